Context: an optimization exercise on an open-source flow, tuned for small area. The choices shown serve that exercise and are no tape-out recipe.
RTL that was checked went through simulation tests only; none was proved equivalent to the original.
Order is by start time. A run may have started before the one above it ended, and the first run may already hold edits.
The series may have gaps, and a smaller design here may also do less where the tests do not look.
The RTL of runs 2, 3, 8, 9, 11 to 13, 19, 21, 23, 25, 26 and 28 was laid out without a check of its function.
Power is estimated from default activity; no workload was simulated.

--- flow/design.v ---
`timescale 1ns/10ps
module rgb2ycrcb(clk, rst, r, g, b, y, cr, cb);
	input        clk;
	input        rst;
	input  [9:0] r, g, b;
	output reg [9:0] y, cr, cb;
	reg [21:0] y1, cr1, cb1;
	reg [19:0] yr, yg, yb;
	always@(posedge clk)
		if (rst) begin
			yr <= 0;
			yb <= 0;
			yg <= 0;
			y1 <= 0;
		end else begin
			yr <= 10'h132 * r;
			yg <= 10'h259 * g;		
			yb <= 10'h074 * b;
			y1 <= yr + yg + yb;
		end
	reg [19:0] crr, crg, crb;
	always@(posedge clk)
		if (rst) begin
			crr <= 0;
			crg <= 0;
			crb <= 0;
			cr1 <= 0;
		end else begin
			crr <= r << 9;
			crg <= 10'h1ad * g;		
			crb <= 10'h053 * b;
			cr1 <= crr - crg - crb;
		end
	reg [19:0] cbr, cbg, cbb;
	always@(posedge clk)
		if (rst) begin
			cbr <= 0;
			cbg <= 0;
			cbb <= 0;
			cb1 <= 0;
		end else begin
			cbr <= 10'h0ad * r;
			cbg <= 10'h153 * g;		
			cbb <= b << 9;
			cb1 <= cbb - cbr - cbg;
		end
	always@(posedge clk)
		if (rst) begin
			y <= 0;
			cr <= 0;
			cb <= 0;
		end else begin
			y <= (y1[19:10] & {10{!y1[21]}}) | {10{(!y1[21] && y1[20])}};
			cr <= (cr1[19:10] & {10{!cr1[21]}}) | {10{(!cr1[21] && cr1[20])}};
			cb <= (cb1[19:10] & {10{!cb1[21]}}) | {10{(!cb1[21] && cb1[20])}};
		end
	endmodule
--- flow/run.sh ---
#!/bin/bash
# synth_recipe.tcl (not shown) runs the flow's synth.tcl, then flattens the netlist and writes it again
# the make line also repeats each setting of config.mk as NAME=value (left out here)
make -C /OpenROAD-flow-scripts/flow DESIGN_CONFIG=/design/flow/config.mk WORK_HOME=/design/flow/orfs CLKGATE_MAP_FILE= SYNTH_SCRIPT=/design/flow/synth_recipe.tcl finish
--- flow/config.mk ---
export PLATFORM = sky130hd
export DESIGN_NAME = rgb2ycrcb
export DESIGN_NICKNAME = rgb2ycrcb
export VERILOG_FILES = /design/flow/design.v
export SDC_FILE = /design/flow/constraint.sdc
export NUM_CORES = 4
export LEC_CHECK = 0
export CAP_MARGIN = 20
export CORE_MARGIN = 2
export CORE_UTILIZATION = 40
export SLEW_MARGIN = 20
--- flow/constraint.sdc ---
create_clock -name core_clock -period 6.0 [get_ports {clk}]
set_input_delay 1.2000 -clock core_clock [delete_from_list [all_inputs] [get_ports {clk}]]
set_output_delay 1.2000 -clock core_clock [all_outputs]
set_load 0.01 [all_outputs]
==> results.cfg, run 1 <==
[yosys]
synth_area_leaders = ha_1 (27%), dfxtp_1 (22%), fa_1 (15%), inv_1 (7.5%), nor2_1 (3.5%)
synth_edf_count = 0
synth-warning-count = 1
synth_async_sr_flop_share = 0
synthFlopType = dfxtp_1
ys_types = 64
synth-seq-area-share = 0.221
avgSynthCellArea_um2 = 9.28
synth_seq_cells = 200
synth_top_area_share = 0.269
netlist_instances = 1953
netlist_area_um2 = 18100
yosysTopAreaCell = ha_1

[timing]
fmax_ghz = 0.183
hold_viol_final = 0
clock-skew-final_ps = 21.2
fin_tns_setup_ps = 0
setup_viol = 0
relSlewSlack = 0.346
worst_slew_pin_slew_ps = 980
fin_ws_ps = 543
fin_crit_sh = 0.909
min_period_ps = 5460
rsz0062_at_grt = false
maxSlewViolCount = 0

[drt]
dr.pass1.iters = 5
drt_iter0_markers = 557
drc = 0
num_vias = 13100
post_drt_wl_per_cell_um = 15.4
routed_wl_mm = 40.8
vias_per_cell = 4.95
ant_nets = 0

[critical_path]
path_common_cell = fa_1
crit_fanout = 6
cp-start-kind = primary input
crit_type = in2reg
cp_data_required_time_ps = 6330
path_buf_inv = 4
cp_cell_sequence = clkdlybuf4s50_1, ha_1, inv_1, fa_1, inv_1, fa_1, fa_1, ha_1, or3_1, o211a_1, a41o_1, o41ai_1, buf_4, o21ai_1, mux2_2
crit_arrival_ps = 5790
crit_slowest_cell = clkdlybuf4s50_1
cp-end-kind = register
cpLargestDelayFamily = adder cells
crit_path_max_incr_delay_ps = 660

[final_layout]
nets = 2595
syn_to_final_growth_pct = 11.7
nFillCells = 4354
drive_gt1_frac = 0.0395
diodes = 0
final_cell_area_um2 = 20200

[cts]
clk_latency_ps = 450
cts_sinks = 200
clk_path_buf_depth = 2
cts_resized = 0
cts_max_level = 4
cts_buffers = 17
clk_pin_slew_ps = 90
postCtsSetupRepairBufs = 0
cts_hold_buf = 0
cts-root-buf = clkbuf_16
cts_tree = yes

[run]
cap_violations = 0

[die]
dieHeight_um = 217
initial_core_util = 0.408
dieArea_um2 = 47000
coreArea_um2 = 44400
num_io_pins = 62
std_cell_rows = 77
chipWidth_um = 217

[placement]
gp_congestion = 0.858
pre_cts_slack_ps = 170
place_area_um2 = 19600
dpl.hpwl_mm = 34.9
port_buffers = 61

[outcome]
status = no timing/DRC/antenna violations

[global_routing]
antenna_found_initial = 1
grt_use_total = 0.178
grt_pass1_vias = 13300
grt_pass1_wl_mm = 66.5
gr-total-overflow = 0
grt_max_degree = 78

[power]
ir_worst_vdd_mv = 0.211
p_leak_nw = 10.1
power_density_nw_per_um2 = 419

[min_path]
min_path_type = reg2reg
[synthesized netlist by cell type, drive strengths merged (9+ instances only)]
master / n
nor2b: 54
a211oi: 11
o21ai: 52
nand2: 52
nor3: 60
a21oi: 69
dfxtp: 200
inv: 361
fa: 134
a21o: 35
a31oi: 10
clkbuf: 19
o211ai: 9
xor2: 50
nand3: 18
xnor2: 58
or3: 14
and3: 19
o21a: 46
nor2: 167
nand2b: 16
ha: 389
[area by class of cell]
type	instances	area (um2)	area share
Multi-Input combinational cell	1367	12700	0.626
Tap cell	592	741	0.0366
Inverter	361	1360	0.0670
Clock inverter	15	194	0.00958
Timing Repair Buffer	93	852	0.0421
Clock buffer	17	425	0.0210
Sequential cell	200	4000	0.198
[where the power goes]
| group | switching [W] | internal (W) |
|---|---|---|
| clock | 0.000599 | 0.000570 |
| combinational | 0.00293 | 0.00239 |
| sequential | 0.000218 | 0.00175 |
[cells in the final DEF (no fill, tap or decap), drive strengths merged, types with 9 or more instances in the layout]
master / instances
a211oi: 11
a21o: 35
a21oi: 69
a31oi: 10
and3: 19
buf: 33
clkbuf: 17
clkdlybuf4s50: 60
clkinv: 9
dfxtp: 200
fa: 134
ha: 389
inv: 367
nand2: 52
nand2b: 16
nand3: 18
nor2: 167
nor2b: 54
nor3: 60
o211ai: 9
o21a: 46
o21ai: 52
or3: 14
xnor2: 58
xor2: 50
[path summary, 6_finish.rpt]
check | from | end | slack [ps] | depth (start not counted)
worst max-delay path | r[0] | cbr[17] | 540 | 15
worst min-delay path | cb1[10] | cb[0] | 420 | 1
worst max register to register | crr[10] | cr1[19] | 2060 | 13
worst min register to register | cb1[10] | cb[0] | 420 | 1
[logic make-up (layout without fill, tap and decap cells)]
kind of cell | after synthesis | in the layout | synth area share
flip-flops | 200 | 200 | 0.221
AO/OA/AOI/OAI | 286 | 286 | 0.106
AND/OR/NAND/NOR | 443 | 443 | 0.120
buffers and inverters | 386 | 486 | 0.0800
XOR/XNOR | 108 | 108 | 0.0522
multiplexers | 7 | 7 | 0.00414
adder cells (fa/ha/maj) | 523 | 523 | 0.417
[per-layer routing]
| layer | track usage | share of wire | wire length, um | up-vias |
|---|---|---|---|---|
| met5 | 0 | 0.00029 | 12 | - |
| met4 | 0.0514 | 0.025 | 1020 | 2 |
| met3 | 0.0229 | 0.024 | 986 | 43 |
| met2 | 0.307 | 0.48 | 19500 | 159 |
| met1 | 0.234 | 0.47 | 19300 | 6232 |
| li1 | - | - | - | 6644 |
[stage by stage]
stage / utilization / cells / total power (W) / hold WS [ps]
floorplan: - / 1953 / 0.00598 / 405
global route: 0.456 / 2645 / 0.00931 / 453
global placement: 0.442 / 2613 / 0.00721 / 413
finish: 0.456 / 2645 / 0.00847 / 424
detailed placement: 0.442 / 2613 / 0.00733 / 411
CTS: 0.456 / 2645 / 0.00855 / 430
[state kept, by name (all words and copies together), names as in the netlist]
name	cells
cb	10
y1	11
y	10
cr	10
cr1	12
crr	10
cbb	10
yb	13
crb	16
crg	17
yr	15
cbg	18
yg	20
cbr	16
cb1	12
==> run 2, diff against run 1 <==
==> flow/design.v (replaced) <==
`timescale 1ns/10ps
module rgb2ycrcb(clk, rst, r, g, b, y, cr, cb);
	input        clk;
	input        rst;
	input  [9:0] r, g, b;
	output reg [9:0] y, cr, cb;
	reg [9:0] ga;
	reg [10:0] d1a;
	reg [10:0] d2a;
	reg [9:0] yb;
	reg [10:0] d1b;
	reg [10:0] d2b;
	reg rst1, rst2;
	wire kill = rst | rst1 | rst2;
	wire i1;
	assign i1 = ~g[0];
	wire i2;
	assign i2 = ~g[1];
	wire i3;
	assign i3 = ~g[2];
	wire i4;
	assign i4 = ~g[3];
	wire i5;
	assign i5 = ~g[4];
	wire i6;
	assign i6 = ~g[5];
	wire i7;
	assign i7 = ~g[6];
	wire i8;
	assign i8 = ~g[7];
	wire i9;
	assign i9 = ~g[8];
	wire i10;
	assign i10 = ~g[9];
	wire s11;
	wire c12;
	ha us11 (.a(r[0]), .b(i1), .s(s11), .co(c12));
	wire s13;
	wire c14;
	fa us13 (.a(r[1]), .b(i2), .c(c12), .s(s13), .co(c14));
	wire s15;
	wire c16;
	fa us15 (.a(r[2]), .b(i3), .c(c14), .s(s15), .co(c16));
	wire s17;
	wire c18;
	fa us17 (.a(r[3]), .b(i4), .c(c16), .s(s17), .co(c18));
	wire s19;
	wire c20;
	fa us19 (.a(r[4]), .b(i5), .c(c18), .s(s19), .co(c20));
	wire s21;
	wire c22;
	fa us21 (.a(r[5]), .b(i6), .c(c20), .s(s21), .co(c22));
	wire s23;
	wire c24;
	fa us23 (.a(r[6]), .b(i7), .c(c22), .s(s23), .co(c24));
	wire s25;
	wire c26;
	fa us25 (.a(r[7]), .b(i8), .c(c24), .s(s25), .co(c26));
	wire s27;
	wire c28;
	fa us27 (.a(r[8]), .b(i9), .c(c26), .s(s27), .co(c28));
	wire s29;
	wire c30;
	fa us29 (.a(r[9]), .b(i10), .c(c28), .s(s29), .co(c30));
	wire s31;
	wire c32;
	ha us31 (.a(b[0]), .b(i1), .s(s31), .co(c32));
	wire s33;
	wire c34;
	fa us33 (.a(b[1]), .b(i2), .c(c32), .s(s33), .co(c34));
	wire s35;
	wire c36;
	fa us35 (.a(b[2]), .b(i3), .c(c34), .s(s35), .co(c36));
	wire s37;
	wire c38;
	fa us37 (.a(b[3]), .b(i4), .c(c36), .s(s37), .co(c38));
	wire s39;
	wire c40;
	fa us39 (.a(b[4]), .b(i5), .c(c38), .s(s39), .co(c40));
	wire s41;
	wire c42;
	fa us41 (.a(b[5]), .b(i6), .c(c40), .s(s41), .co(c42));
	wire s43;
	wire c44;
	fa us43 (.a(b[6]), .b(i7), .c(c42), .s(s43), .co(c44));
	wire s45;
	wire c46;
	fa us45 (.a(b[7]), .b(i8), .c(c44), .s(s45), .co(c46));
	wire s47;
	wire c48;
	fa us47 (.a(b[8]), .b(i9), .c(c46), .s(s47), .co(c48));
	wire s49;
	wire c50;
	fa us49 (.a(b[9]), .b(i10), .c(c48), .s(s49), .co(c50));
	wire i51;
	assign i51 = ~ga[0];
	wire i52;
	assign i52 = ~ga[1];
	wire i53;
	assign i53 = ~ga[2];
	wire i54;
	assign i54 = ~ga[3];
	wire i55;
	assign i55 = ~ga[4];
	wire i56;
	assign i56 = ~ga[5];
	wire i57;
	assign i57 = ~ga[6];
	wire i58;
	assign i58 = ~ga[7];
	wire i59;
	assign i59 = ~ga[8];
	wire i60;
	assign i60 = ~ga[9];
	wire i61;
	assign i61 = ~d1a[0];
	wire i62;
	assign i62 = ~d1a[1];
	wire i63;
	assign i63 = ~d1a[2];
	wire i64;
	assign i64 = ~d1a[3];
	wire i65;
	assign i65 = ~d1a[4];
	wire i66;
	assign i66 = ~d1a[5];
	wire i67;
	assign i67 = ~d1a[6];
	wire i68;
	assign i68 = ~d1a[7];
	wire i69;
	assign i69 = ~d1a[8];
	wire i70;
	assign i70 = ~d1a[9];
	wire i71;
	assign i71 = ~d1a[10];
	wire i72;
	assign i72 = ~d2a[0];
	wire i73;
	assign i73 = ~d2a[1];
	wire i74;
	assign i74 = ~d2a[2];
	wire i75;
	assign i75 = ~d2a[3];
	wire i76;
	assign i76 = ~d2a[4];
	wire i77;
	assign i77 = ~d2a[5];
	wire i78;
	assign i78 = ~d2a[6];
	wire i79;
	assign i79 = ~d2a[7];
	wire i80;
	assign i80 = ~d2a[8];
	wire i81;
	assign i81 = ~d2a[9];
	wire i82;
	assign i82 = ~d2a[10];
	wire s83;
	wire c84;
	assign s83 = ~i51;
	assign c84 = i51;
	wire s85;
	wire c86;
	assign s85 = ~(d1a[0] ^ i52);
	assign c86 = d1a[0] | i52;
	wire s87;
	wire c88;
	ha us87 (.a(c84), .b(s85), .s(s87), .co(c88));
	wire s89;
	wire c90;
	assign s89 = ~(d1a[1] ^ d2a[0]);
	assign c90 = d1a[1] | d2a[0];
	wire s91;
	wire c92;
	fa us91 (.a(i53), .b(s89), .c(c86), .s(s91), .co(c92));
	wire s93;
	wire c94;
	ha us93 (.a(c88), .b(s91), .s(s93), .co(c94));
	wire s95;
	wire c96;
	fa us95 (.a(d1a[2]), .b(d2a[1]), .c(i54), .s(s95), .co(c96));
	wire s97;
	wire c98;
	fa us97 (.a(c90), .b(s95), .c(c92), .s(s97), .co(c98));
	wire s99;
	wire c100;
	ha us99 (.a(c94), .b(s97), .s(s99), .co(c100));
	wire s101;
	wire c102;
	fa us101 (.a(d1a[3]), .b(d2a[2]), .c(i55), .s(s101), .co(c102));
	wire s103;
	wire c104;
	fa us103 (.a(i61), .b(i72), .c(c96), .s(s103), .co(c104));
	wire s105;
	wire c106;
	fa us105 (.a(s101), .b(s103), .c(c98), .s(s105), .co(c106));
	wire s107;
	wire c108;
	ha us107 (.a(c100), .b(s105), .s(s107), .co(c108));
	wire s109;
	wire c110;
	fa us109 (.a(d1a[4]), .b(d2a[3]), .c(i56), .s(s109), .co(c110));
	wire s111;
	wire c112;
	fa us111 (.a(i62), .b(i73), .c(c102), .s(s111), .co(c112));
	wire s113;
	wire c114;
	fa us113 (.a(s109), .b(c104), .c(s111), .s(s113), .co(c114));
	wire s115;
	wire c116;
	fa us115 (.a(s113), .b(c106), .c(c108), .s(s115), .co(c116));
	wire s117;
	wire c118;
	assign s117 = ~(d1a[0] ^ d1a[5]);
	assign c118 = d1a[0] | d1a[5];
	wire s119;
	wire c120;
	fa us119 (.a(d2a[4]), .b(i57), .c(i63), .s(s119), .co(c120));
	wire s121;
	wire c122;
	fa us121 (.a(i74), .b(s117), .c(c110), .s(s121), .co(c122));
	wire s123;
	wire c124;
	fa us123 (.a(s119), .b(c112), .c(s121), .s(s123), .co(c124));
	wire s125;
	wire c126;
	fa us125 (.a(c114), .b(s123), .c(c116), .s(s125), .co(c126));
	wire s127;
	wire c128;
	assign s127 = ~(d1a[1] ^ d1a[6]);
	assign c128 = d1a[1] | d1a[6];
	wire s129;
	wire c130;
	fa us129 (.a(d2a[0]), .b(d2a[5]), .c(i58), .s(s129), .co(c130));
	wire s131;
	wire c132;
	fa us131 (.a(i64), .b(i75), .c(c118), .s(s131), .co(c132));
	wire s133;
	wire c134;
	fa us133 (.a(s127), .b(c120), .c(s129), .s(s133), .co(c134));
	wire s135;
	wire c136;
	fa us135 (.a(s131), .b(c122), .c(s133), .s(s135), .co(c136));
	wire s137;
	wire c138;
	fa us137 (.a(c124), .b(s135), .c(c126), .s(s137), .co(c138));
	wire s139;
	wire c140;
	assign s139 = ~(d1a[0] ^ d1a[2]);
	assign c140 = d1a[0] | d1a[2];
	wire s141;
	wire c142;
	fa us141 (.a(d1a[7]), .b(d2a[1]), .c(d2a[6]), .s(s141), .co(c142));
	wire s143;
	wire c144;
	fa us143 (.a(i59), .b(i65), .c(i76), .s(s143), .co(c144));
	wire s145;
	wire c146;
	fa us145 (.a(c128), .b(s139), .c(s141), .s(s145), .co(c146));
	wire s147;
	wire c148;
	fa us147 (.a(c130), .b(s143), .c(c132), .s(s147), .co(c148));
	wire s149;
	wire c150;
	fa us149 (.a(s145), .b(c134), .c(s147), .s(s149), .co(c150));
	wire s151;
	wire c152;
	fa us151 (.a(c136), .b(s149), .c(c138), .s(s151), .co(c152));
	wire s153;
	wire c154;
	fa us153 (.a(d1a[1]), .b(d1a[3]), .c(d1a[8]), .s(s153), .co(c154));
	wire s155;
	wire c156;
	fa us155 (.a(d2a[2]), .b(d2a[7]), .c(i60), .s(s155), .co(c156));
	wire s157;
	wire c158;
	fa us157 (.a(i66), .b(i77), .c(c140), .s(s157), .co(c158));
	wire s159;
	wire c160;
	fa us159 (.a(c142), .b(s153), .c(c144), .s(s159), .co(c160));
	wire s161;
	wire c162;
	fa us161 (.a(s155), .b(s157), .c(c146), .s(s161), .co(c162));
	wire s163;
	wire c164;
	fa us163 (.a(s159), .b(c148), .c(s161), .s(s163), .co(c164));
	wire s165;
	wire c166;
	fa us165 (.a(c150), .b(s163), .c(c152), .s(s165), .co(c166));
	wire s167;
	wire c168;
	assign s167 = ~(ga[0] ^ d1a[2]);
	assign c168 = ga[0] | d1a[2];
	wire s169;
	wire c170;
	fa us169 (.a(d1a[4]), .b(d1a[9]), .c(d2a[3]), .s(s169), .co(c170));
	wire s171;
	wire c172;
	fa us171 (.a(d2a[8]), .b(i67), .c(i78), .s(s171), .co(c172));
	wire s173;
	wire c174;
	fa us173 (.a(s167), .b(c154), .c(s169), .s(s173), .co(c174));
	wire s175;
	wire c176;
	fa us175 (.a(c156), .b(s171), .c(c158), .s(s175), .co(c176));
	wire s177;
	wire c178;
	fa us177 (.a(c160), .b(s173), .c(s175), .s(s177), .co(c178));
	wire s179;
	wire c180;
	fa us179 (.a(c162), .b(s177), .c(c164), .s(s179), .co(c180));
	wire s181;
	wire c182;
	ha us181 (.a(c166), .b(s179), .s(s181), .co(c182));
	wire s183;
	wire c184;
	fa us183 (.a(ga[1]), .b(d1a[3]), .c(d1a[5]), .s(s183), .co(c184));
	wire s185;
	wire c186;
	fa us185 (.a(d1a[10]), .b(d2a[4]), .c(d2a[9]), .s(s185), .co(c186));
	wire s187;
	wire c188;
	fa us187 (.a(i68), .b(i79), .c(c168), .s(s187), .co(c188));
	wire s189;
	wire c190;
	fa us189 (.a(c170), .b(s183), .c(s185), .s(s189), .co(c190));
	wire s191;
	wire c192;
	fa us191 (.a(c172), .b(s187), .c(c174), .s(s191), .co(c192));
	wire s193;
	wire c194;
	fa us193 (.a(s189), .b(c176), .c(s191), .s(s193), .co(c194));
	wire s195;
	wire c196;
	fa us195 (.a(c178), .b(s193), .c(c180), .s(s195), .co(c196));
	wire s197;
	wire c198;
	ha us197 (.a(c182), .b(s195), .s(s197), .co(c198));
	wire s199;
	wire c200;
	fa us199 (.a(ga[2]), .b(d1a[4]), .c(d1a[6]), .s(s199), .co(c200));
	wire s201;
	wire c202;
	fa us201 (.a(d2a[5]), .b(d2a[10]), .c(i69), .s(s201), .co(c202));
	wire s203;
	wire c204;
	fa us203 (.a(i80), .b(c184), .c(c186), .s(s203), .co(c204));
	wire s205;
	wire c206;
	fa us205 (.a(s199), .b(s201), .c(c188), .s(s205), .co(c206));
	wire s207;
	wire c208;
	fa us207 (.a(c190), .b(s203), .c(s205), .s(s207), .co(c208));
	wire s209;
	wire c210;
	fa us209 (.a(c192), .b(s207), .c(c194), .s(s209), .co(c210));
	wire s211;
	wire c212;
	fa us211 (.a(s209), .b(c196), .c(c198), .s(s211), .co(c212));
	wire s213;
	wire c214;
	assign s213 = ~(ga[3] ^ d1a[5]);
	assign c214 = ga[3] | d1a[5];
	wire s215;
	wire c216;
	fa us215 (.a(d1a[7]), .b(d2a[6]), .c(i70), .s(s215), .co(c216));
	wire s217;
	wire c218;
	fa us217 (.a(i81), .b(s213), .c(c200), .s(s217), .co(c218));
	wire s219;
	wire c220;
	fa us219 (.a(c202), .b(s215), .c(c204), .s(s219), .co(c220));
	wire s221;
	wire c222;
	fa us221 (.a(s217), .b(c206), .c(s219), .s(s221), .co(c222));
	wire s223;
	wire c224;
	fa us223 (.a(c208), .b(s221), .c(c210), .s(s223), .co(c224));
	wire s225;
	wire c226;
	ha us225 (.a(c212), .b(s223), .s(s225), .co(c226));
	wire s227;
	wire c228;
	assign s227 = ~(ga[4] ^ d1a[6]);
	assign c228 = ga[4] | d1a[6];
	wire s229;
	wire c230;
	fa us229 (.a(d1a[8]), .b(d2a[7]), .c(i71), .s(s229), .co(c230));
	wire s231;
	wire c232;
	fa us231 (.a(i82), .b(c214), .c(s227), .s(s231), .co(c232));
	wire s233;
	wire c234;
	fa us233 (.a(c216), .b(s229), .c(s231), .s(s233), .co(c234));
	wire s235;
	wire c236;
	fa us235 (.a(c218), .b(s233), .c(c220), .s(s235), .co(c236));
	wire s237;
	wire c238;
	fa us237 (.a(c222), .b(s235), .c(c224), .s(s237), .co(c238));
	wire s239;
	wire c240;
	ha us239 (.a(c226), .b(s237), .s(s239), .co(c240));
	wire s241;
	wire c242;
	fa us241 (.a(ga[5]), .b(d1a[7]), .c(d1a[9]), .s(s241), .co(c242));
	wire s243;
	wire c244;
	fa us243 (.a(d2a[8]), .b(c228), .c(s241), .s(s243), .co(c244));
	wire s245;
	wire c246;
	fa us245 (.a(c230), .b(c232), .c(s243), .s(s245), .co(c246));
	wire s247;
	wire c248;
	fa us247 (.a(c234), .b(s245), .c(c236), .s(s247), .co(c248));
	wire s249;
	wire c250;
	fa us249 (.a(s247), .b(c238), .c(c240), .s(s249), .co(c250));
	wire s251;
	wire c252;
	fa us251 (.a(ga[6]), .b(d1a[8]), .c(d1a[10]), .s(s251), .co(c252));
	wire s253;
	wire c254;
	fa us253 (.a(d2a[9]), .b(c242), .c(s251), .s(s253), .co(c254));
	wire s255;
	wire c256;
	fa us255 (.a(c244), .b(s253), .c(c246), .s(s255), .co(c256));
	wire s257;
	wire c258;
	fa us257 (.a(s255), .b(c248), .c(c250), .s(s257), .co(c258));
	wire s259;
	wire c260;
	fa us259 (.a(ga[7]), .b(d1a[9]), .c(d2a[10]), .s(s259), .co(c260));
	wire s261;
	wire c262;
	fa us261 (.a(c252), .b(s259), .c(c254), .s(s261), .co(c262));
	wire s263;
	wire c264;
	fa us263 (.a(s261), .b(c256), .c(c258), .s(s263), .co(c264));
	wire s265;
	wire c266;
	fa us265 (.a(ga[8]), .b(d1a[10]), .c(c260), .s(s265), .co(c266));
	wire s267;
	wire c268;
	fa us267 (.a(s265), .b(c262), .c(c264), .s(s267), .co(c268));
	wire s269;
	wire c270;
	assign s269 = ~(ga[9] ^ c266);
	assign c270 = ga[9] | c266;
	wire s271;
	wire c272;
	ha us271 (.a(c268), .b(s269), .s(s271), .co(c272));
	wire i273;
	assign i273 = ~d2b[0];
	wire i274;
	assign i274 = ~d2b[1];
	wire i275;
	assign i275 = ~d2b[2];
	wire i276;
	assign i276 = ~d2b[3];
	wire i277;
	assign i277 = ~d2b[4];
	wire i278;
	assign i278 = ~d2b[5];
	wire i279;
	assign i279 = ~d2b[6];
	wire i280;
	assign i280 = ~d2b[7];
	wire i281;
	assign i281 = ~d2b[8];
	wire i282;
	assign i282 = ~d2b[9];
	wire i283;
	assign i283 = ~d2b[10];
	wire s284;
	wire c285;
	ha us284 (.a(i273), .b(i274), .s(s284), .co(c285));
	wire s286;
	wire c287;
	fa us286 (.a(i274), .b(i275), .c(c285), .s(s286), .co(c287));
	wire s288;
	wire c289;
	fa us288 (.a(i275), .b(i276), .c(c287), .s(s288), .co(c289));
	wire s290;
	wire c291;
	fa us290 (.a(i273), .b(i276), .c(i277), .s(s290), .co(c291));
	wire s292;
	wire c293;
	ha us292 (.a(c289), .b(s290), .s(s292), .co(c293));
	wire s294;
	wire c295;
	fa us294 (.a(i274), .b(i277), .c(i278), .s(s294), .co(c295));
	wire s296;
	wire c297;
	fa us296 (.a(c291), .b(s294), .c(c293), .s(s296), .co(c297));
	wire s298;
	wire c299;
	fa us298 (.a(i273), .b(i275), .c(i278), .s(s298), .co(c299));
	wire s300;
	wire c301;
	fa us300 (.a(i279), .b(c295), .c(s298), .s(s300), .co(c301));
	wire s302;
	wire c303;
	ha us302 (.a(c297), .b(s300), .s(s302), .co(c303));
	wire s304;
	wire c305;
	fa us304 (.a(i274), .b(i276), .c(i279), .s(s304), .co(c305));
	wire s306;
	wire c307;
	fa us306 (.a(i280), .b(c299), .c(s304), .s(s306), .co(c307));
	wire s308;
	wire c309;
	fa us308 (.a(c301), .b(s306), .c(c303), .s(s308), .co(c309));
	wire s310;
	wire c311;
	fa us310 (.a(i275), .b(i277), .c(i280), .s(s310), .co(c311));
	wire s312;
	wire c313;
	fa us312 (.a(i281), .b(c305), .c(s310), .s(s312), .co(c313));
	wire s314;
	wire c315;
	fa us314 (.a(c307), .b(s312), .c(c309), .s(s314), .co(c315));
	wire s316;
	wire c317;
	assign s316 = ~(d1b[0] ^ i276);
	assign c317 = d1b[0] | i276;
	wire s318;
	wire c319;
	fa us318 (.a(i278), .b(i281), .c(i282), .s(s318), .co(c319));
	wire s320;
	wire c321;
	fa us320 (.a(s316), .b(c311), .c(s318), .s(s320), .co(c321));
	wire s322;
	wire c323;
	fa us322 (.a(c313), .b(s320), .c(c315), .s(s322), .co(c323));
	wire s324;
	wire c325;
	assign s324 = ~(d1b[1] ^ i277);
	assign c325 = d1b[1] | i277;
	wire s326;
	wire c327;
	fa us326 (.a(i279), .b(i282), .c(i283), .s(s326), .co(c327));
	wire s328;
	wire c329;
	fa us328 (.a(c317), .b(s324), .c(c319), .s(s328), .co(c329));
	wire s330;
	wire c331;
	fa us330 (.a(s326), .b(c321), .c(s328), .s(s330), .co(c331));
	wire s332;
	wire c333;
	ha us332 (.a(c323), .b(s330), .s(s332), .co(c333));
	wire s334;
	wire c335;
	fa us334 (.a(d1b[2]), .b(i278), .c(i280), .s(s334), .co(c335));
	wire s336;
	wire c337;
	fa us336 (.a(i283), .b(c325), .c(c327), .s(s336), .co(c337));
	wire s338;
	wire c339;
	fa us338 (.a(s334), .b(c329), .c(s336), .s(s338), .co(c339));
	wire s340;
	wire c341;
	fa us340 (.a(c331), .b(s338), .c(c333), .s(s340), .co(c341));
	wire s342;
	wire c343;
	assign s342 = ~(d1b[3] ^ i279);
	assign c343 = d1b[3] | i279;
	wire s344;
	wire c345;
	fa us344 (.a(i281), .b(s342), .c(c335), .s(s344), .co(c345));
	wire s346;
	wire c347;
	fa us346 (.a(c337), .b(s344), .c(c339), .s(s346), .co(c347));
	wire s348;
	wire c349;
	ha us348 (.a(c341), .b(s346), .s(s348), .co(c349));
	wire s350;
	wire c351;
	assign s350 = ~(d1b[4] ^ i280);
	assign c351 = d1b[4] | i280;
	wire s352;
	wire c353;
	fa us352 (.a(i282), .b(c343), .c(s350), .s(s352), .co(c353));
	wire s354;
	wire c355;
	fa us354 (.a(s352), .b(c345), .c(c347), .s(s354), .co(c355));
	wire s356;
	wire c357;
	ha us356 (.a(c349), .b(s354), .s(s356), .co(c357));
	wire s358;
	wire c359;
	fa us358 (.a(d1b[5]), .b(i281), .c(i283), .s(s358), .co(c359));
	wire s360;
	wire c361;
	fa us360 (.a(c351), .b(s358), .c(c353), .s(s360), .co(c361));
	wire s362;
	wire c363;
	fa us362 (.a(s360), .b(c355), .c(c357), .s(s362), .co(c363));
	wire s364;
	wire c365;
	assign s364 = ~(d1b[6] ^ i282);
	assign c365 = d1b[6] | i282;
	wire s366;
	wire c367;
	fa us366 (.a(s364), .b(c359), .c(c361), .s(s366), .co(c367));
	wire s368;
	wire c369;
	ha us368 (.a(c363), .b(s366), .s(s368), .co(c369));
	wire s370;
	wire c371;
	fa us370 (.a(d1b[7]), .b(i283), .c(c365), .s(s370), .co(c371));
	wire s372;
	wire c373;
	fa us372 (.a(s370), .b(c367), .c(c369), .s(s372), .co(c373));
	wire s374;
	wire c375;
	assign s374 = ~(d1b[8] ^ c371);
	assign c375 = d1b[8] | c371;
	wire s376;
	wire c377;
	ha us376 (.a(c373), .b(s374), .s(s376), .co(c377));
	wire s378;
	wire c379;
	assign s378 = ~(d1b[9] ^ c375);
	assign c379 = d1b[9] | c375;
	wire s380;
	wire c381;
	ha us380 (.a(c377), .b(s378), .s(s380), .co(c381));
	wire s382;
	wire c383;
	fa us382 (.a(d1b[10]), .b(c379), .c(c381), .s(s382), .co(c383));
	wire s384;
	wire c385;
	assign s384 = ~c383;
	assign c385 = c383;
	wire i386;
	assign i386 = ~d1b[0];
	wire i387;
	assign i387 = ~d1b[1];
	wire i388;
	assign i388 = ~d1b[2];
	wire i389;
	assign i389 = ~d1b[3];
	wire i390;
	assign i390 = ~d1b[4];
	wire i391;
	assign i391 = ~d1b[5];
	wire i392;
	assign i392 = ~d1b[6];
	wire i393;
	assign i393 = ~d1b[7];
	wire i394;
	assign i394 = ~d1b[8];
	wire i395;
	assign i395 = ~d1b[9];
	wire i396;
	assign i396 = ~d1b[10];
	wire s397;
	wire c398;
	assign s397 = ~d1b[0];
	assign c398 = d1b[0];
	wire s399;
	wire c400;
	assign s399 = ~(d1b[0] ^ d1b[1]);
	assign c400 = d1b[0] | d1b[1];
	wire s401;
	wire c402;
	ha us401 (.a(c398), .b(s399), .s(s401), .co(c402));
	wire s403;
	wire c404;
	fa us403 (.a(d1b[1]), .b(d1b[2]), .c(c400), .s(s403), .co(c404));
	wire s405;
	wire c406;
	ha us405 (.a(c402), .b(s403), .s(s405), .co(c406));
	wire s407;
	wire c408;
	fa us407 (.a(d1b[2]), .b(d1b[3]), .c(c404), .s(s407), .co(c408));
	wire s409;
	wire c410;
	ha us409 (.a(c406), .b(s407), .s(s409), .co(c410));
	wire s411;
	wire c412;
	assign s411 = ~(d1b[0] ^ d1b[3]);
	assign c412 = d1b[0] | d1b[3];
	wire s413;
	wire c414;
	fa us413 (.a(d1b[4]), .b(s411), .c(c408), .s(s413), .co(c414));
	wire s415;
	wire c416;
	ha us415 (.a(c410), .b(s413), .s(s415), .co(c416));
	wire s417;
	wire c418;
	fa us417 (.a(d1b[1]), .b(d1b[4]), .c(d1b[5]), .s(s417), .co(c418));
	wire s419;
	wire c420;
	fa us419 (.a(c412), .b(s417), .c(c414), .s(s419), .co(c420));
	wire s421;
	wire c422;
	ha us421 (.a(c416), .b(s419), .s(s421), .co(c422));
	wire s423;
	wire c424;
	assign s423 = ~(d1b[0] ^ d1b[2]);
	assign c424 = d1b[0] | d1b[2];
	wire s425;
	wire c426;
	fa us425 (.a(d1b[5]), .b(d1b[6]), .c(s423), .s(s425), .co(c426));
	wire s427;
	wire c428;
	fa us427 (.a(c418), .b(s425), .c(c420), .s(s427), .co(c428));
	wire s429;
	wire c430;
	ha us429 (.a(c422), .b(s427), .s(s429), .co(c430));
	wire s431;
	wire c432;
	fa us431 (.a(d1b[1]), .b(d1b[3]), .c(d1b[6]), .s(s431), .co(c432));
	wire s433;
	wire c434;
	fa us433 (.a(d1b[7]), .b(c424), .c(s431), .s(s433), .co(c434));
	wire s435;
	wire c436;
	fa us435 (.a(c426), .b(s433), .c(c428), .s(s435), .co(c436));
	wire s437;
	wire c438;
	ha us437 (.a(c430), .b(s435), .s(s437), .co(c438));
	wire s439;
	wire c440;
	fa us439 (.a(d1b[2]), .b(d1b[4]), .c(d1b[7]), .s(s439), .co(c440));
	wire s441;
	wire c442;
	fa us441 (.a(d1b[8]), .b(i386), .c(c432), .s(s441), .co(c442));
	wire s443;
	wire c444;
	fa us443 (.a(s439), .b(c434), .c(s441), .s(s443), .co(c444));
	wire s445;
	wire c446;
	fa us445 (.a(s443), .b(c436), .c(c438), .s(s445), .co(c446));
	wire s447;
	wire c448;
	assign s447 = ~(d2b[0] ^ d1b[3]);
	assign c448 = d2b[0] | d1b[3];
	wire s449;
	wire c450;
	fa us449 (.a(d1b[5]), .b(d1b[8]), .c(d1b[9]), .s(s449), .co(c450));
	wire s451;
	wire c452;
	fa us451 (.a(i387), .b(s447), .c(c440), .s(s451), .co(c452));
	wire s453;
	wire c454;
	fa us453 (.a(s449), .b(c442), .c(s451), .s(s453), .co(c454));
	wire s455;
	wire c456;
	fa us455 (.a(c444), .b(s453), .c(c446), .s(s455), .co(c456));
	wire s457;
	wire c458;
	assign s457 = ~(d2b[1] ^ d1b[4]);
	assign c458 = d2b[1] | d1b[4];
	wire s459;
	wire c460;
	fa us459 (.a(d1b[6]), .b(d1b[9]), .c(d1b[10]), .s(s459), .co(c460));
	wire s461;
	wire c462;
	fa us461 (.a(i388), .b(c448), .c(s457), .s(s461), .co(c462));
	wire s463;
	wire c464;
	fa us463 (.a(c450), .b(s459), .c(s461), .s(s463), .co(c464));
	wire s465;
	wire c466;
	fa us465 (.a(c452), .b(s463), .c(c454), .s(s465), .co(c466));
	wire s467;
	wire c468;
	ha us467 (.a(c456), .b(s465), .s(s467), .co(c468));
	wire s469;
	wire c470;
	fa us469 (.a(d2b[2]), .b(d1b[5]), .c(d1b[7]), .s(s469), .co(c470));
	wire s471;
	wire c472;
	fa us471 (.a(d1b[10]), .b(i389), .c(c458), .s(s471), .co(c472));
	wire s473;
	wire c474;
	fa us473 (.a(c460), .b(s469), .c(c462), .s(s473), .co(c474));
	wire s475;
	wire c476;
	fa us475 (.a(s471), .b(c464), .c(s473), .s(s475), .co(c476));
	wire s477;
	wire c478;
	fa us477 (.a(s475), .b(c466), .c(c468), .s(s477), .co(c478));
	wire s479;
	wire c480;
	assign s479 = ~(d2b[3] ^ d1b[6]);
	assign c480 = d2b[3] | d1b[6];
	wire s481;
	wire c482;
	fa us481 (.a(d1b[8]), .b(i390), .c(s479), .s(s481), .co(c482));
	wire s483;
	wire c484;
	fa us483 (.a(c470), .b(c472), .c(s481), .s(s483), .co(c484));
	wire s485;
	wire c486;
	fa us485 (.a(c474), .b(s483), .c(c476), .s(s485), .co(c486));
	wire s487;
	wire c488;
	ha us487 (.a(c478), .b(s485), .s(s487), .co(c488));
	wire s489;
	wire c490;
	assign s489 = ~(d2b[4] ^ d1b[7]);
	assign c490 = d2b[4] | d1b[7];
	wire s491;
	wire c492;
	fa us491 (.a(d1b[9]), .b(i391), .c(c480), .s(s491), .co(c492));
	wire s493;
	wire c494;
	fa us493 (.a(s489), .b(c482), .c(s491), .s(s493), .co(c494));
	wire s495;
	wire c496;
	fa us495 (.a(c484), .b(s493), .c(c486), .s(s495), .co(c496));
	wire s497;
	wire c498;
	ha us497 (.a(c488), .b(s495), .s(s497), .co(c498));
	wire s499;
	wire c500;
	fa us499 (.a(d2b[5]), .b(d1b[8]), .c(d1b[10]), .s(s499), .co(c500));
	wire s501;
	wire c502;
	fa us501 (.a(i392), .b(c490), .c(s499), .s(s501), .co(c502));
	wire s503;
	wire c504;
	fa us503 (.a(c492), .b(s501), .c(c494), .s(s503), .co(c504));
	wire s505;
	wire c506;
	fa us505 (.a(s503), .b(c496), .c(c498), .s(s505), .co(c506));
	wire s507;
	wire c508;
	assign s507 = ~(d2b[6] ^ d1b[9]);
	assign c508 = d2b[6] | d1b[9];
	wire s509;
	wire c510;
	fa us509 (.a(i393), .b(s507), .c(c500), .s(s509), .co(c510));
	wire s511;
	wire c512;
	fa us511 (.a(c502), .b(s509), .c(c504), .s(s511), .co(c512));
	wire s513;
	wire c514;
	ha us513 (.a(c506), .b(s511), .s(s513), .co(c514));
	wire s515;
	wire c516;
	fa us515 (.a(d2b[7]), .b(d1b[10]), .c(i394), .s(s515), .co(c516));
	wire s517;
	wire c518;
	fa us517 (.a(c508), .b(s515), .c(c510), .s(s517), .co(c518));
	wire s519;
	wire c520;
	fa us519 (.a(s517), .b(c512), .c(c514), .s(s519), .co(c520));
	wire s521;
	wire c522;
	assign s521 = ~(d2b[8] ^ i395);
	assign c522 = d2b[8] | i395;
	wire s523;
	wire c524;
	fa us523 (.a(s521), .b(c516), .c(c518), .s(s523), .co(c524));
	wire s525;
	wire c526;
	ha us525 (.a(c520), .b(s523), .s(s525), .co(c526));
	wire s527;
	wire c528;
	fa us527 (.a(d2b[9]), .b(i396), .c(c522), .s(s527), .co(c528));
	wire s529;
	wire c530;
	fa us529 (.a(s527), .b(c524), .c(c526), .s(s529), .co(c530));
	wire s531;
	wire c532;
	fa us531 (.a(d2b[10]), .b(c528), .c(c530), .s(s531), .co(c532));
	wire s533;
	wire c534;
	assign s533 = ~c532;
	assign c534 = c532;
	wire [9:0] yn = yb;
	wire [10:0] crn = {s384, s382, s380, s376, s372, s368, s362, s356, s348, s340, s332};
	wire [10:0] cbn = {s533, s531, s529, s525, s519, s513, s505, s497, s487, s477, s467};
	always @(posedge clk) begin
		rst1 <= rst;
		rst2 <= rst1;
		ga <= {g[9], g[8], g[7], g[6], g[5], g[4], g[3], g[2], g[1], g[0]};
		d1a <= {c30, s29, s27, s25, s23, s21, s19, s17, s15, s13, s11};
		d2a <= {c50, s49, s47, s45, s43, s41, s39, s37, s35, s33, s31};
		yb <= {s271, s267, s263, s257, s249, s239, s225, s211, s197, s181};
		d1b <= {d1a[10], d1a[9], d1a[8], d1a[7], d1a[6], d1a[5], d1a[4], d1a[3], d1a[2], d1a[1], d1a[0]};
		d2b <= {d2a[10], d2a[9], d2a[8], d2a[7], d2a[6], d2a[5], d2a[4], d2a[3], d2a[2], d2a[1], d2a[0]};
		y  <= yn & {10{~kill}};
		cr <= crn[9:0] & {10{~(kill | crn[10])}};
		cb <= cbn[9:0] & {10{~(kill | cbn[10])}};
	end
endmodule
module fa(a, b, c, s, co);
	input a, b, c;
	output s, co;
	assign s = a ^ b ^ c;
	assign co = (a & b) | (a & c) | (b & c);
endmodule
module ha(a, b, s, co);
	input a, b;
	output s, co;
	assign s = a ^ b;
	assign co = a & b;
endmodule
--- a/flow/config.mk
+++ b/flow/config.mk
@@ -9,3 +9,5 @@
 export CORE_MARGIN = 2
 export CORE_UTILIZATION = 40
 export SLEW_MARGIN = 20
+export SYNTH_HIERARCHICAL = 1
+export SYNTH_MINIMUM_KEEP_SIZE = 0
==> run 2 against run 1 <==
The layout now fails its checks (setup timing). Non-clock buffer count is 14 higher. Final cell count is 69% lower. Synthesized cell count is 76% lower. Worst setup slack worse by 1200 ps. Register-to-register slack worse by 2700 ps. Via count is 73% lower. Maximum frequency is 18% lower. Critical path depth is 9 higher. Global-route usage is 2.5 points lower. Flip-flop and latch count is 104 lower. Clock skew is 14 ps lower. Critical endpoint is now cb[2].
==> results.cfg, run 2 <==
[outcome]
status = failed layout checks
violations = setup timing

[drt]
drc = 0
num_vias = 3572
drt_iter0_markers = 153
post_drt_wl_per_cell_um = 15.3
routed_wl_mm = 12.4
dr.pass1.iters = 4
ant_nets = 0
vias_per_cell = 4.40

[die]
chipWidth_um = 134
dieHeight_um = 134
coreArea_um2 = 16600
num_io_pins = 62
std_cell_rows = 47
dieArea_um2 = 18000
initial_core_util = 0.408

[yosys]
yosysTopAreaCell = fa_1
synth_area_leaders = fa_1 (51%), dfxtp_1 (28%), ha_1 (10%), inv_1 (6.2%), and3_1 (1.8%)
synthFlopType = dfxtp_1
synth_common_cells = fa_1 (174), inv_1 (111), dfxtp_1 (96)
ys_types = 10
netlist_area_um2 = 6770
avgSynthCellArea_um2 = 14.3
synth_seq_cells = 96
synth_top_area_share = 0.515
synth_edf_count = 0
synth-seq-area-share = 0.284
synth-warning-count = 7
netlist_instances = 472
synth_most_common_cell = fa_1
synth_async_sr_flop_share = 0

[cts]
cts_sinks = 96
cts-root-buf = clkbuf_16
clk_latency_ps = 340
cts_tree = yes
clk_path_buf_depth = 2
clk_pin_slew_ps = 60
cts_max_level = 3
cts_buffers = 9

[final_layout]
nFillCells = 1444
nets = 849
diodes = 0
mostFrequentLayoutCells = fa_1 (140), inv_1 (103), dfxtp_1 (91)
syn_to_final_growth_pct = 27.0
final_common_cell = fa_1
drive_gt1_frac = 0.231

[critical_path]
crit_arrival_ps = 6890
cp_data_required_time_ps = 6240
crit_fanout = 5
cp-end-kind = register
crit_type = reg2reg
cp_cell_sequence = inv_4, ha_4, inv_2, fa_2, fa_2, fa_2, fa_2, fa_2, fa_1, ha_2, fa_2, fa_2, ha_4, fa_2, ha_4, ha_4, fa_2, ha_4, fa_2, ha_4, fa_2, fa_2, buf_6, and3_1
path_common_cell = fa_2
crit_path_max_incr_delay_ps = 450
cp-start-kind = register
crit_slowest_cell = fa_1

[timing]
maxSlewViolCount = 0
rsz0062_at_grt = true
fin_crit_sh = 1.11
fmax_ghz = 0.150
relSlewSlack = 0.439
fin_ws_ps = -648
hold_viol_final = 0
min_period_ps = 6650
setup_viol = 13
clock-skew-final_ps = 7.41
worst_slew_pin_slew_ps = 838

[global_routing]
gr-total-overflow = 0
grt_use_total = 0.153
grt_pass1_wl_mm = 20.8
antenna_found_initial = 0
grt_pass1_vias = 4236
grt_max_degree = 31

[placement]
gp_congestion = 0.840
pre_cts_slack_ps = -757
dpl.hpwl_mm = 10.8
port_buffers = 61

[run]
cap_violations = 0

[min_path]
min_path_type = reg2reg
[run 2: cell count changes in the layout (fill, tap and decap cells not counted), sizes merged, moves of 57 or more]
cell   delta
a21oi    -69
ha      -333
inv     -255
nor3     -59
xnor2    -57
dfxtp   -104
nor2    -167
[run 2: Yosys stat by module (local to each module, per instance)]
module | cells | cell area (um2) | copies in the design
rgb2ycrcb | 266 | 2880 | 1
ha | 1 | 12.5 | 32
fa | 1 | 20.0 | 174
[run 2: critical path, delay by kind of cell (launching register included)]
family | cells | cell delay, ps
AND/OR/NAND/NOR | 1 | 140
adder cells (fa/ha/maj) | 20 | 5840
buffers and inverters | 3 | 230
flip-flops | 1 | 350
[run 2: through the flow]
step                      TNS (ps)  cell area (um2)  cells  hold WS (ps)  utilization
after floorplan              -6570             6890    472           331            -
after global placement       -9050             8070    792           376        0.486
after detailed placement     -9690             8070    792           380        0.486
after CTS                    -6740             8430    809           390        0.508
after global routing         -9300             8590    812           400        0.518
final                        -7310             8590    812           387        0.518
[run 2: path summary, 6_finish.rpt]
kind,slack (ps),depth (start not counted),endpoint,start
worst max-delay path,-650,24,cb[2],d1b[1]
worst min-delay path,390,0,rst2,rst1
worst max register to register,-650,24,cb[2],d1b[1]
worst min register to register,390,0,rst2,rst1
[run 2: repair_timing]
| action | in CTS | in global routing |
|---|---|---|
| resized for setup | 16 | 22 |
| hold buffers | 0 | 0 |
| endpoints found under the setup margin | 23 | 23 |
| buffers inserted | 1 | 3 |
| pin swaps | 15 | 6 |
[run 2: cells by family after synthesis]
group	synth area share
XOR/XNOR	0.00129
flip-flops	0.284
AND/OR/NAND/NOR	0.0301
adder cells (fa/ha/maj)	0.618
buffers and inverters	0.0660
[run 2: final cells by class]
class	instances	area, um2	share of cell area
tap	220	275	0.0320
clock buffer	10	229	0.0266
clock inverter	6	68.8	0.00801
inverter	111	419	0.0488
sequential	96	1930	0.225
timing repair buffer	107	963	0.112
multi-input combinational	262	4710	0.548
[run 2: metal layers]
metal	part of all wire	vias to the layer above	GRT usage
met3	0.037	14	0.0363
met1	0.41	1901	0.191
li1	-	1591	-
met2	0.54	66	0.267
met4	0.015	0	0.0415
met5	0	-	0
Power of run 2 is not shown: the default activity estimate is doubtful for this run.
## Run 3: large edit since run 2, in outline
flow/design.v: 905 -> 844 lines; modules unchanged: 1
  rgb2ycrcb: edited, 892 -> 837 lines, shown in part
  removed: ha
==> module rgb2ycrcb, changes in run 3, first 81 of 1521 lines <==
@@ -3,888 +3,833 @@
 	input        rst;
 	input  [9:0] r, g, b;
 	output reg [9:0] y, cr, cb;
-	reg [9:0] ga;
-	reg [10:0] d1a;
-	reg [10:0] d2a;
-	reg [9:0] yb;
-	reg [10:0] d1b;
-	reg [10:0] d2b;
+	reg [31:0] pa;
+	reg [39:0] pb;
 	reg rst1, rst2;
 	wire kill = rst | rst1 | rst2;
-	wire i1;
-	assign i1 = ~g[0];
-	wire i2;
-	assign i2 = ~g[1];
+	wire x1;
+	assign x1 = r[0] ^ g[0];
+	wire c2;
+	assign c2 = r[0] & ~g[0];
 	wire i3;
-	assign i3 = ~g[2];
-	wire i4;
-	assign i4 = ~g[3];
-	wire i5;
-	assign i5 = ~g[4];
+	assign i3 = ~g[1];
+	wire s4;
+	wire c5;
+	fa us4 (.a(r[1]), .b(i3), .c(c2), .s(s4), .co(c5));
 	wire i6;
-	assign i6 = ~g[5];
-	wire i7;
-	assign i7 = ~g[6];
-	wire i8;
-	assign i8 = ~g[7];
+	assign i6 = ~g[2];
+	wire s7;
+	wire c8;
+	fa us7 (.a(r[2]), .b(i6), .c(c5), .s(s7), .co(c8));
 	wire i9;
-	assign i9 = ~g[8];
-	wire i10;
-	assign i10 = ~g[9];
-	wire s11;
-	wire c12;
-	ha us11 (.a(r[0]), .b(i1), .s(s11), .co(c12));
+	assign i9 = ~g[3];
+	wire s10;
+	wire c11;
+	fa us10 (.a(r[3]), .b(i9), .c(c8), .s(s10), .co(c11));
+	wire i12;
+	assign i12 = ~g[4];
 	wire s13;
 	wire c14;
-	fa us13 (.a(r[1]), .b(i2), .c(c12), .s(s13), .co(c14));
-	wire s15;
-	wire c16;
-	fa us15 (.a(r[2]), .b(i3), .c(c14), .s(s15), .co(c16));
-	wire s17;
-	wire c18;
-	fa us17 (.a(r[3]), .b(i4), .c(c16), .s(s17), .co(c18));
+	fa us13 (.a(r[4]), .b(i12), .c(c11), .s(s13), .co(c14));
+	wire i15;
+	assign i15 = ~g[5];
+	wire s16;
+	wire c17;
+	fa us16 (.a(r[5]), .b(i15), .c(c14), .s(s16), .co(c17));
+	wire i18;
+	assign i18 = ~g[6];
 	wire s19;
 	wire c20;
-	fa us19 (.a(r[4]), .b(i5), .c(c18), .s(s19), .co(c20));
-	wire s21;
-	wire c22;
-	fa us21 (.a(r[5]), .b(i6), .c(c20), .s(s21), .co(c22));
-	wire s23;
-	wire c24;
-	fa us23 (.a(r[6]), .b(i7), .c(c22), .s(s23), .co(c24));
==> run 3 against run 2 <==
The run now finishes clean. Clock skew down 1.3 ps. Flip-flop and latch count up 8. Die area down 1.5%. Routed wire length down 2.3%. Global-route usage up 0.57 points. Synthesized area down 1.6%. Core utilization down 3.5 points. Final cell count down 3.6%. Worst setup slack better by 1300 ps. Via count down 4.6%. Critical path type is now in2reg. Largest cell class unchanged. Highest routed layer unchanged.
==> results.cfg, run 3 <==
[drt]
dr.pass1.iters = 4
drc = 0
routed_wl_mm = 12.1
post_drt_wl_per_cell_um = 15.5
ant_nets = 0
drt_iter0_markers = 92
vias_per_cell = 4.35
num_vias = 3407

[timing]
fmax_ghz = 0.188
clock-skew-final_ps = 6.16
worst_slew_pin_slew_ps = 806
holdWs_ps = 382
hold_viol_final = 0
min_period_ps = 5330
fin_tns_setup_ps = 0
rsz0062_at_grt = false
relSlewSlack = 0.462
fin_crit_sh = 0.888
setup_viol = 0
maxSlewViolCount = 0

[critical_path]
cp_data_required_time_ps = 6230
cp-start-kind = primary input
crit_type = in2reg
cp-end-kind = register
r2r_start = pa[10]
startpoint = g[0]
crit_arrival_ps = 5560
crit_fanout = 2

[global_routing]
grt_pass1_vias = 4125
grt_max_degree = 26
grt_pass1_wl_mm = 21.2
gr-total-overflow = 0
grt_use_total = 0.159
antenna_found_initial = 0

[yosys]
synth_top_family_by_area = adder cells
netlist_area_um2 = 6660
synth_most_common_cell = fa_1
synthFlopType = dfxtp_1
ys_types = 29
synth_async_sr_flop_share = 0
synthMuxAreaShare = 0
synth_edf_count = 0
netlist_instances = 483
synth_xor_area_frac = 0.00263
synth-warning-count = 7
synth_fa_ha_area_frac = 0.564
synth_area_leaders = fa_1 (48%), dfxtp_1 (31%), ha_1 (7.5%), inv_1 (6.2%), and3_2 (1.2%)
synth-seq-area-share = 0.313
synth_compound_area_frac = 0.0137
synth_top_area_share = 0.484
synth_seq_cells = 104
synthSimpleGateAreaFrac = 0.0440
avgSynthCellArea_um2 = 13.8
yosysTopAreaCell = fa_1
synth_common_cells = fa_1 (161), inv_1 (110), dfxtp_1 (104)

[min_path]
min_path_type = reg2reg
min_from = pb[26]

[final_layout]
fin_cells = 783
ff_latch_area_um2 = 2080
largest_register_ffs = 40
syn_to_final_growth_pct = 18.9
nets = 791
top_regs = pb x40, pa x32
nFillCells = 1411
final_cell_area_um2 = 7920
mostFrequentLayoutCells = fa_1 (161), inv_1 (110), dfxtp_1 (104)
top_register = pb
drive_gt1_frac = 0.0657
diodes = 0
multi_input_comb_area_um2 = 4160
final_common_cell = fa_1

[die]
dieHeight_um = 133
initial_core_util = 0.406
std_cell_rows = 47
chipWidth_um = 133
coreArea_um2 = 16400
dieArea_um2 = 17700
num_io_pins = 62

[placement]
port_buffers = 61
dpl.hpwl_mm = 10.5
place_area_um2 = 7570
gp_congestion = 0.833
dp.cells = 767

[run]
cap_violations = 0

[cts]
clk_path_buf_depth = 2
clk_latency_ps = 350
cts-root-buf = clkbuf_16
cts_hold_buf = 0
postCtsSetupRepairBufs = 0
cts_tree = yes
cts_buffers = 9
cts_resized = 0
clk_pin_slew_ps = 70
cts_sinks = 104
cts_max_level = 3

[outcome]
status = no timing/DRC/antenna violations
-- run 3: final timing paths --
check                               to  slack [ps]  cells past startpoint
worst max register to register  pb[15]         770                     13
worst min-delay path              y[1]         380                      1
worst max-delay path            pa[19]         670                     12
worst min register to register    y[1]         380                      1
-- run 3: per-module statistics from Yosys, one instance, submodules excluded --
module | area, um2 | times used | cells
fa | 20.0 | 161 | 1
rgb2ycrcb | 3440 | 1 | 322
-- run 3: per-layer routing --
metal / up-vias / track usage / wire length (um) / share of wire
met3: 13 / 0.0284 / 406 / 0.034
met2: 67 / 0.276 / 6150 / 0.51
met4: 0 / 0.0538 / 199 / 0.016
met1: 1742 / 0.200 / 5350 / 0.44
li1: 1585 / - / - / -
met5: - / 0 / 0 / 0
-- run 3: cells by family (layout without fill, tap and decap cells) --
group	count (synthesis)	after routing
buffers and inverters	112	192
and+or+nand+nor	48	48
DFF	104	104
AOI/OAI and AO/OA	13	13
xor gates and xnor gates	2	2
adders and majority gates	204	204
-- run 3: metrics by stage --
step / util / setup slack, ps
2_1_floorplan: - / 990
3_3_place_gp: 0.462 / 387
3_5_place_dp: 0.462 / 283
4_1_cts: 0.482 / 659
5_1_grt: 0.483 / 531
6_report: 0.483 / 672
-- run 3: final cells by class --
cell class	instances	share of cell area
Multi-Input combinational cell	267	0.526
Sequential cell	104	0.263
Timing Repair Buffer	66	0.0818
Inverter	110	0.0521
Tap cell	220	0.0348
Clock buffer	11	0.0319
Clock inverter	5	0.0109
-- run 3: critical path: stages --
cell and delay (ps):
clkdlybuf4s50_1 480, inv_1 70, ha_1 200, fa_1 390, fa_1 390, fa_1 390
fa_1 390, fa_1 400, fa_1 390, fa_1 420, fa_1 400, fa_1 430
Power of run 3 is not shown: the default activity estimate is doubtful for this run.
==> run 4: too many edits to list; what changed since run 3 <==
flow/design.v: 844 -> 852 lines; modules unchanged: 1
  rgb2ycrcb: edited, 837 -> 834 lines, shown in part
  ha: new, 6 lines
  gx2: new, 5 lines
==> module rgb2ycrcb, changes in run 4, first 74 of 1139 lines <==
@@ -7,15 +7,15 @@
 	reg [39:0] pb;
 	reg rst1, rst2;
 	wire kill = rst | rst1 | rst2;
-	wire x1;
-	assign x1 = r[0] ^ g[0];
-	wire c2;
-	assign c2 = r[0] & ~g[0];
+	wire g1;
+	assign g1 = r[0] & ~g[0];
+	wire g2;
+	gx2 ug2 (.a(r[0]), .b(g[0]), .y(g2));
 	wire i3;
 	assign i3 = ~g[1];
 	wire s4;
 	wire c5;
-	fa us4 (.a(r[1]), .b(i3), .c(c2), .s(s4), .co(c5));
+	fa us4 (.a(r[1]), .b(i3), .c(g1), .s(s4), .co(c5));
 	wire i6;
 	assign i6 = ~g[2];
 	wire s7;
@@ -56,13 +56,13 @@
 	wire s28;
 	wire c29;
 	fa us28 (.a(r[9]), .b(i27), .c(c26), .s(s28), .co(c29));
-	wire x30;
-	assign x30 = b[0] ^ g[0];
-	wire c31;
-	assign c31 = b[0] & ~g[0];
+	wire g30;
+	assign g30 = b[0] & ~g[0];
+	wire g31;
+	gx2 ug31 (.a(b[0]), .b(g[0]), .y(g31));
 	wire s32;
 	wire c33;
-	fa us32 (.a(b[1]), .b(i3), .c(c31), .s(s32), .co(c33));
+	fa us32 (.a(b[1]), .b(i3), .c(g30), .s(s32), .co(c33));
 	wire s34;
 	wire c35;
 	fa us34 (.a(b[2]), .b(i6), .c(c33), .s(s34), .co(c35));
@@ -87,29 +87,29 @@
 	wire s48;
 	wire c49;
 	fa us48 (.a(b[9]), .b(i27), .c(c47), .s(s48), .co(c49));
-	wire x50;
-	assign x50 = pa[1] ^ pa[10];
-	wire c51;
-	assign c51 = ~(pa[1] & pa[10]);
-	wire c52;
-	assign c52 = ~(pa[0] | x50);
-	wire x53;
-	assign x53 = pa[2] ^ pa[21];
-	wire c54;
-	assign c54 = ~(pa[2] & pa[21]);
+	wire g50;
+	assign g50 = ~(pa[1] & pa[10]);
+	wire g51;
+	gx2 ug51 (.a(pa[1]), .b(pa[10]), .y(g51));
+	wire g52;
+	assign g52 = ~(pa[0] | g51);
+	wire g53;
+	assign g53 = ~(pa[2] & pa[21]);
+	wire g54;
+	gx2 ug54 (.a(pa[2]), .b(pa[21]), .y(g54));
 	wire s55;
 	wire c56;
-	fa us55 (.a(pa[11]), .b(c51), .c(c52), .s(s55), .co(c56));
-	wire c57;
-	assign c57 = ~x53 & s55;
+	fa us55 (.a(pa[11]), .b(g50), .c(g52), .s(s55), .co(c56));
+	wire g57;
+	assign g57 = s55 & ~g54;
 	wire s58;
 	wire c59;
==> module ha as of run 4 <==
module ha(a, b, s, co);
	input a, b;
	output s, co;
	assign s = a ^ b;
	assign co = a & b;
endmodule
==> module gx2 as of run 4 <==
module gx2(a, b, y);
	input a, b;
	output y;
	assign y = a ^ b;
endmodule
==> run 4 against run 3 <==
Still clean on timing, DRC and antenna. Via count is 1.3% lower. Synthesized cell count is 3.7% lower. Count of clock-buffer cells in the layout is 1 higher. Largest cell class unchanged. Highest routed layer unchanged.
==> results.cfg, run 4 <==
[outcome]
status = no timing/DRC/antenna violations

[drt]
num_vias = 3362
drt_iter0_markers = 139
ant_nets = 0
post_drt_wl_per_cell_um = 15.6
routed_wl_mm = 12.0
drc = 0
dr.pass1.iters = 5
vias_per_cell = 4.39

[cts]
cts-root-buf = clkbuf_16
clk_path_buf_depth = 2
clk_latency_ps = 350
cts_sinks = 104
cts_resized = 0
cts_buffers = 9
cts_hold_buf = 0
cts_max_level = 3
cts_tree = yes
postCtsSetupRepairBufs = 0
clk_pin_slew_ps = 70

[yosys]
synth_async_sr_flop_share = 0
synth-warning-count = 7
synth_top_area_share = 0.497
netlist_area_um2 = 6480
synth_seq_cells = 104
ys_types = 33
avgSynthCellArea_um2 = 13.9
netlist_instances = 465
synth_common_cells = fa_1 (161), dfxtp_1 (104), inv_1 (50)
synth_edf_count = 0
yosysTopAreaCell = fa_1
synth-seq-area-share = 0.321
synth_area_leaders = fa_1 (50%), dfxtp_1 (32%), xor2_1 (5.7%), inv_1 (2.9%), nor2_1 (1.8%)
synth_most_common_cell = fa_1
synthFlopType = dfxtp_1

[critical_path]
crit_arrival_ps = 5440
cp-end-kind = register
r2r_slack_ps = 910
crit_fanout = 5
crit_type = in2reg
cp-start-kind = primary input
cp_data_required_time_ps = 6220

[timing]
holdWs_ps = 372
fin_tns_setup_ps = 0
relSlewSlack = 0.383
worst_slew_pin_slew_ps = 925
min_period_ps = 5210
fin_crit_sh = 0.869
maxSlewViolCount = 0
fmax_ghz = 0.192
setup_viol = 0
clock-skew-final_ps = 6.03
rsz0062_at_grt = false
hold_viol_final = 0

[global_routing]
grt_pass1_vias = 3917
grt_use_total = 0.155
grt_max_degree = 18
gr-total-overflow = 0
antenna_found_initial = 0
grt_pass1_wl_mm = 20.4

[die]
dieArea_um2 = 17200
dieHeight_um = 131
coreArea_um2 = 15900
initial_core_util = 0.408
chipWidth_um = 131
num_io_pins = 62
std_cell_rows = 46

[final_layout]
nets = 739
drive_gt1_frac = 0.0618
top_regs = pb x40, pa x32
final_common_cell = fa_1
largest_register_ffs = 40
syn_to_final_growth_pct = 19.3
mostFrequentLayoutCells = fa_1 (161), dfxtp_1 (104), clkdlybuf4s50_1 (61)
diodes = 0
final_cell_area_um2 = 7730
top_register = pb
final_core_util = 0.487
nFillCells = 1450

[placement]
port_buffers = 61
gp_congestion = 0.858
place_area_um2 = 7430
dpl.hpwl_mm = 10.0

[min_path]
min_path_type = reg2reg

[run]
cap_violations = 0
## run 4: per-layer routing
metal  GRT usage  up-vias  share of wire
met5           0        -              0
met4      0.0459        0          0.014
met3      0.0336       13          0.047
met2       0.267       72           0.50
met1       0.196     1714           0.44
li1            -     1563              -
## run 4: critical path, cell delays in order
cell and delay (ps):
clkdlybuf4s50_1 570, nor2b_1 90, fa_1 390, fa_1 390, fa_1 390, fa_1 390
fa_1 390, fa_1 390, fa_1 400, fa_1 390, fa_1 440
## run 4: final cells by class
cell class	count	area, um2	area share
Inverter	51	193	0.0249
Tap cell	216	270	0.0349
Clock inverter	4	51.3	0.00663
Sequential cell	104	2080	0.269
Timing Repair Buffer	70	678	0.0877
Clock buffer	12	256	0.0332
Multi-Input combinational cell	309	4200	0.544
## run 4: cell families (layout without fill, tap and decap cells)
group / Yosys count / in the layout / synth area share
fa+ha+maj: 165 / 165 / 0.504
xor+xnor: 42 / 42 / 0.0567
simple gates: 88 / 88 / 0.0708
flops: 104 / 104 / 0.321
compound gates: 14 / 14 / 0.0168
buf+inv: 52 / 137 / 0.0303
## run 4: modules after synthesis (local to each module, per instance)
module	cells inside	flops+latches	cell area [um2]
rgb2ycrcb	261	104	2880
ha	1	0	12.5
gx2	1	0	8.76
fa	1	0	20.0
## run 4: stage by stage
stage	setup slack (ps)	instances
after global routing	600	766
final	788	766
after global placement	470	750
after detailed placement	412	750
after CTS	785	766
after floorplan	902	465
## run 4: worst paths after layout
kind         cells after the start  startpoint     end
max                             11        g[0]  pa[30]
min                              0       pa[3]   pb[9]
max reg2reg                     13      pa[21]  pb[15]
min reg2reg                      0       pa[3]   pb[9]
Power of run 4 is not shown: the default activity estimate is doubtful for this run.
==> run 5, diff against run 4 <==
==> flow/flow/run.sh (new file) <==
#!/bin/bash
# Standard ORFS layout; the only change is the cell used for the port buffers.
set -euo pipefail
bash standard.sh "BUFFER_PORTS_ARGS=-buffer_cell sky130_fd_sc_hd__buf_1" finish > make_finish.log 2>&1
==> flow/standard.sh (new file) <==
#!/bin/bash
# synth_recipe.tcl (not shown) runs the flow's synth.tcl, then flattens the netlist and writes it again
# the make line also repeats each setting of config.mk as NAME=value (left out here)
make -C /OpenROAD-flow-scripts/flow DESIGN_CONFIG=/design/flow/config.mk WORK_HOME=/design/flow/orfs CLKGATE_MAP_FILE= SYNTH_SCRIPT=/design/flow/synth_recipe.tcl "${@:-finish}"
removed: flow/run.sh
==> run 5 against run 4 <==
Die area unchanged. Maximum frequency up 1.1%. Final cell count down 0.26%. Register-to-register slack worse by 70 ps. Worst setup slack better by 56 ps. Critical endpoint is now pb[15].
==> results.cfg, run 5 <==
[yosys]
synth_area_leaders = fa_1 (50%), dfxtp_1 (32%), xor2_1 (5.7%), inv_1 (2.9%), nor2_1 (1.8%)
avgSynthCellArea_um2 = 13.9
yosysTopAreaCell = fa_1
netlist_area_um2 = 6480
synth_top_area_share = 0.497
synth_seq_cells = 104
netlist_instances = 465
synth_top_family_by_area = adder cells
synthMuxAreaShare = 0
synth_fa_ha_area_frac = 0.504
synthSimpleGateAreaFrac = 0.0708
synth_compound_area_frac = 0.0168
synth_common_cells = fa_1 (161), dfxtp_1 (104), inv_1 (50)
synth_edf_count = 0
ys_types = 33
synth_async_sr_flop_share = 0
synthFlopType = dfxtp_1
synth-seq-area-share = 0.321
synth-warning-count = 7
synth_xor_area_frac = 0.0567
synth_most_common_cell = fa_1

[global_routing]
grt_max_degree = 18
grt_pass1_vias = 3975
grt_use_total = 0.154
gr-total-overflow = 0
antenna_found_initial = 0
grt_pass1_wl_mm = 20.4

[drt]
num_vias = 3418
dr.pass1.iters = 4
ant_nets = 0
routed_wl_mm = 12.2
drc = 0
drt_iter0_markers = 111
vias_per_cell = 4.47
post_drt_wl_per_cell_um = 15.9

[cts]
cts_resized = 0
cts_max_level = 3
clk_pin_slew_ps = 70
clk_path_buf_depth = 2
postCtsSetupRepairBufs = 0
cts_tree = yes
cts_sinks = 104
clk_latency_ps = 350
cts-root-buf = clkbuf_16
cts_hold_buf = 0
cts_buffers = 9

[die]
coreArea_um2 = 15900
dieHeight_um = 131
num_io_pins = 62
chipWidth_um = 131
std_cell_rows = 46
dieArea_um2 = 17200
initial_core_util = 0.408

[critical_path]
cp-start-kind = register
cp_cell_sequence = fa_1, fa_1, fa_1, inv_1, fa_1, fa_1, fa_1, fa_1, fa_1, fa_1, fa_1, inv_1, fa_1
crit_arrival_ps = 5380
path_buf_inv = 2
cpLargestDelayFamily = adder cells
path_common_cell = fa_1
crit_slowest_cell = fa_1
cp_data_required_time_ps = 6220
cp-end-kind = register
crit_fanout = 7
crit_type = reg2reg
crit_path_max_incr_delay_ps = 490

[final_layout]
drive_gt1_frac = 0.0602
mostFrequentLayoutCells = fa_1 (161), dfxtp_1 (104), buf_1 (61)
top_regs = pb x40, pa x32
largest_register_ffs = 40
final_core_util = 0.461
top_register = pb
syn_to_final_growth_pct = 13.0
diodes = 0
final_common_cell = fa_1
final_cell_area_um2 = 7330
nFillCells = 1510
nets = 737

[min_path]
min_path_type = reg2reg

[timing]
hold_viol_final = 0
maxSlewViolCount = 0
setup_viol = 0
min_period_ps = 5160
clock-skew-final_ps = 10.1
fin_tns_setup_ps = 0
relSlewSlack = 0.412
fmax_ghz = 0.194
fin_crit_sh = 0.859
rsz0062_at_grt = false
worst_slew_pin_slew_ps = 881

[outcome]
status = no timing/DRC/antenna violations

[placement]
place_area_um2 = 7030
gp_congestion = 0.869
dpl.hpwl_mm = 10.2
port_buffers = 61

[run]
cap_violations = 0
## run 5: cell count changes in the layout (fill, tap and decap cells not counted), sizes merged
cell	delta
clkinv	+4
buf	+59
clkinvlp	-1
clkdlybuf4s50	-61
clkbuf	-3
## run 5: path summary, 6_finish.rpt
kind / slack, ps / from / endpoint / cells past startpoint
setup / recovery: 840 / pa[21] / pb[15] / 13
hold / removal: 380 / rst1 / rst2 / 0
setup reg to reg: 840 / pa[21] / pb[15] / 13
hold reg to reg: 380 / rst1 / rst2 / 0
## run 5: area by class of cell
cell class	count	area, um2	area share
clock buffer	9	225	0.0307
multi-input combinational	309	4200	0.574
tap	216	270	0.0369
timing repair buffer	68	282	0.0384
sequential	104	2080	0.284
clock inverter	7	71.3	0.00973
inverter	51	193	0.0263
## run 5: per-module statistics from Yosys (local to each module, per instance)
module | copies in the design | flip-flops and latches
rgb2ycrcb | 1 | 104
fa | 161 | 0
ha | 1 | 0
gx2 | 42 | 0
## run 5: cells by family after synthesis
group           count (synthesis)
simple gates                   88
flops                         104
buf+inv                        52
xor+xnor                       42
fa+ha+maj                     165
compound gates                 14
## run 5: through the flow
stage / hold slack (ps) / setup slack [ps] / std cells
3_3_place_gp: 364 / 857 / 748
3_5_place_dp: 371 / 720 / 748
6_report: 375 / 844 / 764
2_1_floorplan: 331 / 902 / 465
5_1_grt: 392 / 693 / 764
4_1_cts: 375 / 886 / 764
## run 5: worst register-to-register path, delay by kind of cell, from the launching register on
family / cells / cell delay (ps)
fa+ha+maj: 11 / 4510
flops: 1 / 410
buf+inv: 2 / 130
## run 5: per-layer routing
metal / vias up / track usage / part of all wire
li1: 1563 / - / -
met1: 1773 / 0.198 / 0.44
met2: 70 / 0.266 / 0.50
met3: 12 / 0.0270 / 0.037
met4: 0 / 0.0525 / 0.016
met5: - / 0 / 0
Power of run 5 is not shown: the default activity estimate is doubtful for this run.
==> run 6, diff against run 5 <==
--- a/flow/config.mk
+++ b/flow/config.mk
@@ -7,7 +7,8 @@
 export LEC_CHECK = 0
 export CAP_MARGIN = 20
 export CORE_MARGIN = 2
-export CORE_UTILIZATION = 40
+export CORE_UTILIZATION = 65
+export CTS_BUF_LIST = sky130_fd_sc_hd__clkbuf_8
 export SLEW_MARGIN = 20
 export SYNTH_HIERARCHICAL = 1
 export SYNTH_MINIMUM_KEEP_SIZE = 0
==> run 6 against run 5 <==
Hold slack improved by 7.3 ps. Routed wire length is 5.1% lower. Design area decreased by 2.6%. First-iteration DRC count decreased by 14%. Final cell count decreased by 11%. Sequential share of layout area grew 0.77 points. Synthesized area is the same. Global-route usage grew 8.7 points. Via count up 1.3%. Critical endpoint unchanged.
==> results.cfg, run 6 <==
[yosys]
ys_types = 33
synth_area_leaders = fa_1 (50%), dfxtp_1 (32%), xor2_1 (5.7%), inv_1 (2.9%), nor2_1 (1.8%)
synth_seq_cells = 104
synth-seq-area-share = 0.321
synth_most_common_cell = fa_1
synth_top_area_share = 0.497
synth_edf_count = 0
netlist_area_um2 = 6480
synthFlopType = dfxtp_1
netlist_instances = 465
avgSynthCellArea_um2 = 13.9
synth_common_cells = fa_1 (161), dfxtp_1 (104), inv_1 (50)
synth-warning-count = 7
yosysTopAreaCell = fa_1
synth_async_sr_flop_share = 0

[global_routing]
grt_pass1_wl_mm = 19.4
grt_pass1_vias = 3926
antenna_found_initial = 0
grt_max_degree = 18
gr-total-overflow = 0
grt_use_total = 0.241

[critical_path]
crit_type = reg2reg
path_common_cell = fa_1
crit_arrival_ps = 5350
cp_data_required_time_ps = 6250
cp_cell_sequence = fa_1, fa_1, fa_1, inv_1, fa_1, fa_1, fa_1, fa_1, fa_1, fa_1, fa_1, inv_1, fa_1
crit_slowest_cell = fa_1
cp-start-kind = register
cp-end-kind = register
crit_fanout = 7
crit_path_max_incr_delay_ps = 490

[die]
initial_core_util = 0.666
chipWidth_um = 104
dieArea_um2 = 10800
std_cell_rows = 36
coreArea_um2 = 9730
num_io_pins = 62
dieHeight_um = 104

[placement]
gp_congestion = 0.872
port_buffers = 61
dpl.hpwl_mm = 9.80
dp.cells = 665

[timing]
fmax_ghz = 0.196
rsz0062_at_grt = false
worst_slew_pin_slew_ps = 836
fin_tns_setup_ps = 0
hold_viol_final = 0
clock-skew-final_ps = 9.18
maxSlewViolCount = 0
min_period_ps = 5100
relSlewSlack = 0.442
fin_crit_sh = 0.850
setup_viol = 0

[cts]
clk_path_buf_depth = 2
cts-root-buf = clkbuf_8
cts_resized = 0
clk_latency_ps = 360
clk_pin_slew_ps = 90
cts_sinks = 104
cts_tree = yes
postCtsSetupRepairBufs = 0
cts_max_level = 3
cts_hold_buf = 0
cts_buffers = 9

[outcome]
status = no timing/DRC/antenna violations

[drt]
num_vias = 3464
routed_wl_mm = 11.5
drc = 0
ant_nets = 0
drt_iter0_markers = 95
vias_per_cell = 5.09
dr.pass1.iters = 4
post_drt_wl_per_cell_um = 17.0

[final_layout]
final_core_util = 0.733
fin_cells = 680
final_common_cell = fa_1
syn_to_final_growth_pct = 10.0
drive_gt1_frac = 0.0567
mostFrequentLayoutCells = fa_1 (161), dfxtp_1 (104), buf_1 (61)
top_register = pb
nets = 737
top_regs = pb x40, pa x32
largest_register_ffs = 40
diodes = 0

[run]
cap_violations = 0

[min_path]
min_path_type = reg2reg
[run 6: cell counts after synthesis]
No cell type changed its count.
[run 6: Yosys stat by module, one instance, submodules excluded]
module	flip-flops and latches	cell area [um2]	cells
fa	0	20.0	1
gx2	0	8.76	1
ha	0	12.5	1
rgb2ycrcb	104	2880	261
[run 6: final cells by class]
class	instances	area [um2]
multi-input combinational	309	4200
fill	677	2600
sequential	104	2080
timing repair buffer	68	282
inverter	51	193
tap	133	166
clock buffer	12	165
clock inverter	3	41.3
[run 6: path summary, 6_finish.rpt]
path	from	endpoint	slack (ps)	cells past startpoint
setup / recovery	pa[21]	pb[15]	900	13
hold / removal	rst1	rst2	380	0
setup reg to reg	pa[21]	pb[15]	900	13
hold reg to reg	rst1	rst2	380	0
[run 6: metrics by stage]
step	area, um2	hold slack, ps	setup WS (ps)
global placement	6930	363	833
finish	7130	383	898
floorplan	6480	331	902
CTS	7130	385	911
global route	7130	392	709
detailed placement	6930	371	794
[run 6: logic make-up (layout without fill, tap and decap cells)]
logic type | after synthesis | in the layout | synth area share
compound gates | 14 | 14 | 0.0168
xor+xnor | 42 | 42 | 0.0567
fa+ha+maj | 165 | 165 | 0.504
buf+inv | 52 | 134 | 0.0303
flops | 104 | 104 | 0.321
simple gates | 88 | 88 | 0.0708
[run 6: critical path: cells and delay by family, from the launching register on]
family / cells / cell delay, ps
buf+inv: 2 / 130
fa+ha+maj: 11 / 4440
flops: 1 / 420
[run 6: metal layers]
layer | wire (um) | track usage | vias to the layer above
li1 | - | - | 1559
met1 | 4690 | 0.310 | 1775
met2 | 5880 | 0.413 | 113
met3 | 686 | 0.0520 | 17
met4 | 286 | 0.0811 | 0
met5 | 0 | 0 | -
Power of run 6 is not shown: the default activity estimate is doubtful for this run.
==> run 7, diff against run 6 <==
==> flow/flow/run.sh (replaced) <==
#!/bin/bash
# Standard ORFS layout with two changes: small port buffers, and a clock tree of small
# buffers without dummy loads.
set -euo pipefail
bash standard.sh \
  "BUFFER_PORTS_ARGS=-buffer_cell sky130_fd_sc_hd__buf_1" \
  "CTS_ARGS=-sink_clustering_enable -repair_clock_nets -root_buf sky130_fd_sc_hd__clkbuf_8 -buf_list sky130_fd_sc_hd__clkbuf_4 -sink_clustering_size 7 -sink_clustering_max_diameter 40 -dont_use_dummy_load" \
  finish > make_finish.log 2>&1
--- a/flow/config.mk
+++ b/flow/config.mk
@@ -7,8 +7,7 @@
 export LEC_CHECK = 0
 export CAP_MARGIN = 20
 export CORE_MARGIN = 2
-export CORE_UTILIZATION = 65
-export CTS_BUF_LIST = sky130_fd_sc_hd__clkbuf_8
+export CORE_UTILIZATION = 70
 export SLEW_MARGIN = 20
 export SYNTH_HIERARCHICAL = 1
 export SYNTH_MINIMUM_KEEP_SIZE = 0
==> run 7 against run 6 <==
Routed wire length shrank 0.18%. Maximum frequency is 0.85% lower. Register-to-register slack worse by 40 ps. Still clean on timing, DRC and antenna. Clock skew rose by 24 ps. Core utilization up 3.7 points. Die area is 6.9% lower. Count of clock-buffer cells in the layout is 3 lower. First-iteration DRC count is 13% higher. Sequential share of layout area rose by 0.49 points. Critical endpoint unchanged. Critical path depth unchanged. Via count rose by 1.0%.
==> results.cfg, run 7 <==
[timing]
clock-skew-final_ps = 33.1
fin_crit_sh = 0.858
rsz0062_at_grt = false
fin_tns_setup_ps = 0
worst_slew_pin_slew_ps = 903
fmax_ghz = 0.194
maxSlewViolCount = 0
hold_viol_final = 0
setup_viol = 0
min_period_ps = 5150
relSlewSlack = 0.397

[final_layout]
nets = 736
drive_gt1_frac = 0.0463
top_regs = pb x40, pa x32
largest_register_ffs = 40
diodes = 0
syn_to_final_growth_pct = 8.22
nFillCells = 592
final_common_cell = fa_1
top_register = pb
mostFrequentLayoutCells = fa_1 (161), dfxtp_1 (104), buf_1 (61)

[yosys]
synthMuxAreaShare = 0
synth_most_common_cell = fa_1
synth_async_sr_flop_share = 0
synthFlopType = dfxtp_1
synth-seq-area-share = 0.321
synth-warning-count = 7
netlist_area_um2 = 6480
synth_top_area_share = 0.497
synth_area_leaders = fa_1 (50%), dfxtp_1 (32%), xor2_1 (5.7%), inv_1 (2.9%), nor2_1 (1.8%)
synth_seq_cells = 104
synth_top_family_by_area = adder cells
yosysTopAreaCell = fa_1
avgSynthCellArea_um2 = 13.9
synth_xor_area_frac = 0.0567
netlist_instances = 465
ys_types = 33
synth_compound_area_frac = 0.0168
synthSimpleGateAreaFrac = 0.0708
synth_edf_count = 0
synth_fa_ha_area_frac = 0.504
synth_common_cells = fa_1 (161), dfxtp_1 (104), inv_1 (50)

[min_path]
holdPathStages = 0
min_path_type = reg2reg

[critical_path]
crit_fanout = 7
crit_path_max_incr_delay_ps = 490
path_common_cell = fa_1
crit_arrival_ps = 5360
cpLargestDelayFamily = adder cells
cp_cell_sequence = fa_1, fa_1, fa_1, inv_1, fa_1, fa_1, fa_1, fa_1, fa_1, fa_1, fa_1, inv_1, fa_1
path_buf_inv = 2
cp-end-kind = register
crit_slowest_cell = fa_1
crit_type = reg2reg
cp_data_required_time_ps = 6220
worstRegToRegCells = 13
cp-start-kind = register
cp_num_cells = 13

[global_routing]
use_met2 = 0.459
grt_use_total = 0.268
use_met1 = 0.360
grt_max_degree = 19
grt_pass1_wl_mm = 19.8
busiest_layer = met2
antenna_found_initial = 0
gr-total-overflow = 0
grt_pass1_vias = 4049
globalRouteMet3Util = 0.0383

[die]
dieHeight_um = 100
std_cell_rows = 35
chipWidth_um = 100
coreArea_um2 = 9110
num_io_pins = 62
dieArea_um2 = 10000
initial_core_util = 0.712

[placement]
port_buffers = 61
dpl.hpwl_mm = 9.81
gp_congestion = 0.897

[drt]
num_vias = 3500
dr.pass1.iters = 4
routed_wl_mm = 11.5
vias_per_cell = 5.38
post_drt_wl_per_cell_um = 17.7
drc = 0
drt_iter0_markers = 107
ant_nets = 0

[cts]
clk_pin_slew_ps = 110
cts_buffers = 9
cts_resized = 0
postCtsSetupRepairBufs = 0
clk_path_buf_depth = 2
cts_hold_buf = 0
clk_latency_ps = 370
cts_sinks = 104
cts_tree = yes
cts-root-buf = clkbuf_8
cts_max_level = 3

[run]
cap_violations = 0

[outcome]
status = no timing/DRC/antenna violations
## run 7: cell families (layout without fill, tap and decap cells)
kind of cell               count (synthesis)  count (layout)
adders and majority gates                165             165
DFF                                      104             104
and+or+nand+nor                           88              88
buffers and inverters                     52             127
xor gates and xnor gates                  42              42
AOI/OAI and AO/OA                         14              14
## run 7: layout make-up
type / instances / area [um2] / area share
well taps: 111 / 139 / 0.0198
flip-flops and latches: 104 / 2080 / 0.297
clock buffers: 9 / 124 / 0.0177
repair buffers: 67 / 274 / 0.0391
inverters: 51 / 193 / 0.0275
multi-input cells: 309 / 4200 / 0.599
## run 7: modules after synthesis, one instance, submodules excluded
module	copies in the design	cells inside	cell area, um2	flops+latches
fa	161	1	20.0	0
gx2	42	1	8.76	0
ha	1	1	12.5	0
rgb2ycrcb	1	261	2880	104
## run 7: worst register-to-register path, stage by stage (launching register included)
cell and delay [ps]:
dfxtp_1 440, fa_1 440, fa_1 390, fa_1 490, inv_1 50, fa_1 370
fa_1 390, fa_1 390, fa_1 390, fa_1 390, fa_1 390, fa_1 380
inv_1 80, fa_1 410
## run 7: path summary, 6_finish.rpt
path	from	endpoint	slack, ps
max	pa[21]	pb[15]	850
min reg2reg	pa[4]	pb[16]	390
min	pa[4]	pb[16]	390
max reg2reg	pa[21]	pb[15]	850
## run 7: metrics by stage
step / setup slack [ps] / util / area, um2 / std cells / hold slack [ps]
4_1_cts: 885 / 0.770 / 7020 / 651 / 372
6_report: 854 / 0.770 / 7020 / 651 / 387
3_3_place_gp: 836 / 0.757 / 6890 / 642 / 363
2_1_floorplan: 902 / - / 6480 / 465 / 331
3_5_place_dp: 743 / 0.757 / 6890 / 642 / 373
5_1_grt: 687 / 0.770 / 7020 / 651 / 381
## run 7: metal layers
layer / vias to the layer above / routed length, um / part of all wire
met5: - / 0 / 0
met4: 0 / 184 / 0.016
met3: 16 / 480 / 0.042
met2: 116 / 6010 / 0.52
met1: 1820 / 4840 / 0.42
li1: 1548 / - / -
Power of run 7 is not shown: the default activity estimate is doubtful for this run.
--- run 8: outline of the changes from run 7 ---
flow/design.v: 852 -> 865 lines; modules unchanged: 3
  rgb2ycrcb: edited, 834 -> 847 lines, not shown
==> flow/flow/run.sh (replaced) <==
#!/bin/bash
# Standard ORFS layout with two changes: small port buffers, and a clock tree of small
# buffers without dummy loads.
set -euo pipefail
bash standard.sh \
  "BUFFER_PORTS_ARGS=-buffer_cell sky130_fd_sc_hd__buf_1" \
  "CTS_ARGS=-sink_clustering_enable -repair_clock_nets -buf_list sky130_fd_sc_hd__clkbuf_8 -dont_use_dummy_load" \
  finish > make_finish.log 2>&1
--- a/flow/config.mk
+++ b/flow/config.mk
@@ -7,7 +7,7 @@
 export LEC_CHECK = 0
 export CAP_MARGIN = 20
 export CORE_MARGIN = 2
-export CORE_UTILIZATION = 70
+export CORE_UTILIZATION = 80
 export SLEW_MARGIN = 20
 export SYNTH_HIERARCHICAL = 1
 export SYNTH_MINIMUM_KEEP_SIZE = 0
==> run 8 against run 7 <==
Sequential share of layout area down 1.2 points. Synthesized area decreased by 0.48%. First-iteration DRC count rose to 3.4 times the previous value. Worst setup slack worse by 710 ps. Register-to-register slack got worse by 710 ps. Count of clock-buffer cells in the layout is the same. Hold slack better by 0.52 ps. Non-clock buffer count rose by 15. Final cell count rose by 0.15%. Clock skew about the same. Critical path type unchanged.
==> results.cfg, run 8 <==
[timing]
hold_viol_final = 0
clock-skew-final_ps = 32.9
holdWs_ps = 387
min_period_ps = 5850
relSlewSlack = 0.452
fin_tns_setup_ps = 0
rsz0062_at_grt = false
worst_slew_pin_slew_ps = 820
maxSlewViolCount = 0
setup_viol = 0
fmax_ghz = 0.171
fin_crit_sh = 0.976

[drt]
dr.pass1.iters = 6
drt_iter0_markers = 364
vias_per_cell = 6.27
drc = 0
post_drt_wl_per_cell_um = 24.5
routed_wl_mm = 16.0
num_vias = 4091
ant_nets = 0

[cts]
clk_latency_ps = 370
cts_max_level = 3
cts_tree = yes
cts_hold_buf = 0
clk_path_buf_depth = 2
cts-root-buf = clkbuf_8
cts_buffers = 9
cts_sinks = 101
clk_pin_slew_ps = 100

[outcome]
status = no timing/DRC/antenna violations

[final_layout]
fin_cells = 652
largest_register_ffs = 37
mostFrequentLayoutCells = fa_1 (157), dfxtp_1 (100), buf_1 (61)
final_cell_area_um2 = 7100
top_regs = pa x37, pb x32
drive_gt1_frac = 0.0800
nFillCells = 277
syn_to_final_growth_pct = 10.1
top_register = pa
diodes = 0
nets = 753
final_common_cell = fa_1

[yosys]
ys_types = 31
synth_area_leaders = fa_1 (50%), dfxtp_1 (31%), xor2_1 (4.8%), inv_1 (3.4%), ha_1 (1.6%)
netlist_instances = 461
yosysTopAreaCell = fa_1
synth_edf_count = 0
synth-seq-area-share = 0.313
synth_seq_cells = 101
synth_common_cells = fa_1 (161), dfxtp_1 (101), inv_1 (58)
synth-warning-count = 7
synth_most_common_cell = fa_1
synth_top_area_share = 0.500
synthFlopType = dfxtp_1
netlist_area_um2 = 6450
synth_async_sr_flop_share = 0
avgSynthCellArea_um2 = 14.0

[critical_path]
cp-end-kind = register
cp-start-kind = register
cp_data_required_time_ps = 6220
crit_fanout = 2
crit_arrival_ps = 6070
crit_type = reg2reg

[global_routing]
grt_max_degree = 25
gr-total-overflow = 0
grt_pass1_vias = 4656
grt_pass1_wl_mm = 25.0
grt_use_total = 0.404
antenna_found_initial = 0

[die]
std_cell_rows = 32
num_io_pins = 62
initial_core_util = 0.831
dieHeight_um = 93.8
dieArea_um2 = 8800
coreArea_um2 = 7770
chipWidth_um = 93.8

[placement]
gp_congestion = 0.954
port_buffers = 61
dpl.hpwl_mm = 12.6
dp.cells = 643
place_area_um2 = 6960

[run]
cap_violations = 0

[min_path]
min_path_type = reg2reg
==> run 8: changes by cell type in the layout (fill, tap and decap cells not counted), moves of 4 or more <==
cell,previous run,this run
nor2_1,31,15
buf_4,6,20
inv_1,50,58
ha_1,1,8
xor2_1,42,35
and2_1,5,9
and3_1,10,14
dfxtp_1,104,100
fa_1,161,157
fa_2,0,4
nor2b_1,13,9
==> run 8: cell type report <==
type	instances	area [um2]	share of cell area
Clock buffer	9	124	0.0174
Inverter	58	218	0.0307
Multi-Input combinational cell	300	4220	0.594
Sequential cell	101	2020	0.285
Tap cell	102	128	0.0180
Timing Repair Buffer	82	390	0.0550
==> run 8: cell families after synthesis <==
kind of cell / count (synthesis) / share of synthesized area
AOI/OAI and AO/OA: 15 / 0.0169
xor gates and xnor gates: 35 / 0.0475
adders and majority gates: 174 / 0.524
buffers and inverters: 60 / 0.0349
DFF: 101 / 0.313
and+or+nand+nor: 76 / 0.0636
==> run 8: repair_timing <==
item                       CTS  global route
gates resized for setup      0             6
buffers inserted             0             0
setup endpoints to repair    0             1
hold endpoints to repair     0             0
==> run 8: path summary, 6_finish.rpt <==
| kind | startpoint | to | slack (ps) | cells past startpoint |
|---|---|---|---|---|
| worst max-delay path | pa[11] | pb[9] | 150 | 15 |
| worst min-delay path | pb[14] | cr[3] | 390 | 1 |
| worst max register to register | pa[11] | pb[9] | 150 | 15 |
| worst min register to register | pb[14] | cr[3] | 390 | 1 |
==> run 8: critical path, stage by stage, from the launching register on <==
cell and delay, ps:
dfxtp_1 340, fa_1 440, fa_1 480, fa_2 400
fa_1 430, fa_1 410, fa_1 450, ha_1 230
fa_1 380, ha_1 190, ha_1 210, fa_2 350
fa_1 390, fa_1 400, fa_1 410, xor2_1 180
==> run 8: routing by layer <==
metal / share of wire / global-route usage / up-vias
met5: 0 / 0 / -
met4: 0.056 / 0.191 / 0
met3: 0.092 / 0.0835 / 103
met2: 0.51 / 0.674 / 342
met1: 0.34 / 0.515 / 2081
li1: - / - / 1565
==> run 8: modules after synthesis, one instance, submodules excluded <==
module / cells inside / cell area [um2] / copies in the design / flops+latches
rgb2ycrcb: 257 / 2820 / 1 / 101
fa: 1 / 20.0 / 161 / 0
ha: 1 / 12.5 / 8 / 0
gx2: 1 / 8.76 / 35 / 0
==> run 8: stage by stage <==
stage          worst slack (ps)  utilization
2_1_floorplan              97.7            -
3_3_place_gp                303        0.896
3_5_place_dp               92.0        0.896
4_1_cts                    17.3        0.912
5_1_grt                    22.8        0.914
6_report                    146        0.914
Power of run 8 is not shown: the default activity estimate is doubtful for this run.
==> run 9, diff against run 8 <==
--- a/flow/config.mk
+++ b/flow/config.mk
@@ -7,7 +7,7 @@
 export LEC_CHECK = 0
 export CAP_MARGIN = 20
 export CORE_MARGIN = 2
-export CORE_UTILIZATION = 80
+export CORE_UTILIZATION = 88
 export SLEW_MARGIN = 20
 export SYNTH_HIERARCHICAL = 1
 export SYNTH_MINIMUM_KEEP_SIZE = 0
==> run 9 against run 8 <==
The run now fails in detailed placement (3_5_place_dp). Synthesized cell count unchanged. Synthesized area unchanged.
==> results.cfg, run 9 <==
[outcome]
status = aborted with a tool error
stop_stage = detailed placement (3_5_place_dp)
tool.error = [ERROR DPL-0033] detailed placement checks failed during check placement.

[die]
dieHeight_um = 89.6
chipWidth_um = 89.6
std_cell_rows = 31
num_io_pins = 62
initial_core_util = 0.899

[yosys]
synthMuxAreaShare = 0
synth_top_area_share = 0.500
netlist_area_um2 = 6450
synth-seq-area-share = 0.313
synthSimpleGateAreaFrac = 0.0636
synth_seq_cells = 101
synth_common_cells = fa_1 (161), dfxtp_1 (101), inv_1 (58)
synth-warning-count = 7
synth_xor_area_frac = 0.0475
synth_most_common_cell = fa_1
netlist_instances = 461
synth_top_family_by_area = adder cells
synth_fa_ha_area_frac = 0.524
synthFlopType = dfxtp_1
yosysTopAreaCell = fa_1
avgSynthCellArea_um2 = 14.0
synth_edf_count = 0
synth_compound_area_frac = 0.0169
ys_types = 31
synth_async_sr_flop_share = 0
synth_area_leaders = fa_1 (50%), dfxtp_1 (31%), xor2_1 (4.8%), inv_1 (3.4%), ha_1 (1.6%)

[placement]
dpl.hpwl_mm = 14.6
port_buffers = 61
gp_congestion = 1.06
==> run 9: cell counts after synthesis <==
No cell type changed its count.
==> run 9: how the worst min path moves through the flow <==
stage / startpoint / depth (start not counted) / end
after floorplan: pb[26] / 1 / cb[5]
after global placement: pb[27] / 1 / cb[6]
==> run 9: metrics by stage <==
stage,worst slack (ps),instance area (um2),std cells,hold slack [ps]
floorplan,97.7,6450,461,368
global placement,315,6940,638,375
==> run 9: kinds of logic after synthesis <==
kind of cell | Yosys count
buffers and inverters | 60
AOI/OAI and AO/OA | 15
xor gates and xnor gates | 35
DFF | 101
and+or+nand+nor | 76
adders and majority gates | 174
==> run 9: modules after synthesis, one instance, submodules excluded <==
module | cell area [um2] | cells | flops+latches | copies in the design
fa | 20.0 | 1 | 0 | 161
gx2 | 8.76 | 1 | 0 | 35
ha | 12.5 | 1 | 0 | 8
rgb2ycrcb | 2820 | 257 | 101 | 1
==> run 10, diff against run 9 <==
==> flow/design.v: back to that of run 4 <==
--- a/flow/config.mk
+++ b/flow/config.mk
@@ -7,7 +7,7 @@
 export LEC_CHECK = 0
 export CAP_MARGIN = 20
 export CORE_MARGIN = 2
-export CORE_UTILIZATION = 88
+export CORE_UTILIZATION = 70
 export SLEW_MARGIN = 20
 export SYNTH_HIERARCHICAL = 1
 export SYNTH_MINIMUM_KEEP_SIZE = 0
==> run 10 against run 9 <==
Now clean on timing, DRC and antenna. Synthesized area is 0.48% higher. Synthesized cell count up 0.87%.
==> results.cfg, run 10 <==
[final_layout]
final_core_util = 0.770
drive_gt1_frac = 0.0463
nets = 736
top_regs = pb x40, pa x32
syn_to_final_growth_pct = 8.22
largest_register_ffs = 40
diodes = 0
mostFrequentLayoutCells = fa_1 (161), dfxtp_1 (104), buf_1 (61)
ff_latch_area_um2 = 2080
nFillCells = 592
multi_input_comb_area_um2 = 4200
top_register = pb
final_common_cell = fa_1

[drt]
dr.pass1.iters = 4
post_drt_wl_per_cell_um = 17.7
drt_iter0_markers = 107
num_vias = 3500
vias_per_cell = 5.38
ant_nets = 0
routed_wl_mm = 11.5
drc = 0

[yosys]
synth_top_area_share = 0.497
netlist_area_um2 = 6480
synth_seq_cells = 104
synth_edf_count = 0
synth-seq-area-share = 0.321
synth_area_leaders = fa_1 (50%), dfxtp_1 (32%), xor2_1 (5.7%), inv_1 (2.9%), nor2_1 (1.8%)
synth-warning-count = 7
netlist_instances = 465
synth_common_cells = fa_1 (161), dfxtp_1 (104), inv_1 (50)
synth_async_sr_flop_share = 0
ys_types = 33
avgSynthCellArea_um2 = 13.9
synth_most_common_cell = fa_1
yosysTopAreaCell = fa_1
synthFlopType = dfxtp_1

[cts]
clk_path_buf_depth = 2
cts_sinks = 104
cts_hold_buf = 0
cts_tree = yes
cts-root-buf = clkbuf_8
cts_buffers = 9
postCtsSetupRepairBufs = 0
cts_max_level = 3
clk_latency_ps = 370
cts_resized = 0
clk_pin_slew_ps = 110

[critical_path]
crit_slowest_cell = fa_1
critical_path.endpoint = pb[15]
cp_cell_sequence = fa_1, fa_1, fa_1, inv_1, fa_1, fa_1, fa_1, fa_1, fa_1, fa_1, fa_1, inv_1, fa_1
crit_fanout = 7
timing.rr.end = pb[15]
path_common_cell = fa_1
cp_data_required_time_ps = 6220
r2r_slack_ps = 850
r2r_start = pa[21]
crit_arrival_ps = 5360
cp-start-kind = register
worstRegToRegCells = 13
crit_path_max_incr_delay_ps = 490
startpoint = pa[21]
crit_type = reg2reg
cp-end-kind = register

[die]
chipWidth_um = 100
dieHeight_um = 100
dieArea_um2 = 10000
std_cell_rows = 35
num_io_pins = 62
initial_core_util = 0.712
coreArea_um2 = 9110

[run]
cap_violations = 0

[global_routing]
gr-total-overflow = 0
grt_pass1_wl_mm = 19.8
grt_pass1_vias = 4049
grt_use_total = 0.268
grt_max_degree = 19
antenna_found_initial = 0

[timing]
fin_tns_setup_ps = 0
maxSlewViolCount = 0
worst_slew_pin_slew_ps = 903
fin_crit_sh = 0.858
clock-skew-final_ps = 33.1
rsz0062_at_grt = false
fin_ws_ps = 854
hold_viol_final = 0
min_period_ps = 5150
setup_viol = 0
relSlewSlack = 0.397
fmax_ghz = 0.194

[outcome]
status = no timing/DRC/antenna violations

[min_path]
min_path_type = reg2reg

[placement]
gp_congestion = 0.897
pre_cts_slack_ps = 743
dpl.hpwl_mm = 9.81
port_buffers = 61
[run 10: logic make-up after synthesis]
kind of cell / count (synthesis) / share of synthesized area
flip-flops: 104 / 0.321
AO/OA/AOI/OAI: 14 / 0.0168
buffers and inverters: 52 / 0.0303
AND/OR/NAND/NOR: 88 / 0.0708
XOR/XNOR: 42 / 0.0567
adder cells (fa/ha/maj): 165 / 0.504
[run 10: routing by layer]
metal	GRT usage	part of all wire
met2	0.459	0.52
met4	0.0875	0.016
met1	0.360	0.42
met5	0	0
met3	0.0383	0.042
[run 10: how the worst min path moves through the flow]
stage	cells after the start	slack (ps)	start	to
6_report	0	390	pa[4]	pb[16]
3_3_place_gp	0	360	rst1	rst2
3_5_place_dp	0	370	rst1	rst2
5_1_grt	0	380	pa[4]	pb[16]
4_1_cts	0	370	pa[4]	pb[16]
2_1_floorplan	0	330	pa[3]	pb[9]
[run 10: metrics by stage]
step / hold WS (ps) / cell area (um2) / cells
floorplan: 331 / 6480 / 465
finish: 387 / 7020 / 651
global route: 381 / 7020 / 651
detailed placement: 373 / 6890 / 642
global placement: 363 / 6890 / 642
CTS: 372 / 7020 / 651
[run 10: modules after synthesis (local to each module, per instance)]
module     copies in the design  cell area, um2  flops+latches
rgb2ycrcb                     1            2880            104
ha                            1            12.5              0
gx2                          42            8.76              0
fa                          161            20.0              0
[run 10: final cells by class]
cell class              instances  area share
multi-input cells             309       0.599
repair buffers                 67      0.0391
well taps                     111      0.0198
flip-flops and latches        104       0.297
inverters                      51      0.0275
clock buffers                   9      0.0177
[run 10: worst max-delay path: cells and delay by family, from the launching register on]
kind       cells  cell delay, ps
flops          1             440
buf+inv        2             130
fa+ha+maj     11            4430
Power of run 10 is not shown: the default activity estimate is doubtful for this run.
==> run 11: too many edits to list; what changed since run 10 <==
flow/design.v: 852 -> 832 lines; modules unchanged: 3
  rgb2ycrcb: edited, 834 -> 809 lines, shown in part
  gxn: new, 5 lines
==> module rgb2ycrcb, changes in run 11, first 72 of 1326 lines <==
@@ -4,18 +4,18 @@
 	input  [9:0] r, g, b;
 	output reg [9:0] y, cr, cb;
 	reg [31:0] pa;
-	reg [39:0] pb;
+	reg [40:0] pb;
 	reg rst1, rst2;
 	wire kill = rst | rst1 | rst2;
-	wire g1;
-	assign g1 = r[0] & ~g[0];
-	wire g2;
-	gx2 ug2 (.a(r[0]), .b(g[0]), .y(g2));
+	wire x1;
+	gxn ux1 (.a(r[0]), .b(g[0]), .y(x1));
+	wire c2;
+	assign c2 = (r[0] & ~g[0]);
 	wire i3;
 	assign i3 = ~g[1];
 	wire s4;
 	wire c5;
-	fa us4 (.a(r[1]), .b(i3), .c(g1), .s(s4), .co(c5));
+	fa us4 (.a(r[1]), .b(i3), .c(c2), .s(s4), .co(c5));
 	wire i6;
 	assign i6 = ~g[2];
 	wire s7;
@@ -56,13 +56,13 @@
 	wire s28;
 	wire c29;
 	fa us28 (.a(r[9]), .b(i27), .c(c26), .s(s28), .co(c29));
-	wire g30;
-	assign g30 = b[0] & ~g[0];
-	wire g31;
-	gx2 ug31 (.a(b[0]), .b(g[0]), .y(g31));
+	wire x30;
+	gxn ux30 (.a(b[0]), .b(g[0]), .y(x30));
+	wire c31;
+	assign c31 = (b[0] & ~g[0]);
 	wire s32;
 	wire c33;
-	fa us32 (.a(b[1]), .b(i3), .c(g30), .s(s32), .co(c33));
+	fa us32 (.a(b[1]), .b(i3), .c(c31), .s(s32), .co(c33));
 	wire s34;
 	wire c35;
 	fa us34 (.a(b[2]), .b(i6), .c(c33), .s(s34), .co(c35));
@@ -87,212 +87,212 @@
 	wire s48;
 	wire c49;
 	fa us48 (.a(b[9]), .b(i27), .c(c47), .s(s48), .co(c49));
-	wire g50;
-	assign g50 = ~(pa[1] & pa[10]);
-	wire g51;
-	gx2 ug51 (.a(pa[1]), .b(pa[10]), .y(g51));
-	wire g52;
-	assign g52 = ~(pa[0] | g51);
-	wire g53;
-	assign g53 = ~(pa[2] & pa[21]);
-	wire g54;
-	gx2 ug54 (.a(pa[2]), .b(pa[21]), .y(g54));
+	wire x50;
+	gxn ux50 (.a(pa[1]), .b(pa[0]), .y(x50));
+	wire c51;
+	assign c51 = ~(~pa[1] | ~pa[0]);
+	wire c52;
+	assign c52 = ~(pa[10] & x50);
+	wire x53;
+	gx2 ux53 (.a(pa[11]), .b(pa[21]), .y(x53));
+	wire c54;
+	assign c54 = ~(pa[11] | pa[21]);
 	wire s55;
 	wire c56;
-	fa us55 (.a(pa[11]), .b(g50), .c(g52), .s(s55), .co(c56));
-	wire g57;
==> module gxn as of run 11 <==
module gxn(a, b, y);
	input a, b;
	output y;
	assign y = ~(a ^ b);
endmodule
==> run 11 against run 10 <==
Still clean on timing, DRC and antenna. Flip-flop and latch count fell by 1. Clock skew fell by 1.2 ps. Register-to-register slack got worse by 420 ps. Count of clock-buffer cells in the layout did not move. Die area fell by 1.2%. Highest routed layer unchanged.
==> results.cfg, run 11 <==
[die]
num_io_pins = 62
chipWidth_um = 99.6
dieHeight_um = 99.6
initial_core_util = 0.727
std_cell_rows = 34
coreArea_um2 = 8810
dieArea_um2 = 9920

[critical_path]
crit_fanout = 10
r2r_start = pa[10]
path_buf_inv = 0
crit_slowest_cell = dfxtp_1
timing.rr.end = pb[40]
crit_arrival_ps = 5840
cp-end-kind = register
crit_path_max_incr_delay_ps = 630
worstRegToRegCells = 18
r2r_slack_ps = 430
cpLargestDelayFamily = adder cells
path_common_cell = fa_1
cp_cell_sequence = xor2_1, nor2_1, fa_1, fa_1, fa_1, nand3_1, a21oi_1, fa_1, o21a_1, fa_1, nor2b_1, fa_1, o21a_1, maj3_2, maj3_2, ha_1, fa_1, xnor2_1
cp_data_required_time_ps = 6270
cp-start-kind = register
crit_type = reg2reg

[timing]
fmax_ghz = 0.180
holdWs_ps = 389
worst_slew_pin_slew_ps = 748
fin_ws_ps = 434
relSlewSlack = 0.501
fin_crit_sh = 0.928
min_period_ps = 5570
rsz0062_at_grt = false
fin_tns_setup_ps = 0
clock-skew-final_ps = 31.8
maxSlewViolCount = 0
hold_viol_final = 0
setup_viol = 0

[cts]
cts_sinks = 103
postCtsSetupRepairBufs = 0
cts_resized = 0
cts-root-buf = clkbuf_8
cts_max_level = 3
cts_tree = yes
cts_buffers = 9
clk_pin_slew_ps = 100
clk_path_buf_depth = 2
cts_hold_buf = 0
clk_latency_ps = 370

[yosys]
synth-warning-count = 7
synth_most_common_cell = fa_1
synth_async_sr_flop_share = 0
synth_common_cells = fa_1 (159), dfxtp_1 (103), inv_1 (40)
synth_top_area_share = 0.497
synth-seq-area-share = 0.322
synth_edf_count = 0
synthFlopType = dfxtp_1
netlist_instances = 460
yosysTopAreaCell = fa_1
netlist_area_um2 = 6400
ys_types = 34
synth_area_leaders = fa_1 (50%), dfxtp_1 (32%), xor2_1 (4.1%), inv_1 (2.3%), nor2_1 (2.2%)
synth_seq_cells = 103
avgSynthCellArea_um2 = 13.9

[final_layout]
largest_register_ffs = 41
drive_gt1_frac = 0.0358
diodes = 0
nFillCells = 553
final_core_util = 0.784
syn_to_final_growth_pct = 7.90
top_register = pb
mostFrequentLayoutCells = fa_1 (159), dfxtp_1 (103), buf_1 (59)
top_regs = pb x41, pa x32, y x10
nets = 726
final_common_cell = fa_1

[global_routing]
grt_pass1_vias = 3934
grt_pass1_wl_mm = 19.2
grt_max_degree = 20
antenna_found_initial = 0
grt_use_total = 0.264
gr-total-overflow = 0

[placement]
dpl.hpwl_mm = 9.60
pre_cts_slack_ps = 406
gp_congestion = 0.909
port_buffers = 59

[drt]
drc = 0
ant_nets = 0
post_drt_wl_per_cell_um = 17.8
dr.pass1.iters = 4
num_vias = 3458
drt_iter0_markers = 99
vias_per_cell = 5.41
routed_wl_mm = 11.4

[run]
cap_violations = 0

[min_path]
hold-path-endpoint = y[0]
holdPathStages = 1
min_path_type = reg2reg
min_from = pb[25]

[outcome]
status = no timing/DRC/antenna violations
## run 11: kinds of logic (layout without fill, tap and decap cells)
group,after synthesis,in the layout,synth area share
simple gates,83,83,0.0596
other cells,1,2,0.000586
compound gates,20,20,0.0223
xor+xnor,45,45,0.0616
fa+ha+maj,164,164,0.507
flops,103,103,0.322
buf+inv,44,114,0.0272
## run 11: worst max-delay path by stage
| stage | slack [ps] | end | cells past startpoint | from |
|---|---|---|---|---|
| detailed placement | 410 | pb[40] | 18 | pa[10] |
| finish | 430 | pb[40] | 18 | pa[10] |
| floorplan | 560 | pb[40] | 18 | pa[11] |
| global placement | 550 | pb[40] | 18 | pa[10] |
| CTS | 430 | pb[40] | 18 | pa[10] |
| global route | 150 | pb[40] | 18 | pa[10] |
## run 11: metal layers
| metal | track usage | vias to the layer above | wire length [um] |
|---|---|---|---|
| met2 | 0.460 | 125 | 5930 |
| met1 | 0.339 | 1778 | 4620 |
| li1 | - | 1530 | - |
| met3 | 0.0394 | 25 | 533 |
| met4 | 0.101 | 0 | 301 |
| met5 | 0 | - | 0 |
## run 11: final cells by class
| class | count | area, um2 | share of cell area |
|---|---|---|---|
| repair buffers | 65 | 267 | 0.0386 |
| clock buffers | 9 | 124 | 0.0179 |
| inverters | 40 | 150 | 0.0217 |
| multi-input cells | 314 | 4170 | 0.604 |
| flip-flops and latches | 103 | 2060 | 0.299 |
| well taps | 108 | 135 | 0.0196 |
## run 11: per-module statistics from Yosys (local to each module, per instance)
module | cells inside | times used
rgb2ycrcb | 254 | 1
fa | 1 | 159
ha | 1 | 2
gx2 | 1 | 30
gxn | 1 | 15
## run 11: stage by stage
step	instances	cell area, um2
after floorplan	461	6400
after global placement	630	6780
after detailed placement	630	6780
after CTS	639	6910
after global routing	639	6910
final	639	6910
Power of run 11 is not shown: the default activity estimate is doubtful for this run.
## Run 12: large edit since run 11, in outline
flow/design.v: 832 -> 827 lines; modules unchanged: 4
  rgb2ycrcb: edited, 809 -> 804 lines, shown in part
==> module rgb2ycrcb, changes in run 12, first 61 of 1013 lines <==
@@ -4,7 +4,7 @@
 	input  [9:0] r, g, b;
 	output reg [9:0] y, cr, cb;
 	reg [31:0] pa;
-	reg [40:0] pb;
+	reg [35:0] pb;
 	reg rst1, rst2;
 	wire kill = rst | rst1 | rst2;
 	wire x1;
@@ -277,531 +277,526 @@
 	gx2 ux163 (.a(s161), .b(c147), .y(x163));
 	wire c164;
 	assign c164 = (s161 & ~c147);
-	wire i165;
-	assign i165 = ~c153;
-	wire s166;
-	wire c167;
-	fa us166 (.a(c149), .b(c151), .c(i165), .s(s166), .co(c167));
-	wire s168;
-	wire c169;
-	fa us168 (.a(c155), .b(s166), .c(c157), .s(s168), .co(c169));
-	wire i170;
-	assign i170 = ~c159;
+	wire s165;
+	wire c166;
+	fa us165 (.a(pa[2]), .b(pa[14]), .c(pa[16]), .s(s165), .co(c166));
+	wire s167;
+	wire c168;
+	fa us167 (.a(pa[26]), .b(pa[31]), .c(c149), .s(s167), .co(c168));
+	wire s169;
+	wire c170;
+	fa us169 (.a(pa[18]), .b(pa[29]), .c(c153), .s(s169), .co(c170));
 	wire s171;
 	wire c172;
-	fa us171 (.a(s168), .b(i170), .c(c162), .s(s171), .co(c172));
+	fa us171 (.a(c151), .b(s165), .c(s167), .s(s171), .co(c172));
 	wire s173;
 	wire c174;
-	fa us173 (.a(c167), .b(c169), .c(c172), .s(s173), .co(c174));
-	wire s175;
-	wire c176;
-	fa us175 (.a(pb[0]), .b(pb[1]), .c(pb[2]), .s(s175), .co(c176));
+	fa us173 (.a(c155), .b(s171), .c(c157), .s(s173), .co(c174));
+	wire i175;
+	assign i175 = ~s169;
+	wire i176;
+	assign i176 = ~c159;
 	wire s177;
 	wire c178;
-	fa us177 (.a(pb[4]), .b(pb[6]), .c(pb[7]), .s(s177), .co(c178));
+	fa us177 (.a(i175), .b(s173), .c(i176), .s(s177), .co(c178));
 	wire s179;
 	wire c180;
-	fa us179 (.a(pb[8]), .b(s175), .c(s177), .s(s179), .co(c180));
-	wire i181;
-	assign i181 = ~s179;
-	wire s182;
-	wire c183;
-	fa us182 (.a(pb[3]), .b(pb[5]), .c(i181), .s(s182), .co(c183));
-	wire x184;
-	gx2 ux184 (.a(pb[9]), .b(pb[10]), .y(x184));
==> run 12 against run 11 <==
Flip-flop and latch count down 5. Critical path depth decreased by 3. First-iteration DRC count grew 48%. Global-route usage up 1.7 points. Highest routed layer unchanged. Register-to-register slack got worse by 130 ps.
==> results.cfg, run 12 <==
[timing]
maxSlewViolCount = 0
fmax_ghz = 0.176
min_period_ps = 5700
hold_viol_final = 0
clock-skew-final_ps = 39.5
fin_crit_sh = 0.950
rsz0062_at_grt = false
setup_viol = 0
fin_tns_setup_ps = 0
relSlewSlack = 0.429
worst_slew_pin_slew_ps = 855

[yosys]
synth_most_common_cell = fa_1
synth_common_cells = fa_1 (159), dfxtp_1 (98), inv_1 (37)
synthSimpleGateAreaFrac = 0.0625
synthMuxAreaShare = 0
synth_top_family_by_area = adder cells
ys_types = 35
yosysTopAreaCell = fa_1
synth_fa_ha_area_frac = 0.520
netlist_area_um2 = 6310
synth_edf_count = 0
synth_compound_area_frac = 0.0226
synth_async_sr_flop_share = 0
synth_top_area_share = 0.505
synth_seq_cells = 98
synth-seq-area-share = 0.311
synth_area_leaders = fa_1 (50%), dfxtp_1 (31%), xor2_1 (3.7%), inv_1 (2.2%), xnor2_1 (2.1%)
netlist_instances = 448
avgSynthCellArea_um2 = 14.1
synth_xor_area_frac = 0.0583
synthFlopType = dfxtp_1
synth-warning-count = 7

[global_routing]
grt_use_total = 0.281
antenna_found_initial = 0
grt_pass1_wl_mm = 20.5
grt_max_degree = 18
gr-total-overflow = 0
grt_pass1_vias = 4094

[cts]
cts-root-buf = clkbuf_8
clk_latency_ps = 370
clk_path_buf_depth = 2
postCtsSetupRepairBufs = 0
cts_max_level = 3
cts_resized = 0
cts_tree = yes
cts_hold_buf = 0
clk_pin_slew_ps = 100
cts_sinks = 98
cts_buffers = 9

[die]
initial_core_util = 0.723
std_cell_rows = 34
chipWidth_um = 98.9
coreArea_um2 = 8720
dieHeight_um = 98.9
num_io_pins = 62
dieArea_um2 = 9790

[final_layout]
top_register = pb
diodes = 0
mostFrequentLayoutCells = fa_1 (159), dfxtp_1 (98), buf_1 (59)
final_common_cell = fa_1
largest_register_ffs = 36
nFillCells = 540
drive_gt1_frac = 0.0404
syn_to_final_growth_pct = 8.07
multi_input_comb_area_um2 = 4190
fin_cells = 628
nets = 718
top_regs = pb x36, pa x32, y x10
ff_latch_area_um2 = 1960

[critical_path]
cp_data_required_time_ps = 6240
crit_type = reg2reg
cpLargestDelayFamily = adder cells
startpoint = pb[8]
crit_path_max_incr_delay_ps = 620
cp_cell_sequence = fa_1, fa_1, fa_1, fa_1, ha_1, fa_1, inv_1, fa_1, fa_1, fa_1, inv_1, fa_1, xnor2_1, nor2_4, and2_1
crit_fanout = 7
r2r_start = pb[8]
cp-start-kind = register
crit_arrival_ps = 5930
path_common_cell = fa_1
cp-end-kind = register
path_buf_inv = 2
crit_slowest_cell = dfxtp_1

[drt]
routed_wl_mm = 11.7
ant_nets = 0
num_vias = 3474
post_drt_wl_per_cell_um = 18.7
dr.pass1.iters = 4
drt_iter0_markers = 147
vias_per_cell = 5.53
drc = 0

[run]
cap_violations = 0

[placement]
gp_congestion = 0.860
dp.cells = 619
dpl.hpwl_mm = 9.93
port_buffers = 59

[outcome]
status = no timing/DRC/antenna violations

[min_path]
min_path_type = reg2reg
min_from = rst1
## run 12: cell type report
type,count,area share
Tap cell,108,0.0198
Sequential cell,98,0.288
Timing Repair Buffer,65,0.0391
Clock buffer,9,0.0182
Inverter,37,0.0204
Multi-Input combinational cell,311,0.615
## run 12: layer usage
metal,up-vias,GRT usage,share of wire
li1,1499,-,-
met1,1831,0.380,0.42
met2,121,0.474,0.52
met3,23,0.0589,0.050
met4,0,0.0759,0.019
met5,-,0,0
## run 12: logic make-up (layout without fill, tap and decap cells)
logic type / after synthesis / count (layout)
simple gates: 80 / 80
compound gates: 20 / 20
fa+ha+maj: 167 / 167
other cells: 1 / 2
flops: 98 / 98
xor+xnor: 42 / 42
buf+inv: 40 / 111
## run 12: Yosys stat by module (local to each module, per instance)
module | copies in the design | cells inside | area [um2] | flip-flops and latches
gx2 | 27 | 1 | 8.76 | 0
rgb2ycrcb | 1 | 242 | 2700 | 98
gxn | 15 | 1 | 8.76 | 0
ha | 5 | 1 | 12.5 | 0
fa | 159 | 1 | 20.0 | 0
## run 12: stage by stage
stage	hold slack, ps	util	setup slack, ps	instance area (um2)
after global placement	351	0.768	504	6690
after floorplan	346	-	557	6310
after global routing	390	0.782	36.0	6820
final	369	0.782	303	6820
after detailed placement	358	0.768	343	6690
after CTS	369	0.782	264	6820
## run 12: final timing paths
check | end | slack, ps | cells past startpoint
worst max-delay path | cb[0] | 300 | 15
worst min register to register | rst2 | 370 | 0
worst max register to register | cb[0] | 300 | 15
worst min-delay path | rst2 | 370 | 0
Power of run 12 is not shown: the default activity estimate is doubtful for this run.
## Run 13: large edit since run 12, in outline
flow/design.v: 827 -> 800 lines; modules unchanged: 4
  rgb2ycrcb: edited, 804 -> 777 lines, shown in part
==> module rgb2ycrcb, changes in run 13, first 64 of 1273 lines <==
@@ -10,7 +10,7 @@
 	wire x1;
 	gxn ux1 (.a(r[0]), .b(g[0]), .y(x1));
 	wire c2;
-	assign c2 = (r[0] & ~g[0]);
+	assign c2 = (r[0] | ~g[0]);
 	wire i3;
 	assign i3 = ~g[1];
 	wire s4;
@@ -87,716 +87,689 @@
 	wire s48;
 	wire c49;
 	fa us48 (.a(b[9]), .b(i27), .c(c47), .s(s48), .co(c49));
-	wire x50;
-	gxn ux50 (.a(pa[1]), .b(pa[0]), .y(x50));
-	wire c51;
-	assign c51 = ~(~pa[1] | ~pa[0]);
+	wire c50;
+	assign c50 = (pa[1] & pa[10]) | (pa[1] & pa[0]) | (pa[10] & pa[0]);
+	wire x51;
+	gx2 ux51 (.a(pa[11]), .b(pa[21]), .y(x51));
 	wire c52;
-	assign c52 = ~(pa[10] & x50);
-	wire x53;
-	gx2 ux53 (.a(pa[11]), .b(pa[21]), .y(x53));
-	wire c54;
-	assign c54 = ~(pa[11] | pa[21]);
-	wire s55;
-	wire c56;
-	fa us55 (.a(pa[2]), .b(c51), .c(x53), .s(s55), .co(c56));
+	assign c52 = ~(pa[11] | pa[21]);
+	wire c53;
+	assign c53 = (pa[2] & x51) | (pa[2] & c50) | (x51 & c50);
+	wire s54;
+	wire c55;
+	fa us54 (.a(pa[3]), .b(c52), .c(c53), .s(s54), .co(c55));
+	wire i56;
+	assign i56 = ~s54;
 	wire c57;
-	assign c57 = (~c52 & ~s55);
-	wire s58;
+	assign c57 = (pa[12] & pa[22]) | (pa[12] & i56) | (pa[22] & i56);
+	wire x58;
+	gx2 ux58 (.a(pa[4]), .b(pa[21]), .y(x58));
 	wire c59;
-	fa us58 (.a(pa[3]), .b(c54), .c(c56), .s(s58), .co(c59));
+	assign c59 = (~pa[4] | ~pa[21]);
 	wire s60;
 	wire c61;
-	fa us60 (.a(pa[12]), .b(pa[22]), .c(c57), .s(s60), .co(c61));
-	wire c62;
-	assign c62 = ~(~s58 & s60);
+	fa us60 (.a(pa[10]), .b(pa[13]), .c(pa[23]), .s(s60), .co(c61));
+	wire i62;
+	assign i62 = ~s60;
 	wire s63;
 	wire c64;
-	fa us63 (.a(pa[4]), .b(pa[10]), .c(pa[21]), .s(s63), .co(c64));
-	wire s65;
-	wire c66;
-	fa us65 (.a(pa[13]), .b(pa[23]), .c(c61), .s(s65), .co(c66));
-	wire s67;
-	wire c68;
-	fa us67 (.a(s63), .b(c59), .c(c62), .s(s67), .co(c68));
==> run 13 against run 12 <==
Global-route usage is 1.1 points lower. Count of clock-buffer cells in the layout stayed put. Final cell count is 0.32% higher. Synthesized cell count stayed put. Synthesized area is 1.9% lower. Register-to-register slack better by 710 ps. Worst setup slack better by 710 ps. Clock skew is 19 ps lower. Hold slack better by 10 ps.
==> results.cfg, run 13 <==
[timing]
maxSlewViolCount = 0
min_period_ps = 4990
hold_viol_final = 0
clock-skew-final_ps = 20.7
worst_slew_pin_slew_ps = 734
fmax_ghz = 0.201
fin_tns_setup_ps = 0
rsz0062_at_grt = false
fin_crit_sh = 0.831
relSlewSlack = 0.510
setup_viol = 0

[drt]
drc = 0
dr.pass1.iters = 4
ant_nets = 0
post_drt_wl_per_cell_um = 17.9
routed_wl_mm = 11.3
num_vias = 3342
drt_iter0_markers = 126
vias_per_cell = 5.30

[yosys]
ys_types = 36
synth_top_area_share = 0.498
synth_most_common_cell = fa_1
synth_area_leaders = fa_1 (50%), dfxtp_1 (32%), xor2_1 (4.1%), inv_1 (2.9%), nor2_1 (2.5%)
synthFlopType = dfxtp_1
synth-warning-count = 7
netlist_instances = 448
yosysTopAreaCell = fa_1
synth_seq_cells = 98
synth-seq-area-share = 0.317
synth_edf_count = 0
synth_common_cells = fa_1 (154), dfxtp_1 (98), inv_1 (47)
netlist_area_um2 = 6190
synth_async_sr_flop_share = 0
avgSynthCellArea_um2 = 13.8

[cts]
cts_resized = 0
cts_max_level = 3
cts_sinks = 98
cts_hold_buf = 0
cts-root-buf = clkbuf_8
clk_path_buf_depth = 2
postCtsSetupRepairBufs = 0
clk_latency_ps = 360
clk_pin_slew_ps = 80
cts_buffers = 9
cts_tree = yes

[critical_path]
path_buf_inv = 3
cp_data_required_time_ps = 6230
crit_type = reg2reg
crit_slowest_cell = dfxtp_1
cp-end-kind = register
crit_path_max_incr_delay_ps = 490
cpLargestDelayFamily = adder cells
cp-start-kind = register
path_common_cell = fa_1
cp_cell_sequence = inv_1, fa_1, ha_1, fa_1, inv_1, fa_1, fa_1, fa_1, fa_1, fa_1, inv_1, fa_1, xnor2_1, nand2b_1, nor2_1
crit_arrival_ps = 5220
crit_fanout = 9

[placement]
port_buffers = 59
gp_congestion = 0.840
dpl.hpwl_mm = 9.59

[final_layout]
syn_to_final_growth_pct = 8.55
top_regs = pb x36, pa x32, y x10
mostFrequentLayoutCells = fa_1 (154), dfxtp_1 (98), buf_1 (59)
nFillCells = 564
final_common_cell = fa_1
largest_register_ffs = 36
drive_gt1_frac = 0.0498
top_register = pb
diodes = 0
nets = 711

[die]
num_io_pins = 62
coreArea_um2 = 8640
initial_core_util = 0.716
dieArea_um2 = 9610
dieHeight_um = 98.0
std_cell_rows = 34
chipWidth_um = 98.0

[run]
cap_violations = 0

[global_routing]
antenna_found_initial = 0
gr-total-overflow = 0
grt_use_total = 0.271
grt_max_degree = 16
grt_pass1_wl_mm = 19.3
grt_pass1_vias = 3829

[min_path]
min_path_type = reg2reg

[outcome]
status = no timing/DRC/antenna violations
run 13: changes by cell type after synthesis, sizes merged, moves of 3 or more:
cell	change
nor2b	-3
fa	-5
xnor2	-3
and2	-8
nor2	+13
o22ai	+4
inv	+10
a21oi	+5
nand2	-9
ha	-4
run 13: per-module statistics from Yosys (local to each module, per instance):
module	cells inside	times used
fa	1	154
gx2	1	29
gxn	1	12
ha	1	1
rgb2ycrcb	252	1
run 13: area by class of cell:
cell class / count / area, um2 / share of cell area
well taps: 108 / 135 / 0.0201
multi-input cells: 300 / 4030 / 0.600
clock buffers: 9 / 124 / 0.0184
inverters: 47 / 176 / 0.0263
repair buffers: 68 / 289 / 0.0430
flip-flops and latches: 98 / 1960 / 0.292
run 13: final timing paths:
check             startpoint     to  slack [ps]  depth (start not counted)
setup / recovery       pb[0]  cb[6]        1010                         15
hold / removal          rst1   rst2         380                          0
setup reg to reg       pb[0]  cb[6]        1010                         15
hold reg to reg         rst1   rst2         380                          0
run 13: worst register-to-register path: cells and delay by family, from the launching register on:
family	cells	cell delay (ps)
flops	1	490
fa+ha+maj	9	3620
xor+xnor	1	140
simple gates	2	410
buf+inv	3	220
run 13: metrics by stage:
| stage | cell area, um2 | utilization | setup slack, ps | hold slack (ps) | instances |
|---|---|---|---|---|---|
| floorplan | 6190 | - | 945 | 358 | 449 |
| detailed placement | 6590 | 0.763 | 707 | 370 | 621 |
| finish | 6720 | 0.778 | 1010 | 380 | 630 |
| CTS | 6720 | 0.778 | 1040 | 381 | 630 |
| global route | 6720 | 0.778 | 753 | 394 | 630 |
| global placement | 6590 | 0.763 | 832 | 364 | 621 |
run 13: logic make-up (layout without fill, tap and decap cells):
family / count (synthesis) / in the layout / synth area share
DFF: 98 / 98 / 0.317
AOI/OAI and AO/OA: 26 / 26 / 0.0301
and+or+nand+nor: 71 / 71 / 0.0530
xor gates and xnor gates: 41 / 41 / 0.0580
other: 1 / 2 / 0.000606
adders and majority gates: 160 / 160 / 0.509
buffers and inverters: 51 / 124 / 0.0322
run 13: layer usage:
layer  vias to the layer above  GRT usage  wire length [um]
met5                         -          0                 0
met4                         0     0.0609               165
met3                        13     0.0415               458
met2                        96      0.471              5880
met1                      1736      0.369              4760
li1                       1497          -                 -
Power of run 13 is not shown: the default activity estimate is doubtful for this run.
==> run 14: too many edits to list; what changed since run 13 <==
flow/design.v: 800 -> 802 lines; modules unchanged: 4
  rgb2ycrcb: edited, 777 -> 779 lines, shown in part
==> module rgb2ycrcb, changes in run 14, first 71 of 1233 lines <==
@@ -4,7 +4,7 @@
 	input  [9:0] r, g, b;
 	output reg [9:0] y, cr, cb;
 	reg [31:0] pa;
-	reg [35:0] pb;
+	reg [33:0] pb;
 	reg rst1, rst2;
 	wire kill = rst | rst1 | rst2;
 	wire x1;
@@ -99,677 +99,679 @@
 	wire c55;
 	fa us54 (.a(pa[3]), .b(c52), .c(c53), .s(s54), .co(c55));
 	wire i56;
-	assign i56 = ~s54;
-	wire c57;
-	assign c57 = (pa[12] & pa[22]) | (pa[12] & i56) | (pa[22] & i56);
-	wire x58;
-	gx2 ux58 (.a(pa[4]), .b(pa[21]), .y(x58));
-	wire c59;
-	assign c59 = (~pa[4] | ~pa[21]);
-	wire s60;
-	wire c61;
-	fa us60 (.a(pa[10]), .b(pa[13]), .c(pa[23]), .s(s60), .co(c61));
-	wire i62;
-	assign i62 = ~s60;
-	wire s63;
-	wire c64;
-	fa us63 (.a(x58), .b(i62), .c(c55), .s(s63), .co(c64));
+	assign i56 = ~pa[12];
+	wire i57;
+	assign i57 = ~pa[22];
+	wire c58;
+	assign c58 = (i56 & i57) | (i56 & s54) | (i57 & s54);
+	wire x59;
+	gx2 ux59 (.a(pa[4]), .b(pa[21]), .y(x59));
+	wire c60;
+	assign c60 = (~pa[4] | ~pa[21]);
+	wire s61;
+	wire c62;
+	fa us61 (.a(pa[10]), .b(pa[13]), .c(pa[23]), .s(s61), .co(c62));
+	wire i63;
+	assign i63 = ~s61;
+	wire s64;
 	wire c65;
-	assign c65 = (c57 & ~s63);
-	wire s66;
-	wire c67;
-	fa us66 (.a(pa[5]), .b(pa[11]), .c(pa[22]), .s(s66), .co(c67));
-	wire s68;
-	wire c69;
-	fa us68 (.a(pa[14]), .b(pa[24]), .c(c59), .s(s68), .co(c69));
-	wire s70;
-	wire c71;
-	fa us70 (.a(c61), .b(s68), .c(c65), .s(s70), .co(c71));
-	wire i72;
-	assign i72 = ~s70;
-	wire c73;
-	assign c73 = (s66 & c64) | (s66 & i72) | (c64 & i72);
-	wire s74;
-	wire c75;
-	fa us74 (.a(pa[6]), .b(pa[10]), .c(pa[12]), .s(s74), .co(c75));
-	wire s76;
-	wire c77;
-	fa us76 (.a(pa[23]), .b(c67), .c(s74), .s(s76), .co(c77));
-	wire s78;
-	wire c79;
-	fa us78 (.a(pa[15]), .b(pa[25]), .c(c69), .s(s78), .co(c79));
-	wire i80;
-	assign i80 = ~s76;
-	wire s81;
-	wire c82;
==> run 14 against run 13 <==
Largest cell class unchanged. Count of clock-buffer cells in the layout stayed put. Via count is 1.9% higher. Critical path depth is 2 higher. First-iteration DRC count is 32% higher. Hold slack worse by 8.3 ps. Routed wire length is 2.1% lower. Die area is 1.1% lower. Core utilization is 0.28 points lower. Sequential share of layout area is 0.35 points lower. Non-clock buffer count is 2 higher. Critical endpoint unchanged. Still clean. Design area is 0.86% lower.
==> results.cfg, run 14 <==
[outcome]
status = no timing/DRC/antenna violations

[yosys]
netlist_instances = 446
synth_top_area_share = 0.501
netlist_area_um2 = 6120
synth_fa_ha_area_frac = 0.509
synth_edf_count = 0
yosysTopAreaCell = fa_1
synthMuxAreaShare = 0
avgSynthCellArea_um2 = 13.7
synth_most_common_cell = fa_1
synth_seq_cells = 96
synth_top_family_by_area = adder cells
synth-warning-count = 7
ys_types = 32
synth_compound_area_frac = 0.0235
synth_async_sr_flop_share = 0
synth_common_cells = fa_1 (153), dfxtp_1 (96), nor2_1 (45)
synth-seq-area-share = 0.314
synthSimpleGateAreaFrac = 0.0607
synth_area_leaders = fa_1 (50%), dfxtp_1 (31%), xor2_1 (4.3%), nor2_1 (2.8%), inv_1 (2.5%)
synthFlopType = dfxtp_1
synth_xor_area_frac = 0.0630

[critical_path]
crit_path_max_incr_delay_ps = 560
crit_fanout = 9
path_common_cell = fa_1
cp-start-kind = register
crit_type = reg2reg
cp_cell_sequence = fa_1, fa_1, fa_1, nor2b_1, fa_1, inv_1, fa_1, fa_1, fa_1, nor2_1, fa_1, inv_1, fa_1, nor2_1, xnor2_1, nand2b_1, nor2_1
crit_arrival_ps = 5860
cp_data_required_time_ps = 6230
crit_slowest_cell = dfxtp_1
cp-end-kind = register

[global_routing]
grt_pass1_wl_mm = 18.0
grt_max_degree = 19
antenna_found_initial = 0
grt_pass1_vias = 3795
grt_use_total = 0.257
gr-total-overflow = 0

[die]
std_cell_rows = 34
num_io_pins = 62
chipWidth_um = 97.5
coreArea_um2 = 8590
initial_core_util = 0.712
dieArea_um2 = 9500
dieHeight_um = 97.5

[cts]
cts_tree = yes
cts_sinks = 96
postCtsSetupRepairBufs = 0
cts_buffers = 9
cts_hold_buf = 0
cts-root-buf = clkbuf_8
cts_max_level = 3
cts_resized = 0
clk_pin_slew_ps = 90
clk_latency_ps = 370
clk_path_buf_depth = 2

[final_layout]
final_core_util = 0.775
diodes = 0
fin_cells = 629
top_regs = pb x34, pa x32, y x10
mostFrequentLayoutCells = fa_1 (153), dfxtp_1 (96), buf_1 (59)
top_register = pb
nets = 708
syn_to_final_growth_pct = 8.83
drive_gt1_frac = 0.0499
final_common_cell = fa_1
largest_register_ffs = 34

[timing]
maxSlewViolCount = 0
fin_tns_setup_ps = 0
worst_slew_pin_slew_ps = 771
fin_ws_ps = 363
clock-skew-final_ps = 37.6
min_period_ps = 5640
fin_crit_sh = 0.940
setup_viol = 0
hold_viol_final = 0
relSlewSlack = 0.482
rsz0062_at_grt = false
fmax_ghz = 0.177

[run]
cap_violations = 0

[drt]
drt_iter0_markers = 166
ant_nets = 0
vias_per_cell = 5.42
drc = 0
dr.pass1.iters = 4
num_vias = 3407
routed_wl_mm = 11.0
post_drt_wl_per_cell_um = 17.5

[placement]
port_buffers = 59
gp_congestion = 0.923
dp.cells = 620
pre_cts_slack_ps = 334
dpl.hpwl_mm = 9.44

[min_path]
min_path_type = reg2reg
[run 14: Yosys stat by module (local to each module, per instance)]
module / times used / area (um2) / flip-flops and latches
gx2: 30 / 8.76 / 0
fa: 153 / 20.0 / 0
gxn: 14 / 8.76 / 0
rgb2ycrcb: 1 / 2670 / 96
[run 14: cells by family after synthesis]
family	Yosys count
AND/OR/NAND/NOR	83
flip-flops	96
adder cells (fa/ha/maj)	158
AO/OA/AOI/OAI	19
buffers and inverters	45
other	1
XOR/XNOR	44
[run 14: layout make-up]
| class | count | area, um2 |
|---|---|---|
| repair buffers | 70 | 304 |
| clock buffers | 9 | 124 |
| flip-flops and latches | 96 | 1920 |
| multi-input cells | 306 | 4020 |
| fillers | 579 | 1930 |
| inverters | 40 | 150 |
| well taps | 108 | 135 |
[run 14: critical path, delay by kind of cell, from the launching register on]
family | cells | cell delay [ps]
XOR/XNOR | 1 | 130
adder cells (fa/ha/maj) | 9 | 4070
buffers and inverters | 2 | 110
flip-flops | 1 | 560
AND/OR/NAND/NOR | 5 | 660
[run 14: per-stage QoR]
step	cell area, um2	hold slack [ps]
2_1_floorplan	6120	310
3_3_place_gp	6540	351
3_5_place_dp	6540	365
4_1_cts	6660	374
5_1_grt	6660	385
6_report	6660	371
[run 14: path summary, 6_finish.rpt]
kind | from | end | slack (ps) | cells past startpoint
setup / recovery | pb[8] | cb[6] | 360 | 17
hold / removal | rst1 | rst2 | 370 | 0
setup reg to reg | pb[8] | cb[6] | 360 | 17
hold reg to reg | rst1 | rst2 | 370 | 0
[run 14: routing by layer]
| layer | vias up | routed length (um) | track usage |
|---|---|---|---|
| met3 | 38 | 470 | 0.0345 |
| met4 | 0 | 544 | 0.151 |
| met1 | 1761 | 4300 | 0.316 |
| met5 | - | 0 | 0 |
| met2 | 111 | 5720 | 0.437 |
| li1 | 1497 | - | - |
Power of run 14 is not shown: the default activity estimate is doubtful for this run.
==> run 15, diff against run 14 <==
--- a/flow/config.mk
+++ b/flow/config.mk
@@ -8,6 +8,7 @@
 export CAP_MARGIN = 20
 export CORE_MARGIN = 2
 export CORE_UTILIZATION = 70
+export GPL_TIMING_DRIVEN = 0
 export SLEW_MARGIN = 20
 export SYNTH_HIERARCHICAL = 1
 export SYNTH_MINIMUM_KEEP_SIZE = 0
==> run 15 against run 14 <==
Still clean on timing, DRC and antenna. Critical path depth rose by 1. Non-clock buffer count fell by 7. First-iteration DRC count down 28%. Core utilization is 0.63 points lower. Synthesized cell count did not move. Register-to-register slack got worse by 80 ps. Final cell count shrank 1.1%. Maximum frequency down 1.4%. Design area decreased by 0.81%. Flip-flop and latch count unchanged. Largest cell class unchanged.
==> results.cfg, run 15 <==
[outcome]
status = no timing/DRC/antenna violations

[global_routing]
grt_pass1_wl_mm = 17.6
busiest_layer = met2
grt_max_degree = 19
grt_pass1_vias = 3696
antenna_found_initial = 0
gr-total-overflow = 0
grt_use_total = 0.245
globalRouteMet3Util = 0.0439
use_met2 = 0.420
use_met1 = 0.320

[critical_path]
crit_slowest_cell = fa_1
cp-end-kind = register
crit_arrival_ps = 5920
worstRegToRegCells = 18
cp-start-kind = register
crit_fanout = 10
crit_path_max_incr_delay_ps = 540
crit_type = reg2reg
cp_data_required_time_ps = 6200
path_common_cell = fa_1
cp_cell_sequence = fa_1, fa_1, fa_1, nor2b_1, fa_1, inv_1, fa_1, fa_1, fa_1, nor2_1, fa_1, inv_1, fa_1, nor2_1, xnor2_1, nand2b_1, clkbuf_1, nor2_1

[timing]
relSlewSlack = 0.472
clock-skew-final_ps = 36.4
rsz0062_at_grt = false
min_period_ps = 5720
fin_ws_ps = 281
hold_viol_final = 0
maxSlewViolCount = 0
setup_viol = 0
worst_slew_pin_slew_ps = 790
fin_crit_sh = 0.953
fin_tns_setup_ps = 0
fmax_ghz = 0.175

[yosys]
synthMuxAreaShare = 0
synthSimpleGateAreaFrac = 0.0607
synth_top_family_by_area = adder cells
synth_area_leaders = fa_1 (50%), dfxtp_1 (31%), xor2_1 (4.3%), nor2_1 (2.8%), inv_1 (2.5%)
synth-seq-area-share = 0.314
netlist_area_um2 = 6120
synth_most_common_cell = fa_1
synth_fa_ha_area_frac = 0.509
yosysTopAreaCell = fa_1
netlist_instances = 446
synth_seq_cells = 96
synth_top_area_share = 0.501
synth_async_sr_flop_share = 0
synth_common_cells = fa_1 (153), dfxtp_1 (96), nor2_1 (45)
synth_xor_area_frac = 0.0630
ys_types = 32
avgSynthCellArea_um2 = 13.7
synth_compound_area_frac = 0.0235
synth_edf_count = 0
synth-warning-count = 7
synthFlopType = dfxtp_1

[final_layout]
diodes = 0
syn_to_final_growth_pct = 7.95
mostFrequentLayoutCells = fa_1 (153), dfxtp_1 (93), buf_1 (59)
largest_register_ffs = 34
final_common_cell = fa_1
top_regs = pb x34, pa x32, y x10
top_register = pb
multi_input_comb_area_um2 = 4020
final_core_util = 0.769
fin_cells = 622
drive_gt1_frac = 0.0389
ff_latch_area_um2 = 1930
nets = 701
nFillCells = 564

[drt]
ant_nets = 0
dr.pass1.iters = 4
vias_per_cell = 5.28
routed_wl_mm = 10.3
num_vias = 3284
drc = 0
post_drt_wl_per_cell_um = 16.6
drt_iter0_markers = 119

[die]
dieHeight_um = 97.5
num_io_pins = 62
chipWidth_um = 97.5
std_cell_rows = 34
dieArea_um2 = 9500
coreArea_um2 = 8590
initial_core_util = 0.712

[run]
cap_violations = 0

[cts]
cts_hold_buf = 0
cts_sinks = 96
clk_path_buf_depth = 2
clk_latency_ps = 360
clk_pin_slew_ps = 100
cts_buffers = 9
cts_max_level = 3
cts-root-buf = clkbuf_8
cts_tree = yes

[placement]
dpl.hpwl_mm = 8.87
port_buffers = 59
gp_congestion = 0.892
dp.cells = 614
pre_cts_slack_ps = 4.87

[min_path]
holdPathStages = 0
min_path_type = reg2reg
[run 15: cell counts after synthesis]
No cell type changed its count.
[run 15: path summary, 6_finish.rpt]
check,startpoint,end,slack (ps)
setup reg to reg,pb[2],cb[6],280
setup / recovery,pb[2],cb[6],280
hold / removal,pa[31],pb[5],330
hold reg to reg,pa[31],pb[5],330
[run 15: modules after synthesis (local to each module, per instance)]
module	flip-flops and latches	cells	times used
fa	0	1	153
gx2	0	1	30
gxn	0	1	14
rgb2ycrcb	96	249	1
[run 15: layer usage]
layer  routed length [um]  part of all wire
met4                  284             0.027
met2                 5380              0.52
met1                 4250              0.41
met3                  426             0.041
met5                    0                 0
[run 15: logic make-up after synthesis]
logic type               after synthesis
adder cells (fa/ha/maj)              158
flip-flops                            96
AND/OR/NAND/NOR                       83
buffers and inverters                 45
XOR/XNOR                              44
AO/OA/AOI/OAI                         19
other                                  1
[run 15: cell type report]
cell class,instances,share of cell area
plain buffers,4,0.00341
flip-flops and latches,96,0.292
well taps,108,0.0205
repair buffers,59,0.0335
inverters,40,0.0227
multi-input cells,306,0.609
clock buffers,9,0.0188
[run 15: worst max-delay path, delay by kind of cell, from the launching register on]
family | cells | cell delay, ps
and+or+nand+nor | 5 | 470
buffers and inverters | 3 | 400
DFF | 1 | 530
adders and majority gates | 9 | 4060
xor gates and xnor gates | 1 | 120
[run 15: stage by stage]
step / hold WS [ps] / cell area (um2)
2_1_floorplan: 310 / 6120
3_3_place_gp: 313 / 6480
3_5_place_dp: 315 / 6480
4_1_cts: 336 / 6610
5_1_grt: 339 / 6610
6_report: 331 / 6610
[run 15: timing repair]
item	4_1_cts	5_1_grt
setup buffers	0	0
gates resized for setup	2	2
setup endpoints to repair	10	18
Power of run 15 is not shown: the default activity estimate is doubtful for this run.
==> run 16, diff against run 15 <==
==> flow/flow/run.sh (replaced) <==
#!/bin/bash
# Standard ORFS layout with two changes: small port buffers, and a clock tree of small
# buffers without dummy loads.
set -euo pipefail
bash standard.sh \
  "BUFFER_PORTS_ARGS=-buffer_cell sky130_fd_sc_hd__buf_1" \
  "CTS_ARGS=-sink_clustering_enable -repair_clock_nets -root_buf sky130_fd_sc_hd__clkbuf_8 -buf_list sky130_fd_sc_hd__clkbuf_4 -sink_clustering_size 6 -sink_clustering_max_diameter 25 -sink_clustering_levels 1 -dont_use_dummy_load" \
  finish > make_finish.log 2>&1
--- a/flow/config.mk
+++ b/flow/config.mk
@@ -7,7 +7,7 @@
 export LEC_CHECK = 0
 export CAP_MARGIN = 20
 export CORE_MARGIN = 2
-export CORE_UTILIZATION = 70
+export CORE_UTILIZATION = 75
 export GPL_TIMING_DRIVEN = 0
 export SLEW_MARGIN = 20
 export SYNTH_HIERARCHICAL = 1
==> run 16 against run 15 <==
Still clean on timing, DRC and antenna. Count of clock-buffer cells in the layout is the same. Critical path depth is 1 lower. Hold slack improved by 2.3 ps. Critical endpoint is now cb[7]. Largest cell class unchanged.
==> results.cfg, run 16 <==
[drt]
ant_nets = 0
drt_iter0_markers = 218
drc = 0
post_drt_wl_per_cell_um = 18.8
dr.pass1.iters = 4
routed_wl_mm = 11.6
num_vias = 3420
vias_per_cell = 5.56

[final_layout]
top_regs = pb x34, pa x32, y x10
drive_gt1_frac = 0.0409
final_cell_area_um2 = 6600
final_common_cell = fa_1
nFillCells = 378
fin_cells = 615
mostFrequentLayoutCells = fa_1 (153), dfxtp_1 (93), buf_1 (59)
nets = 700
largest_register_ffs = 34
syn_to_final_growth_pct = 7.81
diodes = 0
top_register = pb

[placement]
dpl.hpwl_mm = 9.47
dp.cells = 608
place_area_um2 = 6470
port_buffers = 59
gp_congestion = 0.894

[timing]
holdWs_ps = 333
worst_slew_pin_slew_ps = 840
hold_viol_final = 0
fin_crit_sh = 0.952
fin_tns_setup_ps = 0
min_period_ps = 5710
maxSlewViolCount = 0
fmax_ghz = 0.175
clock-skew-final_ps = 36.6
setup_viol = 0
relSlewSlack = 0.436
rsz0062_at_grt = false

[yosys]
synth_compound_area_frac = 0.0235
synth-warning-count = 7
netlist_area_um2 = 6120
synth_async_sr_flop_share = 0
synth_top_area_share = 0.501
synthFlopType = dfxtp_1
synth_fa_ha_area_frac = 0.509
synthMuxAreaShare = 0
synthSimpleGateAreaFrac = 0.0607
netlist_instances = 446
ys_types = 32
avgSynthCellArea_um2 = 13.7
synth_top_family_by_area = adder cells
synth_edf_count = 0
synth_xor_area_frac = 0.0630
synth_area_leaders = fa_1 (50%), dfxtp_1 (31%), xor2_1 (4.3%), nor2_1 (2.8%), inv_1 (2.5%)
yosysTopAreaCell = fa_1
synth_most_common_cell = fa_1
synth_common_cells = fa_1 (153), dfxtp_1 (96), nor2_1 (45)
synth_seq_cells = 96
synth-seq-area-share = 0.314

[critical_path]
crit_arrival_ps = 5940
cp-end-kind = register
worstRegToRegCells = 17
r2r_slack_ps = 290
cp-start-kind = register
critical_path.endpoint = cb[7]
cp_data_required_time_ps = 6230
r2r_start = pb[8]
startpoint = pb[8]
crit_type = reg2reg
crit_fanout = 9
timing.rr.end = cb[7]

[die]
initial_core_util = 0.784
dieArea_um2 = 8900
num_io_pins = 62
chipWidth_um = 94.3
std_cell_rows = 32
dieHeight_um = 94.3
coreArea_um2 = 7810

[cts]
postCtsSetupRepairBufs = 0
clk_pin_slew_ps = 100
cts_buffers = 9
cts_max_level = 3
clk_path_buf_depth = 2
cts_tree = yes
cts_hold_buf = 0
cts-root-buf = clkbuf_8
cts_sinks = 96
clk_latency_ps = 370
cts_resized = 3

[global_routing]
grt_use_total = 0.303
grt_max_degree = 19
gr-total-overflow = 0
antenna_found_initial = 0
grt_pass1_vias = 3981
grt_pass1_wl_mm = 19.3

[min_path]
min_from = pa[31]
min_path_type = reg2reg

[run]
cap_violations = 0

[outcome]
status = no timing/DRC/antenna violations
## run 16: Yosys stat by module (local to each module, per instance)
module,cell area [um2],cells,flip-flops and latches
rgb2ycrcb,2670,249,96
gx2,8.76,1,0
gxn,8.76,1,0
fa,20.0,1,0
## run 16: through the flow
stage	setup WS [ps]	utilization
final	288	0.845
after global routing	11.8	0.845
after CTS	82.0	0.845
after detailed placement	-90.2	0.829
after global placement	77.4	0.829
after floorplan	389	-
## run 16: worst min-delay path by stage
stage          depth (start not counted)  slack (ps)    end
5_1_grt                                0         340  pb[5]
4_1_cts                                0         340  pb[5]
3_5_place_dp                           0         320  pb[5]
3_3_place_gp                           0         310  pb[5]
6_report                               0         330  pb[5]
2_1_floorplan                          0         310  pb[5]
## run 16: worst max-delay path: stages (launching register included)
cell,delay (ps)
dfxtp_2,510
fa_1,490
fa_1,400
fa_1,530
nor2b_1,70
fa_1,490
inv_1,50
fa_1,370
fa_1,390
fa_1,530
nor2_1,70
fa_1,480
inv_1,50
fa_1,390
nor2_1,180
xnor2_1,150
nand2b_1,320
nor2_1,90
## run 16: cells by family (layout without fill, tap and decap cells)
| logic type | Yosys count | count (layout) |
|---|---|---|
| buf+inv | 45 | 111 |
| flops | 96 | 96 |
| xor+xnor | 44 | 44 |
| fa+ha+maj | 158 | 158 |
| simple gates | 83 | 83 |
| compound gates | 19 | 19 |
| other cells | 1 | 2 |
## run 16: layout make-up
cell class | instances | area (um2) | area share
sequential | 96 | 1930 | 0.292
inverter | 40 | 150 | 0.0228
clock buffer | 9 | 124 | 0.0188
timing repair buffer | 59 | 221 | 0.0336
buffer | 3 | 18.8 | 0.00285
multi-input combinational | 306 | 4030 | 0.610
tap | 102 | 128 | 0.0193
## run 16: metal layers
metal,vias to the layer above,GRT usage,share of wire,wire (um)
met5,-,0,0,0
met4,0,0.122,0.031,360
met3,34,0.0690,0.064,744
met2,136,0.518,0.53,6170
met1,1763,0.380,0.37,4270
li1,1487,-,-,-
Power of run 16 is not shown: the default activity estimate is doubtful for this run.
==> run 17, diff against run 16 <==
==> flow/flow/run.sh (replaced) <==
#!/bin/bash
# Standard ORFS layout with two changes: small port buffers, and a clock tree of small
# buffers without dummy loads.
set -euo pipefail
bash standard.sh \
  "BUFFER_PORTS_ARGS=-buffer_cell sky130_fd_sc_hd__buf_1" \
  "CTS_ARGS=-sink_clustering_enable -repair_clock_nets -buf_list sky130_fd_sc_hd__clkbuf_8 -dont_use_dummy_load" \
  finish > make_finish.log 2>&1
==> run 17 against run 16 <==
Still clean. Synthesized cell count unchanged. Via count unchanged. Hold slack unchanged. Core utilization unchanged. Routed wire length unchanged. Global-route usage unchanged. Sequential share of layout area unchanged. Flip-flop and latch count unchanged. Register-to-register slack about the same. Highest routed layer unchanged.
==> results.cfg, run 17 <==
[cts]
cts_buffers = 9
postCtsSetupRepairBufs = 0
cts_max_level = 3
cts-root-buf = clkbuf_8
cts_tree = yes
clk_path_buf_depth = 2
cts_sinks = 96
clk_latency_ps = 370
clk_pin_slew_ps = 100

[final_layout]
top_register = pb
fin_cells = 615
nFillCells = 378
top_regs = pb x34, pa x32, y x10
drive_gt1_frac = 0.0409
diodes = 0
final_common_cell = fa_1
mostFrequentLayoutCells = fa_1 (153), dfxtp_1 (93), buf_1 (59)
largest_register_ffs = 34
nets = 700
final_core_util = 0.845
syn_to_final_growth_pct = 7.81

[timing]
fmax_ghz = 0.175
setup_viol = 0
rsz0062_at_grt = false
fin_ws_ps = 288
worst_slew_pin_slew_ps = 840
holdWs_ps = 333
maxSlewViolCount = 0
clock-skew-final_ps = 36.6
fin_crit_sh = 0.952
hold_viol_final = 0
min_period_ps = 5710
relSlewSlack = 0.436

[global_routing]
grt_pass1_vias = 3981
grt_use_total = 0.303
antenna_found_initial = 0
gr-total-overflow = 0
grt_pass1_wl_mm = 19.3
grt_max_degree = 19

[yosys]
synth_top_area_share = 0.501
synth_common_cells = fa_1 (153), dfxtp_1 (96), nor2_1 (45)
yosysTopAreaCell = fa_1
synth_area_leaders = fa_1 (50%), dfxtp_1 (31%), xor2_1 (4.3%), nor2_1 (2.8%), inv_1 (2.5%)
avgSynthCellArea_um2 = 13.7
synth_seq_cells = 96
synthFlopType = dfxtp_1
synth_most_common_cell = fa_1
netlist_instances = 446
ys_types = 32
synth-warning-count = 7
synth_edf_count = 0
netlist_area_um2 = 6120
synth_async_sr_flop_share = 0
synth-seq-area-share = 0.314

[drt]
ant_nets = 0
vias_per_cell = 5.56
routed_wl_mm = 11.6
dr.pass1.iters = 4
post_drt_wl_per_cell_um = 18.8
drt_iter0_markers = 218
drc = 0
num_vias = 3420

[critical_path]
crit_arrival_ps = 5940
cp-start-kind = register
r2r_slack_ps = 290
crit_type = reg2reg
timing.rr.end = cb[7]
crit_fanout = 9
cp-end-kind = register
r2r_start = pb[8]
cp_data_required_time_ps = 6230
worstRegToRegCells = 17

[placement]
pre_cts_slack_ps = -90.2
dp.cells = 608
dpl.hpwl_mm = 9.47
port_buffers = 59
gp_congestion = 0.894

[min_path]
holdPathStages = 0
min_path_type = reg2reg
min_from = pa[31]
hold-path-endpoint = pb[5]

[die]
dieHeight_um = 94.3
dieArea_um2 = 8900
std_cell_rows = 32
num_io_pins = 62
chipWidth_um = 94.3
coreArea_um2 = 7810
initial_core_util = 0.784

[run]
cap_violations = 0

[outcome]
status = no timing/DRC/antenna violations
==> run 17: area by class of cell <==
type                       instances  area [um2]  share of cell area
timing repair buffer              59         221              0.0336
tap                              102         128              0.0193
inverter                          40         150              0.0228
clock buffer                       9         124              0.0188
buffer                             3        18.8             0.00285
sequential                        96        1930               0.292
multi-input combinational        306        4030               0.610
==> run 17: logic make-up (layout without fill, tap and decap cells) <==
family / Yosys count / in the layout / synth area share
and+or+nand+nor: 83 / 83 / 0.0607
buffers and inverters: 45 / 111 / 0.0288
adders and majority gates: 158 / 158 / 0.509
xor gates and xnor gates: 44 / 44 / 0.0630
AOI/OAI and AO/OA: 19 / 19 / 0.0235
other: 1 / 2 / 0.000613
DFF: 96 / 96 / 0.314
==> run 17: repair_timing <==
item | 4_1_cts | 5_1_grt
setup endpoints to repair | 18 | 18
hold buffers | 0 | 0
resized for setup | 3 | 2
==> run 17: critical path, stage by stage, from the launching register on <==
cell and delay (ps):
dfxtp_2 510, fa_1 490, fa_1 400, fa_1 530, nor2b_1 70, fa_1 490
inv_1 50, fa_1 370, fa_1 390, fa_1 530, nor2_1 70, fa_1 480
inv_1 50, fa_1 390, nor2_1 180, xnor2_1 150, nand2b_1 320, nor2_1 90
==> run 17: Yosys stat by module (local to each module, per instance) <==
module,times used,cells,flip-flops and latches
rgb2ycrcb,1,249,96
fa,153,1,0
gx2,30,1,0
gxn,14,1,0
==> run 17: stage by stage <==
step	setup TNS, ps	area, um2
after floorplan	0	6120
after global placement	0	6470
after detailed placement	-623	6470
after CTS	0	6600
after global routing	0	6600
final	0	6600
==> run 17: worst max-delay path by stage <==
| stage | start | end | cells after the start |
|---|---|---|---|
| after floorplan | pb[5] | cr[0] | 18 |
| after global placement | pb[5] | cr[7] | 18 |
| after detailed placement | pb[2] | cb[7] | 18 |
| after CTS | pb[2] | cb[7] | 18 |
| final | pb[8] | cb[7] | 17 |
| after global routing | pb[5] | cr[8] | 17 |
==> run 17: per-layer routing <==
layer / part of all wire / global-route usage / routed length [um]
met5: 0 / 0 / 0
met4: 0.031 / 0.122 / 360
met3: 0.064 / 0.0690 / 744
met2: 0.53 / 0.518 / 6170
met1: 0.37 / 0.380 / 4270
Power of run 17 is not shown: the default activity estimate is doubtful for this run.
==> run 18, diff against run 17 <==
--- a/flow/config.mk
+++ b/flow/config.mk
@@ -7,7 +7,7 @@
 export LEC_CHECK = 0
 export CAP_MARGIN = 20
 export CORE_MARGIN = 2
-export CORE_UTILIZATION = 75
+export CORE_UTILIZATION = 82
 export GPL_TIMING_DRIVEN = 0
 export SLEW_MARGIN = 20
 export SYNTH_HIERARCHICAL = 1
==> run 18 against run 17 <==
Synthesized area did not move. Clock skew fell by 5.8 ps. Flip-flop and latch count did not move. Critical endpoint is now cr[2]. Largest cell class unchanged.
==> results.cfg, run 18 <==
[yosys]
avgSynthCellArea_um2 = 13.7
synth_top_area_share = 0.501
yosysTopAreaCell = fa_1
synthFlopType = dfxtp_1
synth_common_cells = fa_1 (153), dfxtp_1 (96), nor2_1 (45)
synth_edf_count = 0
netlist_area_um2 = 6120
synth-warning-count = 7
synth-seq-area-share = 0.314
synth_async_sr_flop_share = 0
synth_most_common_cell = fa_1
synth_area_leaders = fa_1 (50%), dfxtp_1 (31%), xor2_1 (4.3%), nor2_1 (2.8%), inv_1 (2.5%)
ys_types = 32
netlist_instances = 446
synth_seq_cells = 96

[cts]
postCtsSetupRepairBufs = 0
clk_path_buf_depth = 2
clk_pin_slew_ps = 100
cts_sinks = 96
cts_max_level = 3
cts-root-buf = clkbuf_8
clk_latency_ps = 370
cts_tree = yes
cts_buffers = 9

[final_layout]
nets = 700
top_regs = pb x34, pa x32, y x10
largest_register_ffs = 34
diodes = 0
drive_gt1_frac = 0.0468
syn_to_final_growth_pct = 7.85
multi_input_comb_area_um2 = 4030
ff_latch_area_um2 = 1930
top_register = pb
fin_cells = 612
nFillCells = 252
mostFrequentLayoutCells = fa_1 (153), dfxtp_1 (90), buf_1 (59)
final_common_cell = fa_1

[min_path]
min_path_type = reg2reg
min_from = pa[31]
holdPathStages = 0
hold-path-endpoint = pb[5]

[critical_path]
crit_type = reg2reg
timing.rr.end = cr[2]
cp_data_required_time_ps = 6280
cp-start-kind = register
worstRegToRegCells = 17
crit_arrival_ps = 6040
crit_fanout = 9
r2r_start = pb[11]
cp-end-kind = register
r2r_slack_ps = 240

[run]
cap_violations = 0

[placement]
gp_congestion = 0.910
pre_cts_slack_ps = -249
dpl.hpwl_mm = 11.6
port_buffers = 59
dp.cells = 605

[die]
num_io_pins = 62
initial_core_util = 0.844
dieArea_um2 = 8170
coreArea_um2 = 7250
dieHeight_um = 90.4
chipWidth_um = 90.4
std_cell_rows = 31

[timing]
rsz0062_at_grt = false
clock-skew-final_ps = 30.9
maxSlewViolCount = 0
fin_ws_ps = 240
worst_slew_pin_slew_ps = 943
fin_crit_sh = 0.960
hold_viol_final = 0
relSlewSlack = 0.366
holdWs_ps = 335
min_period_ps = 5760
setup_viol = 0
fmax_ghz = 0.174

[drt]
met3_length_mm = 1.21
routed_wl_mm = 14.6
ant_nets = 0
drc = 0
num_vias = 3764
wl_met2_mm = 7.69
met1Wirelength_mm = 4.49
vias_per_cell = 6.15
drt_iter0_markers = 288
top_layer = met4
post_drt_wl_per_cell_um = 23.8
dr.pass1.iters = 5

[outcome]
status = no timing/DRC/antenna violations

[global_routing]
grt_pass1_vias = 4552
gr-total-overflow = 0
grt_pass1_wl_mm = 23.0
grt_use_total = 0.393
antenna_found_initial = 0
grt_max_degree = 20
## run 18: cell counts after synthesis
Identical to the previous run, type by type.
## run 18: kinds of logic after synthesis
logic type | share of synthesized area
adders and majority gates | 0.509
other | 0.000613
DFF | 0.314
buffers and inverters | 0.0288
and+or+nand+nor | 0.0607
xor gates and xnor gates | 0.0630
AOI/OAI and AO/OA | 0.0235
## run 18: final cells by class
cell class | instances | share of cell area
clock buffer | 9 | 0.0188
timing repair buffer | 59 | 0.0336
buffer | 3 | 0.00284
multi-input combinational | 306 | 0.610
sequential | 96 | 0.293
tap | 99 | 0.0188
inverter | 40 | 0.0228
## run 18: worst max path at each step
stage,start,to,slack [ps],cells after the start
CTS,pb[8],cb[2],40,18
detailed placement,pb[5],cr[4],-250,18
global placement,pb[5],cr[0],100,18
global route,pb[5],cr[4],20,17
floorplan,pb[5],cr[0],390,18
finish,pb[11],cr[2],240,17
## run 18: worst max-delay path, cell delays in order (launching register included)
cell and delay, ps:
dfxtp_2 420, fa_1 510, fa_1 430, fa_1 530, nor2_1 70, fa_1 380
fa_1 480, fa_1 400, fa_1 400, fa_1 500, inv_1 50, fa_1 400
nor2_1 200, xor2_1 240, nor2_1 100, xnor2_1 130, nand2b_2 260, nor2_1 160
## run 18: routing by layer
| layer | vias to the layer above | GRT usage |
|---|---|---|
| met5 | - | 0 |
| met4 | 0 | 0.268 |
| met3 | 109 | 0.0918 |
| met2 | 303 | 0.680 |
| met1 | 1875 | 0.432 |
| li1 | 1477 | - |
## run 18: per-stage QoR
step / instance area (um2) / TNS, ps / util
2_1_floorplan: 6120 / 0 / -
3_3_place_gp: 6470 / 0 / 0.892
3_5_place_dp: 6470 / -2330 / 0.892
4_1_cts: 6590 / 0 / 0.909
5_1_grt: 6600 / 0 / 0.910
6_report: 6600 / 0 / 0.910
## run 18: modules after synthesis, one instance, submodules excluded
module	flip-flops and latches	cells inside
gx2	0	1
gxn	0	1
rgb2ycrcb	96	249
fa	0	1
## run 18: repair_timing
action | 4_1_cts | 5_1_grt
gates resized for setup | 2 | 7
hold buffers | 0 | 0
endpoints found under the setup margin | 18 | 18
pin swaps | 0 | 0
Power of run 18 is left out: the tool's default activity adds up to more than one toggle a clock period on the data nets, which glitch-free logic cannot reach.
==> run 19, diff against run 18 <==
==> flow/design.v (replaced) <==
`timescale 1ns/10ps
module rgb2ycrcb(clk, rst, r, g, b, y, cr, cb);
	input        clk;
	input        rst;
	input  [9:0] r, g, b;
	output reg [9:0] y, cr, cb;
	reg [31:0] pa;
	reg [41:0] pb;
	reg rst1, rst2;
	wire kill = rst | rst1 | rst2;
	wire x1;
	gxn ux1 (.a(r[0]), .b(g[0]), .y(x1));
	wire c2;
	assign c2 = (r[0] | ~g[0]);
	wire i3;
	assign i3 = ~g[1];
	wire s4;
	wire c5;
	fa us4 (.a(r[1]), .b(i3), .c(c2), .s(s4), .co(c5));
	wire i6;
	assign i6 = ~g[2];
	wire s7;
	wire c8;
	fa us7 (.a(r[2]), .b(i6), .c(c5), .s(s7), .co(c8));
	wire i9;
	assign i9 = ~g[3];
	wire s10;
	wire c11;
	fa us10 (.a(r[3]), .b(i9), .c(c8), .s(s10), .co(c11));
	wire i12;
	assign i12 = ~g[4];
	wire s13;
	wire c14;
	fa us13 (.a(r[4]), .b(i12), .c(c11), .s(s13), .co(c14));
	wire i15;
	assign i15 = ~g[5];
	wire s16;
	wire c17;
	fa us16 (.a(r[5]), .b(i15), .c(c14), .s(s16), .co(c17));
	wire i18;
	assign i18 = ~g[6];
	wire s19;
	wire c20;
	fa us19 (.a(r[6]), .b(i18), .c(c17), .s(s19), .co(c20));
	wire i21;
	assign i21 = ~g[7];
	wire s22;
	wire c23;
	fa us22 (.a(r[7]), .b(i21), .c(c20), .s(s22), .co(c23));
	wire i24;
	assign i24 = ~g[8];
	wire s25;
	wire c26;
	fa us25 (.a(r[8]), .b(i24), .c(c23), .s(s25), .co(c26));
	wire i27;
	assign i27 = ~g[9];
	wire s28;
	wire c29;
	fa us28 (.a(r[9]), .b(i27), .c(c26), .s(s28), .co(c29));
	wire x30;
	gxn ux30 (.a(b[0]), .b(g[0]), .y(x30));
	wire c31;
	assign c31 = (b[0] & ~g[0]);
	wire s32;
	wire c33;
	fa us32 (.a(b[1]), .b(i3), .c(c31), .s(s32), .co(c33));
	wire s34;
	wire c35;
	fa us34 (.a(b[2]), .b(i6), .c(c33), .s(s34), .co(c35));
	wire s36;
	wire c37;
	fa us36 (.a(b[3]), .b(i9), .c(c35), .s(s36), .co(c37));
	wire s38;
	wire c39;
	fa us38 (.a(b[4]), .b(i12), .c(c37), .s(s38), .co(c39));
	wire s40;
	wire c41;
	fa us40 (.a(b[5]), .b(i15), .c(c39), .s(s40), .co(c41));
	wire s42;
	wire c43;
	fa us42 (.a(b[6]), .b(i18), .c(c41), .s(s42), .co(c43));
	wire s44;
	wire c45;
	fa us44 (.a(b[7]), .b(i21), .c(c43), .s(s44), .co(c45));
	wire s46;
	wire c47;
	fa us46 (.a(b[8]), .b(i24), .c(c45), .s(s46), .co(c47));
	wire s48;
	wire c49;
	fa us48 (.a(b[9]), .b(i27), .c(c47), .s(s48), .co(c49));
	wire x50;
	gxn ux50 (.a(pa[11]), .b(pa[10]), .y(x50));
	wire c51;
	assign c51 = (pa[11] & ~pa[10]);
	wire s52;
	wire c53;
	fa us52 (.a(pa[12]), .b(pa[11]), .c(c51), .s(s52), .co(c53));
	wire s54;
	wire c55;
	fa us54 (.a(pa[13]), .b(pa[12]), .c(c53), .s(s54), .co(c55));
	wire s56;
	wire c57;
	fa us56 (.a(pa[14]), .b(pa[13]), .c(c55), .s(s56), .co(c57));
	wire s58;
	wire c59;
	fa us58 (.a(pa[15]), .b(pa[14]), .c(c57), .s(s58), .co(c59));
	wire s60;
	wire c61;
	fa us60 (.a(pa[16]), .b(pa[15]), .c(c59), .s(s60), .co(c61));
	wire s62;
	wire c63;
	fa us62 (.a(pa[17]), .b(pa[16]), .c(c61), .s(s62), .co(c63));
	wire s64;
	wire c65;
	fa us64 (.a(pa[18]), .b(pa[17]), .c(c63), .s(s64), .co(c65));
	wire s66;
	wire c67;
	fa us66 (.a(pa[19]), .b(pa[18]), .c(c65), .s(s66), .co(c67));
	wire s68;
	wire c69;
	fa us68 (.a(pa[20]), .b(pa[19]), .c(c67), .s(s68), .co(c69));
	wire x70;
	gx2 ux70 (.a(pa[20]), .b(c69), .y(x70));
	wire c71;
	assign c71 = ~(pa[20] & c69);
	wire c72;
	assign c72 = (pa[1] & pa[10]) | (pa[1] & pa[0]) | (pa[10] & pa[0]);
	wire s73;
	wire c74;
	fa us73 (.a(pa[2]), .b(pa[21]), .c(c72), .s(s73), .co(c74));
	wire c75;
	assign c75 = ~(pa[11] & ~s73);
	wire s76;
	wire c77;
	fa us76 (.a(pa[3]), .b(pa[21]), .c(pa[22]), .s(s76), .co(c77));
	wire i78;
	assign i78 = ~pa[12];
	wire s79;
	wire c80;
	fa us79 (.a(i78), .b(s76), .c(c74), .s(s79), .co(c80));
	wire c81;
	assign c81 = (~c75 & ~s79);
	wire s82;
	wire c83;
	fa us82 (.a(pa[4]), .b(pa[10]), .c(pa[22]), .s(s82), .co(c83));
	wire s84;
	wire c85;
	fa us84 (.a(pa[23]), .b(c77), .c(s82), .s(s84), .co(c85));
	wire i86;
	assign i86 = ~pa[13];
	wire s87;
	wire c88;
	fa us87 (.a(i86), .b(s84), .c(c80), .s(s87), .co(c88));
	wire c89;
	assign c89 = (c81 & ~s87);
	wire s90;
	wire c91;
	fa us90 (.a(pa[5]), .b(pa[23]), .c(pa[24]), .s(s90), .co(c91));
	wire s92;
	wire c93;
	fa us92 (.a(c83), .b(s90), .c(c85), .s(s92), .co(c93));
	wire s94;
	wire c95;
	fa us94 (.a(pa[14]), .b(x50), .c(c89), .s(s94), .co(c95));
	wire i96;
	assign i96 = ~s94;
	wire c97;
	assign c97 = (s92 & c88) | (s92 & i96) | (c88 & i96);
	wire s98;
	wire c99;
	fa us98 (.a(pa[6]), .b(pa[24]), .c(pa[25]), .s(s98), .co(c99));
	wire s100;
	wire c101;
	fa us100 (.a(c91), .b(s98), .c(c93), .s(s100), .co(c101));
	wire s102;
	wire c103;
	fa us102 (.a(pa[15]), .b(s52), .c(c95), .s(s102), .co(c103));
	wire i104;
	assign i104 = ~s102;
	wire c105;
	assign c105 = (s100 & c97) | (s100 & i104) | (c97 & i104);
	wire x106;
	gx2 ux106 (.a(pa[7]), .b(pa[25]), .y(x106));
	wire c107;
	assign c107 = (~pa[7] | ~pa[25]);
	wire s108;
	wire c109;
	fa us108 (.a(pa[26]), .b(x106), .c(c99), .s(s108), .co(c109));
	wire s110;
	wire c111;
	fa us110 (.a(pa[16]), .b(pa[21]), .c(s54), .s(s110), .co(c111));
	wire i112;
	assign i112 = ~s110;
	wire s113;
	wire c114;
	fa us113 (.a(s108), .b(i112), .c(c101), .s(s113), .co(c114));
	wire i115;
	assign i115 = ~c103;
	wire c116;
	assign c116 = (s113 & i115) | (s113 & c105) | (i115 & c105);
	wire s117;
	wire c118;
	fa us117 (.a(pa[8]), .b(pa[10]), .c(pa[26]), .s(s117), .co(c118));
	wire s119;
	wire c120;
	fa us119 (.a(pa[17]), .b(pa[22]), .c(c107), .s(s119), .co(c120));
	wire s121;
	wire c122;
	fa us121 (.a(pa[27]), .b(s117), .c(c109), .s(s121), .co(c122));
	wire s123;
	wire c124;
	fa us123 (.a(s119), .b(s56), .c(c111), .s(s123), .co(c124));
	wire i125;
	assign i125 = ~s123;
	wire s126;
	wire c127;
	fa us126 (.a(s121), .b(i125), .c(c114), .s(s126), .co(c127));
	wire c128;
	assign c128 = (~s126 & ~c116);
	wire s129;
	wire c130;
	fa us129 (.a(pa[11]), .b(pa[18]), .c(pa[23]), .s(s129), .co(c130));
	wire s131;
	wire c132;
	fa us131 (.a(pa[9]), .b(pa[27]), .c(pa[28]), .s(s131), .co(c132));
	wire s133;
	wire c134;
	fa us133 (.a(c118), .b(s131), .c(c122), .s(s133), .co(c134));
	wire s135;
	wire c136;
	fa us135 (.a(s129), .b(c120), .c(s58), .s(s135), .co(c136));
	wire s137;
	wire c138;
	fa us137 (.a(c124), .b(s135), .c(c128), .s(s137), .co(c138));
	wire i139;
	assign i139 = ~s137;
	wire c140;
	assign c140 = (s133 & c127) | (s133 & i139) | (c127 & i139);
	wire x141;
	gx2 ux141 (.a(pa[0]), .b(pa[12]), .y(x141));
	wire c142;
	assign c142 = ~(pa[0] | pa[12]);
	wire s143;
	wire c144;
	fa us143 (.a(pa[28]), .b(pa[29]), .c(x141), .s(s143), .co(c144));
	wire s145;
	wire c146;
	fa us145 (.a(pa[19]), .b(pa[24]), .c(c130), .s(s145), .co(c146));
	wire s147;
	wire c148;
	fa us147 (.a(c132), .b(s143), .c(c134), .s(s147), .co(c148));
	wire s149;
	wire c150;
	fa us149 (.a(s145), .b(s60), .c(c136), .s(s149), .co(c150));
	wire i151;
	assign i151 = ~s147;
	wire s152;
	wire c153;
	fa us152 (.a(i151), .b(s149), .c(c138), .s(s152), .co(c153));
	wire x154;
	gx2 ux154 (.a(c140), .b(s152), .y(x154));
	wire c155;
	assign c155 = (~c140 & s152);
	wire s156;
	wire c157;
	fa us156 (.a(pa[1]), .b(pa[13]), .c(pa[20]), .s(s156), .co(c157));
	wire s158;
	wire c159;
	fa us158 (.a(pa[29]), .b(pa[30]), .c(c142), .s(s158), .co(c159));
	wire s160;
	wire c161;
	fa us160 (.a(pa[25]), .b(s156), .c(c146), .s(s160), .co(c161));
	wire s162;
	wire c163;
	fa us162 (.a(s158), .b(c144), .c(c148), .s(s162), .co(c163));
	wire s164;
	wire c165;
	fa us164 (.a(s160), .b(s62), .c(c150), .s(s164), .co(c165));
	wire s166;
	wire c167;
	fa us166 (.a(s164), .b(c153), .c(c155), .s(s166), .co(c167));
	wire x168;
	gx2 ux168 (.a(s162), .b(s166), .y(x168));
	wire c169;
	assign c169 = (~s162 & s166);
	wire i170;
	assign i170 = ~c159;
	wire s171;
	wire c172;
	fa us171 (.a(pa[2]), .b(c157), .c(i170), .s(s171), .co(c172));
	wire i173;
	assign i173 = ~c163;
	wire s174;
	wire c175;
	fa us174 (.a(s171), .b(c161), .c(i173), .s(s174), .co(c175));
	wire s176;
	wire c177;
	fa us176 (.a(s174), .b(c165), .c(c167), .s(s176), .co(c177));
	wire s178;
	wire c179;
	fa us178 (.a(pa[3]), .b(c172), .c(c175), .s(s178), .co(c179));
	wire s180;
	wire c181;
	fa us180 (.a(pb[0]), .b(pb[1]), .c(pb[2]), .s(s180), .co(c181));
	wire s182;
	wire c183;
	fa us182 (.a(pb[5]), .b(pb[6]), .c(s180), .s(s182), .co(c183));
	wire i184;
	assign i184 = ~pb[3];
	wire i185;
	assign i185 = ~pb[4];
	wire s186;
	wire c187;
	fa us186 (.a(i184), .b(i185), .c(s182), .s(s186), .co(c187));
	wire s188;
	wire c189;
	fa us188 (.a(pb[7]), .b(pb[8]), .c(pb[9]), .s(s188), .co(c189));
	wire s190;
	wire c191;
	fa us190 (.a(pb[10]), .b(pb[11]), .c(c181), .s(s190), .co(c191));
	wire s192;
	wire c193;
	fa us192 (.a(s188), .b(s190), .c(c183), .s(s192), .co(c193));
	wire s194;
	wire c195;
	fa us194 (.a(i185), .b(s192), .c(c187), .s(s194), .co(c195));
	wire s196;
	wire c197;
	fa us196 (.a(pb[12]), .b(pb[13]), .c(pb[14]), .s(s196), .co(c197));
	wire s198;
	wire c199;
	fa us198 (.a(pb[15]), .b(pb[16]), .c(c189), .s(s198), .co(c199));
	wire s200;
	wire c201;
	fa us200 (.a(s196), .b(c191), .c(s198), .s(s200), .co(c201));
	wire s202;
	wire c203;
	fa us202 (.a(c193), .b(s200), .c(c195), .s(s202), .co(c203));
	wire s204;
	wire c205;
	fa us204 (.a(pb[17]), .b(pb[18]), .c(pb[19]), .s(s204), .co(c205));
	wire s206;
	wire c207;
	fa us206 (.a(pb[20]), .b(c197), .c(s204), .s(s206), .co(c207));
	wire s208;
	wire c209;
	fa us208 (.a(c199), .b(s206), .c(c201), .s(s208), .co(c209));
	wire x210;
	gxn ux210 (.a(s208), .b(c203), .y(x210));
	wire c211;
	assign c211 = ~(s208 & c203);
	wire x212;
	gx2 ux212 (.a(pb[21]), .b(pb[22]), .y(x212));
	wire c213;
	assign c213 = ~(pb[21] | pb[22]);
	wire s214;
	wire c215;
	fa us214 (.a(pb[3]), .b(c205), .c(c207), .s(s214), .co(c215));
	wire s216;
	wire c217;
	fa us216 (.a(pb[23]), .b(x212), .c(c211), .s(s216), .co(c217));
	wire i218;
	assign i218 = ~s216;
	wire s219;
	wire c220;
	fa us219 (.a(s214), .b(c209), .c(i218), .s(s219), .co(c220));
	wire s221;
	wire c222;
	fa us221 (.a(pb[24]), .b(pb[25]), .c(pb[4]), .s(s221), .co(c222));
	wire s223;
	wire c224;
	fa us223 (.a(s221), .b(c215), .c(c220), .s(s223), .co(c224));
	wire i225;
	assign i225 = ~s223;
	wire s226;
	wire c227;
	fa us226 (.a(c213), .b(c217), .c(i225), .s(s226), .co(c227));
	wire s228;
	wire c229;
	fa us228 (.a(pb[26]), .b(pb[27]), .c(c222), .s(s228), .co(c229));
	wire i230;
	assign i230 = ~c227;
	wire s231;
	wire c232;
	fa us231 (.a(s228), .b(c224), .c(i230), .s(s231), .co(c232));
	wire x233;
	gx2 ux233 (.a(pb[28]), .b(c229), .y(x233));
	wire x234;
	gx2 ux234 (.a(x233), .b(c232), .y(x234));
	wire c235;
	assign c235 = ~(~pa[21] & ~pa[22]);
	wire c236;
	assign c236 = (pa[22] & pa[23]) | (pa[22] & c235) | (pa[23] & c235);
	wire c237;
	assign c237 = (pa[23] & pa[24]) | (pa[23] & c236) | (pa[24] & c236);
	wire s238;
	wire c239;
	fa us238 (.a(pa[21]), .b(pa[24]), .c(pa[25]), .s(s238), .co(c239));
	wire c240;
	assign c240 = ~(~s238 & ~c237);
	wire s241;
	wire c242;
	fa us241 (.a(pa[22]), .b(pa[25]), .c(pa[26]), .s(s241), .co(c242));
	wire c243;
	assign c243 = (c239 & s241) | (c239 & c240) | (s241 & c240);
	wire s244;
	wire c245;
	fa us244 (.a(pa[21]), .b(pa[23]), .c(pa[26]), .s(s244), .co(c245));
	wire s246;
	wire c247;
	fa us246 (.a(pa[27]), .b(c242), .c(s244), .s(s246), .co(c247));
	wire c248;
	assign c248 = ~(~s246 & ~c243);
	wire s249;
	wire c250;
	fa us249 (.a(pa[22]), .b(pa[24]), .c(pa[27]), .s(s249), .co(c250));
	wire s251;
	wire c252;
	fa us251 (.a(pa[28]), .b(c245), .c(s249), .s(s251), .co(c252));
	wire c253;
	assign c253 = (c247 & s251) | (c247 & c248) | (s251 & c248);
	wire s254;
	wire c255;
	fa us254 (.a(pa[23]), .b(pa[25]), .c(pa[28]), .s(s254), .co(c255));
	wire s256;
	wire c257;
	fa us256 (.a(pa[29]), .b(c250), .c(s254), .s(s256), .co(c257));
	wire c258;
	assign c258 = (c252 & s256) | (c252 & c253) | (s256 & c253);
	wire s259;
	wire c260;
	fa us259 (.a(pa[10]), .b(pa[24]), .c(pa[26]), .s(s259), .co(c260));
	wire s261;
	wire c262;
	fa us261 (.a(pa[29]), .b(pa[30]), .c(c255), .s(s261), .co(c262));
	wire s263;
	wire c264;
	fa us263 (.a(s259), .b(s261), .c(c257), .s(s263), .co(c264));
	wire c265;
	assign c265 = (~s263 & ~c258);
	wire x266;
	gx2 ux266 (.a(pa[25]), .b(pa[27]), .y(x266));
	wire c267;
	assign c267 = (~pa[25] | ~pa[27]);
	wire s268;
	wire c269;
	fa us268 (.a(pa[30]), .b(pa[31]), .c(x266), .s(s268), .co(c269));
	wire s270;
	wire c271;
	fa us270 (.a(c260), .b(s268), .c(c262), .s(s270), .co(c271));
	wire i272;
	assign i272 = ~pa[11];
	wire s273;
	wire c274;
	fa us273 (.a(i272), .b(s270), .c(c264), .s(s273), .co(c274));
	wire x275;
	gx2 ux275 (.a(s273), .b(c265), .y(x275));
	wire c276;
	assign c276 = (~s273 & c265);
	wire s277;
	wire c278;
	fa us277 (.a(pa[26]), .b(pa[28]), .c(pa[31]), .s(s277), .co(c278));
	wire s279;
	wire c280;
	fa us279 (.a(s277), .b(c269), .c(c271), .s(s279), .co(c280));
	wire s281;
	wire c282;
	fa us281 (.a(pa[12]), .b(c267), .c(c276), .s(s281), .co(c282));
	wire i283;
	assign i283 = ~s281;
	wire s284;
	wire c285;
	fa us284 (.a(s279), .b(c274), .c(i283), .s(s284), .co(c285));
	wire s286;
	wire c287;
	fa us286 (.a(i86), .b(c278), .c(c280), .s(s286), .co(c287));
	wire i288;
	assign i288 = ~c282;
	wire s289;
	wire c290;
	fa us289 (.a(s286), .b(i288), .c(c285), .s(s289), .co(c290));
	wire x291;
	gx2 ux291 (.a(pb[9]), .b(pb[20]), .y(x291));
	wire c292;
	assign c292 = (~pb[9] | ~pb[20]);
	wire x293;
	gxn ux293 (.a(pb[31]), .b(x291), .y(x293));
	wire c294;
	assign c294 = (~pb[31] & ~x291);
	wire x295;
	gx2 ux295 (.a(pb[15]), .b(pb[3]), .y(x295));
	wire c296;
	assign c296 = (~pb[15] | ~pb[3]);
	wire s297;
	wire c298;
	fa us297 (.a(pb[32]), .b(pb[33]), .c(x295), .s(s297), .co(c298));
	wire s299;
	wire c300;
	fa us299 (.a(pb[0]), .b(c292), .c(c294), .s(s299), .co(c300));
	wire x301;
	gx2 ux301 (.a(s297), .b(s299), .y(x301));
	wire c302;
	assign c302 = (~s297 & s299);
	wire s303;
	wire c304;
	fa us303 (.a(pb[20]), .b(pb[4]), .c(c298), .s(s303), .co(c304));
	wire s305;
	wire c306;
	fa us305 (.a(pb[7]), .b(c296), .c(c300), .s(s305), .co(c306));
	wire i307;
	assign i307 = ~s303;
	wire s308;
	wire c309;
	fa us308 (.a(c302), .b(i307), .c(s305), .s(s308), .co(c309));
	wire x310;
	gxn ux310 (.a(pb[3]), .b(c304), .y(x310));
	wire c311;
	assign c311 = (~pb[3] | ~c304);
	wire s312;
	wire c313;
	fa us312 (.a(pb[13]), .b(c306), .c(c309), .s(s312), .co(c313));
	wire s314;
	wire c315;
	ha us314 (.a(x310), .b(s312), .s(s314), .co(c315));
	wire s316;
	wire c317;
	fa us316 (.a(pb[18]), .b(c311), .c(c313), .s(s316), .co(c317));
	wire s318;
	wire c319;
	fa us318 (.a(i185), .b(c315), .c(s316), .s(s318), .co(c319));
	wire x320;
	gxn ux320 (.a(pb[22]), .b(c317), .y(x320));
	wire c321;
	assign c321 = ~(pb[22] | c317);
	wire s322;
	wire c323;
	ha us322 (.a(x320), .b(c319), .s(s322), .co(c323));
	wire x324;
	gx2 ux324 (.a(pb[25]), .b(c323), .y(x324));
	wire c325;
	assign c325 = ~(pb[25] | c323);
	wire x326;
	gxn ux326 (.a(c321), .b(x324), .y(x326));
	wire c327;
	assign c327 = (~c321 & ~x324);
	wire x328;
	gx2 ux328 (.a(pb[27]), .b(c325), .y(x328));
	wire x329;
	gxn ux329 (.a(x328), .b(c327), .y(x329));
	wire c330;
	assign c330 = ~(pa[10] | s56);
	wire i331;
	assign i331 = ~s58;
	wire c332;
	assign c332 = (x50 & c330) | (x50 & i331) | (c330 & i331);
	wire i333;
	assign i333 = ~s60;
	wire c334;
	assign c334 = (s52 & c332) | (s52 & i333) | (c332 & i333);
	wire x335;
	gxn ux335 (.a(pa[10]), .b(s54), .y(x335));
	wire c336;
	assign c336 = ~(pa[10] | ~s54);
	wire i337;
	assign i337 = ~s62;
	wire c338;
	assign c338 = (x335 & c334) | (x335 & i337) | (c334 & i337);
	wire s339;
	wire c340;
	fa us339 (.a(pa[11]), .b(c336), .c(s56), .s(s339), .co(c340));
	wire i341;
	assign i341 = ~s64;
	wire c342;
	assign c342 = (s339 & c338) | (s339 & i341) | (c338 & i341);
	wire x343;
	gxn ux343 (.a(pa[21]), .b(pa[12]), .y(x343));
	wire c344;
	assign c344 = (pa[21] | ~pa[12]);
	wire s345;
	wire c346;
	fa us345 (.a(x343), .b(c340), .c(s58), .s(s345), .co(c346));
	wire i347;
	assign i347 = ~s66;
	wire c348;
	assign c348 = (s345 & c342) | (s345 & i347) | (c342 & i347);
	wire x349;
	gx2 ux349 (.a(pa[22]), .b(c344), .y(x349));
	wire c350;
	assign c350 = ~(pa[22] | c344);
	wire s351;
	wire c352;
	fa us351 (.a(pa[13]), .b(x349), .c(s60), .s(s351), .co(c352));
	wire s353;
	wire c354;
	fa us353 (.a(c346), .b(s351), .c(c348), .s(s353), .co(c354));
	wire x355;
	gx2 ux355 (.a(s68), .b(s353), .y(x355));
	wire c356;
	assign c356 = (s68 & ~s353);
	wire i357;
	assign i357 = ~pa[23];
	wire s358;
	wire c359;
	fa us358 (.a(i357), .b(c350), .c(s62), .s(s358), .co(c359));
	wire s360;
	wire c361;
	fa us360 (.a(c352), .b(s358), .c(c354), .s(s360), .co(c361));
	wire i362;
	assign i362 = ~pa[24];
	wire s363;
	wire c364;
	fa us363 (.a(i362), .b(c359), .c(c361), .s(s363), .co(c364));
	wire i365;
	assign i365 = ~pb[0];
	wire s366;
	wire c367;
	fa us366 (.a(i365), .b(pb[19]), .c(pb[36]), .s(s366), .co(c367));
	wire x368;
	gx2 ux368 (.a(pb[37]), .b(s366), .y(x368));
	wire c369;
	assign c369 = (~pb[37] & s366);
	wire x370;
	gx2 ux370 (.a(pb[7]), .b(pb[1]), .y(x370));
	wire c371;
	assign c371 = (~pb[7] | ~pb[1]);
	wire s372;
	wire c373;
	fa us372 (.a(pb[23]), .b(pb[38]), .c(x370), .s(s372), .co(c373));
	wire i374;
	assign i374 = ~s372;
	wire s375;
	wire c376;
	fa us375 (.a(c367), .b(c369), .c(i374), .s(s375), .co(c376));
	wire x377;
	gx2 ux377 (.a(pb[13]), .b(pb[8]), .y(x377));
	wire c378;
	assign c378 = (~pb[13] | ~pb[8]);
	wire s379;
	wire c380;
	fa us379 (.a(pb[40]), .b(x377), .c(c373), .s(s379), .co(c380));
	wire s381;
	wire c382;
	fa us381 (.a(pb[39]), .b(c371), .c(c376), .s(s381), .co(c382));
	wire x383;
	gx2 ux383 (.a(s379), .b(s381), .y(x383));
	wire c384;
	assign c384 = (~s379 & s381);
	wire s385;
	wire c386;
	fa us385 (.a(pb[18]), .b(pb[14]), .c(c380), .s(s385), .co(c386));
	wire s387;
	wire c388;
	fa us387 (.a(pb[2]), .b(c378), .c(c382), .s(s387), .co(c388));
	wire i389;
	assign i389 = ~s385;
	wire s390;
	wire c391;
	fa us390 (.a(i389), .b(c384), .c(s387), .s(s390), .co(c391));
	wire x392;
	gx2 ux392 (.a(pb[22]), .b(pb[19]), .y(x392));
	wire c393;
	assign c393 = (~pb[22] | ~pb[19]);
	wire s394;
	wire c395;
	fa us394 (.a(pb[9]), .b(c388), .c(c391), .s(s394), .co(c395));
	wire i396;
	assign i396 = ~s394;
	wire s397;
	wire c398;
	fa us397 (.a(x392), .b(c386), .c(i396), .s(s397), .co(c398));
	wire s399;
	wire c400;
	fa us399 (.a(pb[15]), .b(pb[23]), .c(c393), .s(s399), .co(c400));
	wire i401;
	assign i401 = ~pb[25];
	wire s402;
	wire c403;
	fa us402 (.a(i401), .b(s399), .c(c395), .s(s402), .co(c403));
	wire x404;
	gx2 ux404 (.a(s402), .b(c398), .y(x404));
	wire c405;
	assign c405 = ~(s402 & ~c398);
	wire s406;
	wire c407;
	fa us406 (.a(pb[20]), .b(c400), .c(c403), .s(s406), .co(c407));
	wire i408;
	assign i408 = ~s406;
	wire s409;
	wire c410;
	fa us409 (.a(pb[27]), .b(c405), .c(i408), .s(s409), .co(c410));
	wire x411;
	gx2 ux411 (.a(pb[3]), .b(c407), .y(x411));
	wire c412;
	assign c412 = ~(pb[3] | c407);
	wire x413;
	gxn ux413 (.a(x411), .b(c410), .y(x413));
	wire c414;
	assign c414 = (~x411 & ~c410);
	wire x415;
	gx2 ux415 (.a(pb[4]), .b(c412), .y(x415));
	wire x416;
	gxn ux416 (.a(x415), .b(c414), .y(x416));
	wire [9:0] yn = {~x234, s231, ~s226, s219, ~x210, s202, s194, s186, ~pb[30], ~pb[29]};
	wire [9:0] crn = {x329, ~x326, s322, s318, s314, s308, ~x301, ~x293, ~pb[35], ~pb[34]};
	wire [9:0] cbn = {x416, ~x413, ~s409, ~x404, ~s397, s390, ~x383, s375, ~x368, ~pb[41]};
	always @(posedge clk) begin
		rst1 <= rst;
		rst2 <= rst1;
		pa <= {c49, s48, s46, s44, s42, s40, s38, s36, s34, s32, x30, c29, s28, s25, s22, s19, s16, s13, s10, s7, s4, x1, g[9], g[8], g[7], g[6], g[5], g[4], g[3], g[2], g[1], g[0]};
		pb <= {x355, c364, pa[25], s363, s360, c356, s284, x275, c290, c287, s289, x168, x154, pa[9], pa[20], pa[8], pa[19], pa[7], c71, pa[18], pa[6], pa[29], x70, pa[17], pa[5], c179, pa[28], s68, pa[16], pa[4], s178, c177, pa[27], s66, pa[15], s176, c169, pa[31], pa[30], pa[26], s64, pa[14]};
		y  <= yn & {10{~kill}};
		cr <= {1'b0, crn[8:0] & {9{~(kill | crn[9])}}};
		cb <= {1'b0, cbn[8:0] & {9{~(kill | cbn[9])}}};
	end
endmodule
module fa(a, b, c, s, co);
	input a, b, c;
	output s, co;
	assign s = a ^ b ^ c;
	assign co = (a & b) | (a & c) | (b & c);
endmodule
module ha(a, b, s, co);
	input a, b;
	output s, co;
	assign s = a ^ b;
	assign co = a & b;
endmodule
module gx2(a, b, y);
	input a, b;
	output y;
	assign y = a ^ b;
endmodule
module gxn(a, b, y);
	input a, b;
	output y;
	assign y = ~(a ^ b);
endmodule
--- a/flow/config.mk
+++ b/flow/config.mk
@@ -7,7 +7,7 @@
 export LEC_CHECK = 0
 export CAP_MARGIN = 20
 export CORE_MARGIN = 2
-export CORE_UTILIZATION = 82
+export CORE_UTILIZATION = 75
 export GPL_TIMING_DRIVEN = 0
 export SLEW_MARGIN = 20
 export SYNTH_HIERARCHICAL = 1
==> run 19 against run 18 <==
Global-route usage down 11 points. Count of clock-buffer cells in the layout did not move. Sequential share of layout area is 3.3 points higher. Routed wire length down 27%. Maximum frequency down 0.89%. Die area increased by 5.3%. First-iteration DRC count fell by 54%. Final cell count is 3.1% lower. Synthesized cell count is 5.4% lower. Flip-flop and latch count up 8.
==> results.cfg, run 19 <==
[run]
cap_violations = 0

[yosys]
synth_area_leaders = fa_1 (47%), dfxtp_1 (35%), xor2_1 (3.7%), inv_1 (2.5%), nor2_1 (2.0%)
avgSynthCellArea_um2 = 14.0
synth_top_area_share = 0.467
netlist_area_um2 = 5910
yosysTopAreaCell = fa_1
synth_edf_count = 0
synthFlopType = dfxtp_1
synth-warning-count = 7
synth-seq-area-share = 0.352
netlist_instances = 422
synth_seq_cells = 104
ys_types = 33
synth_most_common_cell = fa_1
synth_async_sr_flop_share = 0
synth_common_cells = fa_1 (138), dfxtp_1 (104), inv_1 (40)

[timing]
relSlewSlack = 0.590
maxSlewViolCount = 0
fin_tns_setup_ps = 0
fin_crit_sh = 0.969
fmax_ghz = 0.172
setup_viol = 0
worst_slew_pin_slew_ps = 614
hold_viol_final = 0
clock-skew-final_ps = 38.4
rsz0062_at_grt = false
min_period_ps = 5810

[global_routing]
grt_pass1_vias = 3669
gr-total-overflow = 0
antenna_found_initial = 0
grt_max_degree = 22
grt_pass1_wl_mm = 18.1
grt_use_total = 0.288

[drt]
post_drt_wl_per_cell_um = 18.0
drt_iter0_markers = 132
routed_wl_mm = 10.7
vias_per_cell = 5.37
dr.pass1.iters = 4
num_vias = 3186
drc = 0
ant_nets = 0

[final_layout]
fin_cells = 593
mostFrequentLayoutCells = fa_1 (138), dfxtp_1 (104), buf_1 (59)
diodes = 0
top_register = pb
final_core_util = 0.831
final_common_cell = fa_1
nets = 665
syn_to_final_growth_pct = 8.07
nFillCells = 418
largest_register_ffs = 42
drive_gt1_frac = 0.0305
top_regs = pb x42, pa x32, y x10

[outcome]
status = no timing/DRC/antenna violations

[placement]
dp.cells = 584
port_buffers = 59
dpl.hpwl_mm = 9.05
gp_congestion = 0.915

[cts]
clk_path_buf_depth = 2
clk_latency_ps = 370
cts-root-buf = clkbuf_8
clk_pin_slew_ps = 110
cts_resized = 0
cts_tree = yes
cts_sinks = 104
cts_max_level = 3
cts_hold_buf = 0
postCtsSetupRepairBufs = 0
cts_buffers = 9

[critical_path]
timing.rr.end = pb[38]
startpoint = pa[10]
cp_data_required_time_ps = 6220
crit_fanout = 9
worstRegToRegCells = 14
cp-start-kind = register
cp-end-kind = register
crit_arrival_ps = 6030
crit_type = reg2reg
critical_path.endpoint = pb[38]
r2r_start = pa[10]
r2r_slack_ps = 190

[die]
coreArea_um2 = 7690
initial_core_util = 0.769
dieHeight_um = 92.8
chipWidth_um = 92.8
num_io_pins = 62
dieArea_um2 = 8610
std_cell_rows = 32

[min_path]
min_path_type = reg2reg
min_from = pb[29]
## run 19: cell types whose count changed in the layout (fill, tap and decap cells not counted), sizes merged, moves of 4 or more
cell / delta
nor2: -13
nand2b: +4
dfxtp: +8
nor2b: +7
nor3: -5
xor2: -5
fa: -15
## run 19: worst min-delay path by stage
stage	end	slack, ps	cells past startpoint
after detailed placement	rst2	370	0
after global routing	y[0]	400	1
after global placement	rst2	360	0
after floorplan	rst2	360	0
final	y[0]	380	1
after CTS	y[0]	390	1
## run 19: cells by family after synthesis
kind of cell | count (synthesis) | synth area share
flip-flops | 104 | 0.352
buffers and inverters | 44 | 0.0292
adder cells (fa/ha/maj) | 145 | 0.480
AND/OR/NAND/NOR | 78 | 0.0656
AO/OA/AOI/OAI | 12 | 0.0155
XOR/XNOR | 38 | 0.0563
other | 1 | 0.000635
## run 19: final cells by class
type,instances,area (um2),area share
Sequential cell,104,2080,0.326
Tap cell,102,128,0.0200
Clock buffer,9,124,0.0194
Inverter,40,150,0.0235
Multi-Input combinational cell,275,3660,0.573
Buffer,4,22.5,0.00353
Timing Repair Buffer,59,221,0.0347
## run 19: modules after synthesis (local to each module, per instance)
module | cells | times used | flops+latches
gxn | 1 | 13 | 0
ha | 1 | 2 | 0
fa | 1 | 138 | 0
rgb2ycrcb | 244 | 1 | 104
gx2 | 1 | 25 | 0
## run 19: layer usage
layer  routed length [um]  up-vias  track usage
met1                 4010     1640        0.368
met3                  587       25       0.0561
met2                 5760      123        0.507
met4                  313        0       0.0809
met5                    0        -            0
li1                     -     1398            -
## run 19: metrics by stage
| stage | area [um2] | worst slack, ps | hold slack [ps] |
|---|---|---|---|
| after floorplan | 5910 | 560 | 358 |
| after global placement | 6260 | 276 | 363 |
| after detailed placement | 6260 | 219 | 372 |
| after CTS | 6390 | 223 | 386 |
| after global routing | 6390 | 1.56 | 399 |
| final | 6390 | 189 | 379 |
## run 19: critical path: stages, from the launching register on
cell	delay, ps
dfxtp_1	650
nor2_1	110
fa_1	410
fa_1	400
fa_1	420
fa_1	400
fa_1	390
fa_1	390
fa_1	390
fa_1	510
inv_1	50
maj3_1	370
fa_1	400
fa_1	380
fa_1	430
Power of run 19 is not shown: the default activity estimate is doubtful for this run.
==> run 20, diff against run 19 <==
==> flow/design.v (replaced) <==
`timescale 1ns/10ps
module rgb2ycrcb(clk, rst, r, g, b, y, cr, cb);
	input        clk;
	input        rst;
	input  [9:0] r, g, b;
	output reg [9:0] y, cr, cb;
	reg [31:0] pa;
	reg [38:0] pb;
	reg rst1, rst2;
	wire kill = rst | rst1 | rst2;
	wire x1;
	gxn ux1 (.a(r[0]), .b(g[0]), .y(x1));
	wire c2;
	assign c2 = (r[0] | ~g[0]);
	wire i3;
	assign i3 = ~g[1];
	wire s4;
	wire c5;
	fa us4 (.a(r[1]), .b(i3), .c(c2), .s(s4), .co(c5));
	wire i6;
	assign i6 = ~g[2];
	wire s7;
	wire c8;
	fa us7 (.a(r[2]), .b(i6), .c(c5), .s(s7), .co(c8));
	wire i9;
	assign i9 = ~g[3];
	wire s10;
	wire c11;
	fa us10 (.a(r[3]), .b(i9), .c(c8), .s(s10), .co(c11));
	wire i12;
	assign i12 = ~g[4];
	wire s13;
	wire c14;
	fa us13 (.a(r[4]), .b(i12), .c(c11), .s(s13), .co(c14));
	wire i15;
	assign i15 = ~g[5];
	wire s16;
	wire c17;
	fa us16 (.a(r[5]), .b(i15), .c(c14), .s(s16), .co(c17));
	wire i18;
	assign i18 = ~g[6];
	wire s19;
	wire c20;
	fa us19 (.a(r[6]), .b(i18), .c(c17), .s(s19), .co(c20));
	wire i21;
	assign i21 = ~g[7];
	wire s22;
	wire c23;
	fa us22 (.a(r[7]), .b(i21), .c(c20), .s(s22), .co(c23));
	wire i24;
	assign i24 = ~g[8];
	wire s25;
	wire c26;
	fa us25 (.a(r[8]), .b(i24), .c(c23), .s(s25), .co(c26));
	wire i27;
	assign i27 = ~g[9];
	wire s28;
	wire c29;
	fa us28 (.a(r[9]), .b(i27), .c(c26), .s(s28), .co(c29));
	wire x30;
	gxn ux30 (.a(b[0]), .b(g[0]), .y(x30));
	wire c31;
	assign c31 = (b[0] & ~g[0]);
	wire s32;
	wire c33;
	fa us32 (.a(b[1]), .b(i3), .c(c31), .s(s32), .co(c33));
	wire s34;
	wire c35;
	fa us34 (.a(b[2]), .b(i6), .c(c33), .s(s34), .co(c35));
	wire s36;
	wire c37;
	fa us36 (.a(b[3]), .b(i9), .c(c35), .s(s36), .co(c37));
	wire s38;
	wire c39;
	fa us38 (.a(b[4]), .b(i12), .c(c37), .s(s38), .co(c39));
	wire s40;
	wire c41;
	fa us40 (.a(b[5]), .b(i15), .c(c39), .s(s40), .co(c41));
	wire s42;
	wire c43;
	fa us42 (.a(b[6]), .b(i18), .c(c41), .s(s42), .co(c43));
	wire s44;
	wire c45;
	fa us44 (.a(b[7]), .b(i21), .c(c43), .s(s44), .co(c45));
	wire s46;
	wire c47;
	fa us46 (.a(b[8]), .b(i24), .c(c45), .s(s46), .co(c47));
	wire s48;
	wire c49;
	fa us48 (.a(b[9]), .b(i27), .c(c47), .s(s48), .co(c49));
	wire x50;
	gxn ux50 (.a(pa[11]), .b(pa[10]), .y(x50));
	wire c51;
	assign c51 = (pa[11] & ~pa[10]);
	wire s52;
	wire c53;
	fa us52 (.a(pa[12]), .b(pa[11]), .c(c51), .s(s52), .co(c53));
	wire s54;
	wire c55;
	fa us54 (.a(pa[13]), .b(pa[12]), .c(c53), .s(s54), .co(c55));
	wire s56;
	wire c57;
	fa us56 (.a(pa[14]), .b(pa[13]), .c(c55), .s(s56), .co(c57));
	wire s58;
	wire c59;
	fa us58 (.a(pa[15]), .b(pa[14]), .c(c57), .s(s58), .co(c59));
	wire s60;
	wire c61;
	fa us60 (.a(pa[16]), .b(pa[15]), .c(c59), .s(s60), .co(c61));
	wire s62;
	wire c63;
	fa us62 (.a(pa[17]), .b(pa[16]), .c(c61), .s(s62), .co(c63));
	wire s64;
	wire c65;
	fa us64 (.a(pa[18]), .b(pa[17]), .c(c63), .s(s64), .co(c65));
	wire s66;
	wire c67;
	fa us66 (.a(pa[19]), .b(pa[18]), .c(c65), .s(s66), .co(c67));
	wire s68;
	wire c69;
	fa us68 (.a(pa[20]), .b(pa[19]), .c(c67), .s(s68), .co(c69));
	wire x70;
	gx2 ux70 (.a(pa[20]), .b(c69), .y(x70));
	wire c71;
	assign c71 = ~(pa[20] & c69);
	wire c72;
	assign c72 = (pa[1] & pa[10]) | (pa[1] & pa[0]) | (pa[10] & pa[0]);
	wire s73;
	wire c74;
	fa us73 (.a(pa[2]), .b(pa[21]), .c(c72), .s(s73), .co(c74));
	wire c75;
	assign c75 = ~(pa[11] & ~s73);
	wire s76;
	wire c77;
	fa us76 (.a(pa[3]), .b(pa[21]), .c(pa[22]), .s(s76), .co(c77));
	wire i78;
	assign i78 = ~pa[12];
	wire s79;
	wire c80;
	fa us79 (.a(i78), .b(s76), .c(c74), .s(s79), .co(c80));
	wire c81;
	assign c81 = (~c75 & ~s79);
	wire s82;
	wire c83;
	fa us82 (.a(pa[4]), .b(pa[10]), .c(pa[22]), .s(s82), .co(c83));
	wire s84;
	wire c85;
	fa us84 (.a(pa[23]), .b(c77), .c(s82), .s(s84), .co(c85));
	wire i86;
	assign i86 = ~pa[13];
	wire s87;
	wire c88;
	fa us87 (.a(i86), .b(s84), .c(c80), .s(s87), .co(c88));
	wire c89;
	assign c89 = ~(c81 & ~s87);
	wire s90;
	wire c91;
	fa us90 (.a(pa[5]), .b(pa[23]), .c(pa[24]), .s(s90), .co(c91));
	wire i92;
	assign i92 = ~c83;
	wire s93;
	wire c94;
	fa us93 (.a(pa[14]), .b(x50), .c(i92), .s(s93), .co(c94));
	wire i95;
	assign i95 = ~s93;
	wire s96;
	wire c97;
	fa us96 (.a(s90), .b(c85), .c(i95), .s(s96), .co(c97));
	wire c98;
	assign c98 = (s96 & c88) | (s96 & c89) | (c88 & c89);
	wire s99;
	wire c100;
	fa us99 (.a(pa[6]), .b(pa[24]), .c(pa[25]), .s(s99), .co(c100));
	wire s101;
	wire c102;
	fa us101 (.a(pa[15]), .b(s52), .c(c94), .s(s101), .co(c102));
	wire s103;
	wire c104;
	fa us103 (.a(c91), .b(s99), .c(c97), .s(s103), .co(c104));
	wire i105;
	assign i105 = ~s101;
	wire c106;
	assign c106 = (i105 & s103) | (i105 & c98) | (s103 & c98);
	wire x107;
	gx2 ux107 (.a(pa[7]), .b(pa[25]), .y(x107));
	wire c108;
	assign c108 = (~pa[7] | ~pa[25]);
	wire s109;
	wire c110;
	fa us109 (.a(pa[26]), .b(x107), .c(c100), .s(s109), .co(c110));
	wire s111;
	wire c112;
	fa us111 (.a(pa[16]), .b(pa[21]), .c(s54), .s(s111), .co(c112));
	wire i113;
	assign i113 = ~s109;
	wire s114;
	wire c115;
	fa us114 (.a(i113), .b(c102), .c(s111), .s(s114), .co(c115));
	wire i116;
	assign i116 = ~s114;
	wire c117;
	assign c117 = (c104 & i116) | (c104 & c106) | (i116 & c106);
	wire s118;
	wire c119;
	fa us118 (.a(pa[8]), .b(pa[10]), .c(pa[26]), .s(s118), .co(c119));
	wire s120;
	wire c121;
	fa us120 (.a(pa[17]), .b(pa[22]), .c(c108), .s(s120), .co(c121));
	wire s122;
	wire c123;
	fa us122 (.a(pa[27]), .b(s118), .c(c110), .s(s122), .co(c123));
	wire s124;
	wire c125;
	fa us124 (.a(s120), .b(s56), .c(c112), .s(s124), .co(c125));
	wire i126;
	assign i126 = ~s122;
	wire s127;
	wire c128;
	fa us127 (.a(i126), .b(c115), .c(s124), .s(s127), .co(c128));
	wire c129;
	assign c129 = (s127 & ~c117);
	wire s130;
	wire c131;
	fa us130 (.a(pa[11]), .b(pa[18]), .c(pa[23]), .s(s130), .co(c131));
	wire s132;
	wire c133;
	fa us132 (.a(pa[9]), .b(pa[27]), .c(pa[28]), .s(s132), .co(c133));
	wire i134;
	assign i134 = ~s130;
	wire s135;
	wire c136;
	fa us135 (.a(c119), .b(i134), .c(s132), .s(s135), .co(c136));
	wire i137;
	assign i137 = ~s135;
	wire i138;
	assign i138 = ~c123;
	wire s139;
	wire c140;
	fa us139 (.a(c121), .b(i137), .c(i138), .s(s139), .co(c140));
	wire s141;
	wire c142;
	fa us141 (.a(s139), .b(s58), .c(c125), .s(s141), .co(c142));
	wire c143;
	assign c143 = (c128 & s141) | (c128 & c129) | (s141 & c129);
	wire x144;
	gx2 ux144 (.a(pa[0]), .b(pa[12]), .y(x144));
	wire c145;
	assign c145 = ~(pa[0] | pa[12]);
	wire s146;
	wire c147;
	fa us146 (.a(pa[28]), .b(pa[29]), .c(x144), .s(s146), .co(c147));
	wire s148;
	wire c149;
	fa us148 (.a(pa[19]), .b(pa[24]), .c(c131), .s(s148), .co(c149));
	wire s150;
	wire c151;
	fa us150 (.a(c133), .b(s146), .c(c136), .s(s150), .co(c151));
	wire i152;
	assign i152 = ~s150;
	wire s153;
	wire c154;
	fa us153 (.a(s148), .b(i152), .c(c140), .s(s153), .co(c154));
	wire s155;
	wire c156;
	fa us155 (.a(s153), .b(s60), .c(c142), .s(s155), .co(c156));
	wire x157;
	gxn ux157 (.a(s155), .b(c143), .y(x157));
	wire c158;
	assign c158 = ~(s155 & c143);
	wire s159;
	wire c160;
	fa us159 (.a(pa[1]), .b(pa[13]), .c(pa[20]), .s(s159), .co(c160));
	wire s161;
	wire c162;
	fa us161 (.a(pa[29]), .b(pa[30]), .c(c145), .s(s161), .co(c162));
	wire s163;
	wire c164;
	fa us163 (.a(pa[25]), .b(s159), .c(c149), .s(s163), .co(c164));
	wire s165;
	wire c166;
	fa us165 (.a(s161), .b(c147), .c(c151), .s(s165), .co(c166));
	wire i167;
	assign i167 = ~s165;
	wire s168;
	wire c169;
	fa us168 (.a(s163), .b(i167), .c(c154), .s(s168), .co(c169));
	wire s170;
	wire c171;
	fa us170 (.a(s168), .b(s62), .c(c156), .s(s170), .co(c171));
	wire x172;
	gx2 ux172 (.a(s170), .b(c158), .y(x172));
	wire c173;
	assign c173 = (s170 & ~c158);
	wire i174;
	assign i174 = ~c162;
	wire s175;
	wire c176;
	fa us175 (.a(pa[2]), .b(c160), .c(i174), .s(s175), .co(c176));
	wire i177;
	assign i177 = ~c166;
	wire s178;
	wire c179;
	fa us178 (.a(s175), .b(c164), .c(i177), .s(s178), .co(c179));
	wire s180;
	wire c181;
	fa us180 (.a(s178), .b(c169), .c(s64), .s(s180), .co(c181));
	wire s182;
	wire c183;
	fa us182 (.a(c171), .b(s180), .c(c173), .s(s182), .co(c183));
	wire s184;
	wire c185;
	fa us184 (.a(pa[3]), .b(c176), .c(c179), .s(s184), .co(c185));
	wire s186;
	wire c187;
	fa us186 (.a(s184), .b(c181), .c(c183), .s(s186), .co(c187));
	wire s188;
	wire c189;
	fa us188 (.a(pa[4]), .b(c185), .c(c187), .s(s188), .co(c189));
	wire s190;
	wire c191;
	fa us190 (.a(pb[0]), .b(pb[1]), .c(pb[4]), .s(s190), .co(c191));
	wire i192;
	assign i192 = ~pb[2];
	wire i193;
	assign i193 = ~pb[3];
	wire s194;
	wire c195;
	fa us194 (.a(i192), .b(i193), .c(s190), .s(s194), .co(c195));
	wire s196;
	wire c197;
	fa us196 (.a(pb[5]), .b(pb[6]), .c(pb[7]), .s(s196), .co(c197));
	wire s198;
	wire c199;
	fa us198 (.a(pb[8]), .b(c191), .c(s196), .s(s198), .co(c199));
	wire s200;
	wire c201;
	fa us200 (.a(i193), .b(c195), .c(s198), .s(s200), .co(c201));
	wire s202;
	wire c203;
	fa us202 (.a(pb[9]), .b(pb[10]), .c(pb[11]), .s(s202), .co(c203));
	wire s204;
	wire c205;
	fa us204 (.a(pb[12]), .b(c197), .c(s202), .s(s204), .co(c205));
	wire s206;
	wire c207;
	fa us206 (.a(c199), .b(s204), .c(c201), .s(s206), .co(c207));
	wire s208;
	wire c209;
	fa us208 (.a(pb[13]), .b(pb[14]), .c(pb[15]), .s(s208), .co(c209));
	wire s210;
	wire c211;
	fa us210 (.a(pb[16]), .b(pb[17]), .c(c203), .s(s210), .co(c211));
	wire s212;
	wire c213;
	fa us212 (.a(s208), .b(s210), .c(c205), .s(s212), .co(c213));
	wire x214;
	gxn ux214 (.a(s212), .b(c207), .y(x214));
	wire c215;
	assign c215 = ~(s212 & c207);
	wire x216;
	gx2 ux216 (.a(pb[18]), .b(pb[19]), .y(x216));
	wire c217;
	assign c217 = ~(pb[18] | pb[19]);
	wire s218;
	wire c219;
	fa us218 (.a(pb[2]), .b(c209), .c(c211), .s(s218), .co(c219));
	wire s220;
	wire c221;
	fa us220 (.a(pb[20]), .b(x216), .c(c215), .s(s220), .co(c221));
	wire i222;
	assign i222 = ~s220;
	wire s223;
	wire c224;
	fa us223 (.a(s218), .b(c213), .c(i222), .s(s223), .co(c224));
	wire s225;
	wire c226;
	fa us225 (.a(pb[21]), .b(pb[22]), .c(pb[3]), .s(s225), .co(c226));
	wire s227;
	wire c228;
	fa us227 (.a(s225), .b(c219), .c(c224), .s(s227), .co(c228));
	wire i229;
	assign i229 = ~s227;
	wire s230;
	wire c231;
	fa us230 (.a(c217), .b(c221), .c(i229), .s(s230), .co(c231));
	wire s232;
	wire c233;
	fa us232 (.a(pb[23]), .b(pb[24]), .c(c226), .s(s232), .co(c233));
	wire i234;
	assign i234 = ~c231;
	wire s235;
	wire c236;
	fa us235 (.a(s232), .b(c228), .c(i234), .s(s235), .co(c236));
	wire x237;
	gx2 ux237 (.a(pb[25]), .b(c233), .y(x237));
	wire x238;
	gx2 ux238 (.a(x237), .b(c236), .y(x238));
	wire c239;
	assign c239 = ~(~pa[21] & ~pa[22]);
	wire c240;
	assign c240 = (pa[22] & pa[23]) | (pa[22] & c239) | (pa[23] & c239);
	wire c241;
	assign c241 = (pa[23] & pa[24]) | (pa[23] & c240) | (pa[24] & c240);
	wire s242;
	wire c243;
	fa us242 (.a(pa[21]), .b(pa[24]), .c(pa[25]), .s(s242), .co(c243));
	wire c244;
	assign c244 = ~(~s242 & ~c241);
	wire s245;
	wire c246;
	fa us245 (.a(pa[22]), .b(pa[25]), .c(pa[26]), .s(s245), .co(c246));
	wire c247;
	assign c247 = (c243 & s245) | (c243 & c244) | (s245 & c244);
	wire s248;
	wire c249;
	fa us248 (.a(pa[21]), .b(pa[23]), .c(pa[26]), .s(s248), .co(c249));
	wire s250;
	wire c251;
	fa us250 (.a(pa[27]), .b(c246), .c(s248), .s(s250), .co(c251));
	wire c252;
	assign c252 = ~(~s250 & ~c247);
	wire s253;
	wire c254;
	fa us253 (.a(pa[22]), .b(pa[24]), .c(pa[27]), .s(s253), .co(c254));
	wire s255;
	wire c256;
	fa us255 (.a(pa[28]), .b(c249), .c(s253), .s(s255), .co(c256));
	wire c257;
	assign c257 = (c251 & s255) | (c251 & c252) | (s255 & c252);
	wire s258;
	wire c259;
	fa us258 (.a(pa[23]), .b(pa[25]), .c(pa[28]), .s(s258), .co(c259));
	wire s260;
	wire c261;
	fa us260 (.a(pa[29]), .b(c254), .c(s258), .s(s260), .co(c261));
	wire c262;
	assign c262 = (c256 & s260) | (c256 & c257) | (s260 & c257);
	wire s263;
	wire c264;
	fa us263 (.a(pa[10]), .b(pa[24]), .c(pa[26]), .s(s263), .co(c264));
	wire s265;
	wire c266;
	fa us265 (.a(pa[29]), .b(pa[30]), .c(c259), .s(s265), .co(c266));
	wire s267;
	wire c268;
	fa us267 (.a(s263), .b(s265), .c(c261), .s(s267), .co(c268));
	wire c269;
	assign c269 = ~(~s267 & ~c262);
	wire i270;
	assign i270 = ~pa[11];
	wire s271;
	wire c272;
	fa us271 (.a(i270), .b(c264), .c(c266), .s(s271), .co(c272));
	wire s273;
	wire c274;
	fa us273 (.a(s271), .b(c268), .c(c269), .s(s273), .co(c274));
	wire s275;
	wire c276;
	fa us275 (.a(i78), .b(c272), .c(c274), .s(s275), .co(c276));
	wire x277;
	gx2 ux277 (.a(pb[28]), .b(pb[7]), .y(x277));
	wire c278;
	assign c278 = ~(~pb[28] | ~pb[7]);
	wire s279;
	wire c280;
	fa us279 (.a(pb[2]), .b(pb[3]), .c(pb[29]), .s(s279), .co(c280));
	wire x281;
	gxn ux281 (.a(x277), .b(s279), .y(x281));
	wire c282;
	assign c282 = ~(~x277 & ~s279);
	wire s283;
	wire c284;
	fa us283 (.a(pb[1]), .b(pb[11]), .c(pb[3]), .s(s283), .co(c284));
	wire s285;
	wire c286;
	fa us285 (.a(pb[30]), .b(c280), .c(s283), .s(s285), .co(c286));
	wire s287;
	wire c288;
	fa us287 (.a(c278), .b(c282), .c(s285), .s(s287), .co(c288));
	wire x289;
	gx2 ux289 (.a(pb[7]), .b(pb[16]), .y(x289));
	wire c290;
	assign c290 = (~pb[7] | ~pb[16]);
	wire s291;
	wire c292;
	fa us291 (.a(pb[32]), .b(x289), .c(c284), .s(s291), .co(c292));
	wire i293;
	assign i293 = ~pb[31];
	wire s294;
	wire c295;
	fa us294 (.a(i293), .b(s291), .c(c286), .s(s294), .co(c295));
	wire x296;
	gxn ux296 (.a(s294), .b(c288), .y(x296));
	wire c297;
	assign c297 = (~s294 & ~c288);
	wire x298;
	gx2 ux298 (.a(pb[11]), .b(pb[2]), .y(x298));
	wire c299;
	assign c299 = (~pb[11] | ~pb[2]);
	wire s300;
	wire c301;
	fa us300 (.a(x298), .b(c292), .c(c295), .s(s300), .co(c301));
	wire s302;
	wire c303;
	fa us302 (.a(pb[0]), .b(c290), .c(c297), .s(s302), .co(c303));
	wire x304;
	gx2 ux304 (.a(s300), .b(s302), .y(x304));
	wire c305;
	assign c305 = (~s300 & s302);
	wire s306;
	wire c307;
	fa us306 (.a(pb[16]), .b(pb[3]), .c(c301), .s(s306), .co(c307));
	wire s308;
	wire c309;
	fa us308 (.a(pb[5]), .b(c299), .c(c303), .s(s308), .co(c309));
	wire i310;
	assign i310 = ~s306;
	wire s311;
	wire c312;
	fa us311 (.a(i310), .b(c305), .c(s308), .s(s311), .co(c312));
	wire x313;
	gxn ux313 (.a(pb[2]), .b(c307), .y(x313));
	wire c314;
	assign c314 = (~pb[2] | ~c307);
	wire s315;
	wire c316;
	fa us315 (.a(pb[9]), .b(c309), .c(c312), .s(s315), .co(c316));
	wire s317;
	wire c318;
	ha us317 (.a(x313), .b(s315), .s(s317), .co(c318));
	wire s319;
	wire c320;
	fa us319 (.a(pb[14]), .b(c314), .c(c316), .s(s319), .co(c320));
	wire s321;
	wire c322;
	fa us321 (.a(i193), .b(c318), .c(s319), .s(s321), .co(c322));
	wire x323;
	gxn ux323 (.a(pb[19]), .b(c320), .y(x323));
	wire c324;
	assign c324 = ~(pb[19] | c320);
	wire s325;
	wire c326;
	ha us325 (.a(x323), .b(c322), .s(s325), .co(c326));
	wire x327;
	gx2 ux327 (.a(pb[22]), .b(c326), .y(x327));
	wire c328;
	assign c328 = ~(pb[22] | c326);
	wire x329;
	gxn ux329 (.a(c324), .b(x327), .y(x329));
	wire c330;
	assign c330 = (~c324 & ~x327);
	wire x331;
	gx2 ux331 (.a(pb[24]), .b(c328), .y(x331));
	wire x332;
	gxn ux332 (.a(x331), .b(c330), .y(x332));
	wire c333;
	assign c333 = ~(pa[10] | s56);
	wire i334;
	assign i334 = ~s58;
	wire c335;
	assign c335 = (x50 & c333) | (x50 & i334) | (c333 & i334);
	wire i336;
	assign i336 = ~s60;
	wire c337;
	assign c337 = (s52 & c335) | (s52 & i336) | (c335 & i336);
	wire x338;
	gxn ux338 (.a(pa[10]), .b(s54), .y(x338));
	wire c339;
	assign c339 = ~(pa[10] | ~s54);
	wire i340;
	assign i340 = ~s62;
	wire c341;
	assign c341 = (x338 & c337) | (x338 & i340) | (c337 & i340);
	wire s342;
	wire c343;
	fa us342 (.a(pa[11]), .b(c339), .c(s56), .s(s342), .co(c343));
	wire i344;
	assign i344 = ~s64;
	wire c345;
	assign c345 = (s342 & c341) | (s342 & i344) | (c341 & i344);
	wire x346;
	gxn ux346 (.a(pa[21]), .b(pa[12]), .y(x346));
	wire c347;
	assign c347 = (pa[21] | ~pa[12]);
	wire s348;
	wire c349;
	fa us348 (.a(x346), .b(c343), .c(s58), .s(s348), .co(c349));
	wire i350;
	assign i350 = ~s66;
	wire c351;
	assign c351 = (s348 & c345) | (s348 & i350) | (c345 & i350);
	wire x352;
	gx2 ux352 (.a(pa[22]), .b(c347), .y(x352));
	wire c353;
	assign c353 = ~(pa[22] | c347);
	wire s354;
	wire c355;
	fa us354 (.a(pa[13]), .b(x352), .c(s60), .s(s354), .co(c355));
	wire s356;
	wire c357;
	fa us356 (.a(c349), .b(s354), .c(c351), .s(s356), .co(c357));
	wire x358;
	gx2 ux358 (.a(s68), .b(s356), .y(x358));
	wire c359;
	assign c359 = ~(s68 & ~s356);
	wire i360;
	assign i360 = ~pa[23];
	wire s361;
	wire c362;
	fa us361 (.a(i360), .b(pa[14]), .c(c353), .s(s361), .co(c362));
	wire s363;
	wire c364;
	fa us363 (.a(s361), .b(s62), .c(c355), .s(s363), .co(c364));
	wire i365;
	assign i365 = ~x70;
	wire s366;
	wire c367;
	fa us366 (.a(s363), .b(i365), .c(c357), .s(s366), .co(c367));
	wire x368;
	gxn ux368 (.a(c359), .b(s366), .y(x368));
	wire c369;
	assign c369 = ~(~c359 & ~s366);
	wire x370;
	gxn ux370 (.a(pa[24]), .b(pa[15]), .y(x370));
	wire c371;
	assign c371 = ~(pa[24] | ~pa[15]);
	wire s372;
	wire c373;
	fa us372 (.a(x370), .b(c362), .c(s64), .s(s372), .co(c373));
	wire s374;
	wire c375;
	fa us374 (.a(c364), .b(s372), .c(c71), .s(s374), .co(c375));
	wire s376;
	wire c377;
	fa us376 (.a(s374), .b(c367), .c(c369), .s(s376), .co(c377));
	wire s378;
	wire c379;
	fa us378 (.a(c371), .b(c373), .c(c375), .s(s378), .co(c379));
	wire x380;
	gx2 ux380 (.a(pb[9]), .b(pb[6]), .y(x380));
	wire c381;
	assign c381 = (~pb[9] | ~pb[6]);
	wire s382;
	wire c383;
	fa us382 (.a(pb[33]), .b(pb[34]), .c(x380), .s(s382), .co(c383));
	wire x384;
	gx2 ux384 (.a(pb[28]), .b(s382), .y(x384));
	wire c385;
	assign c385 = (pb[28] & ~s382);
	wire s386;
	wire c387;
	fa us386 (.a(pb[14]), .b(pb[10]), .c(pb[35]), .s(s386), .co(c387));
	wire s388;
	wire c389;
	fa us388 (.a(pb[1]), .b(c381), .c(c385), .s(s388), .co(c389));
	wire i390;
	assign i390 = ~s388;
	wire s391;
	wire c392;
	fa us391 (.a(s386), .b(c383), .c(i390), .s(s391), .co(c392));
	wire x393;
	gx2 ux393 (.a(pb[19]), .b(pb[15]), .y(x393));
	wire c394;
	assign c394 = (~pb[19] | ~pb[15]);
	wire s395;
	wire c396;
	fa us395 (.a(x393), .b(c387), .c(c392), .s(s395), .co(c396));
	wire i397;
	assign i397 = ~pb[7];
	wire i398;
	assign i398 = ~c389;
	wire s399;
	wire c400;
	fa us399 (.a(i397), .b(i398), .c(s395), .s(s399), .co(c400));
	wire s401;
	wire c402;
	fa us401 (.a(pb[11]), .b(pb[20]), .c(c394), .s(s401), .co(c402));
	wire i403;
	assign i403 = ~s401;
	wire s404;
	wire c405;
	fa us404 (.a(pb[22]), .b(i403), .c(c396), .s(s404), .co(c405));
	wire x406;
	gxn ux406 (.a(s404), .b(c400), .y(x406));
	wire c407;
	assign c407 = (~s404 & ~c400);
	wire s408;
	wire c409;
	fa us408 (.a(pb[16]), .b(c402), .c(c407), .s(s408), .co(c409));
	wire i410;
	assign i410 = ~s408;
	wire s411;
	wire c412;
	fa us411 (.a(pb[24]), .b(c405), .c(i410), .s(s411), .co(c412));
	wire x413;
	gx2 ux413 (.a(pb[2]), .b(c409), .y(x413));
	wire c414;
	assign c414 = ~(pb[2] | c409);
	wire x415;
	gxn ux415 (.a(x413), .b(c412), .y(x415));
	wire c416;
	assign c416 = (~x413 & ~c412);
	wire x417;
	gx2 ux417 (.a(pb[3]), .b(c414), .y(x417));
	wire x418;
	gxn ux418 (.a(x417), .b(c416), .y(x418));
	wire [9:0] yn = {~x238, s235, ~s230, s223, ~x214, s206, s200, s194, ~pb[27], ~pb[26]};
	wire [9:0] crn = {x332, ~x329, s325, s321, s317, s311, ~x304, ~x296, ~s287, ~x281};
	wire [9:0] cbn = {x418, ~x415, ~s411, ~x406, ~s399, ~s391, ~x384, ~pb[38], ~pb[37], ~pb[36]};
	always @(posedge clk) begin
		rst1 <= rst;
		rst2 <= rst1;
		pa <= {c49, s48, s46, s44, s42, s40, s38, s36, s34, s32, x30, c29, s28, s25, s22, s19, s16, s13, s10, s7, s4, x1, g[9], g[8], g[7], g[6], g[5], g[4], g[3], g[2], g[1], g[0]};
		pb <= {s376, x368, x358, c379, s378, c377, c276, pa[13], s275, s273, pa[25], x172, x157, pa[9], pa[20], pa[8], pa[19], pa[7], c71, pa[18], pa[6], c189, pa[29], x70, pa[17], pa[5], s188, pa[28], s68, pa[16], s186, pa[27], s66, pa[15], s182, pa[31], pa[30], pa[26], pa[14]};
		y  <= yn & {10{~kill}};
		cr <= {1'b0, crn[8:0] & {9{~(kill | crn[9])}}};
		cb <= {1'b0, cbn[8:0] & {9{~(kill | cbn[9])}}};
	end
endmodule
module fa(a, b, c, s, co);
	input a, b, c;
	output s, co;
	assign s = a ^ b ^ c;
	assign co = (a & b) | (a & c) | (b & c);
endmodule
module ha(a, b, s, co);
	input a, b;
	output s, co;
	assign s = a ^ b;
	assign co = a & b;
endmodule
module gx2(a, b, y);
	input a, b;
	output y;
	assign y = a ^ b;
endmodule
module gxn(a, b, y);
	input a, b;
	output y;
	assign y = ~(a ^ b);
endmodule
==> run 20 against run 19 <==
First-iteration DRC count fell by 8.3%. Maximum frequency fell by 1.4%. Final cell count fell by 0.51%. Worst setup slack got worse by 85 ps. Sequential share of layout area fell by 0.52 points. Die area fell by 1.2%. Register-to-register slack got worse by 90 ps. Global-route usage rose by 1.3 points. Flip-flop and latch count fell by 3. Non-clock buffer count did not move. Critical path depth rose by 3.
==> results.cfg, run 20 <==
[outcome]
status = no timing/DRC/antenna violations

[yosys]
synth-warning-count = 7
yosysTopAreaCell = fa_1
ys_types = 31
netlist_area_um2 = 5840
synth_area_leaders = fa_1 (47%), dfxtp_1 (35%), xor2_1 (3.0%), inv_1 (2.7%), xnor2_1 (2.7%)
netlist_instances = 419
synth_edf_count = 0
synth_seq_cells = 101
synth_common_cells = fa_1 (138), dfxtp_1 (101), inv_1 (42)
synth_most_common_cell = fa_1
synthFlopType = dfxtp_1
avgSynthCellArea_um2 = 13.9
synth-seq-area-share = 0.346
synth_top_area_share = 0.473
synth_async_sr_flop_share = 0

[critical_path]
crit_path_max_incr_delay_ps = 560
cp-end-kind = register
path_common_cell = fa_1
crit_type = reg2reg
crit_arrival_ps = 6130
worstRegToRegCells = 17
cp_data_required_time_ps = 6240
cp_cell_sequence = inv_2, nor2_1, fa_1, fa_1, fa_1, fa_1, fa_1, fa_1, fa_1, fa_1, nor2b_1, a21oi_1, a21oi_1, fa_1, fa_1, or2_2, fa_1
crit_slowest_cell = fa_1
crit_fanout = 6
cp-start-kind = register

[drt]
num_vias = 3205
dr.pass1.iters = 4
routed_wl_mm = 11.1
ant_nets = 0
vias_per_cell = 5.43
post_drt_wl_per_cell_um = 18.9
drc = 0
drt_iter0_markers = 121

[die]
num_io_pins = 62
initial_core_util = 0.763
std_cell_rows = 32
dieArea_um2 = 8510
dieHeight_um = 92.2
chipWidth_um = 92.2
coreArea_um2 = 7650

[global_routing]
grt_pass1_vias = 3691
grt_max_degree = 19
gr-total-overflow = 0
grt_pass1_wl_mm = 18.3
antenna_found_initial = 0
grt_use_total = 0.300

[final_layout]
mostFrequentLayoutCells = fa_1 (138), dfxtp_1 (98), buf_1 (59)
nets = 662
final_core_util = 0.827
ff_latch_area_um2 = 2030
largest_register_ffs = 39
top_register = pb
diodes = 0
nFillCells = 443
multi_input_comb_area_um2 = 3640
syn_to_final_growth_pct = 8.27
final_common_cell = fa_1
drive_gt1_frac = 0.0451
top_regs = pb x39, pa x32, y x10

[min_path]
holdPathStages = 0
min_path_type = reg2reg

[placement]
port_buffers = 59
dpl.hpwl_mm = 9.36
gp_congestion = 0.977

[timing]
min_period_ps = 5900
setup_viol = 0
fin_crit_sh = 0.983
hold_viol_final = 0
worst_slew_pin_slew_ps = 775
rsz0062_at_grt = true
relSlewSlack = 0.479
fmax_ghz = 0.170
clock-skew-final_ps = 33.1
maxSlewViolCount = 0

[run]
cap_violations = 0

[cts]
cts-root-buf = clkbuf_8
cts_sinks = 101
postCtsSetupRepairBufs = 0
cts_max_level = 3
clk_pin_slew_ps = 100
clk_latency_ps = 370
clk_path_buf_depth = 2
cts_tree = yes
cts_buffers = 9
run 20: modules after synthesis, one instance, submodules excluded:
module,copies in the design,cells
gx2,20,1
ha,2,1
rgb2ycrcb,1,241
gxn,18,1
fa,138,1
run 20: cell type report:
cell class / instances / area share
sequential: 101 / 0.321
tap: 102 / 0.0202
clock buffer: 9 / 0.0196
buffer: 4 / 0.00356
multi-input combinational: 273 / 0.576
timing repair buffer: 59 / 0.0350
inverter: 42 / 0.0249
run 20: metrics by stage:
stage / setup TNS [ps] / std cells / setup WS (ps) / hold slack (ps) / instance area (um2)
after CTS: 0 / 590 / 8.35 / 319 / 6320
after global routing: -67.5 / 590 / -67.5 / 322 / 6320
after global placement: 0 / 581 / 14.6 / 333 / 6190
after floorplan: 0 / 420 / 310 / 310 / 5840
after detailed placement: -146 / 581 / -113 / 323 / 6190
final: 0 / 590 / 103 / 319 / 6320
run 20: final timing paths:
path             to    from  slack (ps)
min reg2reg   pb[3]  pa[31]         320
max reg2reg  pb[38]  pa[11]         100
max          pb[38]  pa[11]         100
min           pb[3]  pa[31]         320
run 20: critical path, delay by kind of cell (launching register included):
| kind | cells | cell delay (ps) |
|---|---|---|
| buffers and inverters | 1 | 100 |
| DFF | 1 | 390 |
| AOI/OAI and AO/OA | 2 | 200 |
| adders and majority gates | 11 | 4660 |
| and+or+nand+nor | 3 | 450 |
run 20: layer usage:
layer / wire length (um) / track usage / vias up
met5: 0 / 0 / -
met4: 429 / 0.114 / 0
met3: 615 / 0.0616 / 28
met2: 6060 / 0.543 / 138
met1: 4020 / 0.356 / 1643
li1: - / - / 1396
run 20: cell families after synthesis:
family	Yosys count	synth area share
flops	101	0.346
fa+ha+maj	144	0.485
other cells	1	0.000642
buf+inv	46	0.0309
xor+xnor	38	0.0570
simple gates	76	0.0628
compound gates	13	0.0174
run 20: what timing repair did:
item                       in CTS  in global routing
setup endpoints to repair       2                 10
resized for setup               1                  4
cloned                          0                  0
hold buffers                    0                  0
Power of run 20 is not shown: default switching activity piles up to over one toggle a cycle in this logic, so the estimate is an artifact.
==> run 21, diff against run 20 <==
==> flow/design.v (replaced) <==
`timescale 1ns/10ps
module rgb2ycrcb(clk, rst, r, g, b, y, cr, cb);
	input        clk;
	input        rst;
	input  [9:0] r, g, b;
	output reg [9:0] y, cr, cb;
	reg [31:0] pa;
	reg [40:0] pb;
	reg rst1, rst2;
	wire kill = rst | rst1 | rst2;
	wire x1;
	gxn ux1 (.a(r[0]), .b(g[0]), .y(x1));
	wire c2;
	assign c2 = (r[0] | ~g[0]);
	wire i3;
	assign i3 = ~g[1];
	wire s4;
	wire c5;
	fa us4 (.a(r[1]), .b(i3), .c(c2), .s(s4), .co(c5));
	wire i6;
	assign i6 = ~g[2];
	wire s7;
	wire c8;
	fa us7 (.a(r[2]), .b(i6), .c(c5), .s(s7), .co(c8));
	wire i9;
	assign i9 = ~g[3];
	wire s10;
	wire c11;
	fa us10 (.a(r[3]), .b(i9), .c(c8), .s(s10), .co(c11));
	wire i12;
	assign i12 = ~g[4];
	wire s13;
	wire c14;
	fa us13 (.a(r[4]), .b(i12), .c(c11), .s(s13), .co(c14));
	wire i15;
	assign i15 = ~g[5];
	wire s16;
	wire c17;
	fa us16 (.a(r[5]), .b(i15), .c(c14), .s(s16), .co(c17));
	wire i18;
	assign i18 = ~g[6];
	wire s19;
	wire c20;
	fa us19 (.a(r[6]), .b(i18), .c(c17), .s(s19), .co(c20));
	wire i21;
	assign i21 = ~g[7];
	wire s22;
	wire c23;
	fa us22 (.a(r[7]), .b(i21), .c(c20), .s(s22), .co(c23));
	wire i24;
	assign i24 = ~g[8];
	wire s25;
	wire c26;
	fa us25 (.a(r[8]), .b(i24), .c(c23), .s(s25), .co(c26));
	wire i27;
	assign i27 = ~g[9];
	wire s28;
	wire c29;
	fa us28 (.a(r[9]), .b(i27), .c(c26), .s(s28), .co(c29));
	wire x30;
	gxn ux30 (.a(b[0]), .b(g[0]), .y(x30));
	wire c31;
	assign c31 = (b[0] | ~g[0]);
	wire s32;
	wire c33;
	fa us32 (.a(b[1]), .b(i3), .c(c31), .s(s32), .co(c33));
	wire s34;
	wire c35;
	fa us34 (.a(b[2]), .b(i6), .c(c33), .s(s34), .co(c35));
	wire s36;
	wire c37;
	fa us36 (.a(b[3]), .b(i9), .c(c35), .s(s36), .co(c37));
	wire s38;
	wire c39;
	fa us38 (.a(b[4]), .b(i12), .c(c37), .s(s38), .co(c39));
	wire s40;
	wire c41;
	fa us40 (.a(b[5]), .b(i15), .c(c39), .s(s40), .co(c41));
	wire s42;
	wire c43;
	fa us42 (.a(b[6]), .b(i18), .c(c41), .s(s42), .co(c43));
	wire s44;
	wire c45;
	fa us44 (.a(b[7]), .b(i21), .c(c43), .s(s44), .co(c45));
	wire s46;
	wire c47;
	fa us46 (.a(b[8]), .b(i24), .c(c45), .s(s46), .co(c47));
	wire s48;
	wire c49;
	fa us48 (.a(b[9]), .b(i27), .c(c47), .s(s48), .co(c49));
	wire x50;
	gxn ux50 (.a(pa[11]), .b(pa[10]), .y(x50));
	wire c51;
	assign c51 = (pa[11] & ~pa[10]);
	wire s52;
	wire c53;
	fa us52 (.a(pa[12]), .b(pa[11]), .c(c51), .s(s52), .co(c53));
	wire s54;
	wire c55;
	fa us54 (.a(pa[13]), .b(pa[12]), .c(c53), .s(s54), .co(c55));
	wire s56;
	wire c57;
	fa us56 (.a(pa[14]), .b(pa[13]), .c(c55), .s(s56), .co(c57));
	wire s58;
	wire c59;
	fa us58 (.a(pa[15]), .b(pa[14]), .c(c57), .s(s58), .co(c59));
	wire s60;
	wire c61;
	fa us60 (.a(pa[16]), .b(pa[15]), .c(c59), .s(s60), .co(c61));
	wire s62;
	wire c63;
	fa us62 (.a(pa[17]), .b(pa[16]), .c(c61), .s(s62), .co(c63));
	wire s64;
	wire c65;
	fa us64 (.a(pa[18]), .b(pa[17]), .c(c63), .s(s64), .co(c65));
	wire s66;
	wire c67;
	fa us66 (.a(pa[19]), .b(pa[18]), .c(c65), .s(s66), .co(c67));
	wire s68;
	wire c69;
	fa us68 (.a(pa[20]), .b(pa[19]), .c(c67), .s(s68), .co(c69));
	wire x70;
	gx2 ux70 (.a(pa[20]), .b(c69), .y(x70));
	wire c71;
	assign c71 = ~(pa[20] & c69);
	wire x72;
	gxn ux72 (.a(pa[22]), .b(pa[21]), .y(x72));
	wire c73;
	assign c73 = (pa[22] & ~pa[21]);
	wire s74;
	wire c75;
	fa us74 (.a(pa[23]), .b(pa[22]), .c(c73), .s(s74), .co(c75));
	wire s76;
	wire c77;
	fa us76 (.a(pa[24]), .b(pa[23]), .c(c75), .s(s76), .co(c77));
	wire s78;
	wire c79;
	fa us78 (.a(pa[25]), .b(pa[24]), .c(c77), .s(s78), .co(c79));
	wire s80;
	wire c81;
	fa us80 (.a(pa[26]), .b(pa[25]), .c(c79), .s(s80), .co(c81));
	wire s82;
	wire c83;
	fa us82 (.a(pa[27]), .b(pa[26]), .c(c81), .s(s82), .co(c83));
	wire s84;
	wire c85;
	fa us84 (.a(pa[28]), .b(pa[27]), .c(c83), .s(s84), .co(c85));
	wire s86;
	wire c87;
	fa us86 (.a(pa[29]), .b(pa[28]), .c(c85), .s(s86), .co(c87));
	wire s88;
	wire c89;
	fa us88 (.a(pa[30]), .b(pa[29]), .c(c87), .s(s88), .co(c89));
	wire s90;
	wire c91;
	fa us90 (.a(pa[31]), .b(pa[30]), .c(c89), .s(s90), .co(c91));
	wire x92;
	gx2 ux92 (.a(pa[31]), .b(c91), .y(x92));
	wire c93;
	assign c93 = ~(pa[31] & c91);
	wire c94;
	assign c94 = (pa[1] & pa[10]) | (pa[1] & pa[0]) | (pa[10] & pa[0]);
	wire x95;
	gx2 ux95 (.a(pa[11]), .b(pa[21]), .y(x95));
	wire c96;
	assign c96 = ~(pa[11] | pa[21]);
	wire c97;
	assign c97 = (pa[2] & x95) | (pa[2] & c94) | (x95 & c94);
	wire s98;
	wire c99;
	fa us98 (.a(pa[3]), .b(c96), .c(x72), .s(s98), .co(c99));
	wire i100;
	assign i100 = ~pa[12];
	wire c101;
	assign c101 = (i100 & c97) | (i100 & s98) | (c97 & s98);
	wire i102;
	assign i102 = ~pa[13];
	wire s103;
	wire c104;
	fa us103 (.a(pa[4]), .b(pa[10]), .c(i102), .s(s103), .co(c104));
	wire s105;
	wire c106;
	fa us105 (.a(s103), .b(s74), .c(c99), .s(s105), .co(c106));
	wire c107;
	assign c107 = (~c101 & ~s105);
	wire i108;
	assign i108 = ~pa[5];
	wire s109;
	wire c110;
	fa us109 (.a(i108), .b(pa[14]), .c(x50), .s(s109), .co(c110));
	wire s111;
	wire c112;
	fa us111 (.a(c104), .b(s76), .c(c106), .s(s111), .co(c112));
	wire i113;
	assign i113 = ~s111;
	wire c114;
	assign c114 = (s109 & c107) | (s109 & i113) | (c107 & i113);
	wire s115;
	wire c116;
	fa us115 (.a(pa[15]), .b(s52), .c(c110), .s(s115), .co(c116));
	wire s117;
	wire c118;
	fa us117 (.a(pa[6]), .b(s78), .c(c112), .s(s117), .co(c118));
	wire i119;
	assign i119 = ~s117;
	wire c120;
	assign c120 = (s115 & c114) | (s115 & i119) | (c114 & i119);
	wire i121;
	assign i121 = ~pa[16];
	wire s122;
	wire c123;
	fa us122 (.a(pa[7]), .b(i121), .c(pa[21]), .s(s122), .co(c123));
	wire i124;
	assign i124 = ~s122;
	wire s125;
	wire c126;
	fa us125 (.a(i124), .b(s54), .c(c116), .s(s125), .co(c126));
	wire i127;
	assign i127 = ~s125;
	wire s128;
	wire c129;
	fa us128 (.a(i127), .b(s80), .c(c118), .s(s128), .co(c129));
	wire c130;
	assign c130 = ~(c120 & ~s128);
	wire s131;
	wire c132;
	fa us131 (.a(pa[8]), .b(pa[10]), .c(c123), .s(s131), .co(c132));
	wire i133;
	assign i133 = ~s131;
	wire s134;
	wire c135;
	fa us134 (.a(pa[17]), .b(pa[22]), .c(i133), .s(s134), .co(c135));
	wire s136;
	wire c137;
	fa us136 (.a(s56), .b(c126), .c(s134), .s(s136), .co(c137));
	wire i138;
	assign i138 = ~s136;
	wire s139;
	wire c140;
	fa us139 (.a(i138), .b(s82), .c(c129), .s(s139), .co(c140));
	wire c141;
	assign c141 = (~c130 & ~s139);
	wire s142;
	wire c143;
	fa us142 (.a(pa[11]), .b(pa[18]), .c(pa[23]), .s(s142), .co(c143));
	wire i144;
	assign i144 = ~s142;
	wire s145;
	wire c146;
	fa us145 (.a(pa[9]), .b(i144), .c(c132), .s(s145), .co(c146));
	wire s147;
	wire c148;
	fa us147 (.a(c135), .b(s58), .c(c137), .s(s147), .co(c148));
	wire s149;
	wire c150;
	fa us149 (.a(s145), .b(s84), .c(c140), .s(s149), .co(c150));
	wire i151;
	assign i151 = ~s149;
	wire c152;
	assign c152 = (s147 & c141) | (s147 & i151) | (c141 & i151);
	wire x153;
	gx2 ux153 (.a(pa[0]), .b(pa[12]), .y(x153));
	wire c154;
	assign c154 = ~(pa[0] | pa[12]);
	wire s155;
	wire c156;
	fa us155 (.a(pa[19]), .b(pa[24]), .c(c143), .s(s155), .co(c156));
	wire i157;
	assign i157 = ~s155;
	wire s158;
	wire c159;
	fa us158 (.a(x153), .b(i157), .c(c146), .s(s158), .co(c159));
	wire i160;
	assign i160 = ~s158;
	wire s161;
	wire c162;
	fa us161 (.a(i160), .b(s60), .c(c148), .s(s161), .co(c162));
	wire i163;
	assign i163 = ~s161;
	wire s164;
	wire c165;
	fa us164 (.a(i163), .b(s86), .c(c150), .s(s164), .co(c165));
	wire x166;
	gx2 ux166 (.a(c152), .b(s164), .y(x166));
	wire c167;
	assign c167 = ~(c152 & ~s164);
	wire s168;
	wire c169;
	fa us168 (.a(pa[1]), .b(pa[13]), .c(pa[20]), .s(s168), .co(c169));
	wire s170;
	wire c171;
	fa us170 (.a(pa[25]), .b(s168), .c(c156), .s(s170), .co(c171));
	wire i172;
	assign i172 = ~s170;
	wire s173;
	wire c174;
	fa us173 (.a(c154), .b(i172), .c(c159), .s(s173), .co(c174));
	wire i175;
	assign i175 = ~s173;
	wire s176;
	wire c177;
	fa us176 (.a(i175), .b(s62), .c(c162), .s(s176), .co(c177));
	wire i178;
	assign i178 = ~s176;
	wire s179;
	wire c180;
	fa us179 (.a(i178), .b(s88), .c(c165), .s(s179), .co(c180));
	wire x181;
	gxn ux181 (.a(c167), .b(s179), .y(x181));
	wire c182;
	assign c182 = (~c167 & ~s179);
	wire s183;
	wire c184;
	fa us183 (.a(pa[2]), .b(pa[14]), .c(pa[26]), .s(s183), .co(c184));
	wire s185;
	wire c186;
	fa us185 (.a(c169), .b(s183), .c(c171), .s(s185), .co(c186));
	wire s187;
	wire c188;
	fa us187 (.a(s185), .b(s64), .c(c177), .s(s187), .co(c188));
	wire s189;
	wire c190;
	fa us189 (.a(c174), .b(s90), .c(c180), .s(s189), .co(c190));
	wire i191;
	assign i191 = ~s189;
	wire s192;
	wire c193;
	fa us192 (.a(s187), .b(c182), .c(i191), .s(s192), .co(c193));
	wire s194;
	wire c195;
	fa us194 (.a(pa[3]), .b(c184), .c(c186), .s(s194), .co(c195));
	wire i196;
	assign i196 = ~c190;
	wire s197;
	wire c198;
	fa us197 (.a(s194), .b(c188), .c(i196), .s(s197), .co(c198));
	wire s199;
	wire c200;
	fa us199 (.a(pa[4]), .b(c195), .c(c198), .s(s199), .co(c200));
	wire x201;
	gx2 ux201 (.a(pb[0]), .b(pb[1]), .y(x201));
	wire c202;
	assign c202 = ~(pb[0] | pb[1]);
	wire s203;
	wire c204;
	fa us203 (.a(pb[2]), .b(pb[4]), .c(pb[5]), .s(s203), .co(c204));
	wire i205;
	assign i205 = ~s203;
	wire s206;
	wire c207;
	fa us206 (.a(pb[3]), .b(x201), .c(i205), .s(s206), .co(c207));
	wire x208;
	gx2 ux208 (.a(pb[6]), .b(pb[7]), .y(x208));
	wire c209;
	assign c209 = ~(pb[6] | pb[7]);
	wire s210;
	wire c211;
	fa us210 (.a(pb[8]), .b(pb[9]), .c(pb[10]), .s(s210), .co(c211));
	wire s212;
	wire c213;
	fa us212 (.a(c202), .b(x208), .c(c207), .s(s212), .co(c213));
	wire i214;
	assign i214 = ~s212;
	wire s215;
	wire c216;
	fa us215 (.a(c204), .b(s210), .c(i214), .s(s215), .co(c216));
	wire x217;
	gx2 ux217 (.a(pb[11]), .b(pb[12]), .y(x217));
	wire c218;
	assign c218 = ~(pb[11] | pb[12]);
	wire s219;
	wire c220;
	fa us219 (.a(pb[13]), .b(pb[14]), .c(pb[15]), .s(s219), .co(c220));
	wire s221;
	wire c222;
	fa us221 (.a(c209), .b(x217), .c(c213), .s(s221), .co(c222));
	wire s223;
	wire c224;
	fa us223 (.a(c211), .b(s219), .c(c216), .s(s223), .co(c224));
	wire x225;
	gx2 ux225 (.a(s221), .b(s223), .y(x225));
	wire c226;
	assign c226 = (~s221 & s223);
	wire s227;
	wire c228;
	fa us227 (.a(pb[16]), .b(pb[17]), .c(pb[19]), .s(s227), .co(c228));
	wire i229;
	assign i229 = ~c220;
	wire s230;
	wire c231;
	fa us230 (.a(pb[18]), .b(c218), .c(i229), .s(s230), .co(c231));
	wire s232;
	wire c233;
	fa us232 (.a(s227), .b(c224), .c(c226), .s(s232), .co(c233));
	wire i234;
	assign i234 = ~s232;
	wire s235;
	wire c236;
	fa us235 (.a(s230), .b(c222), .c(i234), .s(s235), .co(c236));
	wire s237;
	wire c238;
	fa us237 (.a(pb[20]), .b(pb[21]), .c(pb[22]), .s(s237), .co(c238));
	wire i239;
	assign i239 = ~c231;
	wire s240;
	wire c241;
	fa us240 (.a(c228), .b(s237), .c(i239), .s(s240), .co(c241));
	wire i242;
	assign i242 = ~c236;
	wire s243;
	wire c244;
	fa us243 (.a(s240), .b(c233), .c(i242), .s(s243), .co(c244));
	wire s245;
	wire c246;
	fa us245 (.a(pb[23]), .b(pb[24]), .c(c238), .s(s245), .co(c246));
	wire s247;
	wire c248;
	fa us247 (.a(s245), .b(c241), .c(c244), .s(s247), .co(c248));
	wire x249;
	gx2 ux249 (.a(pb[25]), .b(c246), .y(x249));
	wire x250;
	gx2 ux250 (.a(x249), .b(c248), .y(x250));
	wire c251;
	assign c251 = ~(pa[21] & ~x72);
	wire c252;
	assign c252 = (~c251 & ~s74);
	wire c253;
	assign c253 = (c252 & ~s76);
	wire x254;
	gx2 ux254 (.a(pa[21]), .b(c253), .y(x254));
	wire c255;
	assign c255 = ~(pa[21] | c253);
	wire c256;
	assign c256 = (~s78 & ~x254);
	wire s257;
	wire c258;
	fa us257 (.a(pa[22]), .b(c255), .c(s80), .s(s257), .co(c258));
	wire c259;
	assign c259 = ~(c256 & ~s257);
	wire x260;
	gxn ux260 (.a(pa[21]), .b(pa[23]), .y(x260));
	wire c261;
	assign c261 = ~(pa[21] | ~pa[23]);
	wire s262;
	wire c263;
	fa us262 (.a(x260), .b(s82), .c(c258), .s(s262), .co(c263));
	wire c264;
	assign c264 = (~c259 & ~s262);
	wire s265;
	wire c266;
	fa us265 (.a(pa[22]), .b(pa[24]), .c(c261), .s(s265), .co(c266));
	wire s267;
	wire c268;
	fa us267 (.a(s265), .b(s84), .c(c263), .s(s267), .co(c268));
	wire c269;
	assign c269 = ~(c264 & ~s267);
	wire s270;
	wire c271;
	fa us270 (.a(pa[23]), .b(pa[25]), .c(c266), .s(s270), .co(c271));
	wire s272;
	wire c273;
	fa us272 (.a(s270), .b(s86), .c(c268), .s(s272), .co(c273));
	wire c274;
	assign c274 = ~(~c269 & ~s272);
	wire s275;
	wire c276;
	fa us275 (.a(pa[10]), .b(pa[24]), .c(pa[26]), .s(s275), .co(c276));
	wire s277;
	wire c278;
	fa us277 (.a(s275), .b(c271), .c(s88), .s(s277), .co(c278));
	wire c279;
	assign c279 = (c273 & c274) | (c273 & s277) | (c274 & s277);
	wire i280;
	assign i280 = ~pa[11];
	wire s281;
	wire c282;
	fa us281 (.a(i280), .b(c276), .c(s90), .s(s281), .co(c282));
	wire s283;
	wire c284;
	fa us283 (.a(c278), .b(c279), .c(s281), .s(s283), .co(c284));
	wire s285;
	wire c286;
	fa us285 (.a(i100), .b(c282), .c(c284), .s(s285), .co(c286));
	wire x287;
	gx2 ux287 (.a(pb[29]), .b(pb[2]), .y(x287));
	wire c288;
	assign c288 = ~(~pb[29] | ~pb[2]);
	wire x289;
	gxn ux289 (.a(pb[30]), .b(x287), .y(x289));
	wire c290;
	assign c290 = ~(~pb[30] & ~x287);
	wire x291;
	gx2 ux291 (.a(pb[31]), .b(pb[8]), .y(x291));
	wire c292;
	assign c292 = (~pb[31] | ~pb[8]);
	wire s293;
	wire c294;
	fa us293 (.a(pb[3]), .b(pb[32]), .c(x291), .s(s293), .co(c294));
	wire s295;
	wire c296;
	fa us295 (.a(c288), .b(c290), .c(s293), .s(s295), .co(c296));
	wire s297;
	wire c298;
	fa us297 (.a(pb[2]), .b(pb[14]), .c(pb[34]), .s(s297), .co(c298));
	wire s299;
	wire c300;
	fa us299 (.a(pb[33]), .b(pb[9]), .c(c292), .s(s299), .co(c300));
	wire i301;
	assign i301 = ~s299;
	wire s302;
	wire c303;
	fa us302 (.a(s297), .b(i301), .c(c294), .s(s302), .co(c303));
	wire x304;
	gxn ux304 (.a(s302), .b(c296), .y(x304));
	wire c305;
	assign c305 = (~s302 & ~c296);
	wire x306;
	gx2 ux306 (.a(pb[8]), .b(pb[19]), .y(x306));
	wire c307;
	assign c307 = (~pb[8] | ~pb[19]);
	wire s308;
	wire c309;
	fa us308 (.a(x306), .b(c298), .c(c303), .s(s308), .co(c309));
	wire s310;
	wire c311;
	fa us310 (.a(pb[35]), .b(c300), .c(c305), .s(s310), .co(c311));
	wire x312;
	gx2 ux312 (.a(s308), .b(s310), .y(x312));
	wire c313;
	assign c313 = (~s308 & s310);
	wire i314;
	assign i314 = ~pb[0];
	wire s315;
	wire c316;
	fa us315 (.a(i314), .b(pb[14]), .c(pb[22]), .s(s315), .co(c316));
	wire s317;
	wire c318;
	fa us317 (.a(c307), .b(c311), .c(c313), .s(s317), .co(c318));
	wire i319;
	assign i319 = ~s317;
	wire s320;
	wire c321;
	fa us320 (.a(s315), .b(c309), .c(i319), .s(s320), .co(c321));
	wire x322;
	gxn ux322 (.a(pb[19]), .b(c316), .y(x322));
	wire c323;
	assign c323 = (~pb[19] | ~c316);
	wire s324;
	wire c325;
	fa us324 (.a(pb[6]), .b(x322), .c(c318), .s(s324), .co(c325));
	wire x326;
	gx2 ux326 (.a(s324), .b(c321), .y(x326));
	wire c327;
	assign c327 = (s324 & ~c321);
	wire i328;
	assign i328 = ~pb[22];
	wire s329;
	wire c330;
	fa us329 (.a(pb[12]), .b(i328), .c(c323), .s(s329), .co(c330));
	wire s331;
	wire c332;
	fa us331 (.a(s329), .b(c325), .c(c327), .s(s331), .co(c332));
	wire x333;
	gxn ux333 (.a(pb[17]), .b(c330), .y(x333));
	wire c334;
	assign c334 = ~(pb[17] | c330);
	wire x335;
	gxn ux335 (.a(x333), .b(c332), .y(x335));
	wire c336;
	assign c336 = ~(x333 & c332);
	wire x337;
	gxn ux337 (.a(pb[21]), .b(c334), .y(x337));
	wire c338;
	assign c338 = (pb[21] | ~c334);
	wire x339;
	gxn ux339 (.a(x337), .b(c336), .y(x339));
	wire c340;
	assign c340 = (~x337 & ~c336);
	wire x341;
	gx2 ux341 (.a(pb[24]), .b(c338), .y(x341));
	wire x342;
	gx2 ux342 (.a(x341), .b(c340), .y(x342));
	wire c343;
	assign c343 = ~(pa[10] | s56);
	wire i344;
	assign i344 = ~s58;
	wire c345;
	assign c345 = (x50 & c343) | (x50 & i344) | (c343 & i344);
	wire i346;
	assign i346 = ~s60;
	wire c347;
	assign c347 = (s52 & c345) | (s52 & i346) | (c345 & i346);
	wire x348;
	gxn ux348 (.a(pa[10]), .b(s54), .y(x348));
	wire c349;
	assign c349 = ~(pa[10] | ~s54);
	wire i350;
	assign i350 = ~s62;
	wire c351;
	assign c351 = (x348 & c347) | (x348 & i350) | (c347 & i350);
	wire s352;
	wire c353;
	fa us352 (.a(pa[11]), .b(c349), .c(s56), .s(s352), .co(c353));
	wire i354;
	assign i354 = ~s64;
	wire c355;
	assign c355 = (s352 & c351) | (s352 & i354) | (c351 & i354);
	wire s356;
	wire c357;
	fa us356 (.a(pa[21]), .b(pa[12]), .c(c353), .s(s356), .co(c357));
	wire s358;
	wire c359;
	fa us358 (.a(s58), .b(s356), .c(c355), .s(s358), .co(c359));
	wire c360;
	assign c360 = ~(s66 & ~s358);
	wire i361;
	assign i361 = ~pa[22];
	wire s362;
	wire c363;
	fa us362 (.a(i361), .b(c357), .c(s60), .s(s362), .co(c363));
	wire s364;
	wire c365;
	fa us364 (.a(s362), .b(c359), .c(c360), .s(s364), .co(c365));
	wire i366;
	assign i366 = ~pa[23];
	wire s367;
	wire c368;
	fa us367 (.a(i366), .b(s62), .c(c363), .s(s367), .co(c368));
	wire i369;
	assign i369 = ~pa[24];
	wire s370;
	wire c371;
	fa us370 (.a(i369), .b(s64), .c(c368), .s(s370), .co(c371));
	wire x372;
	gxn ux372 (.a(pb[33]), .b(pb[36]), .y(x372));
	wire c373;
	assign c373 = (~pb[33] | ~pb[36]);
	wire s374;
	wire c375;
	ha us374 (.a(pb[7]), .b(x372), .s(s374), .co(c375));
	wire s376;
	wire c377;
	fa us376 (.a(pb[35]), .b(pb[37]), .c(pb[38]), .s(s376), .co(c377));
	wire s378;
	wire c379;
	fa us378 (.a(pb[13]), .b(c373), .c(c375), .s(s378), .co(c379));
	wire x380;
	gx2 ux380 (.a(s376), .b(s378), .y(x380));
	wire c381;
	assign c381 = (~s376 & s378);
	wire x382;
	gx2 ux382 (.a(pb[0]), .b(pb[18]), .y(x382));
	wire c383;
	assign c383 = (~pb[0] | ~pb[18]);
	wire s384;
	wire c385;
	fa us384 (.a(pb[39]), .b(x382), .c(c377), .s(s384), .co(c385));
	wire i386;
	assign i386 = ~s384;
	wire s387;
	wire c388;
	fa us387 (.a(c379), .b(i386), .c(c381), .s(s387), .co(c388));
	wire x389;
	gx2 ux389 (.a(pb[6]), .b(pb[1]), .y(x389));
	wire c390;
	assign c390 = (~pb[6] | ~pb[1]);
	wire s391;
	wire c392;
	fa us391 (.a(pb[40]), .b(x389), .c(c385), .s(s391), .co(c392));
	wire s393;
	wire c394;
	fa us393 (.a(pb[29]), .b(c383), .c(c388), .s(s393), .co(c394));
	wire x395;
	gx2 ux395 (.a(s391), .b(s393), .y(x395));
	wire c396;
	assign c396 = (~s391 & s393);
	wire s397;
	wire c398;
	fa us397 (.a(pb[12]), .b(pb[7]), .c(c392), .s(s397), .co(c398));
	wire s399;
	wire c400;
	fa us399 (.a(pb[31]), .b(c390), .c(c394), .s(s399), .co(c400));
	wire i401;
	assign i401 = ~s397;
	wire s402;
	wire c403;
	fa us402 (.a(i401), .b(c396), .c(s399), .s(s402), .co(c403));
	wire x404;
	gx2 ux404 (.a(pb[17]), .b(pb[13]), .y(x404));
	wire c405;
	assign c405 = (~pb[17] | ~pb[13]);
	wire s406;
	wire c407;
	fa us406 (.a(pb[2]), .b(c400), .c(c403), .s(s406), .co(c407));
	wire i408;
	assign i408 = ~s406;
	wire s409;
	wire c410;
	fa us409 (.a(x404), .b(c398), .c(i408), .s(s409), .co(c410));
	wire s411;
	wire c412;
	fa us411 (.a(pb[8]), .b(pb[18]), .c(c405), .s(s411), .co(c412));
	wire i413;
	assign i413 = ~pb[21];
	wire s414;
	wire c415;
	fa us414 (.a(i413), .b(s411), .c(c407), .s(s414), .co(c415));
	wire x416;
	gx2 ux416 (.a(s414), .b(c410), .y(x416));
	wire c417;
	assign c417 = (s414 & ~c410);
	wire i418;
	assign i418 = ~pb[24];
	wire s419;
	wire c420;
	fa us419 (.a(pb[14]), .b(i418), .c(c412), .s(s419), .co(c420));
	wire s421;
	wire c422;
	fa us421 (.a(s419), .b(c415), .c(c417), .s(s421), .co(c422));
	wire x423;
	gxn ux423 (.a(pb[19]), .b(c420), .y(x423));
	wire c424;
	assign c424 = ~(pb[19] | c420);
	wire s425;
	wire c426;
	ha us425 (.a(x423), .b(c422), .s(s425), .co(c426));
	wire x427;
	gx2 ux427 (.a(pb[22]), .b(c424), .y(x427));
	wire x428;
	gxn ux428 (.a(x427), .b(c426), .y(x428));
	wire [9:0] yn = {~x250, s247, s243, ~s235, ~x225, s215, ~s206, pb[28], ~pb[27], ~pb[26]};
	wire [9:0] crn = {x342, ~x339, ~x335, s331, ~x326, ~s320, ~x312, ~x304, ~s295, ~x289};
	wire [9:0] cbn = {x428, s425, s421, ~x416, ~s409, s402, ~x395, s387, ~x380, s374};
	always @(posedge clk) begin
		rst1 <= rst;
		rst2 <= rst1;
		pa <= {c49, s48, s46, s44, s42, s40, s38, s36, s34, s32, x30, c29, s28, s25, s22, s19, s16, s13, s10, s7, s4, x1, g[9], g[8], g[7], g[6], g[5], g[4], g[3], g[2], g[1], g[0]};
		pb <= {c371, s370, s367, c365, s364, pa[14], c286, pa[13], s285, pa[26], s283, pa[25], s192, x181, x166, pa[9], pa[20], pa[8], pa[31], pa[19], pa[7], pa[30], c71, pa[18], pa[6], c200, pa[29], x70, pa[17], pa[5], s199, c93, pa[28], s68, pa[16], s197, c193, x92, pa[27], s66, pa[15]};
		y  <= yn & {10{~kill}};
		cr <= {1'b0, crn[8:0] & {9{~(kill | crn[9])}}};
		cb <= {1'b0, cbn[8:0] & {9{~(kill | cbn[9])}}};
	end
endmodule
module fa(a, b, c, s, co);
	input a, b, c;
	output s, co;
	assign s = a ^ b ^ c;
	assign co = (a & b) | (a & c) | (b & c);
endmodule
module ha(a, b, s, co);
	input a, b;
	output s, co;
	assign s = a ^ b;
	assign co = a & b;
endmodule
module gx2(a, b, y);
	input a, b;
	output y;
	assign y = a ^ b;
endmodule
module gxn(a, b, y);
	input a, b;
	output y;
	assign y = ~(a ^ b);
endmodule
==> run 21 against run 20 <==
Synthesized area increased by 1.5%. Still clean on timing, DRC and antenna. Clock skew increased by 17 ps. Hold slack improved by 39 ps. Largest cell class unchanged.
==> results.cfg, run 21 <==
[critical_path]
cp_data_required_time_ps = 6240
crit_arrival_ps = 6010
startpoint = pa[21]
cp-start-kind = register
r2r_start = pa[21]
crit_fanout = 10
cp-end-kind = register
crit_type = reg2reg

[timing]
relSlewSlack = 0.637
setup_viol = 0
fmax_ghz = 0.173
rsz0062_at_grt = false
min_period_ps = 5770
hold_viol_final = 0
maxSlewViolCount = 0
fin_crit_sh = 0.962
worst_slew_pin_slew_ps = 544
fin_tns_setup_ps = 0
clock-skew-final_ps = 49.7

[yosys]
synth_async_sr_flop_share = 0
synth_most_common_cell = fa_1
ys_types = 31
netlist_instances = 439
synth-warning-count = 7
synth_seq_cells = 103
synth_edf_count = 0
synth-seq-area-share = 0.348
synth_area_leaders = fa_1 (45%), dfxtp_1 (35%), xor2_1 (3.8%), inv_1 (3.2%), xnor2_1 (2.5%)
avgSynthCellArea_um2 = 13.5
synth_top_area_share = 0.453
synth_common_cells = fa_1 (134), dfxtp_1 (103), inv_1 (51)
synthFlopType = dfxtp_1
netlist_area_um2 = 5930
yosysTopAreaCell = fa_1

[drt]
routed_wl_mm = 11.5
vias_per_cell = 5.38
num_vias = 3284
drt_iter0_markers = 112
ant_nets = 0
post_drt_wl_per_cell_um = 18.8
dr.pass1.iters = 4
drc = 0

[final_layout]
nets = 678
largest_register_ffs = 41
syn_to_final_growth_pct = 8.09
top_regs = pb x41, pa x32, y x10
final_common_cell = fa_1
mostFrequentLayoutCells = fa_1 (134), dfxtp_1 (101), buf_1 (59)
diodes = 0
top_register = pb
drive_gt1_frac = 0.0413

[min_path]
min_from = pa[5]
min_path_type = reg2reg

[global_routing]
antenna_found_initial = 0
grt_max_degree = 24
grt_pass1_wl_mm = 19.0
grt_pass1_vias = 3844
grt_use_total = 0.309
gr-total-overflow = 0

[placement]
gp_congestion = 0.942
port_buffers = 59
dpl.hpwl_mm = 10.0

[cts]
clk_latency_ps = 390
cts_sinks = 103
postCtsSetupRepairBufs = 0
cts_max_level = 3
cts_tree = yes
clk_path_buf_depth = 2
cts-root-buf = clkbuf_8
clk_pin_slew_ps = 120
cts_buffers = 9
cts_hold_buf = 0

[die]
chipWidth_um = 92.9
coreArea_um2 = 7690
initial_core_util = 0.771
num_io_pins = 62
std_cell_rows = 32
dieHeight_um = 92.9
dieArea_um2 = 8630

[run]
cap_violations = 0

[outcome]
status = no timing/DRC/antenna violations
## run 21: area by class of cell
class / instances / area, um2
tap: 102 / 128
buffer: 4 / 30.0
inverter: 51 / 191
multi-input combinational: 282 / 3650
fill: 406 / 1280
sequential: 103 / 2060
clock buffer: 9 / 124
timing repair buffer: 59 / 221
## run 21: logic make-up (layout without fill, tap and decap cells)
logic type / Yosys count / after routing / synth area share
AOI/OAI and AO/OA: 11 / 11 / 0.0150
adders and majority gates: 138 / 138 / 0.461
xor gates and xnor gates: 43 / 43 / 0.0636
and+or+nand+nor: 88 / 88 / 0.0750
other: 1 / 2 / 0.000633
DFF: 103 / 103 / 0.348
buffers and inverters: 55 / 123 / 0.0374
## run 21: timing repair
item	CTS	global route
endpoints found under the hold margin	0	0
gates resized for setup	0	2
setup endpoints to repair	0	3
## run 21: critical path, cell delays in order, from the launching register on
cell	delay, ps
dfxtp_2	500
nor2_1	100
fa_1	380
fa_1	400
fa_1	430
fa_1	400
fa_1	390
fa_1	390
fa_1	390
fa_1	390
fa_1	590
fa_1	460
fa_1	390
fa_1	430
## run 21: through the flow
stage / instance area, um2 / setup slack [ps] / cells / hold slack (ps) / util
2_1_floorplan: 5930 / 438 / 440 / 331 / -
3_3_place_gp: 6280 / 130 / 601 / 363 / 0.817
3_5_place_dp: 6280 / 65.2 / 601 / 369 / 0.817
4_1_cts: 6400 / 44.2 / 610 / 350 / 0.833
5_1_grt: 6400 / 37.7 / 610 / 344 / 0.833
6_report: 6400 / 225 / 610 / 357 / 0.833
## run 21: path summary, 6_finish.rpt
kind	cells after the start	slack [ps]	end
setup / recovery	13	230	pb[32]
hold / removal	0	360	pb[11]
setup reg to reg	13	230	pb[32]
hold reg to reg	0	360	pb[11]
## run 21: per-module statistics from Yosys, one instance, submodules excluded
module	cells inside	times used	area, um2	flops+latches
rgb2ycrcb	260	1	2840	103
ha	1	2	12.5	0
gxn	1	17	8.76	0
gx2	1	26	8.76	0
fa	1	134	20.0	0
## run 21: layer usage
layer / wire, um / GRT usage / part of all wire / up-vias
li1: - / - / - / 1451
met1: 4440 / 0.385 / 0.39 / 1698
met2: 6140 / 0.533 / 0.54 / 104
met3: 532 / 0.0675 / 0.046 / 31
met4: 356 / 0.120 / 0.031 / 0
met5: 0 / 0 / 0 / -
Power of run 21 is left out for the same reason.
==> run 22, diff against run 21 <==
==> flow/design.v: back to that of run 20 <==
--- a/flow/config.mk
+++ b/flow/config.mk
@@ -8,7 +8,7 @@
 export CAP_MARGIN = 20
 export CORE_MARGIN = 2
 export CORE_UTILIZATION = 75
-export GPL_TIMING_DRIVEN = 0
+export GPL_TIMING_DRIVEN = 1
 export SLEW_MARGIN = 20
 export SYNTH_HIERARCHICAL = 1
 export SYNTH_MINIMUM_KEEP_SIZE = 0
==> run 22 against run 21 <==
Die area fell by 1.4%. Highest routed layer unchanged. Design area fell by 0.96%. Non-clock buffer count rose by 2. Synthesized area fell by 1.5%. Critical path type unchanged. Hold slack got worse by 15 ps. Still clean on timing, DRC and antenna. Routed wire length fell by 3.1%.
==> results.cfg, run 22 <==
[critical_path]
crit_arrival_ps = 6030
r2r_slack_ps = 200
worstRegToRegCells = 17
cp-end-kind = register
cp_cell_sequence = inv_2, nor2_1, fa_1, fa_1, fa_1, fa_2, fa_1, fa_1, fa_2, fa_1, nor2b_1, a21oi_1, a21oi_1, fa_1, fa_1, or2_2, fa_1
crit_path_max_incr_delay_ps = 580
path_common_cell = fa_1
crit_type = reg2reg
path_buf_inv = 1
cpLargestDelayFamily = adder cells
crit_slowest_cell = fa_1
crit_fanout = 6
r2r_start = pa[11]
cp_data_required_time_ps = 6240
cp-start-kind = register
timing.rr.end = pb[38]

[min_path]
min_from = pa[31]
holdPathStages = 0
hold-path-endpoint = pb[3]
min_path_type = reg2reg

[die]
dieArea_um2 = 8510
initial_core_util = 0.763
dieHeight_um = 92.2
chipWidth_um = 92.2
num_io_pins = 62
std_cell_rows = 32
coreArea_um2 = 7650

[drt]
routed_wl_mm = 11.1
ant_nets = 0
vias_per_cell = 5.39
drc = 0
num_vias = 3193
drt_iter0_markers = 154
post_drt_wl_per_cell_um = 18.8
dr.pass1.iters = 5

[timing]
clock-skew-final_ps = 33.3
relSlewSlack = 0.509
min_period_ps = 5800
fin_crit_sh = 0.966
worst_slew_pin_slew_ps = 731
maxSlewViolCount = 0
rsz0062_at_grt = false
setup_viol = 0
hold_viol_final = 0
fmax_ghz = 0.173
fin_tns_setup_ps = 0

[cts]
clk_pin_slew_ps = 90
cts_tree = yes
cts-root-buf = clkbuf_8
cts_max_level = 3
cts_buffers = 9
cts_sinks = 101
clk_latency_ps = 370
cts_hold_buf = 0
clk_path_buf_depth = 2

[global_routing]
gr-total-overflow = 0
grt_max_degree = 19
antenna_found_initial = 0
grt_pass1_vias = 3780
grt_use_total = 0.302
grt_pass1_wl_mm = 18.5

[yosys]
synth-seq-area-share = 0.346
ys_types = 31
synth-warning-count = 7
synth_most_common_cell = fa_1
synth_area_leaders = fa_1 (47%), dfxtp_1 (35%), xor2_1 (3.0%), inv_1 (2.7%), xnor2_1 (2.7%)
synth_edf_count = 0
avgSynthCellArea_um2 = 13.9
yosysTopAreaCell = fa_1
synth_top_area_share = 0.473
synth_seq_cells = 101
synthFlopType = dfxtp_1
synth_async_sr_flop_share = 0
synth_common_cells = fa_1 (138), dfxtp_1 (101), inv_1 (42)
netlist_area_um2 = 5840
netlist_instances = 419

[final_layout]
final_common_cell = fa_1
top_register = pb
diodes = 0
mostFrequentLayoutCells = fa_1 (136), dfxtp_1 (100), buf_1 (59)
syn_to_final_growth_pct = 8.66
largest_register_ffs = 39
drive_gt1_frac = 0.0531
top_regs = pb x39, pa x32, y x10
nets = 664
nFillCells = 442

[placement]
gp_congestion = 0.937
dpl.hpwl_mm = 9.37
port_buffers = 59

[run]
cap_violations = 0

[outcome]
status = no timing/DRC/antenna violations
run 22: how the worst max path moves through the flow:
stage	startpoint	endpoint	slack, ps	depth (start not counted)
2_1_floorplan	pa[10]	pb[38]	310	16
3_3_place_gp	pa[11]	pb[38]	230	17
3_5_place_dp	pa[11]	pb[38]	110	17
4_1_cts	pa[11]	pb[38]	70	17
5_1_grt	pa[11]	pb[38]	20	17
6_report	pa[11]	pb[38]	200	17
run 22: layer usage:
layer	vias up	wire length (um)	global-route usage
met1	1635	4100	0.368
met3	35	663	0.0624
met5	-	0	0.0256
met2	124	5930	0.520
met4	0	429	0.138
li1	1399	-	-
run 22: cells by family after synthesis:
logic type	synth area share
fa+ha+maj	0.485
flops	0.346
simple gates	0.0628
buf+inv	0.0309
xor+xnor	0.0570
compound gates	0.0174
other cells	0.000642
run 22: final cells by class:
cell class | instances | area (um2) | share of cell area
clock buffers | 9 | 124 | 0.0195
multi-input cells | 273 | 3640 | 0.575
flip-flops and latches | 101 | 2020 | 0.319
inverters | 42 | 158 | 0.0249
repair buffers | 65 | 267 | 0.0420
well taps | 102 | 128 | 0.0201
run 22: stage by stage:
stage	area, um2	std cells	setup slack, ps	util	hold WS (ps)
floorplan	5840	420	310	-	310
global placement	6210	582	233	0.812	337
detailed placement	6210	582	113	0.812	325
CTS	6330	591	68.9	0.828	347
global route	6340	592	18.7	0.830	350
finish	6340	592	205	0.830	342
run 22: per-module statistics from Yosys, one instance, submodules excluded:
| module | area, um2 | cells | flip-flops and latches | copies in the design |
|---|---|---|---|---|
| fa | 20.0 | 1 | 0 | 138 |
| gx2 | 8.76 | 1 | 0 | 20 |
| gxn | 8.76 | 1 | 0 | 18 |
| ha | 12.5 | 1 | 0 | 2 |
| rgb2ycrcb | 2720 | 241 | 101 | 1 |
run 22: worst register-to-register path: stages (launching register included):
cell	delay (ps)
dfxtp_2	380
inv_2	90
nor2_1	50
fa_1	370
fa_1	410
fa_1	410
fa_2	370
fa_1	390
fa_1	400
fa_2	360
fa_1	580
nor2b_1	60
a21oi_1	120
a21oi_1	100
fa_1	390
fa_1	470
or2_2	320
fa_1	420
run 22: repair_timing:
item	in CTS	in global routing
buffers inserted	0	1
hold endpoints to repair	0	0
setup endpoints to repair	0	2
resized for setup	0	4
Power of run 22 is left out for the same reason.
==> run 23, diff against run 22 <==
==> flow/design.v (replaced) <==
`timescale 1ns/10ps
module rgb2ycrcb(clk, rst, r, g, b, y, cr, cb);
	input        clk;
	input        rst;
	input  [9:0] r, g, b;
	output reg [9:0] y, cr, cb;
	reg [31:0] pa;
	reg [37:0] pb;
	reg rst1, rst2;
	wire kill = rst | rst1 | rst2;
	wire x1;
	gxn ux1 (.a(r[0]), .b(g[0]), .y(x1));
	wire c2;
	assign c2 = (r[0] | ~g[0]);
	wire i3;
	assign i3 = ~g[1];
	wire s4;
	wire c5;
	fa us4 (.a(r[1]), .b(i3), .c(c2), .s(s4), .co(c5));
	wire i6;
	assign i6 = ~g[2];
	wire s7;
	wire c8;
	fa us7 (.a(r[2]), .b(i6), .c(c5), .s(s7), .co(c8));
	wire i9;
	assign i9 = ~g[3];
	wire s10;
	wire c11;
	fa us10 (.a(r[3]), .b(i9), .c(c8), .s(s10), .co(c11));
	wire i12;
	assign i12 = ~g[4];
	wire s13;
	wire c14;
	fa us13 (.a(r[4]), .b(i12), .c(c11), .s(s13), .co(c14));
	wire i15;
	assign i15 = ~g[5];
	wire s16;
	wire c17;
	fa us16 (.a(r[5]), .b(i15), .c(c14), .s(s16), .co(c17));
	wire i18;
	assign i18 = ~g[6];
	wire s19;
	wire c20;
	fa us19 (.a(r[6]), .b(i18), .c(c17), .s(s19), .co(c20));
	wire i21;
	assign i21 = ~g[7];
	wire s22;
	wire c23;
	fa us22 (.a(r[7]), .b(i21), .c(c20), .s(s22), .co(c23));
	wire i24;
	assign i24 = ~g[8];
	wire s25;
	wire c26;
	fa us25 (.a(r[8]), .b(i24), .c(c23), .s(s25), .co(c26));
	wire i27;
	assign i27 = ~g[9];
	wire s28;
	wire c29;
	fa us28 (.a(r[9]), .b(i27), .c(c26), .s(s28), .co(c29));
	wire x30;
	gxn ux30 (.a(b[0]), .b(g[0]), .y(x30));
	wire c31;
	assign c31 = (b[0] & ~g[0]);
	wire s32;
	wire c33;
	fa us32 (.a(b[1]), .b(i3), .c(c31), .s(s32), .co(c33));
	wire s34;
	wire c35;
	fa us34 (.a(b[2]), .b(i6), .c(c33), .s(s34), .co(c35));
	wire s36;
	wire c37;
	fa us36 (.a(b[3]), .b(i9), .c(c35), .s(s36), .co(c37));
	wire s38;
	wire c39;
	fa us38 (.a(b[4]), .b(i12), .c(c37), .s(s38), .co(c39));
	wire s40;
	wire c41;
	fa us40 (.a(b[5]), .b(i15), .c(c39), .s(s40), .co(c41));
	wire s42;
	wire c43;
	fa us42 (.a(b[6]), .b(i18), .c(c41), .s(s42), .co(c43));
	wire s44;
	wire c45;
	fa us44 (.a(b[7]), .b(i21), .c(c43), .s(s44), .co(c45));
	wire s46;
	wire c47;
	fa us46 (.a(b[8]), .b(i24), .c(c45), .s(s46), .co(c47));
	wire s48;
	wire c49;
	fa us48 (.a(b[9]), .b(i27), .c(c47), .s(s48), .co(c49));
	wire x50;
	gxn ux50 (.a(pa[11]), .b(pa[10]), .y(x50));
	wire c51;
	assign c51 = (pa[11] & ~pa[10]);
	wire s52;
	wire c53;
	fa us52 (.a(pa[12]), .b(pa[11]), .c(c51), .s(s52), .co(c53));
	wire s54;
	wire c55;
	fa us54 (.a(pa[13]), .b(pa[12]), .c(c53), .s(s54), .co(c55));
	wire s56;
	wire c57;
	fa us56 (.a(pa[14]), .b(pa[13]), .c(c55), .s(s56), .co(c57));
	wire s58;
	wire c59;
	fa us58 (.a(pa[15]), .b(pa[14]), .c(c57), .s(s58), .co(c59));
	wire s60;
	wire c61;
	fa us60 (.a(pa[16]), .b(pa[15]), .c(c59), .s(s60), .co(c61));
	wire s62;
	wire c63;
	fa us62 (.a(pa[17]), .b(pa[16]), .c(c61), .s(s62), .co(c63));
	wire s64;
	wire c65;
	fa us64 (.a(pa[18]), .b(pa[17]), .c(c63), .s(s64), .co(c65));
	wire s66;
	wire c67;
	fa us66 (.a(pa[19]), .b(pa[18]), .c(c65), .s(s66), .co(c67));
	wire s68;
	wire c69;
	fa us68 (.a(pa[20]), .b(pa[19]), .c(c67), .s(s68), .co(c69));
	wire x70;
	gx2 ux70 (.a(pa[20]), .b(c69), .y(x70));
	wire c71;
	assign c71 = ~(pa[20] & c69);
	wire c72;
	assign c72 = (pa[1] & pa[10]) | (pa[1] & pa[0]) | (pa[10] & pa[0]);
	wire s73;
	wire c74;
	fa us73 (.a(pa[2]), .b(pa[21]), .c(c72), .s(s73), .co(c74));
	wire c75;
	assign c75 = ~(pa[11] & ~s73);
	wire s76;
	wire c77;
	fa us76 (.a(pa[3]), .b(pa[21]), .c(pa[22]), .s(s76), .co(c77));
	wire i78;
	assign i78 = ~pa[12];
	wire s79;
	wire c80;
	fa us79 (.a(i78), .b(s76), .c(c74), .s(s79), .co(c80));
	wire c81;
	assign c81 = (~c75 & ~s79);
	wire s82;
	wire c83;
	fa us82 (.a(pa[4]), .b(pa[10]), .c(pa[22]), .s(s82), .co(c83));
	wire s84;
	wire c85;
	fa us84 (.a(pa[23]), .b(c77), .c(s82), .s(s84), .co(c85));
	wire i86;
	assign i86 = ~pa[13];
	wire s87;
	wire c88;
	fa us87 (.a(i86), .b(s84), .c(c80), .s(s87), .co(c88));
	wire c89;
	assign c89 = ~(c81 & ~s87);
	wire s90;
	wire c91;
	fa us90 (.a(pa[5]), .b(pa[23]), .c(pa[24]), .s(s90), .co(c91));
	wire i92;
	assign i92 = ~c83;
	wire s93;
	wire c94;
	fa us93 (.a(pa[14]), .b(x50), .c(i92), .s(s93), .co(c94));
	wire i95;
	assign i95 = ~s93;
	wire s96;
	wire c97;
	fa us96 (.a(s90), .b(c85), .c(i95), .s(s96), .co(c97));
	wire c98;
	assign c98 = (s96 & c88) | (s96 & c89) | (c88 & c89);
	wire s99;
	wire c100;
	fa us99 (.a(pa[6]), .b(pa[24]), .c(pa[25]), .s(s99), .co(c100));
	wire s101;
	wire c102;
	fa us101 (.a(pa[15]), .b(s52), .c(c94), .s(s101), .co(c102));
	wire s103;
	wire c104;
	fa us103 (.a(c91), .b(s99), .c(c97), .s(s103), .co(c104));
	wire i105;
	assign i105 = ~s101;
	wire c106;
	assign c106 = (i105 & s103) | (i105 & c98) | (s103 & c98);
	wire x107;
	gx2 ux107 (.a(pa[7]), .b(pa[25]), .y(x107));
	wire c108;
	assign c108 = (~pa[7] | ~pa[25]);
	wire s109;
	wire c110;
	fa us109 (.a(pa[26]), .b(x107), .c(c100), .s(s109), .co(c110));
	wire s111;
	wire c112;
	fa us111 (.a(pa[16]), .b(pa[21]), .c(s54), .s(s111), .co(c112));
	wire i113;
	assign i113 = ~s109;
	wire s114;
	wire c115;
	fa us114 (.a(i113), .b(c102), .c(s111), .s(s114), .co(c115));
	wire i116;
	assign i116 = ~s114;
	wire c117;
	assign c117 = (c104 & i116) | (c104 & c106) | (i116 & c106);
	wire s118;
	wire c119;
	fa us118 (.a(pa[8]), .b(pa[10]), .c(pa[26]), .s(s118), .co(c119));
	wire s120;
	wire c121;
	fa us120 (.a(pa[17]), .b(pa[22]), .c(c108), .s(s120), .co(c121));
	wire s122;
	wire c123;
	fa us122 (.a(pa[27]), .b(s118), .c(c110), .s(s122), .co(c123));
	wire s124;
	wire c125;
	fa us124 (.a(s120), .b(s56), .c(c112), .s(s124), .co(c125));
	wire i126;
	assign i126 = ~s122;
	wire s127;
	wire c128;
	fa us127 (.a(i126), .b(c115), .c(s124), .s(s127), .co(c128));
	wire c129;
	assign c129 = (s127 & ~c117);
	wire s130;
	wire c131;
	fa us130 (.a(pa[9]), .b(pa[27]), .c(pa[28]), .s(s130), .co(c131));
	wire s132;
	wire c133;
	fa us132 (.a(pa[11]), .b(pa[18]), .c(pa[23]), .s(s132), .co(c133));
	wire i134;
	assign i134 = ~s132;
	wire s135;
	wire c136;
	fa us135 (.a(c119), .b(s130), .c(i134), .s(s135), .co(c136));
	wire i137;
	assign i137 = ~s135;
	wire i138;
	assign i138 = ~c123;
	wire s139;
	wire c140;
	fa us139 (.a(c121), .b(i137), .c(i138), .s(s139), .co(c140));
	wire s141;
	wire c142;
	fa us141 (.a(s139), .b(s58), .c(c125), .s(s141), .co(c142));
	wire c143;
	assign c143 = (c128 & s141) | (c128 & c129) | (s141 & c129);
	wire x144;
	gx2 ux144 (.a(pa[0]), .b(pa[12]), .y(x144));
	wire c145;
	assign c145 = ~(pa[0] | pa[12]);
	wire s146;
	wire c147;
	fa us146 (.a(pa[28]), .b(pa[29]), .c(x144), .s(s146), .co(c147));
	wire s148;
	wire c149;
	fa us148 (.a(pa[19]), .b(pa[24]), .c(c133), .s(s148), .co(c149));
	wire s150;
	wire c151;
	fa us150 (.a(c131), .b(s146), .c(c136), .s(s150), .co(c151));
	wire i152;
	assign i152 = ~s150;
	wire s153;
	wire c154;
	fa us153 (.a(s148), .b(i152), .c(c140), .s(s153), .co(c154));
	wire s155;
	wire c156;
	fa us155 (.a(s153), .b(s60), .c(c142), .s(s155), .co(c156));
	wire x157;
	gxn ux157 (.a(s155), .b(c143), .y(x157));
	wire c158;
	assign c158 = ~(s155 & c143);
	wire s159;
	wire c160;
	fa us159 (.a(pa[1]), .b(pa[13]), .c(pa[20]), .s(s159), .co(c160));
	wire s161;
	wire c162;
	fa us161 (.a(pa[29]), .b(pa[30]), .c(c145), .s(s161), .co(c162));
	wire s163;
	wire c164;
	fa us163 (.a(pa[25]), .b(s159), .c(c149), .s(s163), .co(c164));
	wire s165;
	wire c166;
	fa us165 (.a(s161), .b(c147), .c(c151), .s(s165), .co(c166));
	wire i167;
	assign i167 = ~s165;
	wire s168;
	wire c169;
	fa us168 (.a(s163), .b(i167), .c(c154), .s(s168), .co(c169));
	wire s170;
	wire c171;
	fa us170 (.a(s168), .b(s62), .c(c156), .s(s170), .co(c171));
	wire x172;
	gx2 ux172 (.a(s170), .b(c158), .y(x172));
	wire c173;
	assign c173 = (s170 & ~c158);
	wire s174;
	wire c175;
	fa us174 (.a(pa[2]), .b(pa[14]), .c(pa[26]), .s(s174), .co(c175));
	wire s176;
	wire c177;
	fa us176 (.a(pa[30]), .b(pa[31]), .c(c162), .s(s176), .co(c177));
	wire s178;
	wire c179;
	fa us178 (.a(c160), .b(s174), .c(c164), .s(s178), .co(c179));
	wire i180;
	assign i180 = ~s176;
	wire i181;
	assign i181 = ~c166;
	wire s182;
	wire c183;
	fa us182 (.a(i180), .b(s178), .c(i181), .s(s182), .co(c183));
	wire s184;
	wire c185;
	fa us184 (.a(s182), .b(s64), .c(c171), .s(s184), .co(c185));
	wire s186;
	wire c187;
	fa us186 (.a(c169), .b(s184), .c(c173), .s(s186), .co(c187));
	wire s188;
	wire c189;
	fa us188 (.a(pa[3]), .b(pa[15]), .c(pa[27]), .s(s188), .co(c189));
	wire i190;
	assign i190 = ~pa[31];
	wire s191;
	wire c192;
	fa us191 (.a(i190), .b(c175), .c(s188), .s(s191), .co(c192));
	wire i193;
	assign i193 = ~c177;
	wire s194;
	wire c195;
	fa us194 (.a(i193), .b(s191), .c(c179), .s(s194), .co(c195));
	wire s196;
	wire c197;
	fa us196 (.a(s194), .b(s66), .c(c185), .s(s196), .co(c197));
	wire s198;
	wire c199;
	fa us198 (.a(c183), .b(s196), .c(c187), .s(s198), .co(c199));
	wire s200;
	wire c201;
	fa us200 (.a(pa[4]), .b(pa[16]), .c(pa[28]), .s(s200), .co(c201));
	wire s202;
	wire c203;
	fa us202 (.a(c189), .b(s200), .c(c192), .s(s202), .co(c203));
	wire s204;
	wire c205;
	fa us204 (.a(s202), .b(c195), .c(s68), .s(s204), .co(c205));
	wire s206;
	wire c207;
	fa us206 (.a(c197), .b(s204), .c(c199), .s(s206), .co(c207));
	wire s208;
	wire c209;
	fa us208 (.a(pa[5]), .b(c201), .c(c203), .s(s208), .co(c209));
	wire s210;
	wire c211;
	fa us210 (.a(s208), .b(c205), .c(c207), .s(s210), .co(c211));
	wire s212;
	wire c213;
	fa us212 (.a(pb[0]), .b(pb[1]), .c(pb[2]), .s(s212), .co(c213));
	wire x214;
	gxn ux214 (.a(pb[3]), .b(s212), .y(x214));
	wire c215;
	assign c215 = ~(pb[3] & s212);
	wire x216;
	gx2 ux216 (.a(pb[4]), .b(pb[5]), .y(x216));
	wire c217;
	assign c217 = ~(pb[4] | pb[5]);
	wire s218;
	wire c219;
	fa us218 (.a(pb[7]), .b(pb[8]), .c(pb[9]), .s(s218), .co(c219));
	wire s220;
	wire c221;
	fa us220 (.a(pb[6]), .b(x216), .c(c215), .s(s220), .co(c221));
	wire i222;
	assign i222 = ~s220;
	wire s223;
	wire c224;
	fa us223 (.a(c213), .b(s218), .c(i222), .s(s223), .co(c224));
	wire s225;
	wire c226;
	fa us225 (.a(pb[10]), .b(pb[11]), .c(pb[12]), .s(s225), .co(c226));
	wire s227;
	wire c228;
	fa us227 (.a(c219), .b(s225), .c(c224), .s(s227), .co(c228));
	wire i229;
	assign i229 = ~s227;
	wire s230;
	wire c231;
	fa us230 (.a(c217), .b(c221), .c(i229), .s(s230), .co(c231));
	wire s232;
	wire c233;
	fa us232 (.a(pb[13]), .b(pb[14]), .c(c226), .s(s232), .co(c233));
	wire i234;
	assign i234 = ~c231;
	wire s235;
	wire c236;
	fa us235 (.a(s232), .b(c228), .c(i234), .s(s235), .co(c236));
	wire x237;
	gx2 ux237 (.a(pb[15]), .b(c233), .y(x237));
	wire x238;
	gx2 ux238 (.a(x237), .b(c236), .y(x238));
	wire c239;
	assign c239 = ~(~pa[21] & ~pa[22]);
	wire c240;
	assign c240 = (pa[22] & pa[23]) | (pa[22] & c239) | (pa[23] & c239);
	wire c241;
	assign c241 = (pa[23] & pa[24]) | (pa[23] & c240) | (pa[24] & c240);
	wire s242;
	wire c243;
	fa us242 (.a(pa[21]), .b(pa[24]), .c(pa[25]), .s(s242), .co(c243));
	wire c244;
	assign c244 = ~(~s242 & ~c241);
	wire s245;
	wire c246;
	fa us245 (.a(pa[22]), .b(pa[25]), .c(pa[26]), .s(s245), .co(c246));
	wire c247;
	assign c247 = (c243 & s245) | (c243 & c244) | (s245 & c244);
	wire s248;
	wire c249;
	fa us248 (.a(pa[21]), .b(pa[23]), .c(pa[26]), .s(s248), .co(c249));
	wire s250;
	wire c251;
	fa us250 (.a(pa[27]), .b(c246), .c(s248), .s(s250), .co(c251));
	wire c252;
	assign c252 = ~(~s250 & ~c247);
	wire s253;
	wire c254;
	fa us253 (.a(pa[22]), .b(pa[24]), .c(pa[27]), .s(s253), .co(c254));
	wire s255;
	wire c256;
	fa us255 (.a(pa[28]), .b(c249), .c(s253), .s(s255), .co(c256));
	wire c257;
	assign c257 = (c251 & s255) | (c251 & c252) | (s255 & c252);
	wire s258;
	wire c259;
	fa us258 (.a(pa[23]), .b(pa[25]), .c(pa[28]), .s(s258), .co(c259));
	wire s260;
	wire c261;
	fa us260 (.a(pa[29]), .b(c254), .c(s258), .s(s260), .co(c261));
	wire c262;
	assign c262 = (c256 & s260) | (c256 & c257) | (s260 & c257);
	wire s263;
	wire c264;
	fa us263 (.a(pa[10]), .b(pa[24]), .c(pa[26]), .s(s263), .co(c264));
	wire s265;
	wire c266;
	fa us265 (.a(pa[29]), .b(pa[30]), .c(c259), .s(s265), .co(c266));
	wire s267;
	wire c268;
	fa us267 (.a(s263), .b(s265), .c(c261), .s(s267), .co(c268));
	wire c269;
	assign c269 = (~s267 & ~c262);
	wire x270;
	gx2 ux270 (.a(pa[25]), .b(pa[27]), .y(x270));
	wire c271;
	assign c271 = (~pa[25] | ~pa[27]);
	wire s272;
	wire c273;
	fa us272 (.a(pa[30]), .b(pa[31]), .c(x270), .s(s272), .co(c273));
	wire s274;
	wire c275;
	fa us274 (.a(c264), .b(s272), .c(c266), .s(s274), .co(c275));
	wire i276;
	assign i276 = ~pa[11];
	wire s277;
	wire c278;
	fa us277 (.a(i276), .b(s274), .c(c268), .s(s277), .co(c278));
	wire x279;
	gx2 ux279 (.a(s277), .b(c269), .y(x279));
	wire c280;
	assign c280 = ~(~s277 & c269);
	wire i281;
	assign i281 = ~pa[26];
	wire i282;
	assign i282 = ~pa[28];
	wire s283;
	wire c284;
	fa us283 (.a(i281), .b(i282), .c(i190), .s(s283), .co(c284));
	wire s285;
	wire c286;
	fa us285 (.a(pa[12]), .b(c271), .c(s283), .s(s285), .co(c286));
	wire i287;
	assign i287 = ~s285;
	wire s288;
	wire c289;
	fa us288 (.a(c273), .b(i287), .c(c275), .s(s288), .co(c289));
	wire s290;
	wire c291;
	fa us290 (.a(s288), .b(c278), .c(c280), .s(s290), .co(c291));
	wire s292;
	wire c293;
	fa us292 (.a(pa[13]), .b(c284), .c(c286), .s(s292), .co(c293));
	wire i294;
	assign i294 = ~s292;
	wire s295;
	wire c296;
	fa us295 (.a(i294), .b(c289), .c(c291), .s(s295), .co(c296));
	wire i297;
	assign i297 = ~c296;
	wire s298;
	wire c299;
	fa us298 (.a(pa[14]), .b(c293), .c(i297), .s(s298), .co(c299));
	wire x300;
	gx2 ux300 (.a(pb[21]), .b(pb[2]), .y(x300));
	wire c301;
	assign c301 = (~pb[21] | ~pb[2]);
	wire x302;
	gxn ux302 (.a(pb[22]), .b(x300), .y(x302));
	wire c303;
	assign c303 = (~pb[22] & ~x300);
	wire x304;
	gxn ux304 (.a(pb[23]), .b(pb[7]), .y(x304));
	wire c305;
	assign c305 = (~pb[23] | ~pb[7]);
	wire s306;
	wire c307;
	fa us306 (.a(pb[24]), .b(c301), .c(c303), .s(s306), .co(c307));
	wire s308;
	wire c309;
	ha us308 (.a(x304), .b(s306), .s(s308), .co(c309));
	wire s310;
	wire c311;
	fa us310 (.a(pb[25]), .b(pb[26]), .c(c305), .s(s310), .co(c311));
	wire s312;
	wire c313;
	fa us312 (.a(s310), .b(c307), .c(c309), .s(s312), .co(c313));
	wire i314;
	assign i314 = ~s312;
	wire s315;
	wire c316;
	fa us315 (.a(pb[2]), .b(pb[12]), .c(i314), .s(s315), .co(c316));
	wire x317;
	gx2 ux317 (.a(pb[27]), .b(c311), .y(x317));
	wire c318;
	assign c318 = ~(pb[27] | c311);
	wire s319;
	wire c320;
	fa us319 (.a(pb[7]), .b(x317), .c(c316), .s(s319), .co(c320));
	wire x321;
	gx2 ux321 (.a(c313), .b(s319), .y(x321));
	wire c322;
	assign c322 = (c313 & ~s319);
	wire s323;
	wire c324;
	fa us323 (.a(pb[12]), .b(c318), .c(c320), .s(s323), .co(c324));
	wire i325;
	assign i325 = ~s323;
	wire s326;
	wire c327;
	fa us326 (.a(pb[0]), .b(c322), .c(i325), .s(s326), .co(c327));
	wire x328;
	gx2 ux328 (.a(pb[5]), .b(c327), .y(x328));
	wire c329;
	assign c329 = ~(pb[5] | c327);
	wire x330;
	gxn ux330 (.a(c324), .b(x328), .y(x330));
	wire c331;
	assign c331 = (~c324 & ~x328);
	wire x332;
	gx2 ux332 (.a(pb[11]), .b(c331), .y(x332));
	wire c333;
	assign c333 = ~(pb[11] | c331);
	wire x334;
	gxn ux334 (.a(c329), .b(x332), .y(x334));
	wire c335;
	assign c335 = (~c329 & ~x332);
	wire x336;
	gx2 ux336 (.a(pb[14]), .b(c333), .y(x336));
	wire x337;
	gxn ux337 (.a(x336), .b(c335), .y(x337));
	wire c338;
	assign c338 = ~(pa[10] | s56);
	wire i339;
	assign i339 = ~s58;
	wire c340;
	assign c340 = (x50 & c338) | (x50 & i339) | (c338 & i339);
	wire i341;
	assign i341 = ~s60;
	wire c342;
	assign c342 = (s52 & c340) | (s52 & i341) | (c340 & i341);
	wire x343;
	gxn ux343 (.a(pa[10]), .b(s54), .y(x343));
	wire c344;
	assign c344 = ~(pa[10] | ~s54);
	wire i345;
	assign i345 = ~s62;
	wire c346;
	assign c346 = (x343 & c342) | (x343 & i345) | (c342 & i345);
	wire s347;
	wire c348;
	fa us347 (.a(pa[11]), .b(c344), .c(s56), .s(s347), .co(c348));
	wire i349;
	assign i349 = ~s64;
	wire c350;
	assign c350 = (s347 & c346) | (s347 & i349) | (c346 & i349);
	wire x351;
	gxn ux351 (.a(pa[21]), .b(pa[12]), .y(x351));
	wire c352;
	assign c352 = (pa[21] | ~pa[12]);
	wire s353;
	wire c354;
	fa us353 (.a(x351), .b(c348), .c(s58), .s(s353), .co(c354));
	wire i355;
	assign i355 = ~s66;
	wire c356;
	assign c356 = (s353 & c350) | (s353 & i355) | (c350 & i355);
	wire x357;
	gx2 ux357 (.a(pa[22]), .b(c352), .y(x357));
	wire c358;
	assign c358 = ~(pa[22] | c352);
	wire s359;
	wire c360;
	fa us359 (.a(pa[13]), .b(x357), .c(s60), .s(s359), .co(c360));
	wire s361;
	wire c362;
	fa us361 (.a(c354), .b(s359), .c(c356), .s(s361), .co(c362));
	wire x363;
	gx2 ux363 (.a(s68), .b(s361), .y(x363));
	wire c364;
	assign c364 = ~(s68 & ~s361);
	wire i365;
	assign i365 = ~pa[23];
	wire s366;
	wire c367;
	fa us366 (.a(i365), .b(pa[14]), .c(c358), .s(s366), .co(c367));
	wire s368;
	wire c369;
	fa us368 (.a(s366), .b(s62), .c(c360), .s(s368), .co(c369));
	wire i370;
	assign i370 = ~x70;
	wire s371;
	wire c372;
	fa us371 (.a(s368), .b(i370), .c(c362), .s(s371), .co(c372));
	wire x373;
	gxn ux373 (.a(c364), .b(s371), .y(x373));
	wire c374;
	assign c374 = ~(~c364 & ~s371);
	wire i375;
	assign i375 = ~pa[24];
	wire s376;
	wire c377;
	fa us376 (.a(i375), .b(c367), .c(s64), .s(s376), .co(c377));
	wire s378;
	wire c379;
	fa us378 (.a(c369), .b(s376), .c(c372), .s(s378), .co(c379));
	wire i380;
	assign i380 = ~pa[25];
	wire s381;
	wire c382;
	fa us381 (.a(i380), .b(s66), .c(c377), .s(s381), .co(c382));
	wire s383;
	wire c384;
	fa us383 (.a(i281), .b(s68), .c(c382), .s(s383), .co(c384));
	wire x385;
	gx2 ux385 (.a(pb[25]), .b(pb[6]), .y(x385));
	wire c386;
	assign c386 = (~pb[25] | ~pb[6]);
	wire s387;
	wire c388;
	fa us387 (.a(pb[30]), .b(pb[31]), .c(x385), .s(s387), .co(c388));
	wire x389;
	gx2 ux389 (.a(pb[27]), .b(pb[32]), .y(x389));
	wire c390;
	assign c390 = ~(~pb[27] | ~pb[32]);
	wire s391;
	wire c392;
	fa us391 (.a(pb[33]), .b(x389), .c(c388), .s(s391), .co(c392));
	wire x393;
	gx2 ux393 (.a(c386), .b(s391), .y(x393));
	wire c394;
	assign c394 = ~(c386 & ~s391);
	wire s395;
	wire c396;
	fa us395 (.a(pb[0]), .b(pb[34]), .c(c392), .s(s395), .co(c396));
	wire s397;
	wire c398;
	fa us397 (.a(c390), .b(c394), .c(s395), .s(s397), .co(c398));
	wire x399;
	gx2 ux399 (.a(pb[5]), .b(pb[1]), .y(x399));
	wire c400;
	assign c400 = (~pb[5] | ~pb[1]);
	wire s401;
	wire c402;
	fa us401 (.a(pb[35]), .b(x399), .c(c396), .s(s401), .co(c402));
	wire i403;
	assign i403 = ~pb[21];
	wire s404;
	wire c405;
	fa us404 (.a(i403), .b(s401), .c(c398), .s(s404), .co(c405));
	wire s406;
	wire c407;
	fa us406 (.a(pb[23]), .b(pb[6]), .c(c400), .s(s406), .co(c407));
	wire i408;
	assign i408 = ~s406;
	wire s409;
	wire c410;
	fa us409 (.a(pb[11]), .b(i408), .c(c402), .s(s409), .co(c410));
	wire x411;
	gxn ux411 (.a(s409), .b(c405), .y(x411));
	wire c412;
	assign c412 = (~s409 & ~c405);
	wire s413;
	wire c414;
	fa us413 (.a(pb[2]), .b(c407), .c(c412), .s(s413), .co(c414));
	wire i415;
	assign i415 = ~s413;
	wire s416;
	wire c417;
	fa us416 (.a(pb[14]), .b(c410), .c(i415), .s(s416), .co(c417));
	wire x418;
	gx2 ux418 (.a(pb[7]), .b(c414), .y(x418));
	wire c419;
	assign c419 = ~(pb[7] | c414);
	wire x420;
	gxn ux420 (.a(x418), .b(c417), .y(x420));
	wire c421;
	assign c421 = (~x418 & ~c417);
	wire x422;
	gx2 ux422 (.a(pb[12]), .b(c419), .y(x422));
	wire x423;
	gxn ux423 (.a(x422), .b(c421), .y(x423));
	wire [9:0] yn = {~x238, s235, ~s230, s223, ~x214, pb[20], pb[19], pb[18], ~pb[17], ~pb[16]};
	wire [9:0] crn = {x337, ~x334, ~x330, s326, ~x321, ~s315, s308, ~x302, ~pb[29], ~pb[28]};
	wire [9:0] cbn = {x423, ~x420, ~s416, ~x411, ~s404, ~s397, ~x393, ~s387, ~pb[37], ~pb[36]};
	always @(posedge clk) begin
		rst1 <= rst;
		rst2 <= rst1;
		pa <= {c49, s48, s46, s44, s42, s40, s38, s36, s34, s32, x30, c29, s28, s25, s22, s19, s16, s13, s10, s7, s4, x1, g[9], g[8], g[7], g[6], g[5], g[4], g[3], g[2], g[1], g[0]};
		pb <= {x373, x363, c384, s383, s381, c379, s378, c374, s290, x279, pa[16], c299, pa[15], s298, pa[28], s295, pa[27], s206, s198, s186, x172, x157, pa[9], pa[20], pa[8], pa[31], pa[19], pa[7], c211, c209, pa[30], c71, pa[18], pa[6], s210, pa[29], x70, pa[17]};
		y  <= yn & {10{~kill}};
		cr <= {1'b0, crn[8:0] & {9{~(kill | crn[9])}}};
		cb <= {1'b0, cbn[8:0] & {9{~(kill | cbn[9])}}};
	end
endmodule
module fa(a, b, c, s, co);
	input a, b, c;
	output s, co;
	assign s = a ^ b ^ c;
	assign co = (a & b) | (a & c) | (b & c);
endmodule
module ha(a, b, s, co);
	input a, b;
	output s, co;
	assign s = a ^ b;
	assign co = a & b;
endmodule
module gx2(a, b, y);
	input a, b;
	output y;
	assign y = a ^ b;
endmodule
module gxn(a, b, y);
	input a, b;
	output y;
	assign y = ~(a ^ b);
endmodule
--- a/flow/config.mk
+++ b/flow/config.mk
@@ -8,7 +8,7 @@
 export CAP_MARGIN = 20
 export CORE_MARGIN = 2
 export CORE_UTILIZATION = 75
-export GPL_TIMING_DRIVEN = 1
+export GPL_TIMING_DRIVEN = 0
 export SLEW_MARGIN = 20
 export SYNTH_HIERARCHICAL = 1
 export SYNTH_MINIMUM_KEEP_SIZE = 0
==> run 23 against run 22 <==
Die area up 0.68%. Count of clock-buffer cells in the layout unchanged. Clock skew down 1.0 ps. Register-to-register slack about the same. First-iteration DRC count up 22%. Synthesized area up 0.71%. Global-route usage up 0.32 points. Synthesized cell count up 3.6%. Non-clock buffer count down 2. Via count up 5.0%. Design area up 0.59%. Routed wire length up 3.3%. Critical path type unchanged. Critical endpoint is now pb[3]. Largest cell class unchanged.
==> results.cfg, run 23 <==
[timing]
maxSlewViolCount = 0
hold_viol_final = 0
rsz0062_at_grt = false
relSlewSlack = 0.474
worst_slew_pin_slew_ps = 769
setup_viol = 0
fin_crit_sh = 0.964
fmax_ghz = 0.173
min_period_ps = 5780
fin_ws_ps = 216
clock-skew-final_ps = 32.3

[global_routing]
grt_pass1_wl_mm = 18.7
gr-total-overflow = 0
grt_max_degree = 19
antenna_found_initial = 0
grt_pass1_vias = 3775
grt_use_total = 0.305

[yosys]
synth_top_area_share = 0.470
synth_edf_count = 0
synthFlopType = dfxtp_1
synth_area_leaders = fa_1 (47%), dfxtp_1 (34%), xor2_1 (3.4%), inv_1 (3.1%), nor2_1 (2.4%)
synth-warning-count = 7
synth-seq-area-share = 0.340
yosysTopAreaCell = fa_1
netlist_area_um2 = 5880
avgSynthCellArea_um2 = 13.5
synth_async_sr_flop_share = 0
netlist_instances = 434
ys_types = 36
synth_most_common_cell = fa_1
synth_common_cells = fa_1 (138), dfxtp_1 (100), inv_1 (49)
synth_seq_cells = 100

[critical_path]
crit_type = reg2reg
cp-start-kind = register
path_common_cell = fa_1
cpLargestDelayFamily = adder cells
cp_data_required_time_ps = 6220
path_buf_inv = 0
cp-end-kind = register
crit_fanout = 9
crit_path_max_incr_delay_ps = 490
crit_slowest_cell = fa_1
crit_arrival_ps = 6000
cp_cell_sequence = nor2_1, fa_1, fa_1, fa_2, fa_1, fa_1, fa_1, fa_1, fa_1, fa_1, fa_1, fa_1, fa_1

[drt]
ant_nets = 0
num_vias = 3353
drt_iter0_markers = 188
post_drt_wl_per_cell_um = 19.0
drc = 0
routed_wl_mm = 11.5
vias_per_cell = 5.54
dr.pass1.iters = 4

[final_layout]
final_core_util = 0.834
fin_cells = 605
drive_gt1_frac = 0.0577
final_common_cell = fa_1
nets = 676
largest_register_ffs = 38
mostFrequentLayoutCells = fa_1 (132), dfxtp_1 (94), buf_1 (59)
top_regs = pb x38, pa x32, y x10
diodes = 0
top_register = pb
syn_to_final_growth_pct = 8.53

[die]
dieHeight_um = 92.5
dieArea_um2 = 8560
initial_core_util = 0.769
coreArea_um2 = 7650
std_cell_rows = 32
num_io_pins = 62
chipWidth_um = 92.5

[cts]
cts_hold_buf = 0
clk_pin_slew_ps = 110
postCtsSetupRepairBufs = 0
cts_tree = yes
clk_path_buf_depth = 2
cts_sinks = 100
cts_max_level = 3
clk_latency_ps = 370
cts_buffers = 9
cts-root-buf = clkbuf_8

[placement]
port_buffers = 59
dp.cells = 596
gp_congestion = 0.951
pre_cts_slack_ps = -169
dpl.hpwl_mm = 9.69

[run]
cap_violations = 0

[outcome]
status = no timing/DRC/antenna violations

[min_path]
min_path_type = reg2reg
==> run 23: changes by cell type in the layout (fill, tap and decap cells not counted), sizes merged, moves of 3 or more <==
cell	before	now
xor2	20	23
a31oi	0	3
buf	65	61
and2	10	6
maj3	4	1
nand2b	6	10
nor2	33	38
inv	42	49
==> run 23: cell type report <==
cell class | count | area, um2
multi-input cells | 282 | 3690
flip-flops and latches | 100 | 2010
fillers | 399 | 1270
repair buffers | 59 | 221
inverters | 49 | 184
well taps | 102 | 128
clock buffers | 9 | 124
plain buffers | 4 | 22.5
==> run 23: worst paths after layout <==
path | startpoint | endpoint | slack (ps) | cells after the start
worst max-delay path | pa[10] | pb[3] | 220 | 13
worst min register to register | pa[9] | pb[15] | 380 | 0
worst min-delay path | pa[9] | pb[15] | 380 | 0
worst max register to register | pa[10] | pb[3] | 220 | 13
==> run 23: worst register-to-register path: stages (launching register included) <==
cell     delay [ps]
dfxtp_4         450
nor2_1           90
fa_1            390
fa_1            400
fa_2            480
fa_1            450
fa_1            410
fa_1            390
fa_1            400
fa_1            410
fa_1            490
fa_1            430
fa_1            400
fa_1            460
==> run 23: logic make-up after synthesis <==
logic type | share of synthesized area
DFF | 0.340
and+or+nand+nor | 0.0690
xor gates and xnor gates | 0.0581
buffers and inverters | 0.0351
other | 0.000638
adders and majority gates | 0.474
AOI/OAI and AO/OA | 0.0230
==> run 23: layer usage <==
metal | vias up | wire [um] | track usage
li1 | 1443 | - | -
met1 | 1725 | 4150 | 0.362
met2 | 153 | 6210 | 0.540
met3 | 32 | 743 | 0.0627
met4 | 0 | 381 | 0.137
met5 | - | 0 | 0
==> run 23: stage by stage <==
stage                     cell area (um2)  TNS (ps)  hold WS, ps
final                                6380         0          384
after global placement               6230     -47.0          353
after CTS                            6360         0          385
after detailed placement             6230      -240          371
after global routing                 6380         0          387
after floorplan                      5880         0          346
==> run 23: per-module statistics from Yosys (local to each module, per instance) <==
module,flops+latches,times used
rgb2ycrcb,100,1
gx2,0,23
gxn,0,16
fa,0,138
ha,0,1
==> run 23: repair_timing <==
action,4_1_cts,5_1_grt
resized for setup,3,11
setup endpoints to repair,3,5
hold endpoints to repair,0,0
Power of run 23 is left out for the same reason.
==> run 24, diff against run 23 <==
==> flow/design.v: back to that of run 20 <==
--- a/flow/config.mk
+++ b/flow/config.mk
@@ -7,7 +7,7 @@
 export LEC_CHECK = 0
 export CAP_MARGIN = 20
 export CORE_MARGIN = 2
-export CORE_UTILIZATION = 75
+export CORE_UTILIZATION = 80
 export GPL_TIMING_DRIVEN = 0
 export SLEW_MARGIN = 20
 export SYNTH_HIERARCHICAL = 1
==> run 24 against run 23 <==
Global-route usage rose by 4.1 points. Critical path depth rose by 2. Register-to-register slack is essentially flat.
==> results.cfg, run 24 <==
[placement]
port_buffers = 59
dpl.hpwl_mm = 9.68
place_area_um2 = 6190
gp_congestion = 0.978

[global_routing]
gr-total-overflow = 0
antenna_found_initial = 0
grt_use_total = 0.346
grt_pass1_wl_mm = 19.1
grt_pass1_vias = 3775
grt_max_degree = 21

[final_layout]
final_cell_area_um2 = 6330
final_common_cell = fa_1
diodes = 0
mostFrequentLayoutCells = fa_1 (134), dfxtp_1 (98), buf_1 (59)
drive_gt1_frac = 0.0533
nets = 662
top_regs = pb x39, pa x32, y x10
largest_register_ffs = 39
syn_to_final_growth_pct = 8.42
final_core_util = 0.882
top_register = pb

[min_path]
min_path_type = reg2reg

[run]
cap_violations = 0

[yosys]
synth_seq_cells = 101
netlist_instances = 419
synthFlopType = dfxtp_1
synth_area_leaders = fa_1 (47%), dfxtp_1 (35%), xor2_1 (3.0%), inv_1 (2.7%), xnor2_1 (2.7%)
avgSynthCellArea_um2 = 13.9
synth_edf_count = 0
synth_top_area_share = 0.473
synth-warning-count = 7
netlist_area_um2 = 5840
yosysTopAreaCell = fa_1
synth_async_sr_flop_share = 0
ys_types = 31
synth_most_common_cell = fa_1
synth_common_cells = fa_1 (138), dfxtp_1 (101), inv_1 (42)
synth-seq-area-share = 0.346

[timing]
fin_crit_sh = 0.966
setup_viol = 0
min_period_ps = 5800
worst_slew_pin_slew_ps = 765
maxSlewViolCount = 0
relSlewSlack = 0.486
clock-skew-final_ps = 37.6
fmax_ghz = 0.173
fin_tns_setup_ps = 0
hold_viol_final = 0

[drt]
ant_nets = 0
drc = 0
drt_iter0_markers = 184
post_drt_wl_per_cell_um = 20.9
dr.pass1.iters = 4
vias_per_cell = 5.69
routed_wl_mm = 12.2
num_vias = 3339

[cts]
cts_tree = yes
cts_buffers = 9
postCtsSetupRepairBufs = 0
cts_max_level = 3
cts_hold_buf = 0
cts-root-buf = clkbuf_8
clk_pin_slew_ps = 110
clk_latency_ps = 370
cts_sinks = 101
clk_path_buf_depth = 2

[critical_path]
cp_data_required_time_ps = 6240
cp-end-kind = register
crit_fanout = 7
cp-start-kind = register
crit_arrival_ps = 6030
crit_type = reg2reg

[die]
num_io_pins = 62
coreArea_um2 = 7180
std_cell_rows = 31
initial_core_util = 0.814
dieHeight_um = 89.4
chipWidth_um = 89.4
dieArea_um2 = 8000

[outcome]
status = no timing/DRC/antenna violations
## run 24: worst max-delay path, stage by stage (launching register included)
cell	delay, ps
dfxtp_1	450
fa_1	500
fa_2	360
fa_1	420
fa_2	380
fa_1	410
fa_2	360
fa_2	350
fa_1	600
nor2b_1	60
a21oi_1	110
a21oi_1	90
fa_1	390
fa_1	480
or2_2	320
fa_1	420
## run 24: cells by family (layout without fill, tap and decap cells)
group / after synthesis / in the layout / synth area share
fa+ha+maj: 144 / 144 / 0.485
flops: 101 / 101 / 0.346
simple gates: 76 / 76 / 0.0628
buf+inv: 46 / 114 / 0.0309
xor+xnor: 38 / 38 / 0.0570
compound gates: 13 / 13 / 0.0174
other cells: 1 / 2 / 0.000642
## run 24: worst paths after layout
kind | startpoint | to | slack [ps] | cells past startpoint
setup / recovery | pa[12] | pb[38] | 200 | 15
hold / removal | pa[31] | pb[3] | 340 | 0
setup reg to reg | pa[12] | pb[38] | 200 | 15
hold reg to reg | pa[31] | pb[3] | 340 | 0
## run 24: per-stage QoR
stage	std cells	worst slack (ps)	hold slack, ps
6_report	587	204	342
2_1_floorplan	420	310	310
4_1_cts	587	27.3	347
5_1_grt	587	-4.83	356
3_5_place_dp	578	-110	321
3_3_place_gp	578	-2.09	329
## run 24: final cells by class
class / count / area, um2
plain buffers: 4 / 22.5
multi-input cells: 273 / 3650
inverters: 42 / 158
flip-flops and latches: 101 / 2030
clock buffers: 9 / 124
repair buffers: 59 / 221
fillers: 331 / 846
well taps: 99 / 124
## run 24: modules after synthesis (local to each module, per instance)
module / flip-flops and latches / cells inside
fa: 0 / 1
ha: 0 / 1
gx2: 0 / 1
rgb2ycrcb: 101 / 241
gxn: 0 / 1
## run 24: repair_timing
action	in CTS	in global routing
setup endpoints to repair	2	6
gates resized for setup	2	8
pin swaps	0	1
## run 24: layer usage
| metal | GRT usage | up-vias | routed length [um] |
|---|---|---|---|
| met5 | 0 | - | 0 |
| li1 | - | 1395 | - |
| met3 | 0.0905 | 48 | 920 |
| met1 | 0.396 | 1687 | 3990 |
| met2 | 0.603 | 209 | 6790 |
| met4 | 0.176 | 0 | 544 |
Power of run 24 is left out for the same reason.
## Run 25: large edit since run 24, in outline
flow/design.v: 741 -> 779 lines; modules unchanged: 4
  rgb2ycrcb: edited, 718 -> 756 lines, shown in part
==> module rgb2ycrcb, changes in run 25, first 63 of 1109 lines <==
@@ -4,7 +4,7 @@
 	input  [9:0] r, g, b;
 	output reg [9:0] y, cr, cb;
 	reg [31:0] pa;
-	reg [38:0] pb;
+	reg [40:0] pb;
 	reg rst1, rst2;
 	wire kill = rst | rst1 | rst2;
 	wire x1;
@@ -59,7 +59,7 @@
 	wire x30;
 	gxn ux30 (.a(b[0]), .b(g[0]), .y(x30));
 	wire c31;
-	assign c31 = (b[0] & ~g[0]);
+	assign c31 = (b[0] | ~g[0]);
 	wire s32;
 	wire c33;
 	fa us32 (.a(b[1]), .b(i3), .c(c31), .s(s32), .co(c33));
@@ -122,595 +122,633 @@
 	gx2 ux70 (.a(pa[20]), .b(c69), .y(x70));
 	wire c71;
 	assign c71 = ~(pa[20] & c69);
-	wire c72;
-	assign c72 = (pa[1] & pa[10]) | (pa[1] & pa[0]) | (pa[10] & pa[0]);
-	wire s73;
-	wire c74;
-	fa us73 (.a(pa[2]), .b(pa[21]), .c(c72), .s(s73), .co(c74));
+	wire x72;
+	gxn ux72 (.a(pa[22]), .b(pa[21]), .y(x72));
+	wire c73;
+	assign c73 = (pa[22] & ~pa[21]);
+	wire s74;
 	wire c75;
-	assign c75 = ~(pa[11] & ~s73);
+	fa us74 (.a(pa[23]), .b(pa[22]), .c(c73), .s(s74), .co(c75));
 	wire s76;
 	wire c77;
-	fa us76 (.a(pa[3]), .b(pa[21]), .c(pa[22]), .s(s76), .co(c77));
-	wire i78;
-	assign i78 = ~pa[12];
-	wire s79;
-	wire c80;
-	fa us79 (.a(i78), .b(s76), .c(c74), .s(s79), .co(c80));
+	fa us76 (.a(pa[24]), .b(pa[23]), .c(c75), .s(s76), .co(c77));
+	wire s78;
+	wire c79;
+	fa us78 (.a(pa[25]), .b(pa[24]), .c(c77), .s(s78), .co(c79));
+	wire s80;
 	wire c81;
-	assign c81 = (~c75 & ~s79);
+	fa us80 (.a(pa[26]), .b(pa[25]), .c(c79), .s(s80), .co(c81));
 	wire s82;
 	wire c83;
-	fa us82 (.a(pa[4]), .b(pa[10]), .c(pa[22]), .s(s82), .co(c83));
+	fa us82 (.a(pa[27]), .b(pa[26]), .c(c81), .s(s82), .co(c83));
 	wire s84;
 	wire c85;
-	fa us84 (.a(pa[23]), .b(c77), .c(s82), .s(s84), .co(c85));
-	wire i86;
-	assign i86 = ~pa[13];
-	wire s87;
-	wire c88;
-	fa us87 (.a(i86), .b(s84), .c(c80), .s(s87), .co(c88));
--- a/flow/config.mk
+++ b/flow/config.mk
@@ -7,7 +7,7 @@
 export LEC_CHECK = 0
 export CAP_MARGIN = 20
 export CORE_MARGIN = 2
-export CORE_UTILIZATION = 80
+export CORE_UTILIZATION = 75
 export GPL_TIMING_DRIVEN = 0
 export SLEW_MARGIN = 20
 export SYNTH_HIERARCHICAL = 1
==> run 25 against run 24 <==
Non-clock buffer count decreased by 1. Sequential share of layout area increased by 0.36 points. Clock skew increased by 14 ps. Synthesized cell count increased by 5.7%. Die area increased by 7.2%. Maximum frequency decreased by 0.97%. Register-to-register slack got worse by 60 ps. Via count increased by 1.6%. Routed wire length decreased by 3.6%. Critical path type unchanged. Largest cell class unchanged. Highest routed layer unchanged.
==> results.cfg, run 25 <==
[yosys]
synth-warning-count = 7
synth_async_sr_flop_share = 0
yosysTopAreaCell = fa_1
synth_area_leaders = fa_1 (45%), dfxtp_1 (35%), xor2_1 (4.3%), inv_1 (3.6%), nor2_1 (3.0%)
synth_most_common_cell = fa_1
synth_edf_count = 0
synth-seq-area-share = 0.350
synthFlopType = dfxtp_1
netlist_area_um2 = 5890
netlist_instances = 443
avgSynthCellArea_um2 = 13.3
synth_common_cells = fa_1 (131), dfxtp_1 (103), inv_1 (57)
synth_top_area_share = 0.445
ys_types = 28
synth_seq_cells = 103

[cts]
cts_tree = yes
postCtsSetupRepairBufs = 0
clk_pin_slew_ps = 90
cts-root-buf = clkbuf_8
clk_path_buf_depth = 2
cts_sinks = 103
cts_max_level = 3
clk_latency_ps = 390
cts_buffers = 9

[critical_path]
cp-start-kind = register
crit_fanout = 8
cp_data_required_time_ps = 6230
cp-end-kind = register
crit_arrival_ps = 6080
crit_type = reg2reg

[die]
num_io_pins = 62
chipWidth_um = 92.6
coreArea_um2 = 7650
dieHeight_um = 92.6
dieArea_um2 = 8580
initial_core_util = 0.770
std_cell_rows = 32

[global_routing]
grt_use_total = 0.318
gr-total-overflow = 0
grt_pass1_wl_mm = 19.2
grt_max_degree = 23
grt_pass1_vias = 3939
antenna_found_initial = 0

[placement]
port_buffers = 59
dpl.hpwl_mm = 10.0
gp_congestion = 0.866
pre_cts_slack_ps = -102

[timing]
holdWs_ps = 332
min_period_ps = 5850
rsz0062_at_grt = false
worst_slew_pin_slew_ps = 983
fmax_ghz = 0.171
maxSlewViolCount = 0
setup_viol = 0
fin_ws_ps = 147
fin_crit_sh = 0.975
hold_viol_final = 0
clock-skew-final_ps = 51.9
fin_tns_setup_ps = 0
relSlewSlack = 0.340

[final_layout]
nets = 680
final_common_cell = fa_1
top_register = pb
nFillCells = 419
top_regs = pb x41, pa x32, y x10
syn_to_final_growth_pct = 8.22
largest_register_ffs = 41
diodes = 0
drive_gt1_frac = 0.0449
mostFrequentLayoutCells = fa_1 (130), dfxtp_1 (101), buf_1 (59)

[min_path]
min_path_type = reg2reg

[drt]
ant_nets = 0
dr.pass1.iters = 5
met1Wirelength_mm = 4.29
vias_per_cell = 5.52
post_drt_wl_per_cell_um = 19.2
routed_wl_mm = 11.8
wl_met2_mm = 6.16
met3_length_um = 684
drt_iter0_markers = 163
top_layer = met4
num_vias = 3392
drc = 0

[run]
cap_violations = 0

[outcome]
status = no timing/DRC/antenna violations
-- run 25: cell types whose count changed after synthesis, sizes merged, moves of 3 or more --
cell,delta
nor2,+14
nand2,-3
a21oi,-3
inv,+15
and2,-6
xor2,+9
maj3,+4
fa,-7
-- run 25: critical path, cell delays in order, from the launching register on --
cell and delay (ps):
dfxtp_4 400, inv_1 140, nor2_1 90, fa_1 400, fa_1 400, fa_1 400, fa_1 430, fa_1 400
fa_1 400, fa_1 400, fa_1 400, fa_2 580, fa_1 440, fa_1 390, fa_1 450
-- run 25: path summary, 6_finish.rpt --
path	startpoint	endpoint	slack, ps	cells after the start
min reg2reg	pa[5]	pb[11]	330	0
min	pa[5]	pb[11]	330	0
max	pa[22]	pb[32]	150	14
max reg2reg	pa[22]	pb[32]	150	14
-- run 25: timing repair --
item / 4_1_cts / 5_1_grt
hold buffers: 0 / 0
resized for setup: 2 / 3
endpoints found under the hold margin: 0 / 0
endpoints found under the setup margin: 1 / 2
-- run 25: logic make-up after synthesis --
| kind of cell | count (synthesis) | share of synthesized area |
|---|---|---|
| XOR/XNOR | 45 | 0.0669 |
| flip-flops | 103 | 0.350 |
| adder cells (fa/ha/maj) | 142 | 0.466 |
| buffers and inverters | 60 | 0.0395 |
| AND/OR/NAND/NOR | 82 | 0.0657 |
| other | 1 | 0.000637 |
| AO/OA/AOI/OAI | 10 | 0.0111 |
-- run 25: area by class of cell --
| class | count | area [um2] | area share |
|---|---|---|---|
| Multi-Input combinational cell | 281 | 3600 | 0.565 |
| Inverter | 57 | 214 | 0.0336 |
| Tap cell | 102 | 128 | 0.0200 |
| Sequential cell | 103 | 2070 | 0.324 |
| Buffer | 3 | 18.8 | 0.00295 |
| Timing Repair Buffer | 59 | 221 | 0.0348 |
| Clock buffer | 9 | 124 | 0.0194 |
-- run 25: per-module statistics from Yosys (local to each module, per instance) --
module,flops+latches,copies in the design,cell area (um2),cells
rgb2ycrcb,103,1,2830,264
fa,0,131,20.0,1
ha,0,3,12.5,1
gx2,0,29,8.76,1
gxn,0,16,8.76,1
-- run 25: layer usage --
metal,up-vias,GRT usage
met3,62,0.0651
met1,1700,0.374
met5,-,0
met2,179,0.552
met4,0,0.169
li1,1451,-
-- run 25: stage by stage --
step	instances	instance area, um2	util
6_report	614	6370	0.833
3_3_place_gp	605	6240	0.816
5_1_grt	614	6370	0.833
4_1_cts	614	6370	0.833
3_5_place_dp	605	6240	0.816
2_1_floorplan	444	5890	-
Power of run 25 is left out for the same reason.
==> run 26, diff against run 25 <==
==> flow/design.v (replaced) <==
`timescale 1ns/10ps
module rgb2ycrcb(clk, rst, r, g, b, y, cr, cb);
	input        clk;
	input        rst;
	input  [9:0] r, g, b;
	output reg [9:0] y, cr, cb;
	reg [31:0] pa;
	reg [39:0] pb;
	reg rst1, rst2;
	wire kill = rst | rst1 | rst2;
	wire x1;
	gxn ux1 (.a(r[0]), .b(g[0]), .y(x1));
	wire c2;
	assign c2 = (r[0] | ~g[0]);
	wire i3;
	assign i3 = ~g[1];
	wire s4;
	wire c5;
	fa us4 (.a(r[1]), .b(i3), .c(c2), .s(s4), .co(c5));
	wire i6;
	assign i6 = ~g[2];
	wire s7;
	wire c8;
	fa us7 (.a(r[2]), .b(i6), .c(c5), .s(s7), .co(c8));
	wire i9;
	assign i9 = ~g[3];
	wire s10;
	wire c11;
	fa us10 (.a(r[3]), .b(i9), .c(c8), .s(s10), .co(c11));
	wire i12;
	assign i12 = ~g[4];
	wire s13;
	wire c14;
	fa us13 (.a(r[4]), .b(i12), .c(c11), .s(s13), .co(c14));
	wire i15;
	assign i15 = ~g[5];
	wire s16;
	wire c17;
	fa us16 (.a(r[5]), .b(i15), .c(c14), .s(s16), .co(c17));
	wire i18;
	assign i18 = ~g[6];
	wire s19;
	wire c20;
	fa us19 (.a(r[6]), .b(i18), .c(c17), .s(s19), .co(c20));
	wire i21;
	assign i21 = ~g[7];
	wire s22;
	wire c23;
	fa us22 (.a(r[7]), .b(i21), .c(c20), .s(s22), .co(c23));
	wire i24;
	assign i24 = ~g[8];
	wire s25;
	wire c26;
	fa us25 (.a(r[8]), .b(i24), .c(c23), .s(s25), .co(c26));
	wire i27;
	assign i27 = ~g[9];
	wire s28;
	wire c29;
	fa us28 (.a(r[9]), .b(i27), .c(c26), .s(s28), .co(c29));
	wire x30;
	gxn ux30 (.a(b[0]), .b(g[0]), .y(x30));
	wire c31;
	assign c31 = (b[0] & ~g[0]);
	wire s32;
	wire c33;
	fa us32 (.a(b[1]), .b(i3), .c(c31), .s(s32), .co(c33));
	wire s34;
	wire c35;
	fa us34 (.a(b[2]), .b(i6), .c(c33), .s(s34), .co(c35));
	wire s36;
	wire c37;
	fa us36 (.a(b[3]), .b(i9), .c(c35), .s(s36), .co(c37));
	wire s38;
	wire c39;
	fa us38 (.a(b[4]), .b(i12), .c(c37), .s(s38), .co(c39));
	wire s40;
	wire c41;
	fa us40 (.a(b[5]), .b(i15), .c(c39), .s(s40), .co(c41));
	wire s42;
	wire c43;
	fa us42 (.a(b[6]), .b(i18), .c(c41), .s(s42), .co(c43));
	wire s44;
	wire c45;
	fa us44 (.a(b[7]), .b(i21), .c(c43), .s(s44), .co(c45));
	wire s46;
	wire c47;
	fa us46 (.a(b[8]), .b(i24), .c(c45), .s(s46), .co(c47));
	wire s48;
	wire c49;
	fa us48 (.a(b[9]), .b(i27), .c(c47), .s(s48), .co(c49));
	wire x50;
	gxn ux50 (.a(pa[11]), .b(pa[10]), .y(x50));
	wire c51;
	assign c51 = (pa[11] & ~pa[10]);
	wire s52;
	wire c53;
	fa us52 (.a(pa[12]), .b(pa[11]), .c(c51), .s(s52), .co(c53));
	wire s54;
	wire c55;
	fa us54 (.a(pa[13]), .b(pa[12]), .c(c53), .s(s54), .co(c55));
	wire s56;
	wire c57;
	fa us56 (.a(pa[14]), .b(pa[13]), .c(c55), .s(s56), .co(c57));
	wire s58;
	wire c59;
	fa us58 (.a(pa[15]), .b(pa[14]), .c(c57), .s(s58), .co(c59));
	wire s60;
	wire c61;
	fa us60 (.a(pa[16]), .b(pa[15]), .c(c59), .s(s60), .co(c61));
	wire s62;
	wire c63;
	fa us62 (.a(pa[17]), .b(pa[16]), .c(c61), .s(s62), .co(c63));
	wire s64;
	wire c65;
	fa us64 (.a(pa[18]), .b(pa[17]), .c(c63), .s(s64), .co(c65));
	wire s66;
	wire c67;
	fa us66 (.a(pa[19]), .b(pa[18]), .c(c65), .s(s66), .co(c67));
	wire s68;
	wire c69;
	fa us68 (.a(pa[20]), .b(pa[19]), .c(c67), .s(s68), .co(c69));
	wire x70;
	gx2 ux70 (.a(pa[20]), .b(c69), .y(x70));
	wire c71;
	assign c71 = ~(pa[20] & c69);
	wire c72;
	assign c72 = (pa[1] & pa[10]) | (pa[1] & pa[0]) | (pa[10] & pa[0]);
	wire s73;
	wire c74;
	fa us73 (.a(pa[2]), .b(pa[21]), .c(c72), .s(s73), .co(c74));
	wire c75;
	assign c75 = ~(pa[11] & ~s73);
	wire s76;
	wire c77;
	fa us76 (.a(pa[3]), .b(pa[21]), .c(pa[22]), .s(s76), .co(c77));
	wire i78;
	assign i78 = ~pa[12];
	wire s79;
	wire c80;
	fa us79 (.a(i78), .b(s76), .c(c74), .s(s79), .co(c80));
	wire c81;
	assign c81 = (~c75 & ~s79);
	wire s82;
	wire c83;
	fa us82 (.a(pa[4]), .b(pa[10]), .c(pa[22]), .s(s82), .co(c83));
	wire s84;
	wire c85;
	fa us84 (.a(pa[23]), .b(c77), .c(s82), .s(s84), .co(c85));
	wire i86;
	assign i86 = ~pa[13];
	wire s87;
	wire c88;
	fa us87 (.a(i86), .b(s84), .c(c80), .s(s87), .co(c88));
	wire c89;
	assign c89 = ~(c81 & ~s87);
	wire s90;
	wire c91;
	fa us90 (.a(pa[5]), .b(pa[23]), .c(pa[24]), .s(s90), .co(c91));
	wire i92;
	assign i92 = ~c83;
	wire s93;
	wire c94;
	fa us93 (.a(pa[14]), .b(x50), .c(i92), .s(s93), .co(c94));
	wire i95;
	assign i95 = ~s93;
	wire s96;
	wire c97;
	fa us96 (.a(s90), .b(c85), .c(i95), .s(s96), .co(c97));
	wire c98;
	assign c98 = (s96 & c88) | (s96 & c89) | (c88 & c89);
	wire s99;
	wire c100;
	fa us99 (.a(pa[6]), .b(pa[24]), .c(pa[25]), .s(s99), .co(c100));
	wire s101;
	wire c102;
	fa us101 (.a(pa[15]), .b(s52), .c(c94), .s(s101), .co(c102));
	wire s103;
	wire c104;
	fa us103 (.a(c91), .b(s99), .c(c97), .s(s103), .co(c104));
	wire i105;
	assign i105 = ~s101;
	wire c106;
	assign c106 = (i105 & s103) | (i105 & c98) | (s103 & c98);
	wire x107;
	gx2 ux107 (.a(pa[7]), .b(pa[25]), .y(x107));
	wire c108;
	assign c108 = (~pa[7] | ~pa[25]);
	wire s109;
	wire c110;
	fa us109 (.a(pa[26]), .b(x107), .c(c100), .s(s109), .co(c110));
	wire s111;
	wire c112;
	fa us111 (.a(pa[16]), .b(pa[21]), .c(s54), .s(s111), .co(c112));
	wire i113;
	assign i113 = ~s109;
	wire s114;
	wire c115;
	fa us114 (.a(i113), .b(c102), .c(s111), .s(s114), .co(c115));
	wire i116;
	assign i116 = ~s114;
	wire c117;
	assign c117 = (c104 & i116) | (c104 & c106) | (i116 & c106);
	wire s118;
	wire c119;
	fa us118 (.a(pa[8]), .b(pa[10]), .c(pa[26]), .s(s118), .co(c119));
	wire s120;
	wire c121;
	fa us120 (.a(pa[17]), .b(pa[22]), .c(c108), .s(s120), .co(c121));
	wire s122;
	wire c123;
	fa us122 (.a(pa[27]), .b(s118), .c(c110), .s(s122), .co(c123));
	wire s124;
	wire c125;
	fa us124 (.a(s120), .b(s56), .c(c112), .s(s124), .co(c125));
	wire i126;
	assign i126 = ~s122;
	wire s127;
	wire c128;
	fa us127 (.a(i126), .b(c115), .c(s124), .s(s127), .co(c128));
	wire c129;
	assign c129 = (s127 & ~c117);
	wire s130;
	wire c131;
	fa us130 (.a(pa[9]), .b(pa[27]), .c(pa[28]), .s(s130), .co(c131));
	wire s132;
	wire c133;
	fa us132 (.a(pa[11]), .b(pa[18]), .c(pa[23]), .s(s132), .co(c133));
	wire i134;
	assign i134 = ~s132;
	wire s135;
	wire c136;
	fa us135 (.a(c119), .b(s130), .c(i134), .s(s135), .co(c136));
	wire i137;
	assign i137 = ~s135;
	wire i138;
	assign i138 = ~c123;
	wire s139;
	wire c140;
	fa us139 (.a(c121), .b(i137), .c(i138), .s(s139), .co(c140));
	wire s141;
	wire c142;
	fa us141 (.a(s139), .b(s58), .c(c125), .s(s141), .co(c142));
	wire c143;
	assign c143 = (c128 & s141) | (c128 & c129) | (s141 & c129);
	wire x144;
	gx2 ux144 (.a(pa[0]), .b(pa[12]), .y(x144));
	wire c145;
	assign c145 = ~(pa[0] | pa[12]);
	wire s146;
	wire c147;
	fa us146 (.a(pa[28]), .b(pa[29]), .c(x144), .s(s146), .co(c147));
	wire s148;
	wire c149;
	fa us148 (.a(pa[19]), .b(pa[24]), .c(c133), .s(s148), .co(c149));
	wire s150;
	wire c151;
	fa us150 (.a(c131), .b(s146), .c(c136), .s(s150), .co(c151));
	wire i152;
	assign i152 = ~s150;
	wire s153;
	wire c154;
	fa us153 (.a(s148), .b(i152), .c(c140), .s(s153), .co(c154));
	wire s155;
	wire c156;
	fa us155 (.a(s153), .b(s60), .c(c142), .s(s155), .co(c156));
	wire x157;
	gxn ux157 (.a(s155), .b(c143), .y(x157));
	wire c158;
	assign c158 = ~(s155 & c143);
	wire s159;
	wire c160;
	fa us159 (.a(pa[1]), .b(pa[13]), .c(pa[20]), .s(s159), .co(c160));
	wire s161;
	wire c162;
	fa us161 (.a(pa[29]), .b(pa[30]), .c(c145), .s(s161), .co(c162));
	wire s163;
	wire c164;
	fa us163 (.a(pa[25]), .b(s159), .c(c149), .s(s163), .co(c164));
	wire s165;
	wire c166;
	fa us165 (.a(s161), .b(c147), .c(c151), .s(s165), .co(c166));
	wire i167;
	assign i167 = ~s165;
	wire s168;
	wire c169;
	fa us168 (.a(s163), .b(i167), .c(c154), .s(s168), .co(c169));
	wire s170;
	wire c171;
	fa us170 (.a(s168), .b(s62), .c(c156), .s(s170), .co(c171));
	wire x172;
	gx2 ux172 (.a(s170), .b(c158), .y(x172));
	wire c173;
	assign c173 = (s170 & ~c158);
	wire s174;
	wire c175;
	fa us174 (.a(pa[2]), .b(pa[14]), .c(pa[26]), .s(s174), .co(c175));
	wire s176;
	wire c177;
	fa us176 (.a(pa[30]), .b(pa[31]), .c(c162), .s(s176), .co(c177));
	wire s178;
	wire c179;
	fa us178 (.a(c160), .b(s174), .c(c164), .s(s178), .co(c179));
	wire i180;
	assign i180 = ~s176;
	wire i181;
	assign i181 = ~c166;
	wire s182;
	wire c183;
	fa us182 (.a(i180), .b(s178), .c(i181), .s(s182), .co(c183));
	wire s184;
	wire c185;
	fa us184 (.a(s182), .b(s64), .c(c171), .s(s184), .co(c185));
	wire s186;
	wire c187;
	fa us186 (.a(c169), .b(s184), .c(c173), .s(s186), .co(c187));
	wire s188;
	wire c189;
	fa us188 (.a(pa[3]), .b(pa[15]), .c(pa[27]), .s(s188), .co(c189));
	wire i190;
	assign i190 = ~pa[31];
	wire s191;
	wire c192;
	fa us191 (.a(i190), .b(c175), .c(s188), .s(s191), .co(c192));
	wire i193;
	assign i193 = ~c177;
	wire s194;
	wire c195;
	fa us194 (.a(i193), .b(s191), .c(c179), .s(s194), .co(c195));
	wire s196;
	wire c197;
	fa us196 (.a(s194), .b(s66), .c(c185), .s(s196), .co(c197));
	wire s198;
	wire c199;
	fa us198 (.a(c183), .b(s196), .c(c187), .s(s198), .co(c199));
	wire s200;
	wire c201;
	fa us200 (.a(pa[4]), .b(c189), .c(c192), .s(s200), .co(c201));
	wire s202;
	wire c203;
	fa us202 (.a(s200), .b(c195), .c(c197), .s(s202), .co(c203));
	wire s204;
	wire c205;
	fa us204 (.a(pa[5]), .b(c201), .c(c203), .s(s204), .co(c205));
	wire s206;
	wire c207;
	fa us206 (.a(pb[0]), .b(pb[1]), .c(pb[2]), .s(s206), .co(c207));
	wire s208;
	wire c209;
	fa us208 (.a(pb[3]), .b(pb[4]), .c(s206), .s(s208), .co(c209));
	wire s210;
	wire c211;
	fa us210 (.a(pb[5]), .b(pb[6]), .c(pb[7]), .s(s210), .co(c211));
	wire s212;
	wire c213;
	fa us212 (.a(pb[8]), .b(c207), .c(s210), .s(s212), .co(c213));
	wire x214;
	gxn ux214 (.a(c209), .b(s212), .y(x214));
	wire c215;
	assign c215 = ~(c209 & s212);
	wire x216;
	gx2 ux216 (.a(pb[9]), .b(pb[10]), .y(x216));
	wire c217;
	assign c217 = ~(pb[9] | pb[10]);
	wire s218;
	wire c219;
	fa us218 (.a(pb[12]), .b(pb[13]), .c(c211), .s(s218), .co(c219));
	wire s220;
	wire c221;
	fa us220 (.a(pb[11]), .b(x216), .c(c215), .s(s220), .co(c221));
	wire i222;
	assign i222 = ~s220;
	wire s223;
	wire c224;
	fa us223 (.a(s218), .b(c213), .c(i222), .s(s223), .co(c224));
	wire s225;
	wire c226;
	fa us225 (.a(pb[14]), .b(pb[15]), .c(pb[16]), .s(s225), .co(c226));
	wire s227;
	wire c228;
	fa us227 (.a(s225), .b(c219), .c(c224), .s(s227), .co(c228));
	wire i229;
	assign i229 = ~s227;
	wire s230;
	wire c231;
	fa us230 (.a(c217), .b(c221), .c(i229), .s(s230), .co(c231));
	wire s232;
	wire c233;
	fa us232 (.a(pb[17]), .b(pb[18]), .c(c226), .s(s232), .co(c233));
	wire i234;
	assign i234 = ~c231;
	wire s235;
	wire c236;
	fa us235 (.a(s232), .b(c228), .c(i234), .s(s235), .co(c236));
	wire x237;
	gx2 ux237 (.a(pb[19]), .b(c233), .y(x237));
	wire x238;
	gx2 ux238 (.a(x237), .b(c236), .y(x238));
	wire c239;
	assign c239 = (pa[21] | pa[22]);
	wire c240;
	assign c240 = (pa[22] & pa[23]) | (pa[22] & c239) | (pa[23] & c239);
	wire c241;
	assign c241 = (pa[23] & pa[24]) | (pa[23] & c240) | (pa[24] & c240);
	wire x242;
	gxn ux242 (.a(pa[21]), .b(pa[24]), .y(x242));
	wire c243;
	assign c243 = (pa[21] | pa[24]);
	wire c244;
	assign c244 = (pa[25] & x242) | (pa[25] & c241) | (x242 & c241);
	wire s245;
	wire c246;
	fa us245 (.a(pa[22]), .b(pa[25]), .c(pa[26]), .s(s245), .co(c246));
	wire c247;
	assign c247 = (c243 & s245) | (c243 & c244) | (s245 & c244);
	wire x248;
	gxn ux248 (.a(pa[21]), .b(pa[23]), .y(x248));
	wire c249;
	assign c249 = (pa[21] | pa[23]);
	wire s250;
	wire c251;
	fa us250 (.a(pa[26]), .b(pa[27]), .c(c246), .s(s250), .co(c251));
	wire c252;
	assign c252 = (x248 & s250) | (x248 & c247) | (s250 & c247);
	wire s253;
	wire c254;
	fa us253 (.a(pa[22]), .b(pa[24]), .c(pa[27]), .s(s253), .co(c254));
	wire s255;
	wire c256;
	fa us255 (.a(pa[28]), .b(s253), .c(c251), .s(s255), .co(c256));
	wire c257;
	assign c257 = (c249 & s255) | (c249 & c252) | (s255 & c252);
	wire s258;
	wire c259;
	fa us258 (.a(pa[23]), .b(pa[25]), .c(pa[28]), .s(s258), .co(c259));
	wire s260;
	wire c261;
	fa us260 (.a(pa[29]), .b(c254), .c(s258), .s(s260), .co(c261));
	wire c262;
	assign c262 = (s260 & c256) | (s260 & c257) | (c256 & c257);
	wire x263;
	gxn ux263 (.a(pa[10]), .b(pa[24]), .y(x263));
	wire c264;
	assign c264 = ~(pa[10] | pa[24]);
	wire s265;
	wire c266;
	fa us265 (.a(pa[26]), .b(pa[29]), .c(pa[30]), .s(s265), .co(c266));
	wire s267;
	wire c268;
	fa us267 (.a(c259), .b(s265), .c(c261), .s(s267), .co(c268));
	wire c269;
	assign c269 = (x263 & s267) | (x263 & c262) | (s267 & c262);
	wire x270;
	gx2 ux270 (.a(pa[25]), .b(pa[27]), .y(x270));
	wire c271;
	assign c271 = ~(pa[25] | pa[27]);
	wire s272;
	wire c273;
	fa us272 (.a(pa[11]), .b(c264), .c(x270), .s(s272), .co(c273));
	wire s274;
	wire c275;
	fa us274 (.a(pa[30]), .b(pa[31]), .c(c266), .s(s274), .co(c275));
	wire i276;
	assign i276 = ~s272;
	wire s277;
	wire c278;
	fa us277 (.a(i276), .b(s274), .c(c268), .s(s277), .co(c278));
	wire s279;
	wire c280;
	ha us279 (.a(s277), .b(c269), .s(s279), .co(c280));
	wire s281;
	wire c282;
	fa us281 (.a(pa[12]), .b(c271), .c(c273), .s(s281), .co(c282));
	wire i283;
	assign i283 = ~s281;
	wire s284;
	wire c285;
	fa us284 (.a(c275), .b(i283), .c(c278), .s(s284), .co(c285));
	wire s286;
	wire c287;
	fa us286 (.a(pb[24]), .b(pb[2]), .c(pb[16]), .s(s286), .co(c287));
	wire s288;
	wire c289;
	fa us288 (.a(pb[25]), .b(pb[26]), .c(s286), .s(s288), .co(c289));
	wire x290;
	gxn ux290 (.a(pb[27]), .b(pb[29]), .y(x290));
	wire c291;
	assign c291 = (~pb[27] | ~pb[29]);
	wire s292;
	wire c293;
	fa us292 (.a(pb[28]), .b(pb[7]), .c(pb[30]), .s(s292), .co(c293));
	wire s294;
	wire c295;
	fa us294 (.a(c287), .b(s292), .c(c289), .s(s294), .co(c295));
	wire x296;
	gx2 ux296 (.a(x290), .b(s294), .y(x296));
	wire c297;
	assign c297 = ~(x290 & s294);
	wire x298;
	gx2 ux298 (.a(pb[2]), .b(pb[12]), .y(x298));
	wire c299;
	assign c299 = ~(pb[2] | pb[12]);
	wire s300;
	wire c301;
	fa us300 (.a(c291), .b(c293), .c(c295), .s(s300), .co(c301));
	wire s302;
	wire c303;
	fa us302 (.a(pb[31]), .b(x298), .c(c297), .s(s302), .co(c303));
	wire x304;
	gxn ux304 (.a(s300), .b(s302), .y(x304));
	wire c305;
	assign c305 = (s300 & ~s302);
	wire s306;
	wire c307;
	fa us306 (.a(pb[7]), .b(pb[16]), .c(c301), .s(s306), .co(c307));
	wire s308;
	wire c309;
	fa us308 (.a(pb[32]), .b(c299), .c(c303), .s(s308), .co(c309));
	wire i310;
	assign i310 = ~s308;
	wire s311;
	wire c312;
	fa us311 (.a(s306), .b(c305), .c(i310), .s(s311), .co(c312));
	wire x313;
	gx2 ux313 (.a(pb[12]), .b(c307), .y(x313));
	wire c314;
	assign c314 = ~(pb[12] | c307);
	wire s315;
	wire c316;
	fa us315 (.a(pb[0]), .b(x313), .c(c309), .s(s315), .co(c316));
	wire x317;
	gxn ux317 (.a(s315), .b(c312), .y(x317));
	wire c318;
	assign c318 = (~s315 & c312);
	wire s319;
	wire c320;
	fa us319 (.a(pb[5]), .b(c314), .c(c316), .s(s319), .co(c320));
	wire i321;
	assign i321 = ~s319;
	wire s322;
	wire c323;
	fa us322 (.a(pb[16]), .b(c318), .c(i321), .s(s322), .co(c323));
	wire x324;
	gxn ux324 (.a(pb[10]), .b(c320), .y(x324));
	wire c325;
	assign c325 = (~pb[10] | ~c320);
	wire s326;
	wire c327;
	ha us326 (.a(x324), .b(c323), .s(s326), .co(c327));
	wire x328;
	gx2 ux328 (.a(c325), .b(c327), .y(x328));
	wire c329;
	assign c329 = ~(c325 | c327);
	wire x330;
	gx2 ux330 (.a(pb[15]), .b(x328), .y(x330));
	wire c331;
	assign c331 = (~pb[15] & ~x328);
	wire x332;
	gx2 ux332 (.a(pb[18]), .b(c329), .y(x332));
	wire x333;
	gx2 ux333 (.a(x332), .b(c331), .y(x333));
	wire c334;
	assign c334 = (~pa[10] & ~s56);
	wire i335;
	assign i335 = ~s58;
	wire c336;
	assign c336 = (x50 & c334) | (x50 & i335) | (c334 & i335);
	wire i337;
	assign i337 = ~s60;
	wire c338;
	assign c338 = (s52 & c336) | (s52 & i337) | (c336 & i337);
	wire i339;
	assign i339 = ~pa[10];
	wire s340;
	wire c341;
	fa us340 (.a(i339), .b(s54), .c(c338), .s(s340), .co(c341));
	wire c342;
	assign c342 = (~s62 & s340);
	wire s343;
	wire c344;
	fa us343 (.a(pa[11]), .b(s56), .c(c341), .s(s343), .co(c344));
	wire i345;
	assign i345 = ~s64;
	wire c346;
	assign c346 = (i345 & c342) | (i345 & s343) | (c342 & s343);
	wire i347;
	assign i347 = ~pa[21];
	wire s348;
	wire c349;
	fa us348 (.a(i347), .b(pa[12]), .c(s58), .s(s348), .co(c349));
	wire s350;
	wire c351;
	fa us350 (.a(s348), .b(c344), .c(c346), .s(s350), .co(c351));
	wire c352;
	assign c352 = (~s66 & s350);
	wire i353;
	assign i353 = ~pa[22];
	wire s354;
	wire c355;
	fa us354 (.a(i353), .b(s60), .c(c349), .s(s354), .co(c355));
	wire s356;
	wire c357;
	fa us356 (.a(s354), .b(c351), .c(c352), .s(s356), .co(c357));
	wire i358;
	assign i358 = ~pa[23];
	wire s359;
	wire c360;
	fa us359 (.a(i358), .b(s62), .c(c355), .s(s359), .co(c360));
	wire i361;
	assign i361 = ~pa[24];
	wire s362;
	wire c363;
	fa us362 (.a(i361), .b(s64), .c(c360), .s(s362), .co(c363));
	wire i364;
	assign i364 = ~pa[25];
	wire s365;
	wire c366;
	fa us365 (.a(i364), .b(s66), .c(c363), .s(s365), .co(c366));
	wire x367;
	gx2 ux367 (.a(pb[27]), .b(pb[34]), .y(x367));
	wire c368;
	assign c368 = ~(pb[27] | pb[34]);
	wire x369;
	gx2 ux369 (.a(pb[1]), .b(x367), .y(x369));
	wire c370;
	assign c370 = (~pb[1] & ~x367);
	wire x371;
	gx2 ux371 (.a(pb[31]), .b(pb[35]), .y(x371));
	wire c372;
	assign c372 = ~(pb[31] | pb[35]);
	wire s373;
	wire c374;
	fa us373 (.a(pb[6]), .b(c368), .c(x371), .s(s373), .co(c374));
	wire i375;
	assign i375 = ~s373;
	wire s376;
	wire c377;
	fa us376 (.a(pb[36]), .b(c370), .c(i375), .s(s376), .co(c377));
	wire s378;
	wire c379;
	fa us378 (.a(pb[32]), .b(pb[11]), .c(pb[37]), .s(s378), .co(c379));
	wire i380;
	assign i380 = ~s378;
	wire s381;
	wire c382;
	fa us381 (.a(c372), .b(i380), .c(c374), .s(s381), .co(c382));
	wire x383;
	gxn ux383 (.a(s381), .b(c377), .y(x383));
	wire c384;
	assign c384 = ~(~s381 & c377);
	wire x385;
	gx2 ux385 (.a(pb[0]), .b(pb[38]), .y(x385));
	wire c386;
	assign c386 = ~(pb[0] | pb[38]);
	wire i387;
	assign i387 = ~c379;
	wire s388;
	wire c389;
	fa us388 (.a(x385), .b(i387), .c(c382), .s(s388), .co(c389));
	wire x390;
	gx2 ux390 (.a(c384), .b(s388), .y(x390));
	wire c391;
	assign c391 = (~c384 & ~s388);
	wire s392;
	wire c393;
	fa us392 (.a(pb[5]), .b(pb[1]), .c(pb[39]), .s(s392), .co(c393));
	wire s394;
	wire c395;
	fa us394 (.a(pb[24]), .b(c386), .c(c389), .s(s394), .co(c395));
	wire i396;
	assign i396 = ~s394;
	wire s397;
	wire c398;
	fa us397 (.a(s392), .b(c391), .c(i396), .s(s397), .co(c398));
	wire s399;
	wire c400;
	fa us399 (.a(pb[10]), .b(pb[6]), .c(c393), .s(s399), .co(c400));
	wire i401;
	assign i401 = ~s399;
	wire s402;
	wire c403;
	fa us402 (.a(pb[28]), .b(i401), .c(c395), .s(s402), .co(c403));
	wire x404;
	gxn ux404 (.a(s402), .b(c398), .y(x404));
	wire c405;
	assign c405 = (~s402 & c398);
	wire x406;
	gx2 ux406 (.a(pb[2]), .b(pb[11]), .y(x406));
	wire c407;
	assign c407 = (~pb[2] | ~pb[11]);
	wire s408;
	wire c409;
	fa us408 (.a(pb[15]), .b(c400), .c(c405), .s(s408), .co(c409));
	wire i410;
	assign i410 = ~s408;
	wire s411;
	wire c412;
	fa us411 (.a(x406), .b(c403), .c(i410), .s(s411), .co(c412));
	wire s413;
	wire c414;
	fa us413 (.a(pb[18]), .b(c407), .c(c409), .s(s413), .co(c414));
	wire i415;
	assign i415 = ~s413;
	wire s416;
	wire c417;
	fa us416 (.a(pb[7]), .b(i415), .c(c412), .s(s416), .co(c417));
	wire x418;
	gxn ux418 (.a(pb[12]), .b(c417), .y(x418));
	wire c419;
	assign c419 = (~pb[12] | ~c417);
	wire s420;
	wire c421;
	ha us420 (.a(c414), .b(x418), .s(s420), .co(c421));
	wire x422;
	gx2 ux422 (.a(pb[16]), .b(c419), .y(x422));
	wire x423;
	gxn ux423 (.a(x422), .b(c421), .y(x423));
	wire [9:0] yn = {~x238, s235, ~s230, s223, ~x214, s208, pb[23], pb[22], ~pb[21], ~pb[20]};
	wire [9:0] crn = {~x333, ~x330, ~s326, ~s322, ~x317, ~s311, ~x304, ~x296, ~s288, ~pb[33]};
	wire [9:0] cbn = {~x423, ~s420, s416, s411, ~x404, ~s397, ~x390, ~x383, ~s376, ~x369};
	always @(posedge clk) begin
		rst1 <= rst;
		rst2 <= rst1;
		pa <= {c49, s48, s46, s44, s42, s40, s38, s36, s34, s32, x30, c29, s28, s25, s22, s19, s16, s13, s10, s7, s4, x1, g[9], g[8], g[7], g[6], g[5], g[4], g[3], g[2], g[1], g[0]};
		pb <= {c366, s365, s362, s359, c357, s356, s279, pa[15], pa[14], c285, c282, pa[27], pa[13], s284, c280, pa[26], s198, s186, x172, x157, pa[9], pa[20], pa[8], pa[31], pa[19], pa[7], c205, pa[30], c71, pa[18], pa[6], s204, pa[29], x70, pa[17], s202, c199, pa[28], s68, pa[16]};
		y  <= yn & {10{~kill}};
		cr <= {1'b0, crn[8:0] & {9{~(kill | crn[9])}}};
		cb <= {1'b0, cbn[8:0] & {9{~(kill | cbn[9])}}};
	end
endmodule
module fa(a, b, c, s, co);
	input a, b, c;
	output s, co;
	assign s = a ^ b ^ c;
	assign co = (a & b) | (a & c) | (b & c);
endmodule
module ha(a, b, s, co);
	input a, b;
	output s, co;
	assign s = a ^ b;
	assign co = a & b;
endmodule
module gx2(a, b, y);
	input a, b;
	output y;
	assign y = a ^ b;
endmodule
module gxn(a, b, y);
	input a, b;
	output y;
	assign y = ~(a ^ b);
endmodule
==> run 26 against run 25 <==
First-iteration DRC count shrank 6.7%. Count of clock-buffer cells in the layout is the same. Final cell count decreased by 2.0%. Still clean on timing, DRC and antenna. Via count fell by 5.2%. Global-route usage fell by 2.3 points.
==> results.cfg, run 26 <==
[outcome]
status = no timing/DRC/antenna violations

[yosys]
synth-warning-count = 7
synth_top_area_share = 0.467
synth_async_sr_flop_share = 0
netlist_instances = 431
netlist_area_um2 = 5880
synth_edf_count = 0
avgSynthCellArea_um2 = 13.6
synth_area_leaders = fa_1 (47%), dfxtp_1 (35%), xor2_1 (3.3%), inv_1 (3.3%), xnor2_1 (2.4%)
synth-seq-area-share = 0.348
synthFlopType = dfxtp_1
yosysTopAreaCell = fa_1
synth_most_common_cell = fa_1
synth_common_cells = fa_1 (137), dfxtp_1 (102), inv_1 (51)
synth_seq_cells = 102
ys_types = 31

[die]
num_io_pins = 62
chipWidth_um = 92.5
dieArea_um2 = 8560
initial_core_util = 0.768
std_cell_rows = 32
dieHeight_um = 92.5
coreArea_um2 = 7650

[timing]
fin_tns_setup_ps = 0
fin_ws_ps = 240
fin_crit_sh = 0.960
min_period_ps = 5760
clock-skew-final_ps = 32.7
worst_slew_pin_slew_ps = 945
relSlewSlack = 0.365
maxSlewViolCount = 0
hold_viol_final = 0
rsz0062_at_grt = false
holdWs_ps = 376
fmax_ghz = 0.174
setup_viol = 0

[final_layout]
mostFrequentLayoutCells = fa_1 (137), dfxtp_1 (102), buf_1 (59)
final_common_cell = fa_1
multi_input_comb_area_um2 = 3630
top_register = pb
top_regs = pb x40, pa x32, y x10
drive_gt1_frac = 0.0280
nets = 674
final_cell_area_um2 = 6350
nFillCells = 427
largest_register_ffs = 40
syn_to_final_growth_pct = 8.11
ff_latch_area_um2 = 2040
diodes = 0

[placement]
port_buffers = 59
dpl.hpwl_mm = 9.12
pre_cts_slack_ps = 206
place_area_um2 = 6230
gp_congestion = 0.888

[cts]
cts-root-buf = clkbuf_8
clk_pin_slew_ps = 90
cts_buffers = 9
cts_hold_buf = 0
cts_max_level = 3
clk_path_buf_depth = 2
clk_latency_ps = 350
cts_tree = yes
cts_sinks = 102
postCtsSetupRepairBufs = 0
cts_resized = 0

[drt]
dr.pass1.iters = 4
drt_iter0_markers = 152
post_drt_wl_per_cell_um = 18.1
routed_wl_mm = 10.9
num_vias = 3214
vias_per_cell = 5.34
ant_nets = 0
drc = 0

[critical_path]
crit_type = reg2reg
cp_data_required_time_ps = 6230
startpoint = pa[10]
r2r_start = pa[10]
crit_fanout = 9
cp-start-kind = register
cp-end-kind = register
crit_arrival_ps = 5990

[min_path]
min_path_type = reg2reg
min_from = rst1

[run]
cap_violations = 0

[global_routing]
gr-total-overflow = 0
grt_pass1_vias = 3805
antenna_found_initial = 0
grt_use_total = 0.294
grt_pass1_wl_mm = 18.3
grt_max_degree = 18
==> run 26: cell type report <==
cell class,instances,share of cell area
well taps,102,0.0201
flip-flops and latches,102,0.321
multi-input cells,277,0.572
clock buffers,9,0.0195
repair buffers,59,0.0349
plain buffers,2,0.00236
inverters,51,0.0301
==> run 26: per-stage QoR <==
stage,std cells,utilization
after floorplan,432,-
after global placement,593,0.814
after detailed placement,593,0.814
after CTS,602,0.831
after global routing,602,0.831
final,602,0.831
==> run 26: cell families (layout without fill, tap and decap cells) <==
logic type	count (synthesis)	in the layout	share of synthesized area
buffers and inverters	53	121	0.0351
AOI/OAI and AO/OA	20	20	0.0213
DFF	102	102	0.348
other	1	2	0.000638
xor gates and xnor gates	38	38	0.0566
and+or+nand+nor	71	71	0.0549
adders and majority gates	146	146	0.484
==> run 26: final timing paths <==
path             to  slack (ps)  cells past startpoint
min reg2reg    rst2         380                      0
max          pb[34]         240                     14
max reg2reg  pb[34]         240                     14
min            rst2         380                      0
==> run 26: modules after synthesis, one instance, submodules excluded <==
module	cells inside	flip-flops and latches
fa	1	0
gx2	1	0
gxn	1	0
ha	1	0
rgb2ycrcb	253	102
==> run 26: worst max-delay path: stages (launching register included) <==
cell	delay, ps
dfxtp_1	670
nor2b_1	120
fa_1	400
fa_1	390
fa_1	400
fa_1	400
fa_1	600
inv_1	70
maj3_1	350
fa_1	400
fa_1	460
maj3_1	360
fa_1	470
nor2b_1	150
fa_1	430
==> run 26: per-layer routing <==
| metal | GRT usage | up-vias | wire [um] |
|---|---|---|---|
| li1 | - | 1429 | - |
| met1 | 0.373 | 1621 | 4320 |
| met2 | 0.513 | 137 | 5630 |
| met3 | 0.0537 | 27 | 645 |
| met4 | 0.111 | 0 | 295 |
| met5 | 0 | - | 0 |
Power of run 26 is not shown: the default activity estimate is doubtful for this run.
==> run 27, diff against run 26 <==
==> flow/design.v: back to that of run 20 <==
--- a/flow/config.mk
+++ b/flow/config.mk
@@ -5,6 +5,7 @@
 export SDC_FILE = /design/flow/constraint.sdc
 export NUM_CORES = 4
 export LEC_CHECK = 0
+export ABC_CLOCK_PERIOD_IN_PS = 20000
 export CAP_MARGIN = 20
 export CORE_MARGIN = 2
 export CORE_UTILIZATION = 75
==> run 27 against run 26 <==
Still clean. Register-to-register slack worse by 140 ps. Flip-flop and latch count down 1. Design area decreased by 0.49%. Synthesized cell count decreased by 2.8%. Critical path depth is 3 higher. Core utilization down 0.41 points. Worst setup slack worse by 140 ps. Count of clock-buffer cells in the layout unchanged. Routed wire length is 2.2% higher. Global-route usage increased by 0.61 points. Clock skew about the same.
==> results.cfg, run 27 <==
[die]
std_cell_rows = 32
dieArea_um2 = 8510
chipWidth_um = 92.2
dieHeight_um = 92.2
initial_core_util = 0.763
num_io_pins = 62
coreArea_um2 = 7650

[yosys]
synth_edf_count = 0
synth_common_cells = fa_1 (138), dfxtp_1 (101), inv_1 (42)
avgSynthCellArea_um2 = 13.9
ys_types = 31
netlist_area_um2 = 5840
synth-warning-count = 7
yosysTopAreaCell = fa_1
synth_async_sr_flop_share = 0
synth_seq_cells = 101
synthFlopType = dfxtp_1
synth_top_area_share = 0.473
synth-seq-area-share = 0.346
synth_area_leaders = fa_1 (47%), dfxtp_1 (35%), xor2_1 (3.0%), inv_1 (2.7%), xnor2_1 (2.7%)
synth_most_common_cell = fa_1
netlist_instances = 419

[outcome]
status = no timing/DRC/antenna violations

[critical_path]
startpoint = pa[11]
path_buf_inv = 1
worstRegToRegCells = 17
crit_slowest_cell = fa_1
cp_data_required_time_ps = 6240
cpLargestDelayFamily = adder cells
cp-end-kind = register
cp-start-kind = register
path_common_cell = fa_1
crit_path_max_incr_delay_ps = 560
crit_fanout = 6
crit_arrival_ps = 6130
cp_cell_sequence = inv_2, nor2_1, fa_1, fa_1, fa_1, fa_1, fa_1, fa_1, fa_1, fa_1, nor2b_1, a21oi_1, a21oi_1, fa_1, fa_1, or2_2, fa_1
cp_num_cells = 17
crit_type = reg2reg
r2r_slack_ps = 100
r2r_start = pa[11]

[timing]
clock-skew-final_ps = 33.1
fin_crit_sh = 0.983
rsz0062_at_grt = true
setup_viol = 0
hold_viol_final = 0
worst_slew_pin_slew_ps = 775
relSlewSlack = 0.479
min_period_ps = 5900
maxSlewViolCount = 0
fmax_ghz = 0.170

[cts]
postCtsSetupRepairBufs = 0
clk_path_buf_depth = 2
clk_latency_ps = 370
cts_buffers = 9
cts_sinks = 101
cts_max_level = 3
cts_hold_buf = 0
clk_pin_slew_ps = 100
cts-root-buf = clkbuf_8
cts_tree = yes

[placement]
place_area_um2 = 6190
port_buffers = 59
gp_congestion = 0.977
dp.cells = 581
dpl.hpwl_mm = 9.36

[final_layout]
top_register = pb
diodes = 0
largest_register_ffs = 39
fin_cells = 590
syn_to_final_growth_pct = 8.27
final_common_cell = fa_1
final_cell_area_um2 = 6320
top_regs = pb x39, pa x32, y x10
drive_gt1_frac = 0.0451
mostFrequentLayoutCells = fa_1 (138), dfxtp_1 (98), buf_1 (59)
nets = 662

[drt]
ant_nets = 0
routed_wl_mm = 11.1
num_vias = 3205
drt_iter0_markers = 121
vias_per_cell = 5.43
drc = 0
dr.pass1.iters = 4
post_drt_wl_per_cell_um = 18.9

[run]
cap_violations = 0

[global_routing]
grt_pass1_wl_mm = 18.3
antenna_found_initial = 0
grt_pass1_vias = 3691
grt_max_degree = 19
gr-total-overflow = 0
grt_use_total = 0.300

[min_path]
min_path_type = reg2reg
holdPathStages = 0
min_from = pa[31]
## run 27: final timing paths
kind,endpoint
setup / recovery,pb[38]
hold / removal,pb[3]
setup reg to reg,pb[38]
hold reg to reg,pb[3]
## run 27: layout make-up
class,instances,area (um2)
Buffer,4,22.5
Inverter,42,158
Sequential cell,101,2030
Clock buffer,9,124
Multi-Input combinational cell,273,3640
Tap cell,102,128
Fill cell,443,1330
Timing Repair Buffer,59,221
## run 27: what timing repair did
| item | CTS | global route |
|---|---|---|
| pin swaps | 0 | 0 |
| hold endpoints to repair | 0 | 0 |
| endpoints found under the setup margin | 2 | 10 |
| resized for setup | 1 | 4 |
## run 27: per-module statistics from Yosys, one instance, submodules excluded
module	flip-flops and latches	cells	cell area, um2
rgb2ycrcb	101	241	2720
fa	0	1	20.0
gx2	0	1	8.76
ha	0	1	12.5
gxn	0	1	8.76
## run 27: logic make-up after synthesis
| logic type | synth area share |
|---|---|
| AO/OA/AOI/OAI | 0.0174 |
| XOR/XNOR | 0.0570 |
| buffers and inverters | 0.0309 |
| flip-flops | 0.346 |
| adder cells (fa/ha/maj) | 0.485 |
| AND/OR/NAND/NOR | 0.0628 |
| other | 0.000642 |
## run 27: layer usage
layer,GRT usage,up-vias,part of all wire
met5,0,-,0
met3,0.0616,28,0.055
met4,0.114,0,0.039
met2,0.543,138,0.54
met1,0.356,1643,0.36
li1,-,1396,-
## run 27: per-stage QoR
step / TNS, ps / util / hold WS (ps) / worst slack, ps
6_report: 0 / 0.827 / 319 / 103
5_1_grt: -67.5 / 0.827 / 322 / -67.5
4_1_cts: 0 / 0.826 / 319 / 8.35
3_5_place_dp: -146 / 0.810 / 323 / -113
3_3_place_gp: 0 / 0.810 / 333 / 14.6
2_1_floorplan: 0 / - / 310 / 310
Power of run 27 is not shown: default switching activity piles up to over one toggle a cycle in this logic, so the estimate is an artifact.
==> run 28: too many edits to list; what changed since run 27 <==
flow/design.v: 741 -> 772 lines; modules unchanged: 4
  rgb2ycrcb: edited, 718 -> 749 lines, shown in part
==> module rgb2ycrcb, changes in run 28, first 63 of 1130 lines <==
@@ -4,7 +4,7 @@
 	input  [9:0] r, g, b;
 	output reg [9:0] y, cr, cb;
 	reg [31:0] pa;
-	reg [38:0] pb;
+	reg [36:0] pb;
 	reg rst1, rst2;
 	wire kill = rst | rst1 | rst2;
 	wire x1;
@@ -59,7 +59,7 @@
 	wire x30;
 	gxn ux30 (.a(b[0]), .b(g[0]), .y(x30));
 	wire c31;
-	assign c31 = (b[0] & ~g[0]);
+	assign c31 = (b[0] | ~g[0]);
 	wire s32;
 	wire c33;
 	fa us32 (.a(b[1]), .b(i3), .c(c31), .s(s32), .co(c33));
@@ -117,600 +117,631 @@
 	fa us66 (.a(pa[19]), .b(pa[18]), .c(c65), .s(s66), .co(c67));
 	wire s68;
 	wire c69;
-	fa us68 (.a(pa[20]), .b(pa[19]), .c(c67), .s(s68), .co(c69));
+	fa us68 (.a(pb[0]), .b(pb[1]), .c(pb[2]), .s(s68), .co(c69));
 	wire x70;
-	gx2 ux70 (.a(pa[20]), .b(c69), .y(x70));
+	gx2 ux70 (.a(pb[0]), .b(c69), .y(x70));
 	wire c71;
-	assign c71 = ~(pa[20] & c69);
+	assign c71 = ~(pb[0] & c69);
 	wire c72;
 	assign c72 = (pa[1] & pa[10]) | (pa[1] & pa[0]) | (pa[10] & pa[0]);
-	wire s73;
+	wire x73;
+	gx2 ux73 (.a(pa[11]), .b(pa[21]), .y(x73));
 	wire c74;
-	fa us73 (.a(pa[2]), .b(pa[21]), .c(c72), .s(s73), .co(c74));
+	assign c74 = (pa[11] | pa[21]);
 	wire c75;
-	assign c75 = ~(pa[11] & ~s73);
-	wire s76;
+	assign c75 = (pa[2] & x73) | (pa[2] & c72) | (x73 & c72);
+	wire x76;
+	gx2 ux76 (.a(pa[3]), .b(pa[22]), .y(x76));
 	wire c77;
-	fa us76 (.a(pa[3]), .b(pa[21]), .c(pa[22]), .s(s76), .co(c77));
-	wire i78;
-	assign i78 = ~pa[12];
-	wire s79;
-	wire c80;
-	fa us79 (.a(i78), .b(s76), .c(c74), .s(s79), .co(c80));
+	assign c77 = (~pa[3] | ~pa[22]);
+	wire s78;
+	wire c79;
+	fa us78 (.a(pa[12]), .b(pa[21]), .c(c74), .s(s78), .co(c79));
+	wire i80;
+	assign i80 = ~s78;
 	wire c81;
-	assign c81 = (~c75 & ~s79);
+	assign c81 = (x76 & c75) | (x76 & i80) | (c75 & i80);
 	wire s82;
 	wire c83;
 	fa us82 (.a(pa[4]), .b(pa[10]), .c(pa[22]), .s(s82), .co(c83));
--- a/flow/config.mk
+++ b/flow/config.mk
@@ -5,7 +5,6 @@
 export SDC_FILE = /design/flow/constraint.sdc
 export NUM_CORES = 4
 export LEC_CHECK = 0
-export ABC_CLOCK_PERIOD_IN_PS = 20000
 export CAP_MARGIN = 20
 export CORE_MARGIN = 2
 export CORE_UTILIZATION = 75
==> run 28 against run 27 <==
Global-route usage down 0.83 points. Critical path type unchanged. First-iteration DRC count up 20%. Synthesized cell count up 4.8%. Still clean on timing, DRC and antenna. Critical endpoint is now pb[7]. Worst setup slack better by 310 ps. Synthesized area up 0.69%. Maximum frequency up 5.5%.
==> results.cfg, run 28 <==
[critical_path]
r2r_start = pa[21]
timing.rr.end = pb[7]
cp-start-kind = register
crit_fanout = 11
crit_type = reg2reg
worstRegToRegCells = 13
path_common_cell = fa_1
cp-end-kind = register
cp_cell_sequence = fa_1, fa_1, fa_1, fa_1, fa_1, fa_1, fa_1, o21ba_1, fa_1, inv_1, fa_1, inv_1, fa_1
crit_arrival_ps = 5810
cp_data_required_time_ps = 6220
crit_path_max_incr_delay_ps = 690
startpoint = pa[21]
crit_slowest_cell = dfxtp_1
r2r_slack_ps = 410

[timing]
clock-skew-final_ps = 39.0
fin_crit_sh = 0.932
setup_viol = 0
hold_viol_final = 0
holdWs_ps = 375
relSlewSlack = 0.585
rsz0062_at_grt = false
fin_tns_setup_ps = 0
worst_slew_pin_slew_ps = 622
min_period_ps = 5590
maxSlewViolCount = 0
fmax_ghz = 0.179

[cts]
cts_buffers = 9
clk_path_buf_depth = 2
cts_max_level = 3
cts-root-buf = clkbuf_8
postCtsSetupRepairBufs = 0
clk_latency_ps = 370
cts_resized = 0
clk_pin_slew_ps = 80
cts_sinks = 99
cts_tree = yes
cts_hold_buf = 0

[yosys]
netlist_instances = 439
avgSynthCellArea_um2 = 13.4
synth_seq_cells = 99
synth_most_common_cell = fa_1
synth_top_area_share = 0.467
synth_area_leaders = fa_1 (47%), dfxtp_1 (34%), inv_1 (3.7%), xor2_1 (3.6%), nor2_1 (2.4%)
synth-warning-count = 7
netlist_area_um2 = 5880
yosysTopAreaCell = fa_1
synth_edf_count = 0
synth-seq-area-share = 0.337
synthFlopType = dfxtp_1
ys_types = 33
synth_async_sr_flop_share = 0
synth_common_cells = fa_1 (137), dfxtp_1 (99), inv_1 (58)

[placement]
gp_congestion = 0.880
port_buffers = 59
dpl.hpwl_mm = 9.41

[global_routing]
antenna_found_initial = 0
grt_pass1_wl_mm = 18.1
grt_use_total = 0.292
gr-total-overflow = 0
grt_max_degree = 21
grt_pass1_vias = 3854

[final_layout]
diodes = 0
nets = 681
largest_register_ffs = 37
final_common_cell = fa_1
drive_gt1_frac = 0.0394
top_regs = pb x37, pa x32, y x10
mostFrequentLayoutCells = fa_1 (137), dfxtp_1 (99), buf_1 (59)
syn_to_final_growth_pct = 8.11
top_register = pb

[drt]
drt_iter0_markers = 145
post_drt_wl_per_cell_um = 17.7
drc = 0
num_vias = 3259
ant_nets = 0
vias_per_cell = 5.34
routed_wl_mm = 10.8
dr.pass1.iters = 4

[die]
dieArea_um2 = 8560
initial_core_util = 0.769
coreArea_um2 = 7650
num_io_pins = 62
chipWidth_um = 92.5
std_cell_rows = 32
dieHeight_um = 92.5

[min_path]
min_from = pa[5]
min_path_type = reg2reg
hold-path-endpoint = pb[12]
holdPathStages = 0

[run]
cap_violations = 0

[outcome]
status = no timing/DRC/antenna violations
-- run 28: cell type report --
type / count / area (um2)
Buffer: 3 / 18.8
Timing Repair Buffer: 59 / 221
Inverter: 58 / 218
Tap cell: 102 / 128
Clock buffer: 9 / 124
Multi-Input combinational cell: 280 / 3660
Fill cell: 439 / 1290
Sequential cell: 99 / 1980
-- run 28: how the worst max path moves through the flow --
stage	end
6_report	pb[7]
5_1_grt	pb[7]
4_1_cts	pb[7]
3_5_place_dp	pb[7]
3_3_place_gp	pb[7]
2_1_floorplan	pb[7]
-- run 28: cells by family after synthesis --
group	synth area share
adder cells (fa/ha/maj)	0.480
AND/OR/NAND/NOR	0.0590
flip-flops	0.337
other	0.000638
XOR/XNOR	0.0596
buffers and inverters	0.0402
AO/OA/AOI/OAI	0.0234
-- run 28: critical path, delay by kind of cell, from the launching register on --
family	cells	cell delay, ps
compound gates	1	160
fa+ha+maj	10	4490
buf+inv	2	130
flops	1	690
-- run 28: stage by stage --
step                      setup WS (ps)  instances  instance area [um2]  utilization
final                               409        610                 6350        0.831
after global routing                199        610                 6350        0.831
after CTS                           415        610                 6350        0.831
after detailed placement            400        601                 6230        0.815
after global placement              458        601                 6230        0.815
after floorplan                     767        440                 5880            -
-- run 28: per-module statistics from Yosys, one instance, submodules excluded --
module	flops+latches	cells	copies in the design
rgb2ycrcb	99	260	1
fa	0	1	137
ha	0	1	2
gx2	0	1	24
gxn	0	1	16
-- run 28: layer usage --
metal | vias to the layer above | routed length [um] | share of wire | GRT usage
li1 | 1444 | - | - | -
met1 | 1667 | 3850 | 0.36 | 0.341
met2 | 120 | 6060 | 0.56 | 0.537
met3 | 28 | 523 | 0.048 | 0.0529
met4 | 0 | 361 | 0.033 | 0.112
met5 | - | 0 | 0 | 0
Power of run 28 is left out for the same reason.
==> run 29, diff against run 28 <==
==> flow/design.v (replaced) <==
`timescale 1ns/10ps
module rgb2ycrcb(clk, rst, r, g, b, y, cr, cb);
	input        clk;
	input        rst;
	input  [9:0] r, g, b;
	output reg [9:0] y, cr, cb;
	reg [31:0] pa;
	reg [36:0] pb;
	reg rst1, rst2;
	wire kill = rst | rst1 | rst2;
	wire x1;
	gxn ux1 (.a(r[0]), .b(g[0]), .y(x1));
	wire c2;
	assign c2 = (r[0] | ~g[0]);
	wire i3;
	assign i3 = ~g[1];
	wire s4;
	wire c5;
	fa us4 (.a(r[1]), .b(i3), .c(c2), .s(s4), .co(c5));
	wire i6;
	assign i6 = ~g[2];
	wire s7;
	wire c8;
	fa us7 (.a(r[2]), .b(i6), .c(c5), .s(s7), .co(c8));
	wire i9;
	assign i9 = ~g[3];
	wire s10;
	wire c11;
	fa us10 (.a(r[3]), .b(i9), .c(c8), .s(s10), .co(c11));
	wire i12;
	assign i12 = ~g[4];
	wire s13;
	wire c14;
	fa us13 (.a(r[4]), .b(i12), .c(c11), .s(s13), .co(c14));
	wire i15;
	assign i15 = ~g[5];
	wire s16;
	wire c17;
	fa us16 (.a(r[5]), .b(i15), .c(c14), .s(s16), .co(c17));
	wire i18;
	assign i18 = ~g[6];
	wire s19;
	wire c20;
	fa us19 (.a(r[6]), .b(i18), .c(c17), .s(s19), .co(c20));
	wire i21;
	assign i21 = ~g[7];
	wire s22;
	wire c23;
	fa us22 (.a(r[7]), .b(i21), .c(c20), .s(s22), .co(c23));
	wire i24;
	assign i24 = ~g[8];
	wire s25;
	wire c26;
	fa us25 (.a(r[8]), .b(i24), .c(c23), .s(s25), .co(c26));
	wire i27;
	assign i27 = ~g[9];
	wire s28;
	wire c29;
	fa us28 (.a(r[9]), .b(i27), .c(c26), .s(s28), .co(c29));
	wire x30;
	gxn ux30 (.a(b[0]), .b(g[0]), .y(x30));
	wire c31;
	assign c31 = (b[0] & ~g[0]);
	wire s32;
	wire c33;
	fa us32 (.a(b[1]), .b(i3), .c(c31), .s(s32), .co(c33));
	wire s34;
	wire c35;
	fa us34 (.a(b[2]), .b(i6), .c(c33), .s(s34), .co(c35));
	wire s36;
	wire c37;
	fa us36 (.a(b[3]), .b(i9), .c(c35), .s(s36), .co(c37));
	wire s38;
	wire c39;
	fa us38 (.a(b[4]), .b(i12), .c(c37), .s(s38), .co(c39));
	wire s40;
	wire c41;
	fa us40 (.a(b[5]), .b(i15), .c(c39), .s(s40), .co(c41));
	wire s42;
	wire c43;
	fa us42 (.a(b[6]), .b(i18), .c(c41), .s(s42), .co(c43));
	wire s44;
	wire c45;
	fa us44 (.a(b[7]), .b(i21), .c(c43), .s(s44), .co(c45));
	wire s46;
	wire c47;
	fa us46 (.a(b[8]), .b(i24), .c(c45), .s(s46), .co(c47));
	wire s48;
	wire c49;
	fa us48 (.a(b[9]), .b(i27), .c(c47), .s(s48), .co(c49));
	wire x50;
	gxn ux50 (.a(pa[11]), .b(pa[10]), .y(x50));
	wire c51;
	assign c51 = (pa[11] & ~pa[10]);
	wire s52;
	wire c53;
	fa us52 (.a(pa[12]), .b(pa[11]), .c(c51), .s(s52), .co(c53));
	wire s54;
	wire c55;
	fa us54 (.a(pa[13]), .b(pa[12]), .c(c53), .s(s54), .co(c55));
	wire s56;
	wire c57;
	fa us56 (.a(pa[14]), .b(pa[13]), .c(c55), .s(s56), .co(c57));
	wire s58;
	wire c59;
	fa us58 (.a(pa[15]), .b(pa[14]), .c(c57), .s(s58), .co(c59));
	wire s60;
	wire c61;
	fa us60 (.a(pa[16]), .b(pa[15]), .c(c59), .s(s60), .co(c61));
	wire s62;
	wire c63;
	fa us62 (.a(pa[17]), .b(pa[16]), .c(c61), .s(s62), .co(c63));
	wire s64;
	wire c65;
	fa us64 (.a(pa[18]), .b(pa[17]), .c(c63), .s(s64), .co(c65));
	wire s66;
	wire c67;
	fa us66 (.a(pa[19]), .b(pa[18]), .c(c65), .s(s66), .co(c67));
	wire s68;
	wire c69;
	fa us68 (.a(pb[0]), .b(pb[1]), .c(pb[2]), .s(s68), .co(c69));
	wire x70;
	gx2 ux70 (.a(pb[0]), .b(c69), .y(x70));
	wire c71;
	assign c71 = ~(pb[0] & c69);
	wire c72;
	assign c72 = (pa[1] & pa[10]) | (pa[1] & pa[0]) | (pa[10] & pa[0]);
	wire s73;
	wire c74;
	fa us73 (.a(pa[2]), .b(pa[21]), .c(c72), .s(s73), .co(c74));
	wire c75;
	assign c75 = ~(pa[11] & ~s73);
	wire s76;
	wire c77;
	fa us76 (.a(pa[3]), .b(pa[21]), .c(pa[22]), .s(s76), .co(c77));
	wire i78;
	assign i78 = ~pa[12];
	wire s79;
	wire c80;
	fa us79 (.a(i78), .b(s76), .c(c74), .s(s79), .co(c80));
	wire c81;
	assign c81 = (~c75 & ~s79);
	wire s82;
	wire c83;
	fa us82 (.a(pa[4]), .b(pa[10]), .c(pa[22]), .s(s82), .co(c83));
	wire s84;
	wire c85;
	fa us84 (.a(pa[23]), .b(c77), .c(s82), .s(s84), .co(c85));
	wire i86;
	assign i86 = ~pa[13];
	wire s87;
	wire c88;
	fa us87 (.a(i86), .b(s84), .c(c80), .s(s87), .co(c88));
	wire c89;
	assign c89 = ~(c81 & ~s87);
	wire s90;
	wire c91;
	fa us90 (.a(pa[5]), .b(pa[23]), .c(pa[24]), .s(s90), .co(c91));
	wire i92;
	assign i92 = ~c83;
	wire s93;
	wire c94;
	fa us93 (.a(pa[14]), .b(x50), .c(i92), .s(s93), .co(c94));
	wire i95;
	assign i95 = ~s93;
	wire s96;
	wire c97;
	fa us96 (.a(s90), .b(c85), .c(i95), .s(s96), .co(c97));
	wire c98;
	assign c98 = (s96 & c88) | (s96 & c89) | (c88 & c89);
	wire s99;
	wire c100;
	fa us99 (.a(pa[6]), .b(pa[24]), .c(pa[25]), .s(s99), .co(c100));
	wire s101;
	wire c102;
	fa us101 (.a(pa[15]), .b(s52), .c(c94), .s(s101), .co(c102));
	wire s103;
	wire c104;
	fa us103 (.a(c91), .b(s99), .c(c97), .s(s103), .co(c104));
	wire i105;
	assign i105 = ~s101;
	wire c106;
	assign c106 = (i105 & s103) | (i105 & c98) | (s103 & c98);
	wire x107;
	gx2 ux107 (.a(pa[7]), .b(pa[25]), .y(x107));
	wire c108;
	assign c108 = (~pa[7] | ~pa[25]);
	wire s109;
	wire c110;
	fa us109 (.a(pa[26]), .b(x107), .c(c100), .s(s109), .co(c110));
	wire s111;
	wire c112;
	fa us111 (.a(pa[16]), .b(pa[21]), .c(s54), .s(s111), .co(c112));
	wire i113;
	assign i113 = ~s109;
	wire s114;
	wire c115;
	fa us114 (.a(i113), .b(c102), .c(s111), .s(s114), .co(c115));
	wire i116;
	assign i116 = ~s114;
	wire c117;
	assign c117 = (c104 & i116) | (c104 & c106) | (i116 & c106);
	wire s118;
	wire c119;
	fa us118 (.a(pa[8]), .b(pa[10]), .c(pa[26]), .s(s118), .co(c119));
	wire s120;
	wire c121;
	fa us120 (.a(pa[17]), .b(pa[22]), .c(c108), .s(s120), .co(c121));
	wire s122;
	wire c123;
	fa us122 (.a(pa[27]), .b(s118), .c(c110), .s(s122), .co(c123));
	wire s124;
	wire c125;
	fa us124 (.a(s120), .b(s56), .c(c112), .s(s124), .co(c125));
	wire i126;
	assign i126 = ~s122;
	wire s127;
	wire c128;
	fa us127 (.a(i126), .b(c115), .c(s124), .s(s127), .co(c128));
	wire c129;
	assign c129 = (s127 & ~c117);
	wire s130;
	wire c131;
	fa us130 (.a(pa[9]), .b(pa[27]), .c(pa[28]), .s(s130), .co(c131));
	wire s132;
	wire c133;
	fa us132 (.a(pa[11]), .b(pa[18]), .c(pa[23]), .s(s132), .co(c133));
	wire i134;
	assign i134 = ~s132;
	wire s135;
	wire c136;
	fa us135 (.a(c119), .b(s130), .c(i134), .s(s135), .co(c136));
	wire i137;
	assign i137 = ~s135;
	wire i138;
	assign i138 = ~c123;
	wire s139;
	wire c140;
	fa us139 (.a(c121), .b(i137), .c(i138), .s(s139), .co(c140));
	wire s141;
	wire c142;
	fa us141 (.a(s139), .b(s58), .c(c125), .s(s141), .co(c142));
	wire c143;
	assign c143 = (c128 & s141) | (c128 & c129) | (s141 & c129);
	wire x144;
	gx2 ux144 (.a(pa[0]), .b(pa[12]), .y(x144));
	wire c145;
	assign c145 = ~(pa[0] | pa[12]);
	wire s146;
	wire c147;
	fa us146 (.a(pa[28]), .b(pa[29]), .c(x144), .s(s146), .co(c147));
	wire s148;
	wire c149;
	fa us148 (.a(pa[19]), .b(pa[24]), .c(c133), .s(s148), .co(c149));
	wire s150;
	wire c151;
	fa us150 (.a(c131), .b(s146), .c(c136), .s(s150), .co(c151));
	wire i152;
	assign i152 = ~s150;
	wire s153;
	wire c154;
	fa us153 (.a(s148), .b(i152), .c(c140), .s(s153), .co(c154));
	wire s155;
	wire c156;
	fa us155 (.a(s153), .b(s60), .c(c142), .s(s155), .co(c156));
	wire x157;
	gxn ux157 (.a(s155), .b(c143), .y(x157));
	wire c158;
	assign c158 = ~(s155 & c143);
	wire s159;
	wire c160;
	fa us159 (.a(pa[1]), .b(pa[13]), .c(pa[20]), .s(s159), .co(c160));
	wire s161;
	wire c162;
	fa us161 (.a(pa[29]), .b(pa[30]), .c(c145), .s(s161), .co(c162));
	wire s163;
	wire c164;
	fa us163 (.a(pa[25]), .b(s159), .c(c149), .s(s163), .co(c164));
	wire s165;
	wire c166;
	fa us165 (.a(s161), .b(c147), .c(c151), .s(s165), .co(c166));
	wire i167;
	assign i167 = ~s165;
	wire s168;
	wire c169;
	fa us168 (.a(s163), .b(i167), .c(c154), .s(s168), .co(c169));
	wire s170;
	wire c171;
	fa us170 (.a(s168), .b(s62), .c(c156), .s(s170), .co(c171));
	wire x172;
	gx2 ux172 (.a(s170), .b(c158), .y(x172));
	wire c173;
	assign c173 = (s170 & ~c158);
	wire s174;
	wire c175;
	fa us174 (.a(pa[2]), .b(pa[14]), .c(pa[26]), .s(s174), .co(c175));
	wire s176;
	wire c177;
	fa us176 (.a(pa[30]), .b(pa[31]), .c(c162), .s(s176), .co(c177));
	wire s178;
	wire c179;
	fa us178 (.a(c160), .b(s174), .c(c164), .s(s178), .co(c179));
	wire i180;
	assign i180 = ~s176;
	wire i181;
	assign i181 = ~c166;
	wire s182;
	wire c183;
	fa us182 (.a(i180), .b(s178), .c(i181), .s(s182), .co(c183));
	wire s184;
	wire c185;
	fa us184 (.a(s182), .b(s64), .c(c171), .s(s184), .co(c185));
	wire s186;
	wire c187;
	fa us186 (.a(c169), .b(s184), .c(c173), .s(s186), .co(c187));
	wire i188;
	assign i188 = ~c177;
	wire s189;
	wire c190;
	fa us189 (.a(pa[3]), .b(c175), .c(i188), .s(s189), .co(c190));
	wire s191;
	wire c192;
	fa us191 (.a(s189), .b(c179), .c(c183), .s(s191), .co(c192));
	wire s193;
	wire c194;
	fa us193 (.a(s191), .b(c185), .c(c187), .s(s193), .co(c194));
	wire s195;
	wire c196;
	fa us195 (.a(pa[4]), .b(c190), .c(c192), .s(s195), .co(c196));
	wire s197;
	wire c198;
	fa us197 (.a(pb[3]), .b(pb[4]), .c(pb[5]), .s(s197), .co(c198));
	wire i199;
	assign i199 = ~pb[6];
	wire s200;
	wire c201;
	fa us200 (.a(i199), .b(pb[7]), .c(s197), .s(s200), .co(c201));
	wire s202;
	wire c203;
	fa us202 (.a(pb[8]), .b(pb[9]), .c(pb[10]), .s(s202), .co(c203));
	wire s204;
	wire c205;
	fa us204 (.a(pb[11]), .b(c198), .c(s68), .s(s204), .co(c205));
	wire s206;
	wire c207;
	fa us206 (.a(s202), .b(c201), .c(s204), .s(s206), .co(c207));
	wire s208;
	wire c209;
	fa us208 (.a(pb[12]), .b(pb[13]), .c(pb[14]), .s(s208), .co(c209));
	wire s210;
	wire c211;
	fa us210 (.a(pb[15]), .b(c203), .c(s208), .s(s210), .co(c211));
	wire s212;
	wire c213;
	fa us212 (.a(x70), .b(c205), .c(s210), .s(s212), .co(c213));
	wire x214;
	gxn ux214 (.a(c207), .b(s212), .y(x214));
	wire c215;
	assign c215 = ~(c207 & s212);
	wire x216;
	gx2 ux216 (.a(pb[16]), .b(pb[17]), .y(x216));
	wire c217;
	assign c217 = (pb[16] | pb[17]);
	wire s218;
	wire c219;
	fa us218 (.a(pb[18]), .b(c209), .c(c211), .s(s218), .co(c219));
	wire s220;
	wire c221;
	fa us220 (.a(x216), .b(c71), .c(c215), .s(s220), .co(c221));
	wire i222;
	assign i222 = ~s220;
	wire s223;
	wire c224;
	fa us223 (.a(c213), .b(s218), .c(i222), .s(s223), .co(c224));
	wire s225;
	wire c226;
	fa us225 (.a(pb[19]), .b(pb[1]), .c(pb[6]), .s(s225), .co(c226));
	wire s227;
	wire c228;
	fa us227 (.a(c217), .b(s225), .c(c219), .s(s227), .co(c228));
	wire i229;
	assign i229 = ~c221;
	wire s230;
	wire c231;
	fa us230 (.a(s227), .b(i229), .c(c224), .s(s230), .co(c231));
	wire s232;
	wire c233;
	fa us232 (.a(pb[20]), .b(pb[0]), .c(c226), .s(s232), .co(c233));
	wire s234;
	wire c235;
	fa us234 (.a(s232), .b(c228), .c(c231), .s(s234), .co(c235));
	wire x236;
	gx2 ux236 (.a(pb[21]), .b(c233), .y(x236));
	wire x237;
	gx2 ux237 (.a(x236), .b(c235), .y(x237));
	wire c238;
	assign c238 = ~(~pa[21] & ~pa[22]);
	wire c239;
	assign c239 = (pa[22] & pa[23]) | (pa[22] & c238) | (pa[23] & c238);
	wire c240;
	assign c240 = (pa[23] & pa[24]) | (pa[23] & c239) | (pa[24] & c239);
	wire s241;
	wire c242;
	fa us241 (.a(pa[21]), .b(pa[24]), .c(pa[25]), .s(s241), .co(c242));
	wire c243;
	assign c243 = ~(~s241 & ~c240);
	wire s244;
	wire c245;
	fa us244 (.a(pa[22]), .b(pa[25]), .c(pa[26]), .s(s244), .co(c245));
	wire c246;
	assign c246 = (c242 & s244) | (c242 & c243) | (s244 & c243);
	wire s247;
	wire c248;
	fa us247 (.a(pa[21]), .b(pa[23]), .c(pa[26]), .s(s247), .co(c248));
	wire s249;
	wire c250;
	fa us249 (.a(pa[27]), .b(c245), .c(s247), .s(s249), .co(c250));
	wire c251;
	assign c251 = ~(~s249 & ~c246);
	wire s252;
	wire c253;
	fa us252 (.a(pa[22]), .b(pa[24]), .c(pa[27]), .s(s252), .co(c253));
	wire s254;
	wire c255;
	fa us254 (.a(pa[28]), .b(c248), .c(s252), .s(s254), .co(c255));
	wire c256;
	assign c256 = (c250 & s254) | (c250 & c251) | (s254 & c251);
	wire s257;
	wire c258;
	fa us257 (.a(pa[23]), .b(pa[25]), .c(pa[28]), .s(s257), .co(c258));
	wire s259;
	wire c260;
	fa us259 (.a(pa[29]), .b(c253), .c(s257), .s(s259), .co(c260));
	wire c261;
	assign c261 = (c255 & s259) | (c255 & c256) | (s259 & c256);
	wire s262;
	wire c263;
	fa us262 (.a(pa[10]), .b(pa[24]), .c(pa[26]), .s(s262), .co(c263));
	wire s264;
	wire c265;
	fa us264 (.a(pa[29]), .b(pa[30]), .c(c258), .s(s264), .co(c265));
	wire s266;
	wire c267;
	fa us266 (.a(s262), .b(s264), .c(c260), .s(s266), .co(c267));
	wire c268;
	assign c268 = ~(~s266 & ~c261);
	wire i269;
	assign i269 = ~pa[11];
	wire s270;
	wire c271;
	fa us270 (.a(i269), .b(c263), .c(c265), .s(s270), .co(c271));
	wire s272;
	wire c273;
	fa us272 (.a(s270), .b(c267), .c(c268), .s(s272), .co(c273));
	wire s274;
	wire c275;
	fa us274 (.a(i78), .b(c271), .c(c273), .s(s274), .co(c275));
	wire x276;
	gx2 ux276 (.a(pb[25]), .b(pb[5]), .y(x276));
	wire c277;
	assign c277 = ~(~pb[25] | ~pb[5]);
	wire s278;
	wire c279;
	fa us278 (.a(pb[18]), .b(pb[6]), .c(pb[26]), .s(s278), .co(c279));
	wire x280;
	gxn ux280 (.a(x276), .b(s278), .y(x280));
	wire c281;
	assign c281 = ~(~x276 & ~s278);
	wire s282;
	wire c283;
	fa us282 (.a(pb[27]), .b(pb[9]), .c(pb[6]), .s(s282), .co(c283));
	wire s284;
	wire c285;
	fa us284 (.a(pb[28]), .b(c279), .c(s282), .s(s284), .co(c285));
	wire s286;
	wire c287;
	fa us286 (.a(c277), .b(c281), .c(s284), .s(s286), .co(c287));
	wire x288;
	gx2 ux288 (.a(pb[5]), .b(pb[14]), .y(x288));
	wire c289;
	assign c289 = (~pb[5] | ~pb[14]);
	wire s290;
	wire c291;
	fa us290 (.a(pb[30]), .b(x288), .c(c283), .s(s290), .co(c291));
	wire i292;
	assign i292 = ~pb[29];
	wire s293;
	wire c294;
	fa us293 (.a(i292), .b(s290), .c(c285), .s(s293), .co(c294));
	wire x295;
	gxn ux295 (.a(s293), .b(c287), .y(x295));
	wire c296;
	assign c296 = (~s293 & ~c287);
	wire x297;
	gx2 ux297 (.a(pb[9]), .b(pb[18]), .y(x297));
	wire c298;
	assign c298 = (~pb[9] | ~pb[18]);
	wire s299;
	wire c300;
	fa us299 (.a(x297), .b(c291), .c(c294), .s(s299), .co(c300));
	wire s301;
	wire c302;
	fa us301 (.a(pb[31]), .b(c289), .c(c296), .s(s301), .co(c302));
	wire x303;
	gx2 ux303 (.a(s299), .b(s301), .y(x303));
	wire c304;
	assign c304 = (~s299 & s301);
	wire i305;
	assign i305 = ~pb[3];
	wire s306;
	wire c307;
	fa us306 (.a(i305), .b(pb[14]), .c(pb[6]), .s(s306), .co(c307));
	wire s308;
	wire c309;
	fa us308 (.a(c298), .b(c302), .c(c304), .s(s308), .co(c309));
	wire i310;
	assign i310 = ~s308;
	wire s311;
	wire c312;
	fa us311 (.a(s306), .b(c300), .c(i310), .s(s311), .co(c312));
	wire x313;
	gxn ux313 (.a(pb[18]), .b(c307), .y(x313));
	wire c314;
	assign c314 = (~pb[18] | ~c307);
	wire s315;
	wire c316;
	fa us315 (.a(pb[8]), .b(x313), .c(c309), .s(s315), .co(c316));
	wire x317;
	gx2 ux317 (.a(s315), .b(c312), .y(x317));
	wire c318;
	assign c318 = (s315 & ~c312);
	wire s319;
	wire c320;
	fa us319 (.a(pb[13]), .b(i199), .c(c314), .s(s319), .co(c320));
	wire s321;
	wire c322;
	fa us321 (.a(s319), .b(c316), .c(c318), .s(s321), .co(c322));
	wire x323;
	gxn ux323 (.a(pb[17]), .b(c320), .y(x323));
	wire c324;
	assign c324 = ~(pb[17] | c320);
	wire x325;
	gxn ux325 (.a(x323), .b(c322), .y(x325));
	wire c326;
	assign c326 = ~(x323 & c322);
	wire x327;
	gxn ux327 (.a(pb[1]), .b(c324), .y(x327));
	wire c328;
	assign c328 = (pb[1] | ~c324);
	wire x329;
	gxn ux329 (.a(x327), .b(c326), .y(x329));
	wire c330;
	assign c330 = (~x327 & ~c326);
	wire x331;
	gx2 ux331 (.a(pb[0]), .b(c328), .y(x331));
	wire x332;
	gx2 ux332 (.a(x331), .b(c330), .y(x332));
	wire c333;
	assign c333 = (~pa[10] & ~s56);
	wire i334;
	assign i334 = ~s58;
	wire c335;
	assign c335 = (x50 & c333) | (x50 & i334) | (c333 & i334);
	wire i336;
	assign i336 = ~s60;
	wire c337;
	assign c337 = (s52 & c335) | (s52 & i336) | (c335 & i336);
	wire i338;
	assign i338 = ~pa[10];
	wire s339;
	wire c340;
	fa us339 (.a(i338), .b(s54), .c(c337), .s(s339), .co(c340));
	wire c341;
	assign c341 = (~s62 & s339);
	wire s342;
	wire c343;
	fa us342 (.a(pa[11]), .b(s56), .c(c340), .s(s342), .co(c343));
	wire i344;
	assign i344 = ~s64;
	wire c345;
	assign c345 = (i344 & c341) | (i344 & s342) | (c341 & s342);
	wire i346;
	assign i346 = ~pa[21];
	wire s347;
	wire c348;
	fa us347 (.a(i346), .b(pa[12]), .c(s58), .s(s347), .co(c348));
	wire s349;
	wire c350;
	fa us349 (.a(s347), .b(c343), .c(c345), .s(s349), .co(c350));
	wire c351;
	assign c351 = (~s66 & s349);
	wire i352;
	assign i352 = ~pa[22];
	wire s353;
	wire c354;
	fa us353 (.a(i352), .b(s60), .c(c348), .s(s353), .co(c354));
	wire s355;
	wire c356;
	fa us355 (.a(s353), .b(c350), .c(c351), .s(s355), .co(c356));
	wire i357;
	assign i357 = ~pa[23];
	wire s358;
	wire c359;
	fa us358 (.a(i357), .b(s62), .c(c354), .s(s358), .co(c359));
	wire i360;
	assign i360 = ~pa[24];
	wire s361;
	wire c362;
	fa us361 (.a(i360), .b(s64), .c(c359), .s(s361), .co(c362));
	wire x363;
	gx2 ux363 (.a(pb[29]), .b(pb[32]), .y(x363));
	wire c364;
	assign c364 = ~(pb[29] | pb[32]);
	wire x365;
	gx2 ux365 (.a(x363), .b(s68), .y(x365));
	wire c366;
	assign c366 = (~x363 & ~s68);
	wire x367;
	gx2 ux367 (.a(pb[31]), .b(pb[33]), .y(x367));
	wire c368;
	assign c368 = ~(pb[31] | pb[33]);
	wire s369;
	wire c370;
	fa us369 (.a(c364), .b(x367), .c(x70), .s(s369), .co(c370));
	wire i371;
	assign i371 = ~s369;
	wire s372;
	wire c373;
	fa us372 (.a(pb[34]), .b(c366), .c(i371), .s(s372), .co(c373));
	wire s374;
	wire c375;
	fa us374 (.a(pb[3]), .b(pb[35]), .c(c71), .s(s374), .co(c375));
	wire i376;
	assign i376 = ~s374;
	wire s377;
	wire c378;
	fa us377 (.a(c368), .b(i376), .c(c370), .s(s377), .co(c378));
	wire x379;
	gxn ux379 (.a(s377), .b(c373), .y(x379));
	wire c380;
	assign c380 = ~(~s377 & c373);
	wire x381;
	gx2 ux381 (.a(pb[8]), .b(pb[4]), .y(x381));
	wire c382;
	assign c382 = ~(pb[8] | pb[4]);
	wire i383;
	assign i383 = ~pb[36];
	wire s384;
	wire c385;
	fa us384 (.a(pb[25]), .b(i383), .c(x381), .s(s384), .co(c385));
	wire i386;
	assign i386 = ~c375;
	wire s387;
	wire c388;
	fa us387 (.a(s384), .b(i386), .c(c378), .s(s387), .co(c388));
	wire x389;
	gx2 ux389 (.a(c380), .b(s387), .y(x389));
	wire c390;
	assign c390 = (~c380 & ~s387);
	wire s391;
	wire c392;
	fa us391 (.a(pb[27]), .b(c382), .c(c385), .s(s391), .co(c392));
	wire s393;
	wire c394;
	fa us393 (.a(pb[13]), .b(s68), .c(c390), .s(s393), .co(c394));
	wire i395;
	assign i395 = ~s391;
	wire i396;
	assign i396 = ~c388;
	wire s397;
	wire c398;
	fa us397 (.a(i395), .b(i396), .c(s393), .s(s397), .co(c398));
	wire i399;
	assign i399 = ~pb[5];
	wire s400;
	wire c401;
	fa us400 (.a(i399), .b(pb[17]), .c(x70), .s(s400), .co(c401));
	wire i402;
	assign i402 = ~c392;
	wire s403;
	wire c404;
	fa us403 (.a(i402), .b(s400), .c(c394), .s(s403), .co(c404));
	wire s405;
	wire c406;
	ha us405 (.a(s403), .b(c398), .s(s405), .co(c406));
	wire x407;
	gxn ux407 (.a(pb[9]), .b(c71), .y(x407));
	wire c408;
	assign c408 = (~pb[9] | ~c71);
	wire s409;
	wire c410;
	fa us409 (.a(pb[1]), .b(x407), .c(c401), .s(s409), .co(c410));
	wire s411;
	wire c412;
	fa us411 (.a(s409), .b(c404), .c(c406), .s(s411), .co(c412));
	wire s413;
	wire c414;
	fa us413 (.a(pb[0]), .b(c408), .c(c410), .s(s413), .co(c414));
	wire i415;
	assign i415 = ~pb[14];
	wire s416;
	wire c417;
	fa us416 (.a(i415), .b(s413), .c(c412), .s(s416), .co(c417));
	wire x418;
	gx2 ux418 (.a(pb[18]), .b(c414), .y(x418));
	wire c419;
	assign c419 = (~pb[18] | c414);
	wire s420;
	wire c421;
	ha us420 (.a(x418), .b(c417), .s(s420), .co(c421));
	wire x422;
	gx2 ux422 (.a(pb[6]), .b(c419), .y(x422));
	wire x423;
	gxn ux423 (.a(x422), .b(c421), .y(x423));
	wire [9:0] yn = {~x237, s234, s230, s223, ~x214, s206, s200, pb[24], ~pb[23], ~pb[22]};
	wire [9:0] crn = {x332, ~x329, ~x325, s321, ~x317, ~s311, ~x303, ~x295, ~s286, ~x280};
	wire [9:0] cbn = {~x423, ~s420, ~s416, ~s411, ~s405, ~s397, ~x389, ~x379, ~s372, ~x365};
	always @(posedge clk) begin
		rst1 <= rst;
		rst2 <= rst1;
		pa <= {c49, s48, s46, s44, s42, s40, s38, s36, s34, s32, x30, c29, s28, s25, s22, s19, s16, s13, s10, s7, s4, x1, g[9], g[8], g[7], g[6], g[5], g[4], g[3], g[2], g[1], g[0]};
		pb <= {c362, s361, s358, c356, s355, pa[14], c275, pa[13], s274, pa[26], s272, pa[25], s186, x172, x157, pa[9], pa[8], pa[7], pa[30], pa[18], pa[6], c196, pa[29], pa[17], pa[5], s195, c194, pa[28], pa[16], s193, pa[31], pa[27], s66, pa[15], c67, pa[19], pa[20]};
		y  <= yn & {10{~kill}};
		cr <= {1'b0, crn[8:0] & {9{~(kill | crn[9])}}};
		cb <= {1'b0, cbn[8:0] & {9{~(kill | cbn[9])}}};
	end
endmodule
module fa(a, b, c, s, co);
	input a, b, c;
	output s, co;
	assign s = a ^ b ^ c;
	assign co = (a & b) | (a & c) | (b & c);
endmodule
module ha(a, b, s, co);
	input a, b;
	output s, co;
	assign s = a ^ b;
	assign co = a & b;
endmodule
module gx2(a, b, y);
	input a, b;
	output y;
	assign y = a ^ b;
endmodule
module gxn(a, b, y);
	input a, b;
	output y;
	assign y = ~(a ^ b);
endmodule
==> run 29 against run 28 <==
Critical path depth grew 1. Design area decreased by 0.55%. Flip-flop and latch count unchanged. Final cell count decreased by 2.1%. Hold slack improved by 9.5 ps. Still clean. Register-to-register slack got worse by 190 ps. Core utilization decreased by 0.46 points. Sequential share of layout area grew 0.17 points. Synthesized area fell by 0.60%.
==> results.cfg, run 29 <==
[critical_path]
crit_type = reg2reg
cp_cell_sequence = nor2_1, fa_1, fa_1, fa_1, fa_1, fa_1, inv_1, maj3_1, fa_1, fa_1, maj3_1, fa_1, nor2b_1, fa_1
crit_slowest_cell = dfxtp_1
cp-end-kind = register
path_common_cell = fa_1
crit_path_max_incr_delay_ps = 640
crit_fanout = 8
crit_arrival_ps = 6010
cp_data_required_time_ps = 6230
cp-start-kind = register

[timing]
clock-skew-final_ps = 45.6
relSlewSlack = 0.590
rsz0062_at_grt = false
fin_crit_sh = 0.964
fin_tns_setup_ps = 0
fmax_ghz = 0.173
maxSlewViolCount = 0
setup_viol = 0
worst_slew_pin_slew_ps = 614
hold_viol_final = 0
min_period_ps = 5780

[drt]
num_vias = 3146
dr.pass1.iters = 6
routed_wl_mm = 10.4
drc = 0
vias_per_cell = 5.27
ant_nets = 0
post_drt_wl_per_cell_um = 17.4
drt_iter0_markers = 116

[final_layout]
drive_gt1_frac = 0.0343
largest_register_ffs = 37
final_common_cell = fa_1
diodes = 0
top_regs = pb x37, pa x32, y x10
mostFrequentLayoutCells = fa_1 (140), dfxtp_1 (99), buf_1 (59)
nets = 671
ff_latch_area_um2 = 1980
syn_to_final_growth_pct = 8.16
multi_input_comb_area_um2 = 3660
top_register = pb
nFillCells = 419

[yosys]
avgSynthCellArea_um2 = 13.7
synthFlopType = dfxtp_1
netlist_area_um2 = 5840
synth-warning-count = 7
synth_top_area_share = 0.480
synth_edf_count = 0
synth-seq-area-share = 0.339
synth_most_common_cell = fa_1
netlist_instances = 426
ys_types = 28
synth_area_leaders = fa_1 (48%), dfxtp_1 (34%), inv_1 (3.2%), xor2_1 (3.1%), nor2_1 (2.4%)
synth_async_sr_flop_share = 0
synth_seq_cells = 99
synth_common_cells = fa_1 (140), dfxtp_1 (99), inv_1 (50)
yosysTopAreaCell = fa_1

[cts]
clk_path_buf_depth = 2
cts_buffers = 9
clk_latency_ps = 370
cts_resized = 0
postCtsSetupRepairBufs = 0
cts_hold_buf = 0
clk_pin_slew_ps = 110
cts-root-buf = clkbuf_8
cts_tree = yes
cts_max_level = 3
cts_sinks = 99

[global_routing]
antenna_found_initial = 0
gr-total-overflow = 0
grt_max_degree = 21
grt_use_total = 0.286
grt_pass1_wl_mm = 17.3
grt_pass1_vias = 3607

[die]
coreArea_um2 = 7650
initial_core_util = 0.764
dieHeight_um = 92.3
chipWidth_um = 92.3
std_cell_rows = 32
num_io_pins = 62
dieArea_um2 = 8510

[placement]
gp_congestion = 0.882
port_buffers = 59
dpl.hpwl_mm = 8.76

[min_path]
min_path_type = reg2reg

[run]
cap_violations = 0

[outcome]
status = no timing/DRC/antenna violations
-- run 29: changes by cell type in the layout (fill, tap and decap cells not counted), moves of 3 or more --
cell and change:
nand2b_1 -4, inv_1 -8, fa_1 +3, xor2_1 -3
maj3_2 -3, nor3_1 +3
-- run 29: cell families (layout without fill, tap and decap cells) --
group,Yosys count,after routing,synth area share
AOI/OAI and AO/OA,14,14,0.0171
xor gates and xnor gates,36,36,0.0540
adders and majority gates,146,146,0.491
buffers and inverters,53,121,0.0353
DFF,99,99,0.339
other,1,2,0.000642
and+or+nand+nor,77,77,0.0630
-- run 29: routing by layer --
metal | GRT usage | part of all wire | vias up
met5 | 0 | 0 | -
met2 | 0.523 | 0.56 | 104
met3 | 0.0394 | 0.041 | 21
met1 | 0.341 | 0.37 | 1616
met4 | 0.118 | 0.027 | 0
li1 | - | - | 1405
-- run 29: final timing paths --
kind	to	cells after the start	startpoint	slack, ps
max	pb[32]	14	pa[10]	220
min	pb[6]	0	pa[31]	380
max reg2reg	pb[32]	14	pa[10]	220
min reg2reg	pb[6]	0	pa[31]	380
-- run 29: stage by stage --
stage	worst slack (ps)	instances	cell area (um2)	util	hold slack [ps]
after floorplan	642	427	5850	-	349
after global placement	351	588	6200	0.810	362
after detailed placement	300	588	6200	0.810	373
after CTS	228	597	6320	0.826	384
after global routing	30.7	597	6320	0.826	392
final	217	597	6320	0.826	384
-- run 29: cell type report --
cell class / count / area share
multi-input cells: 275 / 0.579
inverters: 50 / 0.0297
well taps: 102 / 0.0202
repair buffers: 59 / 0.0350
plain buffers: 3 / 0.00297
clock buffers: 9 / 0.0196
flip-flops and latches: 99 / 0.314
-- run 29: Yosys stat by module, one instance, submodules excluded --
module | copies in the design | flops+latches | cells inside | cell area, um2
gxn | 15 | 0 | 1 | 8.76
fa | 140 | 0 | 1 | 20.0
rgb2ycrcb | 1 | 99 | 248 | 2700
ha | 2 | 0 | 1 | 12.5
gx2 | 21 | 0 | 1 | 8.76
-- run 29: worst max-delay path: cells and delay by family, from the launching register on --
family	cells	cell delay [ps]
adders and majority gates	11	4690
DFF	1	640
and+or+nand+nor	2	270
buffers and inverters	1	70
Power of run 29 is not shown: the default activity estimate is doubtful for this run.
==> run 30, diff against run 29 <==
==> flow/flow/run.sh (replaced) <==
#!/bin/bash
# Standard ORFS layout with two changes: small port buffers, and a clock tree of small
# buffers without dummy loads.
set -euo pipefail
bash standard.sh \
  "BUFFER_PORTS_ARGS=-buffer_cell sky130_fd_sc_hd__buf_1" \
  "CTS_ARGS=-sink_clustering_enable -repair_clock_nets -buf_list sky130_fd_sc_hd__clkbuf_16 -dont_use_dummy_load" \
  finish > make_finish.log 2>&1
==> run 30 against run 29 <==
Still clean on timing, DRC and antenna. Maximum frequency grew 0.20%. First-iteration DRC count grew 30%. Via count grew 2.5%. Register-to-register slack is essentially flat. Hold slack lost 5.9 ps. Non-clock buffer count is the same. Highest routed layer unchanged.
==> results.cfg, run 30 <==
[critical_path]
crit_arrival_ps = 5970
crit_type = reg2reg
path_buf_inv = 1
r2r_start = pa[10]
timing.rr.end = pb[32]
r2r_slack_ps = 230
cp_cell_sequence = nor2_1, fa_1, fa_1, fa_1, fa_1, fa_1, inv_1, maj3_1, fa_1, fa_1, maj3_1, fa_1, nor2b_1, fa_1
cpLargestDelayFamily = adder cells
crit_path_max_incr_delay_ps = 630
worstRegToRegCells = 14
crit_fanout = 8
cp-end-kind = register
cp-start-kind = register
path_common_cell = fa_1
cp_data_required_time_ps = 6200
crit_slowest_cell = dfxtp_1

[global_routing]
globalRouteMet3Util = 0.0690
busiest_layer = met2
grt_max_degree = 21
use_met2 = 0.566
grt_pass1_vias = 3813
grt_pass1_wl_mm = 18.7
antenna_found_initial = 0
gr-total-overflow = 0
use_met1 = 0.338
grt_use_total = 0.311

[min_path]
min_path_type = reg2reg
hold-path-endpoint = rst2
holdPathStages = 0
min_from = rst1

[yosys]
netlist_area_um2 = 5840
synth_most_common_cell = fa_1
synth-warning-count = 7
synth_compound_area_frac = 0.0171
synth_common_cells = fa_1 (140), dfxtp_1 (99), inv_1 (50)
synth_top_family_by_area = adder cells
synthMuxAreaShare = 0
synth_seq_cells = 99
synth_area_leaders = fa_1 (48%), dfxtp_1 (34%), inv_1 (3.2%), xor2_1 (3.1%), nor2_1 (2.4%)
synth_top_area_share = 0.480
synthSimpleGateAreaFrac = 0.0630
synth_edf_count = 0
netlist_instances = 426
synth-seq-area-share = 0.339
synth_fa_ha_area_frac = 0.491
synthFlopType = dfxtp_1
ys_types = 28
avgSynthCellArea_um2 = 13.7
synth_xor_area_frac = 0.0540
yosysTopAreaCell = fa_1
synth_async_sr_flop_share = 0

[drt]
routed_wl_mm = 11.5
ant_nets = 0
dr.pass1.iters = 4
vias_per_cell = 5.40
drc = 0
num_vias = 3225
drt_iter0_markers = 151
post_drt_wl_per_cell_um = 19.3

[outcome]
status = no timing/DRC/antenna violations

[timing]
clock-skew-final_ps = 23.2
fin_ws_ps = 228
rsz0062_at_grt = false
setup_viol = 0
min_period_ps = 5770
hold_viol_final = 0
relSlewSlack = 0.583
fin_tns_setup_ps = 0
worst_slew_pin_slew_ps = 625
fin_crit_sh = 0.962
fmax_ghz = 0.173
maxSlewViolCount = 0

[final_layout]
drive_gt1_frac = 0.0343
diodes = 0
fin_cells = 597
top_register = pb
syn_to_final_growth_pct = 9.89
final_common_cell = fa_1
largest_register_ffs = 37
top_regs = pb x37, pa x32, y x10
mostFrequentLayoutCells = fa_1 (140), dfxtp_1 (99), buf_1 (59)
nets = 671

[die]
std_cell_rows = 32
chipWidth_um = 92.3
dieHeight_um = 92.3
coreArea_um2 = 7650
initial_core_util = 0.764
dieArea_um2 = 8510
num_io_pins = 62

[cts]
cts_resized = 0
cts_hold_buf = 0
cts_tree = yes
cts_buffers = 9
clk_path_buf_depth = 2
postCtsSetupRepairBufs = 0
clk_pin_slew_ps = 60
clk_latency_ps = 340
cts-root-buf = clkbuf_16
cts_max_level = 3
cts_sinks = 99

[placement]
gp_congestion = 0.882
dpl.hpwl_mm = 8.76
pre_cts_slack_ps = 300
dp.cells = 588
port_buffers = 59

[run]
cap_violations = 0
-- run 30: metrics by stage --
step           hold WS (ps)   util  cell area (um2)
2_1_floorplan           349      -             5850
3_3_place_gp            362  0.810             6200
3_5_place_dp            373  0.810             6200
4_1_cts                 381  0.840             6420
5_1_grt                 393  0.840             6420
6_report                378  0.840             6420
-- run 30: worst max-delay path by stage --
| stage | from | endpoint | slack (ps) | depth (start not counted) |
|---|---|---|---|---|
| after global placement | pa[10] | pb[32] | 350 | 14 |
| after global routing | pa[10] | pb[32] | 10 | 14 |
| after detailed placement | pa[10] | pb[32] | 300 | 14 |
| after floorplan | pa[10] | pb[32] | 640 | 14 |
| final | pa[10] | pb[32] | 230 | 14 |
| after CTS | pa[10] | pb[32] | 250 | 14 |
-- run 30: kinds of logic after synthesis --
kind of cell               after synthesis
AOI/OAI and AO/OA                       14
other                                    1
xor gates and xnor gates                36
adders and majority gates              146
and+or+nand+nor                         77
DFF                                     99
buffers and inverters                   53
-- run 30: modules after synthesis (local to each module, per instance) --
module     cells  area, um2
rgb2ycrcb    248       2700
fa             1       20.0
ha             1       12.5
gx2            1       8.76
gxn            1       8.76
-- run 30: cell type report --
type,count,area (um2)
Tap cell,102,128
Timing Repair Buffer,59,221
Inverter,50,188
Multi-Input combinational cell,275,3660
Fill cell,407,1230
Sequential cell,99,1980
Clock buffer,9,225
Buffer,3,18.8
-- run 30: metal layers --
metal / vias up / wire length (um)
met3: 43 / 578
met2: 141 / 6370
li1: 1409 / -
met5: - / 0
met4: 0 / 638
met1: 1632 / 3910
Power of run 30 is not shown: the default activity estimate is doubtful for this run.
==> run 31, diff against run 30 <==
==> flow/flow/run.sh (replaced) <==
#!/bin/bash
# Standard ORFS layout with two changes: small port buffers, and a clock tree of small
# buffers without dummy loads.
set -euo pipefail
bash standard.sh \
  "BUFFER_PORTS_ARGS=-buffer_cell sky130_fd_sc_hd__buf_1" \
  "CTS_ARGS=-sink_clustering_enable -repair_clock_nets -buf_list sky130_fd_sc_hd__clkbuf_8 -sink_clustering_size 30 -sink_clustering_max_diameter 200 -sink_clustering_levels 1 -dont_use_dummy_load" \
  finish > make_finish.log 2>&1
==> run 31 against run 30 <==
Global-route usage decreased by 2.5 points. Clock skew increased by 22 ps. Register-to-register slack about the same. Critical path type unchanged. Count of clock-buffer cells in the layout unchanged. Design area decreased by 1.6%. Maximum frequency decreased by 0.20%.
==> results.cfg, run 31 <==
[die]
initial_core_util = 0.764
coreArea_um2 = 7650
num_io_pins = 62
dieArea_um2 = 8510
std_cell_rows = 32
dieHeight_um = 92.3
chipWidth_um = 92.3

[final_layout]
drive_gt1_frac = 0.0343
final_common_cell = fa_1
largest_register_ffs = 37
nFillCells = 419
top_register = pb
mostFrequentLayoutCells = fa_1 (140), dfxtp_1 (99), buf_1 (59)
top_regs = pb x37, pa x32, y x10
nets = 671
diodes = 0
syn_to_final_growth_pct = 8.16

[cts]
cts_resized = 0
postCtsSetupRepairBufs = 0
clk_pin_slew_ps = 110
cts_max_level = 3
cts_buffers = 9
cts_tree = yes
clk_path_buf_depth = 2
cts_hold_buf = 0
cts_sinks = 99
cts-root-buf = clkbuf_8
clk_latency_ps = 370

[placement]
port_buffers = 59
dpl.hpwl_mm = 8.76
gp_congestion = 0.882

[yosys]
netlist_instances = 426
synth_most_common_cell = fa_1
netlist_area_um2 = 5840
synth_async_sr_flop_share = 0
avgSynthCellArea_um2 = 13.7
synth_common_cells = fa_1 (140), dfxtp_1 (99), inv_1 (50)
synthFlopType = dfxtp_1
yosysTopAreaCell = fa_1
synth-warning-count = 7
synth_top_area_share = 0.480
synth-seq-area-share = 0.339
synth_edf_count = 0
synth_seq_cells = 99
ys_types = 28
synth_area_leaders = fa_1 (48%), dfxtp_1 (34%), inv_1 (3.2%), xor2_1 (3.1%), nor2_1 (2.4%)

[critical_path]
crit_arrival_ps = 6010
timing.rr.end = pb[32]
r2r_start = pa[10]
startpoint = pa[10]
crit_fanout = 8
cp_data_required_time_ps = 6230
cp_num_cells = 14
cp-end-kind = register
cp_cell_sequence = nor2_1, fa_1, fa_1, fa_1, fa_1, fa_1, inv_1, maj3_1, fa_1, fa_1, maj3_1, fa_1, nor2b_1, fa_1
crit_slowest_cell = dfxtp_1
path_buf_inv = 1
cp-start-kind = register
path_common_cell = fa_1
crit_path_max_incr_delay_ps = 640
r2r_slack_ps = 220
worstRegToRegCells = 14
crit_type = reg2reg
critical_path.endpoint = pb[32]
cpLargestDelayFamily = adder cells

[global_routing]
grt_use_total = 0.286
grt_pass1_wl_mm = 17.3
antenna_found_initial = 0
gr-total-overflow = 0
grt_max_degree = 21
grt_pass1_vias = 3607

[drt]
vias_per_cell = 5.27
drc = 0
drt_iter0_markers = 116
ant_nets = 0
routed_wl_mm = 10.4
num_vias = 3146
post_drt_wl_per_cell_um = 17.4
dr.pass1.iters = 6

[timing]
worst_slew_pin_slew_ps = 614
min_period_ps = 5780
clock-skew-final_ps = 45.6
hold_viol_final = 0
fmax_ghz = 0.173
rsz0062_at_grt = false
relSlewSlack = 0.590
fin_crit_sh = 0.964
fin_tns_setup_ps = 0
maxSlewViolCount = 0
setup_viol = 0
holdWs_ps = 384

[outcome]
status = no timing/DRC/antenna violations

[run]
cap_violations = 0

[min_path]
holdPathStages = 0
min_path_type = reg2reg
==> run 31: cell counts after synthesis <==
Identical to the previous run, type by type.
==> run 31: kinds of logic after synthesis <==
group / Yosys count / share of synthesized area
DFF: 99 / 0.339
and+or+nand+nor: 77 / 0.0630
other: 1 / 0.000642
adders and majority gates: 146 / 0.491
buffers and inverters: 53 / 0.0353
xor gates and xnor gates: 36 / 0.0540
AOI/OAI and AO/OA: 14 / 0.0171
==> run 31: final cells by class <==
cell class | count | area (um2) | share of cell area
buffer | 3 | 18.8 | 0.00297
tap | 102 | 128 | 0.0202
multi-input combinational | 275 | 3660 | 0.579
timing repair buffer | 59 | 221 | 0.0350
clock buffer | 9 | 124 | 0.0196
inverter | 50 | 188 | 0.0297
sequential | 99 | 1980 | 0.314
==> run 31: per-stage QoR <==
step | cells | cell area (um2) | setup WS [ps] | util
after floorplan | 427 | 5850 | 642 | -
after global placement | 588 | 6200 | 351 | 0.810
after detailed placement | 588 | 6200 | 300 | 0.810
after CTS | 597 | 6320 | 228 | 0.826
after global routing | 597 | 6320 | 30.7 | 0.826
final | 597 | 6320 | 217 | 0.826
==> run 31: how the worst min path moves through the flow <==
stage	from	endpoint	slack, ps
detailed placement	rst1	rst2	370
global route	pa[31]	pb[6]	390
global placement	rst1	rst2	360
finish	pa[31]	pb[6]	380
floorplan	pa[20]	pb[0]	350
CTS	rst1	rst2	380
==> run 31: Yosys stat by module (local to each module, per instance) <==
| module | area, um2 | flops+latches | copies in the design |
|---|---|---|---|
| rgb2ycrcb | 2700 | 99 | 1 |
| ha | 12.5 | 0 | 2 |
| gxn | 8.76 | 0 | 15 |
| fa | 20.0 | 0 | 140 |
| gx2 | 8.76 | 0 | 21 |
==> run 31: routing by layer <==
metal  routed length [um]  vias to the layer above  global-route usage
li1                     -                     1405                   -
met1                 3820                     1616               0.341
met2                 5870                      104               0.523
met3                  429                       21              0.0394
met4                  281                        0               0.118
met5                    0                        -                   0
Power of run 31 is not shown: the default activity estimate is doubtful for this run.
==> run 32, diff against run 31 <==
==> flow/flow/run.sh (replaced) <==
#!/bin/bash
# Standard ORFS layout with two changes: small port buffers, and a clock tree of small
# buffers without dummy loads.
set -euo pipefail
bash standard.sh \
  "BUFFER_PORTS_ARGS=-buffer_cell sky130_fd_sc_hd__buf_1" \
  "CTS_ARGS=-sink_clustering_enable -repair_clock_nets -buf_list {sky130_fd_sc_hd__clkbuf_4 sky130_fd_sc_hd__clkbuf_8} -dont_use_dummy_load" \
  finish > make_finish.log 2>&1
==> run 32 against run 31 <==
Flip-flop and latch count is the same. Synthesized cell count is the same. Still clean on timing, DRC and antenna. Critical path depth did not move. Count of clock-buffer cells in the layout unchanged. Sequential share of layout area did not move. Global-route usage unchanged. Critical path type unchanged. Largest cell class unchanged.
==> results.cfg, run 32 <==
[outcome]
status = no timing/DRC/antenna violations

[yosys]
yosysTopAreaCell = fa_1
synth_seq_cells = 99
synth_edf_count = 0
synth-seq-area-share = 0.339
ys_types = 28
synth_async_sr_flop_share = 0
synth_common_cells = fa_1 (140), dfxtp_1 (99), inv_1 (50)
synth_most_common_cell = fa_1
synth_top_area_share = 0.480
netlist_area_um2 = 5840
netlist_instances = 426
synthFlopType = dfxtp_1
avgSynthCellArea_um2 = 13.7
synth_area_leaders = fa_1 (48%), dfxtp_1 (34%), inv_1 (3.2%), xor2_1 (3.1%), nor2_1 (2.4%)
synth-warning-count = 7

[die]
chipWidth_um = 92.3
coreArea_um2 = 7650
num_io_pins = 62
dieArea_um2 = 8510
dieHeight_um = 92.3
std_cell_rows = 32
initial_core_util = 0.764

[final_layout]
top_register = pb
final_common_cell = fa_1
largest_register_ffs = 37
nets = 671
drive_gt1_frac = 0.0343
mostFrequentLayoutCells = fa_1 (140), dfxtp_1 (99), buf_1 (59)
syn_to_final_growth_pct = 8.16
top_regs = pb x37, pa x32, y x10
nFillCells = 419
diodes = 0

[run]
cap_violations = 0

[critical_path]
cpLargestDelayFamily = adder cells
crit_fanout = 8
path_buf_inv = 1
crit_slowest_cell = dfxtp_1
path_common_cell = fa_1
cp-end-kind = register
startpoint = pa[10]
cp_cell_sequence = nor2_1, fa_1, fa_1, fa_1, fa_1, fa_1, inv_1, maj3_1, fa_1, fa_1, maj3_1, fa_1, nor2b_1, fa_1
crit_type = reg2reg
crit_path_max_incr_delay_ps = 640
cp-start-kind = register
r2r_start = pa[10]
crit_arrival_ps = 6010
cp_data_required_time_ps = 6230

[timing]
clock-skew-final_ps = 45.6
relSlewSlack = 0.590
fin_crit_sh = 0.964
setup_viol = 0
maxSlewViolCount = 0
fmax_ghz = 0.173
fin_tns_setup_ps = 0
hold_viol_final = 0
min_period_ps = 5780
worst_slew_pin_slew_ps = 614
rsz0062_at_grt = false

[drt]
ant_nets = 0
drt_iter0_markers = 116
routed_wl_mm = 10.4
num_vias = 3146
drc = 0
post_drt_wl_per_cell_um = 17.4
dr.pass1.iters = 6
vias_per_cell = 5.27

[global_routing]
grt_use_total = 0.286
gr-total-overflow = 0
antenna_found_initial = 0
grt_max_degree = 21
grt_pass1_vias = 3607
grt_pass1_wl_mm = 17.3

[min_path]
min_from = pa[31]
min_path_type = reg2reg

[cts]
cts-root-buf = clkbuf_8
cts_sinks = 99
cts_hold_buf = 0
cts_max_level = 3
cts_buffers = 9
clk_path_buf_depth = 2
clk_pin_slew_ps = 110
clk_latency_ps = 370
cts_tree = yes
cts_resized = 0
postCtsSetupRepairBufs = 0

[placement]
dpl.hpwl_mm = 8.76
port_buffers = 59
gp_congestion = 0.882
-- run 32: kinds of logic after synthesis --
kind of cell	synth area share
and+or+nand+nor	0.0630
other	0.000642
buffers and inverters	0.0353
DFF	0.339
adders and majority gates	0.491
xor gates and xnor gates	0.0540
AOI/OAI and AO/OA	0.0171
-- run 32: layer usage --
layer,routed length [um],share of wire,GRT usage,vias up
li1,-,-,-,1405
met1,3820,0.37,0.341,1616
met3,429,0.041,0.0394,21
met2,5870,0.56,0.523,104
met4,281,0.027,0.118,0
met5,0,0,0,-
-- run 32: path summary, 6_finish.rpt --
kind,cells after the start,end,slack [ps]
worst max-delay path,14,pb[32],220
worst min-delay path,0,pb[6],380
worst max register to register,14,pb[32],220
worst min register to register,0,pb[6],380
-- run 32: cell type report --
type | count | area [um2] | share of cell area
Multi-Input combinational cell | 275 | 3660 | 0.579
Sequential cell | 99 | 1980 | 0.314
Timing Repair Buffer | 59 | 221 | 0.0350
Inverter | 50 | 188 | 0.0297
Tap cell | 102 | 128 | 0.0202
Clock buffer | 9 | 124 | 0.0196
Buffer | 3 | 18.8 | 0.00297
-- run 32: Yosys stat by module (local to each module, per instance) --
module     cell area [um2]  cells  copies in the design  flops+latches
gxn                   8.76      1                    15              0
rgb2ycrcb             2700    248                     1             99
gx2                   8.76      1                    21              0
ha                    12.5      1                     2              0
fa                    20.0      1                   140              0
-- run 32: metrics by stage --
step	hold slack (ps)	util	cell area (um2)	instances	worst slack (ps)
after global placement	362	0.810	6200	588	351
after global routing	392	0.826	6320	597	30.7
after detailed placement	373	0.810	6200	588	300
final	384	0.826	6320	597	217
after CTS	384	0.826	6320	597	228
after floorplan	349	-	5850	427	642
Power of run 32 is not shown: the default activity estimate is doubtful for this run.

## separate check: timing with driven ports
The flow's constraints put no driver on any port. The routed layouts listed below were extracted and timed again, unchanged, in two steps. Step 1 (the two cells are an assumption about what drives the block):
set clk [get_ports {clk}]
set_driving_cell -lib_cell sky130_fd_sc_hd__clkbuf_16 $clk
set_driving_cell -lib_cell sky130_fd_sc_hd__buf_2 [delete_from_list [all_inputs] $clk]
Step 2, shift: input delay + t, output delay - t, t = (earliest + latest rising clock arrival at the registers) / 2. This alone moves slack from input paths to output paths. a / b / c = ideal / step 1 / step 2; a / b = the first two.
run | t (ns) | slack for setup (ns) | worst hold slack (ns) | slew at the worst register clock pin (ns) | worst slew at a driven data input, ns
run 1 | 0.492 | 0.543 / 0.568 / 0.076 | 0.424 / 0.424 / 0.424 | 0.09 / 0.09 | 0.04
run 2 | 0.384 | -0.648 / -0.648 / -0.648 | 0.387 / 0.387 / 0.387 | 0.07 / 0.07 | 0.03
run 3 | 0.392 | 0.672 / 0.694 / 0.303 | 0.382 / 0.382 / 0.382 | 0.07 / 0.07 | 0.03
run 4 | 0.388 | 0.788 / 0.809 / 0.421 | 0.372 / 0.372 / 0.372 | 0.07 / 0.07 | 0.04
run 5 | 0.384 | 0.844 / 0.844 / 0.735 | 0.375 / 0.375 / 0.375 | 0.07 / 0.07 | 0.03
run 6 | 0.389 | 0.898 / 0.898 / 0.785 | 0.383 / 0.383 / 0.383 | 0.09 / 0.09 | 0.03
run 7 | 0.386 | 0.854 / 0.854 / 0.750 | 0.387 / 0.387 / 0.387 | 0.11 / 0.11 | 0.03
run 8 | 0.387 | 0.146 / 0.146 / 0.146 | 0.387 / 0.387 / 0.387 | 0.10 / 0.10 | 0.04
run 10 | 0.386 | 0.854 / 0.854 / 0.750 | 0.387 / 0.387 / 0.387 | 0.11 / 0.11 | 0.03
run 11 | 0.391 | 0.434 / 0.434 / 0.434 | 0.389 / 0.389 / 0.389 | 0.10 / 0.10 | 0.03
run 12 | 0.378 | 0.303 / 0.303 / 0.303 | 0.369 / 0.369 / 0.369 | 0.11 / 0.11 | 0.04
run 13 | 0.381 | 1.014 / 1.014 / 0.698 | 0.380 / 0.380 / 0.380 | 0.09 / 0.09 | 0.04
run 14 | 0.389 | 0.363 / 0.363 / 0.363 | 0.371 / 0.371 / 0.371 | 0.10 / 0.10 | 0.03
run 15 | 0.374 | 0.281 / 0.281 / 0.281 | 0.331 / 0.331 / 0.331 | 0.10 / 0.10 | 0.03
run 16 | 0.387 | 0.288 / 0.288 / 0.288 | 0.333 / 0.333 / 0.333 | 0.10 / 0.10 | 0.04
run 17 | 0.387 | 0.288 / 0.288 / 0.288 | 0.333 / 0.333 / 0.333 | 0.10 / 0.10 | 0.04
run 18 | 0.387 | 0.240 / 0.240 / 0.240 | 0.335 / 0.335 / 0.335 | 0.10 / 0.10 | 0.04
run 19 | 0.381 | 0.189 / 0.189 / 0.189 | 0.379 / 0.379 / 0.379 | 0.11 / 0.11 | 0.03
run 20 | 0.380 | 0.103 / 0.103 / 0.103 | 0.319 / 0.319 / 0.319 | 0.10 / 0.10 | 0.03
run 21 | 0.400 | 0.225 / 0.225 / 0.225 | 0.357 / 0.357 / 0.357 | 0.12 / 0.12 | 0.04
run 22 | 0.380 | 0.205 / 0.205 / 0.205 | 0.342 / 0.342 / 0.342 | 0.10 / 0.10 | 0.03
run 23 | 0.386 | 0.216 / 0.216 / 0.216 | 0.384 / 0.384 / 0.384 | 0.11 / 0.11 | 0.04
run 24 | 0.385 | 0.204 / 0.204 / 0.204 | 0.342 / 0.342 / 0.342 | 0.11 / 0.11 | 0.04
run 25 | 0.392 | 0.147 / 0.147 / 0.147 | 0.332 / 0.332 / 0.332 | 0.12 / 0.12 | 0.04
run 26 | 0.363 | 0.240 / 0.240 / 0.240 | 0.376 / 0.376 / 0.376 | 0.10 / 0.10 | 0.04
run 27 | 0.380 | 0.103 / 0.103 / 0.103 | 0.319 / 0.319 / 0.319 | 0.10 / 0.10 | 0.03
run 28 | 0.382 | 0.409 / 0.409 / 0.409 | 0.375 / 0.375 / 0.375 | 0.10 / 0.10 | 0.04
run 29 | 0.384 | 0.217 / 0.217 / 0.217 | 0.384 / 0.384 / 0.384 | 0.11 / 0.11 | 0.03
run 30 | 0.367 | 0.228 / 0.228 / 0.228 | 0.378 / 0.378 / 0.378 | 0.07 / 0.07 | 0.04
run 31 | 0.384 | 0.217 / 0.217 / 0.217 | 0.384 / 0.384 / 0.384 | 0.11 / 0.11 | 0.03
run 32 | 0.384 | 0.217 / 0.217 / 0.217 | 0.384 / 0.384 / 0.384 | 0.11 / 0.11 | 0.03
The setup slack of run 1, which loses most, moves by +0.025 ns with the drivers and by -0.467 ns with both steps.
